Context: an optimization exercise on an open-source flow, tuned for small area, a short achievable clock period and few clock cycles per item. The choices shown serve that exercise and are no tape-out recipe.
Where RTL was checked, it was by simulation tests only, not by an equivalence proof against the original.
The runs stand in the order in which they began. Some may have run side by side, so a run need not build on the results above it, and the first need not be the original design.
Some runs may be left out. An edit can pass the tests and still lose a function that they never use.
For runs 2 to 6, only the layout was checked, not whether the RTL still works.
No activity file was given, so power comes from the tool's default toggle rates.

===== flow/design.v =====
module mult(
	input clk, rst, start, in_is_signed,
	input[31:0] in_a, in_b,
        output mult_status,
	output reg[63:0] s);
	reg status,is_signed;
	localparam STATUS_GOING = 1'b1;	 
	localparam STATUS_FINISH = 1'b0;
	reg[4:0] state;
	reg [31:0] a;
        reg [31:0] b;
        reg [31:0] newb, newa;
	reg [63:0] acc;
	assign mult_status = status;
	always@(*)
	begin
	acc = s;
	newa = a;
	newb = b;
	if(is_signed == 0) begin
			if(state == 5'b00000) begin
				if(a[0] == 1) begin
			   		acc = b;
				end
				else begin
					acc = 0;
				end
			end
			if(state == 5'b00001) begin
				if(a[1] == 1) begin
			   		acc = acc + (b << 1);
				end
			end
			if(state == 5'b00010) begin
				if(a[2] == 1) begin
			   		acc = acc + (b << 2);
				end
			end
			if(state == 5'b00011) begin
				if(a[3] == 1) begin
			   		acc = acc + (b << 3);
				end
			end
			if(state == 5'b00100) begin
				if(a[4] == 1) begin
			   		acc = acc + (b << 4);
				end
			end
			if(state == 5'b00101) begin
				if(a[5] == 1) begin
			   		acc = acc + (b << 5);
				end
			end
			if(state == 5'b00110) begin
				if(a[6] == 1) begin
			   		acc = acc + (b << 6);
				end
			end
			if(state == 5'b00111) begin
				if(a[7] == 1) begin
			   		acc = acc + (b << 7);
				end
			end
			if(state == 5'b01000) begin
				if(a[8] == 1) begin
			   		acc = acc + (b << 8);
				end
			end
			if(state == 5'b01001) begin
				if(a[9] == 1) begin
			   		acc = acc + (b << 9);
				end
			end
			if(state == 5'b01010) begin
				if(a[10] == 1) begin
			   		acc = acc + (b << 10);
				end
			end
			if(state == 5'b01011) begin
				if(a[11] == 1) begin
			   		acc = acc + (b << 11);
				end
			end
			if(state == 5'b01100) begin
				if(a[12] == 1) begin
			   		acc = acc + (b << 12);
				end
			end
			if(state == 5'b01101) begin
				if(a[13] == 1) begin
			   		acc = acc + (b << 13);
				end
			end
			if(state == 5'b01110) begin
				if(a[14] == 1) begin
			   		acc = acc + (b << 14);
				end
			end
			if(state == 5'b01111) begin
				if(a[15] == 1) begin
			   		acc = acc + (b << 15);
				end
			end
			if(state == 5'b10000) begin
				if(a[16] == 1) begin
			   		acc = acc + (b << 16);
				end
			end
			if(state == 5'b10001) begin
				if(a[17] == 1) begin
			   		acc = acc + (b << 17);
				end
			end
			if(state == 5'b10010) begin
				if(a[18] == 1) begin
			   		acc = acc + (b << 18);
				end
			end
			if(state == 5'b10011) begin
				if(a[19] == 1) begin
			   		acc = acc + (b << 19);
				end
			end
			if(state == 5'b10100) begin
				if(a[20] == 1) begin
			   		acc = acc + (b << 20);
				end
			end
			if(state == 5'b10101) begin
				if(a[21] == 1) begin
			   		acc = acc + (b << 21);
				end
			end
			if(state == 5'b10110) begin
				if(a[22] == 1) begin
			   		acc = acc + (b << 22);
				end
			end
			if(state == 5'b10111) begin
				if(a[23] == 1) begin
			   		acc = acc + (b << 23);
				end
			end
			if(state == 5'b11000) begin
				if(a[24] == 1) begin
			   		acc = acc + (b << 24);
				end
			end
			if(state == 5'b11001) begin
				if(a[25] == 1) begin
			   		acc = acc + (b << 25);
				end
			end
			if(state == 5'b11010) begin
				if(a[26] == 1) begin
			   		acc = acc + (b << 26);
				end
			end
			if(state == 5'b11011) begin
				if(a[27] == 1) begin
			   		acc = acc + (b << 27);
				end
			end
			if(state == 5'b11100) begin
				if(a[28] == 1) begin
			   		acc = acc + (b << 28);
				end
			end
			if(state == 5'b11101) begin
				if(a[29] == 1) begin
			   		acc = acc + (b << 29);
				end
			end
			if(state == 5'b11110) begin
				if(a[30] == 1) begin
			   		acc = acc + (b << 30);
				end
			end
		if(state == 5'b11111) begin
			if(a[31] == 1) begin
		   		acc = acc + (b << 31);
			end
		end
	end
	else begin
			if(b[31] == 1 && a[31] == 0) begin
				newb = ~b + 1;
				newa = a;
			end
			else if(a[31] == 1 && b[31] == 0) begin
				newa = ~a +1;
				newb = b;
			end
			else if(a[31] == 1 && b[31] == 1)begin
				newa = ~a+1;
				newb = ~b+1;
			end
			else begin
				newa = a;
				newb = b;
			end
			if(state == 5'b00000) begin
				if(newa[0] == 1) begin
			   		acc = newb;
				end
				else begin
					acc = 0;
				end
			end
			if(state == 5'b00001) begin
				if(newa[1] == 1) begin
			   		acc = acc + (newb << 1);
				end
			end
			if(state == 5'b00010) begin
				if(newa[2] == 1) begin
			   		acc = acc + (newb << 2);
				end
			end
			if(state == 5'b00011) begin
				if(newa[3] == 1) begin
			   		acc = acc + (newb << 3);
				end
			end
			if(state == 5'b00100) begin
				if(newa[4] == 1) begin
			   		acc = acc + (newb << 4);
				end
			end
			if(state == 5'b00101) begin
				if(newa[5] == 1) begin
			   		acc = acc + (newb << 5);
				end
			end
			if(state == 5'b00110) begin
				if(newa[6] == 1) begin
			   		acc = acc + (newb << 6);
				end
			end
			if(state == 5'b00111) begin
				if(newa[7] == 1) begin
			   		acc = acc + (newb << 7);
				end
			end
			if(state == 5'b01000) begin
				if(newa[8] == 1) begin
			   		acc = acc + (newb << 8);
				end
			end
			if(state == 5'b01001) begin
				if(newa[9] == 1) begin
			   		acc = acc + (newb << 9);
				end
			end
			if(state == 5'b01010) begin
				if(newa[10] == 1) begin
			   		acc = acc + (newb << 10);
				end
			end
			if(state == 5'b01011) begin
				if(newa[11] == 1) begin
			   		acc = acc + (newb << 11);
				end
			end
			if(state == 5'b01100) begin
				if(newa[12] == 1) begin
			   		acc = acc + (newb << 12);
				end
			end
			if(state == 5'b01101) begin
				if(newa[13] == 1) begin
			   		acc = acc + (newb << 13);
				end
			end
			if(state == 5'b01110) begin
				if(newa[14] == 1) begin
			   		acc = acc + (newb << 14);
				end
			end
			if(state == 5'b01111) begin
				if(newa[15] == 1) begin
			   		acc = acc + (newb << 15);
				end
			end
			if(state == 5'b10000) begin
				if(newa[16] == 1) begin
			   		acc = acc + (newb << 16);
				end
			end
			if(state == 5'b10001) begin
				if(newa[17] == 1) begin
			   		acc = acc + (newb << 17);
				end
			end
			if(state == 5'b10010) begin
				if(newa[18] == 1) begin
			   		acc = acc + (newb << 18);
				end
			end
			if(state == 5'b10011) begin
				if(newa[19] == 1) begin
			   		acc = acc + (newb << 19);
				end
			end
			if(state == 5'b10100) begin
				if(newa[20] == 1) begin
			   		acc = acc + (newb << 20);
				end
			end
			if(state == 5'b10101) begin
				if(newa[21] == 1) begin
			   		acc = acc + (newb << 21);
				end
			end
			if(state == 5'b10110) begin
				if(newa[22] == 1) begin
			   		acc = acc + (newb << 22);
				end
			end
			if(state == 5'b10111) begin
				if(newa[23] == 1) begin
			   		acc = acc + (newb << 23);
				end
			end
			if(state == 5'b11000) begin
				if(newa[24] == 1) begin
			   		acc = acc + (newb << 24);
				end
			end
			if(state == 5'b11001) begin
				if(newa[25] == 1) begin
			   		acc = acc + (newb << 25);
				end
			end
			if(state == 5'b11010) begin
				if(newa[26] == 1) begin
			   		acc = acc + (newb << 26);
				end
			end
			if(state == 5'b11011) begin
				if(newa[27] == 1) begin
			   		acc = acc + (newb << 27);
				end
			end
			if(state == 5'b11100) begin
				if(newa[28] == 1) begin
			   		acc = acc + (newb << 28);
				end
			end
			if(state == 5'b11101) begin
				if(newa[29] == 1) begin
			   		acc = acc + (newb << 29);
				end
			end
			if(state == 5'b11110) begin
				if(newa[30] == 1) begin
			   		acc = acc + (newb << 30);
				end
			end
		if(state == 5'b11111) begin
			if(newa[31] == 1) begin
		   		acc = acc + (newb << 31);
			end
			if(a[31] != b[31]) begin
				acc = ~acc+1;	 
			end
		end
	end
	end
	always@(posedge clk)
	begin
	if(rst) begin
		status <= STATUS_FINISH;
		state <= 5'b0;
	end
	else if(status == STATUS_FINISH) begin
		if(start) begin
			is_signed <= in_is_signed;
			status <= STATUS_GOING;
			state <= 5'b0;
			a <= in_a;
			b <= in_b;
		end
	end
	else begin
		s <= acc;
		if(state == 5'b11111)
			status <= STATUS_FINISH;	 
		state <= state + 1;		 
	end
	end
endmodule

===== flow/run.sh =====
#!/bin/bash
# synth_recipe.tcl (not shown) runs the flow's synth.tcl, then flattens the netlist and writes it again
# the make line also repeats each setting of config.mk as NAME=value (left out here)
make -C /OpenROAD-flow-scripts/flow DESIGN_CONFIG=/design/flow/config.mk WORK_HOME=/design/flow/orfs CLKGATE_MAP_FILE= SYNTH_SCRIPT=/design/flow/synth_recipe.tcl finish

===== flow/config.mk =====
export PLATFORM = sky130hd
export DESIGN_NAME = mult
export DESIGN_NICKNAME = mult
export VERILOG_FILES = /design/flow/design.v
export SDC_FILE = /design/flow/constraint.sdc
export NUM_CORES = 4
export LEC_CHECK = 0
export CAP_MARGIN = 20
export CORE_MARGIN = 2
export CORE_UTILIZATION = 40
export SLEW_MARGIN = 20

===== flow/constraint.sdc =====
create_clock -name core_clock -period 50.0 [get_ports {clk}]
set_input_delay 10.0000 -clock core_clock [delete_from_list [all_inputs] [get_ports {clk}]]
set_output_delay 10.0000 -clock core_clock [all_outputs]
set_load 0.01 [all_outputs]

==> impl_results.md, run 1 <==
- I/O Pins: 133
- Actual slew at the worst max-slew pin: 1.39 ns
- Max-cap viol count: 0
- Clock skew: 0.0336 ns
- Synth Area in XOR/XNOR: 0.149
- Clock Sinks: 135
- Via Count: 152726
- Vias/cell: 6.00
- #FFs+latches synth: 135
- Initial DRT Pass Iterations: 6
- Post-Syn Area: 0.142 mm²
- Die W: 601 µm
- Setup TNS Final: 0 ns
- Number of global-route vias before repair: 139448
- Most frequent cells in the layout: a21oi_1 (2220), ha_1 (1996), nor2_1 (1826), xnor2_1 (1749), nand2_1 (1658)
- Fmax: 0.0215 GHz
- Synthesized instance count: 20750
- Worst path max stage delay: 0.65 ns
- Pwr dens: 18.9 mW/mm²
- Die ar.: 0.361 mm²
- H-tree levels: 4
- Most used DFF post-synth: edfxtp_1
- RSZ-0062 raised after global routing: no
- Post-Synth Adder-Cell Area: 0.184
- # port buffers: 132
- Worst path most repeated cell: ha_1
- Routed wire length: 533 mm
- Max-slew headroom: 0.0741
- Top post-synthesis cells by area: ha_1 (18%), xnor2_1 (11%), a21oi_1 (7.8%)
- Total global routing overflow: 0
- Hold WS: 0.622 ns
- First-pass GRT wire length: 809 mm
- Worst path slowest cell: or4b_4
- DP Area: 0.150 mm²
- Core Util, Final: 0.425
- P&R area growth vs syn: 6.01%
- CTS tree: yes
- Final WS setup: 3.45 ns
- Rows: 219
- Synth Area in Simple Gates: 0.221
- Largest net degree at the start of global routing: 92
- Area share of the largest cell type after synthesis: 0.175
- Syn_nets: 22876
- Die Y-Extent: 601 µm
- Fin crit period: 46.55 ns
- Drt wl/cell: 21.0 µm
- Outcome: complete, no violations
- Post-synthesis sequential area ratio: 0.0280
- Nets: 22758
- Final Cycle Share: 0.931
- Commonest non-fill, non-tap cell in the layout: a21oi_1
- Mux contribution to synthesized area: 0.0476
- Max-slew violation count: 0
- GPL Wtd Cong: 1.04
- Warnings, synthesis: 1
- Fin. Hold Viols: 0
- Peak supply drop: 36.5 µV
- Data required time of the worst path: 50.27 ns
- Hold Buf Count CTS: 0
- Placement Setup Slack: 1.63 ns
- GRT Total Usage: 0.279
- Synth area leader: ha_1
- Fraction of registers with async set/reset: 0
- DR DRC count: 0
- Worst skew pair latency: 0.55 ns
- Final instance area: 0.151 mm²
- Crit. End Element: flip-flop
- Initial Utilization: 0.401
- CP Launch Type: flip-flop
- Mapped Avg Cell Area: 6.86 µm²
- Share of cells above drive strength 1: 0.0607
- Buf+Inv Stages, Crit Path: 20
- HPWL Detailed: 435 mm
- WS Path Type: reg2reg
- Num CTS Buffers: 17
- Delay-heaviest family, CP: compound AO/OA/AOI/OAI gates
- Largest family of logic cells by synthesized area: compound AO/OA/AOI/OAI gates
- Clock transition at the registers of the reported paths: 0.09 ns
- Antenna viol nets, final: 0
- Crit Path Max Fanout: 47
- Final setup viols: 0
- Maximum clock insertion buffer count: 2
- Antenna violations before repair: 34
- Drt initial violations: 12867
- Critical Path AT: 46.82 ns
- Hold Path Class: reg2reg
- Unique masters post-synth: 148
- Root Driver: clkbuf_16
- Core area: 0.355 mm²
- EDFF count, synth: 129
- Leak pwr: 65.3 nW
- Synth Area in Compound Gates: 0.319
-- path summary, 6_finish.rpt --
check	start	end	slack [ns]	depth (start not counted)
worst min register to register	state[0]	state[0]	0.62	2
worst min-delay path	state[0]	state[0]	0.62	2
worst max register to register	state[1]	s[63]	3.45	225
worst max-delay path	state[1]	s[63]	3.45	225
-- repair_timing --
item                                    CTS  global route
setup buffers                             0             2
endpoints found under the setup margin    0             6
resized for setup                         0            44
endpoints found under the hold margin     0             0
-- area by class of cell --
class                   instances  area (µm²)
diodes                         42         105
clock buffers                  18         429
clock inverters                13         121
fillers                     37451      204000
inverters                    1385        5200
multi-input cells           18675      132000
flip-flops and latches        135        3990
well taps                    4751        5940
repair buffers                418        3520
-- worst register-to-register path, delay by kind of cell, from the launching register on --
kind                       cells  cell delay, ns
AOI/OAI and AO/OA             74           16.06
xor gates and xnor gates      42            8.30
adders and majority gates     32            9.98
buffers and inverters         20            2.12
DFF                            1            0.37
muxes                          5            1.36
and+or+nand+nor               52            8.16
-- flip-flops by register name (all words and copies together), names as in the netlist --
register and flops:
a 32, b 32, status 1, s 64, state 5, is_signed 1
-- metrics by stage --
stage	power (mW)	cells
2_1_floorplan	2.11	20750
3_3_place_gp	2.62	25357
3_5_place_dp	2.65	25358
4_1_cts	2.81	25389
5_1_grt	3.14	25418
6_report	2.86	25437
-- cells in the mapped netlist (102+ instances only) --
cell	instances
a21oi_1	2229
ha_1	1996
nor2_1	1838
xnor2_1	1767
nand2_1	1659
o21ai_0	1594
inv_1	1379
o21bai_1	662
nor3_1	543
xor2_1	540
o21a_1	508
a21o_1	499
mux2_2	438
nand3_1	426
clkbuf_1	404
nand2b_1	284
nor2b_1	272
or3_1	202
a211oi_1	192
o31ai_1	189
mux2i_1	183
and2_1	181
and3_1	177
nand4_1	168
a21boi_0	161
nor4_1	158
o211ai_1	145
a31oi_1	141
edfxtp_1	129
or2_2	121
buf_1	102
-- power by group --
part / leakage, nW / internal [mW] / switching (mW)
clock network: 0.263 / 0.0686 / 0.0714
logic: 63.8 / 1.07 / 1.49
registers: 1.25 / 0.133 / 0.0181
-- routing by layer --
metal | track usage | wire (µm) | vias up | part of all wire
met5 | 0 | 41 | - | 0.000077
met4 | 0.130 | 28400 | 6 | 0.053
met3 | 0.0262 | 35300 | 927 | 0.066
met2 | 0.465 | 240000 | 4833 | 0.45
met1 | 0.362 | 229000 | 71401 | 0.43
li1 | - | - | 75559 | -
-- kinds of logic after synthesis --
family	Yosys count
AO/OA/AOI/OAI	7175
multiplexers	623
XOR/XNOR	2365
flip-flops	135
adder cells (fa/ha/maj)	2060
AND/OR/NAND/NOR	6450
buffers and inverters	1942
Testbench counts, summed over its fixed seeds: cycles 105,600, items 3,200.
==> run 2, diff against run 1 <==
==> flow/design.v (replaced) <==
module mult(
	input clk, rst, start, in_is_signed,
	input [31:0] in_a, in_b,
	output mult_status,
	output [63:0] s);
	reg [32:0] n;	 
	reg busy;
	reg [18:0] w;	 
	reg [17:0] wlo;	 
	reg [45:0] acc;	 
	assign mult_status = busy;
	wire sha = &in_a[31:17] | ~|in_a[31:17];
	wire shb = &in_b[31:17] | ~|in_b[31:17];
	wire use_a = sha & ~shb;
	wire [31:0] m = use_a ? in_a : in_b;
	wire [31:0] nn = use_a ? in_b : in_a;
	wire msign = in_is_signed & m[31];
	wire corr = ~in_is_signed & m[31];
	always @(posedge clk) begin
		if (rst) begin
			busy <= 1'b0;
		end else if (!busy) begin
			if (start) begin
				n <= {in_is_signed & nn[31], nn};
				wlo <= m[17:0];
				if (sha | shb) begin
					w <= {m[17:0], 1'b0};
					acc <= corr ? {nn, 14'b0} : 46'b0;
				end else begin
					w <= {{4{msign}}, m[31:17]};
					acc <= 46'b0;
					busy <= 1'b1;
				end
			end
		end else begin
			acc <= s[45:0];
			w <= {wlo, 1'b0};
			busy <= 1'b0;
		end
	end
	wire [8:0] one, two, neg;
	wire [34:0] nx = {n[32], n, 1'b0};
	assign one[0] = w[1] ^ w[0];
	assign two[0] = (w[2] & ~w[1] & ~w[0]) | (~w[2] & w[1] & w[0]);
	assign neg[0] = w[2];
	assign one[1] = w[3] ^ w[2];
	assign two[1] = (w[4] & ~w[3] & ~w[2]) | (~w[4] & w[3] & w[2]);
	assign neg[1] = w[4];
	assign one[2] = w[5] ^ w[4];
	assign two[2] = (w[6] & ~w[5] & ~w[4]) | (~w[6] & w[5] & w[4]);
	assign neg[2] = w[6];
	assign one[3] = w[7] ^ w[6];
	assign two[3] = (w[8] & ~w[7] & ~w[6]) | (~w[8] & w[7] & w[6]);
	assign neg[3] = w[8];
	assign one[4] = w[9] ^ w[8];
	assign two[4] = (w[10] & ~w[9] & ~w[8]) | (~w[10] & w[9] & w[8]);
	assign neg[4] = w[10];
	assign one[5] = w[11] ^ w[10];
	assign two[5] = (w[12] & ~w[11] & ~w[10]) | (~w[12] & w[11] & w[10]);
	assign neg[5] = w[12];
	assign one[6] = w[13] ^ w[12];
	assign two[6] = (w[14] & ~w[13] & ~w[12]) | (~w[14] & w[13] & w[12]);
	assign neg[6] = w[14];
	assign one[7] = w[15] ^ w[14];
	assign two[7] = (w[16] & ~w[15] & ~w[14]) | (~w[16] & w[15] & w[14]);
	assign neg[7] = w[16];
	assign one[8] = w[17] ^ w[16];
	assign two[8] = (w[18] & ~w[17] & ~w[16]) | (~w[18] & w[17] & w[16]);
	assign neg[8] = w[18];
	wire [33:0] pp0 = (({34{one[0]}} & nx[34:1]) | ({34{two[0]}} & nx[33:0])) ^ {34{neg[0]}};
	wire [33:0] pp1 = (({34{one[1]}} & nx[34:1]) | ({34{two[1]}} & nx[33:0])) ^ {34{neg[1]}};
	wire [33:0] pp2 = (({34{one[2]}} & nx[34:1]) | ({34{two[2]}} & nx[33:0])) ^ {34{neg[2]}};
	wire [33:0] pp3 = (({34{one[3]}} & nx[34:1]) | ({34{two[3]}} & nx[33:0])) ^ {34{neg[3]}};
	wire [33:0] pp4 = (({34{one[4]}} & nx[34:1]) | ({34{two[4]}} & nx[33:0])) ^ {34{neg[4]}};
	wire [33:0] pp5 = (({34{one[5]}} & nx[34:1]) | ({34{two[5]}} & nx[33:0])) ^ {34{neg[5]}};
	wire [33:0] pp6 = (({34{one[6]}} & nx[34:1]) | ({34{two[6]}} & nx[33:0])) ^ {34{neg[6]}};
	wire [33:0] pp7 = (({34{one[7]}} & nx[34:1]) | ({34{two[7]}} & nx[33:0])) ^ {34{neg[7]}};
	wire [33:0] pp8 = (({34{one[8]}} & nx[34:1]) | ({34{two[8]}} & nx[33:0])) ^ {34{neg[8]}};
	wire fs1;
	wire fc2;
	wire fs3;
	wire fc4;
	wire fs5;
	wire fc6;
	wire fs7;
	wire fc8;
	wire fs9;
	wire fc10;
	wire fs11;
	wire fc12;
	wire fs13;
	wire fc14;
	wire fs15;
	wire fc16;
	wire fs17;
	wire fc18;
	wire fs19;
	wire fc20;
	wire fs21;
	wire fc22;
	wire fs23;
	wire fc24;
	wire fs25;
	wire fc26;
	wire fs27;
	wire fc28;
	wire fs29;
	wire fc30;
	wire fs31;
	wire fc32;
	wire fs33;
	wire fc34;
	wire fs35;
	wire fc36;
	wire fs37;
	wire fc38;
	wire fs39;
	wire fc40;
	wire fs41;
	wire fc42;
	wire fs43;
	wire fc44;
	wire fs45;
	wire fc46;
	wire fs47;
	wire fc48;
	wire fs49;
	wire fc50;
	wire fs51;
	wire fc52;
	wire fs53;
	wire fc54;
	wire fs55;
	wire fc56;
	wire fs57;
	wire fc58;
	wire fs59;
	wire fc60;
	wire fs61;
	wire fc62;
	wire fs63;
	wire fc64;
	wire fs65;
	wire fc66;
	wire fs67;
	wire fc68;
	wire fs69;
	wire fc70;
	wire fs71;
	wire fc72;
	wire fs73;
	wire fc74;
	wire fs75;
	wire fc76;
	wire fs77;
	wire fc78;
	wire fs79;
	wire fc80;
	wire fs81;
	wire fc82;
	wire fs83;
	wire fc84;
	wire fs85;
	wire fc86;
	wire fs87;
	wire fc88;
	wire fs89;
	wire fc90;
	wire fs91;
	wire fc92;
	wire fs93;
	wire fc94;
	wire fs95;
	wire fc96;
	wire fs97;
	wire fc98;
	wire fs99;
	wire fc100;
	wire fs101;
	wire fc102;
	wire fs103;
	wire fc104;
	wire fs105;
	wire fc106;
	wire fs107;
	wire fc108;
	wire fs109;
	wire fc110;
	wire fs111;
	wire fc112;
	wire fs113;
	wire fc114;
	wire fs115;
	wire fc116;
	wire fs117;
	wire fc118;
	wire fs119;
	wire fc120;
	wire fs121;
	wire fc122;
	wire fs123;
	wire fc124;
	wire fs125;
	wire fc126;
	wire fs127;
	wire fc128;
	wire fs129;
	wire fc130;
	wire fs131;
	wire fc132;
	wire fs133;
	wire fc134;
	wire fs135;
	wire fc136;
	wire fs137;
	wire fc138;
	wire fs139;
	wire fc140;
	wire fs141;
	wire fc142;
	wire fs143;
	wire fc144;
	wire fs145;
	wire fc146;
	wire fs147;
	wire fc148;
	wire fs149;
	wire fc150;
	wire fs151;
	wire fc152;
	wire fs153;
	wire fc154;
	wire fs155;
	wire fc156;
	wire fs157;
	wire fc158;
	wire fs159;
	wire fc160;
	wire fs161;
	wire fc162;
	wire fs163;
	wire fc164;
	wire fs165;
	wire fc166;
	wire fs167;
	wire fc168;
	wire fs169;
	wire fc170;
	wire fs171;
	wire fc172;
	wire fs173;
	wire fc174;
	wire fs175;
	wire fc176;
	wire fs177;
	wire fc178;
	wire fs179;
	wire fc180;
	wire fs181;
	wire fc182;
	wire fs183;
	wire fc184;
	wire fs185;
	wire fc186;
	wire fs187;
	wire fc188;
	wire fs189;
	wire fc190;
	wire fs191;
	wire fc192;
	wire fs193;
	wire fc194;
	wire fs195;
	wire fc196;
	wire fs197;
	wire fc198;
	wire fs199;
	wire fc200;
	wire fs201;
	wire fc202;
	wire fs203;
	wire fc204;
	wire fs205;
	wire fc206;
	wire fs207;
	wire fc208;
	wire fs209;
	wire fc210;
	wire fs211;
	wire fc212;
	wire fs213;
	wire fc214;
	wire fs215;
	wire fc216;
	wire fs217;
	wire fc218;
	wire fs219;
	wire fc220;
	wire fs221;
	wire fc222;
	wire fs223;
	wire fc224;
	wire fs225;
	wire fc226;
	wire fs227;
	wire fc228;
	wire fs229;
	wire fc230;
	wire fs231;
	wire fc232;
	wire fs233;
	wire fc234;
	wire fs235;
	wire fc236;
	wire fs237;
	wire fc238;
	wire fs239;
	wire fc240;
	wire fs241;
	wire fc242;
	wire fs243;
	wire fc244;
	wire fs245;
	wire fc246;
	wire fs247;
	wire fc248;
	wire fs249;
	wire fc250;
	wire fs251;
	wire fc252;
	wire fs253;
	wire fc254;
	wire fs255;
	wire fc256;
	wire fs257;
	wire fc258;
	wire fs259;
	wire fc260;
	wire fs261;
	wire fc262;
	wire fs263;
	wire fc264;
	wire fs265;
	wire fc266;
	wire fs267;
	wire fc268;
	wire fs269;
	wire fc270;
	wire fs271;
	wire fc272;
	wire fs273;
	wire fc274;
	wire fs275;
	wire fc276;
	wire fs277;
	wire fc278;
	wire fs279;
	wire fc280;
	wire fs281;
	wire fc282;
	wire fs283;
	wire fc284;
	wire fs285;
	wire fc286;
	wire fs287;
	wire fc288;
	wire fs289;
	wire fc290;
	wire fs291;
	wire fc292;
	wire fs293;
	wire fc294;
	wire fs295;
	wire fc296;
	wire fs297;
	wire fc298;
	wire fs299;
	wire fc300;
	wire fs301;
	wire fc302;
	wire fs303;
	wire fc304;
	wire fs305;
	wire fc306;
	wire fs307;
	wire fc308;
	wire fs309;
	wire fc310;
	wire fs311;
	wire fc312;
	wire fs313;
	wire fc314;
	wire fs315;
	wire fc316;
	wire fs317;
	wire fc318;
	wire fs319;
	wire fc320;
	wire fs321;
	wire fc322;
	wire fs323;
	wire fc324;
	wire fs325;
	wire fc326;
	wire fs327;
	wire fc328;
	wire fs329;
	wire fc330;
	wire fs331;
	wire fc332;
	wire fs333;
	wire fc334;
	wire fs335;
	wire fc336;
	wire fs337;
	wire fc338;
	wire fs339;
	wire fc340;
	wire fs341;
	wire fc342;
	wire fs343;
	wire fc344;
	wire fs345;
	wire fc346;
	wire fs347;
	wire fc348;
	wire fs349;
	wire fc350;
	wire fs351;
	wire fc352;
	wire fs353;
	wire fc354;
	wire fs355;
	wire fc356;
	wire fs357;
	wire fc358;
	wire fs359;
	wire fc360;
	wire fs361;
	wire fc362;
	wire fs363;
	wire fc364;
	wire fs365;
	wire fc366;
	wire fs367;
	wire fc368;
	wire fs369;
	wire fc370;
	wire fs371;
	wire fc372;
	wire fs373;
	wire fc374;
	wire fs375;
	wire fc376;
	wire fs377;
	wire fc378;
	wire fs379;
	wire fc380;
	wire fs381;
	wire fc382;
	wire fs383;
	wire fc384;
	wire fs385;
	wire fc386;
	wire fs387;
	wire fc388;
	wire fs389;
	wire fc390;
	wire fs391;
	wire fc392;
	wire fs393;
	wire fc394;
	wire fs395;
	wire fc396;
	wire fs397;
	wire fc398;
	wire fs399;
	wire fc400;
	wire fs401;
	wire fc402;
	wire fs403;
	wire fc404;
	wire fs405;
	wire fc406;
	wire fs407;
	wire fc408;
	wire fs409;
	wire fc410;
	wire fs411;
	wire fc412;
	wire fs413;
	wire fc414;
	wire fs415;
	wire fc416;
	wire fs417;
	wire fc418;
	wire fs419;
	wire fc420;
	wire fs421;
	wire fc422;
	wire fs423;
	wire fc424;
	wire fs425;
	wire fc426;
	wire fs427;
	wire fc428;
	wire fs429;
	wire fc430;
	wire fs431;
	wire fc432;
	wire fs433;
	wire fc434;
	wire fs435;
	wire fc436;
	wire fs437;
	wire fc438;
	wire fs439;
	wire fc440;
	wire fs441;
	wire fc442;
	wire fs443;
	wire fc444;
	wire fs445;
	wire fc446;
	wire fs447;
	wire fc448;
	wire fs449;
	wire fc450;
	wire fs451;
	wire fc452;
	wire fs453;
	wire fc454;
	wire fs455;
	wire fc456;
	wire fs457;
	wire fc458;
	wire fs459;
	wire fc460;
	wire fs461;
	wire fc462;
	wire fs463;
	wire fc464;
	wire fs465;
	wire fc466;
	wire fs467;
	wire fc468;
	wire fs469;
	wire fc470;
	wire fs471;
	wire fc472;
	wire fs473;
	wire fc474;
	wire fs475;
	wire fc476;
	wire fs477;
	wire fc478;
	wire fs479;
	wire fc480;
	wire fs481;
	wire fc482;
	wire fs483;
	wire fc484;
	wire fs485;
	wire fc486;
	wire fs487;
	wire fc488;
	wire fs489;
	wire fc490;
	wire fs491;
	wire fc492;
	wire fs493;
	wire fc494;
	wire fs495;
	wire fc496;
	wire fs497;
	wire fc498;
	wire fs499;
	wire fc500;
	wire fs501;
	wire fc502;
	wire fs503;
	wire fc504;
	wire fs505;
	wire fc506;
	wire fs507;
	wire fc508;
	wire fs509;
	wire fc510;
	wire fs511;
	wire fc512;
	wire fs513;
	wire fc514;
	wire fs515;
	wire fc516;
	wire fs517;
	wire fc518;
	wire fs519;
	wire fc520;
	wire fs521;
	wire fc522;
	wire fs523;
	wire fc524;
	wire fs525;
	wire fc526;
	wire fs527;
	wire fc528;
	wire fs529;
	wire fc530;
	wire fs531;
	wire fc532;
	wire fs533;
	wire fc534;
	wire fs535;
	wire fc536;
	wire fs537;
	wire fc538;
	wire fs539;
	wire fc540;
	wire fs541;
	wire fc542;
	wire fs543;
	wire fc544;
	wire fs545;
	wire fc546;
	wire fs547;
	wire fc548;
	wire fs549;
	wire fc550;
	wire fs551;
	wire fc552;
	wire fs553;
	wire fc554;
	wire fs555;
	wire fc556;
	wire fs557;
	wire fc558;
	wire fs559;
	wire fc560;
	wire fs561;
	wire fc562;
	wire fs563;
	wire fc564;
	wire fs565;
	wire fc566;
	wire fs567;
	wire fc568;
	wire fs569;
	wire fc570;
	wire fs571;
	wire fc572;
	wire fs573;
	wire fc574;
	wire fs575;
	wire fc576;
	wire fs577;
	wire fc578;
	wire fs579;
	wire fc580;
	wire fs581;
	wire fc582;
	wire fs583;
	wire fc584;
	wire fs585;
	wire fc586;
	wire fs587;
	wire fc588;
	wire fs589;
	wire fc590;
	assign fs1 = neg[1] ^ pp0[2] ^ pp1[0];
	assign fc2 = (neg[1] & pp0[2]) | (neg[1] & pp1[0]) | (pp0[2] & pp1[0]);
	assign fs3 = pp0[3] ^ pp1[1] ^ fc2;
	assign fc4 = (pp0[3] & pp1[1]) | (pp0[3] & fc2) | (pp1[1] & fc2);
	assign fs5 = neg[2] ^ pp0[4] ^ pp1[2];
	assign fc6 = (neg[2] & pp0[4]) | (neg[2] & pp1[2]) | (pp0[4] & pp1[2]);
	assign fs7 = pp2[0] ^ fs5 ^ fc4;
	assign fc8 = (pp2[0] & fs5) | (pp2[0] & fc4) | (fs5 & fc4);
	assign fs9 = pp0[5] ^ pp1[3] ^ pp2[1];
	assign fc10 = (pp0[5] & pp1[3]) | (pp0[5] & pp2[1]) | (pp1[3] & pp2[1]);
	assign fs11 = fc6 ^ fs9 ^ fc8;
	assign fc12 = (fc6 & fs9) | (fc6 & fc8) | (fs9 & fc8);
	assign fs13 = neg[3] ^ pp0[6] ^ pp1[4];
	assign fc14 = (neg[3] & pp0[6]) | (neg[3] & pp1[4]) | (pp0[6] & pp1[4]);
	assign fs15 = pp2[2] ^ pp3[0] ^ fc10;
	assign fc16 = (pp2[2] & pp3[0]) | (pp2[2] & fc10) | (pp3[0] & fc10);
	assign fs17 = fs13 ^ fs15 ^ fc12;
	assign fc18 = (fs13 & fs15) | (fs13 & fc12) | (fs15 & fc12);
	assign fs19 = pp0[7] ^ pp1[5] ^ pp2[3];
	assign fc20 = (pp0[7] & pp1[5]) | (pp0[7] & pp2[3]) | (pp1[5] & pp2[3]);
	assign fs21 = pp3[1] ^ fc14 ^ fs19;
	assign fc22 = (pp3[1] & fc14) | (pp3[1] & fs19) | (fc14 & fs19);
	assign fs23 = fc16 ^ fs21 ^ fc18;
	assign fc24 = (fc16 & fs21) | (fc16 & fc18) | (fs21 & fc18);
	assign fs25 = neg[4] ^ pp0[8] ^ pp1[6];
	assign fc26 = (neg[4] & pp0[8]) | (neg[4] & pp1[6]) | (pp0[8] & pp1[6]);
	assign fs27 = pp2[4] ^ pp3[2] ^ pp4[0];
	assign fc28 = (pp2[4] & pp3[2]) | (pp2[4] & pp4[0]) | (pp3[2] & pp4[0]);
	assign fs29 = fc20 ^ fs25 ^ fs27;
	assign fc30 = (fc20 & fs25) | (fc20 & fs27) | (fs25 & fs27);
	assign fs31 = fc22 ^ fs29 ^ fc24;
	assign fc32 = (fc22 & fs29) | (fc22 & fc24) | (fs29 & fc24);
	assign fs33 = pp0[9] ^ pp1[7] ^ pp2[5];
	assign fc34 = (pp0[9] & pp1[7]) | (pp0[9] & pp2[5]) | (pp1[7] & pp2[5]);
	assign fs35 = pp3[3] ^ pp4[1] ^ fc26;
	assign fc36 = (pp3[3] & pp4[1]) | (pp3[3] & fc26) | (pp4[1] & fc26);
	assign fs37 = fc28 ^ fs33 ^ fc30;
	assign fc38 = (fc28 & fs33) | (fc28 & fc30) | (fs33 & fc30);
	assign fs39 = fs35 ^ fs37 ^ fc32;
	assign fc40 = (fs35 & fs37) | (fs35 & fc32) | (fs37 & fc32);
	assign fs41 = neg[5] ^ pp0[10] ^ pp1[8];
	assign fc42 = (neg[5] & pp0[10]) | (neg[5] & pp1[8]) | (pp0[10] & pp1[8]);
	assign fs43 = pp2[6] ^ pp3[4] ^ pp4[2];
	assign fc44 = (pp2[6] & pp3[4]) | (pp2[6] & pp4[2]) | (pp3[4] & pp4[2]);
	assign fs45 = pp5[0] ^ fc34 ^ fs41;
	assign fc46 = (pp5[0] & fc34) | (pp5[0] & fs41) | (fc34 & fs41);
	assign fs47 = fs43 ^ fc36 ^ fs45;
	assign fc48 = (fs43 & fc36) | (fs43 & fs45) | (fc36 & fs45);
	assign fs49 = fc38 ^ fs47 ^ fc40;
	assign fc50 = (fc38 & fs47) | (fc38 & fc40) | (fs47 & fc40);
	assign fs51 = pp0[11] ^ pp1[9] ^ pp2[7];
	assign fc52 = (pp0[11] & pp1[9]) | (pp0[11] & pp2[7]) | (pp1[9] & pp2[7]);
	assign fs53 = pp3[5] ^ pp4[3] ^ pp5[1];
	assign fc54 = (pp3[5] & pp4[3]) | (pp3[5] & pp5[1]) | (pp4[3] & pp5[1]);
	assign fs55 = fc42 ^ fc44 ^ fs51;
	assign fc56 = (fc42 & fc44) | (fc42 & fs51) | (fc44 & fs51);
	assign fs57 = fs53 ^ fc46 ^ fs55;
	assign fc58 = (fs53 & fc46) | (fs53 & fs55) | (fc46 & fs55);
	assign fs59 = fc48 ^ fs57 ^ fc50;
	assign fc60 = (fc48 & fs57) | (fc48 & fc50) | (fs57 & fc50);
	assign fs61 = neg[6] ^ pp0[12] ^ pp1[10];
	assign fc62 = (neg[6] & pp0[12]) | (neg[6] & pp1[10]) | (pp0[12] & pp1[10]);
	assign fs63 = pp2[8] ^ pp3[6] ^ pp4[4];
	assign fc64 = (pp2[8] & pp3[6]) | (pp2[8] & pp4[4]) | (pp3[6] & pp4[4]);
	assign fs65 = pp5[2] ^ pp6[0] ^ fc52;
	assign fc66 = (pp5[2] & pp6[0]) | (pp5[2] & fc52) | (pp6[0] & fc52);
	assign fs67 = fc54 ^ fs61 ^ fs63;
	assign fc68 = (fc54 & fs61) | (fc54 & fs63) | (fs61 & fs63);
	assign fs69 = fc56 ^ fs65 ^ fs67;
	assign fc70 = (fc56 & fs65) | (fc56 & fs67) | (fs65 & fs67);
	assign fs71 = fc58 ^ fs69 ^ fc60;
	assign fc72 = (fc58 & fs69) | (fc58 & fc60) | (fs69 & fc60);
	assign fs73 = pp0[13] ^ pp1[11] ^ pp2[9];
	assign fc74 = (pp0[13] & pp1[11]) | (pp0[13] & pp2[9]) | (pp1[11] & pp2[9]);
	assign fs75 = pp3[7] ^ pp4[5] ^ pp5[3];
	assign fc76 = (pp3[7] & pp4[5]) | (pp3[7] & pp5[3]) | (pp4[5] & pp5[3]);
	assign fs77 = pp6[1] ^ fc62 ^ fc64;
	assign fc78 = (pp6[1] & fc62) | (pp6[1] & fc64) | (fc62 & fc64);
	assign fs79 = fs73 ^ fs75 ^ fc66;
	assign fc80 = (fs73 & fs75) | (fs73 & fc66) | (fs75 & fc66);
	assign fs81 = fc68 ^ fs77 ^ fs79;
	assign fc82 = (fc68 & fs77) | (fc68 & fs79) | (fs77 & fs79);
	assign fs83 = fc70 ^ fs81 ^ fc72;
	assign fc84 = (fc70 & fs81) | (fc70 & fc72) | (fs81 & fc72);
	assign fs85 = neg[7] ^ pp0[14] ^ pp1[12];
	assign fc86 = (neg[7] & pp0[14]) | (neg[7] & pp1[12]) | (pp0[14] & pp1[12]);
	assign fs87 = pp2[10] ^ pp3[8] ^ pp4[6];
	assign fc88 = (pp2[10] & pp3[8]) | (pp2[10] & pp4[6]) | (pp3[8] & pp4[6]);
	assign fs89 = pp5[4] ^ pp6[2] ^ pp7[0];
	assign fc90 = (pp5[4] & pp6[2]) | (pp5[4] & pp7[0]) | (pp6[2] & pp7[0]);
	assign fs91 = fc74 ^ fc76 ^ fs85;
	assign fc92 = (fc74 & fc76) | (fc74 & fs85) | (fc76 & fs85);
	assign fs93 = fs87 ^ fs89 ^ fc78;
	assign fc94 = (fs87 & fs89) | (fs87 & fc78) | (fs89 & fc78);
	assign fs95 = fs91 ^ fc80 ^ fs93;
	assign fc96 = (fs91 & fc80) | (fs91 & fs93) | (fc80 & fs93);
	assign fs97 = fc82 ^ fs95 ^ fc84;
	assign fc98 = (fc82 & fs95) | (fc82 & fc84) | (fs95 & fc84);
	assign fs99 = pp0[15] ^ pp1[13] ^ pp2[11];
	assign fc100 = (pp0[15] & pp1[13]) | (pp0[15] & pp2[11]) | (pp1[13] & pp2[11]);
	assign fs101 = pp3[9] ^ pp4[7] ^ pp5[5];
	assign fc102 = (pp3[9] & pp4[7]) | (pp3[9] & pp5[5]) | (pp4[7] & pp5[5]);
	assign fs103 = pp6[3] ^ pp7[1] ^ fc86;
	assign fc104 = (pp6[3] & pp7[1]) | (pp6[3] & fc86) | (pp7[1] & fc86);
	assign fs105 = fc88 ^ fc90 ^ fs99;
	assign fc106 = (fc88 & fc90) | (fc88 & fs99) | (fc90 & fs99);
	assign fs107 = fs101 ^ fc92 ^ fs103;
	assign fc108 = (fs101 & fc92) | (fs101 & fs103) | (fc92 & fs103);
	assign fs109 = fs105 ^ fc94 ^ fs107;
	assign fc110 = (fs105 & fc94) | (fs105 & fs107) | (fc94 & fs107);
	assign fs111 = fc96 ^ fs109 ^ fc98;
	assign fc112 = (fc96 & fs109) | (fc96 & fc98) | (fs109 & fc98);
	assign fs113 = neg[8] ^ pp0[16] ^ pp1[14];
	assign fc114 = (neg[8] & pp0[16]) | (neg[8] & pp1[14]) | (pp0[16] & pp1[14]);
	assign fs115 = pp2[12] ^ pp3[10] ^ pp4[8];
	assign fc116 = (pp2[12] & pp3[10]) | (pp2[12] & pp4[8]) | (pp3[10] & pp4[8]);
	assign fs117 = pp5[6] ^ pp6[4] ^ pp7[2];
	assign fc118 = (pp5[6] & pp6[4]) | (pp5[6] & pp7[2]) | (pp6[4] & pp7[2]);
	assign fs119 = pp8[0] ^ fc100 ^ fc102;
	assign fc120 = (pp8[0] & fc100) | (pp8[0] & fc102) | (fc100 & fc102);
	assign fs121 = fs113 ^ fs115 ^ fs117;
	assign fc122 = (fs113 & fs115) | (fs113 & fs117) | (fs115 & fs117);
	assign fs123 = fc104 ^ fc106 ^ fs119;
	assign fc124 = (fc104 & fc106) | (fc104 & fs119) | (fc106 & fs119);
	assign fs125 = fs121 ^ fc108 ^ fs123;
	assign fc126 = (fs121 & fc108) | (fs121 & fs123) | (fc108 & fs123);
	assign fs127 = fc110 ^ fs125 ^ fc112;
	assign fc128 = (fc110 & fs125) | (fc110 & fc112) | (fs125 & fc112);
	assign fs129 = pp0[17] ^ pp1[15] ^ pp2[13];
	assign fc130 = (pp0[17] & pp1[15]) | (pp0[17] & pp2[13]) | (pp1[15] & pp2[13]);
	assign fs131 = pp3[11] ^ pp4[9] ^ pp5[7];
	assign fc132 = (pp3[11] & pp4[9]) | (pp3[11] & pp5[7]) | (pp4[9] & pp5[7]);
	assign fs133 = pp6[5] ^ pp7[3] ^ pp8[1];
	assign fc134 = (pp6[5] & pp7[3]) | (pp6[5] & pp8[1]) | (pp7[3] & pp8[1]);
	assign fs135 = fc114 ^ fc116 ^ fc118;
	assign fc136 = (fc114 & fc116) | (fc114 & fc118) | (fc116 & fc118);
	assign fs137 = fs129 ^ fs131 ^ fs133;
	assign fc138 = (fs129 & fs131) | (fs129 & fs133) | (fs131 & fs133);
	assign fs139 = fc120 ^ fc122 ^ fs135;
	assign fc140 = (fc120 & fc122) | (fc120 & fs135) | (fc122 & fs135);
	assign fs141 = fs137 ^ fc124 ^ fs139;
	assign fc142 = (fs137 & fc124) | (fs137 & fs139) | (fc124 & fs139);
	assign fs143 = fc126 ^ fs141 ^ fc128;
	assign fc144 = (fc126 & fs141) | (fc126 & fc128) | (fs141 & fc128);
	assign fs145 = acc[0] ^ pp0[18] ^ pp1[16];
	assign fc146 = (acc[0] & pp0[18]) | (acc[0] & pp1[16]) | (pp0[18] & pp1[16]);
	assign fs147 = pp2[14] ^ pp3[12] ^ pp4[10];
	assign fc148 = (pp2[14] & pp3[12]) | (pp2[14] & pp4[10]) | (pp3[12] & pp4[10]);
	assign fs149 = pp5[8] ^ pp6[6] ^ pp7[4];
	assign fc150 = (pp5[8] & pp6[6]) | (pp5[8] & pp7[4]) | (pp6[6] & pp7[4]);
	assign fs151 = pp8[2] ^ fc130 ^ fc132;
	assign fc152 = (pp8[2] & fc130) | (pp8[2] & fc132) | (fc130 & fc132);
	assign fs153 = fc134 ^ fs145 ^ fs147;
	assign fc154 = (fc134 & fs145) | (fc134 & fs147) | (fs145 & fs147);
	assign fs155 = fs149 ^ fc136 ^ fc138;
	assign fc156 = (fs149 & fc136) | (fs149 & fc138) | (fc136 & fc138);
	assign fs157 = fs151 ^ fs153 ^ fc140;
	assign fc158 = (fs151 & fs153) | (fs151 & fc140) | (fs153 & fc140);
	assign fs159 = fs155 ^ fc142 ^ fs157;
	assign fc160 = (fs155 & fc142) | (fs155 & fs157) | (fc142 & fs157);
	assign fs161 = acc[1] ^ pp0[19] ^ pp1[17];
	assign fc162 = (acc[1] & pp0[19]) | (acc[1] & pp1[17]) | (pp0[19] & pp1[17]);
	assign fs163 = pp2[15] ^ pp3[13] ^ pp4[11];
	assign fc164 = (pp2[15] & pp3[13]) | (pp2[15] & pp4[11]) | (pp3[13] & pp4[11]);
	assign fs165 = pp5[9] ^ pp6[7] ^ pp7[5];
	assign fc166 = (pp5[9] & pp6[7]) | (pp5[9] & pp7[5]) | (pp6[7] & pp7[5]);
	assign fs167 = pp8[3] ^ fc146 ^ fc148;
	assign fc168 = (pp8[3] & fc146) | (pp8[3] & fc148) | (fc146 & fc148);
	assign fs169 = fc150 ^ fs161 ^ fs163;
	assign fc170 = (fc150 & fs161) | (fc150 & fs163) | (fs161 & fs163);
	assign fs171 = fs165 ^ fc152 ^ fc154;
	assign fc172 = (fs165 & fc152) | (fs165 & fc154) | (fc152 & fc154);
	assign fs173 = fs167 ^ fs169 ^ fc156;
	assign fc174 = (fs167 & fs169) | (fs167 & fc156) | (fs169 & fc156);
	assign fs175 = fs171 ^ fc158 ^ fs173;
	assign fc176 = (fs171 & fc158) | (fs171 & fs173) | (fc158 & fs173);
	assign fs177 = acc[2] ^ pp0[20] ^ pp1[18];
	assign fc178 = (acc[2] & pp0[20]) | (acc[2] & pp1[18]) | (pp0[20] & pp1[18]);
	assign fs179 = pp2[16] ^ pp3[14] ^ pp4[12];
	assign fc180 = (pp2[16] & pp3[14]) | (pp2[16] & pp4[12]) | (pp3[14] & pp4[12]);
	assign fs181 = pp5[10] ^ pp6[8] ^ pp7[6];
	assign fc182 = (pp5[10] & pp6[8]) | (pp5[10] & pp7[6]) | (pp6[8] & pp7[6]);
	assign fs183 = pp8[4] ^ fc162 ^ fc164;
	assign fc184 = (pp8[4] & fc162) | (pp8[4] & fc164) | (fc162 & fc164);
	assign fs185 = fc166 ^ fs177 ^ fs179;
	assign fc186 = (fc166 & fs177) | (fc166 & fs179) | (fs177 & fs179);
	assign fs187 = fs181 ^ fc168 ^ fc170;
	assign fc188 = (fs181 & fc168) | (fs181 & fc170) | (fc168 & fc170);
	assign fs189 = fs183 ^ fs185 ^ fc172;
	assign fc190 = (fs183 & fs185) | (fs183 & fc172) | (fs185 & fc172);
	assign fs191 = fs187 ^ fc174 ^ fs189;
	assign fc192 = (fs187 & fc174) | (fs187 & fs189) | (fc174 & fs189);
	assign fs193 = acc[3] ^ pp0[21] ^ pp1[19];
	assign fc194 = (acc[3] & pp0[21]) | (acc[3] & pp1[19]) | (pp0[21] & pp1[19]);
	assign fs195 = pp2[17] ^ pp3[15] ^ pp4[13];
	assign fc196 = (pp2[17] & pp3[15]) | (pp2[17] & pp4[13]) | (pp3[15] & pp4[13]);
	assign fs197 = pp5[11] ^ pp6[9] ^ pp7[7];
	assign fc198 = (pp5[11] & pp6[9]) | (pp5[11] & pp7[7]) | (pp6[9] & pp7[7]);
	assign fs199 = pp8[5] ^ fc178 ^ fc180;
	assign fc200 = (pp8[5] & fc178) | (pp8[5] & fc180) | (fc178 & fc180);
	assign fs201 = fc182 ^ fs193 ^ fs195;
	assign fc202 = (fc182 & fs193) | (fc182 & fs195) | (fs193 & fs195);
	assign fs203 = fs197 ^ fc184 ^ fc186;
	assign fc204 = (fs197 & fc184) | (fs197 & fc186) | (fc184 & fc186);
	assign fs205 = fs199 ^ fs201 ^ fc188;
	assign fc206 = (fs199 & fs201) | (fs199 & fc188) | (fs201 & fc188);
	assign fs207 = fs203 ^ fc190 ^ fs205;
	assign fc208 = (fs203 & fc190) | (fs203 & fs205) | (fc190 & fs205);
	assign fs209 = acc[4] ^ pp0[22] ^ pp1[20];
	assign fc210 = (acc[4] & pp0[22]) | (acc[4] & pp1[20]) | (pp0[22] & pp1[20]);
	assign fs211 = pp2[18] ^ pp3[16] ^ pp4[14];
	assign fc212 = (pp2[18] & pp3[16]) | (pp2[18] & pp4[14]) | (pp3[16] & pp4[14]);
	assign fs213 = pp5[12] ^ pp6[10] ^ pp7[8];
	assign fc214 = (pp5[12] & pp6[10]) | (pp5[12] & pp7[8]) | (pp6[10] & pp7[8]);
	assign fs215 = pp8[6] ^ fc194 ^ fc196;
	assign fc216 = (pp8[6] & fc194) | (pp8[6] & fc196) | (fc194 & fc196);
	assign fs217 = fc198 ^ fs209 ^ fs211;
	assign fc218 = (fc198 & fs209) | (fc198 & fs211) | (fs209 & fs211);
	assign fs219 = fs213 ^ fc200 ^ fc202;
	assign fc220 = (fs213 & fc200) | (fs213 & fc202) | (fc200 & fc202);
	assign fs221 = fs215 ^ fs217 ^ fc204;
	assign fc222 = (fs215 & fs217) | (fs215 & fc204) | (fs217 & fc204);
	assign fs223 = fs219 ^ fc206 ^ fs221;
	assign fc224 = (fs219 & fc206) | (fs219 & fs221) | (fc206 & fs221);
	assign fs225 = acc[5] ^ pp0[23] ^ pp1[21];
	assign fc226 = (acc[5] & pp0[23]) | (acc[5] & pp1[21]) | (pp0[23] & pp1[21]);
	assign fs227 = pp2[19] ^ pp3[17] ^ pp4[15];
	assign fc228 = (pp2[19] & pp3[17]) | (pp2[19] & pp4[15]) | (pp3[17] & pp4[15]);
	assign fs229 = pp5[13] ^ pp6[11] ^ pp7[9];
	assign fc230 = (pp5[13] & pp6[11]) | (pp5[13] & pp7[9]) | (pp6[11] & pp7[9]);
	assign fs231 = pp8[7] ^ fc210 ^ fc212;
	assign fc232 = (pp8[7] & fc210) | (pp8[7] & fc212) | (fc210 & fc212);
	assign fs233 = fc214 ^ fs225 ^ fs227;
	assign fc234 = (fc214 & fs225) | (fc214 & fs227) | (fs225 & fs227);
	assign fs235 = fs229 ^ fc216 ^ fc218;
	assign fc236 = (fs229 & fc216) | (fs229 & fc218) | (fc216 & fc218);
	assign fs237 = fs231 ^ fs233 ^ fc220;
	assign fc238 = (fs231 & fs233) | (fs231 & fc220) | (fs233 & fc220);
	assign fs239 = fs235 ^ fc222 ^ fs237;
	assign fc240 = (fs235 & fc222) | (fs235 & fs237) | (fc222 & fs237);
	assign fs241 = acc[6] ^ pp0[24] ^ pp1[22];
	assign fc242 = (acc[6] & pp0[24]) | (acc[6] & pp1[22]) | (pp0[24] & pp1[22]);
	assign fs243 = pp2[20] ^ pp3[18] ^ pp4[16];
	assign fc244 = (pp2[20] & pp3[18]) | (pp2[20] & pp4[16]) | (pp3[18] & pp4[16]);
	assign fs245 = pp5[14] ^ pp6[12] ^ pp7[10];
	assign fc246 = (pp5[14] & pp6[12]) | (pp5[14] & pp7[10]) | (pp6[12] & pp7[10]);
	assign fs247 = pp8[8] ^ fc226 ^ fc228;
	assign fc248 = (pp8[8] & fc226) | (pp8[8] & fc228) | (fc226 & fc228);
	assign fs249 = fc230 ^ fs241 ^ fs243;
	assign fc250 = (fc230 & fs241) | (fc230 & fs243) | (fs241 & fs243);
	assign fs251 = fs245 ^ fc232 ^ fc234;
	assign fc252 = (fs245 & fc232) | (fs245 & fc234) | (fc232 & fc234);
	assign fs253 = fs247 ^ fs249 ^ fc236;
	assign fc254 = (fs247 & fs249) | (fs247 & fc236) | (fs249 & fc236);
	assign fs255 = fs251 ^ fc238 ^ fs253;
	assign fc256 = (fs251 & fc238) | (fs251 & fs253) | (fc238 & fs253);
	assign fs257 = acc[7] ^ pp0[25] ^ pp1[23];
	assign fc258 = (acc[7] & pp0[25]) | (acc[7] & pp1[23]) | (pp0[25] & pp1[23]);
	assign fs259 = pp2[21] ^ pp3[19] ^ pp4[17];
	assign fc260 = (pp2[21] & pp3[19]) | (pp2[21] & pp4[17]) | (pp3[19] & pp4[17]);
	assign fs261 = pp5[15] ^ pp6[13] ^ pp7[11];
	assign fc262 = (pp5[15] & pp6[13]) | (pp5[15] & pp7[11]) | (pp6[13] & pp7[11]);
	assign fs263 = pp8[9] ^ fc242 ^ fc244;
	assign fc264 = (pp8[9] & fc242) | (pp8[9] & fc244) | (fc242 & fc244);
	assign fs265 = fc246 ^ fs257 ^ fs259;
	assign fc266 = (fc246 & fs257) | (fc246 & fs259) | (fs257 & fs259);
	assign fs267 = fs261 ^ fc248 ^ fc250;
	assign fc268 = (fs261 & fc248) | (fs261 & fc250) | (fc248 & fc250);
	assign fs269 = fs263 ^ fs265 ^ fc252;
	assign fc270 = (fs263 & fs265) | (fs263 & fc252) | (fs265 & fc252);
	assign fs271 = fs267 ^ fc254 ^ fs269;
	assign fc272 = (fs267 & fc254) | (fs267 & fs269) | (fc254 & fs269);
	assign fs273 = acc[8] ^ pp0[26] ^ pp1[24];
	assign fc274 = (acc[8] & pp0[26]) | (acc[8] & pp1[24]) | (pp0[26] & pp1[24]);
	assign fs275 = pp2[22] ^ pp3[20] ^ pp4[18];
	assign fc276 = (pp2[22] & pp3[20]) | (pp2[22] & pp4[18]) | (pp3[20] & pp4[18]);
	assign fs277 = pp5[16] ^ pp6[14] ^ pp7[12];
	assign fc278 = (pp5[16] & pp6[14]) | (pp5[16] & pp7[12]) | (pp6[14] & pp7[12]);
	assign fs279 = pp8[10] ^ fc258 ^ fc260;
	assign fc280 = (pp8[10] & fc258) | (pp8[10] & fc260) | (fc258 & fc260);
	assign fs281 = fc262 ^ fs273 ^ fs275;
	assign fc282 = (fc262 & fs273) | (fc262 & fs275) | (fs273 & fs275);
	assign fs283 = fs277 ^ fc264 ^ fc266;
	assign fc284 = (fs277 & fc264) | (fs277 & fc266) | (fc264 & fc266);
	assign fs285 = fs279 ^ fs281 ^ fc268;
	assign fc286 = (fs279 & fs281) | (fs279 & fc268) | (fs281 & fc268);
	assign fs287 = fs283 ^ fc270 ^ fs285;
	assign fc288 = (fs283 & fc270) | (fs283 & fs285) | (fc270 & fs285);
	assign fs289 = acc[9] ^ pp0[27] ^ pp1[25];
	assign fc290 = (acc[9] & pp0[27]) | (acc[9] & pp1[25]) | (pp0[27] & pp1[25]);
	assign fs291 = pp2[23] ^ pp3[21] ^ pp4[19];
	assign fc292 = (pp2[23] & pp3[21]) | (pp2[23] & pp4[19]) | (pp3[21] & pp4[19]);
	assign fs293 = pp5[17] ^ pp6[15] ^ pp7[13];
	assign fc294 = (pp5[17] & pp6[15]) | (pp5[17] & pp7[13]) | (pp6[15] & pp7[13]);
	assign fs295 = pp8[11] ^ fc274 ^ fc276;
	assign fc296 = (pp8[11] & fc274) | (pp8[11] & fc276) | (fc274 & fc276);
	assign fs297 = fc278 ^ fs289 ^ fs291;
	assign fc298 = (fc278 & fs289) | (fc278 & fs291) | (fs289 & fs291);
	assign fs299 = fs293 ^ fc280 ^ fc282;
	assign fc300 = (fs293 & fc280) | (fs293 & fc282) | (fc280 & fc282);
	assign fs301 = fs295 ^ fs297 ^ fc284;
	assign fc302 = (fs295 & fs297) | (fs295 & fc284) | (fs297 & fc284);
	assign fs303 = fs299 ^ fc286 ^ fs301;
	assign fc304 = (fs299 & fc286) | (fs299 & fs301) | (fc286 & fs301);
	assign fs305 = acc[10] ^ pp0[28] ^ pp1[26];
	assign fc306 = (acc[10] & pp0[28]) | (acc[10] & pp1[26]) | (pp0[28] & pp1[26]);
	assign fs307 = pp2[24] ^ pp3[22] ^ pp4[20];
	assign fc308 = (pp2[24] & pp3[22]) | (pp2[24] & pp4[20]) | (pp3[22] & pp4[20]);
	assign fs309 = pp5[18] ^ pp6[16] ^ pp7[14];
	assign fc310 = (pp5[18] & pp6[16]) | (pp5[18] & pp7[14]) | (pp6[16] & pp7[14]);
	assign fs311 = pp8[12] ^ fc290 ^ fc292;
	assign fc312 = (pp8[12] & fc290) | (pp8[12] & fc292) | (fc290 & fc292);
	assign fs313 = fc294 ^ fs305 ^ fs307;
	assign fc314 = (fc294 & fs305) | (fc294 & fs307) | (fs305 & fs307);
	assign fs315 = fs309 ^ fc296 ^ fc298;
	assign fc316 = (fs309 & fc296) | (fs309 & fc298) | (fc296 & fc298);
	assign fs317 = fs311 ^ fs313 ^ fc300;
	assign fc318 = (fs311 & fs313) | (fs311 & fc300) | (fs313 & fc300);
	assign fs319 = fs315 ^ fc302 ^ fs317;
	assign fc320 = (fs315 & fc302) | (fs315 & fs317) | (fc302 & fs317);
	assign fs321 = acc[11] ^ pp0[29] ^ pp1[27];
	assign fc322 = (acc[11] & pp0[29]) | (acc[11] & pp1[27]) | (pp0[29] & pp1[27]);
	assign fs323 = pp2[25] ^ pp3[23] ^ pp4[21];
	assign fc324 = (pp2[25] & pp3[23]) | (pp2[25] & pp4[21]) | (pp3[23] & pp4[21]);
	assign fs325 = pp5[19] ^ pp6[17] ^ pp7[15];
	assign fc326 = (pp5[19] & pp6[17]) | (pp5[19] & pp7[15]) | (pp6[17] & pp7[15]);
	assign fs327 = pp8[13] ^ fc306 ^ fc308;
	assign fc328 = (pp8[13] & fc306) | (pp8[13] & fc308) | (fc306 & fc308);
	assign fs329 = fc310 ^ fs321 ^ fs323;
	assign fc330 = (fc310 & fs321) | (fc310 & fs323) | (fs321 & fs323);
	assign fs331 = fs325 ^ fc312 ^ fc314;
	assign fc332 = (fs325 & fc312) | (fs325 & fc314) | (fc312 & fc314);
	assign fs333 = fs327 ^ fs329 ^ fc316;
	assign fc334 = (fs327 & fs329) | (fs327 & fc316) | (fs329 & fc316);
	assign fs335 = fs331 ^ fc318 ^ fs333;
	assign fc336 = (fs331 & fc318) | (fs331 & fs333) | (fc318 & fs333);
	assign fs337 = acc[12] ^ pp0[30] ^ pp1[28];
	assign fc338 = (acc[12] & pp0[30]) | (acc[12] & pp1[28]) | (pp0[30] & pp1[28]);
	assign fs339 = pp2[26] ^ pp3[24] ^ pp4[22];
	assign fc340 = (pp2[26] & pp3[24]) | (pp2[26] & pp4[22]) | (pp3[24] & pp4[22]);
	assign fs341 = pp5[20] ^ pp6[18] ^ pp7[16];
	assign fc342 = (pp5[20] & pp6[18]) | (pp5[20] & pp7[16]) | (pp6[18] & pp7[16]);
	assign fs343 = pp8[14] ^ fc322 ^ fc324;
	assign fc344 = (pp8[14] & fc322) | (pp8[14] & fc324) | (fc322 & fc324);
	assign fs345 = fc326 ^ fs337 ^ fs339;
	assign fc346 = (fc326 & fs337) | (fc326 & fs339) | (fs337 & fs339);
	assign fs347 = fs341 ^ fc328 ^ fc330;
	assign fc348 = (fs341 & fc328) | (fs341 & fc330) | (fc328 & fc330);
	assign fs349 = fs343 ^ fs345 ^ fc332;
	assign fc350 = (fs343 & fs345) | (fs343 & fc332) | (fs345 & fc332);
	assign fs351 = fs347 ^ fc334 ^ fs349;
	assign fc352 = (fs347 & fc334) | (fs347 & fs349) | (fc334 & fs349);
	assign fs353 = acc[13] ^ pp0[31] ^ pp1[29];
	assign fc354 = (acc[13] & pp0[31]) | (acc[13] & pp1[29]) | (pp0[31] & pp1[29]);
	assign fs355 = pp2[27] ^ pp3[25] ^ pp4[23];
	assign fc356 = (pp2[27] & pp3[25]) | (pp2[27] & pp4[23]) | (pp3[25] & pp4[23]);
	assign fs357 = pp5[21] ^ pp6[19] ^ pp7[17];
	assign fc358 = (pp5[21] & pp6[19]) | (pp5[21] & pp7[17]) | (pp6[19] & pp7[17]);
	assign fs359 = pp8[15] ^ fc338 ^ fc340;
	assign fc360 = (pp8[15] & fc338) | (pp8[15] & fc340) | (fc338 & fc340);
	assign fs361 = fc342 ^ fs353 ^ fs355;
	assign fc362 = (fc342 & fs353) | (fc342 & fs355) | (fs353 & fs355);
	assign fs363 = fs357 ^ fc344 ^ fc346;
	assign fc364 = (fs357 & fc344) | (fs357 & fc346) | (fc344 & fc346);
	assign fs365 = fs359 ^ fs361 ^ fc348;
	assign fc366 = (fs359 & fs361) | (fs359 & fc348) | (fs361 & fc348);
	assign fs367 = fs363 ^ fc350 ^ fs365;
	assign fc368 = (fs363 & fc350) | (fs363 & fs365) | (fc350 & fs365);
	assign fs369 = acc[14] ^ pp0[32] ^ pp1[30];
	assign fc370 = (acc[14] & pp0[32]) | (acc[14] & pp1[30]) | (pp0[32] & pp1[30]);
	assign fs371 = pp2[28] ^ pp3[26] ^ pp4[24];
	assign fc372 = (pp2[28] & pp3[26]) | (pp2[28] & pp4[24]) | (pp3[26] & pp4[24]);
	assign fs373 = pp5[22] ^ pp6[20] ^ pp7[18];
	assign fc374 = (pp5[22] & pp6[20]) | (pp5[22] & pp7[18]) | (pp6[20] & pp7[18]);
	assign fs375 = pp8[16] ^ fc354 ^ fc356;
	assign fc376 = (pp8[16] & fc354) | (pp8[16] & fc356) | (fc354 & fc356);
	assign fs377 = fc358 ^ fs369 ^ fs371;
	assign fc378 = (fc358 & fs369) | (fc358 & fs371) | (fs369 & fs371);
	assign fs379 = fs373 ^ fc360 ^ fc362;
	assign fc380 = (fs373 & fc360) | (fs373 & fc362) | (fc360 & fc362);
	assign fs381 = fs375 ^ fs377 ^ fc364;
	assign fc382 = (fs375 & fs377) | (fs375 & fc364) | (fs377 & fc364);
	assign fs383 = fs379 ^ fc366 ^ fs381;
	assign fc384 = (fs379 & fc366) | (fs379 & fs381) | (fc366 & fs381);
	assign fs385 = ~(acc[15] ^ ~pp0[33]);
	assign fc386 = acc[15] | ~pp0[33];
	assign fs387 = pp1[31] ^ pp2[29] ^ pp3[27];
	assign fc388 = (pp1[31] & pp2[29]) | (pp1[31] & pp3[27]) | (pp2[29] & pp3[27]);
	assign fs389 = pp4[25] ^ pp5[23] ^ pp6[21];
	assign fc390 = (pp4[25] & pp5[23]) | (pp4[25] & pp6[21]) | (pp5[23] & pp6[21]);
	assign fs391 = pp7[19] ^ pp8[17] ^ fc370;
	assign fc392 = (pp7[19] & pp8[17]) | (pp7[19] & fc370) | (pp8[17] & fc370);
	assign fs393 = fc372 ^ fc374 ^ fs385;
	assign fc394 = (fc372 & fc374) | (fc372 & fs385) | (fc374 & fs385);
	assign fs395 = fs387 ^ fs389 ^ fc376;
	assign fc396 = (fs387 & fs389) | (fs387 & fc376) | (fs389 & fc376);
	assign fs397 = fc378 ^ fs391 ^ fs393;
	assign fc398 = (fc378 & fs391) | (fc378 & fs393) | (fs391 & fs393);
	assign fs399 = fc380 ^ fs395 ^ fs397;
	assign fc400 = (fc380 & fs395) | (fc380 & fs397) | (fs395 & fs397);
	assign fs401 = fc382 ^ fs399 ^ fc384;
	assign fc402 = (fc382 & fs399) | (fc382 & fc384) | (fs399 & fc384);
	assign fs403 = ~(acc[16] ^ pp1[32]);
	assign fc404 = acc[16] | pp1[32];
	assign fs405 = pp2[30] ^ pp3[28] ^ pp4[26];
	assign fc406 = (pp2[30] & pp3[28]) | (pp2[30] & pp4[26]) | (pp3[28] & pp4[26]);
	assign fs407 = pp5[24] ^ pp6[22] ^ pp7[20];
	assign fc408 = (pp5[24] & pp6[22]) | (pp5[24] & pp7[20]) | (pp6[22] & pp7[20]);
	assign fs409 = pp8[18] ^ fc386 ^ fc388;
	assign fc410 = (pp8[18] & fc386) | (pp8[18] & fc388) | (fc386 & fc388);
	assign fs411 = fc390 ^ fs403 ^ fs405;
	assign fc412 = (fc390 & fs403) | (fc390 & fs405) | (fs403 & fs405);
	assign fs413 = fs407 ^ fc392 ^ fc394;
	assign fc414 = (fs407 & fc392) | (fs407 & fc394) | (fc392 & fc394);
	assign fs415 = fs409 ^ fs411 ^ fc396;
	assign fc416 = (fs409 & fs411) | (fs409 & fc396) | (fs411 & fc396);
	assign fs417 = fc398 ^ fs413 ^ fs415;
	assign fc418 = (fc398 & fs413) | (fc398 & fs415) | (fs413 & fs415);
	assign fs419 = fc400 ^ fs417 ^ fc402;
	assign fc420 = (fc400 & fs417) | (fc400 & fc402) | (fs417 & fc402);
	assign fs421 = acc[17] ^ ~pp1[33] ^ pp2[31];
	assign fc422 = (acc[17] & ~pp1[33]) | (acc[17] & pp2[31]) | (~pp1[33] & pp2[31]);
	assign fs423 = pp3[29] ^ pp4[27] ^ pp5[25];
	assign fc424 = (pp3[29] & pp4[27]) | (pp3[29] & pp5[25]) | (pp4[27] & pp5[25]);
	assign fs425 = pp6[23] ^ pp7[21] ^ pp8[19];
	assign fc426 = (pp6[23] & pp7[21]) | (pp6[23] & pp8[19]) | (pp7[21] & pp8[19]);
	assign fs427 = fc404 ^ fc406 ^ fc408;
	assign fc428 = (fc404 & fc406) | (fc404 & fc408) | (fc406 & fc408);
	assign fs429 = fs421 ^ fs423 ^ fs425;
	assign fc430 = (fs421 & fs423) | (fs421 & fs425) | (fs423 & fs425);
	assign fs431 = fc410 ^ fc412 ^ fs427;
	assign fc432 = (fc410 & fc412) | (fc410 & fs427) | (fc412 & fs427);
	assign fs433 = fs429 ^ fc414 ^ fs431;
	assign fc434 = (fs429 & fc414) | (fs429 & fs431) | (fc414 & fs431);
	assign fs435 = fc416 ^ fs433 ^ fc418;
	assign fc436 = (fc416 & fs433) | (fc416 & fc418) | (fs433 & fc418);
	assign fs437 = ~(acc[18] ^ pp2[32]);
	assign fc438 = acc[18] | pp2[32];
	assign fs439 = pp3[30] ^ pp4[28] ^ pp5[26];
	assign fc440 = (pp3[30] & pp4[28]) | (pp3[30] & pp5[26]) | (pp4[28] & pp5[26]);
	assign fs441 = pp6[24] ^ pp7[22] ^ pp8[20];
	assign fc442 = (pp6[24] & pp7[22]) | (pp6[24] & pp8[20]) | (pp7[22] & pp8[20]);
	assign fs443 = fc422 ^ fc424 ^ fc426;
	assign fc444 = (fc422 & fc424) | (fc422 & fc426) | (fc424 & fc426);
	assign fs445 = fs437 ^ fs439 ^ fs441;
	assign fc446 = (fs437 & fs439) | (fs437 & fs441) | (fs439 & fs441);
	assign fs447 = fc428 ^ fc430 ^ fs443;
	assign fc448 = (fc428 & fc430) | (fc428 & fs443) | (fc430 & fs443);
	assign fs449 = fs445 ^ fc432 ^ fs447;
	assign fc450 = (fs445 & fc432) | (fs445 & fs447) | (fc432 & fs447);
	assign fs451 = fc434 ^ fs449 ^ fc436;
	assign fc452 = (fc434 & fs449) | (fc434 & fc436) | (fs449 & fc436);
	assign fs453 = acc[19] ^ ~pp2[33] ^ pp3[31];
	assign fc454 = (acc[19] & ~pp2[33]) | (acc[19] & pp3[31]) | (~pp2[33] & pp3[31]);
	assign fs455 = pp4[29] ^ pp5[27] ^ pp6[25];
	assign fc456 = (pp4[29] & pp5[27]) | (pp4[29] & pp6[25]) | (pp5[27] & pp6[25]);
	assign fs457 = pp7[23] ^ pp8[21] ^ fc438;
	assign fc458 = (pp7[23] & pp8[21]) | (pp7[23] & fc438) | (pp8[21] & fc438);
	assign fs459 = fc440 ^ fc442 ^ fs453;
	assign fc460 = (fc440 & fc442) | (fc440 & fs453) | (fc442 & fs453);
	assign fs461 = fs455 ^ fc444 ^ fc446;
	assign fc462 = (fs455 & fc444) | (fs455 & fc446) | (fc444 & fc446);
	assign fs463 = fs457 ^ fs459 ^ fc448;
	assign fc464 = (fs457 & fs459) | (fs457 & fc448) | (fs459 & fc448);
	assign fs465 = fs461 ^ fc450 ^ fs463;
	assign fc466 = (fs461 & fc450) | (fs461 & fs463) | (fc450 & fs463);
	assign fs467 = ~(acc[20] ^ pp3[32]);
	assign fc468 = acc[20] | pp3[32];
	assign fs469 = pp4[30] ^ pp5[28] ^ pp6[26];
	assign fc470 = (pp4[30] & pp5[28]) | (pp4[30] & pp6[26]) | (pp5[28] & pp6[26]);
	assign fs471 = pp7[24] ^ pp8[22] ^ fc454;
	assign fc472 = (pp7[24] & pp8[22]) | (pp7[24] & fc454) | (pp8[22] & fc454);
	assign fs473 = fc456 ^ fs467 ^ fs469;
	assign fc474 = (fc456 & fs467) | (fc456 & fs469) | (fs467 & fs469);
	assign fs475 = fc458 ^ fc460 ^ fs471;
	assign fc476 = (fc458 & fc460) | (fc458 & fs471) | (fc460 & fs471);
	assign fs477 = fs473 ^ fc462 ^ fs475;
	assign fc478 = (fs473 & fc462) | (fs473 & fs475) | (fc462 & fs475);
	assign fs479 = fc464 ^ fs477 ^ fc466;
	assign fc480 = (fc464 & fs477) | (fc464 & fc466) | (fs477 & fc466);
	assign fs481 = acc[21] ^ ~pp3[33] ^ pp4[31];
	assign fc482 = (acc[21] & ~pp3[33]) | (acc[21] & pp4[31]) | (~pp3[33] & pp4[31]);
	assign fs483 = pp5[29] ^ pp6[27] ^ pp7[25];
	assign fc484 = (pp5[29] & pp6[27]) | (pp5[29] & pp7[25]) | (pp6[27] & pp7[25]);
	assign fs485 = pp8[23] ^ fc468 ^ fc470;
	assign fc486 = (pp8[23] & fc468) | (pp8[23] & fc470) | (fc468 & fc470);
	assign fs487 = fs481 ^ fs483 ^ fc472;
	assign fc488 = (fs481 & fs483) | (fs481 & fc472) | (fs483 & fc472);
	assign fs489 = fc474 ^ fs485 ^ fc476;
	assign fc490 = (fc474 & fs485) | (fc474 & fc476) | (fs485 & fc476);
	assign fs491 = fs487 ^ fc478 ^ fs489;
	assign fc492 = (fs487 & fc478) | (fs487 & fs489) | (fc478 & fs489);
	assign fs493 = ~(acc[22] ^ pp4[32]);
	assign fc494 = acc[22] | pp4[32];
	assign fs495 = pp5[30] ^ pp6[28] ^ pp7[26];
	assign fc496 = (pp5[30] & pp6[28]) | (pp5[30] & pp7[26]) | (pp6[28] & pp7[26]);
	assign fs497 = pp8[24] ^ fc482 ^ fc484;
	assign fc498 = (pp8[24] & fc482) | (pp8[24] & fc484) | (fc482 & fc484);
	assign fs499 = fs493 ^ fs495 ^ fc486;
	assign fc500 = (fs493 & fs495) | (fs493 & fc486) | (fs495 & fc486);
	assign fs501 = fs497 ^ fc488 ^ fs499;
	assign fc502 = (fs497 & fc488) | (fs497 & fs499) | (fc488 & fs499);
	assign fs503 = fc490 ^ fs501 ^ fc492;
	assign fc504 = (fc490 & fs501) | (fc490 & fc492) | (fs501 & fc492);
	assign fs505 = acc[23] ^ ~pp4[33] ^ pp5[31];
	assign fc506 = (acc[23] & ~pp4[33]) | (acc[23] & pp5[31]) | (~pp4[33] & pp5[31]);
	assign fs507 = pp6[29] ^ pp7[27] ^ pp8[25];
	assign fc508 = (pp6[29] & pp7[27]) | (pp6[29] & pp8[25]) | (pp7[27] & pp8[25]);
	assign fs509 = fc494 ^ fc496 ^ fs505;
	assign fc510 = (fc494 & fc496) | (fc494 & fs505) | (fc496 & fs505);
	assign fs511 = fs507 ^ fc498 ^ fs509;
	assign fc512 = (fs507 & fc498) | (fs507 & fs509) | (fc498 & fs509);
	assign fs513 = fc500 ^ fs511 ^ fc502;
	assign fc514 = (fc500 & fs511) | (fc500 & fc502) | (fs511 & fc502);
	assign fs515 = ~(acc[24] ^ pp5[32]);
	assign fc516 = acc[24] | pp5[32];
	assign fs517 = pp6[30] ^ pp7[28] ^ pp8[26];
	assign fc518 = (pp6[30] & pp7[28]) | (pp6[30] & pp8[26]) | (pp7[28] & pp8[26]);
	assign fs519 = fc506 ^ fc508 ^ fs515;
	assign fc520 = (fc506 & fc508) | (fc506 & fs515) | (fc508 & fs515);
	assign fs521 = fs517 ^ fc510 ^ fs519;
	assign fc522 = (fs517 & fc510) | (fs517 & fs519) | (fc510 & fs519);
	assign fs523 = fc512 ^ fs521 ^ fc514;
	assign fc524 = (fc512 & fs521) | (fc512 & fc514) | (fs521 & fc514);
	assign fs525 = acc[25] ^ ~pp5[33] ^ pp6[31];
	assign fc526 = (acc[25] & ~pp5[33]) | (acc[25] & pp6[31]) | (~pp5[33] & pp6[31]);
	assign fs527 = pp7[29] ^ pp8[27] ^ fc516;
	assign fc528 = (pp7[29] & pp8[27]) | (pp7[29] & fc516) | (pp8[27] & fc516);
	assign fs529 = fc518 ^ fs525 ^ fc520;
	assign fc530 = (fc518 & fs525) | (fc518 & fc520) | (fs525 & fc520);
	assign fs531 = fs527 ^ fc522 ^ fs529;
	assign fc532 = (fs527 & fc522) | (fs527 & fs529) | (fc522 & fs529);
	assign fs533 = ~(acc[26] ^ pp6[32]);
	assign fc534 = acc[26] | pp6[32];
	assign fs535 = pp7[30] ^ pp8[28] ^ fc526;
	assign fc536 = (pp7[30] & pp8[28]) | (pp7[30] & fc526) | (pp8[28] & fc526);
	assign fs537 = fs533 ^ fc528 ^ fs535;
	assign fc538 = (fs533 & fc528) | (fs533 & fs535) | (fc528 & fs535);
	assign fs539 = fc530 ^ fs537 ^ fc532;
	assign fc540 = (fc530 & fs537) | (fc530 & fc532) | (fs537 & fc532);
	assign fs541 = acc[27] ^ ~pp6[33] ^ pp7[31];
	assign fc542 = (acc[27] & ~pp6[33]) | (acc[27] & pp7[31]) | (~pp6[33] & pp7[31]);
	assign fs543 = pp8[29] ^ fc534 ^ fs541;
	assign fc544 = (pp8[29] & fc534) | (pp8[29] & fs541) | (fc534 & fs541);
	assign fs545 = fc536 ^ fs543 ^ fc538;
	assign fc546 = (fc536 & fs543) | (fc536 & fc538) | (fs543 & fc538);
	assign fs547 = ~(acc[28] ^ pp7[32]);
	assign fc548 = acc[28] | pp7[32];
	assign fs549 = pp8[30] ^ fc542 ^ fs547;
	assign fc550 = (pp8[30] & fc542) | (pp8[30] & fs547) | (fc542 & fs547);
	assign fs551 = fc544 ^ fs549 ^ fc546;
	assign fc552 = (fc544 & fs549) | (fc544 & fc546) | (fs549 & fc546);
	assign fs553 = acc[29] ^ ~pp7[33] ^ pp8[31];
	assign fc554 = (acc[29] & ~pp7[33]) | (acc[29] & pp8[31]) | (~pp7[33] & pp8[31]);
	assign fs555 = fc548 ^ fs553 ^ fc550;
	assign fc556 = (fc548 & fs553) | (fc548 & fc550) | (fs553 & fc550);
	assign fs557 = ~(acc[30] ^ pp8[32]);
	assign fc558 = acc[30] | pp8[32];
	assign fs559 = fc554 ^ fs557 ^ fc556;
	assign fc560 = (fc554 & fs557) | (fc554 & fc556) | (fs557 & fc556);
	assign fs561 = acc[31] ^ ~pp8[33] ^ fc558;
	assign fc562 = (acc[31] & ~pp8[33]) | (acc[31] & fc558) | (~pp8[33] & fc558);
	assign fs563 = ~(acc[32] ^ fc562);
	assign fc564 = acc[32] | fc562;
	assign fs565 = ~(acc[33] ^ fc564);
	assign fc566 = acc[33] | fc564;
	assign fs567 = ~(acc[34] ^ fc566);
	assign fc568 = acc[34] | fc566;
	assign fs569 = ~(acc[35] ^ fc568);
	assign fc570 = acc[35] | fc568;
	assign fs571 = ~(acc[36] ^ fc570);
	assign fc572 = acc[36] | fc570;
	assign fs573 = ~(acc[37] ^ fc572);
	assign fc574 = acc[37] | fc572;
	assign fs575 = ~(acc[38] ^ fc574);
	assign fc576 = acc[38] | fc574;
	assign fs577 = ~(acc[39] ^ fc576);
	assign fc578 = acc[39] | fc576;
	assign fs579 = ~(acc[40] ^ fc578);
	assign fc580 = acc[40] | fc578;
	assign fs581 = ~(acc[41] ^ fc580);
	assign fc582 = acc[41] | fc580;
	assign fs583 = ~(acc[42] ^ fc582);
	assign fc584 = acc[42] | fc582;
	assign fs585 = ~(acc[43] ^ fc584);
	assign fc586 = acc[43] | fc584;
	assign fs587 = ~(acc[44] ^ fc586);
	assign fc588 = acc[44] | fc586;
	assign fs589 = ~(acc[45] ^ fc588);
	assign fc590 = acc[45] | fc588;
	wire [63:0] rx = {fs589, fs587, fs585, fs583, fs581, fs579, fs577, fs575, fs573, fs571, fs569, fs567, fs565, fs563, fs561, fs559, fs555, fs551, fs545, fs539, fs531, fs523, fs513, fs503, fs491, fs479, fs465, fs451, fs435, fs419, fs401, fc368, fc352, fc336, fc320, fc304, fc288, fc272, fc256, fc240, fc224, fc208, fc192, fc176, fc160, fs159, fs143, fs127, fs111, fs97, fs83, fs71, fs59, fs49, fs39, fs31, fs23, fs17, fs11, fs7, fs3, fs1, pp0[1], neg[0]};
	wire [63:0] ry = {1'b0, 1'b0, 1'b0, 1'b0, 1'b0, 1'b0, 1'b0, 1'b0, 1'b0, 1'b0, 1'b0, 1'b0, 1'b0, 1'b0, fc560, 1'b0, fc552, 1'b0, fc540, 1'b0, fc524, 1'b0, fc504, 1'b0, fc480, 1'b0, fc452, 1'b0, fc420, 1'b0, 1'b0, fs383, fs367, fs351, fs335, fs319, fs303, fs287, fs271, fs255, fs239, fs223, fs207, fs191, fs175, fc144, 1'b0, 1'b0, 1'b0, 1'b0, 1'b0, 1'b0, 1'b0, 1'b0, 1'b0, 1'b0, 1'b0, 1'b0, 1'b0, 1'b0, 1'b0, 1'b0, 1'b0, pp0[0]};
	assign s = rx + ry;
endmodule
==> impl_results.md, run 2 <==
- Share of cells above drive strength 1: 0.0631 (was 0.0607)
- Total global routing overflow: 0 (unchanged)
- Met2 WL: 45.1 mm (was 240 mm)
- P&R area growth vs syn: 8.55% (was 6.01%)
- Setup TNS Final: 0 ns (unchanged)
- CP Launch Type: flip-flop (unchanged)
- Crit Path Max Fanout: 64 (was 47)
- Crit. End Element: output port (was flip-flop)
- Die Y-Extent: 257 µm (was 601 µm)
- Syn_nets: 3740 (was 22876)
- RSZ-0062 raised after global routing: no (unchanged)
- H-tree levels: 4 (unchanged)
- Hold Buf Count CTS: 0 (unchanged)
- Worst path most repeated cell: fa_1 (was ha_1)
- Post-Syn Area: 0.0256 mm² (was 0.142 mm²)
- GRT Total Usage: 0.306 (was 0.279)
- DRT met1 WL: 40.4 mm (was 229 mm)
- Num CTS Buffers: 17 (unchanged)
- Clock skew: 0.0221 ns (was 0.0336 ns)
- # port buffers: 132 (unchanged)
- Die W: 257 µm (was 601 µm)
- GPL Wtd Cong: 0.994 (was 1.04)
- Nets: 3574 (was 22758)
- Initial DRT Pass Iterations: 8 (was 6)
- Max-slew headroom: 0.339 (was 0.0741)
- CTS tree: yes (unchanged)
- Core area: 0.0632 mm² (was 0.355 mm²)
- Critical Path AT: 11.29 ns (was 46.82 ns)
- Post-CTS Setup Bufs: 0 (unchanged)
- I/O Pins: 133 (unchanged)
- Mapped Avg Cell Area: 7.63 µm² (was 6.86 µm²)
- Max-slew violation count: 0 (unchanged)
- Data required time of the worst path: 40.00 ns (was 50.27 ns)
- Die ar.: 0.0660 mm² (was 0.361 mm²)
- DR DRC count: 0 (unchanged)
- Commonest non-fill, non-tap cell in the layout: inv_1 (was a21oi_1)
- Fraction of registers with async set/reset: 0 (unchanged)
- Worst skew pair latency: 0.46 ns (was 0.55 ns)
- Post-CTS Resized: 0 (unchanged)
- Warnings, synthesis: 1 (unchanged)
- Top flop regs: acc (46), n (33), w (19) (was s (64), a (32), b (32))
- Root Driver: clkbuf_16 (unchanged)
- Final Cycle Share: 0.426 (was 0.931)
- Hold Path Class: reg2reg (unchanged)
- Synth area leader: fa_1 (was ha_1)
- Rows: 92 (was 219)
- Routed wire length: 102 mm (was 533 mm)
- Max-cap viol count: 0 (unchanged)
- Antenna violations before repair: 0 (was 34)
- Fillcell total: 6339 (was 37451)
- Initial Utilization: 0.405 (was 0.401)
- Actual slew at the worst max-slew pin: 0.991 ns (was 1.39 ns)
- Post-synthesis sequential area ratio: 0.137 (was 0.0280)
- #FFs+latches synth: 117 (was 135)
- Fin. Hold Viols: 0 (unchanged)
- Fmax: 0.0470 GHz (was 0.0215 GHz)
- Most frequent cells in the layout: inv_1 (341), nand2_1 (333), a21oi_1 (315), fa_1 (271), nor2_1 (244) (was a21oi_1 (2220), ha_1 (1996), nor2_1 (1826), xnor2_1 (1749), nand2_1 (1658))
- Antenna viol nets, final: 0 (unchanged)
- Most common cell in the netlist: inv_1 (was a21oi_1)
- First-pass GRT wire length: 154 mm (was 809 mm)
- Max reg flops: 46 (was 64)
- Largest net degree at the start of global routing: 85 (was 92)
- N_diodes: 0 (was 42)
- Top sig layer: met4 (was met5)
- Maximum clock insertion buffer count: 2 (unchanged)
- Final setup viols: 0 (unchanged)
- Drt wl/cell: 25.2 µm (was 21.0 µm)
- Most used DFF post-synth: edfxtp_1 (unchanged)
- WS Path Type: reg2out (was reg2reg)
- Clock transition at the registers of the reported paths: 0.06 ns (was 0.09 ns)
- Vias/cell: 6.32 (was 6.00)
- Fin crit period: 21.29 ns (was 46.55 ns)
- Top post-synthesis cells by area: fa_1 (21%), edfxtp_1 (14%), a21oi_1 (6.2%) (was ha_1 (18%), xnor2_1 (11%), a21oi_1 (7.8%))
- Via Count: 25568 (was 152726)
- Drt initial violations: 3095 (was 12867)
- Number of global-route vias before repair: 23429 (was 139448)
- Synth cell count leaders: inv_1 (341), clkbuf_1 (340), nand2_1 (334) (was a21oi_1 (2229), ha_1 (1996), nor2_1 (1838))
- Unique masters post-synth: 82 (was 148)
- Worst path slowest cell: nor4_2 (was or4b_4)
- Clock Sinks: 117 (was 135)
- Outcome: complete, no violations (unchanged)
- WL met3: 10.7 mm (was 35.3 mm)
- EDFF count, synth: 116 (was 129)
- HPWL Detailed: 73.2 mm (was 435 mm)
- Synthesized instance count: 3354 (was 20750)
- Worst path max stage delay: 0.70 ns (was 0.65 ns)
- Area share of the largest cell type after synthesis: 0.212 (was 0.175)
- Top reg by flops: acc (was s)
==> run 2: cell types whose count changed after synthesis, sizes merged, moves of 551 or more <==
cell,delta
inv,-1043
xnor2,-1774
nand2,-1329
nor3,-551
ha,-1949
o21bai,-655
o21ai,-1468
a21oi,-1925
nor2,-1591
==> run 2: cell families (layout without fill, tap and decap cells) <==
logic type	Yosys count	in the layout	synth area share
AOI/OAI and AO/OA	1123	1123	0.286
xor gates and xnor gates	72	72	0.0249
adders and majority gates	406	406	0.269
buffers and inverters	749	595	0.111
DFF	117	117	0.137
muxes	66	66	0.0282
and+or+nand+nor	821	821	0.144
==> run 2: worst max-delay path: cells and delay by family (launching register included) <==
family	cells	cell delay, ns
xor+xnor	1	0.20
buf+inv	9	1.57
flops	1	0.53
simple gates	5	1.48
fa+ha+maj	16	5.46
compound gates	6	1.57
==> run 2: worst paths after layout <==
path,start,end,slack [ns],depth (start not counted)
setup / recovery,w[0],s[62],28.71,37
hold / removal,wlo[9],w[10],0.52,2
setup reg to reg,w[0],acc[35],39.47,36
hold reg to reg,wlo[9],w[10],0.52,2
==> run 2: final cells by class <==
cell class	count	area, µm²	area share
multi-input cells	2488	19300	0.695
flip-flops and latches	117	3500	0.126
repair buffers	222	2010	0.0723
inverters	342	1280	0.0462
well taps	846	1060	0.0381
clock buffers	19	433	0.0156
clock inverters	12	181	0.00653
==> run 2: stage by stage <==
step	hold slack (ns)	instance area [µm²]	std cells	utilization	worst slack (ns)
2_1_floorplan	0.500	25600	3354	-	30.75
3_3_place_gp	0.507	27200	4015	0.430	29.28
3_5_place_dp	0.511	27200	4015	0.430	29.21
4_1_cts	0.522	27800	4046	0.440	28.74
5_1_grt	0.555	27800	4046	0.440	28.05
6_report	0.521	27800	4046	0.440	28.71
==> run 2: metal layers <==
metal,vias to the layer above,GRT usage
met5,-,0
met4,0,0.151
met3,250,0.0649
met2,1439,0.470
met1,12425,0.408
li1,11454,-
Power of run 2 is left out: the tool's default activity adds up to more than one toggle a clock period on the data nets, which glitch-free logic cannot reach.
==> run 3, diff against run 2 <==
==> flow/design.v (replaced) <==
module mult(
	input clk, rst, start, in_is_signed,
	input [31:0] in_a, in_b,
	output mult_status,
	output [63:0] s);
	reg [32:0] n;	 
	reg busy;
	reg [18:0] w;	 
	reg [17:0] wlo;	 
	reg [45:0] acc;	 
	assign mult_status = busy;
	wire sha = &in_a[31:17] | ~|in_a[31:17];
	wire shb = &in_b[31:17] | ~|in_b[31:17];
	wire use_a = sha & ~shb;
	wire [31:0] m = use_a ? in_a : in_b;
	wire [31:0] nn = use_a ? in_b : in_a;
	wire msign = in_is_signed & m[31];
	wire corr = ~in_is_signed & m[31];
	always @(posedge clk) begin
		if (rst) begin
			busy <= 1'b0;
		end else if (!busy) begin
			if (start) begin
				n <= {in_is_signed & nn[31], nn};
				wlo <= m[17:0];
				if (sha | shb) begin
					w <= {m[17:0], 1'b0};
					acc <= corr ? {nn, 14'b0} : 46'b0;
				end else begin
					w <= {{4{msign}}, m[31:17]};
					acc <= 46'b0;
					busy <= 1'b1;
				end
			end
		end else begin
			acc <= s[45:0];
			w <= {wlo, 1'b0};
			busy <= 1'b0;
		end
	end
	wire [8:0] one, two, neg;
	wire [34:0] nx = {n[32], n, 1'b0};
	assign one[0] = w[1] ^ w[0];
	assign two[0] = (w[2] & ~w[1] & ~w[0]) | (~w[2] & w[1] & w[0]);
	assign neg[0] = w[2];
	assign one[1] = w[3] ^ w[2];
	assign two[1] = (w[4] & ~w[3] & ~w[2]) | (~w[4] & w[3] & w[2]);
	assign neg[1] = w[4];
	assign one[2] = w[5] ^ w[4];
	assign two[2] = (w[6] & ~w[5] & ~w[4]) | (~w[6] & w[5] & w[4]);
	assign neg[2] = w[6];
	assign one[3] = w[7] ^ w[6];
	assign two[3] = (w[8] & ~w[7] & ~w[6]) | (~w[8] & w[7] & w[6]);
	assign neg[3] = w[8];
	assign one[4] = w[9] ^ w[8];
	assign two[4] = (w[10] & ~w[9] & ~w[8]) | (~w[10] & w[9] & w[8]);
	assign neg[4] = w[10];
	assign one[5] = w[11] ^ w[10];
	assign two[5] = (w[12] & ~w[11] & ~w[10]) | (~w[12] & w[11] & w[10]);
	assign neg[5] = w[12];
	assign one[6] = w[13] ^ w[12];
	assign two[6] = (w[14] & ~w[13] & ~w[12]) | (~w[14] & w[13] & w[12]);
	assign neg[6] = w[14];
	assign one[7] = w[15] ^ w[14];
	assign two[7] = (w[16] & ~w[15] & ~w[14]) | (~w[16] & w[15] & w[14]);
	assign neg[7] = w[16];
	assign one[8] = w[17] ^ w[16];
	assign two[8] = (w[18] & ~w[17] & ~w[16]) | (~w[18] & w[17] & w[16]);
	assign neg[8] = w[18];
	wire [33:0] pp0 = (({34{one[0]}} & nx[34:1]) | ({34{two[0]}} & nx[33:0])) ^ {34{neg[0]}};
	wire [33:0] pp1 = (({34{one[1]}} & nx[34:1]) | ({34{two[1]}} & nx[33:0])) ^ {34{neg[1]}};
	wire [33:0] pp2 = (({34{one[2]}} & nx[34:1]) | ({34{two[2]}} & nx[33:0])) ^ {34{neg[2]}};
	wire [33:0] pp3 = (({34{one[3]}} & nx[34:1]) | ({34{two[3]}} & nx[33:0])) ^ {34{neg[3]}};
	wire [33:0] pp4 = (({34{one[4]}} & nx[34:1]) | ({34{two[4]}} & nx[33:0])) ^ {34{neg[4]}};
	wire [33:0] pp5 = (({34{one[5]}} & nx[34:1]) | ({34{two[5]}} & nx[33:0])) ^ {34{neg[5]}};
	wire [33:0] pp6 = (({34{one[6]}} & nx[34:1]) | ({34{two[6]}} & nx[33:0])) ^ {34{neg[6]}};
	wire [33:0] pp7 = (({34{one[7]}} & nx[34:1]) | ({34{two[7]}} & nx[33:0])) ^ {34{neg[7]}};
	wire [33:0] pp8 = (({34{one[8]}} & nx[34:1]) | ({34{two[8]}} & nx[33:0])) ^ {34{neg[8]}};
	wire hs1;
	wire hc2;
	wire hs3;
	wire hc4;
	wire fs5;
	wire fc6;
	wire fs7;
	wire fc8;
	wire fs9;
	wire fc10;
	wire fs11;
	wire fc12;
	wire fs13;
	wire fc14;
	wire fs15;
	wire fc16;
	wire fs17;
	wire fc18;
	wire fs19;
	wire fc20;
	wire fs21;
	wire fc22;
	wire fs23;
	wire fc24;
	wire fs25;
	wire fc26;
	wire fs27;
	wire fc28;
	wire fs29;
	wire fc30;
	wire fs31;
	wire fc32;
	wire fs33;
	wire fc34;
	wire fs35;
	wire fc36;
	wire hs37;
	wire hc38;
	wire fs39;
	wire fc40;
	wire hs41;
	wire hc42;
	wire fs43;
	wire fc44;
	wire hs45;
	wire hc46;
	wire hs47;
	wire hc48;
	wire hs49;
	wire hc50;
	wire fs51;
	wire fc52;
	wire hs53;
	wire hc54;
	wire fs55;
	wire fc56;
	wire hs57;
	wire hc58;
	wire fs59;
	wire fc60;
	wire fs61;
	wire fc62;
	wire hs63;
	wire hc64;
	wire fs65;
	wire fc66;
	wire fs67;
	wire fc68;
	wire hs69;
	wire hc70;
	wire fs71;
	wire fc72;
	wire fs73;
	wire fc74;
	wire fs75;
	wire fc76;
	wire fs77;
	wire fc78;
	wire fs79;
	wire fc80;
	wire fs81;
	wire fc82;
	wire fs83;
	wire fc84;
	wire fs85;
	wire fc86;
	wire fs87;
	wire fc88;
	wire fs89;
	wire fc90;
	wire fs91;
	wire fc92;
	wire fs93;
	wire fc94;
	wire fs95;
	wire fc96;
	wire fs97;
	wire fc98;
	wire fs99;
	wire fc100;
	wire fs101;
	wire fc102;
	wire fs103;
	wire fc104;
	wire fs105;
	wire fc106;
	wire fs107;
	wire fc108;
	wire fs109;
	wire fc110;
	wire fs111;
	wire fc112;
	wire fs113;
	wire fc114;
	wire fs115;
	wire fc116;
	wire fs117;
	wire fc118;
	wire fs119;
	wire fc120;
	wire fs121;
	wire fc122;
	wire fs123;
	wire fc124;
	wire fs125;
	wire fc126;
	wire fs127;
	wire fc128;
	wire fs129;
	wire fc130;
	wire fs131;
	wire fc132;
	wire fs133;
	wire fc134;
	wire fs135;
	wire fc136;
	wire fs137;
	wire fc138;
	wire fs139;
	wire fc140;
	wire fs141;
	wire fc142;
	wire fs143;
	wire fc144;
	wire fs145;
	wire fc146;
	wire fs147;
	wire fc148;
	wire fs149;
	wire fc150;
	wire fs151;
	wire fc152;
	wire fs153;
	wire fc154;
	wire fs155;
	wire fc156;
	wire fs157;
	wire fc158;
	wire fs159;
	wire fc160;
	wire fs161;
	wire fc162;
	wire fs163;
	wire fc164;
	wire fs165;
	wire fc166;
	wire fs167;
	wire fc168;
	wire fs169;
	wire fc170;
	wire fs171;
	wire fc172;
	wire fs173;
	wire fc174;
	wire fs175;
	wire fc176;
	wire fs177;
	wire fc178;
	wire fs179;
	wire fc180;
	wire fs181;
	wire fc182;
	wire fs183;
	wire fc184;
	wire fs185;
	wire fc186;
	wire fs187;
	wire fc188;
	wire fs189;
	wire fc190;
	wire fs191;
	wire fc192;
	wire fs193;
	wire fc194;
	wire fs195;
	wire fc196;
	wire fs197;
	wire fc198;
	wire fs199;
	wire fc200;
	wire fs201;
	wire fc202;
	wire fs203;
	wire fc204;
	wire fs205;
	wire fc206;
	wire hs207;
	wire hc208;
	wire fs209;
	wire fc210;
	wire fs211;
	wire fc212;
	wire fs213;
	wire fc214;
	wire hs215;
	wire hc216;
	wire fs217;
	wire fc218;
	wire hs219;
	wire hc220;
	wire hs221;
	wire hc222;
	wire hs223;
	wire hc224;
	wire fs225;
	wire fc226;
	wire hs227;
	wire hc228;
	wire fs229;
	wire fc230;
	wire hs231;
	wire hc232;
	wire fs233;
	wire fc234;
	wire fs235;
	wire fc236;
	wire fs237;
	wire fc238;
	wire fs239;
	wire fc240;
	wire fs241;
	wire fc242;
	wire fs243;
	wire fc244;
	wire fs245;
	wire fc246;
	wire fs247;
	wire fc248;
	wire fs249;
	wire fc250;
	wire fs251;
	wire fc252;
	wire fs253;
	wire fc254;
	wire fs255;
	wire fc256;
	wire fs257;
	wire fc258;
	wire fs259;
	wire fc260;
	wire fs261;
	wire fc262;
	wire fs263;
	wire fc264;
	wire fs265;
	wire fc266;
	wire fs267;
	wire fc268;
	wire fs269;
	wire fc270;
	wire fs271;
	wire fc272;
	wire fs273;
	wire fc274;
	wire fs275;
	wire fc276;
	wire fs277;
	wire fc278;
	wire fs279;
	wire fc280;
	wire fs281;
	wire fc282;
	wire fs283;
	wire fc284;
	wire fs285;
	wire fc286;
	wire fs287;
	wire fc288;
	wire fs289;
	wire fc290;
	wire fs291;
	wire fc292;
	wire fs293;
	wire fc294;
	wire fs295;
	wire fc296;
	wire fs297;
	wire fc298;
	wire fs299;
	wire fc300;
	wire fs301;
	wire fc302;
	wire fs303;
	wire fc304;
	wire fs305;
	wire fc306;
	wire fs307;
	wire fc308;
	wire fs309;
	wire fc310;
	wire fs311;
	wire fc312;
	wire fs313;
	wire fc314;
	wire fs315;
	wire fc316;
	wire fs317;
	wire fc318;
	wire fs319;
	wire fc320;
	wire fs321;
	wire fc322;
	wire fs323;
	wire fc324;
	wire fs325;
	wire fc326;
	wire fs327;
	wire fc328;
	wire fs329;
	wire fc330;
	wire fs331;
	wire fc332;
	wire fs333;
	wire fc334;
	wire fs335;
	wire fc336;
	wire fs337;
	wire fc338;
	wire fs339;
	wire fc340;
	wire fs341;
	wire fc342;
	wire fs343;
	wire fc344;
	wire fs345;
	wire fc346;
	wire fs347;
	wire fc348;
	wire fs349;
	wire fc350;
	wire fs351;
	wire fc352;
	wire fs353;
	wire fc354;
	wire fs355;
	wire fc356;
	wire fs357;
	wire fc358;
	wire fs359;
	wire fc360;
	wire fs361;
	wire fc362;
	wire fs363;
	wire fc364;
	wire fs365;
	wire fc366;
	wire fs367;
	wire fc368;
	wire fs369;
	wire fc370;
	wire hs371;
	wire hc372;
	wire fs373;
	wire fc374;
	wire hs375;
	wire hc376;
	wire hs377;
	wire hc378;
	wire hs379;
	wire hc380;
	wire fs381;
	wire fc382;
	wire fs383;
	wire fc384;
	wire fs385;
	wire fc386;
	wire fs387;
	wire fc388;
	wire fs389;
	wire fc390;
	wire fs391;
	wire fc392;
	wire fs393;
	wire fc394;
	wire fs395;
	wire fc396;
	wire fs397;
	wire fc398;
	wire fs399;
	wire fc400;
	wire fs401;
	wire fc402;
	wire fs403;
	wire fc404;
	wire fs405;
	wire fc406;
	wire fs407;
	wire fc408;
	wire fs409;
	wire fc410;
	wire fs411;
	wire fc412;
	wire fs413;
	wire fc414;
	wire fs415;
	wire fc416;
	wire fs417;
	wire fc418;
	wire fs419;
	wire fc420;
	wire fs421;
	wire fc422;
	wire fs423;
	wire fc424;
	wire fs425;
	wire fc426;
	wire fs427;
	wire fc428;
	wire fs429;
	wire fc430;
	wire fs431;
	wire fc432;
	wire fs433;
	wire fc434;
	wire fs435;
	wire fc436;
	wire fs437;
	wire fc438;
	wire fs439;
	wire fc440;
	wire fs441;
	wire fc442;
	wire fs443;
	wire fc444;
	wire fs445;
	wire fc446;
	wire fs447;
	wire fc448;
	wire fs449;
	wire fc450;
	wire fs451;
	wire fc452;
	wire fs453;
	wire fc454;
	wire fs455;
	wire fc456;
	wire fs457;
	wire fc458;
	wire fs459;
	wire fc460;
	wire fs461;
	wire fc462;
	wire fs463;
	wire fc464;
	wire hs465;
	wire hc466;
	wire hs467;
	wire hc468;
	wire hs469;
	wire hc470;
	wire fs471;
	wire fc472;
	wire fs473;
	wire fc474;
	wire fs475;
	wire fc476;
	wire fs477;
	wire fc478;
	wire fs479;
	wire fc480;
	wire fs481;
	wire fc482;
	wire fs483;
	wire fc484;
	wire fs485;
	wire fc486;
	wire fs487;
	wire fc488;
	wire fs489;
	wire fc490;
	wire fs491;
	wire fc492;
	wire fs493;
	wire fc494;
	wire fs495;
	wire fc496;
	wire fs497;
	wire fc498;
	wire fs499;
	wire fc500;
	wire fs501;
	wire fc502;
	wire fs503;
	wire fc504;
	wire fs505;
	wire fc506;
	wire fs507;
	wire fc508;
	wire fs509;
	wire fc510;
	wire fs511;
	wire fc512;
	wire fs513;
	wire fc514;
	wire fs515;
	wire fc516;
	wire fs517;
	wire fc518;
	wire fs519;
	wire fc520;
	wire fs521;
	wire fc522;
	wire fs523;
	wire fc524;
	wire fs525;
	wire fc526;
	wire fs527;
	wire fc528;
	wire fs529;
	wire fc530;
	wire fs531;
	wire fc532;
	wire fs533;
	wire fc534;
	wire fs535;
	wire fc536;
	wire fs537;
	wire fc538;
	wire fs539;
	wire fc540;
	wire fs541;
	wire fc542;
	wire fs543;
	wire fc544;
	wire fs545;
	wire fc546;
	wire fs547;
	wire fc548;
	wire fs549;
	wire fc550;
	wire fs551;
	wire fc552;
	wire fs553;
	wire fc554;
	wire fs555;
	wire fc556;
	wire fs557;
	wire fc558;
	wire fs559;
	wire fc560;
	wire fs561;
	wire fc562;
	wire hs563;
	wire hc564;
	wire hs565;
	wire hc566;
	wire hs567;
	wire hc568;
	wire hs569;
	wire hc570;
	wire hs571;
	wire hc572;
	wire hs573;
	wire hc574;
	wire hs575;
	wire hc576;
	wire hs577;
	wire hc578;
	wire hs579;
	wire hc580;
	wire hs581;
	wire hc582;
	wire hs583;
	wire hc584;
	wire hs585;
	wire hc586;
	wire hs587;
	wire hc588;
	wire hs589;
	wire hc590;
	assign hs1 = neg[8] ^ pp0[16];
	assign hc2 = neg[8] & pp0[16];
	assign hs3 = pp0[17] ^ pp1[15];
	assign hc4 = pp0[17] & pp1[15];
	assign fs5 = acc[0] ^ pp0[18] ^ pp1[16];
	assign fc6 = (acc[0] & pp0[18]) | (pp1[16] & (acc[0] ^ pp0[18]));
	assign fs7 = acc[1] ^ pp0[19] ^ pp1[17];
	assign fc8 = (acc[1] & pp0[19]) | (pp1[17] & (acc[1] ^ pp0[19]));
	assign fs9 = acc[2] ^ pp0[20] ^ pp1[18];
	assign fc10 = (acc[2] & pp0[20]) | (pp1[18] & (acc[2] ^ pp0[20]));
	assign fs11 = acc[3] ^ pp0[21] ^ pp1[19];
	assign fc12 = (acc[3] & pp0[21]) | (pp1[19] & (acc[3] ^ pp0[21]));
	assign fs13 = acc[4] ^ pp0[22] ^ pp1[20];
	assign fc14 = (acc[4] & pp0[22]) | (pp1[20] & (acc[4] ^ pp0[22]));
	assign fs15 = acc[5] ^ pp0[23] ^ pp1[21];
	assign fc16 = (acc[5] & pp0[23]) | (pp1[21] & (acc[5] ^ pp0[23]));
	assign fs17 = acc[6] ^ pp0[24] ^ pp1[22];
	assign fc18 = (acc[6] & pp0[24]) | (pp1[22] & (acc[6] ^ pp0[24]));
	assign fs19 = acc[7] ^ pp0[25] ^ pp1[23];
	assign fc20 = (acc[7] & pp0[25]) | (pp1[23] & (acc[7] ^ pp0[25]));
	assign fs21 = acc[8] ^ pp0[26] ^ pp1[24];
	assign fc22 = (acc[8] & pp0[26]) | (pp1[24] & (acc[8] ^ pp0[26]));
	assign fs23 = acc[9] ^ pp0[27] ^ pp1[25];
	assign fc24 = (acc[9] & pp0[27]) | (pp1[25] & (acc[9] ^ pp0[27]));
	assign fs25 = acc[10] ^ pp0[28] ^ pp1[26];
	assign fc26 = (acc[10] & pp0[28]) | (pp1[26] & (acc[10] ^ pp0[28]));
	assign fs27 = acc[11] ^ pp0[29] ^ pp1[27];
	assign fc28 = (acc[11] & pp0[29]) | (pp1[27] & (acc[11] ^ pp0[29]));
	assign fs29 = acc[12] ^ pp0[30] ^ pp1[28];
	assign fc30 = (acc[12] & pp0[30]) | (pp1[28] & (acc[12] ^ pp0[30]));
	assign fs31 = acc[13] ^ pp0[31] ^ pp1[29];
	assign fc32 = (acc[13] & pp0[31]) | (pp1[29] & (acc[13] ^ pp0[31]));
	assign fs33 = acc[14] ^ pp0[32] ^ pp1[30];
	assign fc34 = (acc[14] & pp0[32]) | (pp1[30] & (acc[14] ^ pp0[32]));
	assign fs35 = ~(acc[15] ^ ~pp0[33]);
	assign fc36 = acc[15] | ~pp0[33];
	assign hs37 = pp1[31] ^ pp2[29];
	assign hc38 = pp1[31] & pp2[29];
	assign fs39 = ~(acc[16] ^ pp1[32]);
	assign fc40 = acc[16] | pp1[32];
	assign hs41 = pp2[30] ^ pp3[28];
	assign hc42 = pp2[30] & pp3[28];
	assign fs43 = acc[17] ^ ~pp1[33] ^ pp2[31];
	assign fc44 = (acc[17] & ~pp1[33]) | (pp2[31] & (acc[17] ^ ~pp1[33]));
	assign hs45 = ~acc[18];
	assign hc46 = acc[18];
	assign hs47 = neg[5] ^ pp0[10];
	assign hc48 = neg[5] & pp0[10];
	assign hs49 = pp0[11] ^ pp1[9];
	assign hc50 = pp0[11] & pp1[9];
	assign fs51 = neg[6] ^ pp0[12] ^ pp1[10];
	assign fc52 = (neg[6] & pp0[12]) | (pp1[10] & (neg[6] ^ pp0[12]));
	assign hs53 = pp2[8] ^ pp3[6];
	assign hc54 = pp2[8] & pp3[6];
	assign fs55 = pp0[13] ^ pp1[11] ^ pp2[9];
	assign fc56 = (pp0[13] & pp1[11]) | (pp2[9] & (pp0[13] ^ pp1[11]));
	assign hs57 = pp3[7] ^ pp4[5];
	assign hc58 = pp3[7] & pp4[5];
	assign fs59 = neg[7] ^ pp0[14] ^ pp1[12];
	assign fc60 = (neg[7] & pp0[14]) | (pp1[12] & (neg[7] ^ pp0[14]));
	assign fs61 = pp2[10] ^ pp3[8] ^ pp4[6];
	assign fc62 = (pp2[10] & pp3[8]) | (pp4[6] & (pp2[10] ^ pp3[8]));
	assign hs63 = pp5[4] ^ pp6[2];
	assign hc64 = pp5[4] & pp6[2];
	assign fs65 = pp0[15] ^ pp1[13] ^ pp2[11];
	assign fc66 = (pp0[15] & pp1[13]) | (pp2[11] & (pp0[15] ^ pp1[13]));
	assign fs67 = pp3[9] ^ pp4[7] ^ pp5[5];
	assign fc68 = (pp3[9] & pp4[7]) | (pp5[5] & (pp3[9] ^ pp4[7]));
	assign hs69 = pp6[3] ^ pp7[1];
	assign hc70 = pp6[3] & pp7[1];
	assign fs71 = pp1[14] ^ pp2[12] ^ pp3[10];
	assign fc72 = (pp1[14] & pp2[12]) | (pp3[10] & (pp1[14] ^ pp2[12]));
	assign fs73 = pp4[8] ^ pp5[6] ^ pp6[4];
	assign fc74 = (pp4[8] & pp5[6]) | (pp6[4] & (pp4[8] ^ pp5[6]));
	assign fs75 = pp7[2] ^ pp8[0] ^ hs1;
	assign fc76 = (pp7[2] & pp8[0]) | (hs1 & (pp7[2] ^ pp8[0]));
	assign fs77 = pp2[13] ^ pp3[11] ^ pp4[9];
	assign fc78 = (pp2[13] & pp3[11]) | (pp4[9] & (pp2[13] ^ pp3[11]));
	assign fs79 = pp5[7] ^ pp6[5] ^ pp7[3];
	assign fc80 = (pp5[7] & pp6[5]) | (pp7[3] & (pp5[7] ^ pp6[5]));
	assign fs81 = pp8[1] ^ hc2 ^ hs3;
	assign fc82 = (pp8[1] & hc2) | (hs3 & (pp8[1] ^ hc2));
	assign fs83 = pp2[14] ^ pp3[12] ^ pp4[10];
	assign fc84 = (pp2[14] & pp3[12]) | (pp4[10] & (pp2[14] ^ pp3[12]));
	assign fs85 = pp5[8] ^ pp6[6] ^ pp7[4];
	assign fc86 = (pp5[8] & pp6[6]) | (pp7[4] & (pp5[8] ^ pp6[6]));
	assign fs87 = pp8[2] ^ hc4 ^ fs5;
	assign fc88 = (pp8[2] & hc4) | (fs5 & (pp8[2] ^ hc4));
	assign fs89 = pp2[15] ^ pp3[13] ^ pp4[11];
	assign fc90 = (pp2[15] & pp3[13]) | (pp4[11] & (pp2[15] ^ pp3[13]));
	assign fs91 = pp5[9] ^ pp6[7] ^ pp7[5];
	assign fc92 = (pp5[9] & pp6[7]) | (pp7[5] & (pp5[9] ^ pp6[7]));
	assign fs93 = pp8[3] ^ fc6 ^ fs7;
	assign fc94 = (pp8[3] & fc6) | (fs7 & (pp8[3] ^ fc6));
	assign fs95 = pp2[16] ^ pp3[14] ^ pp4[12];
	assign fc96 = (pp2[16] & pp3[14]) | (pp4[12] & (pp2[16] ^ pp3[14]));
	assign fs97 = pp5[10] ^ pp6[8] ^ pp7[6];
	assign fc98 = (pp5[10] & pp6[8]) | (pp7[6] & (pp5[10] ^ pp6[8]));
	assign fs99 = pp8[4] ^ fc8 ^ fs9;
	assign fc100 = (pp8[4] & fc8) | (fs9 & (pp8[4] ^ fc8));
	assign fs101 = pp2[17] ^ pp3[15] ^ pp4[13];
	assign fc102 = (pp2[17] & pp3[15]) | (pp4[13] & (pp2[17] ^ pp3[15]));
	assign fs103 = pp5[11] ^ pp6[9] ^ pp7[7];
	assign fc104 = (pp5[11] & pp6[9]) | (pp7[7] & (pp5[11] ^ pp6[9]));
	assign fs105 = pp8[5] ^ fc10 ^ fs11;
	assign fc106 = (pp8[5] & fc10) | (fs11 & (pp8[5] ^ fc10));
	assign fs107 = pp2[18] ^ pp3[16] ^ pp4[14];
	assign fc108 = (pp2[18] & pp3[16]) | (pp4[14] & (pp2[18] ^ pp3[16]));
	assign fs109 = pp5[12] ^ pp6[10] ^ pp7[8];
	assign fc110 = (pp5[12] & pp6[10]) | (pp7[8] & (pp5[12] ^ pp6[10]));
	assign fs111 = pp8[6] ^ fc12 ^ fs13;
	assign fc112 = (pp8[6] & fc12) | (fs13 & (pp8[6] ^ fc12));
	assign fs113 = pp2[19] ^ pp3[17] ^ pp4[15];
	assign fc114 = (pp2[19] & pp3[17]) | (pp4[15] & (pp2[19] ^ pp3[17]));
	assign fs115 = pp5[13] ^ pp6[11] ^ pp7[9];
	assign fc116 = (pp5[13] & pp6[11]) | (pp7[9] & (pp5[13] ^ pp6[11]));
	assign fs117 = pp8[7] ^ fc14 ^ fs15;
	assign fc118 = (pp8[7] & fc14) | (fs15 & (pp8[7] ^ fc14));
	assign fs119 = pp2[20] ^ pp3[18] ^ pp4[16];
	assign fc120 = (pp2[20] & pp3[18]) | (pp4[16] & (pp2[20] ^ pp3[18]));
	assign fs121 = pp5[14] ^ pp6[12] ^ pp7[10];
	assign fc122 = (pp5[14] & pp6[12]) | (pp7[10] & (pp5[14] ^ pp6[12]));
	assign fs123 = pp8[8] ^ fc16 ^ fs17;
	assign fc124 = (pp8[8] & fc16) | (fs17 & (pp8[8] ^ fc16));
	assign fs125 = pp2[21] ^ pp3[19] ^ pp4[17];
	assign fc126 = (pp2[21] & pp3[19]) | (pp4[17] & (pp2[21] ^ pp3[19]));
	assign fs127 = pp5[15] ^ pp6[13] ^ pp7[11];
	assign fc128 = (pp5[15] & pp6[13]) | (pp7[11] & (pp5[15] ^ pp6[13]));
	assign fs129 = pp8[9] ^ fc18 ^ fs19;
	assign fc130 = (pp8[9] & fc18) | (fs19 & (pp8[9] ^ fc18));
	assign fs131 = pp2[22] ^ pp3[20] ^ pp4[18];
	assign fc132 = (pp2[22] & pp3[20]) | (pp4[18] & (pp2[22] ^ pp3[20]));
	assign fs133 = pp5[16] ^ pp6[14] ^ pp7[12];
	assign fc134 = (pp5[16] & pp6[14]) | (pp7[12] & (pp5[16] ^ pp6[14]));
	assign fs135 = pp8[10] ^ fc20 ^ fs21;
	assign fc136 = (pp8[10] & fc20) | (fs21 & (pp8[10] ^ fc20));
	assign fs137 = pp2[23] ^ pp3[21] ^ pp4[19];
	assign fc138 = (pp2[23] & pp3[21]) | (pp4[19] & (pp2[23] ^ pp3[21]));
	assign fs139 = pp5[17] ^ pp6[15] ^ pp7[13];
	assign fc140 = (pp5[17] & pp6[15]) | (pp7[13] & (pp5[17] ^ pp6[15]));
	assign fs141 = pp8[11] ^ fc22 ^ fs23;
	assign fc142 = (pp8[11] & fc22) | (fs23 & (pp8[11] ^ fc22));
	assign fs143 = pp2[24] ^ pp3[22] ^ pp4[20];
	assign fc144 = (pp2[24] & pp3[22]) | (pp4[20] & (pp2[24] ^ pp3[22]));
	assign fs145 = pp5[18] ^ pp6[16] ^ pp7[14];
	assign fc146 = (pp5[18] & pp6[16]) | (pp7[14] & (pp5[18] ^ pp6[16]));
	assign fs147 = pp8[12] ^ fc24 ^ fs25;
	assign fc148 = (pp8[12] & fc24) | (fs25 & (pp8[12] ^ fc24));
	assign fs149 = pp2[25] ^ pp3[23] ^ pp4[21];
	assign fc150 = (pp2[25] & pp3[23]) | (pp4[21] & (pp2[25] ^ pp3[23]));
	assign fs151 = pp5[19] ^ pp6[17] ^ pp7[15];
	assign fc152 = (pp5[19] & pp6[17]) | (pp7[15] & (pp5[19] ^ pp6[17]));
	assign fs153 = pp8[13] ^ fc26 ^ fs27;
	assign fc154 = (pp8[13] & fc26) | (fs27 & (pp8[13] ^ fc26));
	assign fs155 = pp2[26] ^ pp3[24] ^ pp4[22];
	assign fc156 = (pp2[26] & pp3[24]) | (pp4[22] & (pp2[26] ^ pp3[24]));
	assign fs157 = pp5[20] ^ pp6[18] ^ pp7[16];
	assign fc158 = (pp5[20] & pp6[18]) | (pp7[16] & (pp5[20] ^ pp6[18]));
	assign fs159 = pp8[14] ^ fc28 ^ fs29;
	assign fc160 = (pp8[14] & fc28) | (fs29 & (pp8[14] ^ fc28));
	assign fs161 = pp2[27] ^ pp3[25] ^ pp4[23];
	assign fc162 = (pp2[27] & pp3[25]) | (pp4[23] & (pp2[27] ^ pp3[25]));
	assign fs163 = pp5[21] ^ pp6[19] ^ pp7[17];
	assign fc164 = (pp5[21] & pp6[19]) | (pp7[17] & (pp5[21] ^ pp6[19]));
	assign fs165 = pp8[15] ^ fc30 ^ fs31;
	assign fc166 = (pp8[15] & fc30) | (fs31 & (pp8[15] ^ fc30));
	assign fs167 = pp2[28] ^ pp3[26] ^ pp4[24];
	assign fc168 = (pp2[28] & pp3[26]) | (pp4[24] & (pp2[28] ^ pp3[26]));
	assign fs169 = pp5[22] ^ pp6[20] ^ pp7[18];
	assign fc170 = (pp5[22] & pp6[20]) | (pp7[18] & (pp5[22] ^ pp6[20]));
	assign fs171 = pp8[16] ^ fc32 ^ fs33;
	assign fc172 = (pp8[16] & fc32) | (fs33 & (pp8[16] ^ fc32));
	assign fs173 = pp3[27] ^ pp4[25] ^ pp5[23];
	assign fc174 = (pp3[27] & pp4[25]) | (pp5[23] & (pp3[27] ^ pp4[25]));
	assign fs175 = pp6[21] ^ pp7[19] ^ pp8[17];
	assign fc176 = (pp6[21] & pp7[19]) | (pp8[17] & (pp6[21] ^ pp7[19]));
	assign fs177 = fc34 ^ fs35 ^ hs37;
	assign fc178 = (fc34 & fs35) | (hs37 & (fc34 ^ fs35));
	assign fs179 = pp4[26] ^ pp5[24] ^ pp6[22];
	assign fc180 = (pp4[26] & pp5[24]) | (pp6[22] & (pp4[26] ^ pp5[24]));
	assign fs181 = pp7[20] ^ pp8[18] ^ fc36;
	assign fc182 = (pp7[20] & pp8[18]) | (fc36 & (pp7[20] ^ pp8[18]));
	assign fs183 = hc38 ^ fs39 ^ hs41;
	assign fc184 = (hc38 & fs39) | (hs41 & (hc38 ^ fs39));
	assign fs185 = pp3[29] ^ pp4[27] ^ pp5[25];
	assign fc186 = (pp3[29] & pp4[27]) | (pp5[25] & (pp3[29] ^ pp4[27]));
	assign fs187 = pp6[23] ^ pp7[21] ^ pp8[19];
	assign fc188 = (pp6[23] & pp7[21]) | (pp8[19] & (pp6[23] ^ pp7[21]));
	assign fs189 = fc40 ^ hc42 ^ fs43;
	assign fc190 = (fc40 & hc42) | (fs43 & (fc40 ^ hc42));
	assign fs191 = hs45 ^ pp2[32] ^ pp3[30];
	assign fc192 = (hs45 & pp2[32]) | (pp3[30] & (hs45 ^ pp2[32]));
	assign fs193 = pp4[28] ^ pp5[26] ^ pp6[24];
	assign fc194 = (pp4[28] & pp5[26]) | (pp6[24] & (pp4[28] ^ pp5[26]));
	assign fs195 = pp7[22] ^ pp8[20] ^ fc44;
	assign fc196 = (pp7[22] & pp8[20]) | (fc44 & (pp7[22] ^ pp8[20]));
	assign fs197 = acc[19] ^ hc46 ^ ~pp2[33];
	assign fc198 = (acc[19] & hc46) | (~pp2[33] & (acc[19] ^ hc46));
	assign fs199 = pp3[31] ^ pp4[29] ^ pp5[27];
	assign fc200 = (pp3[31] & pp4[29]) | (pp5[27] & (pp3[31] ^ pp4[29]));
	assign fs201 = pp6[25] ^ pp7[23] ^ pp8[21];
	assign fc202 = (pp6[25] & pp7[23]) | (pp8[21] & (pp6[25] ^ pp7[23]));
	assign fs203 = ~(acc[20] ^ pp3[32]);
	assign fc204 = acc[20] | pp3[32];
	assign fs205 = pp4[30] ^ pp5[28] ^ pp6[26];
	assign fc206 = (pp4[30] & pp5[28]) | (pp6[26] & (pp4[30] ^ pp5[28]));
	assign hs207 = pp7[24] ^ pp8[22];
	assign hc208 = pp7[24] & pp8[22];
	assign fs209 = acc[21] ^ ~pp3[33] ^ pp4[31];
	assign fc210 = (acc[21] & ~pp3[33]) | (pp4[31] & (acc[21] ^ ~pp3[33]));
	assign fs211 = pp5[29] ^ pp6[27] ^ pp7[25];
	assign fc212 = (pp5[29] & pp6[27]) | (pp7[25] & (pp5[29] ^ pp6[27]));
	assign fs213 = ~(acc[22] ^ pp4[32]);
	assign fc214 = acc[22] | pp4[32];
	assign hs215 = pp5[30] ^ pp6[28];
	assign hc216 = pp5[30] & pp6[28];
	assign fs217 = acc[23] ^ ~pp4[33] ^ pp5[31];
	assign fc218 = (acc[23] & ~pp4[33]) | (pp5[31] & (acc[23] ^ ~pp4[33]));
	assign hs219 = ~acc[24];
	assign hc220 = acc[24];
	assign hs221 = neg[3] ^ pp0[6];
	assign hc222 = neg[3] & pp0[6];
	assign hs223 = pp0[7] ^ pp1[5];
	assign hc224 = pp0[7] & pp1[5];
	assign fs225 = neg[4] ^ pp0[8] ^ pp1[6];
	assign fc226 = (neg[4] & pp0[8]) | (pp1[6] & (neg[4] ^ pp0[8]));
	assign hs227 = pp2[4] ^ pp3[2];
	assign hc228 = pp2[4] & pp3[2];
	assign fs229 = pp0[9] ^ pp1[7] ^ pp2[5];
	assign fc230 = (pp0[9] & pp1[7]) | (pp2[5] & (pp0[9] ^ pp1[7]));
	assign hs231 = pp3[3] ^ pp4[1];
	assign hc232 = pp3[3] & pp4[1];
	assign fs233 = pp1[8] ^ pp2[6] ^ pp3[4];
	assign fc234 = (pp1[8] & pp2[6]) | (pp3[4] & (pp1[8] ^ pp2[6]));
	assign fs235 = pp4[2] ^ pp5[0] ^ hs47;
	assign fc236 = (pp4[2] & pp5[0]) | (hs47 & (pp4[2] ^ pp5[0]));
	assign fs237 = pp2[7] ^ pp3[5] ^ pp4[3];
	assign fc238 = (pp2[7] & pp3[5]) | (pp4[3] & (pp2[7] ^ pp3[5]));
	assign fs239 = pp5[1] ^ hc48 ^ hs49;
	assign fc240 = (pp5[1] & hc48) | (hs49 & (pp5[1] ^ hc48));
	assign fs241 = pp4[4] ^ pp5[2] ^ pp6[0];
	assign fc242 = (pp4[4] & pp5[2]) | (pp6[0] & (pp4[4] ^ pp5[2]));
	assign fs243 = hc50 ^ fs51 ^ hs53;
	assign fc244 = (hc50 & fs51) | (hs53 & (hc50 ^ fs51));
	assign fs245 = pp5[3] ^ pp6[1] ^ fc52;
	assign fc246 = (pp5[3] & pp6[1]) | (fc52 & (pp5[3] ^ pp6[1]));
	assign fs247 = hc54 ^ fs55 ^ hs57;
	assign fc248 = (hc54 & fs55) | (hs57 & (hc54 ^ fs55));
	assign fs249 = pp7[0] ^ fc56 ^ hc58;
	assign fc250 = (pp7[0] & fc56) | (hc58 & (pp7[0] ^ fc56));
	assign fs251 = fs59 ^ fs61 ^ hs63;
	assign fc252 = (fs59 & fs61) | (hs63 & (fs59 ^ fs61));
	assign fs253 = fc60 ^ fc62 ^ hc64;
	assign fc254 = (fc60 & fc62) | (hc64 & (fc60 ^ fc62));
	assign fs255 = fs65 ^ fs67 ^ hs69;
	assign fc256 = (fs65 & fs67) | (hs69 & (fs65 ^ fs67));
	assign fs257 = fc66 ^ fc68 ^ hc70;
	assign fc258 = (fc66 & fc68) | (hc70 & (fc66 ^ fc68));
	assign fs259 = fs71 ^ fs73 ^ fs75;
	assign fc260 = (fs71 & fs73) | (fs75 & (fs71 ^ fs73));
	assign fs261 = fc72 ^ fc74 ^ fs77;
	assign fc262 = (fc72 & fc74) | (fs77 & (fc72 ^ fc74));
	assign fs263 = fs79 ^ fc76 ^ fs81;
	assign fc264 = (fs79 & fc76) | (fs81 & (fs79 ^ fc76));
	assign fs265 = fc78 ^ fc80 ^ fs83;
	assign fc266 = (fc78 & fc80) | (fs83 & (fc78 ^ fc80));
	assign fs267 = fs85 ^ fc82 ^ fs87;
	assign fc268 = (fs85 & fc82) | (fs87 & (fs85 ^ fc82));
	assign fs269 = fc84 ^ fc86 ^ fs89;
	assign fc270 = (fc84 & fc86) | (fs89 & (fc84 ^ fc86));
	assign fs271 = fs91 ^ fc88 ^ fs93;
	assign fc272 = (fs91 & fc88) | (fs93 & (fs91 ^ fc88));
	assign fs273 = fc90 ^ fc92 ^ fs95;
	assign fc274 = (fc90 & fc92) | (fs95 & (fc90 ^ fc92));
	assign fs275 = fs97 ^ fc94 ^ fs99;
	assign fc276 = (fs97 & fc94) | (fs99 & (fs97 ^ fc94));
	assign fs277 = fc96 ^ fc98 ^ fs101;
	assign fc278 = (fc96 & fc98) | (fs101 & (fc96 ^ fc98));
	assign fs279 = fs103 ^ fc100 ^ fs105;
	assign fc280 = (fs103 & fc100) | (fs105 & (fs103 ^ fc100));
	assign fs281 = fc102 ^ fc104 ^ fs107;
	assign fc282 = (fc102 & fc104) | (fs107 & (fc102 ^ fc104));
	assign fs283 = fs109 ^ fc106 ^ fs111;
	assign fc284 = (fs109 & fc106) | (fs111 & (fs109 ^ fc106));
	assign fs285 = fc108 ^ fc110 ^ fs113;
	assign fc286 = (fc108 & fc110) | (fs113 & (fc108 ^ fc110));
	assign fs287 = fs115 ^ fc112 ^ fs117;
	assign fc288 = (fs115 & fc112) | (fs117 & (fs115 ^ fc112));
	assign fs289 = fc114 ^ fc116 ^ fs119;
	assign fc290 = (fc114 & fc116) | (fs119 & (fc114 ^ fc116));
	assign fs291 = fs121 ^ fc118 ^ fs123;
	assign fc292 = (fs121 & fc118) | (fs123 & (fs121 ^ fc118));
	assign fs293 = fc120 ^ fc122 ^ fs125;
	assign fc294 = (fc120 & fc122) | (fs125 & (fc120 ^ fc122));
	assign fs295 = fs127 ^ fc124 ^ fs129;
	assign fc296 = (fs127 & fc124) | (fs129 & (fs127 ^ fc124));
	assign fs297 = fc126 ^ fc128 ^ fs131;
	assign fc298 = (fc126 & fc128) | (fs131 & (fc126 ^ fc128));
	assign fs299 = fs133 ^ fc130 ^ fs135;
	assign fc300 = (fs133 & fc130) | (fs135 & (fs133 ^ fc130));
	assign fs301 = fc132 ^ fc134 ^ fs137;
	assign fc302 = (fc132 & fc134) | (fs137 & (fc132 ^ fc134));
	assign fs303 = fs139 ^ fc136 ^ fs141;
	assign fc304 = (fs139 & fc136) | (fs141 & (fs139 ^ fc136));
	assign fs305 = fc138 ^ fc140 ^ fs143;
	assign fc306 = (fc138 & fc140) | (fs143 & (fc138 ^ fc140));
	assign fs307 = fs145 ^ fc142 ^ fs147;
	assign fc308 = (fs145 & fc142) | (fs147 & (fs145 ^ fc142));
	assign fs309 = fc144 ^ fc146 ^ fs149;
	assign fc310 = (fc144 & fc146) | (fs149 & (fc144 ^ fc146));
	assign fs311 = fs151 ^ fc148 ^ fs153;
	assign fc312 = (fs151 & fc148) | (fs153 & (fs151 ^ fc148));
	assign fs313 = fc150 ^ fc152 ^ fs155;
	assign fc314 = (fc150 & fc152) | (fs155 & (fc150 ^ fc152));
	assign fs315 = fs157 ^ fc154 ^ fs159;
	assign fc316 = (fs157 & fc154) | (fs159 & (fs157 ^ fc154));
	assign fs317 = fc156 ^ fc158 ^ fs161;
	assign fc318 = (fc156 & fc158) | (fs161 & (fc156 ^ fc158));
	assign fs319 = fs163 ^ fc160 ^ fs165;
	assign fc320 = (fs163 & fc160) | (fs165 & (fs163 ^ fc160));
	assign fs321 = fc162 ^ fc164 ^ fs167;
	assign fc322 = (fc162 & fc164) | (fs167 & (fc162 ^ fc164));
	assign fs323 = fs169 ^ fc166 ^ fs171;
	assign fc324 = (fs169 & fc166) | (fs171 & (fs169 ^ fc166));
	assign fs325 = fc168 ^ fc170 ^ fs173;
	assign fc326 = (fc168 & fc170) | (fs173 & (fc168 ^ fc170));
	assign fs327 = fs175 ^ fc172 ^ fs177;
	assign fc328 = (fs175 & fc172) | (fs177 & (fs175 ^ fc172));
	assign fs329 = fc174 ^ fc176 ^ fs179;
	assign fc330 = (fc174 & fc176) | (fs179 & (fc174 ^ fc176));
	assign fs331 = fc178 ^ fs181 ^ fs183;
	assign fc332 = (fc178 & fs181) | (fs183 & (fc178 ^ fs181));
	assign fs333 = fc180 ^ fs185 ^ fs187;
	assign fc334 = (fc180 & fs185) | (fs187 & (fc180 ^ fs185));
	assign fs335 = fc182 ^ fc184 ^ fs189;
	assign fc336 = (fc182 & fc184) | (fs189 & (fc182 ^ fc184));
	assign fs337 = fc186 ^ fc188 ^ fs191;
	assign fc338 = (fc186 & fc188) | (fs191 & (fc186 ^ fc188));
	assign fs339 = fs193 ^ fc190 ^ fs195;
	assign fc340 = (fs193 & fc190) | (fs195 & (fs193 ^ fc190));
	assign fs341 = fc192 ^ fc194 ^ fs197;
	assign fc342 = (fc192 & fc194) | (fs197 & (fc192 ^ fc194));
	assign fs343 = fs199 ^ fs201 ^ fc196;
	assign fc344 = (fs199 & fs201) | (fc196 & (fs199 ^ fs201));
	assign fs345 = fc198 ^ fc200 ^ fc202;
	assign fc346 = (fc198 & fc200) | (fc202 & (fc198 ^ fc200));
	assign fs347 = fs203 ^ fs205 ^ hs207;
	assign fc348 = (fs203 & fs205) | (hs207 & (fs203 ^ fs205));
	assign fs349 = pp8[23] ^ fc204 ^ fc206;
	assign fc350 = (pp8[23] & fc204) | (fc206 & (pp8[23] ^ fc204));
	assign fs351 = hc208 ^ fs209 ^ fs211;
	assign fc352 = (hc208 & fs209) | (fs211 & (hc208 ^ fs209));
	assign fs353 = pp7[26] ^ pp8[24] ^ fc210;
	assign fc354 = (pp7[26] & pp8[24]) | (fc210 & (pp7[26] ^ pp8[24]));
	assign fs355 = fc212 ^ fs213 ^ hs215;
	assign fc356 = (fc212 & fs213) | (hs215 & (fc212 ^ fs213));
	assign fs357 = pp6[29] ^ pp7[27] ^ pp8[25];
	assign fc358 = (pp6[29] & pp7[27]) | (pp8[25] & (pp6[29] ^ pp7[27]));
	assign fs359 = fc214 ^ hc216 ^ fs217;
	assign fc360 = (fc214 & hc216) | (fs217 & (fc214 ^ hc216));
	assign fs361 = hs219 ^ pp5[32] ^ pp6[30];
	assign fc362 = (hs219 & pp5[32]) | (pp6[30] & (hs219 ^ pp5[32]));
	assign fs363 = pp7[28] ^ pp8[26] ^ fc218;
	assign fc364 = (pp7[28] & pp8[26]) | (fc218 & (pp7[28] ^ pp8[26]));
	assign fs365 = acc[25] ^ hc220 ^ ~pp5[33];
	assign fc366 = (acc[25] & hc220) | (~pp5[33] & (acc[25] ^ hc220));
	assign fs367 = pp6[31] ^ pp7[29] ^ pp8[27];
	assign fc368 = (pp6[31] & pp7[29]) | (pp8[27] & (pp6[31] ^ pp7[29]));
	assign fs369 = ~(acc[26] ^ pp6[32]);
	assign fc370 = acc[26] | pp6[32];
	assign hs371 = pp7[30] ^ pp8[28];
	assign hc372 = pp7[30] & pp8[28];
	assign fs373 = acc[27] ^ ~pp6[33] ^ pp7[31];
	assign fc374 = (acc[27] & ~pp6[33]) | (pp7[31] & (acc[27] ^ ~pp6[33]));
	assign hs375 = ~acc[28];
	assign hc376 = acc[28];
	assign hs377 = neg[2] ^ pp0[4];
	assign hc378 = neg[2] & pp0[4];
	assign hs379 = pp0[5] ^ pp1[3];
	assign hc380 = pp0[5] & pp1[3];
	assign fs381 = pp1[4] ^ pp2[2] ^ pp3[0];
	assign fc382 = (pp1[4] & pp2[2]) | (pp3[0] & (pp1[4] ^ pp2[2]));
	assign fs383 = pp2[3] ^ pp3[1] ^ hc222;
	assign fc384 = (pp2[3] & pp3[1]) | (hc222 & (pp2[3] ^ pp3[1]));
	assign fs385 = pp4[0] ^ hc224 ^ fs225;
	assign fc386 = (pp4[0] & hc224) | (fs225 & (pp4[0] ^ hc224));
	assign fs387 = fc226 ^ hc228 ^ fs229;
	assign fc388 = (fc226 & hc228) | (fs229 & (fc226 ^ hc228));
	assign fs389 = fc230 ^ hc232 ^ fs233;
	assign fc390 = (fc230 & hc232) | (fs233 & (fc230 ^ hc232));
	assign fs391 = fc234 ^ fs237 ^ fc236;
	assign fc392 = (fc234 & fs237) | (fc236 & (fc234 ^ fs237));
	assign fs393 = fc238 ^ fs241 ^ fc240;
	assign fc394 = (fc238 & fs241) | (fc240 & (fc238 ^ fs241));
	assign fs395 = fc242 ^ fc244 ^ fs245;
	assign fc396 = (fc242 & fc244) | (fs245 & (fc242 ^ fc244));
	assign fs397 = fc246 ^ fc248 ^ fs249;
	assign fc398 = (fc246 & fc248) | (fs249 & (fc246 ^ fc248));
	assign fs399 = fc250 ^ fc252 ^ fs253;
	assign fc400 = (fc250 & fc252) | (fs253 & (fc250 ^ fc252));
	assign fs401 = fc254 ^ fc256 ^ fs257;
	assign fc402 = (fc254 & fc256) | (fs257 & (fc254 ^ fc256));
	assign fs403 = fc258 ^ fs261 ^ fc260;
	assign fc404 = (fc258 & fs261) | (fc260 & (fc258 ^ fs261));
	assign fs405 = fc262 ^ fs265 ^ fc264;
	assign fc406 = (fc262 & fs265) | (fc264 & (fc262 ^ fs265));
	assign fs407 = fc266 ^ fs269 ^ fc268;
	assign fc408 = (fc266 & fs269) | (fc268 & (fc266 ^ fs269));
	assign fs409 = fc270 ^ fs273 ^ fc272;
	assign fc410 = (fc270 & fs273) | (fc272 & (fc270 ^ fs273));
	assign fs411 = fc274 ^ fs277 ^ fc276;
	assign fc412 = (fc274 & fs277) | (fc276 & (fc274 ^ fs277));
	assign fs413 = fc278 ^ fs281 ^ fc280;
	assign fc414 = (fc278 & fs281) | (fc280 & (fc278 ^ fs281));
	assign fs415 = fc282 ^ fs285 ^ fc284;
	assign fc416 = (fc282 & fs285) | (fc284 & (fc282 ^ fs285));
	assign fs417 = fc286 ^ fs289 ^ fc288;
	assign fc418 = (fc286 & fs289) | (fc288 & (fc286 ^ fs289));
	assign fs419 = fc290 ^ fs293 ^ fc292;
	assign fc420 = (fc290 & fs293) | (fc292 & (fc290 ^ fs293));
	assign fs421 = fc294 ^ fs297 ^ fc296;
	assign fc422 = (fc294 & fs297) | (fc296 & (fc294 ^ fs297));
	assign fs423 = fc298 ^ fs301 ^ fc300;
	assign fc424 = (fc298 & fs301) | (fc300 & (fc298 ^ fs301));
	assign fs425 = fc302 ^ fs305 ^ fc304;
	assign fc426 = (fc302 & fs305) | (fc304 & (fc302 ^ fs305));
	assign fs427 = fc306 ^ fs309 ^ fc308;
	assign fc428 = (fc306 & fs309) | (fc308 & (fc306 ^ fs309));
	assign fs429 = fc310 ^ fs313 ^ fc312;
	assign fc430 = (fc310 & fs313) | (fc312 & (fc310 ^ fs313));
	assign fs431 = fc314 ^ fs317 ^ fc316;
	assign fc432 = (fc314 & fs317) | (fc316 & (fc314 ^ fs317));
	assign fs433 = fc318 ^ fs321 ^ fc320;
	assign fc434 = (fc318 & fs321) | (fc320 & (fc318 ^ fs321));
	assign fs435 = fc322 ^ fs325 ^ fc324;
	assign fc436 = (fc322 & fs325) | (fc324 & (fc322 ^ fs325));
	assign fs437 = fc326 ^ fs329 ^ fc328;
	assign fc438 = (fc326 & fs329) | (fc328 & (fc326 ^ fs329));
	assign fs439 = fc330 ^ fs333 ^ fc332;
	assign fc440 = (fc330 & fs333) | (fc332 & (fc330 ^ fs333));
	assign fs441 = fc334 ^ fs337 ^ fc336;
	assign fc442 = (fc334 & fs337) | (fc336 & (fc334 ^ fs337));
	assign fs443 = fc338 ^ fs341 ^ fc340;
	assign fc444 = (fc338 & fs341) | (fc340 & (fc338 ^ fs341));
	assign fs445 = fc342 ^ fs345 ^ fs347;
	assign fc446 = (fc342 & fs345) | (fs347 & (fc342 ^ fs345));
	assign fs447 = fc346 ^ fc348 ^ fs349;
	assign fc448 = (fc346 & fc348) | (fs349 & (fc346 ^ fc348));
	assign fs449 = fc350 ^ fc352 ^ fs353;
	assign fc450 = (fc350 & fc352) | (fs353 & (fc350 ^ fc352));
	assign fs451 = fs357 ^ fc354 ^ fc356;
	assign fc452 = (fs357 & fc354) | (fc356 & (fs357 ^ fc354));
	assign fs453 = fc358 ^ fs361 ^ fc360;
	assign fc454 = (fc358 & fs361) | (fc360 & (fc358 ^ fs361));
	assign fs455 = fc362 ^ fs365 ^ fs367;
	assign fc456 = (fc362 & fs365) | (fs367 & (fc362 ^ fs365));
	assign fs457 = fc366 ^ fc368 ^ fs369;
	assign fc458 = (fc366 & fc368) | (fs369 & (fc366 ^ fc368));
	assign fs459 = pp8[29] ^ fc370 ^ hc372;
	assign fc460 = (pp8[29] & fc370) | (hc372 & (pp8[29] ^ fc370));
	assign fs461 = hs375 ^ pp7[32] ^ pp8[30];
	assign fc462 = (hs375 & pp7[32]) | (pp8[30] & (hs375 ^ pp7[32]));
	assign fs463 = acc[29] ^ hc376 ^ ~pp7[33];
	assign fc464 = (acc[29] & hc376) | (~pp7[33] & (acc[29] ^ hc376));
	assign hs465 = ~acc[30];
	assign hc466 = acc[30];
	assign hs467 = neg[1] ^ pp0[2];
	assign hc468 = neg[1] & pp0[2];
	assign hs469 = pp0[3] ^ pp1[1];
	assign hc470 = pp0[3] & pp1[1];
	assign fs471 = pp1[2] ^ pp2[0] ^ hs377;
	assign fc472 = (pp1[2] & pp2[0]) | (hs377 & (pp1[2] ^ pp2[0]));
	assign fs473 = pp2[1] ^ hc378 ^ hs379;
	assign fc474 = (pp2[1] & hc378) | (hs379 & (pp2[1] ^ hc378));
	assign fs475 = hc380 ^ fs381 ^ hs221;
	assign fc476 = (hc380 & fs381) | (hs221 & (hc380 ^ fs381));
	assign fs477 = fc382 ^ hs223 ^ fs383;
	assign fc478 = (fc382 & hs223) | (fs383 & (fc382 ^ hs223));
	assign fs479 = hs227 ^ fc384 ^ fs385;
	assign fc480 = (hs227 & fc384) | (fs385 & (hs227 ^ fc384));
	assign fs481 = hs231 ^ fc386 ^ fs387;
	assign fc482 = (hs231 & fc386) | (fs387 & (hs231 ^ fc386));
	assign fs483 = fc388 ^ fs389 ^ fs235;
	assign fc484 = (fc388 & fs389) | (fs235 & (fc388 ^ fs389));
	assign fs485 = fc390 ^ fs239 ^ fs391;
	assign fc486 = (fc390 & fs239) | (fs391 & (fc390 ^ fs239));
	assign fs487 = fs243 ^ fc392 ^ fs393;
	assign fc488 = (fs243 & fc392) | (fs393 & (fs243 ^ fc392));
	assign fs489 = fs247 ^ fc394 ^ fs395;
	assign fc490 = (fs247 & fc394) | (fs395 & (fs247 ^ fc394));
	assign fs491 = fs251 ^ fc396 ^ fs397;
	assign fc492 = (fs251 & fc396) | (fs397 & (fs251 ^ fc396));
	assign fs493 = fs255 ^ fc398 ^ fs399;
	assign fc494 = (fs255 & fc398) | (fs399 & (fs255 ^ fc398));
	assign fs495 = fc400 ^ fs401 ^ fs259;
	assign fc496 = (fc400 & fs401) | (fs259 & (fc400 ^ fs401));
	assign fs497 = fc402 ^ fs263 ^ fs403;
	assign fc498 = (fc402 & fs263) | (fs403 & (fc402 ^ fs263));
	assign fs499 = fs267 ^ fc404 ^ fs405;
	assign fc500 = (fs267 & fc404) | (fs405 & (fs267 ^ fc404));
	assign fs501 = fs271 ^ fc406 ^ fs407;
	assign fc502 = (fs271 & fc406) | (fs407 & (fs271 ^ fc406));
	assign fs503 = fs275 ^ fc408 ^ fs409;
	assign fc504 = (fs275 & fc408) | (fs409 & (fs275 ^ fc408));
	assign fs505 = fs279 ^ fc410 ^ fs411;
	assign fc506 = (fs279 & fc410) | (fs411 & (fs279 ^ fc410));
	assign fs507 = fs283 ^ fc412 ^ fs413;
	assign fc508 = (fs283 & fc412) | (fs413 & (fs283 ^ fc412));
	assign fs509 = fs287 ^ fc414 ^ fs415;
	assign fc510 = (fs287 & fc414) | (fs415 & (fs287 ^ fc414));
	assign fs511 = fs291 ^ fc416 ^ fs417;
	assign fc512 = (fs291 & fc416) | (fs417 & (fs291 ^ fc416));
	assign fs513 = fs295 ^ fc418 ^ fs419;
	assign fc514 = (fs295 & fc418) | (fs419 & (fs295 ^ fc418));
	assign fs515 = fs299 ^ fc420 ^ fs421;
	assign fc516 = (fs299 & fc420) | (fs421 & (fs299 ^ fc420));
	assign fs517 = fs303 ^ fc422 ^ fs423;
	assign fc518 = (fs303 & fc422) | (fs423 & (fs303 ^ fc422));
	assign fs519 = fs307 ^ fc424 ^ fs425;
	assign fc520 = (fs307 & fc424) | (fs425 & (fs307 ^ fc424));
	assign fs521 = fs311 ^ fc426 ^ fs427;
	assign fc522 = (fs311 & fc426) | (fs427 & (fs311 ^ fc426));
	assign fs523 = fs315 ^ fc428 ^ fs429;
	assign fc524 = (fs315 & fc428) | (fs429 & (fs315 ^ fc428));
	assign fs525 = fs319 ^ fc430 ^ fs431;
	assign fc526 = (fs319 & fc430) | (fs431 & (fs319 ^ fc430));
	assign fs527 = fs323 ^ fc432 ^ fs433;
	assign fc528 = (fs323 & fc432) | (fs433 & (fs323 ^ fc432));
	assign fs529 = fs327 ^ fc434 ^ fs435;
	assign fc530 = (fs327 & fc434) | (fs435 & (fs327 ^ fc434));
	assign fs531 = fs331 ^ fc436 ^ fs437;
	assign fc532 = (fs331 & fc436) | (fs437 & (fs331 ^ fc436));
	assign fs533 = fs335 ^ fc438 ^ fs439;
	assign fc534 = (fs335 & fc438) | (fs439 & (fs335 ^ fc438));
	assign fs535 = fs339 ^ fc440 ^ fs441;
	assign fc536 = (fs339 & fc440) | (fs441 & (fs339 ^ fc440));
	assign fs537 = fs343 ^ fc442 ^ fs443;
	assign fc538 = (fs343 & fc442) | (fs443 & (fs343 ^ fc442));
	assign fs539 = fc344 ^ fs445 ^ fc444;
	assign fc540 = (fc344 & fs445) | (fc444 & (fc344 ^ fs445));
	assign fs541 = fs351 ^ fc446 ^ fs447;
	assign fc542 = (fs351 & fc446) | (fs447 & (fs351 ^ fc446));
	assign fs543 = fs355 ^ fc448 ^ fs449;
	assign fc544 = (fs355 & fc448) | (fs449 & (fs355 ^ fc448));
	assign fs545 = fs359 ^ fc450 ^ fs451;
	assign fc546 = (fs359 & fc450) | (fs451 & (fs359 ^ fc450));
	assign fs547 = fs363 ^ fc452 ^ fs453;
	assign fc548 = (fs363 & fc452) | (fs453 & (fs363 ^ fc452));
	assign fs549 = fc364 ^ fs455 ^ fc454;
	assign fc550 = (fc364 & fs455) | (fc454 & (fc364 ^ fs455));
	assign fs551 = hs371 ^ fc456 ^ fs457;
	assign fc552 = (hs371 & fc456) | (fs457 & (hs371 ^ fc456));
	assign fs553 = fs373 ^ fc458 ^ fs459;
	assign fc554 = (fs373 & fc458) | (fs459 & (fs373 ^ fc458));
	assign fs555 = fc374 ^ fs461 ^ fc460;
	assign fc556 = (fc374 & fs461) | (fc460 & (fc374 ^ fs461));
	assign fs557 = pp8[31] ^ fc462 ^ fs463;
	assign fc558 = (pp8[31] & fc462) | (fs463 & (pp8[31] ^ fc462));
	assign fs559 = hs465 ^ pp8[32] ^ fc464;
	assign fc560 = (hs465 & pp8[32]) | (fc464 & (hs465 ^ pp8[32]));
	assign fs561 = acc[31] ^ hc466 ^ ~pp8[33];
	assign fc562 = (acc[31] & hc466) | (~pp8[33] & (acc[31] ^ hc466));
	assign hs563 = ~acc[32];
	assign hc564 = acc[32];
	assign hs565 = ~acc[33];
	assign hc566 = acc[33];
	assign hs567 = ~acc[34];
	assign hc568 = acc[34];
	assign hs569 = ~acc[35];
	assign hc570 = acc[35];
	assign hs571 = ~acc[36];
	assign hc572 = acc[36];
	assign hs573 = ~acc[37];
	assign hc574 = acc[37];
	assign hs575 = ~acc[38];
	assign hc576 = acc[38];
	assign hs577 = ~acc[39];
	assign hc578 = acc[39];
	assign hs579 = ~acc[40];
	assign hc580 = acc[40];
	assign hs581 = ~acc[41];
	assign hc582 = acc[41];
	assign hs583 = ~acc[42];
	assign hc584 = acc[42];
	assign hs585 = ~acc[43];
	assign hc586 = acc[43];
	assign hs587 = ~acc[44];
	assign hc588 = acc[44];
	assign hs589 = ~acc[45];
	assign hc590 = acc[45];
	wire [63:0] rx = {hc588, hc586, hc584, hc582, hc580, hc578, hc576, hc574, hc572, hc570, hc568, hc566, hc564, fc562, fc560, fc558, fc556, fc554, fc552, fc550, fc548, fc546, fc544, fc542, fc540, fc538, fc536, fc534, fc532, fc530, fc528, fc526, fc524, fc522, fc520, fc518, fc516, fc514, fc512, fc510, fc508, fc506, fc504, fc502, fc500, fc498, fc496, fc494, fc492, fc490, fc488, fc486, fc484, fc482, fc480, fc478, fc476, fc474, fc472, hc470, hc468, hs467, pp0[1], neg[0]};
	wire [63:0] ry = {hs589, hs587, hs585, hs583, hs581, hs579, hs577, hs575, hs573, hs571, hs569, hs567, hs565, hs563, fs561, fs559, fs557, fs555, fs553, fs551, fs549, fs547, fs545, fs543, fs541, fs539, fs537, fs535, fs533, fs531, fs529, fs527, fs525, fs523, fs521, fs519, fs517, fs515, fs513, fs511, fs509, fs507, fs505, fs503, fs501, fs499, fs497, fs495, fs493, fs491, fs489, fs487, fs485, fs483, fs481, fs479, fs477, fs475, fs473, fs471, hs469, pp1[0], 1'b0, pp0[0]};
	assign s = rx + ry;
endmodule
--- a/flow/config.mk
+++ b/flow/config.mk
@@ -6,4 +6,5 @@
 export NUM_CORES = 4
 export LEC_CHECK = 0
+export ABC_AREA = 1
 export CAP_MARGIN = 20
 export CORE_MARGIN = 2
==> impl_results.md, run 3 <==
- Top flop regs: acc (46), n (33), w (19) (unchanged)
- Maximum clock insertion buffer count: 2 (unchanged)
- Die W: 237 µm (was 257 µm)
- Fmax: 0.0547 GHz (was 0.0470 GHz)
- RSZ-0062 raised after global routing: no (unchanged)
- Commonest non-fill, non-tap cell in the layout: inv_1 (unchanged)
- Fillcell total: 5467 (was 6339)
- Drt wl/cell: 26.8 µm (was 25.2 µm)
- Initial DRT Pass Iterations: 6 (was 8)
- Most used DFF post-synth: edfxtp_1 (unchanged)
- Clock skew: 0.0164 ns (was 0.0221 ns)
- Min-Delay Startpoint: wlo[15] (was wlo[9])
- R2R depth: 24 (was 36)
- Worst hold endpoint: w[16] (was w[10])
- EDFF count, synth: 116 (unchanged)
- Max-slew headroom: 0.278 (was 0.339)
- Mapped Avg Cell Area: 7.82 µm² (was 7.63 µm²)
- Die Y-Extent: 237 µm (was 257 µm)
- Worst skew pair latency: 0.44 ns (was 0.46 ns)
- Fin crit period: 18.29 ns (was 21.29 ns)
- Antenna viol nets, final: 0 (unchanged)
- WS Path Type: reg2out (unchanged)
- P&R area growth vs syn: 11.9% (was 8.55%)
- Max reg flops: 46 (unchanged)
- Clock Sinks: 117 (unchanged)
- HPWL Detailed: 74.4 mm (was 73.2 mm)
- Post-Syn Area: 0.0217 mm² (was 0.0256 mm²)
- Synth area leader: fa_1 (unchanged)
- CTS tree: yes (unchanged)
- Rows: 85 (was 92)
- Max-slew violation count: 0 (unchanged)
- Most common cell in the netlist: inv_1 (unchanged)
- First-pass GRT wire length: 140 mm (was 154 mm)
- Post-synthesis sequential area ratio: 0.162 (was 0.137)
- Synth cell count leaders: inv_1 (489), nand2_1 (394), xor2_1 (324) (was inv_1 (341), clkbuf_1 (340), nand2_1 (334))
- Internal reg-to-reg setup slack: 42.45 ns (was 39.47 ns)
- Multi-input logic area: 0.0156 mm² (was 0.0193 mm²)
- Synthesized instance count: 2769 (was 3354)
- Antenna violations before repair: 2 (was 0)
- Top reg by flops: acc (unchanged)
- Data required time of the worst path: 40.00 ns (about the same)
- Crit Path Max Fanout: 33 (was 64)
- Final setup viols: 0 (unchanged)
- Post-CTS Resized: 0 (unchanged)
- GPL Wtd Cong: 1.06 (was 0.994)
- Nets: 3229 (was 3574)
- H-tree levels: 4 (unchanged)
- I/O Pins: 133 (unchanged)
- Hold Buf Count CTS: 0 (unchanged)
- DR DRC count: 0 (unchanged)
- Root Driver: clkbuf_16 (unchanged)
- Routed wire length: 94.7 mm (was 102 mm)
- Warnings, synthesis: 1 (unchanged)
- FF/Latch Area: 0.00350 mm² (unchanged)
- Fraction of registers with async set/reset: 0 (unchanged)
- Syn_nets: 3177 (was 3740)
- R2R Path End: acc[41] (was acc[35])
- Post-CTS Setup Bufs: 0 (unchanged)
- Hold depth: 2 (unchanged)
- Fin. Hold Viols: 0 (unchanged)
- #FFs+latches synth: 117 (unchanged)
- Final Cycle Share: 0.366 (was 0.426)
- Clock transition at the registers of the reported paths: 0.07 ns (was 0.06 ns)
- Max-cap viol count: 0 (unchanged)
- Number of global-route vias before repair: 21540 (was 23429)
- # port buffers: 132 (unchanged)
- Core area: 0.0537 mm² (was 0.0632 mm²)
- Num CTS Buffers: 17 (unchanged)
- Drt initial violations: 2260 (was 3095)
- Actual slew at the worst max-slew pin: 1.07 ns (was 0.991 ns)
- Unique masters post-synth: 51 (was 82)
- Most frequent cells in the layout: inv_1 (489), nand2_1 (392), xor2_1 (324), o22ai_1 (287), fa_1 (251) (was inv_1 (341), nand2_1 (333), a21oi_1 (315), fa_1 (271), nor2_1 (244))
- Die ar.: 0.0560 mm² (was 0.0660 mm²)
- Top post-synthesis cells by area: fa_1 (23%), edfxtp_1 (16%), xor2_1 (13%) (was fa_1 (21%), edfxtp_1 (14%), a21oi_1 (6.2%))
- GRT Total Usage: 0.340 (was 0.306)
- Area share of the largest cell type after synthesis: 0.232 (was 0.212)
- Initial Utilization: 0.403 (was 0.405)
- Crit. End Element: output port (unchanged)
- Hold Path Class: reg2reg (unchanged)
- Critical Path AT: 8.29 ns (was 11.29 ns)
- Via Count: 20886 (was 25568)
- Outcome: complete, no violations (unchanged)
- Largest net degree at the start of global routing: 66 (was 85)
- CP Launch Type: flip-flop (unchanged)
- Share of cells above drive strength 1: 0.0406 (was 0.0631)
- RR Startpoint: w[14] (was w[0])
- Vias/cell: 5.92 (was 6.32)
- Setup TNS Final: 0 ns (unchanged)
- Total global routing overflow: 0 (unchanged)
-- run 3: cell types whose count changed after synthesis, sizes merged, moves of 81 or more --
cell,before,now
a221oi,94,1
a21oi,315,105
xor2,43,324
o22ai,186,287
inv,341,496
maj3,88,0
a22oi,124,0
clkbuf,340,111
nor2,254,173
-- run 3: worst max path at each step --
stage / start / to / slack, ns / cells after the start
6_report: w[4] / s[42] / 31.71 / 21
3_3_place_gp: w[4] / s[57] / 32.27 / 27
4_1_cts: w[14] / s[57] / 31.71 / 26
2_1_floorplan: w[4] / s[52] / 34.41 / 24
3_5_place_dp: w[14] / s[57] / 32.23 / 26
5_1_grt: w[14] / s[57] / 31.38 / 26
-- run 3: metal layers --
metal / GRT usage / vias to the layer above / share of wire
met4: 0.123 / 0 / 0.037
met1: 0.459 / 10422 / 0.41
met3: 0.0625 / 173 / 0.094
met2: 0.545 / 1191 / 0.46
met5: 0 / - / 0
li1: - / 9100 / -
-- run 3: kinds of logic after synthesis --
logic type / synth area share
simple gates: 0.139
buf+inv: 0.119
compound gates: 0.161
fa+ha+maj: 0.283
xor+xnor: 0.136
flops: 0.162
-- run 3: worst max-delay path, stage by stage, from the launching register on --
cell and delay (ns):
edfxtp_1 0.33, buf_4 0.52, inv_2 0.30, o21ai_2 0.19, buf_4 0.41, o22ai_1 0.15
xor2_1 0.20, fa_1 0.52, fa_1 0.55, inv_1 0.07, fa_1 0.47, fa_1 0.55
fa_1 0.55, inv_1 0.05, ha_1 0.42, a21o_1 0.25, a31oi_1 0.24, o21ai_0 0.24
a21oi_1 0.37, nand3_1 0.29, xor2_1 0.47, clkdlybuf4s50_1 0.63
-- run 3: final cells by class --
| class | count | share of cell area |
|---|---|---|
| Clock buffer | 17 | 0.0176 |
| Sequential cell | 117 | 0.145 |
| Antenna cell | 1 | 0.000103 |
| Inverter | 529 | 0.0820 |
| Tap cell | 696 | 0.0359 |
| Clock inverter | 15 | 0.00666 |
| Multi-Input combinational cell | 1978 | 0.644 |
| Timing Repair Buffer | 178 | 0.0688 |
-- run 3: metrics by stage --
stage / hold WS, ns / std cells / cell area [µm²] / setup WS, ns / util
global placement: 0.519 / 3498 / 23700 / 32.27 / 0.440
global route: 0.550 / 3530 / 24200 / 31.38 / 0.451
CTS: 0.538 / 3530 / 24200 / 31.71 / 0.451
finish: 0.541 / 3531 / 24200 / 31.71 / 0.451
floorplan: 0.507 / 2769 / 21700 / 34.41 / -
detailed placement: 0.525 / 3498 / 23700 / 32.23 / 0.440
Power of run 3 is left out for the same reason.
==> run 4, diff against run 3 <==
--- a/flow/design.v
+++ b/flow/design.v
@@ -6,5 +6,5 @@
 	reg [32:0] n;	 
 	reg busy;
-	reg [18:0] w;	 
+	reg [8:0] one, two, neg;	 
 	reg [17:0] wlo;	 
 	reg [45:0] acc;	 
@@ -17,4 +17,33 @@
 	wire msign = in_is_signed & m[31];
 	wire corr = ~in_is_signed & m[31];
+	wire [18:0] wn = busy ? {wlo, 1'b0} : (sha | shb) ? {m[17:0], 1'b0} : {{4{msign}}, m[31:17]};
+	wire [8:0] one_n, two_n, neg_n;
+	assign one_n[0] = wn[1] ^ wn[0];
+	assign two_n[0] = (wn[2] & ~wn[1] & ~wn[0]) | (~wn[2] & wn[1] & wn[0]);
+	assign neg_n[0] = wn[2];
+	assign one_n[1] = wn[3] ^ wn[2];
+	assign two_n[1] = (wn[4] & ~wn[3] & ~wn[2]) | (~wn[4] & wn[3] & wn[2]);
+	assign neg_n[1] = wn[4];
+	assign one_n[2] = wn[5] ^ wn[4];
+	assign two_n[2] = (wn[6] & ~wn[5] & ~wn[4]) | (~wn[6] & wn[5] & wn[4]);
+	assign neg_n[2] = wn[6];
+	assign one_n[3] = wn[7] ^ wn[6];
+	assign two_n[3] = (wn[8] & ~wn[7] & ~wn[6]) | (~wn[8] & wn[7] & wn[6]);
+	assign neg_n[3] = wn[8];
+	assign one_n[4] = wn[9] ^ wn[8];
+	assign two_n[4] = (wn[10] & ~wn[9] & ~wn[8]) | (~wn[10] & wn[9] & wn[8]);
+	assign neg_n[4] = wn[10];
+	assign one_n[5] = wn[11] ^ wn[10];
+	assign two_n[5] = (wn[12] & ~wn[11] & ~wn[10]) | (~wn[12] & wn[11] & wn[10]);
+	assign neg_n[5] = wn[12];
+	assign one_n[6] = wn[13] ^ wn[12];
+	assign two_n[6] = (wn[14] & ~wn[13] & ~wn[12]) | (~wn[14] & wn[13] & wn[12]);
+	assign neg_n[6] = wn[14];
+	assign one_n[7] = wn[15] ^ wn[14];
+	assign two_n[7] = (wn[16] & ~wn[15] & ~wn[14]) | (~wn[16] & wn[15] & wn[14]);
+	assign neg_n[7] = wn[16];
+	assign one_n[8] = wn[17] ^ wn[16];
+	assign two_n[8] = (wn[18] & ~wn[17] & ~wn[16]) | (~wn[18] & wn[17] & wn[16]);
+	assign neg_n[8] = wn[18];
 	always @(posedge clk) begin
 		if (rst) begin
@@ -24,48 +53,15 @@
 				n <= {in_is_signed & nn[31], nn};
 				wlo <= m[17:0];
-				if (sha | shb) begin
-					w <= {m[17:0], 1'b0};
-					acc <= corr ? {nn, 14'b0} : 46'b0;
-				end else begin
-					w <= {{4{msign}}, m[31:17]};
-					acc <= 46'b0;
-					busy <= 1'b1;
-				end
+				one <= one_n; two <= two_n; neg <= neg_n;
+				acc <= (corr & (sha | shb)) ? {nn, 14'b0} : 46'b0;
+				busy <= ~(sha | shb);
 			end
 		end else begin
 			acc <= s[45:0];
-			w <= {wlo, 1'b0};
+			one <= one_n; two <= two_n; neg <= neg_n;
 			busy <= 1'b0;
 		end
 	end
-	wire [8:0] one, two, neg;
 	wire [34:0] nx = {n[32], n, 1'b0};
-	assign one[0] = w[1] ^ w[0];
-	assign two[0] = (w[2] & ~w[1] & ~w[0]) | (~w[2] & w[1] & w[0]);
-	assign neg[0] = w[2];
-	assign one[1] = w[3] ^ w[2];
-	assign two[1] = (w[4] & ~w[3] & ~w[2]) | (~w[4] & w[3] & w[2]);
-	assign neg[1] = w[4];
-	assign one[2] = w[5] ^ w[4];
-	assign two[2] = (w[6] & ~w[5] & ~w[4]) | (~w[6] & w[5] & w[4]);
-	assign neg[2] = w[6];
-	assign one[3] = w[7] ^ w[6];
-	assign two[3] = (w[8] & ~w[7] & ~w[6]) | (~w[8] & w[7] & w[6]);
-	assign neg[3] = w[8];
-	assign one[4] = w[9] ^ w[8];
-	assign two[4] = (w[10] & ~w[9] & ~w[8]) | (~w[10] & w[9] & w[8]);
-	assign neg[4] = w[10];
-	assign one[5] = w[11] ^ w[10];
-	assign two[5] = (w[12] & ~w[11] & ~w[10]) | (~w[12] & w[11] & w[10]);
-	assign neg[5] = w[12];
-	assign one[6] = w[13] ^ w[12];
-	assign two[6] = (w[14] & ~w[13] & ~w[12]) | (~w[14] & w[13] & w[12]);
-	assign neg[6] = w[14];
-	assign one[7] = w[15] ^ w[14];
-	assign two[7] = (w[16] & ~w[15] & ~w[14]) | (~w[16] & w[15] & w[14]);
-	assign neg[7] = w[16];
-	assign one[8] = w[17] ^ w[16];
-	assign two[8] = (w[18] & ~w[17] & ~w[16]) | (~w[18] & w[17] & w[16]);
-	assign neg[8] = w[18];
 	wire [33:0] pp0 = (({34{one[0]}} & nx[34:1]) | ({34{two[0]}} & nx[33:0])) ^ {34{neg[0]}};
 	wire [33:0] pp1 = (({34{one[1]}} & nx[34:1]) | ({34{two[1]}} & nx[33:0])) ^ {34{neg[1]}};
==> impl_results.md, run 4 <==
- Critical Path AT: 7.55 ns (was 8.29 ns)
- Routed wire length: 95.1 mm (was 94.7 mm)
- Most used DFF post-synth: edfxtp_1 (unchanged)
- Nets: 3350 (was 3229)
- Fin cells: 3702 (was 3531)
- RSZ-0062 raised after global routing: no (unchanged)
- I/O Pins: 133 (unchanged)
- CP Capture Point: s[25] (was s[42])
- Crit Path Max Fanout: 18 (was 33)
- Max reg flops: 46 (unchanged)
- Total global routing overflow: 0 (unchanged)
- Fmax: 0.0570 GHz (was 0.0547 GHz)
- Mux contribution to synthesized area: 0 (unchanged)
- Final setup viols: 0 (unchanged)
- Share of cells above drive strength 1: 0.0423 (was 0.0406)
- Area share of the largest cell type after synthesis: 0.225 (was 0.232)
- R2R depth: 22 (was 24)
- Synth Area in Simple Gates: 0.155 (was 0.139)
- Antenna violations before repair: 0 (was 2)
- # port buffers: 132 (unchanged)
- EDFF count, synth: 124 (was 116)
- Setup TNS Final: 0 ns (unchanged)
- Post-Synth Adder-Cell Area: 0.275 (was 0.283)
- Final Cycle Share: 0.351 (was 0.366)
- Num CTS Buffers: 17 (unchanged)
- Fillcell total: 5566 (was 5467)
- Warnings, synthesis: 1 (unchanged)
- Data required time of the worst path: 40.00 ns (about the same)
- Die Y-Extent: 240 µm (was 237 µm)
- Synth area leader: fa_1 (unchanged)
- Placed Cells: 3671 (was 3498)
- GPL Wtd Cong: 1.07 (was 1.06)
- Antenna viol nets, final: 0 (unchanged)
- Die W: 240 µm (was 237 µm)
- Fin. Hold Viols: 0 (unchanged)
- Drt initial violations: 2201 (was 2260)
- Internal reg-to-reg setup slack: 43.13 ns (was 42.45 ns)
- Clock skew: 0.0160 ns (was 0.0164 ns)
- N_diodes: 0 (was 1)
- Clock transition at the registers of the reported paths: 0.08 ns (was 0.07 ns)
- GRT Total Usage: 0.335 (was 0.340)
- WS Path Type: reg2out (unchanged)
- CTS tree: yes (unchanged)
- Crit. End Element: output port (unchanged)
- Max-slew headroom: 0.341 (was 0.278)
- Syn_nets: 3288 (was 3177)
- Largest family of logic cells by synthesized area: adder cells (unchanged)
- Clock Sinks: 125 (was 117)
- Initial Utilization: 0.405 (was 0.403)
- R2R Path End: acc[40] (was acc[41])
- Top post-synthesis cells by area: fa_1 (22%), edfxtp_1 (17%), xor2_1 (13%) (was fa_1 (23%), edfxtp_1 (16%), xor2_1 (13%))
- Fraction of registers with async set/reset: 0 (unchanged)
- First-pass GRT wire length: 141 mm (was 140 mm)
- Via Count: 21451 (was 20886)
- Most common cell in the netlist: inv_1 (unchanged)
- Hold Buf Count CTS: 0 (unchanged)
- P&R area growth vs syn: 11.8% (was 11.9%)
- CP Launch Type: flip-flop (unchanged)
- Actual slew at the worst max-slew pin: 0.983 ns (was 1.07 ns)
- HPWL Detailed: 73.6 mm (was 74.4 mm)
- Vias/cell: 5.79 (was 5.92)
- Post-synthesis sequential area ratio: 0.168 (was 0.162)
- CP startpoint: n[22] (was w[4])
- Mapped Avg Cell Area: 7.76 µm² (was 7.82 µm²)
- Commonest non-fill, non-tap cell in the layout: inv_1 (unchanged)
- Post-CTS Resized: 0 (unchanged)
- Max-slew violation count: 0 (unchanged)
- Top reg by flops: acc (unchanged)
- Drt wl/cell: 25.7 µm (was 26.8 µm)
- Synth cell count leaders: inv_1 (514), nand2_1 (452), xor2_1 (337) (was inv_1 (489), nand2_1 (394), xor2_1 (324))
- Number of global-route vias before repair: 22008 (was 21540)
- Max-cap viol count: 0 (unchanged)
- Multi-input logic area: 0.0159 mm² (was 0.0156 mm²)
- Worst skew pair latency: 0.46 ns (was 0.44 ns)
- Rows: 86 (was 85)
- Core Util, Final: 0.453 (was 0.451)
- Synth Area in XOR/XNOR: 0.135 (was 0.136)
- #FFs+latches synth: 125 (was 117)
- Synth Area in Compound Gates: 0.148 (was 0.161)
- Maximum clock insertion buffer count: 2 (unchanged)
- Unique masters post-synth: 43 (was 51)
- Post-Syn Area: 0.0223 mm² (was 0.0217 mm²)
- H-tree levels: 4 (unchanged)
- Die ar.: 0.0578 mm² (was 0.0560 mm²)
- Top flop regs: acc (46), n (33), wlo (18) (was acc (46), n (33), w (19))
- RR Startpoint: n[32] (was w[14])
- Largest net degree at the start of global routing: 59 (was 66)
- Fin crit period: 17.55 ns (was 18.29 ns)
- Core area: 0.0552 mm² (was 0.0537 mm²)
- Post-CTS Setup Bufs: 0 (unchanged)
- Hold depth: 2 (unchanged)
- DR DRC count: 0 (unchanged)
- FF/Latch Area: 0.00374 mm² (was 0.00350 mm²)
- Root Driver: clkbuf_16 (unchanged)
- Synthesized instance count: 2880 (was 2769)
- Hold Path Class: reg2reg (unchanged)
- Outcome: complete, no violations (unchanged)
- Initial DRT Pass Iterations: 6 (unchanged)
- Most frequent cells in the layout: inv_1 (514), nand2_1 (452), xor2_1 (337), o22ai_1 (299), fa_1 (251) (was inv_1 (489), nand2_1 (392), xor2_1 (324), o22ai_1 (287), fa_1 (251))
run 4: changes by cell type in the layout (fill, tap and decap cells not counted), moves of 9 or more:
cell / delta
o21ai_1: -9
o22ai_1: +12
nand2_1: +60
o21ai_0: -17
nor4_1: -9
o221ai_1: -13
inv_1: +25
nand3_1: +26
xor2_1: +13
nor2_1: +18
run 4: cell type report:
type	instances	area share
flip-flops and latches	125	0.150
repair buffers	180	0.0673
clock buffers	17	0.0170
inverters	559	0.0840
clock inverters	14	0.00611
well taps	748	0.0375
multi-input cells	2059	0.638
run 4: cells by family after synthesis:
family,count (synthesis)
simple gates,820
buf+inv,696
compound gates,554
xor+xnor,345
fa+ha+maj,340
flops,125
run 4: through the flow:
step	hold WS, ns	setup WS, ns	instance area, µm²
after global placement	0.546	33.13	24400
after global routing	0.619	32.25	25000
final	0.567	32.45	25000
after floorplan	0.529	34.73	22300
after detailed placement	0.544	33.12	24400
after CTS	0.565	32.61	25000
run 4: how the worst min path moves through the flow:
stage,startpoint,end,slack (ns)
6_report,wlo[17],neg[8],0.57
5_1_grt,wlo[17],neg[8],0.62
4_1_cts,wlo[17],neg[8],0.57
3_5_place_dp,wlo[17],neg[8],0.54
3_3_place_gp,wlo[17],neg[8],0.55
2_1_floorplan,wlo[17],neg[8],0.53
run 4: critical path: stages (launching register included):
cell	delay, ns
edfxtp_1	0.33
clkinv_1	0.54
o22ai_1	0.49
xor2_1	0.22
fa_1	0.47
fa_1	0.49
fa_1	0.42
inv_1	0.09
fa_1	0.43
fa_1	0.55
inv_1	0.05
ha_1	0.41
a21oi_1	0.31
o21ai_0	0.24
a21oi_1	0.31
o21ai_0	0.18
inv_1	0.09
o21ai_0	0.29
or2_2	0.41
and2_1	0.20
clkdlybuf4s50_1	0.57
run 4: per-layer routing:
metal | global-route usage | wire length, µm | vias up
met5 | 0 | 0 | -
met2 | 0.536 | 43200 | 1261
li1 | - | - | 9372
met4 | 0.140 | 4370 | 0
met3 | 0.0699 | 8940 | 245
met1 | 0.438 | 38500 | 10573
Power of run 4 is left out for the same reason.
==> run 5, diff against run 4 <==
--- a/flow/design.v
+++ b/flow/design.v
@@ -1255,4 +1255,251 @@
 	wire [63:0] rx = {hc588, hc586, hc584, hc582, hc580, hc578, hc576, hc574, hc572, hc570, hc568, hc566, hc564, fc562, fc560, fc558, fc556, fc554, fc552, fc550, fc548, fc546, fc544, fc542, fc540, fc538, fc536, fc534, fc532, fc530, fc528, fc526, fc524, fc522, fc520, fc518, fc516, fc514, fc512, fc510, fc508, fc506, fc504, fc502, fc500, fc498, fc496, fc494, fc492, fc490, fc488, fc486, fc484, fc482, fc480, fc478, fc476, fc474, fc472, hc470, hc468, hs467, pp0[1], neg[0]};
 	wire [63:0] ry = {hs589, hs587, hs585, hs583, hs581, hs579, hs577, hs575, hs573, hs571, hs569, hs567, hs565, hs563, fs561, fs559, fs557, fs555, fs553, fs551, fs549, fs547, fs545, fs543, fs541, fs539, fs537, fs535, fs533, fs531, fs529, fs527, fs525, fs523, fs521, fs519, fs517, fs515, fs513, fs511, fs509, fs507, fs505, fs503, fs501, fs499, fs497, fs495, fs493, fs491, fs489, fs487, fs485, fs483, fs481, fs479, fs477, fs475, fs473, fs471, hs469, pp1[0], 1'b0, pp0[0]};
-	assign s = rx + ry;
+	wire [63:0] g0 = rx & ry, p0 = rx ^ ry;
+	wire gu1_1 = g0[1] | (p0[1] & g0[0]);
+	wire pu1_1 = p0[1] & p0[0];
+	wire gu1_3 = g0[3] | (p0[3] & g0[2]);
+	wire pu1_3 = p0[3] & p0[2];
+	wire gu1_5 = g0[5] | (p0[5] & g0[4]);
+	wire pu1_5 = p0[5] & p0[4];
+	wire gu1_7 = g0[7] | (p0[7] & g0[6]);
+	wire pu1_7 = p0[7] & p0[6];
+	wire gu1_9 = g0[9] | (p0[9] & g0[8]);
+	wire pu1_9 = p0[9] & p0[8];
+	wire gu1_11 = g0[11] | (p0[11] & g0[10]);
+	wire pu1_11 = p0[11] & p0[10];
+	wire gu1_13 = g0[13] | (p0[13] & g0[12]);
+	wire pu1_13 = p0[13] & p0[12];
+	wire gu1_15 = g0[15] | (p0[15] & g0[14]);
+	wire pu1_15 = p0[15] & p0[14];
+	wire gu1_17 = g0[17] | (p0[17] & g0[16]);
+	wire pu1_17 = p0[17] & p0[16];
+	wire gu1_19 = g0[19] | (p0[19] & g0[18]);
+	wire pu1_19 = p0[19] & p0[18];
+	wire gu1_21 = g0[21] | (p0[21] & g0[20]);
+	wire pu1_21 = p0[21] & p0[20];
+	wire gu1_23 = g0[23] | (p0[23] & g0[22]);
+	wire pu1_23 = p0[23] & p0[22];
+	wire gu1_25 = g0[25] | (p0[25] & g0[24]);
+	wire pu1_25 = p0[25] & p0[24];
+	wire gu1_27 = g0[27] | (p0[27] & g0[26]);
+	wire pu1_27 = p0[27] & p0[26];
+	wire gu1_29 = g0[29] | (p0[29] & g0[28]);
+	wire pu1_29 = p0[29] & p0[28];
+	wire gu1_31 = g0[31] | (p0[31] & g0[30]);
+	wire pu1_31 = p0[31] & p0[30];
+	wire gu1_33 = g0[33] | (p0[33] & g0[32]);
+	wire pu1_33 = p0[33] & p0[32];
+	wire gu1_35 = g0[35] | (p0[35] & g0[34]);
+	wire pu1_35 = p0[35] & p0[34];
+	wire gu1_37 = g0[37] | (p0[37] & g0[36]);
+	wire pu1_37 = p0[37] & p0[36];
+	wire gu1_39 = g0[39] | (p0[39] & g0[38]);
+	wire pu1_39 = p0[39] & p0[38];
+	wire gu1_41 = g0[41] | (p0[41] & g0[40]);
+	wire pu1_41 = p0[41] & p0[40];
+	wire gu1_43 = g0[43] | (p0[43] & g0[42]);
+	wire pu1_43 = p0[43] & p0[42];
+	wire gu1_45 = g0[45] | (p0[45] & g0[44]);
+	wire pu1_45 = p0[45] & p0[44];
+	wire gu1_47 = g0[47] | (p0[47] & g0[46]);
+	wire pu1_47 = p0[47] & p0[46];
+	wire gu1_49 = g0[49] | (p0[49] & g0[48]);
+	wire pu1_49 = p0[49] & p0[48];
+	wire gu1_51 = g0[51] | (p0[51] & g0[50]);
+	wire pu1_51 = p0[51] & p0[50];
+	wire gu1_53 = g0[53] | (p0[53] & g0[52]);
+	wire pu1_53 = p0[53] & p0[52];
+	wire gu1_55 = g0[55] | (p0[55] & g0[54]);
+	wire pu1_55 = p0[55] & p0[54];
+	wire gu1_57 = g0[57] | (p0[57] & g0[56]);
+	wire pu1_57 = p0[57] & p0[56];
+	wire gu1_59 = g0[59] | (p0[59] & g0[58]);
+	wire pu1_59 = p0[59] & p0[58];
+	wire gu1_61 = g0[61] | (p0[61] & g0[60]);
+	wire pu1_61 = p0[61] & p0[60];
+	wire gu1_63 = g0[63] | (p0[63] & g0[62]);
+	wire pu1_63 = p0[63] & p0[62];
+	wire gu2_3 = gu1_3 | (pu1_3 & gu1_1);
+	wire pu2_3 = pu1_3 & pu1_1;
+	wire gu2_7 = gu1_7 | (pu1_7 & gu1_5);
+	wire pu2_7 = pu1_7 & pu1_5;
+	wire gu2_11 = gu1_11 | (pu1_11 & gu1_9);
+	wire pu2_11 = pu1_11 & pu1_9;
+	wire gu2_15 = gu1_15 | (pu1_15 & gu1_13);
+	wire pu2_15 = pu1_15 & pu1_13;
+	wire gu2_19 = gu1_19 | (pu1_19 & gu1_17);
+	wire pu2_19 = pu1_19 & pu1_17;
+	wire gu2_23 = gu1_23 | (pu1_23 & gu1_21);
+	wire pu2_23 = pu1_23 & pu1_21;
+	wire gu2_27 = gu1_27 | (pu1_27 & gu1_25);
+	wire pu2_27 = pu1_27 & pu1_25;
+	wire gu2_31 = gu1_31 | (pu1_31 & gu1_29);
+	wire pu2_31 = pu1_31 & pu1_29;
+	wire gu2_35 = gu1_35 | (pu1_35 & gu1_33);
+	wire pu2_35 = pu1_35 & pu1_33;
+	wire gu2_39 = gu1_39 | (pu1_39 & gu1_37);
+	wire pu2_39 = pu1_39 & pu1_37;
+	wire gu2_43 = gu1_43 | (pu1_43 & gu1_41);
+	wire pu2_43 = pu1_43 & pu1_41;
+	wire gu2_47 = gu1_47 | (pu1_47 & gu1_45);
+	wire pu2_47 = pu1_47 & pu1_45;
+	wire gu2_51 = gu1_51 | (pu1_51 & gu1_49);
+	wire pu2_51 = pu1_51 & pu1_49;
+	wire gu2_55 = gu1_55 | (pu1_55 & gu1_53);
+	wire pu2_55 = pu1_55 & pu1_53;
+	wire gu2_59 = gu1_59 | (pu1_59 & gu1_57);
+	wire pu2_59 = pu1_59 & pu1_57;
+	wire gu2_63 = gu1_63 | (pu1_63 & gu1_61);
+	wire pu2_63 = pu1_63 & pu1_61;
+	wire gu3_7 = gu2_7 | (pu2_7 & gu2_3);
+	wire pu3_7 = pu2_7 & pu2_3;
+	wire gu3_15 = gu2_15 | (pu2_15 & gu2_11);
+	wire pu3_15 = pu2_15 & pu2_11;
+	wire gu3_23 = gu2_23 | (pu2_23 & gu2_19);
+	wire pu3_23 = pu2_23 & pu2_19;
+	wire gu3_31 = gu2_31 | (pu2_31 & gu2_27);
+	wire pu3_31 = pu2_31 & pu2_27;
+	wire gu3_39 = gu2_39 | (pu2_39 & gu2_35);
+	wire pu3_39 = pu2_39 & pu2_35;
+	wire gu3_47 = gu2_47 | (pu2_47 & gu2_43);
+	wire pu3_47 = pu2_47 & pu2_43;
+	wire gu3_55 = gu2_55 | (pu2_55 & gu2_51);
+	wire pu3_55 = pu2_55 & pu2_51;
+	wire gu3_63 = gu2_63 | (pu2_63 & gu2_59);
+	wire pu3_63 = pu2_63 & pu2_59;
+	wire gu4_15 = gu3_15 | (pu3_15 & gu3_7);
+	wire pu4_15 = pu3_15 & pu3_7;
+	wire gu4_31 = gu3_31 | (pu3_31 & gu3_23);
+	wire pu4_31 = pu3_31 & pu3_23;
+	wire gu4_47 = gu3_47 | (pu3_47 & gu3_39);
+	wire pu4_47 = pu3_47 & pu3_39;
+	wire gu4_63 = gu3_63 | (pu3_63 & gu3_55);
+	wire pu4_63 = pu3_63 & pu3_55;
+	wire gu5_31 = gu4_31 | (pu4_31 & gu4_15);
+	wire pu5_31 = pu4_31 & pu4_15;
+	wire gu5_63 = gu4_63 | (pu4_63 & gu4_47);
+	wire pu5_63 = pu4_63 & pu4_47;
+	wire gu6_63 = gu5_63 | (pu5_63 & gu5_31);
+	wire pu6_63 = pu5_63 & pu5_31;
+	wire gd8_47 = gu4_47 | (pu4_47 & gu5_31);
+	wire gd9_23 = gu3_23 | (pu3_23 & gu4_15);
+	wire gd9_39 = gu3_39 | (pu3_39 & gu5_31);
+	wire gd9_55 = gu3_55 | (pu3_55 & gd8_47);
+	wire gd10_11 = gu2_11 | (pu2_11 & gu3_7);
+	wire gd10_19 = gu2_19 | (pu2_19 & gu4_15);
+	wire gd10_27 = gu2_27 | (pu2_27 & gd9_23);
+	wire gd10_35 = gu2_35 | (pu2_35 & gu5_31);
+	wire gd10_43 = gu2_43 | (pu2_43 & gd9_39);
+	wire gd10_51 = gu2_51 | (pu2_51 & gd8_47);
+	wire gd10_59 = gu2_59 | (pu2_59 & gd9_55);
+	wire gd11_5 = gu1_5 | (pu1_5 & gu2_3);
+	wire gd11_9 = gu1_9 | (pu1_9 & gu3_7);
+	wire gd11_13 = gu1_13 | (pu1_13 & gd10_11);
+	wire gd11_17 = gu1_17 | (pu1_17 & gu4_15);
+	wire gd11_21 = gu1_21 | (pu1_21 & gd10_19);
+	wire gd11_25 = gu1_25 | (pu1_25 & gd9_23);
+	wire gd11_29 = gu1_29 | (pu1_29 & gd10_27);
+	wire gd11_33 = gu1_33 | (pu1_33 & gu5_31);
+	wire gd11_37 = gu1_37 | (pu1_37 & gd10_35);
+	wire gd11_41 = gu1_41 | (pu1_41 & gd9_39);
+	wire gd11_45 = gu1_45 | (pu1_45 & gd10_43);
+	wire gd11_49 = gu1_49 | (pu1_49 & gd8_47);
+	wire gd11_53 = gu1_53 | (pu1_53 & gd10_51);
+	wire gd11_57 = gu1_57 | (pu1_57 & gd9_55);
+	wire gd11_61 = gu1_61 | (pu1_61 & gd10_59);
+	wire gd12_2 = g0[2] | (p0[2] & gu1_1);
+	wire gd12_4 = g0[4] | (p0[4] & gu2_3);
+	wire gd12_6 = g0[6] | (p0[6] & gd11_5);
+	wire gd12_8 = g0[8] | (p0[8] & gu3_7);
+	wire gd12_10 = g0[10] | (p0[10] & gd11_9);
+	wire gd12_12 = g0[12] | (p0[12] & gd10_11);
+	wire gd12_14 = g0[14] | (p0[14] & gd11_13);
+	wire gd12_16 = g0[16] | (p0[16] & gu4_15);
+	wire gd12_18 = g0[18] | (p0[18] & gd11_17);
+	wire gd12_20 = g0[20] | (p0[20] & gd10_19);
+	wire gd12_22 = g0[22] | (p0[22] & gd11_21);
+	wire gd12_24 = g0[24] | (p0[24] & gd9_23);
+	wire gd12_26 = g0[26] | (p0[26] & gd11_25);
+	wire gd12_28 = g0[28] | (p0[28] & gd10_27);
+	wire gd12_30 = g0[30] | (p0[30] & gd11_29);
+	wire gd12_32 = g0[32] | (p0[32] & gu5_31);
+	wire gd12_34 = g0[34] | (p0[34] & gd11_33);
+	wire gd12_36 = g0[36] | (p0[36] & gd10_35);
+	wire gd12_38 = g0[38] | (p0[38] & gd11_37);
+	wire gd12_40 = g0[40] | (p0[40] & gd9_39);
+	wire gd12_42 = g0[42] | (p0[42] & gd11_41);
+	wire gd12_44 = g0[44] | (p0[44] & gd10_43);
+	wire gd12_46 = g0[46] | (p0[46] & gd11_45);
+	wire gd12_48 = g0[48] | (p0[48] & gd8_47);
+	wire gd12_50 = g0[50] | (p0[50] & gd11_49);
+	wire gd12_52 = g0[52] | (p0[52] & gd10_51);
+	wire gd12_54 = g0[54] | (p0[54] & gd11_53);
+	wire gd12_56 = g0[56] | (p0[56] & gd9_55);
+	wire gd12_58 = g0[58] | (p0[58] & gd11_57);
+	wire gd12_60 = g0[60] | (p0[60] & gd10_59);
+	wire gd12_62 = g0[62] | (p0[62] & gd11_61);
+	assign s[0] = p0[0];
+	assign s[1] = p0[1] ^ g0[0];
+	assign s[2] = p0[2] ^ gu1_1;
+	assign s[3] = p0[3] ^ gd12_2;
+	assign s[4] = p0[4] ^ gu2_3;
+	assign s[5] = p0[5] ^ gd12_4;
+	assign s[6] = p0[6] ^ gd11_5;
+	assign s[7] = p0[7] ^ gd12_6;
+	assign s[8] = p0[8] ^ gu3_7;
+	assign s[9] = p0[9] ^ gd12_8;
+	assign s[10] = p0[10] ^ gd11_9;
+	assign s[11] = p0[11] ^ gd12_10;
+	assign s[12] = p0[12] ^ gd10_11;
+	assign s[13] = p0[13] ^ gd12_12;
+	assign s[14] = p0[14] ^ gd11_13;
+	assign s[15] = p0[15] ^ gd12_14;
+	assign s[16] = p0[16] ^ gu4_15;
+	assign s[17] = p0[17] ^ gd12_16;
+	assign s[18] = p0[18] ^ gd11_17;
+	assign s[19] = p0[19] ^ gd12_18;
+	assign s[20] = p0[20] ^ gd10_19;
+	assign s[21] = p0[21] ^ gd12_20;
+	assign s[22] = p0[22] ^ gd11_21;
+	assign s[23] = p0[23] ^ gd12_22;
+	assign s[24] = p0[24] ^ gd9_23;
+	assign s[25] = p0[25] ^ gd12_24;
+	assign s[26] = p0[26] ^ gd11_25;
+	assign s[27] = p0[27] ^ gd12_26;
+	assign s[28] = p0[28] ^ gd10_27;
+	assign s[29] = p0[29] ^ gd12_28;
+	assign s[30] = p0[30] ^ gd11_29;
+	assign s[31] = p0[31] ^ gd12_30;
+	assign s[32] = p0[32] ^ gu5_31;
+	assign s[33] = p0[33] ^ gd12_32;
+	assign s[34] = p0[34] ^ gd11_33;
+	assign s[35] = p0[35] ^ gd12_34;
+	assign s[36] = p0[36] ^ gd10_35;
+	assign s[37] = p0[37] ^ gd12_36;
+	assign s[38] = p0[38] ^ gd11_37;
+	assign s[39] = p0[39] ^ gd12_38;
+	assign s[40] = p0[40] ^ gd9_39;
+	assign s[41] = p0[41] ^ gd12_40;
+	assign s[42] = p0[42] ^ gd11_41;
+	assign s[43] = p0[43] ^ gd12_42;
+	assign s[44] = p0[44] ^ gd10_43;
+	assign s[45] = p0[45] ^ gd12_44;
+	assign s[46] = p0[46] ^ gd11_45;
+	assign s[47] = p0[47] ^ gd12_46;
+	assign s[48] = p0[48] ^ gd8_47;
+	assign s[49] = p0[49] ^ gd12_48;
+	assign s[50] = p0[50] ^ gd11_49;
+	assign s[51] = p0[51] ^ gd12_50;
+	assign s[52] = p0[52] ^ gd10_51;
+	assign s[53] = p0[53] ^ gd12_52;
+	assign s[54] = p0[54] ^ gd11_53;
+	assign s[55] = p0[55] ^ gd12_54;
+	assign s[56] = p0[56] ^ gd9_55;
+	assign s[57] = p0[57] ^ gd12_56;
+	assign s[58] = p0[58] ^ gd11_57;
+	assign s[59] = p0[59] ^ gd12_58;
+	assign s[60] = p0[60] ^ gd10_59;
+	assign s[61] = p0[61] ^ gd12_60;
+	assign s[62] = p0[62] ^ gd11_61;
+	assign s[63] = p0[63] ^ gd12_62;
 endmodule
--- a/flow/config.mk
+++ b/flow/config.mk
@@ -6,5 +6,4 @@
 export NUM_CORES = 4
 export LEC_CHECK = 0
-export ABC_AREA = 1
 export CAP_MARGIN = 20
 export CORE_MARGIN = 2
==> impl_results.md, run 5 <==
- CTS tree: yes (unchanged)
- Largest net degree at the start of global routing: 74 (was 59)
- Die W: 230 µm (was 240 µm)
- Post-synthesis sequential area ratio: 0.184 (was 0.168)
- Die Y-Extent: 230 µm (was 240 µm)
- GPL Wtd Cong: 0.900 (was 1.07)
- Total global routing overflow: 0 (unchanged)
- Top reg by flops: acc (unchanged)
- HPWL Detailed: 47.0 mm (was 73.6 mm)
- Routed wire length: 67.1 mm (was 95.1 mm)
- Clock transition at the registers of the reported paths: 0.06 ns (was 0.08 ns)
- #FFs+latches synth: 125 (unchanged)
- Maximum clock insertion buffer count: 2 (unchanged)
- Worst skew pair latency: 0.46 ns (about the same)
- Max-cap viol count: 0 (unchanged)
- Commonest non-fill, non-tap cell in the layout: inv_1 (unchanged)
- Final setup viols: 0 (unchanged)
- DR DRC count: 0 (unchanged)
- N_diodes: 0 (unchanged)
- Die ar.: 0.0528 mm² (was 0.0578 mm²)
- Actual slew at the worst max-slew pin: 1.05 ns (was 0.983 ns)
- Antenna viol nets, final: 0 (unchanged)
- Multi-input logic area: 0.0146 mm² (was 0.0159 mm²)
- Rows: 82 (was 86)
- First-pass GRT wire length: 103 mm (was 141 mm)
- CP Launch Type: flip-flop (unchanged)
- Warnings, synthesis: 1 (unchanged)
- Synth area leader: fa_1 (unchanged)
- Synth Area in Compound Gates: 0.164 (was 0.148)
- Via Count: 15724 (was 21451)
- Data required time of the worst path: 40.00 ns (about the same)
- Number of global-route vias before repair: 16964 (was 22008)
- Most frequent cells in the layout: inv_1 (329), a22oi_1 (288), fa_1 (282), xnor2_1 (210), xor2_1 (137) (was inv_1 (514), nand2_1 (452), xor2_1 (337), o22ai_1 (299), fa_1 (251))
- Fmax: 0.0533 GHz (was 0.0570 GHz)
- Setup TNS Final: 0 ns (unchanged)
- Drt wl/cell: 24.7 µm (was 25.7 µm)
- Syn_nets: 2462 (was 3288)
- H-tree levels: 4 (unchanged)
- Drt initial violations: 1571 (was 2201)
- Post-Synth Adder-Cell Area: 0.331 (was 0.275)
- Outcome: complete, no violations (unchanged)
- Max reg flops: 46 (unchanged)
- Post-CTS Setup Bufs: 0 (unchanged)
- Most used DFF post-synth: edfxtp_1 (unchanged)
- Initial Utilization: 0.406 (was 0.405)
- Nets: 2469 (was 3350)
- I/O Pins: 133 (unchanged)
- Synth Area in Simple Gates: 0.0370 (was 0.155)
- Area share of the largest cell type after synthesis: 0.277 (was 0.225)
- Clock skew: 0.0150 ns (was 0.0160 ns)
- Most common cell in the netlist: inv_1 (unchanged)
- Top post-synthesis cells by area: fa_1 (28%), edfxtp_1 (18%), a22oi_1 (11%) (was fa_1 (22%), edfxtp_1 (17%), xor2_1 (13%))
- Largest family of logic cells by synthesized area: adder cells (unchanged)
- Final Cycle Share: 0.375 (was 0.351)
- Antenna violations before repair: 1 (was 0)
- Post-CTS Resized: 0 (unchanged)
- Synth cell count leaders: inv_1 (329), a22oi_1 (288), fa_1 (282) (was inv_1 (514), nand2_1 (452), xor2_1 (337))
- Mux contribution to synthesized area: 0.0364 (was 0)
- Clock Sinks: 125 (unchanged)
- Share of cells above drive strength 1: 0.0734 (was 0.0423)
- Vias/cell: 5.79 (about the same)
- Crit Path Max Fanout: 19 (was 18)
- FF/Latch Area: 0.00375 mm² (was 0.00374 mm²)
- Fillcell total: 4726 (was 5566)
- EDFF count, synth: 124 (unchanged)
- Top flop regs: acc (46), n (33), wlo (18) (unchanged)
- Synthesized instance count: 2024 (was 2880)
- Hold Path Class: reg2reg (unchanged)
- Critical Path AT: 8.76 ns (was 7.55 ns)
- Root Driver: clkbuf_16 (unchanged)
- Core area: 0.0502 mm² (was 0.0552 mm²)
- Fraction of registers with async set/reset: 0 (unchanged)
- # port buffers: 132 (unchanged)
- Unique masters post-synth: 62 (was 43)
- Mapped Avg Cell Area: 10.1 µm² (was 7.76 µm²)
- Fin. Hold Viols: 0 (unchanged)
- Max-slew violation count: 0 (unchanged)
- GRT Total Usage: 0.260 (was 0.335)
- P&R area growth vs syn: 11.8% (about the same)
- Fin crit period: 18.76 ns (was 17.55 ns)
- Crit. End Element: output port (unchanged)
- Synth Area in XOR/XNOR: 0.149 (was 0.135)
- WS Path Type: reg2out (unchanged)
- Max-slew headroom: 0.300 (was 0.341)
- Initial DRT Pass Iterations: 6 (unchanged)
- Hold Buf Count CTS: 0 (unchanged)
- Post-Syn Area: 0.0204 mm² (was 0.0223 mm²)
- RSZ-0062 raised after global routing: no (unchanged)
- Num CTS Buffers: 17 (unchanged)
## run 5: changes by cell type in the layout (fill, tap and decap cells not counted), sizes merged, moves of 75 or more
| cell | delta |
|---|---|
| xor2 | -200 |
| nor2 | -184 |
| inv | -197 |
| a22oi | +288 |
| a21oi | -75 |
| nand3 | -78 |
| nand2 | -413 |
| o22ai | -292 |
| xnor2 | +202 |
## run 5: final timing paths
check | start | to | slack (ns) | cells past startpoint
worst max-delay path | one[1] | s[54] | 31.24 | 22
worst min-delay path | wlo[17] | neg[8] | 0.61 | 2
worst max register to register | one[1] | acc[39] | 41.91 | 21
worst min register to register | wlo[17] | neg[8] | 0.61 | 2
## run 5: layout make-up
| class | instances | area share |
|---|---|---|
| clock buffers | 18 | 0.0188 |
| clock inverters | 14 | 0.00632 |
| inverters | 330 | 0.0544 |
| multi-input cells | 1373 | 0.642 |
| flip-flops and latches | 125 | 0.164 |
| well taps | 672 | 0.0369 |
| repair buffers | 184 | 0.0767 |
## run 5: logic make-up after synthesis
family,Yosys count
AND/OR/NAND/NOR,142
flip-flops,125
adder cells (fa/ha/maj),370
multiplexers,66
buffers and inverters,526
XOR/XNOR,347
AO/OA/AOI/OAI,448
## run 5: through the flow
| step | area, µm² | utilization | setup WS (ns) | instances | hold WS [ns] |
|---|---|---|---|---|---|
| after CTS | 22700 | 0.453 | 31.16 | 2713 | 0.615 |
| after detailed placement | 22200 | 0.442 | 31.66 | 2681 | 0.598 |
| final | 22800 | 0.454 | 31.24 | 2716 | 0.607 |
| after global routing | 22800 | 0.454 | 30.72 | 2716 | 0.670 |
| after floorplan | 20400 | - | 33.50 | 2024 | 0.560 |
| after global placement | 22200 | 0.442 | 31.80 | 2681 | 0.599 |
## run 5: layer usage
layer	vias to the layer above	wire, µm	track usage	part of all wire
met5	-	0	0	0
met4	0	3160	0.132	0.047
met3	174	6240	0.0603	0.093
met2	875	30600	0.398	0.46
met1	7884	27100	0.345	0.40
li1	6791	-	-	-
## run 5: critical path: stages, from the launching register on
cell and delay, ns:
edfxtp_1 0.78, buf_4 0.38, a22oi_1 0.12, xnor2_1 0.25
fa_1 0.47, fa_1 0.55, inv_1 0.06, fa_1 0.44
fa_1 0.55, inv_1 0.06, fa_1 0.49, ha_1 0.37
a21oi_1 0.19, o21ai_0 0.12, a221oi_1 0.56, o221ai_1 0.24
o21ai_0 0.80, o21ai_0 0.30, a21boi_0 0.39, o21a_1 0.20
fa_1 0.40, inv_1 0.06, clkdlybuf4s50_1 0.52
Power of run 5 is left out for the same reason.
==> run 6, diff against run 5 <==
--- a/flow/config.mk
+++ b/flow/config.mk
@@ -6,4 +6,5 @@
 export NUM_CORES = 4
 export LEC_CHECK = 0
+export ABC_AREA = 1
 export CAP_MARGIN = 20
 export CORE_MARGIN = 2
==> impl_results.md, run 6 <==
- CTS tree: yes (unchanged)
- EDFF count, synth: 124 (unchanged)
- Synth Area in Compound Gates: 0.136 (was 0.164)
- Die ar.: 0.0526 mm² (was 0.0528 mm²)
- Antenna viol nets, final: 0 (unchanged)
- R2R Path End: acc[31] (was acc[39])
- First-pass GRT wire length: 105 mm (was 103 mm)
- Drt wl/cell: 22.7 µm (was 24.7 µm)
- Worst hold endpoint: neg[8] (unchanged)
- Post-synthesis sequential area ratio: 0.184 (about the same)
- N_diodes: 0 (unchanged)
- Hold Path Class: reg2reg (unchanged)
- Share of cells above drive strength 1: 0.0607 (was 0.0734)
- Cell Chain, Critical Path: inv_1 > o22ai_1 > xor2_1 > fa_1 > fa_1 > inv_1 > fa_1 > fa_1 > fa_1 > inv_1 > ha_1 > nand2_1 > a21oi_1 > nor2_1 > nand2_1 > a21oi_1 > inv_1 > a21oi_1 > o21ai_0 > fa_1 > xor2_1 > clkdlybuf4s50_1 (was buf_4 > a22oi_1 > xnor2_1 > fa_1 > fa_1 > inv_1 > fa_1 > fa_1 > inv_1 > fa_1 > ha_1 > a21oi_1 > o21ai_0 > a221oi_1 > o221ai_1 > o21ai_0 > o21ai_0 > a21boi_0 > o21a_1 > fa_1 > inv_1 > clkdlybuf4s50_1)
- Hold Buf Count CTS: 0 (unchanged)
- Largest family of logic cells by synthesized area: adder cells (unchanged)
- Max reg flops: 46 (unchanged)
- Final setup viols: 0 (unchanged)
- Fmax: 0.0553 GHz (was 0.0533 GHz)
- Most used DFF post-synth: edfxtp_1 (unchanged)
- Top flop regs: acc (46), n (33), wlo (18) (unchanged)
- Unique masters post-synth: 44 (was 62)
- # port buffers: 132 (unchanged)
- Top reg by flops: acc (unchanged)
- Fin. Hold Viols: 0 (unchanged)
- Actual slew at the worst max-slew pin: 1.08 ns (was 1.05 ns)
- Synth Area in Simple Gates: 0.0826 (was 0.0370)
- Die Y-Extent: 229 µm (was 230 µm)
- Warnings, synthesis: 1 (unchanged)
- Setup TNS Final: 0 ns (unchanged)
- Crit. End Element: output port (unchanged)
- Synthesized instance count: 2274 (was 2024)
- Number of global-route vias before repair: 17294 (was 16964)
- Most common cell in the netlist: inv_1 (unchanged)
- Synth cell count leaders: inv_1 (418), xor2_1 (323), o22ai_1 (309) (was inv_1 (329), a22oi_1 (288), fa_1 (282))
- Worst path max stage delay: 0.77 ns (was 0.80 ns)
- Rows: 82 (unchanged)
- Max-slew headroom: 0.282 (was 0.300)
- Num CTS Buffers: 17 (unchanged)
- Clock skew: 0.0161 ns (was 0.0150 ns)
- Post-Synth Adder-Cell Area: 0.332 (was 0.331)
- Routed wire length: 68.5 mm (was 67.1 mm)
- Hold depth: 2 (unchanged)
- Clock transition at the registers of the reported paths: 0.07 ns (was 0.06 ns)
- Crit Path Max Fanout: 32 (was 19)
- Fraction of registers with async set/reset: 0 (unchanged)
- Synth area leader: fa_1 (unchanged)
- CP Launch Type: flip-flop (unchanged)
- Post-CTS Resized: 0 (unchanged)
- Core area: 0.0502 mm² (unchanged)
- Max-cap viol count: 0 (unchanged)
- Mapped Avg Cell Area: 8.92 µm² (was 10.1 µm²)
- Critical Path AT: 8.08 ns (was 8.76 ns)
- Commonest non-fill, non-tap cell in the layout: inv_1 (unchanged)
- Drt initial violations: 1649 (was 1571)
- Worst skew pair latency: 0.46 ns (about the same)
- P&R area growth vs syn: 12.4% (was 11.8%)
- Via Count: 16979 (was 15724)
- DR DRC count: 0 (unchanged)
- Max-slew violation count: 0 (unchanged)
- Clock Sinks: 125 (unchanged)
- Root Driver: clkbuf_16 (unchanged)
- Syn_nets: 2712 (was 2462)
- Largest net degree at the start of global routing: 89 (was 74)
- HPWL Detailed: 50.1 mm (was 47.0 mm)
- Synth Area in XOR/XNOR: 0.147 (was 0.149)
- WS Path Type: reg2out (unchanged)
- R2R depth: 23 (was 21)
- GRT Total Usage: 0.262 (was 0.260)
- Worst path slowest cell: inv_1 (was o21ai_0)
- Initial Utilization: 0.404 (was 0.406)
- Data required time of the worst path: 40.00 ns (about the same)
- Antenna violations before repair: 0 (was 1)
- Initial DRT Pass Iterations: 6 (unchanged)
- I/O Pins: 133 (unchanged)
- Vias/cell: 5.64 (was 5.79)
- #FFs+latches synth: 125 (unchanged)
- Final Cycle Share: 0.362 (was 0.375)
- Post-Syn Area: 0.0203 mm² (was 0.0204 mm²)
- Post-CTS Setup Bufs: 0 (unchanged)
- Die W: 229 µm (was 230 µm)
- GPL Wtd Cong: 0.940 (was 0.900)
- Nets: 2763 (was 2469)
- Min-Delay Startpoint: wlo[17] (unchanged)
- RR Startpoint: one[1] (unchanged)
- Area share of the largest cell type after synthesis: 0.278 (was 0.277)
- Mux contribution to synthesized area: 0.00333 (was 0.0364)
- Outcome: complete, no violations (unchanged)
- Most frequent cells in the layout: inv_1 (417), xor2_1 (323), o22ai_1 (309), fa_1 (282), nand2_1 (229) (was inv_1 (329), a22oi_1 (288), fa_1 (282), xnor2_1 (210), xor2_1 (137))
- Worst path most repeated cell: fa_1 (unchanged)
- Top post-synthesis cells by area: fa_1 (28%), edfxtp_1 (18%), xor2_1 (14%) (was fa_1 (28%), edfxtp_1 (18%), a22oi_1 (11%))
- RSZ-0062 raised after global routing: no (unchanged)
- Maximum clock insertion buffer count: 2 (unchanged)
- Total global routing overflow: 0 (unchanged)
- Fin crit period: 18.09 ns (was 18.76 ns)
- Internal reg-to-reg setup slack: 42.66 ns (was 41.91 ns)
- H-tree levels: 4 (unchanged)
[run 6: cell type report]
cell class	instances	area, µm²
fill	4838	27400
multi-input combinational	1546	14200
clock buffer	18	429
timing repair buffer	174	1640
tap	672	841
sequential	125	3740
inverter	461	1740
clock inverter	14	181
[run 6: routing by layer]
metal  vias up  share of wire  GRT usage
li1       7438              -          -
met1      8466           0.41      0.355
met2       927           0.46      0.413
met3       148          0.097     0.0604
met4         0          0.032     0.0921
met5         -              0          0
[run 6: worst max path at each step]
| stage | cells after the start | slack, ns | endpoint | startpoint |
|---|---|---|---|---|
| 4_1_cts | 22 | 31.86 | s[31] | one[1] |
| 6_report | 22 | 31.92 | s[31] | one[1] |
| 2_1_floorplan | 25 | 34.01 | s[47] | neg[0] |
| 5_1_grt | 22 | 31.45 | s[31] | one[1] |
| 3_5_place_dp | 22 | 32.37 | s[31] | one[1] |
| 3_3_place_gp | 24 | 32.51 | s[31] | one[1] |
[run 6: cells by family (layout without fill, tap and decap cells)]
family | Yosys count | in the layout
buffers and inverters | 603 | 667
AOI/OAI and AO/OA | 445 | 445
and+or+nand+nor | 385 | 385
adders and majority gates | 370 | 370
xor gates and xnor gates | 340 | 340
DFF | 125 | 125
muxes | 6 | 6
[run 6: metrics by stage]
stage / utilization / area, µm² / setup slack (ns) / instances / hold WS, ns
finish: 0.455 / 22800 / 31.92 / 3010 / 0.614
global route: 0.455 / 22800 / 31.45 / 3010 / 0.666
CTS: 0.455 / 22800 / 31.86 / 3010 / 0.606
detailed placement: 0.443 / 22200 / 32.37 / 2978 / 0.592
global placement: 0.443 / 22200 / 32.51 / 2978 / 0.609
floorplan: - / 20300 / 34.01 / 2274 / 0.557
[run 6: critical path: cells and delay by family (launching register included)]
family                     cells  cell delay, ns
AOI/OAI and AO/OA              5            1.11
and+or+nand+nor                3            0.29
DFF                            1            0.41
buffers and inverters          5            1.66
xor gates and xnor gates       2            0.73
adders and majority gates      7            3.42
Power of run 6 is left out for the same reason.
==> run 7, diff against run 6 <==
==> flow/design.v (replaced) <==
module mult(
	input clk, rst, start, in_is_signed,
	input [31:0] in_a, in_b,
	output mult_status,
	output [63:0] s);
	reg [32:0] n;	 
	reg busy;
	reg [8:0] one, two, neg;	 
	reg [17:0] wlo;	 
	reg [45:0] acc;	 
	assign mult_status = busy;
	wire sha = &in_a[31:17] | ~|in_a[31:17];
	wire shb = &in_b[31:17] | ~|in_b[31:17];
	wire use_a = sha & ~shb;
	wire [17:0] mlo = use_a ? in_a[17:0] : in_b[17:0];
	wire mtop = use_a ? in_a[31] : in_b[31];
	wire [31:0] nn = use_a ? in_b : in_a;
	wire msign = in_is_signed & in_b[31];
	wire corr = ~in_is_signed & mtop;
	wire [18:0] wn = busy ? {wlo, 1'b0} : (sha | shb) ? {mlo, 1'b0} : {{4{msign}}, in_b[31:17]};
	wire [8:0] one_n, two_n, neg_n;
	assign one_n[0] = wn[1] ^ wn[0];
	assign two_n[0] = (wn[2] & ~wn[1] & ~wn[0]) | (~wn[2] & wn[1] & wn[0]);
	assign neg_n[0] = wn[2];
	assign one_n[1] = wn[3] ^ wn[2];
	assign two_n[1] = (wn[4] & ~wn[3] & ~wn[2]) | (~wn[4] & wn[3] & wn[2]);
	assign neg_n[1] = wn[4];
	assign one_n[2] = wn[5] ^ wn[4];
	assign two_n[2] = (wn[6] & ~wn[5] & ~wn[4]) | (~wn[6] & wn[5] & wn[4]);
	assign neg_n[2] = wn[6];
	assign one_n[3] = wn[7] ^ wn[6];
	assign two_n[3] = (wn[8] & ~wn[7] & ~wn[6]) | (~wn[8] & wn[7] & wn[6]);
	assign neg_n[3] = wn[8];
	assign one_n[4] = wn[9] ^ wn[8];
	assign two_n[4] = (wn[10] & ~wn[9] & ~wn[8]) | (~wn[10] & wn[9] & wn[8]);
	assign neg_n[4] = wn[10];
	assign one_n[5] = wn[11] ^ wn[10];
	assign two_n[5] = (wn[12] & ~wn[11] & ~wn[10]) | (~wn[12] & wn[11] & wn[10]);
	assign neg_n[5] = wn[12];
	assign one_n[6] = wn[13] ^ wn[12];
	assign two_n[6] = (wn[14] & ~wn[13] & ~wn[12]) | (~wn[14] & wn[13] & wn[12]);
	assign neg_n[6] = wn[14];
	assign one_n[7] = wn[15] ^ wn[14];
	assign two_n[7] = (wn[16] & ~wn[15] & ~wn[14]) | (~wn[16] & wn[15] & wn[14]);
	assign neg_n[7] = wn[16];
	assign one_n[8] = wn[17] ^ wn[16];
	assign two_n[8] = (wn[18] & ~wn[17] & ~wn[16]) | (~wn[18] & wn[17] & wn[16]);
	assign neg_n[8] = wn[18];
	always @(posedge clk) begin
		if (rst) begin
			busy <= 1'b0;
		end else if (!busy) begin
			if (start) begin
				n <= {in_is_signed & nn[31], nn};
				one <= one_n; two <= two_n; neg <= neg_n;
				acc <= (corr & (sha | shb)) ? {nn, 14'b0} : 46'b0;
				busy <= ~(sha | shb);
			end
		end else begin
			acc <= s[45:0];
			one <= one_n; two <= two_n; neg <= neg_n;
			busy <= 1'b0;
		end
	end
	always @(posedge clk)
		wlo <= mlo;
	wire [34:0] nx = {n[32], n, 1'b0};
	wire [33:0] pp0 = (({34{one[0]}} & nx[34:1]) | ({34{two[0]}} & nx[33:0])) ^ {34{neg[0]}};
	wire [33:0] pp1 = (({34{one[1]}} & nx[34:1]) | ({34{two[1]}} & nx[33:0])) ^ {34{neg[1]}};
	wire [33:0] pp2 = (({34{one[2]}} & nx[34:1]) | ({34{two[2]}} & nx[33:0])) ^ {34{neg[2]}};
	wire [33:0] pp3 = (({34{one[3]}} & nx[34:1]) | ({34{two[3]}} & nx[33:0])) ^ {34{neg[3]}};
	wire [33:0] pp4 = (({34{one[4]}} & nx[34:1]) | ({34{two[4]}} & nx[33:0])) ^ {34{neg[4]}};
	wire [33:0] pp5 = (({34{one[5]}} & nx[34:1]) | ({34{two[5]}} & nx[33:0])) ^ {34{neg[5]}};
	wire [33:0] pp6 = (({34{one[6]}} & nx[34:1]) | ({34{two[6]}} & nx[33:0])) ^ {34{neg[6]}};
	wire [33:0] pp7 = (({34{one[7]}} & nx[34:1]) | ({34{two[7]}} & nx[33:0])) ^ {34{neg[7]}};
	wire [33:0] pp8 = (({34{one[8]}} & nx[34:1]) | ({34{two[8]}} & nx[33:0])) ^ {34{neg[8]}};
	wire hs1;
	wire hc2;
	wire hs3;
	wire hc4;
	wire fs5;
	wire fc6;
	wire fs7;
	wire fc8;
	wire fs9;
	wire fc10;
	wire fs11;
	wire fc12;
	wire fs13;
	wire fc14;
	wire fs15;
	wire fc16;
	wire fs17;
	wire fc18;
	wire fs19;
	wire fc20;
	wire fs21;
	wire fc22;
	wire fs23;
	wire fc24;
	wire fs25;
	wire fc26;
	wire fs27;
	wire fc28;
	wire fs29;
	wire fc30;
	wire fs31;
	wire fc32;
	wire fs33;
	wire fc34;
	wire fs35;
	wire fc36;
	wire hs37;
	wire hc38;
	wire fs39;
	wire fc40;
	wire hs41;
	wire hc42;
	wire fs43;
	wire fc44;
	wire hs45;
	wire hc46;
	wire hs47;
	wire hc48;
	wire hs49;
	wire hc50;
	wire fs51;
	wire fc52;
	wire hs53;
	wire hc54;
	wire fs55;
	wire fc56;
	wire hs57;
	wire hc58;
	wire fs59;
	wire fc60;
	wire fs61;
	wire fc62;
	wire hs63;
	wire hc64;
	wire fs65;
	wire fc66;
	wire fs67;
	wire fc68;
	wire hs69;
	wire hc70;
	wire fs71;
	wire fc72;
	wire fs73;
	wire fc74;
	wire fs75;
	wire fc76;
	wire fs77;
	wire fc78;
	wire fs79;
	wire fc80;
	wire fs81;
	wire fc82;
	wire fs83;
	wire fc84;
	wire fs85;
	wire fc86;
	wire fs87;
	wire fc88;
	wire fs89;
	wire fc90;
	wire fs91;
	wire fc92;
	wire fs93;
	wire fc94;
	wire fs95;
	wire fc96;
	wire fs97;
	wire fc98;
	wire fs99;
	wire fc100;
	wire fs101;
	wire fc102;
	wire fs103;
	wire fc104;
	wire fs105;
	wire fc106;
	wire fs107;
	wire fc108;
	wire fs109;
	wire fc110;
	wire fs111;
	wire fc112;
	wire fs113;
	wire fc114;
	wire fs115;
	wire fc116;
	wire fs117;
	wire fc118;
	wire fs119;
	wire fc120;
	wire fs121;
	wire fc122;
	wire fs123;
	wire fc124;
	wire fs125;
	wire fc126;
	wire fs127;
	wire fc128;
	wire fs129;
	wire fc130;
	wire fs131;
	wire fc132;
	wire fs133;
	wire fc134;
	wire fs135;
	wire fc136;
	wire fs137;
	wire fc138;
	wire fs139;
	wire fc140;
	wire fs141;
	wire fc142;
	wire fs143;
	wire fc144;
	wire fs145;
	wire fc146;
	wire fs147;
	wire fc148;
	wire fs149;
	wire fc150;
	wire fs151;
	wire fc152;
	wire fs153;
	wire fc154;
	wire fs155;
	wire fc156;
	wire fs157;
	wire fc158;
	wire fs159;
	wire fc160;
	wire fs161;
	wire fc162;
	wire fs163;
	wire fc164;
	wire fs165;
	wire fc166;
	wire fs167;
	wire fc168;
	wire fs169;
	wire fc170;
	wire fs171;
	wire fc172;
	wire fs173;
	wire fc174;
	wire fs175;
	wire fc176;
	wire fs177;
	wire fc178;
	wire fs179;
	wire fc180;
	wire fs181;
	wire fc182;
	wire fs183;
	wire fc184;
	wire fs185;
	wire fc186;
	wire fs187;
	wire fc188;
	wire fs189;
	wire fc190;
	wire fs191;
	wire fc192;
	wire fs193;
	wire fc194;
	wire fs195;
	wire fc196;
	wire fs197;
	wire fc198;
	wire fs199;
	wire fc200;
	wire fs201;
	wire fc202;
	wire fs203;
	wire fc204;
	wire fs205;
	wire fc206;
	wire hs207;
	wire hc208;
	wire fs209;
	wire fc210;
	wire fs211;
	wire fc212;
	wire fs213;
	wire fc214;
	wire hs215;
	wire hc216;
	wire fs217;
	wire fc218;
	wire hs219;
	wire hc220;
	wire hs221;
	wire hc222;
	wire hs223;
	wire hc224;
	wire fs225;
	wire fc226;
	wire hs227;
	wire hc228;
	wire fs229;
	wire fc230;
	wire hs231;
	wire hc232;
	wire fs233;
	wire fc234;
	wire fs235;
	wire fc236;
	wire fs237;
	wire fc238;
	wire fs239;
	wire fc240;
	wire fs241;
	wire fc242;
	wire fs243;
	wire fc244;
	wire fs245;
	wire fc246;
	wire fs247;
	wire fc248;
	wire fs249;
	wire fc250;
	wire fs251;
	wire fc252;
	wire fs253;
	wire fc254;
	wire fs255;
	wire fc256;
	wire fs257;
	wire fc258;
	wire fs259;
	wire fc260;
	wire fs261;
	wire fc262;
	wire fs263;
	wire fc264;
	wire fs265;
	wire fc266;
	wire fs267;
	wire fc268;
	wire fs269;
	wire fc270;
	wire fs271;
	wire fc272;
	wire fs273;
	wire fc274;
	wire fs275;
	wire fc276;
	wire fs277;
	wire fc278;
	wire fs279;
	wire fc280;
	wire fs281;
	wire fc282;
	wire fs283;
	wire fc284;
	wire fs285;
	wire fc286;
	wire fs287;
	wire fc288;
	wire fs289;
	wire fc290;
	wire fs291;
	wire fc292;
	wire fs293;
	wire fc294;
	wire fs295;
	wire fc296;
	wire fs297;
	wire fc298;
	wire fs299;
	wire fc300;
	wire fs301;
	wire fc302;
	wire fs303;
	wire fc304;
	wire fs305;
	wire fc306;
	wire fs307;
	wire fc308;
	wire fs309;
	wire fc310;
	wire fs311;
	wire fc312;
	wire fs313;
	wire fc314;
	wire fs315;
	wire fc316;
	wire fs317;
	wire fc318;
	wire fs319;
	wire fc320;
	wire fs321;
	wire fc322;
	wire fs323;
	wire fc324;
	wire fs325;
	wire fc326;
	wire fs327;
	wire fc328;
	wire fs329;
	wire fc330;
	wire fs331;
	wire fc332;
	wire fs333;
	wire fc334;
	wire fs335;
	wire fc336;
	wire fs337;
	wire fc338;
	wire fs339;
	wire fc340;
	wire fs341;
	wire fc342;
	wire fs343;
	wire fc344;
	wire fs345;
	wire fc346;
	wire fs347;
	wire fc348;
	wire fs349;
	wire fc350;
	wire fs351;
	wire fc352;
	wire fs353;
	wire fc354;
	wire fs355;
	wire fc356;
	wire fs357;
	wire fc358;
	wire fs359;
	wire fc360;
	wire fs361;
	wire fc362;
	wire fs363;
	wire fc364;
	wire fs365;
	wire fc366;
	wire fs367;
	wire fc368;
	wire fs369;
	wire fc370;
	wire hs371;
	wire hc372;
	wire fs373;
	wire fc374;
	wire hs375;
	wire hc376;
	wire hs377;
	wire hc378;
	wire hs379;
	wire hc380;
	wire fs381;
	wire fc382;
	wire fs383;
	wire fc384;
	wire fs385;
	wire fc386;
	wire fs387;
	wire fc388;
	wire fs389;
	wire fc390;
	wire fs391;
	wire fc392;
	wire fs393;
	wire fc394;
	wire fs395;
	wire fc396;
	wire fs397;
	wire fc398;
	wire fs399;
	wire fc400;
	wire fs401;
	wire fc402;
	wire fs403;
	wire fc404;
	wire fs405;
	wire fc406;
	wire fs407;
	wire fc408;
	wire fs409;
	wire fc410;
	wire fs411;
	wire fc412;
	wire fs413;
	wire fc414;
	wire fs415;
	wire fc416;
	wire fs417;
	wire fc418;
	wire fs419;
	wire fc420;
	wire fs421;
	wire fc422;
	wire fs423;
	wire fc424;
	wire fs425;
	wire fc426;
	wire fs427;
	wire fc428;
	wire fs429;
	wire fc430;
	wire fs431;
	wire fc432;
	wire fs433;
	wire fc434;
	wire fs435;
	wire fc436;
	wire fs437;
	wire fc438;
	wire fs439;
	wire fc440;
	wire fs441;
	wire fc442;
	wire fs443;
	wire fc444;
	wire fs445;
	wire fc446;
	wire fs447;
	wire fc448;
	wire fs449;
	wire fc450;
	wire fs451;
	wire fc452;
	wire fs453;
	wire fc454;
	wire fs455;
	wire fc456;
	wire fs457;
	wire fc458;
	wire fs459;
	wire fc460;
	wire fs461;
	wire fc462;
	wire fs463;
	wire fc464;
	wire hs465;
	wire hc466;
	wire hs467;
	wire hc468;
	wire hs469;
	wire hc470;
	wire fs471;
	wire fc472;
	wire fs473;
	wire fc474;
	wire fs475;
	wire fc476;
	wire fs477;
	wire fc478;
	wire fs479;
	wire fc480;
	wire fs481;
	wire fc482;
	wire fs483;
	wire fc484;
	wire fs485;
	wire fc486;
	wire fs487;
	wire fc488;
	wire fs489;
	wire fc490;
	wire fs491;
	wire fc492;
	wire fs493;
	wire fc494;
	wire fs495;
	wire fc496;
	wire fs497;
	wire fc498;
	wire fs499;
	wire fc500;
	wire fs501;
	wire fc502;
	wire fs503;
	wire fc504;
	wire fs505;
	wire fc506;
	wire fs507;
	wire fc508;
	wire fs509;
	wire fc510;
	wire fs511;
	wire fc512;
	wire fs513;
	wire fc514;
	wire fs515;
	wire fc516;
	wire fs517;
	wire fc518;
	wire fs519;
	wire fc520;
	wire fs521;
	wire fc522;
	wire fs523;
	wire fc524;
	wire fs525;
	wire fc526;
	wire fs527;
	wire fc528;
	wire fs529;
	wire fc530;
	wire fs531;
	wire fc532;
	wire fs533;
	wire fc534;
	wire fs535;
	wire fc536;
	wire fs537;
	wire fc538;
	wire fs539;
	wire fc540;
	wire fs541;
	wire fc542;
	wire fs543;
	wire fc544;
	wire fs545;
	wire fc546;
	wire fs547;
	wire fc548;
	wire fs549;
	wire fc550;
	wire fs551;
	wire fc552;
	wire fs553;
	wire fc554;
	wire fs555;
	wire fc556;
	wire fs557;
	wire fc558;
	wire fs559;
	wire fc560;
	wire fs561;
	wire fc562;
	wire hs563;
	wire hc564;
	wire hs565;
	wire hc566;
	wire hs567;
	wire hc568;
	wire hs569;
	wire hc570;
	wire hs571;
	wire hc572;
	wire hs573;
	wire hc574;
	wire hs575;
	wire hc576;
	wire hs577;
	wire hc578;
	wire hs579;
	wire hc580;
	wire hs581;
	wire hc582;
	wire hs583;
	wire hc584;
	wire hs585;
	wire hc586;
	wire hs587;
	wire hc588;
	wire hs589;
	wire hc590;
	mult_ha u_hs1 (.a(neg[8]), .b(pp0[16]), .s(hs1), .co(hc2));
	mult_ha u_hs3 (.a(pp0[17]), .b(pp1[15]), .s(hs3), .co(hc4));
	mult_fa u_fs5 (.a(acc[0]), .b(pp0[18]), .c(pp1[16]), .s(fs5), .co(fc6));
	mult_fa u_fs7 (.a(acc[1]), .b(pp0[19]), .c(pp1[17]), .s(fs7), .co(fc8));
	mult_fa u_fs9 (.a(acc[2]), .b(pp0[20]), .c(pp1[18]), .s(fs9), .co(fc10));
	mult_fa u_fs11 (.a(acc[3]), .b(pp0[21]), .c(pp1[19]), .s(fs11), .co(fc12));
	mult_fa u_fs13 (.a(acc[4]), .b(pp0[22]), .c(pp1[20]), .s(fs13), .co(fc14));
	mult_fa u_fs15 (.a(acc[5]), .b(pp0[23]), .c(pp1[21]), .s(fs15), .co(fc16));
	mult_fa u_fs17 (.a(acc[6]), .b(pp0[24]), .c(pp1[22]), .s(fs17), .co(fc18));
	mult_fa u_fs19 (.a(acc[7]), .b(pp0[25]), .c(pp1[23]), .s(fs19), .co(fc20));
	mult_fa u_fs21 (.a(acc[8]), .b(pp0[26]), .c(pp1[24]), .s(fs21), .co(fc22));
	mult_fa u_fs23 (.a(acc[9]), .b(pp0[27]), .c(pp1[25]), .s(fs23), .co(fc24));
	mult_fa u_fs25 (.a(acc[10]), .b(pp0[28]), .c(pp1[26]), .s(fs25), .co(fc26));
	mult_fa u_fs27 (.a(acc[11]), .b(pp0[29]), .c(pp1[27]), .s(fs27), .co(fc28));
	mult_fa u_fs29 (.a(acc[12]), .b(pp0[30]), .c(pp1[28]), .s(fs29), .co(fc30));
	mult_fa u_fs31 (.a(acc[13]), .b(pp0[31]), .c(pp1[29]), .s(fs31), .co(fc32));
	mult_fa u_fs33 (.a(acc[14]), .b(pp0[32]), .c(pp1[30]), .s(fs33), .co(fc34));
	assign fs35 = ~(acc[15] ^ ~pp0[33]);
	assign fc36 = acc[15] | ~pp0[33];
	mult_ha u_hs37 (.a(pp1[31]), .b(pp2[29]), .s(hs37), .co(hc38));
	assign fs39 = ~(acc[16] ^ pp1[32]);
	assign fc40 = acc[16] | pp1[32];
	mult_ha u_hs41 (.a(pp2[30]), .b(pp3[28]), .s(hs41), .co(hc42));
	mult_fa u_fs43 (.a(acc[17]), .b(~pp1[33]), .c(pp2[31]), .s(fs43), .co(fc44));
	assign hs45 = ~acc[18];
	assign hc46 = acc[18];
	mult_ha u_hs47 (.a(neg[5]), .b(pp0[10]), .s(hs47), .co(hc48));
	mult_ha u_hs49 (.a(pp0[11]), .b(pp1[9]), .s(hs49), .co(hc50));
	mult_fa u_fs51 (.a(neg[6]), .b(pp0[12]), .c(pp1[10]), .s(fs51), .co(fc52));
	mult_ha u_hs53 (.a(pp2[8]), .b(pp3[6]), .s(hs53), .co(hc54));
	mult_fa u_fs55 (.a(pp0[13]), .b(pp1[11]), .c(pp2[9]), .s(fs55), .co(fc56));
	mult_ha u_hs57 (.a(pp3[7]), .b(pp4[5]), .s(hs57), .co(hc58));
	mult_fa u_fs59 (.a(neg[7]), .b(pp0[14]), .c(pp1[12]), .s(fs59), .co(fc60));
	mult_fa u_fs61 (.a(pp2[10]), .b(pp3[8]), .c(pp4[6]), .s(fs61), .co(fc62));
	mult_ha u_hs63 (.a(pp5[4]), .b(pp6[2]), .s(hs63), .co(hc64));
	mult_fa u_fs65 (.a(pp0[15]), .b(pp1[13]), .c(pp2[11]), .s(fs65), .co(fc66));
	mult_fa u_fs67 (.a(pp3[9]), .b(pp4[7]), .c(pp5[5]), .s(fs67), .co(fc68));
	mult_ha u_hs69 (.a(pp6[3]), .b(pp7[1]), .s(hs69), .co(hc70));
	mult_fa u_fs71 (.a(pp1[14]), .b(pp2[12]), .c(pp3[10]), .s(fs71), .co(fc72));
	mult_fa u_fs73 (.a(pp4[8]), .b(pp5[6]), .c(pp6[4]), .s(fs73), .co(fc74));
	mult_fa u_fs75 (.a(pp7[2]), .b(pp8[0]), .c(hs1), .s(fs75), .co(fc76));
	mult_fa u_fs77 (.a(pp2[13]), .b(pp3[11]), .c(pp4[9]), .s(fs77), .co(fc78));
	mult_fa u_fs79 (.a(pp5[7]), .b(pp6[5]), .c(pp7[3]), .s(fs79), .co(fc80));
	mult_fa u_fs81 (.a(pp8[1]), .b(hc2), .c(hs3), .s(fs81), .co(fc82));
	mult_fa u_fs83 (.a(pp2[14]), .b(pp3[12]), .c(pp4[10]), .s(fs83), .co(fc84));
	mult_fa u_fs85 (.a(pp5[8]), .b(pp6[6]), .c(pp7[4]), .s(fs85), .co(fc86));
	mult_fa u_fs87 (.a(pp8[2]), .b(hc4), .c(fs5), .s(fs87), .co(fc88));
	mult_fa u_fs89 (.a(pp2[15]), .b(pp3[13]), .c(pp4[11]), .s(fs89), .co(fc90));
	mult_fa u_fs91 (.a(pp5[9]), .b(pp6[7]), .c(pp7[5]), .s(fs91), .co(fc92));
	mult_fa u_fs93 (.a(pp8[3]), .b(fc6), .c(fs7), .s(fs93), .co(fc94));
	mult_fa u_fs95 (.a(pp2[16]), .b(pp3[14]), .c(pp4[12]), .s(fs95), .co(fc96));
	mult_fa u_fs97 (.a(pp5[10]), .b(pp6[8]), .c(pp7[6]), .s(fs97), .co(fc98));
	mult_fa u_fs99 (.a(pp8[4]), .b(fc8), .c(fs9), .s(fs99), .co(fc100));
	mult_fa u_fs101 (.a(pp2[17]), .b(pp3[15]), .c(pp4[13]), .s(fs101), .co(fc102));
	mult_fa u_fs103 (.a(pp5[11]), .b(pp6[9]), .c(pp7[7]), .s(fs103), .co(fc104));
	mult_fa u_fs105 (.a(pp8[5]), .b(fc10), .c(fs11), .s(fs105), .co(fc106));
	mult_fa u_fs107 (.a(pp2[18]), .b(pp3[16]), .c(pp4[14]), .s(fs107), .co(fc108));
	mult_fa u_fs109 (.a(pp5[12]), .b(pp6[10]), .c(pp7[8]), .s(fs109), .co(fc110));
	mult_fa u_fs111 (.a(pp8[6]), .b(fc12), .c(fs13), .s(fs111), .co(fc112));
	mult_fa u_fs113 (.a(pp2[19]), .b(pp3[17]), .c(pp4[15]), .s(fs113), .co(fc114));
	mult_fa u_fs115 (.a(pp5[13]), .b(pp6[11]), .c(pp7[9]), .s(fs115), .co(fc116));
	mult_fa u_fs117 (.a(pp8[7]), .b(fc14), .c(fs15), .s(fs117), .co(fc118));
	mult_fa u_fs119 (.a(pp2[20]), .b(pp3[18]), .c(pp4[16]), .s(fs119), .co(fc120));
	mult_fa u_fs121 (.a(pp5[14]), .b(pp6[12]), .c(pp7[10]), .s(fs121), .co(fc122));
	mult_fa u_fs123 (.a(pp8[8]), .b(fc16), .c(fs17), .s(fs123), .co(fc124));
	mult_fa u_fs125 (.a(pp2[21]), .b(pp3[19]), .c(pp4[17]), .s(fs125), .co(fc126));
	mult_fa u_fs127 (.a(pp5[15]), .b(pp6[13]), .c(pp7[11]), .s(fs127), .co(fc128));
	mult_fa u_fs129 (.a(pp8[9]), .b(fc18), .c(fs19), .s(fs129), .co(fc130));
	mult_fa u_fs131 (.a(pp2[22]), .b(pp3[20]), .c(pp4[18]), .s(fs131), .co(fc132));
	mult_fa u_fs133 (.a(pp5[16]), .b(pp6[14]), .c(pp7[12]), .s(fs133), .co(fc134));
	mult_fa u_fs135 (.a(pp8[10]), .b(fc20), .c(fs21), .s(fs135), .co(fc136));
	mult_fa u_fs137 (.a(pp2[23]), .b(pp3[21]), .c(pp4[19]), .s(fs137), .co(fc138));
	mult_fa u_fs139 (.a(pp5[17]), .b(pp6[15]), .c(pp7[13]), .s(fs139), .co(fc140));
	mult_fa u_fs141 (.a(pp8[11]), .b(fc22), .c(fs23), .s(fs141), .co(fc142));
	mult_fa u_fs143 (.a(pp2[24]), .b(pp3[22]), .c(pp4[20]), .s(fs143), .co(fc144));
	mult_fa u_fs145 (.a(pp5[18]), .b(pp6[16]), .c(pp7[14]), .s(fs145), .co(fc146));
	mult_fa u_fs147 (.a(pp8[12]), .b(fc24), .c(fs25), .s(fs147), .co(fc148));
	mult_fa u_fs149 (.a(pp2[25]), .b(pp3[23]), .c(pp4[21]), .s(fs149), .co(fc150));
	mult_fa u_fs151 (.a(pp5[19]), .b(pp6[17]), .c(pp7[15]), .s(fs151), .co(fc152));
	mult_fa u_fs153 (.a(pp8[13]), .b(fc26), .c(fs27), .s(fs153), .co(fc154));
	mult_fa u_fs155 (.a(pp2[26]), .b(pp3[24]), .c(pp4[22]), .s(fs155), .co(fc156));
	mult_fa u_fs157 (.a(pp5[20]), .b(pp6[18]), .c(pp7[16]), .s(fs157), .co(fc158));
	mult_fa u_fs159 (.a(pp8[14]), .b(fc28), .c(fs29), .s(fs159), .co(fc160));
	mult_fa u_fs161 (.a(pp2[27]), .b(pp3[25]), .c(pp4[23]), .s(fs161), .co(fc162));
	mult_fa u_fs163 (.a(pp5[21]), .b(pp6[19]), .c(pp7[17]), .s(fs163), .co(fc164));
	mult_fa u_fs165 (.a(pp8[15]), .b(fc30), .c(fs31), .s(fs165), .co(fc166));
	mult_fa u_fs167 (.a(pp2[28]), .b(pp3[26]), .c(pp4[24]), .s(fs167), .co(fc168));
	mult_fa u_fs169 (.a(pp5[22]), .b(pp6[20]), .c(pp7[18]), .s(fs169), .co(fc170));
	mult_fa u_fs171 (.a(pp8[16]), .b(fc32), .c(fs33), .s(fs171), .co(fc172));
	mult_fa u_fs173 (.a(pp3[27]), .b(pp4[25]), .c(pp5[23]), .s(fs173), .co(fc174));
	mult_fa u_fs175 (.a(pp6[21]), .b(pp7[19]), .c(pp8[17]), .s(fs175), .co(fc176));
	mult_fa u_fs177 (.a(fc34), .b(fs35), .c(hs37), .s(fs177), .co(fc178));
	mult_fa u_fs179 (.a(pp4[26]), .b(pp5[24]), .c(pp6[22]), .s(fs179), .co(fc180));
	mult_fa u_fs181 (.a(pp7[20]), .b(pp8[18]), .c(fc36), .s(fs181), .co(fc182));
	mult_fa u_fs183 (.a(hc38), .b(fs39), .c(hs41), .s(fs183), .co(fc184));
	mult_fa u_fs185 (.a(pp3[29]), .b(pp4[27]), .c(pp5[25]), .s(fs185), .co(fc186));
	mult_fa u_fs187 (.a(pp6[23]), .b(pp7[21]), .c(pp8[19]), .s(fs187), .co(fc188));
	mult_fa u_fs189 (.a(fc40), .b(hc42), .c(fs43), .s(fs189), .co(fc190));
	mult_fa u_fs191 (.a(hs45), .b(pp2[32]), .c(pp3[30]), .s(fs191), .co(fc192));
	mult_fa u_fs193 (.a(pp4[28]), .b(pp5[26]), .c(pp6[24]), .s(fs193), .co(fc194));
	mult_fa u_fs195 (.a(pp7[22]), .b(pp8[20]), .c(fc44), .s(fs195), .co(fc196));
	mult_fa u_fs197 (.a(acc[19]), .b(hc46), .c(~pp2[33]), .s(fs197), .co(fc198));
	mult_fa u_fs199 (.a(pp3[31]), .b(pp4[29]), .c(pp5[27]), .s(fs199), .co(fc200));
	mult_fa u_fs201 (.a(pp6[25]), .b(pp7[23]), .c(pp8[21]), .s(fs201), .co(fc202));
	assign fs203 = ~(acc[20] ^ pp3[32]);
	assign fc204 = acc[20] | pp3[32];
	mult_fa u_fs205 (.a(pp4[30]), .b(pp5[28]), .c(pp6[26]), .s(fs205), .co(fc206));
	mult_ha u_hs207 (.a(pp7[24]), .b(pp8[22]), .s(hs207), .co(hc208));
	mult_fa u_fs209 (.a(acc[21]), .b(~pp3[33]), .c(pp4[31]), .s(fs209), .co(fc210));
	mult_fa u_fs211 (.a(pp5[29]), .b(pp6[27]), .c(pp7[25]), .s(fs211), .co(fc212));
	assign fs213 = ~(acc[22] ^ pp4[32]);
	assign fc214 = acc[22] | pp4[32];
	mult_ha u_hs215 (.a(pp5[30]), .b(pp6[28]), .s(hs215), .co(hc216));
	mult_fa u_fs217 (.a(acc[23]), .b(~pp4[33]), .c(pp5[31]), .s(fs217), .co(fc218));
	assign hs219 = ~acc[24];
	assign hc220 = acc[24];
	mult_ha u_hs221 (.a(neg[3]), .b(pp0[6]), .s(hs221), .co(hc222));
	mult_ha u_hs223 (.a(pp0[7]), .b(pp1[5]), .s(hs223), .co(hc224));
	mult_fa u_fs225 (.a(neg[4]), .b(pp0[8]), .c(pp1[6]), .s(fs225), .co(fc226));
	mult_ha u_hs227 (.a(pp2[4]), .b(pp3[2]), .s(hs227), .co(hc228));
	mult_fa u_fs229 (.a(pp0[9]), .b(pp1[7]), .c(pp2[5]), .s(fs229), .co(fc230));
	mult_ha u_hs231 (.a(pp3[3]), .b(pp4[1]), .s(hs231), .co(hc232));
	mult_fa u_fs233 (.a(pp1[8]), .b(pp2[6]), .c(pp3[4]), .s(fs233), .co(fc234));
	mult_fa u_fs235 (.a(pp4[2]), .b(pp5[0]), .c(hs47), .s(fs235), .co(fc236));
	mult_fa u_fs237 (.a(pp2[7]), .b(pp3[5]), .c(pp4[3]), .s(fs237), .co(fc238));
	mult_fa u_fs239 (.a(pp5[1]), .b(hc48), .c(hs49), .s(fs239), .co(fc240));
	mult_fa u_fs241 (.a(pp4[4]), .b(pp5[2]), .c(pp6[0]), .s(fs241), .co(fc242));
	mult_fa u_fs243 (.a(hc50), .b(fs51), .c(hs53), .s(fs243), .co(fc244));
	mult_fa u_fs245 (.a(pp5[3]), .b(pp6[1]), .c(fc52), .s(fs245), .co(fc246));
	mult_fa u_fs247 (.a(hc54), .b(fs55), .c(hs57), .s(fs247), .co(fc248));
	mult_fa u_fs249 (.a(pp7[0]), .b(fc56), .c(hc58), .s(fs249), .co(fc250));
	mult_fa u_fs251 (.a(fs59), .b(fs61), .c(hs63), .s(fs251), .co(fc252));
	mult_fa u_fs253 (.a(fc60), .b(fc62), .c(hc64), .s(fs253), .co(fc254));
	mult_fa u_fs255 (.a(fs65), .b(fs67), .c(hs69), .s(fs255), .co(fc256));
	mult_fa u_fs257 (.a(fc66), .b(fc68), .c(hc70), .s(fs257), .co(fc258));
	mult_fa u_fs259 (.a(fs71), .b(fs73), .c(fs75), .s(fs259), .co(fc260));
	mult_fa u_fs261 (.a(fc72), .b(fc74), .c(fs77), .s(fs261), .co(fc262));
	mult_fa u_fs263 (.a(fs79), .b(fc76), .c(fs81), .s(fs263), .co(fc264));
	mult_fa u_fs265 (.a(fc78), .b(fc80), .c(fs83), .s(fs265), .co(fc266));
	mult_fa u_fs267 (.a(fs85), .b(fc82), .c(fs87), .s(fs267), .co(fc268));
	mult_fa u_fs269 (.a(fc84), .b(fc86), .c(fs89), .s(fs269), .co(fc270));
	mult_fa u_fs271 (.a(fs91), .b(fc88), .c(fs93), .s(fs271), .co(fc272));
	mult_fa u_fs273 (.a(fc90), .b(fc92), .c(fs95), .s(fs273), .co(fc274));
	mult_fa u_fs275 (.a(fs97), .b(fc94), .c(fs99), .s(fs275), .co(fc276));
	mult_fa u_fs277 (.a(fc96), .b(fc98), .c(fs101), .s(fs277), .co(fc278));
	mult_fa u_fs279 (.a(fs103), .b(fc100), .c(fs105), .s(fs279), .co(fc280));
	mult_fa u_fs281 (.a(fc102), .b(fc104), .c(fs107), .s(fs281), .co(fc282));
	mult_fa u_fs283 (.a(fs109), .b(fc106), .c(fs111), .s(fs283), .co(fc284));
	mult_fa u_fs285 (.a(fc108), .b(fc110), .c(fs113), .s(fs285), .co(fc286));
	mult_fa u_fs287 (.a(fs115), .b(fc112), .c(fs117), .s(fs287), .co(fc288));
	mult_fa u_fs289 (.a(fc114), .b(fc116), .c(fs119), .s(fs289), .co(fc290));
	mult_fa u_fs291 (.a(fs121), .b(fc118), .c(fs123), .s(fs291), .co(fc292));
	mult_fa u_fs293 (.a(fc120), .b(fc122), .c(fs125), .s(fs293), .co(fc294));
	mult_fa u_fs295 (.a(fs127), .b(fc124), .c(fs129), .s(fs295), .co(fc296));
	mult_fa u_fs297 (.a(fc126), .b(fc128), .c(fs131), .s(fs297), .co(fc298));
	mult_fa u_fs299 (.a(fs133), .b(fc130), .c(fs135), .s(fs299), .co(fc300));
	mult_fa u_fs301 (.a(fc132), .b(fc134), .c(fs137), .s(fs301), .co(fc302));
	mult_fa u_fs303 (.a(fs139), .b(fc136), .c(fs141), .s(fs303), .co(fc304));
	mult_fa u_fs305 (.a(fc138), .b(fc140), .c(fs143), .s(fs305), .co(fc306));
	mult_fa u_fs307 (.a(fs145), .b(fc142), .c(fs147), .s(fs307), .co(fc308));
	mult_fa u_fs309 (.a(fc144), .b(fc146), .c(fs149), .s(fs309), .co(fc310));
	mult_fa u_fs311 (.a(fs151), .b(fc148), .c(fs153), .s(fs311), .co(fc312));
	mult_fa u_fs313 (.a(fc150), .b(fc152), .c(fs155), .s(fs313), .co(fc314));
	mult_fa u_fs315 (.a(fs157), .b(fc154), .c(fs159), .s(fs315), .co(fc316));
	mult_fa u_fs317 (.a(fc156), .b(fc158), .c(fs161), .s(fs317), .co(fc318));
	mult_fa u_fs319 (.a(fs163), .b(fc160), .c(fs165), .s(fs319), .co(fc320));
	mult_fa u_fs321 (.a(fc162), .b(fc164), .c(fs167), .s(fs321), .co(fc322));
	mult_fa u_fs323 (.a(fs169), .b(fc166), .c(fs171), .s(fs323), .co(fc324));
	mult_fa u_fs325 (.a(fc168), .b(fc170), .c(fs173), .s(fs325), .co(fc326));
	mult_fa u_fs327 (.a(fs175), .b(fc172), .c(fs177), .s(fs327), .co(fc328));
	mult_fa u_fs329 (.a(fc174), .b(fc176), .c(fs179), .s(fs329), .co(fc330));
	mult_fa u_fs331 (.a(fc178), .b(fs181), .c(fs183), .s(fs331), .co(fc332));
	mult_fa u_fs333 (.a(fc180), .b(fs185), .c(fs187), .s(fs333), .co(fc334));
	mult_fa u_fs335 (.a(fc182), .b(fc184), .c(fs189), .s(fs335), .co(fc336));
	mult_fa u_fs337 (.a(fc186), .b(fc188), .c(fs191), .s(fs337), .co(fc338));
	mult_fa u_fs339 (.a(fs193), .b(fc190), .c(fs195), .s(fs339), .co(fc340));
	mult_fa u_fs341 (.a(fc192), .b(fc194), .c(fs197), .s(fs341), .co(fc342));
	mult_fa u_fs343 (.a(fs199), .b(fs201), .c(fc196), .s(fs343), .co(fc344));
	mult_fa u_fs345 (.a(fc198), .b(fc200), .c(fc202), .s(fs345), .co(fc346));
	mult_fa u_fs347 (.a(fs203), .b(fs205), .c(hs207), .s(fs347), .co(fc348));
	mult_fa u_fs349 (.a(pp8[23]), .b(fc204), .c(fc206), .s(fs349), .co(fc350));
	mult_fa u_fs351 (.a(hc208), .b(fs209), .c(fs211), .s(fs351), .co(fc352));
	mult_fa u_fs353 (.a(pp7[26]), .b(pp8[24]), .c(fc210), .s(fs353), .co(fc354));
	mult_fa u_fs355 (.a(fc212), .b(fs213), .c(hs215), .s(fs355), .co(fc356));
	mult_fa u_fs357 (.a(pp6[29]), .b(pp7[27]), .c(pp8[25]), .s(fs357), .co(fc358));
	mult_fa u_fs359 (.a(fc214), .b(hc216), .c(fs217), .s(fs359), .co(fc360));
	mult_fa u_fs361 (.a(hs219), .b(pp5[32]), .c(pp6[30]), .s(fs361), .co(fc362));
	mult_fa u_fs363 (.a(pp7[28]), .b(pp8[26]), .c(fc218), .s(fs363), .co(fc364));
	mult_fa u_fs365 (.a(acc[25]), .b(hc220), .c(~pp5[33]), .s(fs365), .co(fc366));
	mult_fa u_fs367 (.a(pp6[31]), .b(pp7[29]), .c(pp8[27]), .s(fs367), .co(fc368));
	assign fs369 = ~(acc[26] ^ pp6[32]);
	assign fc370 = acc[26] | pp6[32];
	mult_ha u_hs371 (.a(pp7[30]), .b(pp8[28]), .s(hs371), .co(hc372));
	mult_fa u_fs373 (.a(acc[27]), .b(~pp6[33]), .c(pp7[31]), .s(fs373), .co(fc374));
	assign hs375 = ~acc[28];
	assign hc376 = acc[28];
	mult_ha u_hs377 (.a(neg[2]), .b(pp0[4]), .s(hs377), .co(hc378));
	mult_ha u_hs379 (.a(pp0[5]), .b(pp1[3]), .s(hs379), .co(hc380));
	mult_fa u_fs381 (.a(pp1[4]), .b(pp2[2]), .c(pp3[0]), .s(fs381), .co(fc382));
	mult_fa u_fs383 (.a(pp2[3]), .b(pp3[1]), .c(hc222), .s(fs383), .co(fc384));
	mult_fa u_fs385 (.a(pp4[0]), .b(hc224), .c(fs225), .s(fs385), .co(fc386));
	mult_fa u_fs387 (.a(fc226), .b(hc228), .c(fs229), .s(fs387), .co(fc388));
	mult_fa u_fs389 (.a(fc230), .b(hc232), .c(fs233), .s(fs389), .co(fc390));
	mult_fa u_fs391 (.a(fc234), .b(fs237), .c(fc236), .s(fs391), .co(fc392));
	mult_fa u_fs393 (.a(fc238), .b(fs241), .c(fc240), .s(fs393), .co(fc394));
	mult_fa u_fs395 (.a(fc242), .b(fc244), .c(fs245), .s(fs395), .co(fc396));
	mult_fa u_fs397 (.a(fc246), .b(fc248), .c(fs249), .s(fs397), .co(fc398));
	mult_fa u_fs399 (.a(fc250), .b(fc252), .c(fs253), .s(fs399), .co(fc400));
	mult_fa u_fs401 (.a(fc254), .b(fc256), .c(fs257), .s(fs401), .co(fc402));
	mult_fa u_fs403 (.a(fc258), .b(fs261), .c(fc260), .s(fs403), .co(fc404));
	mult_fa u_fs405 (.a(fc262), .b(fs265), .c(fc264), .s(fs405), .co(fc406));
	mult_fa u_fs407 (.a(fc266), .b(fs269), .c(fc268), .s(fs407), .co(fc408));
	mult_fa u_fs409 (.a(fc270), .b(fs273), .c(fc272), .s(fs409), .co(fc410));
	mult_fa u_fs411 (.a(fc274), .b(fs277), .c(fc276), .s(fs411), .co(fc412));
	mult_fa u_fs413 (.a(fc278), .b(fs281), .c(fc280), .s(fs413), .co(fc414));
	mult_fa u_fs415 (.a(fc282), .b(fs285), .c(fc284), .s(fs415), .co(fc416));
	mult_fa u_fs417 (.a(fc286), .b(fs289), .c(fc288), .s(fs417), .co(fc418));
	mult_fa u_fs419 (.a(fc290), .b(fs293), .c(fc292), .s(fs419), .co(fc420));
	mult_fa u_fs421 (.a(fc294), .b(fs297), .c(fc296), .s(fs421), .co(fc422));
	mult_fa u_fs423 (.a(fc298), .b(fs301), .c(fc300), .s(fs423), .co(fc424));
	mult_fa u_fs425 (.a(fc302), .b(fs305), .c(fc304), .s(fs425), .co(fc426));
	mult_fa u_fs427 (.a(fc306), .b(fs309), .c(fc308), .s(fs427), .co(fc428));
	mult_fa u_fs429 (.a(fc310), .b(fs313), .c(fc312), .s(fs429), .co(fc430));
	mult_fa u_fs431 (.a(fc314), .b(fs317), .c(fc316), .s(fs431), .co(fc432));
	mult_fa u_fs433 (.a(fc318), .b(fs321), .c(fc320), .s(fs433), .co(fc434));
	mult_fa u_fs435 (.a(fc322), .b(fs325), .c(fc324), .s(fs435), .co(fc436));
	mult_fa u_fs437 (.a(fc326), .b(fs329), .c(fc328), .s(fs437), .co(fc438));
	mult_fa u_fs439 (.a(fc330), .b(fs333), .c(fc332), .s(fs439), .co(fc440));
	mult_fa u_fs441 (.a(fc334), .b(fs337), .c(fc336), .s(fs441), .co(fc442));
	mult_fa u_fs443 (.a(fc338), .b(fs341), .c(fc340), .s(fs443), .co(fc444));
	mult_fa u_fs445 (.a(fc342), .b(fs345), .c(fs347), .s(fs445), .co(fc446));
	mult_fa u_fs447 (.a(fc346), .b(fc348), .c(fs349), .s(fs447), .co(fc448));
	mult_fa u_fs449 (.a(fc350), .b(fc352), .c(fs353), .s(fs449), .co(fc450));
	mult_fa u_fs451 (.a(fs357), .b(fc354), .c(fc356), .s(fs451), .co(fc452));
	mult_fa u_fs453 (.a(fc358), .b(fs361), .c(fc360), .s(fs453), .co(fc454));
	mult_fa u_fs455 (.a(fc362), .b(fs365), .c(fs367), .s(fs455), .co(fc456));
	mult_fa u_fs457 (.a(fc366), .b(fc368), .c(fs369), .s(fs457), .co(fc458));
	mult_fa u_fs459 (.a(pp8[29]), .b(fc370), .c(hc372), .s(fs459), .co(fc460));
	mult_fa u_fs461 (.a(hs375), .b(pp7[32]), .c(pp8[30]), .s(fs461), .co(fc462));
	mult_fa u_fs463 (.a(acc[29]), .b(hc376), .c(~pp7[33]), .s(fs463), .co(fc464));
	assign hs465 = ~acc[30];
	assign hc466 = acc[30];
	mult_ha u_hs467 (.a(neg[1]), .b(pp0[2]), .s(hs467), .co(hc468));
	mult_ha u_hs469 (.a(pp0[3]), .b(pp1[1]), .s(hs469), .co(hc470));
	mult_fa u_fs471 (.a(pp1[2]), .b(pp2[0]), .c(hs377), .s(fs471), .co(fc472));
	mult_fa u_fs473 (.a(pp2[1]), .b(hc378), .c(hs379), .s(fs473), .co(fc474));
	mult_fa u_fs475 (.a(hc380), .b(fs381), .c(hs221), .s(fs475), .co(fc476));
	mult_fa u_fs477 (.a(fc382), .b(hs223), .c(fs383), .s(fs477), .co(fc478));
	mult_fa u_fs479 (.a(hs227), .b(fc384), .c(fs385), .s(fs479), .co(fc480));
	mult_fa u_fs481 (.a(hs231), .b(fc386), .c(fs387), .s(fs481), .co(fc482));
	mult_fa u_fs483 (.a(fc388), .b(fs389), .c(fs235), .s(fs483), .co(fc484));
	mult_fa u_fs485 (.a(fc390), .b(fs239), .c(fs391), .s(fs485), .co(fc486));
	mult_fa u_fs487 (.a(fs243), .b(fc392), .c(fs393), .s(fs487), .co(fc488));
	mult_fa u_fs489 (.a(fs247), .b(fc394), .c(fs395), .s(fs489), .co(fc490));
	mult_fa u_fs491 (.a(fs251), .b(fc396), .c(fs397), .s(fs491), .co(fc492));
	mult_fa u_fs493 (.a(fs255), .b(fc398), .c(fs399), .s(fs493), .co(fc494));
	mult_fa u_fs495 (.a(fc400), .b(fs401), .c(fs259), .s(fs495), .co(fc496));
	mult_fa u_fs497 (.a(fc402), .b(fs263), .c(fs403), .s(fs497), .co(fc498));
	mult_fa u_fs499 (.a(fs267), .b(fc404), .c(fs405), .s(fs499), .co(fc500));
	mult_fa u_fs501 (.a(fs271), .b(fc406), .c(fs407), .s(fs501), .co(fc502));
	mult_fa u_fs503 (.a(fs275), .b(fc408), .c(fs409), .s(fs503), .co(fc504));
	mult_fa u_fs505 (.a(fs279), .b(fc410), .c(fs411), .s(fs505), .co(fc506));
	mult_fa u_fs507 (.a(fs283), .b(fc412), .c(fs413), .s(fs507), .co(fc508));
	mult_fa u_fs509 (.a(fs287), .b(fc414), .c(fs415), .s(fs509), .co(fc510));
	mult_fa u_fs511 (.a(fs291), .b(fc416), .c(fs417), .s(fs511), .co(fc512));
	mult_fa u_fs513 (.a(fs295), .b(fc418), .c(fs419), .s(fs513), .co(fc514));
	mult_fa u_fs515 (.a(fs299), .b(fc420), .c(fs421), .s(fs515), .co(fc516));
	mult_fa u_fs517 (.a(fs303), .b(fc422), .c(fs423), .s(fs517), .co(fc518));
	mult_fa u_fs519 (.a(fs307), .b(fc424), .c(fs425), .s(fs519), .co(fc520));
	mult_fa u_fs521 (.a(fs311), .b(fc426), .c(fs427), .s(fs521), .co(fc522));
	mult_fa u_fs523 (.a(fs315), .b(fc428), .c(fs429), .s(fs523), .co(fc524));
	mult_fa u_fs525 (.a(fs319), .b(fc430), .c(fs431), .s(fs525), .co(fc526));
	mult_fa u_fs527 (.a(fs323), .b(fc432), .c(fs433), .s(fs527), .co(fc528));
	mult_fa u_fs529 (.a(fs327), .b(fc434), .c(fs435), .s(fs529), .co(fc530));
	mult_fa u_fs531 (.a(fs331), .b(fc436), .c(fs437), .s(fs531), .co(fc532));
	mult_fa u_fs533 (.a(fs335), .b(fc438), .c(fs439), .s(fs533), .co(fc534));
	mult_fa u_fs535 (.a(fs339), .b(fc440), .c(fs441), .s(fs535), .co(fc536));
	mult_fa u_fs537 (.a(fs343), .b(fc442), .c(fs443), .s(fs537), .co(fc538));
	mult_fa u_fs539 (.a(fc344), .b(fs445), .c(fc444), .s(fs539), .co(fc540));
	mult_fa u_fs541 (.a(fs351), .b(fc446), .c(fs447), .s(fs541), .co(fc542));
	mult_fa u_fs543 (.a(fs355), .b(fc448), .c(fs449), .s(fs543), .co(fc544));
	mult_fa u_fs545 (.a(fs359), .b(fc450), .c(fs451), .s(fs545), .co(fc546));
	mult_fa u_fs547 (.a(fs363), .b(fc452), .c(fs453), .s(fs547), .co(fc548));
	mult_fa u_fs549 (.a(fc364), .b(fs455), .c(fc454), .s(fs549), .co(fc550));
	mult_fa u_fs551 (.a(hs371), .b(fc456), .c(fs457), .s(fs551), .co(fc552));
	mult_fa u_fs553 (.a(fs373), .b(fc458), .c(fs459), .s(fs553), .co(fc554));
	mult_fa u_fs555 (.a(fc374), .b(fs461), .c(fc460), .s(fs555), .co(fc556));
	mult_fa u_fs557 (.a(pp8[31]), .b(fc462), .c(fs463), .s(fs557), .co(fc558));
	mult_fa u_fs559 (.a(hs465), .b(pp8[32]), .c(fc464), .s(fs559), .co(fc560));
	mult_fa u_fs561 (.a(acc[31]), .b(hc466), .c(~pp8[33]), .s(fs561), .co(fc562));
	assign hs563 = ~acc[32];
	assign hc564 = acc[32];
	assign hs565 = ~acc[33];
	assign hc566 = acc[33];
	assign hs567 = ~acc[34];
	assign hc568 = acc[34];
	assign hs569 = ~acc[35];
	assign hc570 = acc[35];
	assign hs571 = ~acc[36];
	assign hc572 = acc[36];
	assign hs573 = ~acc[37];
	assign hc574 = acc[37];
	assign hs575 = ~acc[38];
	assign hc576 = acc[38];
	assign hs577 = ~acc[39];
	assign hc578 = acc[39];
	assign hs579 = ~acc[40];
	assign hc580 = acc[40];
	assign hs581 = ~acc[41];
	assign hc582 = acc[41];
	assign hs583 = ~acc[42];
	assign hc584 = acc[42];
	assign hs585 = ~acc[43];
	assign hc586 = acc[43];
	assign hs587 = ~acc[44];
	assign hc588 = acc[44];
	assign hs589 = ~acc[45];
	assign hc590 = acc[45];
	wire [63:0] rx = {hc588, hc586, hc584, hc582, hc580, hc578, hc576, hc574, hc572, hc570, hc568, hc566, hc564, fc562, fc560, fc558, fc556, fc554, fc552, fc550, fc548, fc546, fc544, fc542, fc540, fc538, fc536, fc534, fc532, fc530, fc528, fc526, fc524, fc522, fc520, fc518, fc516, fc514, fc512, fc510, fc508, fc506, fc504, fc502, fc500, fc498, fc496, fc494, fc492, fc490, fc488, fc486, fc484, fc482, fc480, fc478, fc476, fc474, fc472, hc470, hc468, hs467, pp0[1], neg[0]};
	wire [63:0] ry = {hs589, hs587, hs585, hs583, hs581, hs579, hs577, hs575, hs573, hs571, hs569, hs567, hs565, hs563, fs561, fs559, fs557, fs555, fs553, fs551, fs549, fs547, fs545, fs543, fs541, fs539, fs537, fs535, fs533, fs531, fs529, fs527, fs525, fs523, fs521, fs519, fs517, fs515, fs513, fs511, fs509, fs507, fs505, fs503, fs501, fs499, fs497, fs495, fs493, fs491, fs489, fs487, fs485, fs483, fs481, fs479, fs477, fs475, fs473, fs471, hs469, pp1[0], 1'b0, pp0[0]};
	wire [63:0] g0 = rx & ry, p0 = rx ^ ry;
	wire gu1_1 = g0[1] | (p0[1] & g0[0]);
	wire pu1_1 = p0[1] & p0[0];
	wire gu1_3 = g0[3] | (p0[3] & g0[2]);
	wire pu1_3 = p0[3] & p0[2];
	wire gu1_5 = g0[5] | (p0[5] & g0[4]);
	wire pu1_5 = p0[5] & p0[4];
	wire gu1_7 = g0[7] | (p0[7] & g0[6]);
	wire pu1_7 = p0[7] & p0[6];
	wire gu1_9 = g0[9] | (p0[9] & g0[8]);
	wire pu1_9 = p0[9] & p0[8];
	wire gu1_11 = g0[11] | (p0[11] & g0[10]);
	wire pu1_11 = p0[11] & p0[10];
	wire gu1_13 = g0[13] | (p0[13] & g0[12]);
	wire pu1_13 = p0[13] & p0[12];
	wire gu1_15 = g0[15] | (p0[15] & g0[14]);
	wire pu1_15 = p0[15] & p0[14];
	wire gu1_17 = g0[17] | (p0[17] & g0[16]);
	wire pu1_17 = p0[17] & p0[16];
	wire gu1_19 = g0[19] | (p0[19] & g0[18]);
	wire pu1_19 = p0[19] & p0[18];
	wire gu1_21 = g0[21] | (p0[21] & g0[20]);
	wire pu1_21 = p0[21] & p0[20];
	wire gu1_23 = g0[23] | (p0[23] & g0[22]);
	wire pu1_23 = p0[23] & p0[22];
	wire gu1_25 = g0[25] | (p0[25] & g0[24]);
	wire pu1_25 = p0[25] & p0[24];
	wire gu1_27 = g0[27] | (p0[27] & g0[26]);
	wire pu1_27 = p0[27] & p0[26];
	wire gu1_29 = g0[29] | (p0[29] & g0[28]);
	wire pu1_29 = p0[29] & p0[28];
	wire gu1_31 = g0[31] | (p0[31] & g0[30]);
	wire pu1_31 = p0[31] & p0[30];
	wire gu1_33 = g0[33] | (p0[33] & g0[32]);
	wire pu1_33 = p0[33] & p0[32];
	wire gu1_35 = g0[35] | (p0[35] & g0[34]);
	wire pu1_35 = p0[35] & p0[34];
	wire gu1_37 = g0[37] | (p0[37] & g0[36]);
	wire pu1_37 = p0[37] & p0[36];
	wire gu1_39 = g0[39] | (p0[39] & g0[38]);
	wire pu1_39 = p0[39] & p0[38];
	wire gu1_41 = g0[41] | (p0[41] & g0[40]);
	wire pu1_41 = p0[41] & p0[40];
	wire gu1_43 = g0[43] | (p0[43] & g0[42]);
	wire pu1_43 = p0[43] & p0[42];
	wire gu1_45 = g0[45] | (p0[45] & g0[44]);
	wire pu1_45 = p0[45] & p0[44];
	wire gu1_47 = g0[47] | (p0[47] & g0[46]);
	wire pu1_47 = p0[47] & p0[46];
	wire gu1_49 = g0[49] | (p0[49] & g0[48]);
	wire pu1_49 = p0[49] & p0[48];
	wire gu1_51 = g0[51] | (p0[51] & g0[50]);
	wire pu1_51 = p0[51] & p0[50];
	wire gu1_53 = g0[53] | (p0[53] & g0[52]);
	wire pu1_53 = p0[53] & p0[52];
	wire gu1_55 = g0[55] | (p0[55] & g0[54]);
	wire pu1_55 = p0[55] & p0[54];
	wire gu1_57 = g0[57] | (p0[57] & g0[56]);
	wire pu1_57 = p0[57] & p0[56];
	wire gu1_59 = g0[59] | (p0[59] & g0[58]);
	wire pu1_59 = p0[59] & p0[58];
	wire gu1_61 = g0[61] | (p0[61] & g0[60]);
	wire pu1_61 = p0[61] & p0[60];
	wire gu1_63 = g0[63] | (p0[63] & g0[62]);
	wire pu1_63 = p0[63] & p0[62];
	wire gu2_3 = gu1_3 | (pu1_3 & gu1_1);
	wire pu2_3 = pu1_3 & pu1_1;
	wire gu2_7 = gu1_7 | (pu1_7 & gu1_5);
	wire pu2_7 = pu1_7 & pu1_5;
	wire gu2_11 = gu1_11 | (pu1_11 & gu1_9);
	wire pu2_11 = pu1_11 & pu1_9;
	wire gu2_15 = gu1_15 | (pu1_15 & gu1_13);
	wire pu2_15 = pu1_15 & pu1_13;
	wire gu2_19 = gu1_19 | (pu1_19 & gu1_17);
	wire pu2_19 = pu1_19 & pu1_17;
	wire gu2_23 = gu1_23 | (pu1_23 & gu1_21);
	wire pu2_23 = pu1_23 & pu1_21;
	wire gu2_27 = gu1_27 | (pu1_27 & gu1_25);
	wire pu2_27 = pu1_27 & pu1_25;
	wire gu2_31 = gu1_31 | (pu1_31 & gu1_29);
	wire pu2_31 = pu1_31 & pu1_29;
	wire gu2_35 = gu1_35 | (pu1_35 & gu1_33);
	wire pu2_35 = pu1_35 & pu1_33;
	wire gu2_39 = gu1_39 | (pu1_39 & gu1_37);
	wire pu2_39 = pu1_39 & pu1_37;
	wire gu2_43 = gu1_43 | (pu1_43 & gu1_41);
	wire pu2_43 = pu1_43 & pu1_41;
	wire gu2_47 = gu1_47 | (pu1_47 & gu1_45);
	wire pu2_47 = pu1_47 & pu1_45;
	wire gu2_51 = gu1_51 | (pu1_51 & gu1_49);
	wire pu2_51 = pu1_51 & pu1_49;
	wire gu2_55 = gu1_55 | (pu1_55 & gu1_53);
	wire pu2_55 = pu1_55 & pu1_53;
	wire gu2_59 = gu1_59 | (pu1_59 & gu1_57);
	wire pu2_59 = pu1_59 & pu1_57;
	wire gu2_63 = gu1_63 | (pu1_63 & gu1_61);
	wire pu2_63 = pu1_63 & pu1_61;
	wire gu3_7 = gu2_7 | (pu2_7 & gu2_3);
	wire pu3_7 = pu2_7 & pu2_3;
	wire gu3_15 = gu2_15 | (pu2_15 & gu2_11);
	wire pu3_15 = pu2_15 & pu2_11;
	wire gu3_23 = gu2_23 | (pu2_23 & gu2_19);
	wire pu3_23 = pu2_23 & pu2_19;
	wire gu3_31 = gu2_31 | (pu2_31 & gu2_27);
	wire pu3_31 = pu2_31 & pu2_27;
	wire gu3_39 = gu2_39 | (pu2_39 & gu2_35);
	wire pu3_39 = pu2_39 & pu2_35;
	wire gu3_47 = gu2_47 | (pu2_47 & gu2_43);
	wire pu3_47 = pu2_47 & pu2_43;
	wire gu3_55 = gu2_55 | (pu2_55 & gu2_51);
	wire pu3_55 = pu2_55 & pu2_51;
	wire gu3_63 = gu2_63 | (pu2_63 & gu2_59);
	wire pu3_63 = pu2_63 & pu2_59;
	wire gu4_15 = gu3_15 | (pu3_15 & gu3_7);
	wire pu4_15 = pu3_15 & pu3_7;
	wire gu4_31 = gu3_31 | (pu3_31 & gu3_23);
	wire pu4_31 = pu3_31 & pu3_23;
	wire gu4_47 = gu3_47 | (pu3_47 & gu3_39);
	wire pu4_47 = pu3_47 & pu3_39;
	wire gu4_63 = gu3_63 | (pu3_63 & gu3_55);
	wire pu4_63 = pu3_63 & pu3_55;
	wire gu5_31 = gu4_31 | (pu4_31 & gu4_15);
	wire pu5_31 = pu4_31 & pu4_15;
	wire gu5_63 = gu4_63 | (pu4_63 & gu4_47);
	wire pu5_63 = pu4_63 & pu4_47;
	wire gu6_63 = gu5_63 | (pu5_63 & gu5_31);
	wire pu6_63 = pu5_63 & pu5_31;
	wire gd8_47 = gu4_47 | (pu4_47 & gu5_31);
	wire gd9_23 = gu3_23 | (pu3_23 & gu4_15);
	wire gd9_39 = gu3_39 | (pu3_39 & gu5_31);
	wire gd9_55 = gu3_55 | (pu3_55 & gd8_47);
	wire gd10_11 = gu2_11 | (pu2_11 & gu3_7);
	wire gd10_19 = gu2_19 | (pu2_19 & gu4_15);
	wire gd10_27 = gu2_27 | (pu2_27 & gd9_23);
	wire gd10_35 = gu2_35 | (pu2_35 & gu5_31);
	wire gd10_43 = gu2_43 | (pu2_43 & gd9_39);
	wire gd10_51 = gu2_51 | (pu2_51 & gd8_47);
	wire gd10_59 = gu2_59 | (pu2_59 & gd9_55);
	wire gd11_5 = gu1_5 | (pu1_5 & gu2_3);
	wire gd11_9 = gu1_9 | (pu1_9 & gu3_7);
	wire gd11_13 = gu1_13 | (pu1_13 & gd10_11);
	wire gd11_17 = gu1_17 | (pu1_17 & gu4_15);
	wire gd11_21 = gu1_21 | (pu1_21 & gd10_19);
	wire gd11_25 = gu1_25 | (pu1_25 & gd9_23);
	wire gd11_29 = gu1_29 | (pu1_29 & gd10_27);
	wire gd11_33 = gu1_33 | (pu1_33 & gu5_31);
	wire gd11_37 = gu1_37 | (pu1_37 & gd10_35);
	wire gd11_41 = gu1_41 | (pu1_41 & gd9_39);
	wire gd11_45 = gu1_45 | (pu1_45 & gd10_43);
	wire gd11_49 = gu1_49 | (pu1_49 & gd8_47);
	wire gd11_53 = gu1_53 | (pu1_53 & gd10_51);
	wire gd11_57 = gu1_57 | (pu1_57 & gd9_55);
	wire gd11_61 = gu1_61 | (pu1_61 & gd10_59);
	wire gd12_2 = g0[2] | (p0[2] & gu1_1);
	wire gd12_4 = g0[4] | (p0[4] & gu2_3);
	wire gd12_6 = g0[6] | (p0[6] & gd11_5);
	wire gd12_8 = g0[8] | (p0[8] & gu3_7);
	wire gd12_10 = g0[10] | (p0[10] & gd11_9);
	wire gd12_12 = g0[12] | (p0[12] & gd10_11);
	wire gd12_14 = g0[14] | (p0[14] & gd11_13);
	wire gd12_16 = g0[16] | (p0[16] & gu4_15);
	wire gd12_18 = g0[18] | (p0[18] & gd11_17);
	wire gd12_20 = g0[20] | (p0[20] & gd10_19);
	wire gd12_22 = g0[22] | (p0[22] & gd11_21);
	wire gd12_24 = g0[24] | (p0[24] & gd9_23);
	wire gd12_26 = g0[26] | (p0[26] & gd11_25);
	wire gd12_28 = g0[28] | (p0[28] & gd10_27);
	wire gd12_30 = g0[30] | (p0[30] & gd11_29);
	wire gd12_32 = g0[32] | (p0[32] & gu5_31);
	wire gd12_34 = g0[34] | (p0[34] & gd11_33);
	wire gd12_36 = g0[36] | (p0[36] & gd10_35);
	wire gd12_38 = g0[38] | (p0[38] & gd11_37);
	wire gd12_40 = g0[40] | (p0[40] & gd9_39);
	wire gd12_42 = g0[42] | (p0[42] & gd11_41);
	wire gd12_44 = g0[44] | (p0[44] & gd10_43);
	wire gd12_46 = g0[46] | (p0[46] & gd11_45);
	wire gd12_48 = g0[48] | (p0[48] & gd8_47);
	wire gd12_50 = g0[50] | (p0[50] & gd11_49);
	wire gd12_52 = g0[52] | (p0[52] & gd10_51);
	wire gd12_54 = g0[54] | (p0[54] & gd11_53);
	wire gd12_56 = g0[56] | (p0[56] & gd9_55);
	wire gd12_58 = g0[58] | (p0[58] & gd11_57);
	wire gd12_60 = g0[60] | (p0[60] & gd10_59);
	wire gd12_62 = g0[62] | (p0[62] & gd11_61);
	assign s[0] = p0[0];
	assign s[1] = p0[1] ^ g0[0];
	assign s[2] = p0[2] ^ gu1_1;
	assign s[3] = p0[3] ^ gd12_2;
	assign s[4] = p0[4] ^ gu2_3;
	assign s[5] = p0[5] ^ gd12_4;
	assign s[6] = p0[6] ^ gd11_5;
	assign s[7] = p0[7] ^ gd12_6;
	assign s[8] = p0[8] ^ gu3_7;
	assign s[9] = p0[9] ^ gd12_8;
	assign s[10] = p0[10] ^ gd11_9;
	assign s[11] = p0[11] ^ gd12_10;
	assign s[12] = p0[12] ^ gd10_11;
	assign s[13] = p0[13] ^ gd12_12;
	assign s[14] = p0[14] ^ gd11_13;
	assign s[15] = p0[15] ^ gd12_14;
	assign s[16] = p0[16] ^ gu4_15;
	assign s[17] = p0[17] ^ gd12_16;
	assign s[18] = p0[18] ^ gd11_17;
	assign s[19] = p0[19] ^ gd12_18;
	assign s[20] = p0[20] ^ gd10_19;
	assign s[21] = p0[21] ^ gd12_20;
	assign s[22] = p0[22] ^ gd11_21;
	assign s[23] = p0[23] ^ gd12_22;
	assign s[24] = p0[24] ^ gd9_23;
	assign s[25] = p0[25] ^ gd12_24;
	assign s[26] = p0[26] ^ gd11_25;
	assign s[27] = p0[27] ^ gd12_26;
	assign s[28] = p0[28] ^ gd10_27;
	assign s[29] = p0[29] ^ gd12_28;
	assign s[30] = p0[30] ^ gd11_29;
	assign s[31] = p0[31] ^ gd12_30;
	assign s[32] = p0[32] ^ gu5_31;
	assign s[33] = p0[33] ^ gd12_32;
	assign s[34] = p0[34] ^ gd11_33;
	assign s[35] = p0[35] ^ gd12_34;
	assign s[36] = p0[36] ^ gd10_35;
	assign s[37] = p0[37] ^ gd12_36;
	assign s[38] = p0[38] ^ gd11_37;
	assign s[39] = p0[39] ^ gd12_38;
	assign s[40] = p0[40] ^ gd9_39;
	assign s[41] = p0[41] ^ gd12_40;
	assign s[42] = p0[42] ^ gd11_41;
	assign s[43] = p0[43] ^ gd12_42;
	assign s[44] = p0[44] ^ gd10_43;
	assign s[45] = p0[45] ^ gd12_44;
	assign s[46] = p0[46] ^ gd11_45;
	assign s[47] = p0[47] ^ gd12_46;
	assign s[48] = p0[48] ^ gd8_47;
	assign s[49] = p0[49] ^ gd12_48;
	assign s[50] = p0[50] ^ gd11_49;
	assign s[51] = p0[51] ^ gd12_50;
	assign s[52] = p0[52] ^ gd10_51;
	assign s[53] = p0[53] ^ gd12_52;
	assign s[54] = p0[54] ^ gd11_53;
	assign s[55] = p0[55] ^ gd12_54;
	assign s[56] = p0[56] ^ gd9_55;
	assign s[57] = p0[57] ^ gd12_56;
	assign s[58] = p0[58] ^ gd11_57;
	assign s[59] = p0[59] ^ gd12_58;
	assign s[60] = p0[60] ^ gd10_59;
	assign s[61] = p0[61] ^ gd12_60;
	assign s[62] = p0[62] ^ gd11_61;
	assign s[63] = p0[63] ^ gd12_62;
endmodule
module mult_fa(input a, b, c, output s, co);
	assign s = a ^ b ^ c;
	assign co = (a & b) | (c & (a ^ b));
endmodule
module mult_ha(input a, b, output s, co);
	assign s = a ^ b;
	assign co = a & b;
endmodule
--- a/flow/config.mk
+++ b/flow/config.mk
@@ -11,2 +11,3 @@
 export CORE_UTILIZATION = 40
 export SLEW_MARGIN = 20
+export SYNTH_HIERARCHICAL = 1
==> impl_results.md, run 7 <==
- Outcome: complete, no violations (unchanged)
- Synth Area in Compound Gates: 0.144 (was 0.136)
- Warnings, synthesis: 7 (was 1)
- Fin crit period: 17.48 ns (was 18.09 ns)
- Most used DFF post-synth: edfxtp_1 (unchanged)
- Post-synthesis sequential area ratio: 0.186 (was 0.184)
- Rows: 80 (was 82)
- Die Y-Extent: 223 µm (was 229 µm)
- Commonest non-fill, non-tap cell in the layout: xor2_1 (was inv_1)
- Fin. Hold Viols: 0 (unchanged)
- #FFs+latches synth: 125 (unchanged)
- Delay-heaviest family, CP: adder cells (unchanged)
- CTS tree: yes (unchanged)
- Hold WS: 0.567 ns (was 0.614 ns)
- Largest net degree at the start of global routing: 75 (was 89)
- Critical Path AT: 7.48 ns (was 8.08 ns)
- Drt wl/cell: 23.5 µm (was 22.7 µm)
- Initial DRT Pass Iterations: 5 (was 6)
- Clock transition at the registers of the reported paths: 0.06 ns (was 0.07 ns)
- I/O Pins: 133 (unchanged)
- Final setup viols: 0 (unchanged)
- First-pass GRT wire length: 98.9 mm (was 105 mm)
- Post-Synth Adder-Cell Area: 0.352 (was 0.332)
- DR DRC count: 0 (unchanged)
- Top reg by flops: acc (unchanged)
- Fraction of registers with async set/reset: 0 (unchanged)
- Crit. End Element: output port (unchanged)
- Top flop regs: acc (46), n (33), wlo (18) (unchanged)
- Largest family of logic cells by synthesized area: adder cells (unchanged)
- DRT met1 WL: 26.0 mm (was 28.2 mm)
- Core area: 0.0474 mm² (was 0.0502 mm²)
- Top post-synthesis cells by area: fa_1 (29%), edfxtp_1 (17%), xor2_1 (14%) (was fa_1 (28%), edfxtp_1 (18%), xor2_1 (14%))
- Max reg flops: 46 (unchanged)
- Post-CTS Resized: 0 (unchanged)
- GPL Wtd Cong: 0.956 (was 0.940)
- Synth Area in Simple Gates: 0.0900 (was 0.0826)
- Fmax: 0.0572 GHz (was 0.0553 GHz)
- Syn_nets: 2502 (was 2712)
- Met2 WL: 29.4 mm (was 31.4 mm)
- # port buffers: 132 (unchanged)
- Synth area leader: fa_1 (unchanged)
- Worst skew pair latency: 0.45 ns (was 0.46 ns)
- Root Driver: clkbuf_16 (unchanged)
- Unique masters post-synth: 37 (was 44)
- Clock skew: 0.0138 ns (was 0.0161 ns)
- Antenna violations before repair: 0 (unchanged)
- Most common cell in the netlist: xor2_1 (was inv_1)
- HPWL Detailed: 47.1 mm (was 50.1 mm)
- Initial Utilization: 0.403 (was 0.404)
- Area share of the largest cell type after synthesis: 0.295 (was 0.278)
- Clock Sinks: 125 (unchanged)
- Die W: 223 µm (was 229 µm)
- DP Area: 0.0209 mm² (was 0.0222 mm²)
- GRT Total Usage: 0.262 (about the same)
- Antenna viol nets, final: 0 (unchanged)
- WL met3: 5.99 mm (was 6.62 mm)
- Max-slew headroom: 0.268 (was 0.282)
- Buf+Inv Stages, Crit Path: 3 (was 5)
- Vias/cell: 5.82 (was 5.64)
- Final Cycle Share: 0.350 (was 0.362)
- Routed wire length: 64.0 mm (was 68.5 mm)
- Via Count: 15844 (was 16979)
- Die ar.: 0.0496 mm² (was 0.0526 mm²)
- Max-cap viol count: 0 (unchanged)
- Worst path max stage delay: 0.81 ns (was 0.77 ns)
- P&R area growth vs syn: 12.1% (was 12.4%)
- Post-Syn Area: 0.0191 mm² (was 0.0203 mm²)
- Synthesized instance count: 2064 (was 2274)
- N_diodes: 0 (unchanged)
- Nets: 2533 (was 2763)
- Most frequent cells in the layout: xor2_1 (316), nand2_1 (307), o22ai_1 (296), fa_1 (282), inv_1 (168) (was inv_1 (417), xor2_1 (323), o22ai_1 (309), fa_1 (282), nand2_1 (229))
- H-tree levels: 4 (unchanged)
- Mapped Avg Cell Area: 9.27 µm² (was 8.92 µm²)
- Hold Buf Count CTS: 0 (unchanged)
- Num CTS Buffers: 17 (unchanged)
- Worst path slowest cell: inv_1 (unchanged)
- Post-CTS Setup Bufs: 0 (unchanged)
- EDFF count, synth: 106 (was 124)
- Mux contribution to synthesized area: 0 (was 0.00333)
- Synth cell count leaders: xor2_1 (316), nand2_1 (308), o22ai_1 (296) (was inv_1 (418), xor2_1 (323), o22ai_1 (309))
- Share of cells above drive strength 1: 0.0441 (was 0.0607)
- Data required time of the worst path: 40.00 ns (about the same)
- Drt initial violations: 1462 (was 1649)
- Actual slew at the worst max-slew pin: 1.10 ns (was 1.08 ns)
- Total global routing overflow: 0 (unchanged)
- RSZ-0062 raised after global routing: no (unchanged)
- Setup TNS Final: 0 ns (unchanged)
- Maximum clock insertion buffer count: 2 (unchanged)
- CP Launch Type: flip-flop (unchanged)
- Top sig layer: met4 (unchanged)
- Max-slew violation count: 0 (unchanged)
- WS Path Type: reg2out (unchanged)
- Hold Path Class: reg2reg (unchanged)
- Synth Area in XOR/XNOR: 0.156 (was 0.147)
- Number of global-route vias before repair: 16253 (was 17294)
- Crit Path Max Fanout: 32 (unchanged)
- Final instance area: 0.0215 mm² (was 0.0228 mm²)
## run 7: changes by cell type in the layout (fill, tap and decap cells not counted), sizes merged, moves of 8 or more
cell / before / now
nand2: 234 / 314
o22ai: 309 / 296
o211ai: 0 / 9
nor2: 85 / 42
dfxtp: 1 / 19
a21boi: 1 / 9
buf: 42 / 32
inv: 432 / 175
edfxtp: 124 / 106
## run 7: per-module statistics from Yosys (local to each module, per instance)
module / cells inside / copies in the design / area (µm²)
mult_ha: 1 / 21 / 12.5
mult_fa: 1 / 251 / 20.0
mult: 1792 / 1 / 13900
## run 7: layout make-up
class / count / area, µm²
Fill cell: 4620 / 26000
Inverter: 205 / 769
Sequential cell: 125 / 3560
Tap cell: 615 / 769
Clock inverter: 13 / 140
Timing Repair Buffer: 164 / 1560
Multi-Input combinational cell: 1582 / 14200
Clock buffer: 19 / 433
## run 7: path summary, 6_finish.rpt
check	startpoint	end	slack [ns]	depth (start not counted)
worst max-delay path	one[1]	s[55]	32.52	25
worst min-delay path	wlo[17]	neg[8]	0.57	2
worst max register to register	one[1]	acc[45]	43.18	22
worst min register to register	wlo[17]	neg[8]	0.57	2
## run 7: logic make-up (layout without fill, tap and decap cells)
family / Yosys count / in the layout
AO/OA/AOI/OAI: 451 / 451
AND/OR/NAND/NOR: 421 / 421
adder cells (fa/ha/maj): 370 / 370
buffers and inverters: 357 / 401
XOR/XNOR: 340 / 340
flip-flops: 125 / 125
## run 7: stage by stage
step,utilization,cells,worst slack [ns]
6_report,0.452,2723,32.52
5_1_grt,0.452,2723,32.15
4_1_cts,0.452,2723,32.47
3_5_place_dp,0.440,2691,32.98
3_3_place_gp,0.440,2691,33.04
2_1_floorplan,-,2064,34.60
## run 7: per-layer routing
metal | track usage | up-vias
li1 | - | 7016
met1 | 0.346 | 7849
met2 | 0.417 | 846
met3 | 0.0591 | 133
met4 | 0.107 | 0
met5 | 0 | -
## run 7: worst min-delay path, delay by kind of cell (launching register included)
family,cells,cell delay (ns)
flip-flops,1,0.30
AND/OR/NAND/NOR,2,0.14
Testbench counts for the RTL of run 7, summed over its fixed seeds: cycles 4,019, items 3,200.
Power of run 7 is left out for the same reason.
==> run 8, diff against run 7 <==
==> flow/flow/run.sh (new file) <==
#!/bin/bash
set -euo pipefail
export BUFFER_PORTS_ARGS="-buffer_cell sky130_fd_sc_hd__buf_2"
bash standard.sh > standard.log 2>&1
==> flow/standard.sh (new file) <==
#!/bin/bash
# synth_recipe.tcl (not shown) runs the flow's synth.tcl, then flattens the netlist and writes it again
# the make line also repeats each setting of config.mk as NAME=value (left out here)
make -C /OpenROAD-flow-scripts/flow DESIGN_CONFIG=/design/flow/config.mk WORK_HOME=/design/flow/orfs CLKGATE_MAP_FILE= SYNTH_SCRIPT=/design/flow/synth_recipe.tcl "${@:-finish}"
removed: flow/run.sh
==> impl_results.md, run 8 <==
- Rows: 80 (unchanged)
- I/O Pins: 133 (unchanged)
- P&R area growth vs syn: 8.69% (was 12.1%)
- Actual slew at the worst max-slew pin: 1.14 ns (was 1.10 ns)
- Drt wl/cell: 23.4 µm (was 23.5 µm)
- Final Cycle Share: 0.342 (was 0.350)
- Final setup viols: 0 (unchanged)
- Fin crit period: 17.11 ns (was 17.48 ns)
- Top reg by flops: acc (unchanged)
- Nets: 2531 (was 2533)
- WS Path Type: reg2out (unchanged)
- HPWL Detailed: 46.2 mm (was 47.1 mm)
- Die Y-Extent: 223 µm (unchanged)
- Top flop regs: acc (46), n (33), wlo (18) (unchanged)
- Synth area leader: fa_1 (unchanged)
- Most used DFF post-synth: edfxtp_1 (unchanged)
- Critical Path AT: 7.11 ns (was 7.48 ns)
- CP Launch Type: flip-flop (unchanged)
- Antenna viol nets, final: 0 (unchanged)
- Clock transition at the registers of the reported paths: 0.06 ns (about the same)
- Initial DRT Pass Iterations: 6 (was 5)
- Drt initial violations: 1571 (was 1462)
- Largest net degree at the start of global routing: 75 (unchanged)
- Clock Sinks: 125 (unchanged)
- CTS tree: yes (unchanged)
- Fraction of registers with async set/reset: 0 (unchanged)
- Max reg flops: 46 (unchanged)
- GPL Wtd Cong: 0.933 (was 0.956)
- Share of cells above drive strength 1: 0.107 (was 0.0441)
- Initial Utilization: 0.403 (unchanged)
- Most frequent cells in the layout: xor2_1 (316), nand2_1 (307), o22ai_1 (296), fa_1 (282), inv_1 (168) (unchanged)
- Area share of the largest cell type after synthesis: 0.295 (unchanged)
- Post-CTS Setup Bufs: 0 (unchanged)
- # port buffers: 132 (unchanged)
- Max-slew headroom: 0.238 (was 0.268)
- Top post-synthesis cells by area: fa_1 (29%), edfxtp_1 (17%), xor2_1 (14%) (unchanged)
- First-pass GRT wire length: 97.1 mm (was 98.9 mm)
- Max-cap viol count: 0 (unchanged)
- Crit Path Max Fanout: 32 (unchanged)
- Fin. Hold Viols: 0 (unchanged)
- RR Startpoint: one[1] (unchanged)
- Num CTS Buffers: 17 (unchanged)
- Warnings, synthesis: 7 (unchanged)
- Met2 WL: 29.1 mm (was 29.4 mm)
- Unique masters post-synth: 37 (unchanged)
- Via Count: 16037 (was 15844)
- Synthesized instance count: 2064 (unchanged)
- Crit. End Element: output port (unchanged)
- WL met3: 6.68 mm (was 5.99 mm)
- Max-slew violation count: 0 (unchanged)
- Maximum clock insertion buffer count: 2 (unchanged)
- Routed wire length: 63.7 mm (was 64.0 mm)
- Antenna violations before repair: 0 (unchanged)
- Hold Path Class: reg2reg (unchanged)
- Fmax: 0.0585 GHz (was 0.0572 GHz)
- N_diodes: 0 (unchanged)
- Mapped Avg Cell Area: 9.27 µm² (unchanged)
- CP Capture Point: s[47] (was s[55])
- Outcome: complete, no violations (unchanged)
- DR DRC count: 0 (unchanged)
- Total global routing overflow: 0 (unchanged)
- EDFF count, synth: 106 (unchanged)
- Worst skew pair latency: 0.44 ns (was 0.45 ns)
- R2R Path End: acc[45] (unchanged)
- Most common cell in the netlist: xor2_1 (unchanged)
- Root Driver: clkbuf_16 (unchanged)
- Core area: 0.0474 mm² (unchanged)
- Hold Buf Count CTS: 0 (unchanged)
- Die ar.: 0.0496 mm² (unchanged)
- GRT Total Usage: 0.258 (was 0.262)
- Post-synthesis sequential area ratio: 0.186 (unchanged)
- Syn_nets: 2502 (unchanged)
- Number of global-route vias before repair: 16111 (was 16253)
- CP startpoint: one[1] (unchanged)
- Vias/cell: 5.89 (was 5.82)
- Data required time of the worst path: 40.00 ns (about the same)
- Post-Syn Area: 0.0191 mm² (unchanged)
- Top sig layer: met4 (unchanged)
- R2R depth: 25 (was 22)
- Commonest non-fill, non-tap cell in the layout: xor2_1 (unchanged)
- DRT met1 WL: 25.1 mm (was 26.0 mm)
- Clock skew: 0.00911 ns (was 0.0138 ns)
- Synth cell count leaders: xor2_1 (316), nand2_1 (308), o22ai_1 (296) (unchanged)
- Die W: 223 µm (unchanged)
- Setup TNS Final: 0 ns (unchanged)
- H-tree levels: 4 (unchanged)
- Internal reg-to-reg setup slack: 43.10 ns (was 43.18 ns)
- Post-CTS Resized: 0 (unchanged)
- #FFs+latches synth: 125 (unchanged)
- RSZ-0062 raised after global routing: no (unchanged)
-- run 8: cell counts after synthesis --
Identical to the previous run, type by type.
-- run 8: cell type report --
| cell class | instances | area, µm² |
|---|---|---|
| Timing Repair Buffer | 162 | 886 |
| Clock buffer | 18 | 429 |
| Tap cell | 615 | 769 |
| Inverter | 205 | 769 |
| Fill cell | 4656 | 26600 |
| Multi-Input combinational cell | 1582 | 14200 |
| Clock inverter | 14 | 158 |
| Sequential cell | 125 | 3560 |
-- run 8: layer usage --
layer | GRT usage | vias up
li1 | - | 7007
met2 | 0.406 | 965
met3 | 0.0581 | 151
met4 | 0.120 | 0
met1 | 0.339 | 7914
met5 | 0 | -
-- run 8: worst max-delay path: stages, from the launching register on --
cell,delay [ns]
edfxtp_1,0.42
inv_1,0.85
o22ai_1,0.23
xor2_1,0.20
fa_1,0.53
fa_1,0.44
fa_1,0.46
fa_1,0.53
fa_1,0.42
ha_1,0.35
nand2_1,0.08
nand2_1,0.06
nand2_1,0.07
nand2_1,0.05
nand2_1,0.06
nand2_1,0.08
a21oi_1,0.13
nand2_1,0.27
nand2_1,0.13
nand3_1,0.14
nand2_1,0.12
nand3_1,0.13
nand3_1,0.10
nand2_1,0.07
fa_1,0.37
xor2_1,0.19
buf_2,0.16
-- run 8: kinds of logic (layout without fill, tap and decap cells) --
kind of cell,after synthesis,after routing,share of synthesized area
xor+xnor,340,340,0.156
simple gates,421,421,0.0900
compound gates,451,451,0.144
fa+ha+maj,370,370,0.352
flops,125,125,0.186
buf+inv,357,399,0.0720
-- run 8: per-module statistics from Yosys, one instance, submodules excluded --
module / cells inside / cell area, µm² / times used / flops+latches
mult_ha: 1 / 12.5 / 21 / 0
mult: 1792 / 13900 / 1 / 125
mult_fa: 1 / 20.0 / 251 / 0
-- run 8: worst min path at each step --
stage               slack, ns  endpoint     from  cells after the start
global route             0.47      busy     busy                      1
global placement         0.44      busy     busy                      1
floorplan                0.52    neg[8]  wlo[17]                      2
detailed placement       0.44      busy     busy                      1
CTS                      0.45      busy     busy                      1
finish                   0.45      busy     busy                      1
-- run 8: metrics by stage --
stage          utilization  hold WS (ns)  std cells  worst slack (ns)  instance area (µm²)
6_report             0.439         0.453       2721             32.89                20800
5_1_grt              0.439         0.470       2721             32.51                20800
4_1_cts              0.438         0.453       2721             32.90                20800
3_5_place_dp         0.426         0.444       2689             33.39                20200
3_3_place_gp         0.426         0.441       2689             33.44                20200
2_1_floorplan            -         0.521       2064             34.60                19100
Power of run 8 is left out for the same reason.
==> run 9, diff against run 8 <==
--- a/flow/config.mk
+++ b/flow/config.mk
@@ -7,7 +7,7 @@
 export LEC_CHECK = 0
 export ABC_AREA = 1
-export CAP_MARGIN = 20
+export CAP_MARGIN = 60
 export CORE_MARGIN = 2
 export CORE_UTILIZATION = 40
-export SLEW_MARGIN = 20
+export SLEW_MARGIN = 80
 export SYNTH_HIERARCHICAL = 1
==> impl_results.md, run 9 <==
- Total global routing overflow: 0 (unchanged)
- Top post-synthesis cells by area: fa_1 (29%), edfxtp_1 (17%), xor2_1 (14%) (unchanged)
- Worst path slowest cell: fa_1 (was inv_1)
- Core area: 0.0474 mm² (unchanged)
- Initial DRT Pass Iterations: 8 (was 6)
- Final setup viols: 0 (unchanged)
- I/O Pins: 133 (unchanged)
- DP Area: 0.0217 mm² (was 0.0202 mm²)
- HPWL Detailed: 49.4 mm (was 46.2 mm)
- Placement Setup Slack: 34.02 ns (was 33.39 ns)
- Worst skew pair latency: 0.45 ns (was 0.44 ns)
- Drt wl/cell: 23.4 µm (about the same)
- Max-cap viol count: 0 (unchanged)
- Largest net degree at the start of global routing: 34 (was 75)
- Die W: 223 µm (unchanged)
- N_diodes: 0 (unchanged)
- Root Driver: clkbuf_16 (unchanged)
- P&R area growth vs syn: 17.5% (was 8.69%)
- DR DRC count: 0 (unchanged)
- GPL Wtd Cong: 0.933 (unchanged)
- Actual slew at the worst max-slew pin: 0.325 ns (was 1.14 ns)
- Min-Delay Startpoint: busy (unchanged)
- Fillcell total: 4430 (was 4656)
- Critical Path AT: 6.40 ns (was 7.11 ns)
- Core Util, Final: 0.474 (was 0.439)
- Synthesized instance count: 2064 (unchanged)
- Synth cell count leaders: xor2_1 (316), nand2_1 (308), o22ai_1 (296) (unchanged)
- First-pass GRT wire length: 99.2 mm (was 97.1 mm)
- Initial Utilization: 0.403 (unchanged)
- Mapped Avg Cell Area: 9.27 µm² (unchanged)
- Fmax: 0.0610 GHz (was 0.0585 GHz)
- Max reg flops: 46 (unchanged)
- Worst path max stage delay: 0.51 ns (was 0.85 ns)
- Most used DFF post-synth: edfxtp_1 (unchanged)
- WS Path Type: reg2out (unchanged)
- RSZ-0062 raised after global routing: no (unchanged)
- Final WS setup: 33.60 ns (was 32.89 ns)
- Clock transition at the registers of the reported paths: 0.06 ns (about the same)
- Syn_nets: 2502 (unchanged)
- Via Count: 16389 (was 16037)
- H-tree levels: 4 (unchanged)
- CP Launch Type: flip-flop (unchanged)
- Clock Sinks: 125 (unchanged)
- Crit. End Element: output port (unchanged)
- Multi-input logic area: 0.0147 mm² (was 0.0142 mm²)
- Max-slew violation count: 0 (unchanged)
- Share of cells above drive strength 1: 0.176 (was 0.107)
- Setup TNS Final: 0 ns (unchanged)
- FF/Latch Area: 0.00356 mm² (unchanged)
- Post-CTS Resized: 0 (unchanged)
- Fin crit period: 16.40 ns (was 17.11 ns)
- Final instance area: 0.0225 mm² (was 0.0208 mm²)
- Antenna viol nets, final: 0 (unchanged)
- Maximum clock insertion buffer count: 2 (unchanged)
- Hold Path Class: reg2reg (unchanged)
- Antenna violations before repair: 0 (unchanged)
- Post-CTS Setup Bufs: 0 (unchanged)
- Warnings, synthesis: 7 (unchanged)
- Num CTS Buffers: 17 (unchanged)
- Rows: 80 (unchanged)
- Routed wire length: 64.8 mm (was 63.7 mm)
- Most frequent cells in the layout: nand2_1 (305), xor2_1 (305), o22ai_1 (289), fa_1 (278), inv_1 (161) (was xor2_1 (316), nand2_1 (307), o22ai_1 (296), fa_1 (282), inv_1 (168))
- Drt initial violations: 1826 (was 1571)
- Outcome: complete, no violations (unchanged)
- RR Startpoint: neg[0] (was one[1])
- CTS tree: yes (unchanged)
- Max-slew headroom: 0.784 (was 0.238)
- Fin. Hold Viols: 0 (unchanged)
- Die Y-Extent: 223 µm (unchanged)
- Clock skew: 0.0145 ns (was 0.00911 ns)
- CP startpoint: neg[0] (was one[1])
- Post-Syn Area: 0.0191 mm² (unchanged)
- Unique masters post-synth: 37 (unchanged)
- #FFs+latches synth: 125 (unchanged)
- Top flop regs: acc (46), n (33), wlo (18) (unchanged)
- # port buffers: 132 (unchanged)
- Area share of the largest cell type after synthesis: 0.295 (unchanged)
- Nets: 2581 (was 2531)
- Post-synthesis sequential area ratio: 0.186 (unchanged)
- Crit Path Max Fanout: 19 (was 32)
- Fraction of registers with async set/reset: 0 (unchanged)
- Die ar.: 0.0496 mm² (unchanged)
- Final Cycle Share: 0.328 (was 0.342)
- Hold Buf Count CTS: 0 (unchanged)
- Number of global-route vias before repair: 16679 (was 16111)
- GRT Total Usage: 0.262 (was 0.258)
- Most common cell in the netlist: xor2_1 (unchanged)
- Top reg by flops: acc (unchanged)
- Synth area leader: fa_1 (unchanged)
- Data required time of the worst path: 40.00 ns (about the same)
- Vias/cell: 5.92 (was 5.89)
- EDFF count, synth: 106 (unchanged)
## run 9: cell counts after synthesis
No cell type changed its count.
## run 9: final timing paths
path	end	slack (ns)	depth (start not counted)
max reg2reg	acc[45]	43.86	26
min reg2reg	busy	0.54	1
min	busy	0.54	1
max	s[47]	33.60	27
## run 9: area by class of cell
cell class,instances,share of cell area
Inverter,205,0.0420
Multi-Input combinational cell,1582,0.652
Tap cell,615,0.0342
Clock inverter,13,0.00740
Timing Repair Buffer,212,0.0869
Clock buffer,18,0.0191
Sequential cell,125,0.159
## run 9: kinds of logic after synthesis
| logic type | Yosys count | share of synthesized area |
|---|---|---|
| adders and majority gates | 370 | 0.352 |
| DFF | 125 | 0.186 |
| and+or+nand+nor | 421 | 0.0900 |
| xor gates and xnor gates | 340 | 0.156 |
| buffers and inverters | 357 | 0.0720 |
| AOI/OAI and AO/OA | 451 | 0.144 |
## run 9: metal layers
layer,wire length [µm],GRT usage,vias up
li1,-,-,7107
met1,25400,0.345,8094
met2,29500,0.412,1004
met3,6680,0.0579,184
met4,3230,0.126,0
met5,0,0,-
## run 9: modules after synthesis, one instance, submodules excluded
| module | cell area [µm²] | flops+latches |
|---|---|---|
| mult_fa | 20.0 | 0 |
| mult | 13900 | 125 |
| mult_ha | 12.5 | 0 |
## run 9: metrics by stage
stage	hold slack, ns	cells
floorplan	0.521	2064
global placement	0.441	2689
detailed placement	0.534	2734
CTS	0.542	2765
global route	0.555	2770
finish	0.538	2770
## run 9: critical path: cells and delay by family (launching register included)
kind	cells	cell delay, ns
adders and majority gates	7	3.01
DFF	1	0.40
AOI/OAI and AO/OA	1	0.16
buffers and inverters	5	0.69
and+or+nand+nor	12	1.23
xor gates and xnor gates	2	0.44
Power of run 9 is left out for the same reason.
==> run 10, diff against run 9 <==
--- a/flow/config.mk
+++ b/flow/config.mk
@@ -7,7 +7,8 @@
 export LEC_CHECK = 0
 export ABC_AREA = 1
-export CAP_MARGIN = 60
+export CAP_MARGIN = 20
 export CORE_MARGIN = 2
-export CORE_UTILIZATION = 40
-export SLEW_MARGIN = 80
+export CORE_UTILIZATION = 60
+export PLACE_DENSITY = 0.75
+export SLEW_MARGIN = 20
 export SYNTH_HIERARCHICAL = 1
==> impl_results.md, run 10 <==
- Post-CTS Setup Bufs: 0 (unchanged)
- Drt wl/cell: 24.6 µm (was 23.4 µm)
- Die ar.: 0.0333 mm² (was 0.0496 mm²)
- Antenna violations before repair: 0 (unchanged)
- Drt initial violations: 1941 (was 1826)
- Crit Path Max Fanout: 32 (was 19)
- Hold Path Class: reg2reg (unchanged)
- Actual slew at the worst max-slew pin: 1.04 ns (was 0.325 ns)
- Max-slew headroom: 0.306 (was 0.784)
- Fin crit period: 17.06 ns (was 16.40 ns)
- DR DRC count: 0 (unchanged)
- Hold Buf Count CTS: 0 (unchanged)
- Unique masters post-synth: 37 (unchanged)
- Syn_nets: 2502 (unchanged)
- Critical Path AT: 7.06 ns (was 6.40 ns)
- Fillcell total: 2574 (was 4430)
- Synthesized instance count: 2064 (unchanged)
- Final Cycle Share: 0.341 (was 0.328)
- Initial DRT Pass Iterations: 7 (was 8)
- Die W: 183 µm (was 223 µm)
- Final setup viols: 0 (unchanged)
- Top flop regs: acc (46), n (33), wlo (18) (unchanged)
- Antenna viol nets, final: 0 (unchanged)
- Routed wire length: 61.8 mm (was 64.8 mm)
- Clock transition at the registers of the reported paths: 0.06 ns (about the same)
- Rows: 65 (was 80)
- CP Launch Type: flip-flop (unchanged)
- Most common cell in the netlist: xor2_1 (unchanged)
- Via Count: 16535 (was 16389)
- EDFF count, synth: 106 (unchanged)
- H-tree levels: 4 (unchanged)
- #FFs+latches synth: 125 (unchanged)
- Number of global-route vias before repair: 16461 (was 16679)
- Max-cap viol count: 0 (unchanged)
- Fin. Hold Viols: 0 (unchanged)
- Area share of the largest cell type after synthesis: 0.295 (unchanged)
- Share of cells above drive strength 1: 0.108 (was 0.176)
- GRT Total Usage: 0.378 (was 0.262)
- P&R area growth vs syn: 7.50% (was 17.5%)
- Warnings, synthesis: 7 (unchanged)
- WS Path Type: reg2out (unchanged)
- Synth cell count leaders: xor2_1 (316), nand2_1 (308), o22ai_1 (296) (unchanged)
- CTS tree: yes (unchanged)
- Post-CTS Resized: 0 (unchanged)
- Fraction of registers with async set/reset: 0 (unchanged)
- Maximum clock insertion buffer count: 2 (unchanged)
- Most frequent cells in the layout: xor2_1 (316), nand2_1 (307), o22ai_1 (296), fa_1 (282), inv_1 (168) (was nand2_1 (305), xor2_1 (305), o22ai_1 (289), fa_1 (278), inv_1 (161))
- Vias/cell: 6.58 (was 5.92)
- Nets: 2535 (was 2581)
- I/O Pins: 133 (unchanged)
- Root Driver: clkbuf_16 (unchanged)
- Final instance area: 0.0206 mm² (was 0.0225 mm²)
- Clock skew: 0.00986 ns (was 0.0145 ns)
- Commonest non-fill, non-tap cell in the layout: xor2_1
- Largest net degree at the start of global routing: 74 (was 34)
- Max-slew violation count: 0 (unchanged)
- N_diodes: 0 (unchanged)
- Top reg by flops: acc (unchanged)
- Max reg flops: 46 (unchanged)
- Core area: 0.0315 mm² (was 0.0474 mm²)
- DP Area: 0.0200 mm² (was 0.0217 mm²)
- Post-Syn Area: 0.0191 mm² (unchanged)
- Synth area leader: fa_1 (unchanged)
- Mapped Avg Cell Area: 9.27 µm² (unchanged)
- Outcome: complete, no violations (unchanged)
- Setup TNS Final: 0 ns (unchanged)
- Placed Cells: 2480 (was 2734)
- Total global routing overflow: 0 (unchanged)
- Fin cells: 2512 (was 2770)
- First-pass GRT wire length: 94.9 mm (was 99.2 mm)
- Most used DFF post-synth: edfxtp_1 (unchanged)
- Worst skew pair latency: 0.43 ns (was 0.45 ns)
- Data required time of the worst path: 40.00 ns (about the same)
- GPL Wtd Cong: 0.976 (was 0.933)
- Num CTS Buffers: 17 (unchanged)
- Crit. End Element: output port (unchanged)
- Initial Utilization: 0.608 (was 0.403)
- # port buffers: 132 (unchanged)
- Top post-synthesis cells by area: fa_1 (29%), edfxtp_1 (17%), xor2_1 (14%) (unchanged)
- RSZ-0062 raised after global routing: no (unchanged)
- HPWL Detailed: 44.4 mm (was 49.4 mm)
- Die Y-Extent: 183 µm (was 223 µm)
- Post-synthesis sequential area ratio: 0.186 (unchanged)
- Clock Sinks: 125 (unchanged)
- Fmax: 0.0586 GHz (was 0.0610 GHz)
==> run 10: cell counts after synthesis <==
Identical to the previous run, type by type.
==> run 10: worst max-delay path, stage by stage (launching register included) <==
cell and delay, ns:
edfxtp_1 0.40, inv_1 0.75, o22ai_1 0.23, xor2_1 0.21, fa_1 0.54, fa_1 0.45
fa_1 0.41, fa_1 0.51, fa_1 0.42, ha_1 0.34, a21oi_1 0.25, nand2_1 0.10
nand2_1 0.06, nand2_1 0.09, a21oi_1 0.15, nand2_1 0.25, nand2_1 0.13, nand3_1 0.13
nand2_1 0.10, nand3_1 0.12, nand3_1 0.12, nand2_1 0.08, fa_1 0.38, xor2_1 0.22
buf_2 0.17
==> run 10: Yosys stat by module, one instance, submodules excluded <==
module / cell area [µm²] / flip-flops and latches / copies in the design
mult_ha: 12.5 / 0 / 21
mult: 13900 / 125 / 1
mult_fa: 20.0 / 0 / 251
==> run 10: final timing paths <==
| kind | from | to | slack (ns) | cells past startpoint |
|---|---|---|---|---|
| setup / recovery | one[0] | s[47] | 32.94 | 24 |
| hold / removal | wlo[17] | neg[8] | 0.57 | 2 |
| setup reg to reg | one[0] | acc[31] | 43.16 | 23 |
| hold reg to reg | wlo[17] | neg[8] | 0.57 | 2 |
==> run 10: logic make-up (layout without fill, tap and decap cells) <==
kind of cell	count (synthesis)	in the layout	synth area share
AO/OA/AOI/OAI	451	451	0.144
XOR/XNOR	340	340	0.156
adder cells (fa/ha/maj)	370	370	0.352
buffers and inverters	357	403	0.0720
AND/OR/NAND/NOR	421	421	0.0900
flip-flops	125	125	0.186
==> run 10: through the flow <==
step / hold slack [ns] / utilization / worst slack [ns]
2_1_floorplan: 0.521 / - / 34.60
3_3_place_gp: 0.534 / 0.635 / 33.71
3_5_place_dp: 0.546 / 0.635 / 33.54
4_1_cts: 0.565 / 0.654 / 33.07
5_1_grt: 0.583 / 0.654 / 32.66
6_report: 0.570 / 0.654 / 32.94
==> run 10: metal layers <==
layer,wire [µm],track usage
met5,0,0
met1,22100,0.483
met3,7900,0.106
met4,3770,0.201
met2,28000,0.589
==> run 10: area by class of cell <==
type | count | area, µm² | area share
multi-input cells | 1582 | 14200 | 0.691
flip-flops and latches | 125 | 3560 | 0.173
repair buffers | 166 | 928 | 0.0451
inverters | 205 | 769 | 0.0374
well taps | 402 | 503 | 0.0244
clock buffers | 18 | 429 | 0.0209
clock inverters | 14 | 158 | 0.00766
Power of run 10 is left out for the same reason.
==> run 11, diff against run 10 <==
--- a/flow/design.v
+++ b/flow/design.v
@@ -4,7 +4,9 @@
 	output mult_status,
 	output [63:0] s);
-	reg [32:0] n;	 
+	reg [32:0] n_b;	 
+	wire [32:0] n = ~n_b;
 	reg busy;
-	reg [8:0] one, two, neg;	 
+	reg [8:0] one_b, two_b, neg;	 
+	wire [8:0] one = ~one_b, two = ~two_b;
 	reg [17:0] wlo;	 
 	reg [45:0] acc;	 
@@ -52,6 +54,6 @@
 		end else if (!busy) begin
 			if (start) begin
-				n <= {in_is_signed & nn[31], nn};
-				one <= one_n; two <= two_n; neg <= neg_n;
+				n_b <= ~{in_is_signed & nn[31], nn};
+				one_b <= ~one_n; two_b <= ~two_n; neg <= neg_n;
 				acc <= (corr & (sha | shb)) ? {nn, 14'b0} : 46'b0;
 				busy <= ~(sha | shb);
@@ -59,5 +61,5 @@
 		end else begin
 			acc <= s[45:0];
-			one <= one_n; two <= two_n; neg <= neg_n;
+			one_b <= ~one_n; two_b <= ~two_n; neg <= neg_n;
 			busy <= 1'b0;
 		end
--- a/flow/config.mk
+++ b/flow/config.mk
@@ -9,6 +9,5 @@
 export CAP_MARGIN = 20
 export CORE_MARGIN = 2
-export CORE_UTILIZATION = 60
-export PLACE_DENSITY = 0.75
-export SLEW_MARGIN = 20
+export CORE_UTILIZATION = 40
+export SLEW_MARGIN = 55
 export SYNTH_HIERARCHICAL = 1
==> impl_results.md, run 11 <==
- Largest net degree at the start of global routing: 88 (was 74)
- Die Y-Extent: 223 µm (was 183 µm)
- Fmax: 0.0598 GHz (was 0.0586 GHz)
- Most used DFF post-synth: edfxtp_1 (unchanged)
- Setup TNS Final: 0 ns (unchanged)
- Met2 WL: 28.4 mm (was 28.0 mm)
- RSZ-0062 raised after global routing: no (unchanged)
- Worst skew pair latency: 0.45 ns (was 0.43 ns)
- Vias/cell: 5.91 (was 6.58)
- Post-CTS Setup Bufs: 0 (unchanged)
- #FFs+latches synth: 125 (unchanged)
- Maximum clock insertion buffer count: 2 (unchanged)
- Final Cycle Share: 0.335 (was 0.341)
- Max-cap viol count: 0 (unchanged)
- Num CTS Buffers: 17 (unchanged)
- Data required time of the worst path: 40.00 ns (about the same)
- Fin crit period: 16.73 ns (was 17.06 ns)
- CP Launch Type: flip-flop (unchanged)
- First-pass GRT wire length: 99.0 mm (was 94.9 mm)
- Post-CTS Resized: 0 (unchanged)
- I/O Pins: 133 (unchanged)
- # port buffers: 132 (unchanged)
- R2R depth: 24 (was 23)
- Top flop regs: acc (46), n_b (33), wlo (18) (was acc (46), n (33), wlo (18))
- Antenna violations before repair: 0 (unchanged)
- Fin cells: 2705 (was 2512)
- Crit Path Max Fanout: 25 (was 32)
- Clock Sinks: 125 (unchanged)
- Die ar.: 0.0495 mm² (was 0.0333 mm²)
- Share of cells above drive strength 1: 0.131 (was 0.108)
- Fin. Hold Viols: 0 (unchanged)
- Outcome: complete, no violations (unchanged)
- Most frequent cells in the layout: xor2_1 (303), o22ai_1 (296), fa_1 (282), nand2_1 (245), inv_1 (179) (was xor2_1 (316), nand2_1 (307), o22ai_1 (296), fa_1 (282), inv_1 (168))
- Initial Utilization: 0.403 (was 0.608)
- Total global routing overflow: 0 (unchanged)
- Fillcell total: 4551 (was 2574)
- Hold depth: 2 (unchanged)
- FF/Latch Area: 0.00356 mm² (unchanged)
- Rows: 80 (was 65)
- Root Driver: clkbuf_16 (unchanged)
- Number of global-route vias before repair: 16682 (was 16461)
- Placed Cells: 2664 (was 2480)
- Crit. End Element: output port (unchanged)
- CTS tree: yes (unchanged)
- Actual slew at the worst max-slew pin: 0.660 ns (was 1.04 ns)
- Synthesized instance count: 2056 (was 2064)
- Clock skew: 0.0153 ns (was 0.00986 ns)
- EDFF count, synth: 106 (unchanged)
- Top post-synthesis cells by area: fa_1 (30%), edfxtp_1 (17%), xor2_1 (14%) (was fa_1 (29%), edfxtp_1 (17%), xor2_1 (14%))
- Routed wire length: 64.4 mm (was 61.8 mm)
- Post-synthesis sequential area ratio: 0.186 (about the same)
- Area share of the largest cell type after synthesis: 0.295 (about the same)
- Unique masters post-synth: 39 (was 37)
- Internal reg-to-reg setup slack: 43.58 ns (was 43.16 ns)
- GRT Total Usage: 0.263 (was 0.378)
- WS Path Type: reg2out (unchanged)
- GPL Wtd Cong: 0.932 (was 0.976)
- Worst path max stage delay: 0.55 ns (was 0.75 ns)
- Antenna viol nets, final: 0 (unchanged)
- Hold Path Class: reg2reg (unchanged)
- P&R area growth vs syn: 9.90% (was 7.50%)
- Syn_nets: 2494 (was 2502)
- Drt initial violations: 1963 (was 1941)
- Worst path slowest cell: fa_1 (was inv_1)
- Drt wl/cell: 23.8 µm (was 24.6 µm)
- Worst path most repeated cell: nand2_1 (unchanged)
- Critical Path AT: 6.73 ns (was 7.06 ns)
- Multi-input logic area: 0.0141 mm² (was 0.0142 mm²)
- Fraction of registers with async set/reset: 0 (unchanged)
- Max-slew violation count: 0 (unchanged)
- Mapped Avg Cell Area: 9.30 µm² (was 9.27 µm²)
- Final setup viols: 0 (unchanged)
- H-tree levels: 4 (unchanged)
- DRT met1 WL: 25.8 mm (was 22.1 mm)
- Synth area leader: fa_1 (unchanged)
- Die W: 223 µm (was 183 µm)
- Warnings, synthesis: 7 (unchanged)
- Max-slew headroom: 0.557 (was 0.306)
- N_diodes: 0 (unchanged)
- HPWL Detailed: 46.4 mm (was 44.4 mm)
- Top sig layer: met4 (unchanged)
- Most common cell in the netlist: xor2_1 (unchanged)
- WL met3: 6.59 mm (was 7.90 mm)
- Initial DRT Pass Iterations: 6 (was 7)
- Nets: 2515 (was 2535)
- Via Count: 16000 (was 16535)
- Clock transition at the registers of the reported paths: 0.06 ns (about the same)
- Core area: 0.0474 mm² (was 0.0315 mm²)
- Hold Buf Count CTS: 0 (unchanged)
- Top reg by flops: acc (unchanged)
- Synth cell count leaders: xor2_1 (303), o22ai_1 (296), fa_1 (282) (was xor2_1 (316), nand2_1 (308), o22ai_1 (296))
- Max reg flops: 46 (unchanged)
- Commonest non-fill, non-tap cell in the layout: xor2_1 (unchanged)
- Post-Syn Area: 0.0191 mm² (about the same)
- DR DRC count: 0 (unchanged)
run 11: changes by cell type after synthesis, moves of 5 or more:
cell      previous run  this run
nand2_1            308       245
clkbuf_1            92       141
clkinv_1            33         0
a21oi_1             40        55
o21ai_1             21         6
and2_1               0        14
nor2_1              40        54
xor2_1             316       303
o21ai_0             47        59
inv_1              168       179
o21ai_2              0         8
nand3_1             38        45
o211ai_1             6         0
a21boi_1             5         0
run 11: kinds of logic (layout without fill, tap and decap cells):
group / count (synthesis) / after routing / share of synthesized area
adders and majority gates: 370 / 370 / 0.353
buffers and inverters: 381 / 415 / 0.0771
xor gates and xnor gates: 331 / 331 / 0.152
DFF: 125 / 125 / 0.186
AOI/OAI and AO/OA: 455 / 455 / 0.145
and+or+nand+nor: 394 / 394 / 0.0872
run 11: path summary, 6_finish.rpt:
kind | startpoint | endpoint
setup reg to reg | one_b[0] | acc[39]
setup / recovery | one_b[0] | s[47]
hold / removal | wlo[1] | neg[0]
hold reg to reg | wlo[1] | neg[0]
run 11: metrics by stage:
step,setup slack (ns),hold slack (ns),utilization,instance area [µm²]
2_1_floorplan,34.58,0.541,-,19100
3_3_place_gp,33.84,0.565,0.423,20100
3_5_place_dp,33.74,0.564,0.428,20300
4_1_cts,33.26,0.583,0.440,20900
5_1_grt,32.85,0.613,0.443,21000
6_report,33.27,0.581,0.443,21000
run 11: critical path: cells and delay by family, from the launching register on:
| kind | cells | cell delay, ns |
|---|---|---|
| adders and majority gates | 7 | 3.16 |
| AOI/OAI and AO/OA | 2 | 0.28 |
| xor gates and xnor gates | 2 | 0.41 |
| buffers and inverters | 2 | 0.56 |
| DFF | 1 | 0.53 |
| and+or+nand+nor | 13 | 1.35 |
run 11: layout make-up:
| cell class | instances | share of cell area |
|---|---|---|
| repair buffers | 202 | 0.0612 |
| clock buffers | 20 | 0.0228 |
| flip-flops and latches | 125 | 0.170 |
| well taps | 615 | 0.0366 |
| inverters | 181 | 0.0323 |
| clock inverters | 12 | 0.00459 |
| multi-input cells | 1550 | 0.673 |
run 11: metal layers:
metal,up-vias,GRT usage
li1,6943,-
met1,7812,0.345
met2,1021,0.402
met3,224,0.0644
met4,0,0.141
met5,-,0
run 11: modules after synthesis (local to each module, per instance):
| module | flops+latches | cells inside | copies in the design |
|---|---|---|---|
| mult | 125 | 1784 | 1 |
| mult_fa | 0 | 1 | 251 |
| mult_ha | 0 | 1 | 21 |
Testbench counts for the RTL of run 11, summed over its fixed seeds: cycles 4,019, items 3,200.
Power of run 11 is left out for the same reason.
==> run 12, diff against run 11 <==
--- a/flow/config.mk
+++ b/flow/config.mk
@@ -10,4 +10,4 @@
 export CORE_MARGIN = 2
 export CORE_UTILIZATION = 40
-export SLEW_MARGIN = 55
+export SLEW_MARGIN = 20
 export SYNTH_HIERARCHICAL = 1
==> impl_results.md, run 12 <==
- Outcome: complete, no violations (unchanged)
- Via Count: 15777 (was 16000)
- Actual slew at the worst max-slew pin: 1.08 ns (was 0.660 ns)
- I/O Pins: 133 (unchanged)
- Crit. End Element: output port (unchanged)
- Delay-heaviest family, CP: adder cells (unchanged)
- Synth area leader: fa_1 (unchanged)
- R2R Path End: acc[39] (unchanged)
- Commonest non-fill, non-tap cell in the layout: xor2_1 (unchanged)
- Final Cycle Share: 0.335 (about the same)
- RSZ-0062 raised after global routing: no (unchanged)
- First-pass GRT wire length: 97.8 mm (was 99.0 mm)
- Die Y-Extent: 223 µm (unchanged)
- Fillcell total: 4662 (was 4551)
- P&R area growth vs syn: 8.13% (was 9.90%)
- DR DRC count: 0 (unchanged)
- WS Path Type: reg2out (unchanged)
- Fin cells: 2677 (was 2705)
- # port buffers: 132 (unchanged)
- Antenna violations before repair: 1 (was 0)
- Synthesized instance count: 2056 (unchanged)
- Final setup viols: 0 (unchanged)
- Synth cell count leaders: xor2_1 (303), o22ai_1 (296), fa_1 (282) (unchanged)
- Syn_nets: 2494 (unchanged)
- Setup TNS Final: 0 ns (unchanged)
- Top flop regs: acc (46), n_b (33), wlo (18) (unchanged)
- Crit Path Max Fanout: 18 (was 25)
- Clock Sinks: 125 (unchanged)
- Max-slew violation count: 0 (unchanged)
- Max-cap viol count: 0 (unchanged)
- Multi-input logic area: 0.0141 mm² (about the same)
- Post-synthesis sequential area ratio: 0.186 (unchanged)
- N_diodes: 0 (unchanged)
- EDFF count, synth: 106 (unchanged)
- Worst hold endpoint: neg[0] (unchanged)
- Top reg by flops: acc (unchanged)
- Maximum clock insertion buffer count: 2 (unchanged)
- Die ar.: 0.0495 mm² (unchanged)
- Max-slew headroom: 0.279 (was 0.557)
- CTS tree: yes (unchanged)
- Buf+Inv Stages, Crit Path: 1 (was 2)
- Hold Buf Count CTS: 0 (unchanged)
- FF/Latch Area: 0.00356 mm² (unchanged)
- Max reg flops: 46 (unchanged)
- Min-Delay Startpoint: wlo[1] (unchanged)
- Clock transition at the registers of the reported paths: 0.06 ns (about the same)
- GRT Total Usage: 0.260 (was 0.263)
- Rows: 80 (unchanged)
- Most common cell in the netlist: xor2_1 (unchanged)
- Unique masters post-synth: 39 (unchanged)
- Post-CTS Resized: 0 (unchanged)
- Mapped Avg Cell Area: 9.30 µm² (unchanged)
- HPWL Detailed: 45.3 mm (was 46.4 mm)
- Fin crit period: 16.75 ns (was 16.73 ns)
- #FFs+latches synth: 125 (unchanged)
- Clock skew: 0.0156 ns (was 0.0153 ns)
- Vias/cell: 5.89 (was 5.91)
- Area share of the largest cell type after synthesis: 0.295 (unchanged)
- Drt initial violations: 1791 (was 1963)
- Top post-synthesis cells by area: fa_1 (30%), edfxtp_1 (17%), xor2_1 (14%) (unchanged)
- Number of global-route vias before repair: 16485 (was 16682)
- Root Driver: clkbuf_16 (unchanged)
- Worst skew pair latency: 0.44 ns (was 0.45 ns)
- Worst path most repeated cell: nand2_1 (unchanged)
- Critical Path AT: 6.75 ns (was 6.73 ns)
- R2R depth: 23 (was 24)
- Internal reg-to-reg setup slack: 43.55 ns (was 43.58 ns)
- Antenna viol nets, final: 0 (unchanged)
- Routed wire length: 63.6 mm (was 64.4 mm)
- CP Launch Type: flip-flop (unchanged)
- Core area: 0.0474 mm² (unchanged)
- Initial DRT Pass Iterations: 7 (was 6)
- Placed Cells: 2645 (was 2664)
- H-tree levels: 4 (unchanged)
- Initial Utilization: 0.403 (unchanged)
- Drt wl/cell: 23.8 µm (about the same)
- Most used DFF post-synth: edfxtp_1 (unchanged)
- Hold Path Class: reg2reg (unchanged)
- Post-CTS Setup Bufs: 0 (unchanged)
- Num CTS Buffers: 17 (unchanged)
- Share of cells above drive strength 1: 0.117 (was 0.131)
- GPL Wtd Cong: 0.932 (unchanged)
- Post-Syn Area: 0.0191 mm² (unchanged)
- Worst path max stage delay: 0.92 ns (was 0.55 ns)
- Warnings, synthesis: 7 (unchanged)
- Hold depth: 2 (unchanged)
- Fraction of registers with async set/reset: 0 (unchanged)
- Fin. Hold Viols: 0 (unchanged)
- Nets: 2487 (was 2515)
- Most frequent cells in the layout: xor2_1 (303), o22ai_1 (296), fa_1 (282), nand2_1 (245), inv_1 (179) (unchanged)
- Fmax: 0.0597 GHz (was 0.0598 GHz)
- Total global routing overflow: 0 (unchanged)
- Die W: 223 µm (unchanged)
- Largest net degree at the start of global routing: 88 (unchanged)
- RR Startpoint: n_b[22] (was one_b[0])
- Worst path slowest cell: edfxtp_1 (was fa_1)
- Data required time of the worst path: 40.00 ns (about the same)
-- run 12: how the worst max path moves through the flow --
stage                     startpoint    end  slack [ns]  cells past startpoint
after floorplan               neg[0]  s[55]       34.58                     23
after detailed placement    one_b[0]  s[47]       33.74                     26
after global routing         n_b[22]  s[47]       32.85                     25
after CTS                   one_b[0]  s[47]       33.25                     26
final                        n_b[22]  s[47]       33.25                     25
after global placement       n_b[22]  s[31]       33.84                     20
-- run 12: cell families after synthesis --
family,count (synthesis),share of synthesized area
buf+inv,381,0.0771
flops,125,0.186
xor+xnor,331,0.152
fa+ha+maj,370,0.353
compound gates,455,0.145
simple gates,394,0.0872
-- run 12: final cells by class --
type                    instances  area share
clock buffers                  20      0.0237
clock inverters                12     0.00466
inverters                     181      0.0329
well taps                     615      0.0372
flip-flops and latches        125       0.172
repair buffers                174      0.0472
multi-input cells            1550       0.682
-- run 12: stage by stage --
| step | setup WS (ns) | utilization | instance area [µm²] | hold WS [ns] |
|---|---|---|---|---|
| floorplan | 34.58 | - | 19100 | 0.541 |
| global placement | 33.84 | 0.423 | 20100 | 0.565 |
| detailed placement | 33.74 | 0.423 | 20100 | 0.568 |
| CTS | 33.25 | 0.436 | 20700 | 0.581 |
| global route | 32.85 | 0.436 | 20700 | 0.613 |
| finish | 33.25 | 0.436 | 20700 | 0.576 |
-- run 12: worst min-delay path, stage by stage (launching register included) --
cell,delay [ns]
dfxtp_1,0.32
o21ai_2,0.06
inv_1,0.08
-- run 12: modules after synthesis (local to each module, per instance) --
module | flops+latches | cells | times used | area (µm²)
mult | 125 | 1784 | 1 | 13800
mult_fa | 0 | 1 | 251 | 20.0
mult_ha | 0 | 1 | 21 | 12.5
-- run 12: per-layer routing --
| metal | global-route usage | share of wire | vias up |
|---|---|---|---|
| met4 | 0.130 | 0.056 | 0 |
| li1 | - | - | 6886 |
| met2 | 0.400 | 0.44 | 942 |
| met3 | 0.0702 | 0.10 | 225 |
| met1 | 0.338 | 0.40 | 7724 |
| met5 | 0 | 0 | - |
Power of run 12 is left out for the same reason.
==> run 13, diff against run 12 <==
--- a/flow/config.mk
+++ b/flow/config.mk
@@ -10,4 +10,5 @@
 export CORE_MARGIN = 2
 export CORE_UTILIZATION = 40
+export GPL_TIMING_DRIVEN = 0
 export SLEW_MARGIN = 20
 export SYNTH_HIERARCHICAL = 1
==> impl_results.md, run 13 <==
- Top reg by flops: acc (unchanged)
- Clock skew: 0.0180 ns (was 0.0156 ns)
- EDFF count, synth: 106 (unchanged)
- Fraction of registers with async set/reset: 0 (unchanged)
- R2R Path End: acc[39] (unchanged)
- GRT Total Usage: 0.291 (was 0.260)
- Worst path slowest cell: fa_1 (was edfxtp_1)
- Total global routing overflow: 0 (unchanged)
- Fmax: 0.0574 GHz (was 0.0597 GHz)
- Data required time of the worst path: 40.00 ns (about the same)
- Max reg flops: 46 (unchanged)
- Setup TNS Final: 0 ns (unchanged)
- Mapped Avg Cell Area: 9.30 µm² (unchanged)
- Outcome: complete, no violations (unchanged)
- Top post-synthesis cells by area: fa_1 (30%), edfxtp_1 (17%), xor2_1 (14%) (unchanged)
- Unique masters post-synth: 39 (unchanged)
- Drt wl/cell: 25.2 µm (was 23.8 µm)
- RSZ-0062 raised after global routing: no (unchanged)
- Worst skew pair latency: 0.43 ns (was 0.44 ns)
- Min-Delay Startpoint: wlo[9] (was wlo[1])
- Hold WS: 0.576 ns (about the same)
- Die Y-Extent: 223 µm (unchanged)
- Clock Sinks: 125 (unchanged)
- Max-cap viol count: 0 (unchanged)
- Post-Syn Area: 0.0191 mm² (unchanged)
- Maximum clock insertion buffer count: 2 (unchanged)
- Antenna violations before repair: 3 (was 1)
- Hold Buf Count CTS: 0 (unchanged)
- Fin. Hold Viols: 0 (unchanged)
- # port buffers: 132 (unchanged)
- GPL Wtd Cong: 0.992 (was 0.932)
- Area share of the largest cell type after synthesis: 0.295 (unchanged)
- #FFs+latches synth: 125 (unchanged)
- Hold depth: 2 (unchanged)
- Top flop regs: acc (46), n_b (33), wlo (18) (unchanged)
- Crit. End Element: output port (unchanged)
- Worst hold endpoint: neg[4] (was neg[0])
- Final Cycle Share: 0.349 (was 0.335)
- Critical Path AT: 7.43 ns (was 6.75 ns)
- Fin crit period: 17.43 ns (was 16.75 ns)
- Synthesized instance count: 2056 (unchanged)
- P&R area growth vs syn: 11.1% (was 8.13%)
- Final instance area: 0.0212 mm² (was 0.0207 mm²)
- DP Area: 0.0207 mm² (was 0.0201 mm²)
- Die ar.: 0.0495 mm² (unchanged)
- Vias/cell: 5.81 (was 5.89)
- Rows: 80 (unchanged)
- Synth cell count leaders: xor2_1 (303), o22ai_1 (296), fa_1 (282) (unchanged)
- Routed wire length: 71.6 mm (was 63.6 mm)
- H-tree levels: 4 (unchanged)
- Num CTS Buffers: 17 (unchanged)
- Crit Path Max Fanout: 10 (was 18)
- Commonest non-fill, non-tap cell in the layout: xor2_1 (unchanged)
- Cell Chain, Critical Path: clkbuf_1 > buf_1 > o22ai_1 > xor2_1 > fa_1 > fa_1 > fa_1 > fa_1 > fa_1 > ha_1 > nand2_1 > inv_1 > nand2_1 > nand2_1 > nand2_1 > nand2_1 > a21oi_1 > nand2_1 > inv_1 > o21bai_1 > a31o_2 > fa_1 > xor2_1 > buf_2
- WS Path Type: reg2out (unchanged)
- Root Driver: clkbuf_16 (unchanged)
- Largest net degree at the start of global routing: 20 (was 88)
- CP Launch Type: flip-flop (unchanged)
- Actual slew at the worst max-slew pin: 0.926 ns (was 1.08 ns)
- Max-slew violation count: 0 (unchanged)
- Hold Path Class: reg2reg (unchanged)
- HPWL Detailed: 58.8 mm (was 45.3 mm)
- Synth area leader: fa_1 (unchanged)
- First-pass GRT wire length: 107 mm (was 97.8 mm)
- Placed Cells: 2810 (was 2645)
- Nets: 2652 (was 2487)
- Most frequent cells in the layout: xor2_1 (303), o22ai_1 (296), fa_1 (282), nand2_1 (245), inv_1 (179) (unchanged)
- Antenna viol nets, final: 0 (unchanged)
- Initial DRT Pass Iterations: 5 (was 7)
- Max-slew headroom: 0.383 (was 0.279)
- Core area: 0.0474 mm² (unchanged)
- Final setup viols: 0 (unchanged)
- R2R depth: 25 (was 23)
- Share of cells above drive strength 1: 0.0974 (was 0.117)
- Warnings, synthesis: 7 (unchanged)
- Internal reg-to-reg setup slack: 42.83 ns (was 43.55 ns)
- Drt initial violations: 1786 (was 1791)
- Number of global-route vias before repair: 16927 (was 16485)
- Most used DFF post-synth: edfxtp_1 (unchanged)
- Die W: 223 µm (unchanged)
- Fillcell total: 4748 (was 4662)
- CTS tree: yes (unchanged)
- Via Count: 16520 (was 15777)
- DR DRC count: 0 (unchanged)
- Fin cells: 2844 (was 2677)
- Post-CTS Setup Bufs: 0 (unchanged)
- RR Startpoint: n_b[17] (was n_b[22])
- Initial Utilization: 0.403 (unchanged)
- Syn_nets: 2494 (unchanged)
- Most common cell in the netlist: xor2_1 (unchanged)
- Post-CTS Resized: 0 (unchanged)
- Worst path max stage delay: 0.56 ns (was 0.92 ns)
- Post-synthesis sequential area ratio: 0.186 (unchanged)
- Clock transition at the registers of the reported paths: 0.06 ns (about the same)
- I/O Pins: 133 (unchanged)
-- run 13: cell counts after synthesis --
No cell type changed its count.
-- run 13: critical path, delay by kind of cell, from the launching register on --
kind / cells / cell delay (ns)
AO/OA/AOI/OAI: 4 / 0.63
XOR/XNOR: 2 / 0.63
adder cells (fa/ha/maj): 7 / 3.12
buffers and inverters: 5 / 1.51
flip-flops: 1 / 0.43
AND/OR/NAND/NOR: 6 / 0.66
-- run 13: cell families (layout without fill, tap and decap cells) --
family,Yosys count,after routing,share of synthesized area
XOR/XNOR,331,331,0.152
flip-flops,125,125,0.186
other,0,2,0
adder cells (fa/ha/maj),370,370,0.353
buffers and inverters,381,552,0.0771
AND/OR/NAND/NOR,394,394,0.0872
AO/OA/AOI/OAI,455,455,0.145
-- run 13: per-layer routing --
layer / GRT usage / wire [µm]
met3: 0.0532 / 6560
met4: 0.123 / 3180
met2: 0.457 / 32100
met1: 0.396 / 29700
met5: 0 / 0
-- run 13: how the worst max path moves through the flow --
stage	start	end	slack (ns)
floorplan	neg[0]	s[55]	34.58
global placement	n_b[25]	s[39]	33.11
detailed placement	n_b[15]	s[63]	33.08
CTS	n_b[15]	s[63]	32.62
global route	n_b[24]	s[63]	32.23
finish	n_b[17]	s[39]	32.57
-- run 13: per-module statistics from Yosys (local to each module, per instance) --
module	copies in the design	flops+latches
mult	1	125
mult_fa	251	0
mult_ha	21	0
-- run 13: cell type report --
class	instances	area, µm²	share of cell area
Clock inverter	14	110	0.00518
Sequential cell	125	3560	0.168
Clock buffer	18	429	0.0202
Multi-Input combinational cell	1550	14100	0.663
Antenna cell	2	5.00	0.000236
Timing Repair Buffer	139	801	0.0377
Tap cell	615	769	0.0362
Buffer	200	795	0.0374
Inverter	181	679	0.0320
-- run 13: stage by stage --
| stage | utilization | worst slack [ns] |
|---|---|---|
| after floorplan | - | 34.58 |
| after global placement | 0.433 | 33.11 |
| after detailed placement | 0.436 | 33.08 |
| after CTS | 0.448 | 32.62 |
| after global routing | 0.448 | 32.23 |
| final | 0.448 | 32.57 |
Power of run 13 is left out for the same reason.
==> run 14, diff against run 13 <==
==> flow/design.v (replaced) <==
module mult(
	input clk, rst, start, in_is_signed,
	input [31:0] in_a, in_b,
	output mult_status,
	output [63:0] s);
	reg busy;
	reg [32:0] n_b;		 
	reg [7:0] one_b, two_b, neg;	 
	reg [15:0] wlo;		 
	reg [47:0] acc;		 
	assign mult_status = busy;
	wire [32:0] n = ~n_b;
	wire [7:0] one = ~one_b, two = ~two_b;
	wire sha = ~|in_a[31:16] | &in_a[31:15];
	wire shb = ~|in_b[31:16] | &in_b[31:15];
	wire short = sha | shb;
	wire use_a = sha & ~shb;	 
	wire [15:0] mlo = use_a ? in_a[15:0] : in_b[15:0];
	wire mtop = use_a ? in_a[31] : in_b[31];
	wire [31:0] nn = use_a ? in_b : in_a;
	wire [32:0] nx33 = {in_is_signed & nn[31], nn};
	wire c32 = ~in_is_signed & mtop;	 
	wire c16 = short & ~mtop & mlo[15];	 
	wire [47:0] acc0 = (short & c32) ? {nn, 16'b0} :
	                   (c16 | (~short & c32)) ? {{15{nx33[32]}}, nx33} : 48'b0;
	wire [16:0] wn = busy ? {wlo, 1'b0} : short ? {mlo, 1'b0} : in_b[31:15];
	wire [7:0] one_n, two_n, neg_n;
	assign one_n[0] = wn[1] ^ wn[0];
	assign two_n[0] = (wn[2] & ~wn[1] & ~wn[0]) | (~wn[2] & wn[1] & wn[0]);
	assign neg_n[0] = wn[2];
	assign one_n[1] = wn[3] ^ wn[2];
	assign two_n[1] = (wn[4] & ~wn[3] & ~wn[2]) | (~wn[4] & wn[3] & wn[2]);
	assign neg_n[1] = wn[4];
	assign one_n[2] = wn[5] ^ wn[4];
	assign two_n[2] = (wn[6] & ~wn[5] & ~wn[4]) | (~wn[6] & wn[5] & wn[4]);
	assign neg_n[2] = wn[6];
	assign one_n[3] = wn[7] ^ wn[6];
	assign two_n[3] = (wn[8] & ~wn[7] & ~wn[6]) | (~wn[8] & wn[7] & wn[6]);
	assign neg_n[3] = wn[8];
	assign one_n[4] = wn[9] ^ wn[8];
	assign two_n[4] = (wn[10] & ~wn[9] & ~wn[8]) | (~wn[10] & wn[9] & wn[8]);
	assign neg_n[4] = wn[10];
	assign one_n[5] = wn[11] ^ wn[10];
	assign two_n[5] = (wn[12] & ~wn[11] & ~wn[10]) | (~wn[12] & wn[11] & wn[10]);
	assign neg_n[5] = wn[12];
	assign one_n[6] = wn[13] ^ wn[12];
	assign two_n[6] = (wn[14] & ~wn[13] & ~wn[12]) | (~wn[14] & wn[13] & wn[12]);
	assign neg_n[6] = wn[14];
	assign one_n[7] = wn[15] ^ wn[14];
	assign two_n[7] = (wn[16] & ~wn[15] & ~wn[14]) | (~wn[16] & wn[15] & wn[14]);
	assign neg_n[7] = wn[16];
	always @(posedge clk) begin
		if (rst) begin
			busy <= 1'b0;
		end else if (!busy) begin
			if (start) begin
				n_b <= ~nx33;
				one_b <= ~one_n; two_b <= ~two_n; neg <= neg_n;
				acc <= acc0;
				busy <= ~short;
			end
		end else begin
			acc <= s[47:0];
			one_b <= ~one_n; two_b <= ~two_n; neg <= neg_n;
			busy <= 1'b0;
		end
	end
	always @(posedge clk)
		wlo <= mlo;
	wire [34:0] nx = {n[32], n, 1'b0};
	wire [33:0] pp0 = (({34{one[0]}} & nx[34:1]) | ({34{two[0]}} & nx[33:0])) ^ {34{neg[0]}};
	wire [33:0] pp1 = (({34{one[1]}} & nx[34:1]) | ({34{two[1]}} & nx[33:0])) ^ {34{neg[1]}};
	wire [33:0] pp2 = (({34{one[2]}} & nx[34:1]) | ({34{two[2]}} & nx[33:0])) ^ {34{neg[2]}};
	wire [33:0] pp3 = (({34{one[3]}} & nx[34:1]) | ({34{two[3]}} & nx[33:0])) ^ {34{neg[3]}};
	wire [33:0] pp4 = (({34{one[4]}} & nx[34:1]) | ({34{two[4]}} & nx[33:0])) ^ {34{neg[4]}};
	wire [33:0] pp5 = (({34{one[5]}} & nx[34:1]) | ({34{two[5]}} & nx[33:0])) ^ {34{neg[5]}};
	wire [33:0] pp6 = (({34{one[6]}} & nx[34:1]) | ({34{two[6]}} & nx[33:0])) ^ {34{neg[6]}};
	wire [33:0] pp7 = (({34{one[7]}} & nx[34:1]) | ({34{two[7]}} & nx[33:0])) ^ {34{neg[7]}};
	wire hs1;
	wire hc2;
	wire hs3;
	wire hc4;
	wire hs5;
	wire hc6;
	wire hs7;
	wire hc8;
	wire fs9;
	wire fc10;
	wire hs11;
	wire hc12;
	wire fs13;
	wire fc14;
	wire hs15;
	wire hc16;
	wire fs17;
	wire fc18;
	wire fs19;
	wire fc20;
	wire hs21;
	wire hc22;
	wire fs23;
	wire fc24;
	wire fs25;
	wire fc26;
	wire hs27;
	wire hc28;
	wire fs29;
	wire fc30;
	wire fs31;
	wire fc32;
	wire fs33;
	wire fc34;
	wire fs35;
	wire fc36;
	wire fs37;
	wire fc38;
	wire fs39;
	wire fc40;
	wire fs41;
	wire fc42;
	wire fs43;
	wire fc44;
	wire fs45;
	wire fc46;
	wire fs47;
	wire fc48;
	wire fs49;
	wire fc50;
	wire fs51;
	wire fc52;
	wire fs53;
	wire fc54;
	wire fs55;
	wire fc56;
	wire fs57;
	wire fc58;
	wire fs59;
	wire fc60;
	wire fs61;
	wire fc62;
	wire fs63;
	wire fc64;
	wire fs65;
	wire fc66;
	wire fs67;
	wire fc68;
	wire fs69;
	wire fc70;
	wire fs71;
	wire fc72;
	wire fs73;
	wire fc74;
	wire fs75;
	wire fc76;
	wire fs77;
	wire fc78;
	wire fs79;
	wire fc80;
	wire fs81;
	wire fc82;
	wire fs83;
	wire fc84;
	wire fs85;
	wire fc86;
	wire fs87;
	wire fc88;
	wire fs89;
	wire fc90;
	wire fs91;
	wire fc92;
	wire fs93;
	wire fc94;
	wire fs95;
	wire fc96;
	wire fs97;
	wire fc98;
	wire fs99;
	wire fc100;
	wire fs101;
	wire fc102;
	wire fs103;
	wire fc104;
	wire fs105;
	wire fc106;
	wire fs107;
	wire fc108;
	wire fs109;
	wire fc110;
	wire fs111;
	wire fc112;
	wire fs113;
	wire fc114;
	wire fs115;
	wire fc116;
	wire fs117;
	wire fc118;
	wire fs119;
	wire fc120;
	wire fs121;
	wire fc122;
	wire fs123;
	wire fc124;
	wire fs125;
	wire fc126;
	wire fs127;
	wire fc128;
	wire fs129;
	wire fc130;
	wire fs131;
	wire fc132;
	wire fs133;
	wire fc134;
	wire fs135;
	wire fc136;
	wire fs137;
	wire fc138;
	wire fs139;
	wire fc140;
	wire fs141;
	wire fc142;
	wire fs143;
	wire fc144;
	wire fs145;
	wire fc146;
	wire fs147;
	wire fc148;
	wire fs149;
	wire fc150;
	wire fs151;
	wire fc152;
	wire hs153;
	wire hc154;
	wire fs155;
	wire fc156;
	wire fs157;
	wire fc158;
	wire fs159;
	wire fc160;
	wire hs161;
	wire hc162;
	wire fs163;
	wire fc164;
	wire hs165;
	wire hc166;
	wire hs167;
	wire hc168;
	wire hs169;
	wire hc170;
	wire fs171;
	wire fc172;
	wire hs173;
	wire hc174;
	wire fs175;
	wire fc176;
	wire hs177;
	wire hc178;
	wire fs179;
	wire fc180;
	wire fs181;
	wire fc182;
	wire fs183;
	wire fc184;
	wire fs185;
	wire fc186;
	wire fs187;
	wire fc188;
	wire fs189;
	wire fc190;
	wire fs191;
	wire fc192;
	wire fs193;
	wire fc194;
	wire fs195;
	wire fc196;
	wire fs197;
	wire fc198;
	wire fs199;
	wire fc200;
	wire fs201;
	wire fc202;
	wire fs203;
	wire fc204;
	wire fs205;
	wire fc206;
	wire fs207;
	wire fc208;
	wire fs209;
	wire fc210;
	wire fs211;
	wire fc212;
	wire fs213;
	wire fc214;
	wire fs215;
	wire fc216;
	wire fs217;
	wire fc218;
	wire fs219;
	wire fc220;
	wire fs221;
	wire fc222;
	wire fs223;
	wire fc224;
	wire fs225;
	wire fc226;
	wire fs227;
	wire fc228;
	wire fs229;
	wire fc230;
	wire fs231;
	wire fc232;
	wire fs233;
	wire fc234;
	wire fs235;
	wire fc236;
	wire fs237;
	wire fc238;
	wire fs239;
	wire fc240;
	wire fs241;
	wire fc242;
	wire fs243;
	wire fc244;
	wire fs245;
	wire fc246;
	wire fs247;
	wire fc248;
	wire fs249;
	wire fc250;
	wire fs251;
	wire fc252;
	wire fs253;
	wire fc254;
	wire fs255;
	wire fc256;
	wire fs257;
	wire fc258;
	wire fs259;
	wire fc260;
	wire fs261;
	wire fc262;
	wire fs263;
	wire fc264;
	wire fs265;
	wire fc266;
	wire fs267;
	wire fc268;
	wire fs269;
	wire fc270;
	wire fs271;
	wire fc272;
	wire fs273;
	wire fc274;
	wire fs275;
	wire fc276;
	wire fs277;
	wire fc278;
	wire fs279;
	wire fc280;
	wire fs281;
	wire fc282;
	wire fs283;
	wire fc284;
	wire fs285;
	wire fc286;
	wire fs287;
	wire fc288;
	wire fs289;
	wire fc290;
	wire fs291;
	wire fc292;
	wire fs293;
	wire fc294;
	wire fs295;
	wire fc296;
	wire fs297;
	wire fc298;
	wire fs299;
	wire fc300;
	wire fs301;
	wire fc302;
	wire fs303;
	wire fc304;
	wire fs305;
	wire fc306;
	wire fs307;
	wire fc308;
	wire hs309;
	wire hc310;
	wire fs311;
	wire fc312;
	wire hs313;
	wire hc314;
	wire hs315;
	wire hc316;
	wire hs317;
	wire hc318;
	wire fs319;
	wire fc320;
	wire fs321;
	wire fc322;
	wire fs323;
	wire fc324;
	wire fs325;
	wire fc326;
	wire fs327;
	wire fc328;
	wire fs329;
	wire fc330;
	wire fs331;
	wire fc332;
	wire fs333;
	wire fc334;
	wire fs335;
	wire fc336;
	wire fs337;
	wire fc338;
	wire fs339;
	wire fc340;
	wire fs341;
	wire fc342;
	wire fs343;
	wire fc344;
	wire fs345;
	wire fc346;
	wire fs347;
	wire fc348;
	wire fs349;
	wire fc350;
	wire fs351;
	wire fc352;
	wire fs353;
	wire fc354;
	wire fs355;
	wire fc356;
	wire fs357;
	wire fc358;
	wire fs359;
	wire fc360;
	wire fs361;
	wire fc362;
	wire fs363;
	wire fc364;
	wire fs365;
	wire fc366;
	wire fs367;
	wire fc368;
	wire fs369;
	wire fc370;
	wire fs371;
	wire fc372;
	wire fs373;
	wire fc374;
	wire fs375;
	wire fc376;
	wire fs377;
	wire fc378;
	wire fs379;
	wire fc380;
	wire fs381;
	wire fc382;
	wire fs383;
	wire fc384;
	wire fs385;
	wire fc386;
	wire fs387;
	wire fc388;
	wire fs389;
	wire fc390;
	wire fs391;
	wire fc392;
	wire fs393;
	wire fc394;
	wire fs395;
	wire fc396;
	wire fs397;
	wire fc398;
	wire hs399;
	wire hc400;
	wire hs401;
	wire hc402;
	wire hs403;
	wire hc404;
	wire fs405;
	wire fc406;
	wire fs407;
	wire fc408;
	wire fs409;
	wire fc410;
	wire fs411;
	wire fc412;
	wire fs413;
	wire fc414;
	wire fs415;
	wire fc416;
	wire fs417;
	wire fc418;
	wire fs419;
	wire fc420;
	wire fs421;
	wire fc422;
	wire fs423;
	wire fc424;
	wire fs425;
	wire fc426;
	wire fs427;
	wire fc428;
	wire fs429;
	wire fc430;
	wire fs431;
	wire fc432;
	wire fs433;
	wire fc434;
	wire fs435;
	wire fc436;
	wire fs437;
	wire fc438;
	wire fs439;
	wire fc440;
	wire fs441;
	wire fc442;
	wire fs443;
	wire fc444;
	wire fs445;
	wire fc446;
	wire fs447;
	wire fc448;
	wire fs449;
	wire fc450;
	wire fs451;
	wire fc452;
	wire fs453;
	wire fc454;
	wire fs455;
	wire fc456;
	wire fs457;
	wire fc458;
	wire fs459;
	wire fc460;
	wire fs461;
	wire fc462;
	wire fs463;
	wire fc464;
	wire fs465;
	wire fc466;
	wire fs467;
	wire fc468;
	wire fs469;
	wire fc470;
	wire fs471;
	wire fc472;
	wire fs473;
	wire fc474;
	wire fs475;
	wire fc476;
	wire fs477;
	wire fc478;
	wire fs479;
	wire fc480;
	wire fs481;
	wire fc482;
	wire fs483;
	wire fc484;
	wire fs485;
	wire fc486;
	wire fs487;
	wire fc488;
	wire fs489;
	wire fc490;
	wire fs491;
	wire fc492;
	wire hs493;
	wire hc494;
	wire hs495;
	wire hc496;
	wire hs497;
	wire hc498;
	wire hs499;
	wire hc500;
	wire hs501;
	wire hc502;
	wire hs503;
	wire hc504;
	wire hs505;
	wire hc506;
	wire hs507;
	wire hc508;
	wire hs509;
	wire hc510;
	wire hs511;
	wire hc512;
	wire hs513;
	wire hc514;
	wire hs515;
	wire hc516;
	wire hs517;
	wire hc518;
	wire hs519;
	wire hc520;
	wire hs521;
	wire hc522;
	wire hs523;
	wire hc524;
	assign hs1 = ~acc[17];
	assign hc2 = acc[17];
	assign hs3 = ~acc[18];
	assign hc4 = acc[18];
	mult_ha u_hs5 (.a(neg[5]), .b(pp0[10]), .s(hs5), .co(hc6));
	mult_ha u_hs7 (.a(pp0[11]), .b(pp1[9]), .s(hs7), .co(hc8));
	mult_fa u_fs9 (.a(neg[6]), .b(pp0[12]), .c(pp1[10]), .s(fs9), .co(fc10));
	mult_ha u_hs11 (.a(pp2[8]), .b(pp3[6]), .s(hs11), .co(hc12));
	mult_fa u_fs13 (.a(pp0[13]), .b(pp1[11]), .c(pp2[9]), .s(fs13), .co(fc14));
	mult_ha u_hs15 (.a(pp3[7]), .b(pp4[5]), .s(hs15), .co(hc16));
	mult_fa u_fs17 (.a(neg[7]), .b(pp0[14]), .c(pp1[12]), .s(fs17), .co(fc18));
	mult_fa u_fs19 (.a(pp2[10]), .b(pp3[8]), .c(pp4[6]), .s(fs19), .co(fc20));
	mult_ha u_hs21 (.a(pp5[4]), .b(pp6[2]), .s(hs21), .co(hc22));
	mult_fa u_fs23 (.a(pp0[15]), .b(pp1[13]), .c(pp2[11]), .s(fs23), .co(fc24));
	mult_fa u_fs25 (.a(pp3[9]), .b(pp4[7]), .c(pp5[5]), .s(fs25), .co(fc26));
	mult_ha u_hs27 (.a(pp6[3]), .b(pp7[1]), .s(hs27), .co(hc28));
	mult_fa u_fs29 (.a(acc[0]), .b(pp0[16]), .c(pp1[14]), .s(fs29), .co(fc30));
	mult_fa u_fs31 (.a(pp2[12]), .b(pp3[10]), .c(pp4[8]), .s(fs31), .co(fc32));
	mult_fa u_fs33 (.a(pp5[6]), .b(pp6[4]), .c(pp7[2]), .s(fs33), .co(fc34));
	mult_fa u_fs35 (.a(acc[1]), .b(pp0[17]), .c(pp1[15]), .s(fs35), .co(fc36));
	mult_fa u_fs37 (.a(pp2[13]), .b(pp3[11]), .c(pp4[9]), .s(fs37), .co(fc38));
	mult_fa u_fs39 (.a(pp5[7]), .b(pp6[5]), .c(pp7[3]), .s(fs39), .co(fc40));
	mult_fa u_fs41 (.a(acc[2]), .b(pp0[18]), .c(pp1[16]), .s(fs41), .co(fc42));
	mult_fa u_fs43 (.a(pp2[14]), .b(pp3[12]), .c(pp4[10]), .s(fs43), .co(fc44));
	mult_fa u_fs45 (.a(pp5[8]), .b(pp6[6]), .c(pp7[4]), .s(fs45), .co(fc46));
	mult_fa u_fs47 (.a(acc[3]), .b(pp0[19]), .c(pp1[17]), .s(fs47), .co(fc48));
	mult_fa u_fs49 (.a(pp2[15]), .b(pp3[13]), .c(pp4[11]), .s(fs49), .co(fc50));
	mult_fa u_fs51 (.a(pp5[9]), .b(pp6[7]), .c(pp7[5]), .s(fs51), .co(fc52));
	mult_fa u_fs53 (.a(acc[4]), .b(pp0[20]), .c(pp1[18]), .s(fs53), .co(fc54));
	mult_fa u_fs55 (.a(pp2[16]), .b(pp3[14]), .c(pp4[12]), .s(fs55), .co(fc56));
	mult_fa u_fs57 (.a(pp5[10]), .b(pp6[8]), .c(pp7[6]), .s(fs57), .co(fc58));
	mult_fa u_fs59 (.a(acc[5]), .b(pp0[21]), .c(pp1[19]), .s(fs59), .co(fc60));
	mult_fa u_fs61 (.a(pp2[17]), .b(pp3[15]), .c(pp4[13]), .s(fs61), .co(fc62));
	mult_fa u_fs63 (.a(pp5[11]), .b(pp6[9]), .c(pp7[7]), .s(fs63), .co(fc64));
	mult_fa u_fs65 (.a(acc[6]), .b(pp0[22]), .c(pp1[20]), .s(fs65), .co(fc66));
	mult_fa u_fs67 (.a(pp2[18]), .b(pp3[16]), .c(pp4[14]), .s(fs67), .co(fc68));
	mult_fa u_fs69 (.a(pp5[12]), .b(pp6[10]), .c(pp7[8]), .s(fs69), .co(fc70));
	mult_fa u_fs71 (.a(acc[7]), .b(pp0[23]), .c(pp1[21]), .s(fs71), .co(fc72));
	mult_fa u_fs73 (.a(pp2[19]), .b(pp3[17]), .c(pp4[15]), .s(fs73), .co(fc74));
	mult_fa u_fs75 (.a(pp5[13]), .b(pp6[11]), .c(pp7[9]), .s(fs75), .co(fc76));
	mult_fa u_fs77 (.a(acc[8]), .b(pp0[24]), .c(pp1[22]), .s(fs77), .co(fc78));
	mult_fa u_fs79 (.a(pp2[20]), .b(pp3[18]), .c(pp4[16]), .s(fs79), .co(fc80));
	mult_fa u_fs81 (.a(pp5[14]), .b(pp6[12]), .c(pp7[10]), .s(fs81), .co(fc82));
	mult_fa u_fs83 (.a(acc[9]), .b(pp0[25]), .c(pp1[23]), .s(fs83), .co(fc84));
	mult_fa u_fs85 (.a(pp2[21]), .b(pp3[19]), .c(pp4[17]), .s(fs85), .co(fc86));
	mult_fa u_fs87 (.a(pp5[15]), .b(pp6[13]), .c(pp7[11]), .s(fs87), .co(fc88));
	mult_fa u_fs89 (.a(acc[10]), .b(pp0[26]), .c(pp1[24]), .s(fs89), .co(fc90));
	mult_fa u_fs91 (.a(pp2[22]), .b(pp3[20]), .c(pp4[18]), .s(fs91), .co(fc92));
	mult_fa u_fs93 (.a(pp5[16]), .b(pp6[14]), .c(pp7[12]), .s(fs93), .co(fc94));
	mult_fa u_fs95 (.a(acc[11]), .b(pp0[27]), .c(pp1[25]), .s(fs95), .co(fc96));
	mult_fa u_fs97 (.a(pp2[23]), .b(pp3[21]), .c(pp4[19]), .s(fs97), .co(fc98));
	mult_fa u_fs99 (.a(pp5[17]), .b(pp6[15]), .c(pp7[13]), .s(fs99), .co(fc100));
	mult_fa u_fs101 (.a(acc[12]), .b(pp0[28]), .c(pp1[26]), .s(fs101), .co(fc102));
	mult_fa u_fs103 (.a(pp2[24]), .b(pp3[22]), .c(pp4[20]), .s(fs103), .co(fc104));
	mult_fa u_fs105 (.a(pp5[18]), .b(pp6[16]), .c(pp7[14]), .s(fs105), .co(fc106));
	mult_fa u_fs107 (.a(acc[13]), .b(pp0[29]), .c(pp1[27]), .s(fs107), .co(fc108));
	mult_fa u_fs109 (.a(pp2[25]), .b(pp3[23]), .c(pp4[21]), .s(fs109), .co(fc110));
	mult_fa u_fs111 (.a(pp5[19]), .b(pp6[17]), .c(pp7[15]), .s(fs111), .co(fc112));
	mult_fa u_fs113 (.a(acc[14]), .b(pp0[30]), .c(pp1[28]), .s(fs113), .co(fc114));
	mult_fa u_fs115 (.a(pp2[26]), .b(pp3[24]), .c(pp4[22]), .s(fs115), .co(fc116));
	mult_fa u_fs117 (.a(pp5[20]), .b(pp6[18]), .c(pp7[16]), .s(fs117), .co(fc118));
	mult_fa u_fs119 (.a(acc[15]), .b(pp0[31]), .c(pp1[29]), .s(fs119), .co(fc120));
	mult_fa u_fs121 (.a(pp2[27]), .b(pp3[25]), .c(pp4[23]), .s(fs121), .co(fc122));
	mult_fa u_fs123 (.a(pp5[21]), .b(pp6[19]), .c(pp7[17]), .s(fs123), .co(fc124));
	mult_fa u_fs125 (.a(acc[16]), .b(pp0[32]), .c(pp1[30]), .s(fs125), .co(fc126));
	mult_fa u_fs127 (.a(pp2[28]), .b(pp3[26]), .c(pp4[24]), .s(fs127), .co(fc128));
	mult_fa u_fs129 (.a(pp5[22]), .b(pp6[20]), .c(pp7[18]), .s(fs129), .co(fc130));
	mult_fa u_fs131 (.a(hs1), .b(~pp0[33]), .c(pp1[31]), .s(fs131), .co(fc132));
	mult_fa u_fs133 (.a(pp2[29]), .b(pp3[27]), .c(pp4[25]), .s(fs133), .co(fc134));
	mult_fa u_fs135 (.a(pp5[23]), .b(pp6[21]), .c(pp7[19]), .s(fs135), .co(fc136));
	mult_fa u_fs137 (.a(hc2), .b(hs3), .c(pp1[32]), .s(fs137), .co(fc138));
	mult_fa u_fs139 (.a(pp2[30]), .b(pp3[28]), .c(pp4[26]), .s(fs139), .co(fc140));
	mult_fa u_fs141 (.a(pp5[24]), .b(pp6[22]), .c(pp7[20]), .s(fs141), .co(fc142));
	mult_fa u_fs143 (.a(acc[19]), .b(hc4), .c(~pp1[33]), .s(fs143), .co(fc144));
	mult_fa u_fs145 (.a(pp2[31]), .b(pp3[29]), .c(pp4[27]), .s(fs145), .co(fc146));
	mult_fa u_fs147 (.a(pp5[25]), .b(pp6[23]), .c(pp7[21]), .s(fs147), .co(fc148));
	assign fs149 = ~(acc[20] ^ pp2[32]);
	assign fc150 = acc[20] | pp2[32];
	mult_fa u_fs151 (.a(pp3[30]), .b(pp4[28]), .c(pp5[26]), .s(fs151), .co(fc152));
	mult_ha u_hs153 (.a(pp6[24]), .b(pp7[22]), .s(hs153), .co(hc154));
	mult_fa u_fs155 (.a(acc[21]), .b(~pp2[33]), .c(pp3[31]), .s(fs155), .co(fc156));
	mult_fa u_fs157 (.a(pp4[29]), .b(pp5[27]), .c(pp6[25]), .s(fs157), .co(fc158));
	assign fs159 = ~(acc[22] ^ pp3[32]);
	assign fc160 = acc[22] | pp3[32];
	mult_ha u_hs161 (.a(pp4[30]), .b(pp5[28]), .s(hs161), .co(hc162));
	mult_fa u_fs163 (.a(acc[23]), .b(~pp3[33]), .c(pp4[31]), .s(fs163), .co(fc164));
	assign hs165 = ~acc[24];
	assign hc166 = acc[24];
	mult_ha u_hs167 (.a(neg[3]), .b(pp0[6]), .s(hs167), .co(hc168));
	mult_ha u_hs169 (.a(pp0[7]), .b(pp1[5]), .s(hs169), .co(hc170));
	mult_fa u_fs171 (.a(neg[4]), .b(pp0[8]), .c(pp1[6]), .s(fs171), .co(fc172));
	mult_ha u_hs173 (.a(pp2[4]), .b(pp3[2]), .s(hs173), .co(hc174));
	mult_fa u_fs175 (.a(pp0[9]), .b(pp1[7]), .c(pp2[5]), .s(fs175), .co(fc176));
	mult_ha u_hs177 (.a(pp3[3]), .b(pp4[1]), .s(hs177), .co(hc178));
	mult_fa u_fs179 (.a(pp1[8]), .b(pp2[6]), .c(pp3[4]), .s(fs179), .co(fc180));
	mult_fa u_fs181 (.a(pp4[2]), .b(pp5[0]), .c(hs5), .s(fs181), .co(fc182));
	mult_fa u_fs183 (.a(pp2[7]), .b(pp3[5]), .c(pp4[3]), .s(fs183), .co(fc184));
	mult_fa u_fs185 (.a(pp5[1]), .b(hc6), .c(hs7), .s(fs185), .co(fc186));
	mult_fa u_fs187 (.a(pp4[4]), .b(pp5[2]), .c(pp6[0]), .s(fs187), .co(fc188));
	mult_fa u_fs189 (.a(hc8), .b(hs11), .c(fs9), .s(fs189), .co(fc190));
	mult_fa u_fs191 (.a(pp5[3]), .b(pp6[1]), .c(hc12), .s(fs191), .co(fc192));
	mult_fa u_fs193 (.a(hs15), .b(fc10), .c(fs13), .s(fs193), .co(fc194));
	mult_fa u_fs195 (.a(pp7[0]), .b(hc16), .c(hs21), .s(fs195), .co(fc196));
	mult_fa u_fs197 (.a(fc14), .b(fs17), .c(fs19), .s(fs197), .co(fc198));
	mult_fa u_fs199 (.a(hc22), .b(hs27), .c(fc18), .s(fs199), .co(fc200));
	mult_fa u_fs201 (.a(fc20), .b(fs23), .c(fs25), .s(fs201), .co(fc202));
	mult_fa u_fs203 (.a(hc28), .b(fc24), .c(fc26), .s(fs203), .co(fc204));
	mult_fa u_fs205 (.a(fs29), .b(fs31), .c(fs33), .s(fs205), .co(fc206));
	mult_fa u_fs207 (.a(fc30), .b(fc32), .c(fc34), .s(fs207), .co(fc208));
	mult_fa u_fs209 (.a(fs35), .b(fs37), .c(fs39), .s(fs209), .co(fc210));
	mult_fa u_fs211 (.a(fc36), .b(fc38), .c(fc40), .s(fs211), .co(fc212));
	mult_fa u_fs213 (.a(fs41), .b(fs43), .c(fs45), .s(fs213), .co(fc214));
	mult_fa u_fs215 (.a(fc42), .b(fc44), .c(fc46), .s(fs215), .co(fc216));
	mult_fa u_fs217 (.a(fs47), .b(fs49), .c(fs51), .s(fs217), .co(fc218));
	mult_fa u_fs219 (.a(fc48), .b(fc50), .c(fc52), .s(fs219), .co(fc220));
	mult_fa u_fs221 (.a(fs53), .b(fs55), .c(fs57), .s(fs221), .co(fc222));
	mult_fa u_fs223 (.a(fc54), .b(fc56), .c(fc58), .s(fs223), .co(fc224));
	mult_fa u_fs225 (.a(fs59), .b(fs61), .c(fs63), .s(fs225), .co(fc226));
	mult_fa u_fs227 (.a(fc60), .b(fc62), .c(fc64), .s(fs227), .co(fc228));
	mult_fa u_fs229 (.a(fs65), .b(fs67), .c(fs69), .s(fs229), .co(fc230));
	mult_fa u_fs231 (.a(fc66), .b(fc68), .c(fc70), .s(fs231), .co(fc232));
	mult_fa u_fs233 (.a(fs71), .b(fs73), .c(fs75), .s(fs233), .co(fc234));
	mult_fa u_fs235 (.a(fc72), .b(fc74), .c(fc76), .s(fs235), .co(fc236));
	mult_fa u_fs237 (.a(fs77), .b(fs79), .c(fs81), .s(fs237), .co(fc238));
	mult_fa u_fs239 (.a(fc78), .b(fc80), .c(fc82), .s(fs239), .co(fc240));
	mult_fa u_fs241 (.a(fs83), .b(fs85), .c(fs87), .s(fs241), .co(fc242));
	mult_fa u_fs243 (.a(fc84), .b(fc86), .c(fc88), .s(fs243), .co(fc244));
	mult_fa u_fs245 (.a(fs89), .b(fs91), .c(fs93), .s(fs245), .co(fc246));
	mult_fa u_fs247 (.a(fc90), .b(fc92), .c(fc94), .s(fs247), .co(fc248));
	mult_fa u_fs249 (.a(fs95), .b(fs97), .c(fs99), .s(fs249), .co(fc250));
	mult_fa u_fs251 (.a(fc96), .b(fc98), .c(fc100), .s(fs251), .co(fc252));
	mult_fa u_fs253 (.a(fs101), .b(fs103), .c(fs105), .s(fs253), .co(fc254));
	mult_fa u_fs255 (.a(fc102), .b(fc104), .c(fc106), .s(fs255), .co(fc256));
	mult_fa u_fs257 (.a(fs107), .b(fs109), .c(fs111), .s(fs257), .co(fc258));
	mult_fa u_fs259 (.a(fc108), .b(fc110), .c(fc112), .s(fs259), .co(fc260));
	mult_fa u_fs261 (.a(fs113), .b(fs115), .c(fs117), .s(fs261), .co(fc262));
	mult_fa u_fs263 (.a(fc114), .b(fc116), .c(fc118), .s(fs263), .co(fc264));
	mult_fa u_fs265 (.a(fs119), .b(fs121), .c(fs123), .s(fs265), .co(fc266));
	mult_fa u_fs267 (.a(fc120), .b(fc122), .c(fc124), .s(fs267), .co(fc268));
	mult_fa u_fs269 (.a(fs125), .b(fs127), .c(fs129), .s(fs269), .co(fc270));
	mult_fa u_fs271 (.a(fc126), .b(fc128), .c(fc130), .s(fs271), .co(fc272));
	mult_fa u_fs273 (.a(fs131), .b(fs133), .c(fs135), .s(fs273), .co(fc274));
	mult_fa u_fs275 (.a(fc132), .b(fc134), .c(fc136), .s(fs275), .co(fc276));
	mult_fa u_fs277 (.a(fs137), .b(fs139), .c(fs141), .s(fs277), .co(fc278));
	mult_fa u_fs279 (.a(fc138), .b(fc140), .c(fc142), .s(fs279), .co(fc280));
	mult_fa u_fs281 (.a(fs143), .b(fs145), .c(fs147), .s(fs281), .co(fc282));
	mult_fa u_fs283 (.a(hs153), .b(fc144), .c(fc146), .s(fs283), .co(fc284));
	mult_fa u_fs285 (.a(fc148), .b(fs149), .c(fs151), .s(fs285), .co(fc286));
	mult_fa u_fs287 (.a(pp7[23]), .b(hc154), .c(fc150), .s(fs287), .co(fc288));
	mult_fa u_fs289 (.a(fc152), .b(fs155), .c(fs157), .s(fs289), .co(fc290));
	mult_fa u_fs291 (.a(pp6[26]), .b(pp7[24]), .c(hs161), .s(fs291), .co(fc292));
	mult_fa u_fs293 (.a(fc156), .b(fc158), .c(fs159), .s(fs293), .co(fc294));
	mult_fa u_fs295 (.a(pp5[29]), .b(pp6[27]), .c(pp7[25]), .s(fs295), .co(fc296));
	mult_fa u_fs297 (.a(hc162), .b(fc160), .c(fs163), .s(fs297), .co(fc298));
	mult_fa u_fs299 (.a(hs165), .b(pp4[32]), .c(pp5[30]), .s(fs299), .co(fc300));
	mult_fa u_fs301 (.a(pp6[28]), .b(pp7[26]), .c(fc164), .s(fs301), .co(fc302));
	mult_fa u_fs303 (.a(acc[25]), .b(hc166), .c(~pp4[33]), .s(fs303), .co(fc304));
	mult_fa u_fs305 (.a(pp5[31]), .b(pp6[29]), .c(pp7[27]), .s(fs305), .co(fc306));
	assign fs307 = ~(acc[26] ^ pp5[32]);
	assign fc308 = acc[26] | pp5[32];
	mult_ha u_hs309 (.a(pp6[30]), .b(pp7[28]), .s(hs309), .co(hc310));
	mult_fa u_fs311 (.a(acc[27]), .b(~pp5[33]), .c(pp6[31]), .s(fs311), .co(fc312));
	assign hs313 = ~acc[28];
	assign hc314 = acc[28];
	mult_ha u_hs315 (.a(neg[2]), .b(pp0[4]), .s(hs315), .co(hc316));
	mult_ha u_hs317 (.a(pp0[5]), .b(pp1[3]), .s(hs317), .co(hc318));
	mult_fa u_fs319 (.a(pp1[4]), .b(pp2[2]), .c(pp3[0]), .s(fs319), .co(fc320));
	mult_fa u_fs321 (.a(pp2[3]), .b(pp3[1]), .c(hc168), .s(fs321), .co(fc322));
	mult_fa u_fs323 (.a(pp4[0]), .b(hc170), .c(hs173), .s(fs323), .co(fc324));
	mult_fa u_fs325 (.a(hc174), .b(hs177), .c(fc172), .s(fs325), .co(fc326));
	mult_fa u_fs327 (.a(hc178), .b(fc176), .c(fs179), .s(fs327), .co(fc328));
	mult_fa u_fs329 (.a(fc180), .b(fs183), .c(fc182), .s(fs329), .co(fc330));
	mult_fa u_fs331 (.a(fc184), .b(fs187), .c(fc186), .s(fs331), .co(fc332));
	mult_fa u_fs333 (.a(fc188), .b(fs191), .c(fc190), .s(fs333), .co(fc334));
	mult_fa u_fs335 (.a(fc192), .b(fs195), .c(fc194), .s(fs335), .co(fc336));
	mult_fa u_fs337 (.a(fc196), .b(fc198), .c(fs199), .s(fs337), .co(fc338));
	mult_fa u_fs339 (.a(fc200), .b(fc202), .c(fs203), .s(fs339), .co(fc340));
	mult_fa u_fs341 (.a(fc204), .b(fc206), .c(fs207), .s(fs341), .co(fc342));
	mult_fa u_fs343 (.a(fc208), .b(fc210), .c(fs211), .s(fs343), .co(fc344));
	mult_fa u_fs345 (.a(fc212), .b(fc214), .c(fs215), .s(fs345), .co(fc346));
	mult_fa u_fs347 (.a(fc216), .b(fc218), .c(fs219), .s(fs347), .co(fc348));
	mult_fa u_fs349 (.a(fc220), .b(fc222), .c(fs223), .s(fs349), .co(fc350));
	mult_fa u_fs351 (.a(fc224), .b(fc226), .c(fs227), .s(fs351), .co(fc352));
	mult_fa u_fs353 (.a(fc228), .b(fc230), .c(fs231), .s(fs353), .co(fc354));
	mult_fa u_fs355 (.a(fc232), .b(fc234), .c(fs235), .s(fs355), .co(fc356));
	mult_fa u_fs357 (.a(fc236), .b(fc238), .c(fs239), .s(fs357), .co(fc358));
	mult_fa u_fs359 (.a(fc240), .b(fc242), .c(fs243), .s(fs359), .co(fc360));
	mult_fa u_fs361 (.a(fc244), .b(fc246), .c(fs247), .s(fs361), .co(fc362));
	mult_fa u_fs363 (.a(fc248), .b(fc250), .c(fs251), .s(fs363), .co(fc364));
	mult_fa u_fs365 (.a(fc252), .b(fc254), .c(fs255), .s(fs365), .co(fc366));
	mult_fa u_fs367 (.a(fc256), .b(fc258), .c(fs259), .s(fs367), .co(fc368));
	mult_fa u_fs369 (.a(fc260), .b(fc262), .c(fs263), .s(fs369), .co(fc370));
	mult_fa u_fs371 (.a(fc264), .b(fc266), .c(fs267), .s(fs371), .co(fc372));
	mult_fa u_fs373 (.a(fc268), .b(fc270), .c(fs271), .s(fs373), .co(fc374));
	mult_fa u_fs375 (.a(fc272), .b(fc274), .c(fs275), .s(fs375), .co(fc376));
	mult_fa u_fs377 (.a(fc276), .b(fc278), .c(fs279), .s(fs377), .co(fc378));
	mult_fa u_fs379 (.a(fc280), .b(fc282), .c(fs283), .s(fs379), .co(fc380));
	mult_fa u_fs381 (.a(fc284), .b(fc286), .c(fs287), .s(fs381), .co(fc382));
	mult_fa u_fs383 (.a(fs291), .b(fc288), .c(fc290), .s(fs383), .co(fc384));
	mult_fa u_fs385 (.a(fs295), .b(fc292), .c(fc294), .s(fs385), .co(fc386));
	mult_fa u_fs387 (.a(fc296), .b(fs299), .c(fc298), .s(fs387), .co(fc388));
	mult_fa u_fs389 (.a(fc300), .b(fs303), .c(fs305), .s(fs389), .co(fc390));
	mult_fa u_fs391 (.a(hs309), .b(fc304), .c(fc306), .s(fs391), .co(fc392));
	mult_fa u_fs393 (.a(pp7[29]), .b(hc310), .c(fc308), .s(fs393), .co(fc394));
	mult_fa u_fs395 (.a(hs313), .b(pp6[32]), .c(pp7[30]), .s(fs395), .co(fc396));
	mult_fa u_fs397 (.a(acc[29]), .b(hc314), .c(~pp6[33]), .s(fs397), .co(fc398));
	assign hs399 = ~acc[30];
	assign hc400 = acc[30];
	mult_ha u_hs401 (.a(neg[1]), .b(pp0[2]), .s(hs401), .co(hc402));
	mult_ha u_hs403 (.a(pp0[3]), .b(pp1[1]), .s(hs403), .co(hc404));
	mult_fa u_fs405 (.a(pp1[2]), .b(pp2[0]), .c(hs315), .s(fs405), .co(fc406));
	mult_fa u_fs407 (.a(pp2[1]), .b(hc316), .c(hs317), .s(fs407), .co(fc408));
	mult_fa u_fs409 (.a(hc318), .b(hs167), .c(fs319), .s(fs409), .co(fc410));
	mult_fa u_fs411 (.a(hs169), .b(fc320), .c(fs321), .s(fs411), .co(fc412));
	mult_fa u_fs413 (.a(fs171), .b(fc322), .c(fs323), .s(fs413), .co(fc414));
	mult_fa u_fs415 (.a(fs175), .b(fc324), .c(fs325), .s(fs415), .co(fc416));
	mult_fa u_fs417 (.a(fs181), .b(fc326), .c(fs327), .s(fs417), .co(fc418));
	mult_fa u_fs419 (.a(fs185), .b(fc328), .c(fs329), .s(fs419), .co(fc420));
	mult_fa u_fs421 (.a(fs189), .b(fc330), .c(fs331), .s(fs421), .co(fc422));
	mult_fa u_fs423 (.a(fs193), .b(fc332), .c(fs333), .s(fs423), .co(fc424));
	mult_fa u_fs425 (.a(fs197), .b(fc334), .c(fs335), .s(fs425), .co(fc426));
	mult_fa u_fs427 (.a(fs201), .b(fc336), .c(fs337), .s(fs427), .co(fc428));
	mult_fa u_fs429 (.a(fs205), .b(fc338), .c(fs339), .s(fs429), .co(fc430));
	mult_fa u_fs431 (.a(fs209), .b(fc340), .c(fs341), .s(fs431), .co(fc432));
	mult_fa u_fs433 (.a(fs213), .b(fc342), .c(fs343), .s(fs433), .co(fc434));
	mult_fa u_fs435 (.a(fs217), .b(fc344), .c(fs345), .s(fs435), .co(fc436));
	mult_fa u_fs437 (.a(fs221), .b(fc346), .c(fs347), .s(fs437), .co(fc438));
	mult_fa u_fs439 (.a(fs225), .b(fc348), .c(fs349), .s(fs439), .co(fc440));
	mult_fa u_fs441 (.a(fs229), .b(fc350), .c(fs351), .s(fs441), .co(fc442));
	mult_fa u_fs443 (.a(fs233), .b(fc352), .c(fs353), .s(fs443), .co(fc444));
	mult_fa u_fs445 (.a(fs237), .b(fc354), .c(fs355), .s(fs445), .co(fc446));
	mult_fa u_fs447 (.a(fs241), .b(fc356), .c(fs357), .s(fs447), .co(fc448));
	mult_fa u_fs449 (.a(fs245), .b(fc358), .c(fs359), .s(fs449), .co(fc450));
	mult_fa u_fs451 (.a(fs249), .b(fc360), .c(fs361), .s(fs451), .co(fc452));
	mult_fa u_fs453 (.a(fs253), .b(fc362), .c(fs363), .s(fs453), .co(fc454));
	mult_fa u_fs455 (.a(fs257), .b(fc364), .c(fs365), .s(fs455), .co(fc456));
	mult_fa u_fs457 (.a(fs261), .b(fc366), .c(fs367), .s(fs457), .co(fc458));
	mult_fa u_fs459 (.a(fs265), .b(fc368), .c(fs369), .s(fs459), .co(fc460));
	mult_fa u_fs461 (.a(fs269), .b(fc370), .c(fs371), .s(fs461), .co(fc462));
	mult_fa u_fs463 (.a(fs273), .b(fc372), .c(fs373), .s(fs463), .co(fc464));
	mult_fa u_fs465 (.a(fs277), .b(fc374), .c(fs375), .s(fs465), .co(fc466));
	mult_fa u_fs467 (.a(fs281), .b(fc376), .c(fs377), .s(fs467), .co(fc468));
	mult_fa u_fs469 (.a(fs285), .b(fc378), .c(fs379), .s(fs469), .co(fc470));
	mult_fa u_fs471 (.a(fs289), .b(fc380), .c(fs381), .s(fs471), .co(fc472));
	mult_fa u_fs473 (.a(fs293), .b(fc382), .c(fs383), .s(fs473), .co(fc474));
	mult_fa u_fs475 (.a(fs297), .b(fc384), .c(fs385), .s(fs475), .co(fc476));
	mult_fa u_fs477 (.a(fs301), .b(fc386), .c(fs387), .s(fs477), .co(fc478));
	mult_fa u_fs479 (.a(fc302), .b(fs389), .c(fc388), .s(fs479), .co(fc480));
	mult_fa u_fs481 (.a(fs307), .b(fc390), .c(fs391), .s(fs481), .co(fc482));
	mult_fa u_fs483 (.a(fs311), .b(fc392), .c(fs393), .s(fs483), .co(fc484));
	mult_fa u_fs485 (.a(fc312), .b(fs395), .c(fc394), .s(fs485), .co(fc486));
	mult_fa u_fs487 (.a(pp7[31]), .b(fc396), .c(fs397), .s(fs487), .co(fc488));
	mult_fa u_fs489 (.a(hs399), .b(pp7[32]), .c(fc398), .s(fs489), .co(fc490));
	mult_fa u_fs491 (.a(acc[31]), .b(hc400), .c(~pp7[33]), .s(fs491), .co(fc492));
	assign hs493 = ~acc[32];
	assign hc494 = acc[32];
	assign hs495 = ~acc[33];
	assign hc496 = acc[33];
	assign hs497 = ~acc[34];
	assign hc498 = acc[34];
	assign hs499 = ~acc[35];
	assign hc500 = acc[35];
	assign hs501 = ~acc[36];
	assign hc502 = acc[36];
	assign hs503 = ~acc[37];
	assign hc504 = acc[37];
	assign hs505 = ~acc[38];
	assign hc506 = acc[38];
	assign hs507 = ~acc[39];
	assign hc508 = acc[39];
	assign hs509 = ~acc[40];
	assign hc510 = acc[40];
	assign hs511 = ~acc[41];
	assign hc512 = acc[41];
	assign hs513 = ~acc[42];
	assign hc514 = acc[42];
	assign hs515 = ~acc[43];
	assign hc516 = acc[43];
	assign hs517 = ~acc[44];
	assign hc518 = acc[44];
	assign hs519 = ~acc[45];
	assign hc520 = acc[45];
	assign hs521 = ~acc[46];
	assign hc522 = acc[46];
	assign hs523 = ~acc[47];
	assign hc524 = acc[47];
	wire [63:0] rx = {hc522, hc520, hc518, hc516, hc514, hc512, hc510, hc508, hc506, hc504, hc502, hc500, hc498, hc496, hc494, fc492, fc490, fc488, fc486, fc484, fc482, fc480, fc478, fc476, fc474, fc472, fc470, fc468, fc466, fc464, fc462, fc460, fc458, fc456, fc454, fc452, fc450, fc448, fc446, fc444, fc442, fc440, fc438, fc436, fc434, fc432, fc430, fc428, fc426, fc424, fc422, fc420, fc418, fc416, fc414, fc412, fc410, fc408, fc406, hc404, hc402, hs401, pp0[1], neg[0]};
	wire [63:0] ry = {hs523, hs521, hs519, hs517, hs515, hs513, hs511, hs509, hs507, hs505, hs503, hs501, hs499, hs497, hs495, hs493, fs491, fs489, fs487, fs485, fs483, fs481, fs479, fs477, fs475, fs473, fs471, fs469, fs467, fs465, fs463, fs461, fs459, fs457, fs455, fs453, fs451, fs449, fs447, fs445, fs443, fs441, fs439, fs437, fs435, fs433, fs431, fs429, fs427, fs425, fs423, fs421, fs419, fs417, fs415, fs413, fs411, fs409, fs407, fs405, hs403, pp1[0], 1'b0, pp0[0]};
	wire [63:0] g0 = rx & ry, p0 = rx ^ ry;
	wire gu1_1 = g0[1] | (p0[1] & g0[0]);
	wire pu1_1 = p0[1] & p0[0];
	wire gu1_3 = g0[3] | (p0[3] & g0[2]);
	wire pu1_3 = p0[3] & p0[2];
	wire gu1_5 = g0[5] | (p0[5] & g0[4]);
	wire pu1_5 = p0[5] & p0[4];
	wire gu1_7 = g0[7] | (p0[7] & g0[6]);
	wire pu1_7 = p0[7] & p0[6];
	wire gu1_9 = g0[9] | (p0[9] & g0[8]);
	wire pu1_9 = p0[9] & p0[8];
	wire gu1_11 = g0[11] | (p0[11] & g0[10]);
	wire pu1_11 = p0[11] & p0[10];
	wire gu1_13 = g0[13] | (p0[13] & g0[12]);
	wire pu1_13 = p0[13] & p0[12];
	wire gu1_15 = g0[15] | (p0[15] & g0[14]);
	wire pu1_15 = p0[15] & p0[14];
	wire gu1_17 = g0[17] | (p0[17] & g0[16]);
	wire pu1_17 = p0[17] & p0[16];
	wire gu1_19 = g0[19] | (p0[19] & g0[18]);
	wire pu1_19 = p0[19] & p0[18];
	wire gu1_21 = g0[21] | (p0[21] & g0[20]);
	wire pu1_21 = p0[21] & p0[20];
	wire gu1_23 = g0[23] | (p0[23] & g0[22]);
	wire pu1_23 = p0[23] & p0[22];
	wire gu1_25 = g0[25] | (p0[25] & g0[24]);
	wire pu1_25 = p0[25] & p0[24];
	wire gu1_27 = g0[27] | (p0[27] & g0[26]);
	wire pu1_27 = p0[27] & p0[26];
	wire gu1_29 = g0[29] | (p0[29] & g0[28]);
	wire pu1_29 = p0[29] & p0[28];
	wire gu1_31 = g0[31] | (p0[31] & g0[30]);
	wire pu1_31 = p0[31] & p0[30];
	wire gu1_33 = g0[33] | (p0[33] & g0[32]);
	wire pu1_33 = p0[33] & p0[32];
	wire gu1_35 = g0[35] | (p0[35] & g0[34]);
	wire pu1_35 = p0[35] & p0[34];
	wire gu1_37 = g0[37] | (p0[37] & g0[36]);
	wire pu1_37 = p0[37] & p0[36];
	wire gu1_39 = g0[39] | (p0[39] & g0[38]);
	wire pu1_39 = p0[39] & p0[38];
	wire gu1_41 = g0[41] | (p0[41] & g0[40]);
	wire pu1_41 = p0[41] & p0[40];
	wire gu1_43 = g0[43] | (p0[43] & g0[42]);
	wire pu1_43 = p0[43] & p0[42];
	wire gu1_45 = g0[45] | (p0[45] & g0[44]);
	wire pu1_45 = p0[45] & p0[44];
	wire gu1_47 = g0[47] | (p0[47] & g0[46]);
	wire pu1_47 = p0[47] & p0[46];
	wire gu1_49 = g0[49] | (p0[49] & g0[48]);
	wire pu1_49 = p0[49] & p0[48];
	wire gu1_51 = g0[51] | (p0[51] & g0[50]);
	wire pu1_51 = p0[51] & p0[50];
	wire gu1_53 = g0[53] | (p0[53] & g0[52]);
	wire pu1_53 = p0[53] & p0[52];
	wire gu1_55 = g0[55] | (p0[55] & g0[54]);
	wire pu1_55 = p0[55] & p0[54];
	wire gu1_57 = g0[57] | (p0[57] & g0[56]);
	wire pu1_57 = p0[57] & p0[56];
	wire gu1_59 = g0[59] | (p0[59] & g0[58]);
	wire pu1_59 = p0[59] & p0[58];
	wire gu1_61 = g0[61] | (p0[61] & g0[60]);
	wire pu1_61 = p0[61] & p0[60];
	wire gu1_63 = g0[63] | (p0[63] & g0[62]);
	wire pu1_63 = p0[63] & p0[62];
	wire gu2_3 = gu1_3 | (pu1_3 & gu1_1);
	wire pu2_3 = pu1_3 & pu1_1;
	wire gu2_7 = gu1_7 | (pu1_7 & gu1_5);
	wire pu2_7 = pu1_7 & pu1_5;
	wire gu2_11 = gu1_11 | (pu1_11 & gu1_9);
	wire pu2_11 = pu1_11 & pu1_9;
	wire gu2_15 = gu1_15 | (pu1_15 & gu1_13);
	wire pu2_15 = pu1_15 & pu1_13;
	wire gu2_19 = gu1_19 | (pu1_19 & gu1_17);
	wire pu2_19 = pu1_19 & pu1_17;
	wire gu2_23 = gu1_23 | (pu1_23 & gu1_21);
	wire pu2_23 = pu1_23 & pu1_21;
	wire gu2_27 = gu1_27 | (pu1_27 & gu1_25);
	wire pu2_27 = pu1_27 & pu1_25;
	wire gu2_31 = gu1_31 | (pu1_31 & gu1_29);
	wire pu2_31 = pu1_31 & pu1_29;
	wire gu2_35 = gu1_35 | (pu1_35 & gu1_33);
	wire pu2_35 = pu1_35 & pu1_33;
	wire gu2_39 = gu1_39 | (pu1_39 & gu1_37);
	wire pu2_39 = pu1_39 & pu1_37;
	wire gu2_43 = gu1_43 | (pu1_43 & gu1_41);
	wire pu2_43 = pu1_43 & pu1_41;
	wire gu2_47 = gu1_47 | (pu1_47 & gu1_45);
	wire pu2_47 = pu1_47 & pu1_45;
	wire gu2_51 = gu1_51 | (pu1_51 & gu1_49);
	wire pu2_51 = pu1_51 & pu1_49;
	wire gu2_55 = gu1_55 | (pu1_55 & gu1_53);
	wire pu2_55 = pu1_55 & pu1_53;
	wire gu2_59 = gu1_59 | (pu1_59 & gu1_57);
	wire pu2_59 = pu1_59 & pu1_57;
	wire gu2_63 = gu1_63 | (pu1_63 & gu1_61);
	wire pu2_63 = pu1_63 & pu1_61;
	wire gu3_7 = gu2_7 | (pu2_7 & gu2_3);
	wire pu3_7 = pu2_7 & pu2_3;
	wire gu3_15 = gu2_15 | (pu2_15 & gu2_11);
	wire pu3_15 = pu2_15 & pu2_11;
	wire gu3_23 = gu2_23 | (pu2_23 & gu2_19);
	wire pu3_23 = pu2_23 & pu2_19;
	wire gu3_31 = gu2_31 | (pu2_31 & gu2_27);
	wire pu3_31 = pu2_31 & pu2_27;
	wire gu3_39 = gu2_39 | (pu2_39 & gu2_35);
	wire pu3_39 = pu2_39 & pu2_35;
	wire gu3_47 = gu2_47 | (pu2_47 & gu2_43);
	wire pu3_47 = pu2_47 & pu2_43;
	wire gu3_55 = gu2_55 | (pu2_55 & gu2_51);
	wire pu3_55 = pu2_55 & pu2_51;
	wire gu3_63 = gu2_63 | (pu2_63 & gu2_59);
	wire pu3_63 = pu2_63 & pu2_59;
	wire gu4_15 = gu3_15 | (pu3_15 & gu3_7);
	wire pu4_15 = pu3_15 & pu3_7;
	wire gu4_31 = gu3_31 | (pu3_31 & gu3_23);
	wire pu4_31 = pu3_31 & pu3_23;
	wire gu4_47 = gu3_47 | (pu3_47 & gu3_39);
	wire pu4_47 = pu3_47 & pu3_39;
	wire gu4_63 = gu3_63 | (pu3_63 & gu3_55);
	wire pu4_63 = pu3_63 & pu3_55;
	wire gu5_31 = gu4_31 | (pu4_31 & gu4_15);
	wire pu5_31 = pu4_31 & pu4_15;
	wire gu5_63 = gu4_63 | (pu4_63 & gu4_47);
	wire pu5_63 = pu4_63 & pu4_47;
	wire gu6_63 = gu5_63 | (pu5_63 & gu5_31);
	wire pu6_63 = pu5_63 & pu5_31;
	wire gd8_47 = gu4_47 | (pu4_47 & gu5_31);
	wire gd9_23 = gu3_23 | (pu3_23 & gu4_15);
	wire gd9_39 = gu3_39 | (pu3_39 & gu5_31);
	wire gd9_55 = gu3_55 | (pu3_55 & gd8_47);
	wire gd10_11 = gu2_11 | (pu2_11 & gu3_7);
	wire gd10_19 = gu2_19 | (pu2_19 & gu4_15);
	wire gd10_27 = gu2_27 | (pu2_27 & gd9_23);
	wire gd10_35 = gu2_35 | (pu2_35 & gu5_31);
	wire gd10_43 = gu2_43 | (pu2_43 & gd9_39);
	wire gd10_51 = gu2_51 | (pu2_51 & gd8_47);
	wire gd10_59 = gu2_59 | (pu2_59 & gd9_55);
	wire gd11_5 = gu1_5 | (pu1_5 & gu2_3);
	wire gd11_9 = gu1_9 | (pu1_9 & gu3_7);
	wire gd11_13 = gu1_13 | (pu1_13 & gd10_11);
	wire gd11_17 = gu1_17 | (pu1_17 & gu4_15);
	wire gd11_21 = gu1_21 | (pu1_21 & gd10_19);
	wire gd11_25 = gu1_25 | (pu1_25 & gd9_23);
	wire gd11_29 = gu1_29 | (pu1_29 & gd10_27);
	wire gd11_33 = gu1_33 | (pu1_33 & gu5_31);
	wire gd11_37 = gu1_37 | (pu1_37 & gd10_35);
	wire gd11_41 = gu1_41 | (pu1_41 & gd9_39);
	wire gd11_45 = gu1_45 | (pu1_45 & gd10_43);
	wire gd11_49 = gu1_49 | (pu1_49 & gd8_47);
	wire gd11_53 = gu1_53 | (pu1_53 & gd10_51);
	wire gd11_57 = gu1_57 | (pu1_57 & gd9_55);
	wire gd11_61 = gu1_61 | (pu1_61 & gd10_59);
	wire gd12_2 = g0[2] | (p0[2] & gu1_1);
	wire gd12_4 = g0[4] | (p0[4] & gu2_3);
	wire gd12_6 = g0[6] | (p0[6] & gd11_5);
	wire gd12_8 = g0[8] | (p0[8] & gu3_7);
	wire gd12_10 = g0[10] | (p0[10] & gd11_9);
	wire gd12_12 = g0[12] | (p0[12] & gd10_11);
	wire gd12_14 = g0[14] | (p0[14] & gd11_13);
	wire gd12_16 = g0[16] | (p0[16] & gu4_15);
	wire gd12_18 = g0[18] | (p0[18] & gd11_17);
	wire gd12_20 = g0[20] | (p0[20] & gd10_19);
	wire gd12_22 = g0[22] | (p0[22] & gd11_21);
	wire gd12_24 = g0[24] | (p0[24] & gd9_23);
	wire gd12_26 = g0[26] | (p0[26] & gd11_25);
	wire gd12_28 = g0[28] | (p0[28] & gd10_27);
	wire gd12_30 = g0[30] | (p0[30] & gd11_29);
	wire gd12_32 = g0[32] | (p0[32] & gu5_31);
	wire gd12_34 = g0[34] | (p0[34] & gd11_33);
	wire gd12_36 = g0[36] | (p0[36] & gd10_35);
	wire gd12_38 = g0[38] | (p0[38] & gd11_37);
	wire gd12_40 = g0[40] | (p0[40] & gd9_39);
	wire gd12_42 = g0[42] | (p0[42] & gd11_41);
	wire gd12_44 = g0[44] | (p0[44] & gd10_43);
	wire gd12_46 = g0[46] | (p0[46] & gd11_45);
	wire gd12_48 = g0[48] | (p0[48] & gd8_47);
	wire gd12_50 = g0[50] | (p0[50] & gd11_49);
	wire gd12_52 = g0[52] | (p0[52] & gd10_51);
	wire gd12_54 = g0[54] | (p0[54] & gd11_53);
	wire gd12_56 = g0[56] | (p0[56] & gd9_55);
	wire gd12_58 = g0[58] | (p0[58] & gd11_57);
	wire gd12_60 = g0[60] | (p0[60] & gd10_59);
	wire gd12_62 = g0[62] | (p0[62] & gd11_61);
	assign s[0] = p0[0];
	assign s[1] = p0[1] ^ g0[0];
	assign s[2] = p0[2] ^ gu1_1;
	assign s[3] = p0[3] ^ gd12_2;
	assign s[4] = p0[4] ^ gu2_3;
	assign s[5] = p0[5] ^ gd12_4;
	assign s[6] = p0[6] ^ gd11_5;
	assign s[7] = p0[7] ^ gd12_6;
	assign s[8] = p0[8] ^ gu3_7;
	assign s[9] = p0[9] ^ gd12_8;
	assign s[10] = p0[10] ^ gd11_9;
	assign s[11] = p0[11] ^ gd12_10;
	assign s[12] = p0[12] ^ gd10_11;
	assign s[13] = p0[13] ^ gd12_12;
	assign s[14] = p0[14] ^ gd11_13;
	assign s[15] = p0[15] ^ gd12_14;
	assign s[16] = p0[16] ^ gu4_15;
	assign s[17] = p0[17] ^ gd12_16;
	assign s[18] = p0[18] ^ gd11_17;
	assign s[19] = p0[19] ^ gd12_18;
	assign s[20] = p0[20] ^ gd10_19;
	assign s[21] = p0[21] ^ gd12_20;
	assign s[22] = p0[22] ^ gd11_21;
	assign s[23] = p0[23] ^ gd12_22;
	assign s[24] = p0[24] ^ gd9_23;
	assign s[25] = p0[25] ^ gd12_24;
	assign s[26] = p0[26] ^ gd11_25;
	assign s[27] = p0[27] ^ gd12_26;
	assign s[28] = p0[28] ^ gd10_27;
	assign s[29] = p0[29] ^ gd12_28;
	assign s[30] = p0[30] ^ gd11_29;
	assign s[31] = p0[31] ^ gd12_30;
	assign s[32] = p0[32] ^ gu5_31;
	assign s[33] = p0[33] ^ gd12_32;
	assign s[34] = p0[34] ^ gd11_33;
	assign s[35] = p0[35] ^ gd12_34;
	assign s[36] = p0[36] ^ gd10_35;
	assign s[37] = p0[37] ^ gd12_36;
	assign s[38] = p0[38] ^ gd11_37;
	assign s[39] = p0[39] ^ gd12_38;
	assign s[40] = p0[40] ^ gd9_39;
	assign s[41] = p0[41] ^ gd12_40;
	assign s[42] = p0[42] ^ gd11_41;
	assign s[43] = p0[43] ^ gd12_42;
	assign s[44] = p0[44] ^ gd10_43;
	assign s[45] = p0[45] ^ gd12_44;
	assign s[46] = p0[46] ^ gd11_45;
	assign s[47] = p0[47] ^ gd12_46;
	assign s[48] = p0[48] ^ gd8_47;
	assign s[49] = p0[49] ^ gd12_48;
	assign s[50] = p0[50] ^ gd11_49;
	assign s[51] = p0[51] ^ gd12_50;
	assign s[52] = p0[52] ^ gd10_51;
	assign s[53] = p0[53] ^ gd12_52;
	assign s[54] = p0[54] ^ gd11_53;
	assign s[55] = p0[55] ^ gd12_54;
	assign s[56] = p0[56] ^ gd9_55;
	assign s[57] = p0[57] ^ gd12_56;
	assign s[58] = p0[58] ^ gd11_57;
	assign s[59] = p0[59] ^ gd12_58;
	assign s[60] = p0[60] ^ gd10_59;
	assign s[61] = p0[61] ^ gd12_60;
	assign s[62] = p0[62] ^ gd11_61;
	assign s[63] = p0[63] ^ gd12_62;
endmodule
module mult_fa(input a, b, c, output s, co);
	assign s = a ^ b ^ c;
	assign co = (a & b) | (c & (a ^ b));
endmodule
module mult_ha(input a, b, output s, co);
	assign s = a ^ b;
	assign co = a & b;
endmodule
--- a/flow/config.mk
+++ b/flow/config.mk
@@ -10,5 +10,4 @@
 export CORE_MARGIN = 2
 export CORE_UTILIZATION = 40
-export GPL_TIMING_DRIVEN = 0
 export SLEW_MARGIN = 20
 export SYNTH_HIERARCHICAL = 1
==> impl_results.md, run 14 <==
- Worst skew pair latency: 0.44 ns (was 0.43 ns)
- Most frequent cells in the layout: nand2_1 (371), xor2_1 (275), o22ai_1 (258), fa_1 (252), inv_1 (163) (was xor2_1 (303), o22ai_1 (296), fa_1 (282), nand2_1 (245), inv_1 (179))
- Critical Path AT: 6.48 ns (was 7.43 ns)
- Antenna viol nets, final: 0 (unchanged)
- Max reg flops: 48 (was 46)
- Share of cells above drive strength 1: 0.110 (was 0.0974)
- Initial DRT Pass Iterations: 5 (unchanged)
- Area share of the largest cell type after synthesis: 0.275 (was 0.295)
- Clock Sinks: 122 (was 125)
- Clock transition at the registers of the reported paths: 0.06 ns (about the same)
- Fin cells: 2660 (was 2844)
- Min-Delay Startpoint: wlo[1] (was wlo[9])
- Mux contribution to synthesized area: 0 (unchanged)
- Post-Synth Adder-Cell Area: 0.331 (was 0.353)
- Crit Path Max Fanout: 19 (was 10)
- Most used DFF post-synth: edfxtp_1 (unchanged)
- Setup TNS Final: 0 ns (unchanged)
- Synth Area in Simple Gates: 0.128 (was 0.0872)
- Core area: 0.0453 mm² (was 0.0474 mm²)
- Die W: 218 µm (was 223 µm)
- Hold Path Class: reg2reg (unchanged)
- Synth cell count leaders: nand2_1 (371), xor2_1 (275), o22ai_1 (258) (was xor2_1 (303), o22ai_1 (296), fa_1 (282))
- WS Path Type: reg2out (unchanged)
- Post-Syn Area: 0.0183 mm² (was 0.0191 mm²)
- Synth Area in Compound Gates: 0.126 (was 0.145)
- Warnings, synthesis: 7 (unchanged)
- Die ar.: 0.0475 mm² (was 0.0495 mm²)
- Max-slew violation count: 0 (unchanged)
- Syn_nets: 2467 (was 2494)
- Via Count: 15552 (was 16520)
- GRT Total Usage: 0.255 (was 0.291)
- Final WS setup: 33.52 ns (was 32.57 ns)
- Antenna violations before repair: 1 (was 3)
- Synthesized instance count: 2065 (was 2056)
- EDFF count, synth: 105 (was 106)
- P&R area growth vs syn: 7.91% (was 11.1%)
- Drt initial violations: 1539 (was 1786)
- Fraction of registers with async set/reset: 0 (unchanged)
- Clock skew: 0.0110 ns (was 0.0180 ns)
- Top post-synthesis cells by area: fa_1 (28%), edfxtp_1 (17%), xor2_1 (13%) (was fa_1 (30%), edfxtp_1 (17%), xor2_1 (14%))
- Unique masters post-synth: 39 (unchanged)
- Fmax: 0.0607 GHz (was 0.0574 GHz)
- Post-CTS Setup Bufs: 0 (unchanged)
- Initial Utilization: 0.405 (was 0.403)
- Total global routing overflow: 0 (unchanged)
- Post-CTS Resized: 0 (unchanged)
- Final Cycle Share: 0.330 (was 0.349)
- Routed wire length: 59.6 mm (was 71.6 mm)
- Final setup viols: 0 (unchanged)
- Outcome: complete, no violations (unchanged)
- Drt wl/cell: 22.4 µm (was 25.2 µm)
- RR Startpoint: one_b[0] (was n_b[17])
- DR DRC count: 0 (unchanged)
- Top reg by flops: acc (unchanged)
- Hold WS: 0.568 ns (was 0.576 ns)
- Synth Area in XOR/XNOR: 0.145 (was 0.152)
- Synth area leader: fa_1 (unchanged)
- R2R depth: 25 (unchanged)
- Largest family of logic cells by synthesized area: adder cells (unchanged)
- Commonest non-fill, non-tap cell in the layout: nand2_1 (was xor2_1)
- Crit. End Element: output port (unchanged)
- HPWL Detailed: 43.2 mm (was 58.8 mm)
- Hold depth: 2 (unchanged)
- # port buffers: 132 (unchanged)
- Actual slew at the worst max-slew pin: 0.911 ns (was 0.926 ns)
- Data required time of the worst path: 40.00 ns (about the same)
- CP Launch Type: flip-flop (unchanged)
- CP startpoint: one_b[0] (was n_b[17])
- FF/Latch Area: 0.00349 mm² (was 0.00356 mm²)
- N_diodes: 0 (was 2)
- Largest net degree at the start of global routing: 65 (was 20)
- Fin crit period: 16.48 ns (was 17.43 ns)
- #FFs+latches synth: 122 (was 125)
- Post-synthesis sequential area ratio: 0.191 (was 0.186)
- Most common cell in the netlist: nand2_1 (was xor2_1)
- Multi-input logic area: 0.0134 mm² (was 0.0141 mm²)
- GPL Wtd Cong: 0.899 (was 0.992)
- Hold Buf Count CTS: 0 (unchanged)
- Rows: 78 (was 80)
- Fin. Hold Viols: 0 (unchanged)
- Vias/cell: 5.85 (was 5.81)
- First-pass GRT wire length: 92.0 mm (was 107 mm)
- H-tree levels: 4 (unchanged)
- Maximum clock insertion buffer count: 2 (unchanged)
- Number of global-route vias before repair: 15883 (was 16927)
- Root Driver: clkbuf_16 (unchanged)
- Max-cap viol count: 0 (unchanged)
- RSZ-0062 raised after global routing: no (unchanged)
- Placed Cells: 2625 (was 2810)
- Fillcell total: 4460 (was 4748)
- Max-slew headroom: 0.391 (was 0.383)
- I/O Pins: 133 (unchanged)
- Die Y-Extent: 218 µm (was 223 µm)
- Mapped Avg Cell Area: 8.87 µm² (was 9.30 µm²)
- CTS tree: yes (unchanged)
- Placement Setup Slack: 33.66 ns (was 33.08 ns)
- Num CTS Buffers: 17 (unchanged)
- Nets: 2449 (was 2652)
- Top flop regs: acc (48), n_b (33), wlo (16) (was acc (46), n_b (33), wlo (18))
[run 14: stage by stage]
stage                     utilization  area [µm²]
final                           0.437       19800
after global routing            0.437       19800
after CTS                       0.436       19700
after detailed placement        0.423       19100
after global placement          0.423       19100
after floorplan                     -       18300
[run 14: layer usage]
| layer | routed length, µm | track usage | vias to the layer above |
|---|---|---|---|
| met2 | 26300 | 0.385 | 883 |
| met1 | 24300 | 0.341 | 7662 |
| met3 | 5980 | 0.0600 | 177 |
| met4 | 3090 | 0.132 | 0 |
| met5 | 0 | 0 | - |
| li1 | - | - | 6830 |
[run 14: path summary, 6_finish.rpt]
path / endpoint / slack (ns)
worst max-delay path: s[31] / 33.52
worst min-delay path: neg[0] / 0.57
worst max register to register: acc[46] / 43.77
worst min register to register: neg[0] / 0.57
[run 14: per-module statistics from Yosys (local to each module, per instance)]
| module | cells inside | cell area [µm²] |
|---|---|---|
| mult_fa | 1 | 20.0 |
| mult | 1827 | 13700 |
| mult_ha | 1 | 12.5 |
[run 14: final cells by class]
type / instances / share of cell area
timing repair buffer: 163 / 0.0463
sequential: 122 / 0.177
clock inverter: 13 / 0.00722
tap: 600 / 0.0380
inverter: 167 / 0.0317
clock buffer: 19 / 0.0224
multi-input combinational: 1576 / 0.678
[run 14: logic make-up after synthesis]
kind of cell | count (synthesis)
XOR/XNOR | 304
AND/OR/NAND/NOR | 561
adder cells (fa/ha/maj) | 334
AO/OA/AOI/OAI | 377
buffers and inverters | 367
flip-flops | 122
[run 14: critical path, cell delays in order (launching register included)]
cell and delay [ns]:
edfxtp_1 0.75, buf_8 0.26, o22ai_1 0.12, xor2_1 0.21, fa_1 0.49, fa_1 0.46, fa_1 0.53, fa_1 0.42
ha_1 0.33, nand2_1 0.09, inv_1 0.04, nand2_1 0.05, nand2_1 0.06, a21oi_1 0.14, nand2_1 0.23, a31oi_1 0.28
inv_1 0.09, nand2_1 0.07, nand3_1 0.06, inv_1 0.08, o21ai_0 0.10, fa_1 0.39, xor2_1 0.52, buf_2 0.24
Testbench counts for the RTL of run 14, summed over its fixed seeds: cycles 4,019, items 3,200.
Power of run 14 is left out for the same reason.
==> run 15, diff against run 14 <==
--- a/flow/config.mk
+++ b/flow/config.mk
@@ -10,4 +10,5 @@
 export CORE_MARGIN = 2
 export CORE_UTILIZATION = 40
+export CTS_BUF_LIST = sky130_fd_sc_hd__clkbuf_8
 export SLEW_MARGIN = 20
 export SYNTH_HIERARCHICAL = 1
==> impl_results.md, run 15 <==
- Outcome: complete, no violations (unchanged)
- #FFs+latches synth: 122 (unchanged)
- Clock skew: 0.0161 ns (was 0.0110 ns)
- Routed wire length: 59.6 mm (about the same)
- Post-CTS Setup Bufs: 0 (unchanged)
- Hold Path Class: reg2reg (unchanged)
- Post-Syn Area: 0.0183 mm² (unchanged)
- Largest net degree at the start of global routing: 65 (unchanged)
- H-tree levels: 4 (unchanged)
- Top reg by flops: acc (unchanged)
- N_diodes: 0 (unchanged)
- Die Y-Extent: 218 µm (unchanged)
- Delay-heaviest family, CP: adder cells (unchanged)
- CP Launch Type: flip-flop (unchanged)
- DR DRC count: 0 (unchanged)
- Fillcell total: 4472 (was 4460)
- R2R Path End: acc[46] (unchanged)
- Critical Path AT: 6.52 ns (was 6.48 ns)
- Drt initial violations: 1565 (was 1539)
- I/O Pins: 133 (unchanged)
- Internal reg-to-reg setup slack: 43.75 ns (was 43.77 ns)
- Initial Utilization: 0.405 (unchanged)
- Most used DFF post-synth: edfxtp_1 (unchanged)
- WP depth: 24 (was 23)
- Crit Path Max Fanout: 19 (unchanged)
- HPWL Detailed: 43.2 mm (unchanged)
- Antenna viol nets, final: 0 (unchanged)
- Data required time of the worst path: 40.00 ns (about the same)
- Commonest non-fill, non-tap cell in the layout: nand2_1 (unchanged)
- CP Capture Point: s[46] (was s[31])
- CTS tree: yes (unchanged)
- Most frequent cells in the layout: nand2_1 (371), xor2_1 (275), o22ai_1 (258), fa_1 (252), inv_1 (164) (was nand2_1 (371), xor2_1 (275), o22ai_1 (258), fa_1 (252), inv_1 (163))
- Max-slew headroom: 0.383 (was 0.391)
- Syn_nets: 2467 (unchanged)
- Core area: 0.0453 mm² (unchanged)
- Top flop regs: acc (48), n_b (33), wlo (16) (unchanged)
- Top post-synthesis cells by area: fa_1 (28%), edfxtp_1 (17%), xor2_1 (13%) (unchanged)
- Synthesized instance count: 2065 (unchanged)
- R2R depth: 25 (unchanged)
- Num CTS Buffers: 17 (unchanged)
- Drt wl/cell: 22.4 µm (about the same)
- Hold Buf Count CTS: 0 (unchanged)
- Rows: 78 (unchanged)
- Max-cap viol count: 0 (unchanged)
- Fraction of registers with async set/reset: 0 (unchanged)
- Crit. End Element: output port (unchanged)
- First-pass GRT wire length: 91.8 mm (was 92.0 mm)
- Unique masters post-synth: 39 (unchanged)
- Worst skew pair latency: 0.48 ns (was 0.44 ns)
- P&R area growth vs syn: 6.86% (was 7.91%)
- Share of cells above drive strength 1: 0.110 (unchanged)
- GPL Wtd Cong: 0.899 (unchanged)
- Max reg flops: 48 (unchanged)
- # port buffers: 132 (unchanged)
- Mapped Avg Cell Area: 8.87 µm² (unchanged)
- Area share of the largest cell type after synthesis: 0.275 (unchanged)
- Setup TNS Final: 0 ns (unchanged)
- Via Count: 15561 (was 15552)
- Cell Chain, Critical Path: buf_8 > o22ai_1 > xor2_1 > fa_1 > fa_1 > fa_1 > fa_1 > ha_1 > nand2_1 > nor2_1 > inv_1 > nor2_1 > nand2_1 > nand2_1 > nand2_1 > nand2_1 > inv_1 > o21bai_1 > nand2_1 > nand3_1 > nand2_1 > nand2_1 > fa_1 > buf_2 (was buf_8 > o22ai_1 > xor2_1 > fa_1 > fa_1 > fa_1 > fa_1 > ha_1 > nand2_1 > inv_1 > nand2_1 > nand2_1 > a21oi_1 > nand2_1 > a31oi_1 > inv_1 > nand2_1 > nand3_1 > inv_1 > o21ai_0 > fa_1 > xor2_1 > buf_2)
- Buf+Inv Stages, Crit Path: 4 (was 5)
- Fin crit period: 16.52 ns (was 16.48 ns)
- Final setup viols: 0 (unchanged)
- Nets: 2449 (unchanged)
- Fmax: 0.0605 GHz (was 0.0607 GHz)
- WS Path Type: reg2out (unchanged)
- Worst path slowest cell: edfxtp_1 (unchanged)
- Number of global-route vias before repair: 15872 (was 15883)
- Root Driver: clkbuf_8 (was clkbuf_16)
- Clock transition at the registers of the reported paths: 0.09 ns (was 0.06 ns)
- Post-CTS Resized: 0 (unchanged)
- Most common cell in the netlist: nand2_1 (unchanged)
- Maximum clock insertion buffer count: 2 (unchanged)
- Synth cell count leaders: nand2_1 (371), xor2_1 (275), o22ai_1 (258) (unchanged)
- GRT Total Usage: 0.255 (about the same)
- Vias/cell: 5.85 (about the same)
- Initial DRT Pass Iterations: 8 (was 5)
- Hold WS: 0.573 ns (was 0.568 ns)
- Max-slew violation count: 0 (unchanged)
- Final Cycle Share: 0.330 (about the same)
- Antenna violations before repair: 1 (unchanged)
- RSZ-0062 raised after global routing: no (unchanged)
- Worst path max stage delay: 0.76 ns (was 0.75 ns)
- Synth area leader: fa_1 (unchanged)
- Total global routing overflow: 0 (unchanged)
- Worst path most repeated cell: nand2_1
- Die ar.: 0.0475 mm² (unchanged)
- Post-synthesis sequential area ratio: 0.191 (unchanged)
- EDFF count, synth: 105 (unchanged)
- Actual slew at the worst max-slew pin: 0.923 ns (was 0.911 ns)
- Fin. Hold Viols: 0 (unchanged)
- RR Startpoint: one_b[0] (unchanged)
- Die W: 218 µm (unchanged)
- Clock Sinks: 122 (unchanged)
- CP startpoint: one_b[0] (unchanged)
- Warnings, synthesis: 7 (unchanged)
-- run 15: worst min path at each step --
| stage | start | end | slack, ns | cells after the start |
|---|---|---|---|---|
| 6_report | wlo[1] | neg[0] | 0.57 | 2 |
| 5_1_grt | wlo[11] | neg[5] | 0.60 | 2 |
| 3_3_place_gp | wlo[1] | neg[0] | 0.54 | 2 |
| 4_1_cts | wlo[1] | neg[0] | 0.57 | 2 |
| 3_5_place_dp | wlo[1] | neg[0] | 0.55 | 2 |
| 2_1_floorplan | wlo[3] | neg[1] | 0.53 | 2 |
-- run 15: cell type report --
class / instances / area [µm²] / share of cell area
tap: 600 / 751 / 0.0383
clock buffer: 18 / 248 / 0.0127
multi-input combinational: 1576 / 13400 / 0.684
timing repair buffer: 163 / 916 / 0.0468
clock inverter: 14 / 146 / 0.00748
inverter: 167 / 627 / 0.0320
sequential: 122 / 3490 / 0.179
-- run 15: worst reg2reg max path, stage by stage, from the launching register on --
cell and delay, ns:
edfxtp_1 0.76, buf_8 0.26, o22ai_1 0.12, xor2_1 0.20
fa_1 0.52, fa_1 0.43, fa_1 0.53, fa_1 0.42
ha_1 0.34, nand2_1 0.08, nor2_1 0.16, inv_1 0.06
nor2_1 0.10, nand2_1 0.06, nand2_1 0.25, nand2_1 0.09
nand2_1 0.23, inv_1 0.15, o21bai_1 0.32, nand2_1 0.10
nand3_1 0.12, nand2_1 0.07, nand2_1 0.08, fa_1 0.44
nand2_1 0.08, nand2_1 0.05
-- run 15: per-module statistics from Yosys, one instance, submodules excluded --
module | flops+latches | cells inside
mult_ha | 0 | 1
mult_fa | 0 | 1
mult | 122 | 1827
-- run 15: cells by family (layout without fill, tap and decap cells) --
kind of cell | count (synthesis) | count (layout) | share of synthesized area
XOR/XNOR | 304 | 304 | 0.145
AND/OR/NAND/NOR | 561 | 561 | 0.128
AO/OA/AOI/OAI | 377 | 377 | 0.126
flip-flops | 122 | 122 | 0.191
adder cells (fa/ha/maj) | 334 | 334 | 0.331
buffers and inverters | 367 | 362 | 0.0790
-- run 15: per-layer routing --
layer | global-route usage | wire length (µm) | vias up
met1 | 0.341 | 24300 | 7702
met2 | 0.385 | 26300 | 876
li1 | - | - | 6827
met5 | 0 | 0 | -
met4 | 0.129 | 2860 | 0
met3 | 0.0608 | 6100 | 156
-- run 15: through the flow --
| stage | worst slack, ns | util | cells | cell area (µm²) |
|---|---|---|---|---|
| 3_3_place_gp | 33.75 | 0.423 | 2625 | 19100 |
| 4_1_cts | 33.11 | 0.431 | 2657 | 19500 |
| 2_1_floorplan | 34.83 | - | 2065 | 18300 |
| 6_report | 33.48 | 0.432 | 2660 | 19600 |
| 3_5_place_dp | 33.66 | 0.423 | 2625 | 19100 |
| 5_1_grt | 32.98 | 0.432 | 2660 | 19600 |
Power of run 15 is left out for the same reason.
==> run 16, diff against run 15 <==
--- a/flow/design.v
+++ b/flow/design.v
@@ -889,5 +889,70 @@
 	wire [63:0] rx = {hc522, hc520, hc518, hc516, hc514, hc512, hc510, hc508, hc506, hc504, hc502, hc500, hc498, hc496, hc494, fc492, fc490, fc488, fc486, fc484, fc482, fc480, fc478, fc476, fc474, fc472, fc470, fc468, fc466, fc464, fc462, fc460, fc458, fc456, fc454, fc452, fc450, fc448, fc446, fc444, fc442, fc440, fc438, fc436, fc434, fc432, fc430, fc428, fc426, fc424, fc422, fc420, fc418, fc416, fc414, fc412, fc410, fc408, fc406, hc404, hc402, hs401, pp0[1], neg[0]};
 	wire [63:0] ry = {hs523, hs521, hs519, hs517, hs515, hs513, hs511, hs509, hs507, hs505, hs503, hs501, hs499, hs497, hs495, hs493, fs491, fs489, fs487, fs485, fs483, fs481, fs479, fs477, fs475, fs473, fs471, fs469, fs467, fs465, fs463, fs461, fs459, fs457, fs455, fs453, fs451, fs449, fs447, fs445, fs443, fs441, fs439, fs437, fs435, fs433, fs431, fs429, fs427, fs425, fs423, fs421, fs419, fs417, fs415, fs413, fs411, fs409, fs407, fs405, hs403, pp1[0], 1'b0, pp0[0]};
-	wire [63:0] g0 = rx & ry, p0 = rx ^ ry;
+	wire [63:0] g0, p0;
+	mult_ha u_pg0 (.a(rx[0]), .b(ry[0]), .s(p0[0]), .co(g0[0]));
+	assign p0[1] = rx[1];
+	assign g0[1] = 1'b0;
+	mult_ha u_pg2 (.a(rx[2]), .b(ry[2]), .s(p0[2]), .co(g0[2]));
+	mult_ha u_pg3 (.a(rx[3]), .b(ry[3]), .s(p0[3]), .co(g0[3]));
+	mult_ha u_pg4 (.a(rx[4]), .b(ry[4]), .s(p0[4]), .co(g0[4]));
+	mult_ha u_pg5 (.a(rx[5]), .b(ry[5]), .s(p0[5]), .co(g0[5]));
+	mult_ha u_pg6 (.a(rx[6]), .b(ry[6]), .s(p0[6]), .co(g0[6]));
+	mult_ha u_pg7 (.a(rx[7]), .b(ry[7]), .s(p0[7]), .co(g0[7]));
+	mult_ha u_pg8 (.a(rx[8]), .b(ry[8]), .s(p0[8]), .co(g0[8]));
+	mult_ha u_pg9 (.a(rx[9]), .b(ry[9]), .s(p0[9]), .co(g0[9]));
+	mult_ha u_pg10 (.a(rx[10]), .b(ry[10]), .s(p0[10]), .co(g0[10]));
+	mult_ha u_pg11 (.a(rx[11]), .b(ry[11]), .s(p0[11]), .co(g0[11]));
+	mult_ha u_pg12 (.a(rx[12]), .b(ry[12]), .s(p0[12]), .co(g0[12]));
+	mult_ha u_pg13 (.a(rx[13]), .b(ry[13]), .s(p0[13]), .co(g0[13]));
+	mult_ha u_pg14 (.a(rx[14]), .b(ry[14]), .s(p0[14]), .co(g0[14]));
+	mult_ha u_pg15 (.a(rx[15]), .b(ry[15]), .s(p0[15]), .co(g0[15]));
+	mult_ha u_pg16 (.a(rx[16]), .b(ry[16]), .s(p0[16]), .co(g0[16]));
+	mult_ha u_pg17 (.a(rx[17]), .b(ry[17]), .s(p0[17]), .co(g0[17]));
+	mult_ha u_pg18 (.a(rx[18]), .b(ry[18]), .s(p0[18]), .co(g0[18]));
+	mult_ha u_pg19 (.a(rx[19]), .b(ry[19]), .s(p0[19]), .co(g0[19]));
+	mult_ha u_pg20 (.a(rx[20]), .b(ry[20]), .s(p0[20]), .co(g0[20]));
+	mult_ha u_pg21 (.a(rx[21]), .b(ry[21]), .s(p0[21]), .co(g0[21]));
+	mult_ha u_pg22 (.a(rx[22]), .b(ry[22]), .s(p0[22]), .co(g0[22]));
+	mult_ha u_pg23 (.a(rx[23]), .b(ry[23]), .s(p0[23]), .co(g0[23]));
+	mult_ha u_pg24 (.a(rx[24]), .b(ry[24]), .s(p0[24]), .co(g0[24]));
+	mult_ha u_pg25 (.a(rx[25]), .b(ry[25]), .s(p0[25]), .co(g0[25]));
+	mult_ha u_pg26 (.a(rx[26]), .b(ry[26]), .s(p0[26]), .co(g0[26]));
+	mult_ha u_pg27 (.a(rx[27]), .b(ry[27]), .s(p0[27]), .co(g0[27]));
+	mult_ha u_pg28 (.a(rx[28]), .b(ry[28]), .s(p0[28]), .co(g0[28]));
+	mult_ha u_pg29 (.a(rx[29]), .b(ry[29]), .s(p0[29]), .co(g0[29]));
+	mult_ha u_pg30 (.a(rx[30]), .b(ry[30]), .s(p0[30]), .co(g0[30]));
+	mult_ha u_pg31 (.a(rx[31]), .b(ry[31]), .s(p0[31]), .co(g0[31]));
+	mult_ha u_pg32 (.a(rx[32]), .b(ry[32]), .s(p0[32]), .co(g0[32]));
+	mult_ha u_pg33 (.a(rx[33]), .b(ry[33]), .s(p0[33]), .co(g0[33]));
+	mult_ha u_pg34 (.a(rx[34]), .b(ry[34]), .s(p0[34]), .co(g0[34]));
+	mult_ha u_pg35 (.a(rx[35]), .b(ry[35]), .s(p0[35]), .co(g0[35]));
+	mult_ha u_pg36 (.a(rx[36]), .b(ry[36]), .s(p0[36]), .co(g0[36]));
+	mult_ha u_pg37 (.a(rx[37]), .b(ry[37]), .s(p0[37]), .co(g0[37]));
+	mult_ha u_pg38 (.a(rx[38]), .b(ry[38]), .s(p0[38]), .co(g0[38]));
+	mult_ha u_pg39 (.a(rx[39]), .b(ry[39]), .s(p0[39]), .co(g0[39]));
+	mult_ha u_pg40 (.a(rx[40]), .b(ry[40]), .s(p0[40]), .co(g0[40]));
+	mult_ha u_pg41 (.a(rx[41]), .b(ry[41]), .s(p0[41]), .co(g0[41]));
+	mult_ha u_pg42 (.a(rx[42]), .b(ry[42]), .s(p0[42]), .co(g0[42]));
+	mult_ha u_pg43 (.a(rx[43]), .b(ry[43]), .s(p0[43]), .co(g0[43]));
+	mult_ha u_pg44 (.a(rx[44]), .b(ry[44]), .s(p0[44]), .co(g0[44]));
+	mult_ha u_pg45 (.a(rx[45]), .b(ry[45]), .s(p0[45]), .co(g0[45]));
+	mult_ha u_pg46 (.a(rx[46]), .b(ry[46]), .s(p0[46]), .co(g0[46]));
+	mult_ha u_pg47 (.a(rx[47]), .b(ry[47]), .s(p0[47]), .co(g0[47]));
+	mult_ha u_pg48 (.a(rx[48]), .b(ry[48]), .s(p0[48]), .co(g0[48]));
+	mult_ha u_pg49 (.a(rx[49]), .b(ry[49]), .s(p0[49]), .co(g0[49]));
+	mult_ha u_pg50 (.a(rx[50]), .b(ry[50]), .s(p0[50]), .co(g0[50]));
+	mult_ha u_pg51 (.a(rx[51]), .b(ry[51]), .s(p0[51]), .co(g0[51]));
+	mult_ha u_pg52 (.a(rx[52]), .b(ry[52]), .s(p0[52]), .co(g0[52]));
+	mult_ha u_pg53 (.a(rx[53]), .b(ry[53]), .s(p0[53]), .co(g0[53]));
+	mult_ha u_pg54 (.a(rx[54]), .b(ry[54]), .s(p0[54]), .co(g0[54]));
+	mult_ha u_pg55 (.a(rx[55]), .b(ry[55]), .s(p0[55]), .co(g0[55]));
+	mult_ha u_pg56 (.a(rx[56]), .b(ry[56]), .s(p0[56]), .co(g0[56]));
+	mult_ha u_pg57 (.a(rx[57]), .b(ry[57]), .s(p0[57]), .co(g0[57]));
+	mult_ha u_pg58 (.a(rx[58]), .b(ry[58]), .s(p0[58]), .co(g0[58]));
+	mult_ha u_pg59 (.a(rx[59]), .b(ry[59]), .s(p0[59]), .co(g0[59]));
+	mult_ha u_pg60 (.a(rx[60]), .b(ry[60]), .s(p0[60]), .co(g0[60]));
+	mult_ha u_pg61 (.a(rx[61]), .b(ry[61]), .s(p0[61]), .co(g0[61]));
+	mult_ha u_pg62 (.a(rx[62]), .b(ry[62]), .s(p0[62]), .co(g0[62]));
+	mult_ha u_pg63 (.a(rx[63]), .b(ry[63]), .s(p0[63]), .co(g0[63]));
 	wire gu1_1 = g0[1] | (p0[1] & g0[0]);
 	wire pu1_1 = p0[1] & p0[0];
==> flow/flow/run.sh (replaced) <==
#!/bin/bash
set -euo pipefail
export BUFFER_PORTS_ARGS="-buffer_cell sky130_fd_sc_hd__buf_1"
bash standard.sh > standard.log 2>&1
==> impl_results.md, run 16 <==
- Post-CTS Resized: 0 (unchanged)
- Warnings, synthesis: 7 (unchanged)
- GRT Total Usage: 0.254 (was 0.255)
- Synth area leader: fa_1 (unchanged)
- RSZ-0062 raised after global routing: no (unchanged)
- CTS tree: yes (unchanged)
- Fillcell total: 4534 (was 4472)
- Most common cell in the netlist: nand2_1 (unchanged)
- Post-Syn Area: 0.0183 mm² (about the same)
- First-pass GRT wire length: 92.3 mm (was 91.8 mm)
- Num CTS Buffers: 17 (unchanged)
- Mapped Avg Cell Area: 8.73 µm² (was 8.87 µm²)
- Placed Cells: 2658 (was 2625)
- Final Cycle Share: 0.330 (about the same)
- Die W: 218 µm (about the same)
- H-tree levels: 4 (unchanged)
- Drt initial violations: 1799 (was 1565)
- Fin cells: 2690 (was 2660)
- Share of cells above drive strength 1: 0.0589 (was 0.110)
- Actual slew at the worst max-slew pin: 0.959 ns (was 0.923 ns)
- CP Launch Type: flip-flop (unchanged)
- Nets: 2481 (was 2449)
- Most used DFF post-synth: edfxtp_1 (unchanged)
- Top post-synthesis cells by area: fa_1 (24%), edfxtp_1 (17%), xor2_1 (13%) (was fa_1 (28%), edfxtp_1 (17%), xor2_1 (13%))
- Top reg by flops: acc (unchanged)
- # port buffers: 132 (unchanged)
- Max-slew headroom: 0.360 (was 0.383)
- Outcome: complete, no violations (unchanged)
- Hold Path Class: reg2reg (unchanged)
- Die Y-Extent: 218 µm (about the same)
- Crit. End Element: output port (unchanged)
- Synth cell count leaders: nand2_1 (367), xor2_1 (262), o22ai_1 (256) (was nand2_1 (371), xor2_1 (275), o22ai_1 (258))
- Antenna viol nets, final: 0 (unchanged)
- Initial Utilization: 0.405 (about the same)
- Commonest non-fill, non-tap cell in the layout: nand2_1 (unchanged)
- WS Path Type: reg2out (unchanged)
- Crit Path Max Fanout: 19 (unchanged)
- Drt wl/cell: 22.2 µm (was 22.4 µm)
- Busiest layer in global routing: met2 (unchanged)
- Antenna violations before repair: 1 (unchanged)
- Clock transition at the registers of the reported paths: 0.08 ns (was 0.09 ns)
- Maximum clock insertion buffer count: 2 (unchanged)
- Max-slew violation count: 0 (unchanged)
- HPWL Detailed: 43.1 mm (was 43.2 mm)
- Synthesized instance count: 2099 (was 2065)
- Placement Setup Slack: 34.10 ns (was 33.66 ns)
- Max-cap viol count: 0 (unchanged)
- Clock skew: 0.0213 ns (was 0.0161 ns)
- Post-synthesis sequential area ratio: 0.191 (about the same)
- Number of global-route vias before repair: 15864 (was 15872)
- Final WS setup: 33.52 ns (was 33.48 ns)
- Die ar.: 0.0475 mm² (about the same)
- Fmax: 0.0607 GHz (was 0.0605 GHz)
- Via Count: 15771 (was 15561)
- Area share of the largest cell type after synthesis: 0.241 (was 0.275)
- EDFF count, synth: 105 (unchanged)
- Fin crit period: 16.48 ns (was 16.52 ns)
- I/O Pins: 133 (unchanged)
- GPL Wtd Cong: 0.887 (was 0.899)
- Fin. Hold Viols: 0 (unchanged)
- #FFs+latches synth: 122 (unchanged)
- Met3 global-route usage: 0.0538 (was 0.0608)
- Critical Path AT: 6.48 ns (was 6.52 ns)
- Syn_nets: 2503 (was 2467)
- DR DRC count: 0 (unchanged)
- Worst skew pair latency: 0.45 ns (was 0.48 ns)
- Setup TNS Final: 0 ns (unchanged)
- Data required time of the worst path: 40.00 ns (about the same)
- Unique masters post-synth: 41 (was 39)
- GR Util met1: 0.348 (was 0.341)
- Fraction of registers with async set/reset: 0 (unchanged)
- Vias/cell: 5.86 (was 5.85)
- Routed wire length: 59.6 mm (about the same)
- GRT met2 Usage: 0.393 (was 0.385)
- Core area: 0.0453 mm² (unchanged)
- P&R area growth vs syn: 6.04% (was 6.86%)
- Post-CTS Setup Bufs: 0 (unchanged)
- Max reg flops: 48 (unchanged)
- Clock Sinks: 122 (unchanged)
- Top flop regs: acc (48), n_b (33), wlo (16) (unchanged)
- Total global routing overflow: 0 (unchanged)
- N_diodes: 0 (unchanged)
- Final setup viols: 0 (unchanged)
- Root Driver: clkbuf_8 (unchanged)
- Most frequent cells in the layout: nand2_1 (367), xor2_1 (262), o22ai_1 (256), fa_1 (221), buf_1 (132) (was nand2_1 (371), xor2_1 (275), o22ai_1 (258), fa_1 (252), inv_1 (164))
- Hold Buf Count CTS: 0 (unchanged)
- Rows: 78 (unchanged)
- Largest net degree at the start of global routing: 88 (was 65)
- Initial DRT Pass Iterations: 6 (was 8)
[run 16: cell types whose count changed after synthesis, sizes merged, moves of 6 or more]
cell	previous run	this run
xor2	275	262
a31o	3	10
nand3	64	74
a31oi	9	0
nor2	72	104
fa	252	221
or2	8	23
nand2	382	388
inv	167	132
nand4	26	43
ha	82	115
a21oi	52	59
[run 16: final cells by class]
| class | instances | area (µm²) | share of cell area |
|---|---|---|---|
| Inverter | 133 | 502 | 0.0258 |
| Clock buffer | 17 | 234 | 0.0120 |
| Timing Repair Buffer | 160 | 746 | 0.0384 |
| Multi-Input combinational cell | 1643 | 13500 | 0.696 |
| Clock inverter | 15 | 176 | 0.00908 |
| Sequential cell | 122 | 3490 | 0.180 |
| Tap cell | 600 | 751 | 0.0386 |
[run 16: path summary, 6_finish.rpt]
check            from      end  slack [ns]  cells past startpoint
max          one_b[7]    s[63]       33.52                     26
min            wlo[3]   neg[1]        0.58                      2
max reg2reg  one_b[7]  acc[31]       43.71                     25
min reg2reg    wlo[3]   neg[1]        0.58                      2
[run 16: metal layers]
metal / up-vias / part of all wire
met4: 0 / 0.035
met2: 933 / 0.45
li1: 7015 / -
met1: 7676 / 0.42
met5: - / 0
met3: 147 / 0.10
[run 16: worst max-delay path, cell delays in order, from the launching register on]
cell and delay [ns]:
edfxtp_1 0.93, buf_4 0.40, o22ai_1 0.14, xor2_1 0.28
fa_1 0.48, fa_1 0.41, fa_1 0.54, fa_1 0.42
ha_1 0.33, a21oi_1 0.21, nand2_1 0.13, nand2_1 0.08
nand2_1 0.09, a21oi_1 0.17, nand2_2 0.18, nand2_1 0.10
nand2_1 0.11, nand2_1 0.08, nand2_1 0.10, nand2_1 0.08
nand2_1 0.07, nand2_1 0.06, nand2_1 0.05, ha_1 0.17
nor2_1 0.12, xnor2_1 0.13, buf_1 0.16
[run 16: logic make-up (layout without fill, tap and decap cells)]
kind of cell,Yosys count,in the layout,share of synthesized area
AO/OA/AOI/OAI,374,374,0.125
XOR/XNOR,295,295,0.141
adder cells (fa/ha/maj),336,336,0.320
buffers and inverters,334,325,0.0721
flip-flops,122,122,0.191
AND/OR/NAND/NOR,638,638,0.152
[run 16: stage by stage]
step	hold slack, ns	util	area [µm²]
global placement	0.559	0.419	19000
floorplan	0.532	-	18300
detailed placement	0.561	0.420	19000
CTS	0.580	0.429	19400
finish	0.580	0.429	19400
global route	0.604	0.429	19400
[run 16: Yosys stat by module, one instance, submodules excluded]
module,cells inside,copies in the design,flip-flops and latches
mult,1798,1,122
mult_fa,1,221,0
mult_ha,1,80,0
Testbench counts for the RTL of run 16, summed over its fixed seeds: cycles 4,019, items 3,200.
Power of run 16 is left out for the same reason.
==> run 17, diff against run 16 <==
==> flow/flow/run.sh (replaced) <==
#!/bin/bash
set -euo pipefail
export BUFFER_PORTS_ARGS="-buffer_cell sky130_fd_sc_hd__buf_2"
bash standard.sh > standard.log 2>&1
==> impl_results.md, run 17 <==
- Top post-synthesis cells by area: fa_1 (24%), edfxtp_1 (17%), xor2_1 (13%) (unchanged)
- Post-CTS Setup Bufs: 0 (unchanged)
- Crit. End Element: output port (unchanged)
- Antenna violations before repair: 0 (was 1)
- Mapped Avg Cell Area: 8.73 µm² (unchanged)
- Setup TNS Final: 0 ns (unchanged)
- DR DRC count: 0 (unchanged)
- Drt wl/cell: 22.6 µm (was 22.2 µm)
- Root Driver: clkbuf_8 (unchanged)
- Met3 global-route usage: 0.0584 (was 0.0538)
- CP Launch Type: flip-flop (unchanged)
- GRT met2 Usage: 0.406 (was 0.393)
- Vias/cell: 5.96 (was 5.86)
- Outcome: complete, no violations (unchanged)
- Number of global-route vias before repair: 16071 (was 15864)
- Fillcell total: 4483 (was 4534)
- Cell Chain, Critical Path: buf_16 > o22ai_1 > xor2_1 > fa_1 > fa_1 > fa_1 > fa_1 > ha_1 > nand2_1 > nor2_1 > inv_1 > nor2_1 > nand2_1 > nand2_1 > nand2_1 > nand2_2 > a21oi_1 > o21bai_1 > nand3_1 > nand2_1 > ha_1 > nor2_1 > xnor2_1 > buf_2
- GR Util met1: 0.345 (was 0.348)
- Warnings, synthesis: 7 (unchanged)
- Critical Path AT: 6.28 ns (was 6.48 ns)
- Clock skew: 0.0165 ns (was 0.0213 ns)
- I/O Pins: 133 (unchanged)
- Hold Buf Count CTS: 0 (unchanged)
- Initial DRT Pass Iterations: 7 (was 6)
- Synthesized instance count: 2099 (unchanged)
- Worst skew pair latency: 0.46 ns (was 0.45 ns)
- Internal reg-to-reg setup slack: 43.86 ns (was 43.71 ns)
- RR Startpoint: one_b[0] (was one_b[7])
- Maximum clock insertion buffer count: 2 (unchanged)
- Commonest non-fill, non-tap cell in the layout: nand2_1 (unchanged)
- Die ar.: 0.0475 mm² (unchanged)
- R2R depth: 25 (unchanged)
- Post-Syn Area: 0.0183 mm² (unchanged)
- Worst path max stage delay: 0.81 ns (was 0.93 ns)
- #FFs+latches synth: 122 (unchanged)
- Top flop regs: acc (48), n_b (33), wlo (16) (unchanged)
- Fraction of registers with async set/reset: 0 (unchanged)
- # port buffers: 132 (unchanged)
- Max-slew violation count: 0 (unchanged)
- Hold depth: 2 (unchanged)
- H-tree levels: 4 (unchanged)
- Die Y-Extent: 218 µm (unchanged)
- Rows: 78 (unchanged)
- Delay-heaviest family, CP: adder cells (unchanged)
- Fmax: 0.0614 GHz (was 0.0607 GHz)
- Syn_nets: 2503 (unchanged)
- Unique masters post-synth: 41 (unchanged)
- Final setup viols: 0 (unchanged)
- First-pass GRT wire length: 93.8 mm (was 92.3 mm)
- Synth area leader: fa_1 (unchanged)
- Routed wire length: 60.9 mm (was 59.6 mm)
- Max-cap viol count: 0 (unchanged)
- Clock Sinks: 122 (unchanged)
- RSZ-0062 raised after global routing: no (unchanged)
- Via Count: 16028 (was 15771)
- Most frequent cells in the layout: nand2_1 (367), xor2_1 (262), o22ai_1 (256), fa_1 (221), buf_2 (132) (was nand2_1 (367), xor2_1 (262), o22ai_1 (256), fa_1 (221), buf_1 (132))
- Total global routing overflow: 0 (unchanged)
- WS Path Type: reg2out (unchanged)
- Antenna viol nets, final: 0 (unchanged)
- CTS tree: yes (unchanged)
- Area share of the largest cell type after synthesis: 0.241 (unchanged)
- Max-slew headroom: 0.347 (was 0.360)
- Max reg flops: 48 (unchanged)
- Die W: 218 µm (unchanged)
- Clock transition at the registers of the reported paths: 0.08 ns (about the same)
- Post-synthesis sequential area ratio: 0.191 (unchanged)
- Multi-input logic area: 0.0135 mm² (unchanged)
- Share of cells above drive strength 1: 0.121 (was 0.0589)
- Actual slew at the worst max-slew pin: 0.980 ns (was 0.959 ns)
- P&R area growth vs syn: 7.00% (was 6.04%)
- GPL Wtd Cong: 0.881 (was 0.887)
- Worst hold endpoint: neg[4] (was neg[1])
- Largest net degree at the start of global routing: 88 (unchanged)
- Core Util, Final: 0.433 (was 0.429)
- Most common cell in the netlist: nand2_1 (unchanged)
- Num CTS Buffers: 17 (unchanged)
- Worst path slowest cell: edfxtp_1 (unchanged)
- Hold Path Class: reg2reg (unchanged)
- Worst path most repeated cell: nand2_1 (unchanged)
- Data required time of the worst path: 40.00 ns (about the same)
- Crit Path Max Fanout: 22 (was 19)
- Final Cycle Share: 0.326 (was 0.330)
- N_diodes: 0 (unchanged)
- GRT Total Usage: 0.258 (was 0.254)
- Initial Utilization: 0.405 (unchanged)
- EDFF count, synth: 105 (unchanged)
- Top reg by flops: acc (unchanged)
- Most used DFF post-synth: edfxtp_1 (unchanged)
- Synth cell count leaders: nand2_1 (367), xor2_1 (262), o22ai_1 (256) (unchanged)
- R2R Path End: acc[31] (unchanged)
- Buf+Inv Stages, Crit Path: 3 (was 2)
- HPWL Detailed: 43.1 mm (about the same)
- Fin crit period: 16.28 ns (was 16.48 ns)
- Min-Delay Startpoint: wlo[9] (was wlo[3])
- FF/Latch Area: 0.00349 mm² (unchanged)
- Drt initial violations: 1799 (unchanged)
- Fin. Hold Viols: 0 (unchanged)
- Post-CTS Resized: 0 (unchanged)
- Busiest layer in global routing: met2 (unchanged)
- Nets: 2482 (was 2481)
- Core area: 0.0453 mm² (unchanged)
[run 17: cell counts after synthesis]
No cell type changed its count.
[run 17: final cells by class]
| class | instances | area share |
|---|---|---|
| multi-input cells | 1643 | 0.690 |
| flip-flops and latches | 122 | 0.178 |
| inverters | 133 | 0.0256 |
| repair buffers | 161 | 0.0468 |
| clock inverters | 12 | 0.00708 |
| clock buffers | 20 | 0.0140 |
| well taps | 600 | 0.0383 |
[run 17: cells by family after synthesis]
| kind of cell | share of synthesized area |
|---|---|
| compound gates | 0.125 |
| xor+xnor | 0.141 |
| fa+ha+maj | 0.320 |
| buf+inv | 0.0721 |
| flops | 0.191 |
| simple gates | 0.152 |
[run 17: through the flow]
stage / cell area (µm²) / cells / hold WS (ns) / worst slack [ns]
2_1_floorplan: 18300 / 2099 / 0.532 / 35.02
3_3_place_gp: 19100 / 2657 / 0.557 / 33.93
3_5_place_dp: 19200 / 2659 / 0.557 / 34.24
4_1_cts: 19600 / 2691 / 0.573 / 33.74
5_1_grt: 19600 / 2691 / 0.605 / 33.36
6_report: 19600 / 2691 / 0.574 / 33.72
[run 17: worst reg2reg max path: stages, from the launching register on]
cell      delay, ns
edfxtp_1       0.81
buf_16         0.25
o22ai_1        0.12
xor2_1         0.21
fa_1           0.49
fa_1           0.45
fa_1           0.53
fa_1           0.43
ha_1           0.34
nand2_1        0.08
nor2_1         0.15
inv_1          0.06
nor2_1         0.10
nand2_1        0.06
nand2_1        0.30
a31o_2         0.28
nand2_1        0.06
nand3_1        0.10
nand3_1        0.08
nand2_1        0.07
ha_1           0.14
nor2_1         0.04
or2_2          0.28
a21oi_1        0.31
nor2_1         0.16
nand2_1        0.10
[run 17: per-layer routing]
metal  part of all wire  wire length, µm  up-vias
li1                   -                -     7014
met1               0.41            24700     7858
met2               0.45            27500      967
met3               0.10             6360      189
met4              0.040             2430        0
met5                  0                0        -
[run 17: per-module statistics from Yosys, one instance, submodules excluded]
module	area, µm²	copies in the design	flip-flops and latches
mult	12900	1	122
mult_fa	20.0	221	0
mult_ha	12.5	80	0
[run 17: worst max-delay path by stage]
stage | startpoint | to | slack (ns) | depth (start not counted)
global placement | one_b[0] | s[63] | 33.93 | 27
detailed placement | one_b[0] | s[47] | 34.24 | 24
finish | one_b[0] | s[47] | 33.72 | 24
global route | one_b[0] | s[47] | 33.36 | 24
CTS | one_b[0] | s[47] | 33.74 | 24
floorplan | neg[0] | s[63] | 35.02 | 27
Power of run 17 is left out for the same reason.
==> run 18, diff against run 17 <==
--- a/flow/config.mk
+++ b/flow/config.mk
@@ -11,4 +11,4 @@
 export CORE_UTILIZATION = 40
 export CTS_BUF_LIST = sky130_fd_sc_hd__clkbuf_8
-export SLEW_MARGIN = 20
+export SLEW_MARGIN = 50
 export SYNTH_HIERARCHICAL = 1
==> impl_results.md, run 18 <==
- Routed wire length: 60.1 mm (was 60.9 mm)
- Post-synthesis sequential area ratio: 0.191 (unchanged)
- Post-CTS Resized: 0 (unchanged)
- Worst skew pair latency: 0.44 ns (was 0.46 ns)
- Commonest non-fill, non-tap cell in the layout: nand2_1 (unchanged)
- Die ar.: 0.0475 mm² (unchanged)
- Unique masters post-synth: 41 (unchanged)
- Fraction of registers with async set/reset: 0 (unchanged)
- HPWL Detailed: 43.7 mm (was 43.1 mm)
- Initial Utilization: 0.405 (unchanged)
- I/O Pins: 133 (unchanged)
- Num CTS Buffers: 17 (unchanged)
- P&R area growth vs syn: 8.12% (was 7.00%)
- Warnings, synthesis: 7 (unchanged)
- Max reg flops: 48 (unchanged)
- Top reg by flops: acc (unchanged)
- Mapped Avg Cell Area: 8.73 µm² (unchanged)
- Post-CTS Setup Bufs: 0 (unchanged)
- Outcome: complete, no violations (unchanged)
- GRT met2 Usage: 0.403 (was 0.406)
- Synthesized instance count: 2099 (unchanged)
- Fin. Hold Viols: 0 (unchanged)
- CP Launch Type: flip-flop (unchanged)
- Drt wl/cell: 22.1 µm (was 22.6 µm)
- Share of cells above drive strength 1: 0.133 (was 0.121)
- Crit. End Element: output port (unchanged)
- Clock transition at the registers of the reported paths: 0.08 ns (about the same)
- Critical Path AT: 6.09 ns (was 6.28 ns)
- Fmax: 0.0622 GHz (was 0.0614 GHz)
- Clock Sinks: 122 (unchanged)
- Final WS setup: 33.91 ns (was 33.72 ns)
- Max-slew violation count: 0 (unchanged)
- Post-Syn Area: 0.0183 mm² (unchanged)
- GR Util met1: 0.348 (was 0.345)
- Most common cell in the netlist: nand2_1 (unchanged)
- Final Cycle Share: 0.322 (was 0.326)
- RSZ-0062 raised after global routing: no (unchanged)
- Total global routing overflow: 0 (unchanged)
- Placement Setup Slack: 34.36 ns (was 34.24 ns)
- Via Count: 15855 (was 16028)
- Setup TNS Final: 0 ns (unchanged)
- Buf+Inv Stages, Crit Path: 2 (was 3)
- WS Path Type: reg2out (unchanged)
- Core area: 0.0453 mm² (unchanged)
- GRT Total Usage: 0.257 (was 0.258)
- R2R Path End: acc[31] (unchanged)
- Syn_nets: 2503 (unchanged)
- R2R depth: 25 (unchanged)
- Max-slew headroom: 0.500 (was 0.347)
- Synth area leader: fa_1 (unchanged)
- DR DRC count: 0 (unchanged)
- Top post-synthesis cells by area: fa_1 (24%), edfxtp_1 (17%), xor2_1 (13%) (unchanged)
- Met3 global-route usage: 0.0509 (was 0.0584)
- Internal reg-to-reg setup slack: 44.03 ns (was 43.86 ns)
- WP depth: 28 (was 24)
- Vias/cell: 5.83 (was 5.96)
- Die Y-Extent: 218 µm (unchanged)
- Nets: 2508 (was 2482)
- Die W: 218 µm (unchanged)
- Most frequent cells in the layout: nand2_1 (367), xor2_1 (262), o22ai_1 (256), fa_1 (221), buf_2 (132) (unchanged)
- # port buffers: 132 (unchanged)
- Most used DFF post-synth: edfxtp_1 (unchanged)
- Area share of the largest cell type after synthesis: 0.241 (unchanged)
- Drt initial violations: 1775 (was 1799)
- Max-cap viol count: 0 (unchanged)
- Maximum clock insertion buffer count: 2 (unchanged)
- Final instance area: 0.0198 mm² (was 0.0196 mm²)
- H-tree levels: 4 (unchanged)
- Clock skew: 0.0174 ns (was 0.0165 ns)
- Crit Path Max Fanout: 13 (was 22)
- Delay-heaviest family, CP: adder cells (unchanged)
- Antenna violations before repair: 0 (unchanged)
- Top flop regs: acc (48), n_b (33), wlo (16) (unchanged)
- Hold Path Class: reg2reg (unchanged)
- DP Area: 0.0193 mm² (was 0.0192 mm²)
- GPL Wtd Cong: 0.881 (unchanged)
- CP startpoint: two_b[0] (was one_b[0])
- Fin crit period: 16.09 ns (was 16.28 ns)
- Number of global-route vias before repair: 16032 (was 16071)
- Initial DRT Pass Iterations: 6 (was 7)
- Hold Buf Count CTS: 0 (unchanged)
- Busiest layer in global routing: met2 (unchanged)
- Largest net degree at the start of global routing: 88 (unchanged)
- CP Capture Point: s[63] (was s[47])
- CTS tree: yes (unchanged)
- RR Startpoint: two_b[0] (was one_b[0])
- Worst path most repeated cell: nand2_1 (unchanged)
- Synth cell count leaders: nand2_1 (367), xor2_1 (262), o22ai_1 (256) (unchanged)
- Actual slew at the worst max-slew pin: 0.750 ns (was 0.980 ns)
- Root Driver: clkbuf_8 (unchanged)
- Antenna viol nets, final: 0 (unchanged)
- First-pass GRT wire length: 93.3 mm (was 93.8 mm)
- #FFs+latches synth: 122 (unchanged)
- Hold WS: 0.572 ns (was 0.574 ns)
- Data required time of the worst path: 40.00 ns (about the same)
- Rows: 78 (unchanged)
- Worst path max stage delay: 0.65 ns (was 0.81 ns)
- EDFF count, synth: 105 (unchanged)
- Final setup viols: 0 (unchanged)
- Worst path slowest cell: edfxtp_1 (unchanged)
==> run 18: layout make-up <==
class                   count  area, µm²
fillers                  4483      25500
clock inverters            15        126
repair buffers            187       1170
multi-input cells        1643      13500
diodes                      1       2.50
flip-flops and latches    122       3490
well taps                 600        751
inverters                 133        502
clock buffers              17        234
==> run 18: cells by family after synthesis <==
family / after synthesis / share of synthesized area
flip-flops: 122 / 0.191
AND/OR/NAND/NOR: 638 / 0.152
AO/OA/AOI/OAI: 374 / 0.125
XOR/XNOR: 295 / 0.141
adder cells (fa/ha/maj): 336 / 0.320
buffers and inverters: 334 / 0.0721
==> run 18: modules after synthesis, one instance, submodules excluded <==
module   cells inside  copies in the design
mult             1798                     1
mult_fa             1                   221
mult_ha             1                    80
==> run 18: worst min path at each step <==
| stage | end | cells past startpoint | startpoint | slack [ns] |
|---|---|---|---|---|
| floorplan | neg[7] | 2 | wlo[15] | 0.53 |
| global placement | neg[1] | 2 | wlo[3] | 0.56 |
| CTS | neg[1] | 2 | wlo[3] | 0.58 |
| global route | neg[0] | 2 | wlo[1] | 0.60 |
| finish | neg[4] | 2 | wlo[9] | 0.57 |
| detailed placement | neg[1] | 2 | wlo[3] | 0.56 |
==> run 18: worst reg2reg max path, cell delays in order, from the launching register on <==
cell and delay (ns):
edfxtp_1 0.65, buf_6 0.27, o22ai_1 0.17, xor2_1 0.21, fa_1 0.46, fa_1 0.43, fa_1 0.53, fa_1 0.43
ha_1 0.34, nand2_1 0.08, nor2_1 0.13, inv_1 0.05, nor2_1 0.10, nand2_1 0.06, nand2_1 0.29, a31o_2 0.28
nand2_1 0.06, nand3_1 0.09, nand3_1 0.07, nand2_1 0.08, ha_1 0.14, nor2_1 0.04, or2_2 0.28, a21oi_1 0.32
nor2_1 0.17, nand2_1 0.10
==> run 18: through the flow <==
| stage | util | std cells |
|---|---|---|
| 2_1_floorplan | - | 2099 |
| 6_report | 0.437 | 2718 |
| 3_5_place_dp | 0.426 | 2672 |
| 3_3_place_gp | 0.423 | 2657 |
| 4_1_cts | 0.434 | 2704 |
| 5_1_grt | 0.437 | 2717 |
==> run 18: routing by layer <==
layer	share of wire	wire length [µm]
met1	0.42	25000
met2	0.45	27300
met3	0.097	5810
met4	0.033	1980
met5	0	0
Power of run 18 is left out for the same reason.
==> run 19, diff against run 18 <==
--- a/flow/config.mk
+++ b/flow/config.mk
@@ -9,6 +9,6 @@
 export CAP_MARGIN = 20
 export CORE_MARGIN = 2
-export CORE_UTILIZATION = 40
+export CORE_UTILIZATION = 55
 export CTS_BUF_LIST = sky130_fd_sc_hd__clkbuf_8
-export SLEW_MARGIN = 50
+export SLEW_MARGIN = 40
 export SYNTH_HIERARCHICAL = 1
==> impl_results.md, run 19 <==
- Worst path slowest cell: edfxtp_1 (unchanged)
- Root Driver: clkbuf_8 (unchanged)
- Setup TNS Final: 0 ns (unchanged)
- # port buffers: 132 (unchanged)
- Total global routing overflow: 0 (unchanged)
- Initial DRT Pass Iterations: 5 (was 6)
- GRT Total Usage: 0.353 (was 0.257)
- Die W: 187 µm (was 218 µm)
- Top post-synthesis cells by area: fa_1 (24%), edfxtp_1 (17%), xor2_1 (13%) (unchanged)
- Post-CTS Resized: 0 (unchanged)
- Num CTS Buffers: 17 (unchanged)
- Initial Utilization: 0.560 (was 0.405)
- Fillcell total: 3049 (was 4483)
- Top reg by flops: acc (unchanged)
- #FFs+latches synth: 122 (unchanged)
- RR Startpoint: one_b[0] (was two_b[0])
- Most frequent cells in the layout: nand2_1 (367), xor2_1 (262), o22ai_1 (256), fa_1 (221), buf_2 (132) (unchanged)
- Outcome: complete, no violations (unchanged)
- Final Cycle Share: 0.327 (was 0.322)
- Antenna viol nets, final: 0 (unchanged)
- Max-slew headroom: 0.380 (was 0.500)
- Post-CTS Setup Bufs: 0 (unchanged)
- FF/Latch Area: 0.00349 mm² (unchanged)
- EDFF count, synth: 105 (unchanged)
- Max-cap viol count: 0 (unchanged)
- Core area: 0.0327 mm² (was 0.0453 mm²)
- Most used DFF post-synth: edfxtp_1 (unchanged)
- Hold Path Class: reg2reg (unchanged)
- Mapped Avg Cell Area: 8.73 µm² (unchanged)
- Die Y-Extent: 187 µm (was 218 µm)
- Most common cell in the netlist: nand2_1 (unchanged)
- Synth cell count leaders: nand2_1 (367), xor2_1 (262), o22ai_1 (256) (unchanged)
- Synth area leader: fa_1 (unchanged)
- I/O Pins: 133 (unchanged)
- Fmax: 0.0611 GHz (was 0.0622 GHz)
- Multi-input logic area: 0.0135 mm² (about the same)
- First-pass GRT wire length: 94.0 mm (was 93.3 mm)
- Max reg flops: 48 (unchanged)
- Routed wire length: 60.5 mm (was 60.1 mm)
- Crit. End Element: output port (unchanged)
- Commonest non-fill, non-tap cell in the layout: nand2_1 (unchanged)
- Crit Path Max Fanout: 20 (was 13)
- DR DRC count: 0 (unchanged)
- Vias/cell: 6.23 (was 5.83)
- H-tree levels: 4 (unchanged)
- Antenna violations before repair: 4 (was 0)
- Critical Path AT: 6.37 ns (was 6.09 ns)
- HPWL Detailed: 42.4 mm (was 43.7 mm)
- Fin. Hold Viols: 0 (unchanged)
- CP startpoint: one_b[0] (was two_b[0])
- Fin crit period: 16.37 ns (was 16.09 ns)
- Data required time of the worst path: 40.00 ns (about the same)
- Via Count: 15803 (was 15855)
- Hold WS: 0.592 ns (was 0.572 ns)
- Maximum clock insertion buffer count: 2 (unchanged)
- Top flop regs: acc (48), n_b (33), wlo (16) (unchanged)
- Hold Buf Count CTS: 0 (unchanged)
- Warnings, synthesis: 7 (unchanged)
- Fraction of registers with async set/reset: 0 (unchanged)
- Rows: 66 (was 78)
- Worst path most repeated cell: nand2_1 (unchanged)
- CTS tree: yes (unchanged)
- Syn_nets: 2503 (unchanged)
- WS Path Type: reg2out (unchanged)
- CP Launch Type: flip-flop (unchanged)
- Actual slew at the worst max-slew pin: 0.930 ns (was 0.750 ns)
- Share of cells above drive strength 1: 0.124 (was 0.133)
- Largest net degree at the start of global routing: 87 (was 88)
- Area share of the largest cell type after synthesis: 0.241 (unchanged)
- Final setup viols: 0 (unchanged)
- Worst path max stage delay: 0.75 ns (was 0.65 ns)
- Post-Syn Area: 0.0183 mm² (unchanged)
- GPL Wtd Cong: 0.930 (was 0.881)
- Max-slew violation count: 0 (unchanged)
- RSZ-0062 raised after global routing: no (unchanged)
- Clock Sinks: 122 (unchanged)
- Drt initial violations: 1763 (was 1775)
- Worst skew pair latency: 0.46 ns (was 0.44 ns)
- Nets: 2485 (was 2508)
- Min-Delay Startpoint: wlo[3] (was wlo[9])
- Clock skew: 0.0152 ns (was 0.0174 ns)
- Synthesized instance count: 2099 (unchanged)
- Number of global-route vias before repair: 15788 (was 16032)
- Die ar.: 0.0348 mm² (was 0.0475 mm²)
- Clock transition at the registers of the reported paths: 0.08 ns (about the same)
- Post-synthesis sequential area ratio: 0.191 (unchanged)
- P&R area growth vs syn: 5.89% (was 8.12%)
- Drt wl/cell: 23.8 µm (was 22.1 µm)
- Unique masters post-synth: 41 (unchanged)
[run 19: area by class of cell]
cell class / count / area share
tap: 442 / 0.0285
timing repair buffer: 164 / 0.0476
antenna: 2 / 0.000258
multi-input combinational: 1643 / 0.697
inverter: 133 / 0.0259
clock inverter: 15 / 0.00851
clock buffer: 17 / 0.0121
sequential: 122 / 0.180
[run 19: cells by family (layout without fill, tap and decap cells)]
logic type,Yosys count,count (layout),share of synthesized area
and+or+nand+nor,638,638,0.152
AOI/OAI and AO/OA,374,374,0.125
adders and majority gates,336,336,0.320
buffers and inverters,334,329,0.0721
xor gates and xnor gates,295,295,0.141
DFF,122,122,0.191
other,0,2,0
[run 19: final timing paths]
path                            endpoint  slack, ns  depth (start not counted)
worst max-delay path               s[63]      33.63                         28
worst min-delay path              neg[1]       0.59                          2
worst max register to register   acc[31]      43.60                         25
worst min register to register    neg[1]       0.59                          2
[run 19: metal layers]
metal | GRT usage | vias to the layer above | share of wire
met5 | 0 | - | 0.00046
met4 | 0.144 | 4 | 0.039
met3 | 0.0636 | 165 | 0.094
met2 | 0.544 | 921 | 0.45
met1 | 0.495 | 7677 | 0.41
li1 | - | 7036 | -
[run 19: stage by stage]
stage          cell area, µm²  utilization  cells  setup WS [ns]
4_1_cts                 19400        0.592   2534          33.68
5_1_grt                 19400        0.593   2536          33.22
3_5_place_dp            19000        0.580   2502          34.18
3_3_place_gp            19000        0.580   2501          34.17
6_report                19400        0.593   2538          33.63
2_1_floorplan           18300            -   2099          35.02
[run 19: critical path, delay by kind of cell (launching register included)]
family	cells	cell delay [ns]
adders and majority gates	6	2.48
xor gates and xnor gates	2	0.32
AOI/OAI and AO/OA	2	0.36
and+or+nand+nor	16	1.45
buffers and inverters	2	0.54
DFF	1	0.75
[run 19: Yosys stat by module (local to each module, per instance)]
module,flip-flops and latches,area (µm²),cells
mult,122,12900,1798
mult_ha,0,12.5,1
mult_fa,0,20.0,1
Power of run 19 is left out for the same reason.
==> run 20, diff against run 19 <==
--- a/flow/config.mk
+++ b/flow/config.mk
@@ -6,8 +6,8 @@
 export NUM_CORES = 4
 export LEC_CHECK = 0
-export ABC_AREA = 1
+export ABC_AREA = 0
 export CAP_MARGIN = 20
 export CORE_MARGIN = 2
-export CORE_UTILIZATION = 55
+export CORE_UTILIZATION = 40
 export CTS_BUF_LIST = sky130_fd_sc_hd__clkbuf_8
 export SLEW_MARGIN = 40
==> impl_results.md, run 20 <==
- Largest net degree at the start of global routing: 73 (was 87)
- Data required time of the worst path: 40.00 ns (about the same)
- HPWL Detailed: 42.1 mm (was 42.4 mm)
- Fmax: 0.0581 GHz (was 0.0611 GHz)
- DR DRC count: 0 (unchanged)
- Most frequent cells in the layout: o22ai_1 (262), xor2_1 (261), fa_1 (221), buf_2 (132), ha_1 (115) (was nand2_1 (367), xor2_1 (262), o22ai_1 (256), fa_1 (221), buf_2 (132))
- Multi-input logic area: 0.0132 mm² (was 0.0135 mm²)
- Max-cap viol count: 0 (unchanged)
- Worst path max stage delay: 0.93 ns (was 0.75 ns)
- Antenna violations before repair: 2 (was 4)
- Unique masters post-synth: 59 (was 41)
- I/O Pins: 133 (unchanged)
- EDFF count, synth: 105 (unchanged)
- Setup TNS Final: 0 ns (unchanged)
- Routed wire length: 58.9 mm (was 60.5 mm)
- Fin. Hold Viols: 0 (unchanged)
- Actual slew at the worst max-slew pin: 0.914 ns (was 0.930 ns)
- First-pass GRT wire length: 90.4 mm (was 94.0 mm)
- Worst path most repeated cell: fa_1 (was nand2_1)
- Num CTS Buffers: 17 (unchanged)
- Antenna viol nets, final: 0 (unchanged)
- Max reg flops: 48 (unchanged)
- Clock transition at the registers of the reported paths: 0.09 ns (was 0.08 ns)
- GPL Wtd Cong: 0.955 (was 0.930)
- RSZ-0062 raised after global routing: no (unchanged)
- Syn_nets: 2136 (was 2503)
- Post-CTS Resized: 0 (unchanged)
- Fin crit period: 17.22 ns (was 16.37 ns)
- Cell Chain, Critical Path: o22ai_1 > xor2_1 > fa_1 > fa_1 > fa_1 > fa_1 > ha_1 > and4_1 > o211ai_1 > o21bai_1 > a21oi_1 > o21bai_1 > o21ai_0 > a21boi_0 > o311ai_0 > ha_1 > nor2_1 > xnor2_1 > buf_2
- Hold Path Class: reg2reg (unchanged)
- Most common cell in the netlist: o22ai_1 (was nand2_1)
- Nets: 2134 (was 2485)
- GRT Total Usage: 0.258 (was 0.353)
- Hold Buf Count CTS: 0 (unchanged)
- Initial Utilization: 0.407 (was 0.560)
- Most used DFF post-synth: edfxtp_1 (unchanged)
- P&R area growth vs syn: 8.06% (was 5.89%)
- Warnings, synthesis: 7 (unchanged)
- Synth cell count leaders: o22ai_1 (262), xor2_1 (261), fa_1 (221) (was nand2_1 (367), xor2_1 (262), o22ai_1 (256))
- Crit. End Element: output port (unchanged)
- Worst skew pair latency: 0.46 ns (about the same)
- Hold WS: 0.644 ns (was 0.592 ns)
- Worst path slowest cell: edfxtp_1 (unchanged)
- Fillcell total: 4112 (was 3049)
- Synth area leader: fa_1 (unchanged)
- Top post-synthesis cells by area: fa_1 (25%), edfxtp_1 (18%), xor2_1 (13%) (was fa_1 (24%), edfxtp_1 (17%), xor2_1 (13%))
- Synthesized instance count: 1732 (was 2099)
- Clock Sinks: 122 (unchanged)
- Max-slew headroom: 0.391 (was 0.380)
- H-tree levels: 4 (unchanged)
- Share of cells above drive strength 1: 0.138 (was 0.124)
- Post-CTS Setup Bufs: 0 (unchanged)
- Commonest non-fill, non-tap cell in the layout: o22ai_1 (was nand2_1)
- Final Cycle Share: 0.344 (was 0.327)
- Die Y-Extent: 214 µm (was 187 µm)
- Final setup viols: 0 (unchanged)
- Mapped Avg Cell Area: 10.2 µm² (was 8.73 µm²)
- Post-synthesis sequential area ratio: 0.198 (was 0.191)
- Fraction of registers with async set/reset: 0 (unchanged)
- Die W: 214 µm (was 187 µm)
- FF/Latch Area: 0.00349 mm² (unchanged)
- Crit Path Max Fanout: 16 (was 20)
- Total global routing overflow: 0 (unchanged)
- #FFs+latches synth: 122 (unchanged)
- Core area: 0.0433 mm² (was 0.0327 mm²)
- Post-Syn Area: 0.0176 mm² (was 0.0183 mm²)
- Maximum clock insertion buffer count: 2 (unchanged)
- Max-slew violation count: 0 (unchanged)
- Rows: 76 (was 66)
- Top flop regs: acc (48), n_b (33), wlo (16) (unchanged)
- CTS tree: yes (unchanged)
- Clock skew: 0.0178 ns (was 0.0152 ns)
- Via Count: 14485 (was 15803)
- Drt initial violations: 1576 (was 1763)
- Top reg by flops: acc (unchanged)
- # port buffers: 132 (unchanged)
- WS Path Type: reg2out (unchanged)
- Area share of the largest cell type after synthesis: 0.251 (was 0.241)
- Critical Path AT: 7.22 ns (was 6.37 ns)
- Drt wl/cell: 25.3 µm (was 23.8 µm)
- Initial DRT Pass Iterations: 5 (unchanged)
- CP Launch Type: flip-flop (unchanged)
- Root Driver: clkbuf_8 (unchanged)
- Die ar.: 0.0458 mm² (was 0.0348 mm²)
- Outcome: complete, no violations (unchanged)
- Number of global-route vias before repair: 14940 (was 15788)
- Vias/cell: 6.22 (was 6.23)
[run 20: layout make-up]
cell class,instances,area share
antenna,2,0.000263
clock buffer,17,0.0123
clock inverter,15,0.00992
inverter,55,0.0108
multi-input combinational,1365,0.693
sequential,122,0.183
tap,585,0.0384
timing repair buffer,169,0.0516
[run 20: worst paths after layout]
| check | startpoint | to | slack, ns | depth (start not counted) |
|---|---|---|---|---|
| worst min-delay path | wlo[1] | neg[0] | 0.64 | 1 |
| worst max-delay path | n_b[11] | s[55] | 32.78 | 19 |
| worst min register to register | wlo[1] | neg[0] | 0.64 | 1 |
| worst max register to register | one_b[2] | acc[47] | 43.28 | 20 |
[run 20: cell families after synthesis]
logic type      count (synthesis)  share of synthesized area
compound gates                449                      0.167
xor+xnor                      310                      0.154
fa+ha+maj                     336                      0.333
buf+inv                       245                     0.0547
flops                         122                      0.198
mux                            65                     0.0385
simple gates                  205                     0.0546
[run 20: through the flow]
| stage | worst slack (ns) | area (µm²) | cells | utilization |
|---|---|---|---|---|
| 6_report | 32.78 | 19000 | 2330 | 0.440 |
| 2_1_floorplan | 34.34 | 17600 | 1732 | - |
| 5_1_grt | 32.49 | 19000 | 2328 | 0.440 |
| 3_3_place_gp | 33.01 | 18500 | 2289 | 0.428 |
| 3_5_place_dp | 33.32 | 18600 | 2295 | 0.430 |
| 4_1_cts | 32.76 | 19000 | 2327 | 0.439 |
[run 20: modules after synthesis, one instance, submodules excluded]
module | cells | copies in the design | cell area [µm²]
mult | 1431 | 1 | 12200
mult_fa | 1 | 221 | 20.0
mult_ha | 1 | 80 | 12.5
[run 20: critical path: cells and delay by family (launching register included)]
family,cells,cell delay [ns]
buffers and inverters,1,0.16
adders and majority gates,6,2.48
and+or+nand+nor,2,0.30
AOI/OAI and AO/OA,8,2.55
DFF,1,0.93
xor gates and xnor gates,2,0.32
[run 20: routing by layer]
layer  vias up  wire (µm)  global-route usage
li1       6185          -                   -
met1      7210      23500               0.350
met5         -          0                   0
met2       931      26400               0.397
met4         0       2770               0.125
met3       159       6150              0.0481
Power of run 20 is left out for the same reason.
==> run 21, diff against run 20 <==
--- a/flow/config.mk
+++ b/flow/config.mk
@@ -6,9 +6,9 @@
 export NUM_CORES = 4
 export LEC_CHECK = 0
-export ABC_AREA = 0
+export ABC_AREA = 1
 export CAP_MARGIN = 20
 export CORE_MARGIN = 2
 export CORE_UTILIZATION = 40
 export CTS_BUF_LIST = sky130_fd_sc_hd__clkbuf_8
-export SLEW_MARGIN = 40
+export SLEW_MARGIN = 65
 export SYNTH_HIERARCHICAL = 1
==> impl_results.md, run 21 <==
- Outcome: complete, no violations (unchanged)
- Actual slew at the worst max-slew pin: 0.530 ns (was 0.914 ns)
- Most common cell in the netlist: nand2_1 (was o22ai_1)
- Min-Delay Startpoint: wlo[3] (was wlo[1])
- I/O Pins: 133 (unchanged)
- Drt wl/cell: 22.0 µm (was 25.3 µm)
- Max-cap viol count: 0 (unchanged)
- CP Launch Type: flip-flop (unchanged)
- Warnings, synthesis: 7 (unchanged)
- Top flop regs: acc (48), n_b (33), wlo (16) (unchanged)
- R2R Path End: acc[31] (was acc[47])
- Top post-synthesis cells by area: fa_1 (24%), edfxtp_1 (17%), xor2_1 (13%) (was fa_1 (25%), edfxtp_1 (18%), xor2_1 (13%))
- Share of cells above drive strength 1: 0.155 (was 0.138)
- Setup TNS Final: 0 ns (unchanged)
- Post-synthesis sequential area ratio: 0.191 (was 0.198)
- Largest net degree at the start of global routing: 88 (was 73)
- Critical Path AT: 6.24 ns (was 7.22 ns)
- Die W: 218 µm (was 214 µm)
- Mapped Avg Cell Area: 8.73 µm² (was 10.2 µm²)
- DRT met1 WL: 24.8 mm (was 23.5 mm)
- Clock skew: 0.0141 ns (was 0.0178 ns)
- Fin crit period: 16.24 ns (was 17.22 ns)
- Internal reg-to-reg setup slack: 43.91 ns (was 43.28 ns)
- Hold depth: 2 (was 1)
- Nets: 2558 (was 2134)
- Top sig layer: met4 (unchanged)
- Met2 WL: 27.0 mm (was 26.4 mm)
- Fin. Hold Viols: 0 (unchanged)
- Clock Sinks: 122 (unchanged)
- Synth area leader: fa_1 (unchanged)
- Placement Setup Slack: 34.29 ns (was 33.32 ns)
- Die ar.: 0.0475 mm² (was 0.0458 mm²)
- Drt initial violations: 1868 (was 1576)
- Final setup viols: 0 (unchanged)
- Post-Syn Area: 0.0183 mm² (was 0.0176 mm²)
- Syn_nets: 2503 (was 2136)
- Area share of the largest cell type after synthesis: 0.241 (was 0.251)
- Antenna viol nets, final: 0 (unchanged)
- Crit Path Max Fanout: 9 (was 16)
- H-tree levels: 4 (unchanged)
- Root Driver: clkbuf_8 (unchanged)
- Worst hold endpoint: neg[1] (was neg[0])
- EDFF count, synth: 105 (unchanged)
- Core area: 0.0453 mm² (was 0.0433 mm²)
- Unique masters post-synth: 41 (was 59)
- First-pass GRT wire length: 94.4 mm (was 90.4 mm)
- Data required time of the worst path: 40.00 ns (about the same)
- Most used DFF post-synth: edfxtp_1 (unchanged)
- Fmax: 0.0616 GHz (was 0.0581 GHz)
- Routed wire length: 61.0 mm (was 58.9 mm)
- N_diodes: 0 (was 2)
- Synthesized instance count: 2099 (was 1732)
- CTS tree: yes (unchanged)
- DR DRC count: 0 (unchanged)
- Post-CTS Resized: 0 (unchanged)
- RR Startpoint: two_b[0] (was one_b[2])
- Commonest non-fill, non-tap cell in the layout: nand2_1 (was o22ai_1)
- Fraction of registers with async set/reset: 0 (unchanged)
- Die Y-Extent: 218 µm (was 214 µm)
- R2R depth: 26 (was 20)
- GRT Total Usage: 0.259 (was 0.258)
- Max-slew violation count: 0 (unchanged)
- # port buffers: 132 (unchanged)
- Synth cell count leaders: nand2_1 (367), xor2_1 (262), o22ai_1 (256) (was o22ai_1 (262), xor2_1 (261), fa_1 (221))
- Antenna violations before repair: 0 (was 2)
- Crit. End Element: output port (unchanged)
- Maximum clock insertion buffer count: 2 (unchanged)
- Final Cycle Share: 0.325 (was 0.344)
- Total global routing overflow: 0 (unchanged)
- Core Util, Final: 0.448 (was 0.440)
- Num CTS Buffers: 17 (unchanged)
- HPWL Detailed: 46.0 mm (was 42.1 mm)
- Vias/cell: 5.88 (was 6.22)
- Number of global-route vias before repair: 16377 (was 14940)
- Top reg by flops: acc (unchanged)
- Via Count: 16277 (was 14485)
- Most frequent cells in the layout: nand2_1 (367), xor2_1 (262), o22ai_1 (256), fa_1 (221), buf_2 (133) (was o22ai_1 (262), xor2_1 (261), fa_1 (221), buf_2 (132), ha_1 (115))
- Initial Utilization: 0.405 (was 0.407)
- RSZ-0062 raised after global routing: no (unchanged)
- WS Path Type: reg2out (unchanged)
- WL met3: 6.30 mm (was 6.15 mm)
- Max-slew headroom: 0.647 (was 0.391)
- Max reg flops: 48 (unchanged)
- GPL Wtd Cong: 0.881 (was 0.955)
- Clock transition at the registers of the reported paths: 0.08 ns (was 0.09 ns)
- Post-CTS Setup Bufs: 0 (unchanged)
- Hold Path Class: reg2reg (unchanged)
- Rows: 78 (was 76)
- P&R area growth vs syn: 10.8% (was 8.06%)
- #FFs+latches synth: 122 (unchanged)
- Initial DRT Pass Iterations: 6 (was 5)
- Final WS setup: 33.76 ns (was 32.78 ns)
- Worst skew pair latency: 0.45 ns (was 0.46 ns)
- Hold Buf Count CTS: 0 (unchanged)
[run 21: cell count changes after synthesis, moves of 22 or more]
| cell | previous run | this run |
|---|---|---|
| nand2_1 | 65 | 367 |
| inv_1 | 55 | 122 |
| nand3_1 | 9 | 71 |
| mux2i_1 | 43 | 0 |
| nor2_1 | 62 | 100 |
| nand4_1 | 15 | 43 |
| mux2_2 | 22 | 0 |
[run 21: kinds of logic (layout without fill, tap and decap cells)]
group | after synthesis | count (layout) | share of synthesized area
and+or+nand+nor | 638 | 638 | 0.152
AOI/OAI and AO/OA | 374 | 374 | 0.125
adders and majority gates | 336 | 336 | 0.320
buffers and inverters | 334 | 402 | 0.0721
xor gates and xnor gates | 295 | 295 | 0.141
DFF | 122 | 122 | 0.191
[run 21: worst max-delay path, cell delays in order, from the launching register on]
cell and delay [ns]:
edfxtp_1 0.54, buf_4 0.25, buf_2 0.17, o22ai_1 0.17
xor2_1 0.21, fa_1 0.46, fa_1 0.42, fa_1 0.53
fa_1 0.43, ha_1 0.37, nand2_1 0.08, nor2_1 0.14
inv_1 0.06, nor2_1 0.10, nand2_1 0.06, nand2_1 0.31
nand2_1 0.12, nand2_2 0.20, a21oi_1 0.10, o21bai_1 0.22
nand3_1 0.11, nand2_1 0.08, ha_1 0.13, nor2_1 0.05
xnor2_1 0.26, buf_2 0.19
[run 21: cell type report]
class	count	area, µm²
clock buffers	19	262
clock inverters	13	128
fillers	4457	25000
inverters	133	503
multi-input cells	1643	13600
flip-flops and latches	122	3490
well taps	600	751
repair buffers	237	1610
[run 21: worst max path at each step]
stage          slack (ns)  depth (start not counted)     start  endpoint
2_1_floorplan       35.02                         27    neg[0]     s[63]
3_3_place_gp        33.93                         27  one_b[0]     s[63]
3_5_place_dp        34.29                         25  two_b[0]     s[47]
4_1_cts             33.77                         25  two_b[0]     s[47]
5_1_grt             33.39                         25  two_b[0]     s[47]
6_report            33.76                         25  two_b[0]     s[47]
[run 21: stage by stage]
stage	area, µm²	cells	hold slack [ns]
after floorplan	18300	2099	0.532
after global placement	19100	2657	0.557
after detailed placement	19800	2732	0.556
after CTS	20200	2764	0.574
after global routing	20300	2767	0.598
final	20300	2767	0.573
[run 21: modules after synthesis, one instance, submodules excluded]
module	cells	times used	flops+latches	cell area, µm²
mult_ha	1	80	0	12.5
mult	1798	1	122	12900
mult_fa	1	221	0	20.0
[run 21: per-layer routing]
layer / up-vias / track usage
li1: 7165 / -
met1: 7936 / 0.348
met2: 993 / 0.398
met3: 183 / 0.0544
met4: 0 / 0.125
met5: - / 0
Power of run 21 is left out for the same reason.
==> run 22, diff against run 21 <==
--- a/flow/config.mk
+++ b/flow/config.mk
@@ -11,4 +11,4 @@
 export CORE_UTILIZATION = 40
 export CTS_BUF_LIST = sky130_fd_sc_hd__clkbuf_8
-export SLEW_MARGIN = 65
+export SLEW_MARGIN = 40
 export SYNTH_HIERARCHICAL = 1
==> impl_results.md, run 22 <==
- Hold depth: 2 (unchanged)
- P&R area growth vs syn: 6.70% (was 10.8%)
- FF/Latch Area: 0.00349 mm² (unchanged)
- Maximum clock insertion buffer count: 2 (unchanged)
- DR DRC count: 0 (unchanged)
- Drt initial violations: 1918 (was 1868)
- Largest net degree at the start of global routing: 88 (unchanged)
- Clock transition at the registers of the reported paths: 0.08 ns (about the same)
- Die ar.: 0.0475 mm² (unchanged)
- Total global routing overflow: 0 (unchanged)
- Max-slew violation count: 0 (unchanged)
- I/O Pins: 133 (unchanged)
- Die Y-Extent: 218 µm (unchanged)
- #FFs+latches synth: 122 (unchanged)
- Fmax: 0.0616 GHz (about the same)
- Fin. Hold Viols: 0 (unchanged)
- Fin cells: 2695 (was 2767)
- Synth area leader: fa_1 (unchanged)
- Worst path most repeated cell: nand2_1 (unchanged)
- Critical Path AT: 6.23 ns (was 6.24 ns)
- Cell Chain, Critical Path: buf_4 > o22ai_1 > xor2_1 > fa_1 > fa_1 > fa_1 > fa_1 > ha_1 > a21oi_1 > o21ai_0 > nand2_1 > nand3_1 > a21oi_1 > nand2_1 > nand2_1 > nand2_1 > nand2_1 > nand2_1 > nand2_1 > nand2_1 > ha_1 > nor2_1 > xnor2_1 > buf_2
- Worst path slowest cell: edfxtp_1 (unchanged)
- Clock skew: 0.0218 ns (was 0.0141 ns)
- EDFF count, synth: 105 (unchanged)
- RSZ-0062 raised after global routing: no (unchanged)
- Hold Buf Count CTS: 0 (unchanged)
- R2R depth: 25 (was 26)
- Commonest non-fill, non-tap cell in the layout: nand2_1 (unchanged)
- Min-Delay Startpoint: wlo[3] (unchanged)
- Vias/cell: 5.91 (was 5.88)
- Root Driver: clkbuf_8 (unchanged)
- Post-CTS Resized: 0 (unchanged)
- Final Cycle Share: 0.325 (about the same)
- Initial Utilization: 0.405 (unchanged)
- R2R Path End: acc[31] (unchanged)
- CTS tree: yes (unchanged)
- CP startpoint: two_b[7] (was two_b[0])
- Max-slew headroom: 0.393 (was 0.647)
- Area share of the largest cell type after synthesis: 0.241 (unchanged)
- Number of global-route vias before repair: 15969 (was 16377)
- Core Util, Final: 0.432 (was 0.448)
- Fraction of registers with async set/reset: 0 (unchanged)
- Num CTS Buffers: 17 (unchanged)
- RR Startpoint: one_b[0] (was two_b[0])
- Synth cell count leaders: nand2_1 (367), xor2_1 (262), o22ai_1 (256) (unchanged)
- Worst hold endpoint: neg[1] (unchanged)
- Post-Syn Area: 0.0183 mm² (unchanged)
- Warnings, synthesis: 7 (unchanged)
- Hold Path Class: reg2reg (unchanged)
- Max reg flops: 48 (unchanged)
- WS Path Type: reg2out (unchanged)
- Outcome: complete, no violations (unchanged)
- Crit. End Element: output port (unchanged)
- Most common cell in the netlist: nand2_1 (unchanged)
- Setup TNS Final: 0 ns (unchanged)
- Fillcell total: 4519 (was 4457)
- H-tree levels: 4 (unchanged)
- GPL Wtd Cong: 0.881 (unchanged)
- Unique masters post-synth: 41 (unchanged)
- Initial DRT Pass Iterations: 7 (was 6)
- Hold WS: 0.574 ns (was 0.573 ns)
- Top flop regs: acc (48), n_b (33), wlo (16) (unchanged)
- CP Launch Type: flip-flop (unchanged)
- HPWL Detailed: 43.0 mm (was 46.0 mm)
- Post-synthesis sequential area ratio: 0.191 (unchanged)
- Via Count: 15914 (was 16277)
- Internal reg-to-reg setup slack: 43.94 ns (was 43.91 ns)
- Core area: 0.0453 mm² (unchanged)
- Final setup viols: 0 (unchanged)
- Die W: 218 µm (unchanged)
- Nets: 2486 (was 2558)
- N_diodes: 0 (unchanged)
- Fin crit period: 16.23 ns (was 16.24 ns)
- First-pass GRT wire length: 93.0 mm (was 94.4 mm)
- Mapped Avg Cell Area: 8.73 µm² (unchanged)
- Top post-synthesis cells by area: fa_1 (24%), edfxtp_1 (17%), xor2_1 (13%) (unchanged)
- Drt wl/cell: 22.3 µm (was 22.0 µm)
- Most frequent cells in the layout: nand2_1 (367), xor2_1 (262), o22ai_1 (256), fa_1 (221), buf_2 (132) (was nand2_1 (367), xor2_1 (262), o22ai_1 (256), fa_1 (221), buf_2 (133))
- Crit Path Max Fanout: 19 (was 9)
- # port buffers: 132 (unchanged)
- Clock Sinks: 122 (unchanged)
- Post-CTS Setup Bufs: 0 (unchanged)
- Share of cells above drive strength 1: 0.123 (was 0.155)
- Antenna viol nets, final: 0 (unchanged)
- Worst skew pair latency: 0.46 ns (was 0.45 ns)
- Most used DFF post-synth: edfxtp_1 (unchanged)
- Multi-input logic area: 0.0135 mm² (was 0.0136 mm²)
- Syn_nets: 2503 (unchanged)
- Actual slew at the worst max-slew pin: 0.910 ns (was 0.530 ns)
- Synthesized instance count: 2099 (unchanged)
- Placed Cells: 2661 (was 2732)
- Rows: 78 (unchanged)
- Max-cap viol count: 0 (unchanged)
- Data required time of the worst path: 40.00 ns (about the same)
- Routed wire length: 60.2 mm (was 61.0 mm)
- GRT Total Usage: 0.256 (was 0.259)
- Antenna violations before repair: 0 (unchanged)
- Top reg by flops: acc (unchanged)
- Worst path max stage delay: 0.94 ns (was 0.54 ns)
==> run 22: cell counts after synthesis <==
No cell type changed its count.
==> run 22: metal layers <==
layer / track usage / vias up / routed length (µm)
li1: - / 7038 / -
met1: 0.350 / 7776 / 24800
met2: 0.404 / 959 / 27500
met3: 0.0469 / 141 / 5980
met4: 0.0941 / 0 / 2000
met5: 0 / - / 0
==> run 22: cell type report <==
cell class,instances,share of cell area
Multi-Input combinational cell,1643,0.692
Inverter,133,0.0257
Sequential cell,122,0.179
Timing Repair Buffer,165,0.0482
Tap cell,600,0.0384
Clock buffer,18,0.0127
Clock inverter,14,0.00448
==> run 22: cell families (layout without fill, tap and decap cells) <==
group	count (synthesis)	after routing	synth area share
adder cells (fa/ha/maj)	336	336	0.320
XOR/XNOR	295	295	0.141
AO/OA/AOI/OAI	374	374	0.125
flip-flops	122	122	0.191
buffers and inverters	334	330	0.0721
AND/OR/NAND/NOR	638	638	0.152
==> run 22: through the flow <==
stage          cell area (µm²)  setup WS (ns)
4_1_cts                  19500          33.81
3_5_place_dp             19200          34.33
5_1_grt                  19500          33.46
6_report                 19500          33.77
3_3_place_gp             19100          33.93
2_1_floorplan            18300          35.02
==> run 22: worst max-delay path: cells and delay by family (launching register included) <==
kind	cells	cell delay, ns
compound gates	4	0.70
fa+ha+maj	6	2.33
flops	1	0.94
buf+inv	2	0.55
xor+xnor	2	0.33
simple gates	10	0.90
==> run 22: per-module statistics from Yosys (local to each module, per instance) <==
module   flip-flops and latches  cells inside  copies in the design  area (µm²)
mult                        122          1798                     1       12900
mult_fa                       0             1                   221        20.0
mult_ha                       0             1                    80        12.5
==> run 22: how the worst max path moves through the flow <==
stage / endpoint / slack (ns) / depth (start not counted)
5_1_grt: s[63] / 33.46 / 25
3_3_place_gp: s[63] / 33.93 / 27
4_1_cts: s[63] / 33.81 / 27
3_5_place_dp: s[63] / 34.33 / 27
2_1_floorplan: s[63] / 35.02 / 27
6_report: s[63] / 33.77 / 24
Power of run 22 is left out for the same reason.
==> run 23, diff against run 22 <==
==> flow/flow/run.sh (replaced) <==
#!/bin/bash
set -euo pipefail
export BUFFER_PORTS_ARGS="-buffer_cell sky130_fd_sc_hd__buf_1"
export PRE_RESIZE_TCL="$PWD/flow/outbuf.tcl"
bash standard.sh > standard.log 2>&1
==> flow/flow/outbuf.tcl (new file) <==
# Make the buffer that drives each output port a buf_2.
set n 0
foreach port [get_ports -filter "direction == output"] {
  foreach pin [get_pins -of_objects [get_nets -of_objects $port] -filter "direction == output"] {
    set inst [get_cells -of_objects $pin]
    if { [get_property [get_lib_cells -of_objects $inst] name] == "sky130_fd_sc_hd__buf_1" } {
      replace_cell $inst sky130_fd_sc_hd__buf_2
      incr n
    }
  }
}
puts "outbuf.tcl: $n output buffers made buf_2"
==> impl_results.md, run 23 <==
- Outcome: aborted with a tool error (was complete, no violations)
- Exit stage: placement repair (3_4_place_resized)
- Error: [ERROR STA-0100] unsupported object type Port.
- Most used DFF post-synth: edfxtp_1 (unchanged)
- Fraction of registers with async set/reset: 0 (unchanged)
- Area share of the largest cell type after synthesis: 0.241 (unchanged)
- Top post-synthesis cells by area: fa_1 (24%), edfxtp_1 (17%), xor2_1 (13%) (unchanged)
- GPL Wtd Cong: 0.887 (was 0.881)
- Rows: 78 (unchanged)
- Synth area leader: fa_1 (unchanged)
- Unique masters post-synth: 41 (unchanged)
- Die Y-Extent: 218 µm (unchanged)
- Synth cell count leaders: nand2_1 (367), xor2_1 (262), o22ai_1 (256) (unchanged)
- EDFF count, synth: 105 (unchanged)
- # port buffers: 132 (unchanged)
- Initial Utilization: 0.405 (unchanged)
- Warnings, synthesis: 7 (unchanged)
- Post-synthesis sequential area ratio: 0.191 (unchanged)
- Post-Syn Area: 0.0183 mm² (unchanged)
- #FFs+latches synth: 122 (unchanged)
- Die W: 218 µm (unchanged)
- Most common cell in the netlist: nand2_1 (unchanged)
- Synthesized instance count: 2099 (unchanged)
- Mapped Avg Cell Area: 8.73 µm² (unchanged)
- I/O Pins: 133 (unchanged)
- Syn_nets: 2503 (unchanged)
[run 23: how the worst max path moves through the flow]
stage	from	endpoint	slack, ns	cells after the start
floorplan	neg[0]	s[63]	35.02	27
global placement	one_b[0]	s[63]	33.89	27
[run 23: stage by stage]
| step | hold slack (ns) | std cells | cell area, µm² | worst slack (ns) |
|---|---|---|---|---|
| after floorplan | 0.532 | 2099 | 18300 | 35.02 |
| after global placement | 0.559 | 2656 | 19000 | 33.89 |
[run 23: cells by family after synthesis]
group | Yosys count | synth area share
buf+inv | 334 | 0.0721
xor+xnor | 295 | 0.141
flops | 122 | 0.191
compound gates | 374 | 0.125
fa+ha+maj | 336 | 0.320
simple gates | 638 | 0.152
[run 23: per-module statistics from Yosys (local to each module, per instance)]
module / cells / area, µm² / flops+latches
mult: 1798 / 12900 / 122
mult_ha: 1 / 12.5 / 0
mult_fa: 1 / 20.0 / 0
==> run 24, diff against run 23 <==
==> flow/flow/outbuf.tcl (replaced) <==
# Make the buffer that drives each output port a buf_2.
set n 0
foreach bterm [[ord::get_db_block] getBTerms] {
  if { [$bterm getIoType] != "OUTPUT" } { continue }
  foreach iterm [[$bterm getNet] getITerms] {
    if { ![$iterm isOutputSignal] } { continue }
    set inst [$iterm getInst]
    if { [[$inst getMaster] getName] == "sky130_fd_sc_hd__buf_1" } {
      replace_cell [get_cells [$inst getName]] sky130_fd_sc_hd__buf_2
      incr n
    }
  }
}
puts "outbuf.tcl: $n output buffers made buf_2"
==> impl_results.md, run 24 <==
- Data required time of the worst path: 40.00 ns
- Vias/cell: 5.90
- Max-slew violation count: 0
- Max-slew headroom: 0.421
- Crit Path Max Fanout: 19
- Post-synthesis sequential area ratio: 0.191 (unchanged)
- Critical Path AT: 6.33 ns
- Fraction of registers with async set/reset: 0 (unchanged)
- WS Path Type: reg2out
- Area share of the largest cell type after synthesis: 0.241 (unchanged)
- Initial Utilization: 0.405 (unchanged)
- Commonest non-fill, non-tap cell in the layout: nand2_1
- Synth cell count leaders: nand2_1 (367), xor2_1 (262), o22ai_1 (256) (unchanged)
- Maximum clock insertion buffer count: 2
- EDFF count, synth: 105 (unchanged)
- Outcome: complete, no violations (was aborted with a tool error)
- Hold Path Class: reg2reg
- Antenna viol nets, final: 0
- DR DRC count: 0
- #FFs+latches synth: 122 (unchanged)
- H-tree levels: 4
- Die W: 218 µm (unchanged)
- Post-CTS Setup Bufs: 0
- Clock skew: 0.0184 ns
- N_diodes: 0
- Fmax: 0.0613 GHz
- Unique masters post-synth: 41 (unchanged)
- Final setup viols: 0
- Worst skew pair latency: 0.45 ns
- Hold Buf Count CTS: 0
- Drt initial violations: 1885
- Share of cells above drive strength 1: 0.0916
- RSZ-0062 raised after global routing: no
- Post-Syn Area: 0.0183 mm² (unchanged)
- Placed Cells: 2660
- Fin crit period: 16.33 ns
- Synthesized instance count: 2099 (unchanged)
- Number of global-route vias before repair: 16027
- Crit. End Element: output port
- # port buffers: 132 (unchanged)
- Post-CTS Resized: 0
- Clock Sinks: 122
- P&R area growth vs syn: 6.43%
- Actual slew at the worst max-slew pin: 0.868 ns
- Num CTS Buffers: 17
- Placement Setup Slack: 34.10 ns
- Max-cap viol count: 0
- Drt wl/cell: 22.3 µm
- Setup TNS Final: 0 ns
- Top post-synthesis cells by area: fa_1 (24%), edfxtp_1 (17%), xor2_1 (13%) (unchanged)
- Syn_nets: 2503 (unchanged)
- Warnings, synthesis: 7 (unchanged)
- HPWL Detailed: 43.2 mm
- CTS tree: yes
- Via Count: 15898
- Initial DRT Pass Iterations: 6
- Max reg flops: 48
- CP Launch Type: flip-flop
- Final WS setup: 33.67 ns
- Synth area leader: fa_1 (unchanged)
- Clock transition at the registers of the reported paths: 0.08 ns
- Top flop regs: acc (48), n_b (33), wlo (16)
- Root Driver: clkbuf_8
- Fin. Hold Viols: 0
- Nets: 2486
- I/O Pins: 133 (unchanged)
- Fin cells: 2695
- First-pass GRT wire length: 92.7 mm
- Routed wire length: 60.2 mm
- GRT Total Usage: 0.256
- Final Cycle Share: 0.327
- Die ar.: 0.0475 mm²
- Antenna violations before repair: 0
- Rows: 78 (unchanged)
- Mapped Avg Cell Area: 8.73 µm² (unchanged)
- Most used DFF post-synth: edfxtp_1 (unchanged)
- Die Y-Extent: 218 µm (unchanged)
- Most common cell in the netlist: nand2_1 (unchanged)
- Total global routing overflow: 0
- Most frequent cells in the layout: nand2_1 (367), xor2_1 (262), o22ai_1 (256), fa_1 (221), inv_1 (124)
- Core area: 0.0453 mm²
- Top reg by flops: acc
- Largest net degree at the start of global routing: 88
- GPL Wtd Cong: 0.887 (unchanged)
-- run 24: cell counts after synthesis --
No cell type changed its count.
-- run 24: layout make-up --
| cell class | instances | area [µm²] |
|---|---|---|
| Clock buffer | 19 | 262 |
| Multi-Input combinational cell | 1643 | 13500 |
| Inverter | 133 | 502 |
| Fill cell | 4573 | 25800 |
| Sequential cell | 122 | 3490 |
| Clock inverter | 13 | 105 |
| Timing Repair Buffer | 165 | 862 |
| Tap cell | 600 | 751 |
-- run 24: final timing paths --
| check | start | to | slack (ns) | depth (start not counted) |
|---|---|---|---|---|
| setup / recovery | two_b[7] | s[63] | 33.67 | 25 |
| hold / removal | wlo[7] | neg[3] | 0.59 | 2 |
| setup reg to reg | n_b[12] | acc[31] | 43.95 | 24 |
| hold reg to reg | wlo[7] | neg[3] | 0.59 | 2 |
-- run 24: through the flow --
stage               hold slack, ns  cell area (µm²)  utilization
floorplan                    0.532            18300            -
global route                 0.615            19500        0.431
global placement             0.559            19000        0.419
CTS                          0.591            19500        0.430
finish                       0.589            19500        0.431
detailed placement           0.567            19100        0.422
-- run 24: cell families after synthesis --
kind of cell | count (synthesis) | share of synthesized area
AND/OR/NAND/NOR | 638 | 0.152
adder cells (fa/ha/maj) | 336 | 0.320
XOR/XNOR | 295 | 0.141
AO/OA/AOI/OAI | 374 | 0.125
buffers and inverters | 334 | 0.0721
flip-flops | 122 | 0.191
-- run 24: worst max-delay path, cell delays in order, from the launching register on --
cell and delay (ns):
edfxtp_1 0.92, buf_4 0.41, o22ai_1 0.16, xor2_1 0.21, fa_1 0.52, fa_1 0.42
fa_1 0.55, fa_1 0.42, ha_1 0.35, a21o_1 0.20, nor2_1 0.09, nand2_1 0.05
a21oi_1 0.14, nand2_2 0.17, nand2_1 0.11, nand2_1 0.11, nand2_1 0.08, nand2_1 0.10
nand2_1 0.08, nand2_1 0.07, nand2_1 0.06, nand2_1 0.05, ha_1 0.18, nor2_1 0.13
xnor2_1 0.12, buf_2 0.14
-- run 24: metal layers --
layer	wire length, µm	vias up	track usage	part of all wire
met5	0	-	0	0
met4	2250	0	0.0984	0.037
li1	-	7025	-	-
met1	24800	7786	0.346	0.41
met3	5940	149	0.0543	0.099
met2	27200	938	0.400	0.45
-- run 24: per-module statistics from Yosys (local to each module, per instance) --
module,flops+latches,copies in the design
mult,122,1
mult_fa,0,221
mult_ha,0,80
Power of run 24 is left out for the same reason.
==> run 25, diff against run 24 <==
==> flow/flow/run.sh (replaced) <==
#!/bin/bash
set -euo pipefail
export BUFFER_PORTS_ARGS="-buffer_cell sky130_fd_sc_hd__buf_2"
export PRE_RESIZE_TCL="$PWD/flow/fanout.tcl"
bash standard.sh > standard.log 2>&1
==> flow/flow/fanout.tcl (new file) <==
set_max_fanout 12 [current_design]
removed: flow/flow/outbuf.tcl
==> impl_results.md, run 25 <==
- Outcome: complete, no violations (unchanged)
- Core Util, Final: 0.467 (was 0.431)
- Worst path most repeated cell: nand2_1 (unchanged)
- Crit Path Max Fanout: 12 (was 19)
- RSZ-0062 raised after global routing: no (unchanged)
- Max-cap viol count: 0 (unchanged)
- Clock skew: 0.0116 ns (was 0.0184 ns)
- Final Cycle Share: 0.375 (was 0.327)
- Max-slew violation count: 0 (unchanged)
- Fin crit period: 18.73 ns (was 16.33 ns)
- Clock Sinks: 122 (unchanged)
- Clock transition at the registers of the reported paths: 0.08 ns (about the same)
- Routed wire length: 67.2 mm (was 60.2 mm)
- Fin. Hold Viols: 0 (unchanged)
- CTS tree: yes (unchanged)
- GRT Total Usage: 0.285 (was 0.256)
- Number of global-route vias before repair: 17210 (was 16027)
- Max reg flops: 48 (unchanged)
- Crit. End Element: output port (unchanged)
- Total global routing overflow: 0 (unchanged)
- Worst path max stage delay: 1.16 ns (was 0.92 ns)
- Top flop regs: acc (48), n_b (33), wlo (16) (unchanged)
- #FFs+latches synth: 122 (unchanged)
- Synthesized instance count: 2099 (unchanged)
- Post-Syn Area: 0.0183 mm² (unchanged)
- Die Y-Extent: 218 µm (unchanged)
- Synth cell count leaders: nand2_1 (367), xor2_1 (262), o22ai_1 (256) (unchanged)
- Rows: 78 (unchanged)
- # port buffers: 132 (unchanged)
- Maximum clock insertion buffer count: 2 (unchanged)
- P&R area growth vs syn: 15.5% (was 6.43%)
- GPL Wtd Cong: 0.881 (was 0.887)
- Fillcell total: 4369 (was 4573)
- Largest net degree at the start of global routing: 17 (was 88)
- Top reg by flops: acc (unchanged)
- Commonest non-fill, non-tap cell in the layout: nand2_1 (unchanged)
- Hold Buf Count CTS: 0 (unchanged)
- Unique masters post-synth: 41 (unchanged)
- Area share of the largest cell type after synthesis: 0.241 (unchanged)
- Hold Path Class: reg2reg (unchanged)
- Post-CTS Setup Bufs: 0 (unchanged)
- First-pass GRT wire length: 102 mm (was 92.7 mm)
- Nets: 2646 (was 2486)
- Top post-synthesis cells by area: fa_1 (24%), edfxtp_1 (17%), xor2_1 (13%) (unchanged)
- Initial Utilization: 0.405 (unchanged)
- Fraction of registers with async set/reset: 0 (unchanged)
- I/O Pins: 133 (unchanged)
- Most common cell in the netlist: nand2_1 (unchanged)
- H-tree levels: 4 (unchanged)
- Synth area leader: fa_1 (unchanged)
- Most used DFF post-synth: edfxtp_1 (unchanged)
- Die W: 218 µm (unchanged)
- Num CTS Buffers: 17 (unchanged)
- Max-slew headroom: 0.396 (was 0.421)
- Core area: 0.0453 mm² (unchanged)
- Drt wl/cell: 23.5 µm (was 22.3 µm)
- Actual slew at the worst max-slew pin: 0.903 ns (was 0.868 ns)
- Die ar.: 0.0475 mm² (unchanged)
- Root Driver: clkbuf_8 (unchanged)
- CP Launch Type: flip-flop (unchanged)
- Setup TNS Final: 0 ns (unchanged)
- Fmax: 0.0534 GHz (was 0.0613 GHz)
- Post-CTS Resized: 0 (unchanged)
- Most frequent cells in the layout: nand2_1 (367), xor2_1 (262), o22ai_1 (256), fa_1 (221), clkdlybuf4s50_1 (161) (was nand2_1 (367), xor2_1 (262), o22ai_1 (256), fa_1 (221), inv_1 (124))
- Worst skew pair latency: 0.45 ns (about the same)
- Critical Path AT: 8.73 ns (was 6.33 ns)
- Antenna violations before repair: 0 (unchanged)
- EDFF count, synth: 105 (unchanged)
- Initial DRT Pass Iterations: 6 (unchanged)
- Final setup viols: 0 (unchanged)
- Antenna viol nets, final: 0 (unchanged)
- DR DRC count: 0 (unchanged)
- Worst path slowest cell: clkdlybuf4s50_1 (was edfxtp_1)
- Syn_nets: 2503 (unchanged)
- Warnings, synthesis: 7 (unchanged)
- Vias/cell: 5.98 (was 5.90)
- Via Count: 17093 (was 15898)
- Data required time of the worst path: 40.00 ns (about the same)
- Mapped Avg Cell Area: 8.73 µm² (unchanged)
- Share of cells above drive strength 1: 0.114 (was 0.0916)
- Drt initial violations: 2296 (was 1885)
- WS Path Type: reg2out (unchanged)
- HPWL Detailed: 54.6 mm (was 43.2 mm)
- Post-synthesis sequential area ratio: 0.191 (unchanged)
run 25: cells by family after synthesis:
logic type | Yosys count | synth area share
flops | 122 | 0.191
simple gates | 638 | 0.152
xor+xnor | 295 | 0.141
buf+inv | 334 | 0.0721
fa+ha+maj | 336 | 0.320
compound gates | 374 | 0.125
run 25: final timing paths:
| check | from | endpoint | slack [ns] | cells after the start |
|---|---|---|---|---|
| max reg2reg | neg[0] | acc[31] | 41.47 | 25 |
| min reg2reg | wlo[9] | neg[4] | 0.57 | 2 |
| max | neg[0] | s[63] | 31.27 | 28 |
| min | wlo[9] | neg[4] | 0.57 | 2 |
run 25: layout make-up:
| cell class | instances | area [µm²] | area share |
|---|---|---|---|
| multi-input combinational | 1643 | 13500 | 0.639 |
| inverter | 133 | 502 | 0.0237 |
| sequential | 122 | 3490 | 0.165 |
| clock inverter | 15 | 148 | 0.00698 |
| antenna | 2 | 5.00 | 0.000237 |
| clock buffer | 17 | 234 | 0.0111 |
| timing repair buffer | 325 | 2500 | 0.118 |
| tap | 600 | 751 | 0.0355 |
run 25: critical path: cells and delay by family (launching register included):
kind            cells  cell delay (ns)
fa+ha+maj           6             2.41
xor+xnor            2             0.38
simple gates       13             1.22
compound gates      2             0.38
flops               1             0.34
buf+inv             5             3.55
run 25: stage by stage:
stage / instance area, µm² / worst slack [ns] / std cells / hold slack, ns
global route: 21200 / 30.84 / 2855 / 0.608
detailed placement: 20800 / 31.82 / 2823 / 0.556
floorplan: 18300 / 35.02 / 2099 / 0.532
global placement: 19100 / 33.93 / 2657 / 0.557
CTS: 21200 / 31.32 / 2855 / 0.575
finish: 21200 / 31.27 / 2857 / 0.573
run 25: routing by layer:
layer	track usage	wire length, µm	vias up
met2	0.437	29300	1226
met5	0	0	-
met1	0.364	25300	8253
met3	0.0835	8680	251
met4	0.150	4020	0
li1	-	-	7363
run 25: Yosys stat by module (local to each module, per instance):
module	flip-flops and latches	area (µm²)
mult	122	12900
mult_fa	0	20.0
mult_ha	0	12.5
Power of run 25 is left out for the same reason.
==> run 26, diff against run 25 <==
==> flow/flow/run.sh (replaced) <==
#!/bin/bash
set -euo pipefail
export BUFFER_PORTS_ARGS="-buffer_cell sky130_fd_sc_hd__buf_2"
bash standard.sh > standard.log 2>&1
--- a/flow/config.mk
+++ b/flow/config.mk
@@ -11,4 +11,6 @@
 export CORE_UTILIZATION = 40
 export CTS_BUF_LIST = sky130_fd_sc_hd__clkbuf_8
+export CTS_CLUSTER_DIAMETER = 100
+export CTS_CLUSTER_SIZE = 30
 export SLEW_MARGIN = 40
 export SYNTH_HIERARCHICAL = 1
removed: flow/flow/fanout.tcl
==> impl_results.md, run 26 <==
- CTS tree: yes (unchanged)
- Vias/cell: 5.91 (was 5.98)
- Routed wire length: 60.2 mm (was 67.2 mm)
- Buf+Inv Stages, Crit Path: 2 (was 5)
- Fin. Hold Viols: 0 (unchanged)
- Clock skew: 0.0218 ns (was 0.0116 ns)
- Area share of the largest cell type after synthesis: 0.241 (unchanged)
- Initial Utilization: 0.405 (unchanged)
- Syn_nets: 2503 (unchanged)
- Root Driver: clkbuf_8 (unchanged)
- Hold Path Class: reg2reg (unchanged)
- Post-CTS Resized: 0 (unchanged)
- Actual slew at the worst max-slew pin: 0.910 ns (was 0.903 ns)
- Synthesized instance count: 2099 (unchanged)
- Top flop regs: acc (48), n_b (33), wlo (16) (unchanged)
- HPWL Detailed: 43.0 mm (was 54.6 mm)
- Commonest non-fill, non-tap cell in the layout: nand2_1 (unchanged)
- Max reg flops: 48 (unchanged)
- Rows: 78 (unchanged)
- Top post-synthesis cells by area: fa_1 (24%), edfxtp_1 (17%), xor2_1 (13%) (unchanged)
- Crit Path Max Fanout: 19 (was 12)
- H-tree levels: 4 (unchanged)
- Placed Cells: 2661 (was 2823)
- Die W: 218 µm (unchanged)
- CP startpoint: two_b[7] (was neg[0])
- Drt wl/cell: 22.3 µm (was 23.5 µm)
- Antenna viol nets, final: 0 (unchanged)
- P&R area growth vs syn: 6.70% (was 15.5%)
- Final Cycle Share: 0.325 (was 0.375)
- Synth area leader: fa_1 (unchanged)
- Core area: 0.0453 mm² (unchanged)
- Post-Syn Area: 0.0183 mm² (unchanged)
- Worst path slowest cell: edfxtp_1 (was clkdlybuf4s50_1)
- RSZ-0062 raised after global routing: no (unchanged)
- Hold Buf Count CTS: 0 (unchanged)
- GRT Total Usage: 0.256 (was 0.285)
- DR DRC count: 0 (unchanged)
- Fraction of registers with async set/reset: 0 (unchanged)
- Clock Sinks: 122 (unchanged)
- Crit. End Element: output port (unchanged)
- Nets: 2486 (was 2646)
- RR Startpoint: one_b[0] (was neg[0])
- # port buffers: 132 (unchanged)
- Warnings, synthesis: 7 (unchanged)
- Hold WS: 0.574 ns (was 0.573 ns)
- Via Count: 15914 (was 17093)
- Post-synthesis sequential area ratio: 0.191 (unchanged)
- Synth cell count leaders: nand2_1 (367), xor2_1 (262), o22ai_1 (256) (unchanged)
- Share of cells above drive strength 1: 0.123 (was 0.114)
- Total global routing overflow: 0 (unchanged)
- Unique masters post-synth: 41 (unchanged)
- GPL Wtd Cong: 0.881 (unchanged)
- Num CTS Buffers: 17 (unchanged)
- WS Path Type: reg2out (unchanged)
- Fmax: 0.0616 GHz (was 0.0534 GHz)
- N_diodes: 0 (was 2)
- Worst path most repeated cell: nand2_1 (unchanged)
- Delay-heaviest family, CP: adder cells (was buffers and inverters)
- Die ar.: 0.0475 mm² (unchanged)
- Worst skew pair latency: 0.46 ns (was 0.45 ns)
- Max-slew headroom: 0.393 (was 0.396)
- Clock transition at the registers of the reported paths: 0.08 ns (about the same)
- Data required time of the worst path: 40.00 ns (about the same)
- Cell Chain, Critical Path: buf_4 > o22ai_1 > xor2_1 > fa_1 > fa_1 > fa_1 > fa_1 > ha_1 > a21oi_1 > o21ai_0 > nand2_1 > nand3_1 > a21oi_1 > nand2_1 > nand2_1 > nand2_1 > nand2_1 > nand2_1 > nand2_1 > nand2_1 > ha_1 > nor2_1 > xnor2_1 > buf_2
- Number of global-route vias before repair: 15969 (was 17210)
- Fin crit period: 16.23 ns (was 18.73 ns)
- Setup TNS Final: 0 ns (unchanged)
- Critical Path AT: 6.23 ns (was 8.73 ns)
- Worst path max stage delay: 0.94 ns (was 1.16 ns)
- Antenna violations before repair: 0 (unchanged)
- Post-CTS Setup Bufs: 0 (unchanged)
- Fin cells: 2695 (was 2857)
- Drt initial violations: 1918 (was 2296)
- Most used DFF post-synth: edfxtp_1 (unchanged)
- Max-slew violation count: 0 (unchanged)
- First-pass GRT wire length: 93.0 mm (was 102 mm)
- CP Launch Type: flip-flop (unchanged)
- Min-Delay Startpoint: wlo[3] (was wlo[9])
- Die Y-Extent: 218 µm (unchanged)
- Max-cap viol count: 0 (unchanged)
- Maximum clock insertion buffer count: 2 (unchanged)
- Outcome: complete, no violations (unchanged)
- Initial DRT Pass Iterations: 7 (was 6)
- Most frequent cells in the layout: nand2_1 (367), xor2_1 (262), o22ai_1 (256), fa_1 (221), buf_2 (132) (was nand2_1 (367), xor2_1 (262), o22ai_1 (256), fa_1 (221), clkdlybuf4s50_1 (161))
- #FFs+latches synth: 122 (unchanged)
- Final setup viols: 0 (unchanged)
- Top reg by flops: acc (unchanged)
- Most common cell in the netlist: nand2_1 (unchanged)
- Largest net degree at the start of global routing: 88 (was 17)
- EDFF count, synth: 105 (unchanged)
- Mapped Avg Cell Area: 8.73 µm² (unchanged)
- I/O Pins: 133 (unchanged)
## run 26: cell counts after synthesis
No cell type changed its count.
## run 26: final cells by class
cell class | instances | area, µm²
multi-input cells | 1643 | 13500
repair buffers | 165 | 942
fillers | 4519 | 25700
inverters | 133 | 502
clock buffers | 18 | 248
well taps | 600 | 751
flip-flops and latches | 122 | 3490
clock inverters | 14 | 87.6
## run 26: tightest hold or removal path: stages (launching register included)
cell	delay [ns]
dfxtp_1	0.31
nand2_1	0.06
nand2_2	0.10
## run 26: final timing paths
check                                to  slack (ns)  cells past startpoint
worst max-delay path              s[63]       33.77                     24
worst min-delay path             neg[1]        0.57                      2
worst max register to register  acc[31]       43.94                     25
worst min register to register   neg[1]        0.57                      2
## run 26: routing by layer
layer | share of wire | up-vias | GRT usage
li1 | - | 7038 | -
met1 | 0.41 | 7776 | 0.350
met2 | 0.46 | 959 | 0.404
met3 | 0.099 | 141 | 0.0469
met4 | 0.033 | 0 | 0.0941
met5 | 0 | - | 0
## run 26: kinds of logic after synthesis
family	after synthesis	synth area share
compound gates	374	0.125
xor+xnor	295	0.141
fa+ha+maj	336	0.320
buf+inv	334	0.0721
flops	122	0.191
simple gates	638	0.152
## run 26: stage by stage
| stage | util | setup WS [ns] | cell area (µm²) |
|---|---|---|---|
| after floorplan | - | 35.02 | 18300 |
| after global placement | 0.423 | 33.93 | 19100 |
| after detailed placement | 0.424 | 34.33 | 19200 |
| after CTS | 0.431 | 33.81 | 19500 |
| after global routing | 0.432 | 33.46 | 19500 |
| final | 0.432 | 33.77 | 19500 |
## run 26: Yosys stat by module (local to each module, per instance)
module | cell area, µm² | times used | cells
mult_ha | 12.5 | 80 | 1
mult_fa | 20.0 | 221 | 1
mult | 12900 | 1 | 1798
Power of run 26 is left out for the same reason.

[what the ideal ports hide]
No port has a modelled driver above. Below, the same layouts with a new extraction and two added sets of constraints.
Step 1, drivers: a clkbuf_16 drives clk and a buf_2 each remaining input, both assumed.
Step 2 times the ports against the registers' clock, not the clock port: input delays grow and output delays shrink by t, the midpoint of the rising clock arrivals with the driver on.
Slacks: no drivers / after step 1 / after step 2; pairs: no drivers / after step 1.
| run | t, ns | setup WS [ns] | worst data-port slew with drivers (ns) | pins driven straight from the clock port |
|---|---|---|---|---|
| run 1 | 0.597 | 3.454 / 3.454 / 3.454 | 0.14 | 1 |
| run 2 | 0.504 | 28.715 / 28.658 / 29.163 | 0.06 | 1 |
| run 3 | 0.496 | 31.709 / 31.648 / 32.144 | 0.05 | 1 |
| run 4 | 0.509 | 32.454 / 32.394 / 32.903 | 0.04 | 1 |
| run 5 | 0.506 | 31.238 / 31.181 / 31.687 | 0.06 | 1 |
| run 6 | 0.511 | 31.915 / 31.859 / 32.370 | 0.04 | 1 |
| run 7 | 0.498 | 32.523 / 32.471 / 32.969 | 0.05 | 1 |
| run 8 | 0.492 | 32.892 / 32.839 / 33.331 | 0.05 | 1 |
| run 9 | 0.491 | 33.596 / 33.549 / 34.040 | 0.05 | 1 |
| run 10 | 0.476 | 32.937 / 32.884 / 33.360 | 0.04 | 1 |
| run 11 | 0.497 | 33.267 / 33.216 / 33.713 | 0.04 | 1 |
| run 12 | 0.487 | 33.249 / 33.198 / 33.686 | 0.04 | 1 |
| run 13 | 0.476 | 32.566 / 32.515 / 32.991 | 0.04 | 1 |
| run 14 | 0.484 | 33.520 / 33.472 / 33.957 | 0.04 | 1 |
| run 15 | 0.518 | 33.483 / 33.440 / 33.958 | 0.04 | 1 |
| run 16 | 0.482 | 33.516 / 33.473 / 33.955 | 0.04 | 1 |
| run 17 | 0.495 | 33.723 / 33.678 / 34.173 | 0.04 | 1 |
| run 18 | 0.480 | 33.911 / 33.866 / 34.346 | 0.03 | 1 |
| run 19 | 0.494 | 33.629 / 33.585 / 34.079 | 0.03 | 1 |
| run 20 | 0.492 | 32.784 / 32.740 / 33.232 | 0.05 | 1 |
| run 21 | 0.483 | 33.763 / 33.718 / 34.201 | 0.04 | 1 |
| run 22 | 0.490 | 33.773 / 33.727 / 34.217 | 0.03 | 1 |
| run 24 | 0.488 | 33.674 / 33.630 / 34.118 | 0.04 | 1 |
| run 25 | 0.488 | 31.267 / 31.221 / 31.709 | 0.04 | 1 |
| run 26 | 0.490 | 33.773 / 33.727 / 34.217 | 0.03 | 1 |
After both steps setup and hold are still met in every run listed.
